Context: an optimization exercise on an open-source flow, tuned for small area and a short achievable clock period. The choices shown serve that exercise and are no tape-out recipe.
Where RTL was checked, it was by simulation tests only, not by an equivalence proof against the original.
The runs stand in the order in which they began. Some may have run side by side, so a run need not build on the results above it, and the first need not be the original design.
Some runs may be left out. An edit can pass the tests and still lose a function that they never use.
No functional check of the RTL was part of runs 12 and 16.
Power and IR drop assume default switching activity.

### flow/design.v
module Decoder_2_to_4_Unit
(
    input   wire    [3 : 0] alu_fun,     
    output  reg     arith_En,
    output  reg     logic_En,
    output  reg     cmp_En,
    output  reg     shift_En
);
wire    [1:0]   alu_fun_MSBs = alu_fun[3:2];
always @ (*)
    begin
        case (alu_fun_MSBs)
        2'b00 : begin
                    arith_En = 1'b1;    
                    logic_En = 1'b0;
                    cmp_En = 1'b0;
                    shift_En = 1'b0;
                end 
        2'b01 : begin
                    arith_En = 1'b0;   
                    logic_En = 1'b1;    
                    cmp_En = 1'b0;
                    shift_En = 1'b0;
                end 
        2'b10 : begin
                    arith_En = 1'b0;   
                    logic_En = 1'b0;
                    cmp_En = 1'b1;      
                    shift_En = 1'b0;
                end 
        2'b11 : begin
                    arith_En = 1'b0;   
                    logic_En = 1'b0;
                    cmp_En = 1'b0;
                    shift_En = 1'b1;    
                end 
        endcase
    end
endmodule
module Arithmetic_Unit #(parameter Data_In_Width = 16)
(
    input   wire    signed  [Data_In_Width-1 : 0]    A_in ,      
    input   wire    signed  [Data_In_Width-1 : 0]    B_in ,      
    input   wire                          [3 : 0]    alu_fun,    
    input   wire                                     CLK_in,
    input   wire                                     RST_in,
    input   wire                                     arith_En,
    output  reg         [(2*Data_In_Width)-1 : 0]    arith_out,  
    output  reg                                      arith_flag,
    output  reg                                      over_flow
);
wire    [1:0]   alu_fun_LSBs = alu_fun[1:0];      
reg     [(2*Data_In_Width)-1 : 0]   arith_out_comb;
reg     arith_flag_comb;
reg     over_flow_comb;
always @ (posedge CLK_in or negedge RST_in)   
    begin
        if (!RST_in)
            begin
               arith_out  <= 'sb0; 
               arith_flag <= 1'b0;
               over_flow  <= 1'b0;
            end
        else
            begin
                arith_out  <= arith_out_comb;
                arith_flag <= arith_flag_comb;
                over_flow  <= over_flow_comb;
            end
    end
always @ (*)
    begin
        if (arith_En)
            begin
                arith_flag_comb = 1'b1;
                case (alu_fun_LSBs)
                    2'b00 : {over_flow_comb , arith_out_comb} = A_in + B_in ;
                    2'b10 : {over_flow_comb , arith_out_comb} = A_in * B_in ;
                    2'b01 : {over_flow_comb , arith_out_comb} = A_in - B_in ;
                    2'b11 : begin over_flow_comb = 1'b0; arith_out_comb = (B_in != 'sb0) ? A_in / B_in : 'sb0 ; end   
                endcase
            end
        else
            begin
                arith_flag_comb = 1'b0;
                arith_out_comb = 'sb0;
                over_flow_comb = 1'b0;
            end
    end
endmodule
module Logic_Unit #(parameter Data_In_Width = 16) 
(
    input   wire    [Data_In_Width-1 : 0]    A_in ,    
    input   wire    [Data_In_Width-1 : 0]    B_in ,    
    input   wire                  [3 : 0]    alu_fun,  
    input   wire                             CLK_in,
    input   wire                             RST_in,
    input   wire                             logic_En,
    output  reg    [Data_In_Width-1 : 0]     logic_out, 
    output  reg                              logic_flag
);
wire    [1:0]   alu_fun_LSBs = alu_fun[1:0];      
reg     [Data_In_Width-1 : 0]   logic_out_comb;
reg     logic_flag_comb;
always @ (posedge CLK_in or negedge RST_in)       
    begin
        if (!RST_in)
            begin
                logic_out  <= 'b0;
                logic_flag <= 1'b0;
            end
        else
            begin
                logic_out  <= logic_out_comb;
                logic_flag <= logic_flag_comb;
            end
    end
always @ (*)
    begin
        if (logic_En)
            begin
                logic_flag_comb = 1'b1;
                case (alu_fun_LSBs)
                2'b00 : logic_out_comb = A_in & B_in;    
                2'b01 : logic_out_comb = A_in | B_in;    
                2'b10 : logic_out_comb = ~(A_in & B_in);     
                2'b11 : logic_out_comb = ~(A_in | B_in);     
                endcase
            end
        else
            begin
                logic_flag_comb = 1'b0;
                logic_out_comb = 'b0;
            end
    end
endmodule
module CMP_Unit #(parameter Data_In_Width = 16)
(
    input   wire    signed  [Data_In_Width-1 : 0]    A_in ,      
    input   wire    signed  [Data_In_Width-1 : 0]    B_in ,      
    input   wire                          [3 : 0]    alu_fun,    
    input   wire                                     CLK_in,
    input   wire                                     RST_in,
    input   wire                                     cmp_En,
    output  reg             [1 : 0]                  cmp_out,
    output  reg                                      cmp_flag
);
wire    [1 : 0]   alu_fun_LSBs = alu_fun[1:0];      
reg     [1 : 0]   cmp_out_comb;
reg     cmp_flag_comb;
always @ (posedge CLK_in or negedge RST_in)
    begin
        if (!RST_in)
            begin
                cmp_out  <= 'sb0;
                cmp_flag <= 1'b0;
            end
        else
            begin
                cmp_out  <= cmp_out_comb;
                cmp_flag <= cmp_flag_comb;
            end
    end
always @ (*)
    begin
        if (cmp_En)
            begin
                case (alu_fun_LSBs)
                2'b00 : begin
                            cmp_flag_comb = 1'b0;
                            cmp_out_comb = 'sb0;
                        end
                2'b01 : begin
                            cmp_flag_comb = 1'b1;
                            cmp_out_comb = (A_in == B_in) ? 'sd1 : 'sd0;
                        end
                2'b10 : begin
                            cmp_flag_comb = 1'b1;
                            cmp_out_comb = (A_in > B_in) ?  'sd2 : 'sd0;
                        end
                2'b11 : begin   
                            cmp_flag_comb = 1'b1;
                            cmp_out_comb = (A_in < B_in) ?  'sd3 : 'sd0;
                        end
                endcase
            end
        else
            begin
                cmp_flag_comb = 1'b0;
                cmp_out_comb = 'sb0;
            end
    end
endmodule
module Shift_unit #(parameter Data_In_Width = 16)
(
    input   wire    signed  [Data_In_Width-1 : 0]    A_in ,      
    input   wire    signed  [Data_In_Width-1 : 0]    B_in ,      
    input   wire                          [3 : 0]    alu_fun,    
    input   wire                                     CLK_in,
    input   wire                                     RST_in,
    input   wire                                     shift_En,
    output  reg     signed  [Data_In_Width-1 : 0]    shift_out, 
    output  reg                                      shift_flag
);
wire    [1:0]   alu_fun_LSBs = alu_fun[1:0];      
reg     [Data_In_Width-1 : 0]   shift_out_comb;
reg     shift_flag_comb;
always @ (posedge CLK_in or negedge RST_in)
    begin
        if (!RST_in)
            begin
                shift_out  <= 'sb0;
                shift_flag <= 1'b0;
            end
        else
            begin
                shift_out  <= shift_out_comb;
                shift_flag <= shift_flag_comb;
            end
    end
always @ (*)
    begin
        if (shift_En)
            begin
                shift_flag_comb = 1'b1;
                case (alu_fun_LSBs)
                2'b00 : shift_out_comb = (A_in >> 1'b1);    
                2'b01 : shift_out_comb = (A_in << 1'b1);    
                2'b10 : shift_out_comb = (B_in >> 1'b1);    
                2'b11 : shift_out_comb = (B_in << 1'b1);    
                endcase
            end
        else
            begin
                shift_flag_comb = 1'b0;
                shift_out_comb = 'sb0;
            end
    end
endmodule
module ALU_Top #(parameter Data_In_Width = 16)
(
    input   wire            [Data_In_Width-1 : 0]    A ,      
    input   wire            [Data_In_Width-1 : 0]    B ,      
    input   wire                          [3 : 0]    ALU_FUN,   
    input   wire                                     CLK,
    input   wire                                     RST,
    output  wire      [(2*Data_In_Width)-1 : 0]      Arith_OUT,   
    output  wire                                     Arith_Flag,
    output  wire            [Data_In_Width-1 : 0]    Logic_OUT, 
    output  wire                                     Logic_Flag,
    output  wire                          [1 : 0]    CMP_OUT,
    output  wire                                     CMP_Flag,
    output  wire            [Data_In_Width-1 : 0]    Shift_OUT, 
    output  wire                                     Shift_Flag
);
wire    Arith_Enable;
wire    Logic_Enable;
wire    CMP_Enable;
wire    Shift_Enable;
wire    Over_Flow;
Decoder_2_to_4_Unit ins_Decoder_2_to_4_Unit (
    .alu_fun (ALU_FUN),
    .arith_En (Arith_Enable),
    .logic_En (Logic_Enable),
    .cmp_En (CMP_Enable),
    .shift_En (Shift_Enable)
);
Arithmetic_Unit ins_Arithmetic_Unit (
    .A_in (A),
    .B_in (B),
    .alu_fun (ALU_FUN),
    .CLK_in (CLK),
    .RST_in (RST),
    .arith_En (Arith_Enable),
    .arith_out (Arith_OUT),
    .arith_flag (Arith_Flag),
    .over_flow (Over_Flow)
);
Logic_Unit ins_Logic_unit (
    .A_in (A),
    .B_in (B),
    .alu_fun (ALU_FUN),
    .CLK_in (CLK),
    .RST_in (RST),
    .logic_En (Logic_Enable),
    .logic_out (Logic_OUT),
    .logic_flag (Logic_Flag)
);
CMP_Unit ins_CMP_Unit (
    .A_in (A),
    .B_in (B),
    .alu_fun  (ALU_FUN),
    .CLK_in (CLK),
    .RST_in (RST),
    .cmp_En (CMP_Enable),
    .cmp_out (CMP_OUT),
    .cmp_flag (CMP_Flag)
);
Shift_unit ins_Shift_Unit (
    .A_in (A),
    .B_in (B),
    .alu_fun  (ALU_FUN),
    .CLK_in (CLK),
    .RST_in (RST),
    .shift_En (Shift_Enable),
    .shift_out (Shift_OUT),
    .shift_flag (Shift_Flag)
);
endmodule
### flow/run.sh
#!/bin/bash
# synth_recipe.tcl (not shown) runs the flow's synth.tcl, then flattens the netlist and writes it again
# the make line also repeats each setting of config.mk as NAME=value (left out here)
make -C /OpenROAD-flow-scripts/flow DESIGN_CONFIG=/design/flow/config.mk WORK_HOME=/design/flow/orfs CLKGATE_MAP_FILE= SYNTH_SCRIPT=/design/flow/synth_recipe.tcl finish
### flow/config.mk
export PLATFORM = sky130hd
export DESIGN_NAME = ALU_Top
export DESIGN_NICKNAME = ALU_Top
export VERILOG_FILES = /design/flow/design.v
export SDC_FILE = /design/flow/constraint.sdc
export NUM_CORES = 4
export LEC_CHECK = 0
export CAP_MARGIN = 20
export CORE_MARGIN = 2
export CORE_UTILIZATION = 40
export SLEW_MARGIN = 20
### flow/constraint.sdc
create_clock -name core_clock -period 85.0 [get_ports {CLK}]
set_input_delay 17.0000 -clock core_clock [delete_from_list [all_inputs] [get_ports {CLK}]]
set_output_delay 17.0000 -clock core_clock [all_outputs]
set_load 0.01 [all_outputs]
==> impl_results.md, run 1 <==
- Capturing element type of the critical path: flip-flop
- Number of detailed-routing iterations run before antenna repair: 6
- Number of placed cells counting well taps: 8206
- Detail Placement HPWL: 151000 µm
- Path category of the worst min-delay check: primary input to async pin
- Final core utilization: 50.3%
- Final ANT Viol Nets: 0
- Die Span Y: 337 µm
- Cell repeated most along the worst path: buf_4
- Slowest Stage Delay on Critical Path: 0.66 ns
- Area grow syn2layout: 25.2%
- Dominant cell by count in the synthesized netlist: ha_1
- Area leader, netlist: ha_1
- CTS tree: done
- Slew of the pin with the lowest slew margin: 1.21 ns
- Routed metal-1 wire length: 82400 µm
- Critical path startpoint category: primary input
- Final Max Tran Viols: 0
- H-Tree Level Count: 3
- Area enclosed by the die boundary: 113000 µm²
- Initial standard-cell utilization of the core: 40.2%
- Detail-routed via count per cell: 5.97
- Detailed-route wire length: 188000 µm
- Final cell count without fillers: 8293
- Met3 routed WL: 16400 µm
- Number of antenna violations at the first check in global routing: 8
- Worst EP arrival: 82.66 ns
- Largest net degree at the start of global routing: 64
- Via Count: 49500
- Outcome: timing/DRC/antenna clean
- Sink count of the clock tree: 70
- Critical path start-end classification: primary input to flip-flop
- Global router's overall resource usage: 32.1%
- Diodes inserted: 0
- Fin Hold WS: 16.53 ns
- Asr flop ratio synth: 100%
- RePlAce Congestion: 1.04
- Final count of hold timing violations: 0
- Fraction of synthesized cell area taken by the top area cell type: 18.7%
- Headroom to the max-slew limit: 19.1%
- Number of distinct library cells after synthesis: 113
- Post-DR wirelength/cell: 22.7 µm
- Top Metal Used: met5
- Post-detailed-route DRC marker count: 0
- Share of the cycle needed by the critical path after routing: 96.9%
- Total I/O pin count: 108
- Number of enable-type register cells in the synthesized netlist: 0
- Gate count after technology mapping: 5930
- Max-cap viol count: 0
- Most frequently used flop master after synthesis: dfrtp_1
- Remaining Overflow, GRT: 0
- Post-synthesis cell area: 44300 µm²
- Iteration-0 DRC count of the detailed router: 5071
- Max FO, Critical Path: 24
- Post-synth top cells: 662 x ha_1, 596 x nand2_1, 593 x nor2_1
- Synth top area cells: ha_1 19%, fa_1 12%, xnor2_1 5.7%, nand2_1 5.1%, nor2_1 5.0%
- Average cell area after synthesis: 7.47 µm²
- Final setup fails: 0
- Seq cells post-synth: 70
- Cts hold-fix bufs: 0
- Data required time of the worst path: 85.31 ns
- Number of global-route vias before repair: 47200
- Root Buffer Master: clkbuf_16
- Wire length of the first global-routing pass: 282000 µm
- Cell type of the slowest stage on the worst timing path: or4b_2
- Final #Nets: 7764
- Share of synthesized area occupied by flip-flops and latches: 3.96%
- Buffer levels on the longest clock path: 2
- Standard-cell rows: 122
- Count of port buffers added during placement: 107
- Warnings, synthesis: 5
- Ratio of cells with drive above 1 in the final layout: 19.7%
- Chip Width: 337 µm
- Met2 routed wirelength: 81800 µm
- Num CTS Buffers: 9
- Min Clock Period, post-route: 82.35 ns
- Clock slew at reported path FFs: 0.09 ns
- Area of the core: 110000 µm²
- Highest attainable clock frequency: 12.1 MHz
## how the worst max path moves through the flow
stage          startpoint                                 to  slack, ns  cells after the start
6_report             B[2]  ins_Arithmetic_Unit.arith_out[12]       2.65                    310
5_1_grt              B[2]  ins_Arithmetic_Unit.arith_out[12]      -0.43                    320
4_1_cts              B[0]  ins_Arithmetic_Unit.arith_out[12]       0.06                    305
3_5_place_dp         B[0]  ins_Arithmetic_Unit.arith_out[12]      -3.79                    306
3_3_place_gp         B[0]  ins_Arithmetic_Unit.arith_out[12]      -3.90                    308
2_1_floorplan        B[0]  ins_Arithmetic_Unit.arith_out[24]       0.02                    318
## area by class of cell
cell class / count / area (µm²)
fillers: 10900 / 54800
multi-input cells: 5332 / 42500
repair buffers: 911 / 7280
well taps: 1488 / 1860
inverters: 476 / 1790
flip-flops and latches: 70 / 1750
clock buffers: 9 / 225
clock inverters: 7 / 56.3
## worst max-delay path, delay by kind of cell
family | cells | cell delay, ns
and+or+nand+nor | 88 | 15.52
adders and majority gates | 32 | 9.93
AOI/OAI and AO/OA | 138 | 29.99
xor gates and xnor gates | 2 | 0.26
buffers and inverters | 45 | 7.97
muxes | 5 | 1.73
## layer usage
metal  GRT usage [%]  vias to the layer above
li1                -                    23000
met1            44.4                    23800
met2            51.3                     2230
met3            4.60                      441
met4            9.96                        6
met5               0                        -
## sequential cells by signal (all words and copies together), names as in the netlist
signal                          count
ins_Arithmetic_Unit.arith_out      32
ins_Logic_unit.logic_out           16
ins_Shift_Unit.shift_out           16
ins_CMP_Unit.cmp_out                2
ins_Arithmetic_Unit.arith_flag      1
ins_CMP_Unit.cmp_flag               1
ins_Logic_unit.logic_flag           1
ins_Shift_Unit.shift_flag           1
## metrics by stage
stage	setup TNS, ns	worst slack [ns]	area, µm²
6_report	0	2.65	55400
5_1_grt	-7.36	-0.428	55400
3_3_place_gp	-104.08	-3.90	52800
4_1_cts	0	0.0576	53400
2_1_floorplan	0	0.0163	45000
3_5_place_dp	-103.12	-3.79	52800
## kinds of logic after synthesis
family          count (synthesis)  synth area share (%)
simple gates                 1955                  20.7
compound gates               1733                  26.7
fa+ha+maj                     926                  30.7
buf+inv                       679                  5.83
xor+xnor                      444                  8.78
mux                           121                  3.34
flops                          70                  3.96
other cells                     2                0.0170
## what timing repair did
| action | in CTS | in global routing |
|---|---|---|
| buffers inserted | 6 | 64 |
| hold endpoints to repair | 0 | 0 |
| pin swaps | 9 | 82 |
| cloned | 0 | 1 |
| endpoints found under the setup margin | 32 | 32 |
| resized for setup | 85 | 325 |
## cell usage in the layout (no fill, tap or decap), types with 45 or more instances in the layout
| cell type | count |
|---|---|
| ha_1 | 646 |
| xor2_1 | 158 |
| and2_1 | 45 |
| nand4_1 | 49 |
| nand2_1 | 580 |
| nor2b_1 | 52 |
| a21oi_1 | 382 |
| nor3_1 | 134 |
| xnor2_1 | 276 |
| o21a_1 | 127 |
| a31oi_1 | 47 |
| inv_1 | 459 |
| o31ai_1 | 52 |
| nand3_1 | 120 |
| a21o_1 | 191 |
| dfrtp_1 | 70 |
| conb_1 | 152 |
| nor2_1 | 569 |
| o211ai_1 | 72 |
| or3_1 | 63 |
| nand2b_1 | 54 |
| or2_2 | 45 |
| buf_4 | 784 |
| mux2_2 | 71 |
| fa_1 | 264 |
| o21ai_0 | 218 |
| a21oi_2 | 49 |
| clkdlybuf4s50_1 | 97 |
| o21bai_1 | 48 |
Power of run 1 is left out: the tool's default activity adds up to more than one toggle a clock period on the data nets, which glitch-free logic cannot reach.
==> inputs of run 2 (changes only) <==
--- a/flow/design.v
+++ b/flow/design.v
@@ -39,54 +39,89 @@
 endmodule
 module Arithmetic_Unit #(parameter Data_In_Width = 16)
 (
-    input   wire    signed  [Data_In_Width-1 : 0]    A_in ,      
-    input   wire    signed  [Data_In_Width-1 : 0]    B_in ,      
-    input   wire                          [3 : 0]    alu_fun,    
+    input   wire    signed  [Data_In_Width-1 : 0]    A_in ,
+    input   wire    signed  [Data_In_Width-1 : 0]    B_in ,
+    input   wire                          [3 : 0]    alu_fun,
     input   wire                                     CLK_in,
     input   wire                                     RST_in,
     input   wire                                     arith_En,
-    output  reg         [(2*Data_In_Width)-1 : 0]    arith_out,  
-    output  reg                                      arith_flag,
-    output  reg                                      over_flow
+    output  reg         [(2*Data_In_Width)-1 : 0]    arith_out,
+    output  reg                                      arith_flag
 );
-wire    [1:0]   alu_fun_LSBs = alu_fun[1:0];      
-reg     [(2*Data_In_Width)-1 : 0]   arith_out_comb;
-reg     arith_flag_comb;
-reg     over_flow_comb;
-always @ (posedge CLK_in or negedge RST_in)   
+localparam N = Data_In_Width;
+wire            sub = alu_fun[0];
+wire [N : 0]    addsub = {A_in[N-1], A_in} + ({B_in[N-1], B_in} ^ {(N+1){sub}}) + {{N{1'b0}}, sub};
+wire signed [2*N-1 : 0] prod = A_in * B_in;
+wire [N-1 : 0]  quot;
+Div_Unsigned #(.N(N)) ins_div (
+    .a ((A_in[N-1]) ? (~A_in + 1'b1) : A_in),
+    .b ((B_in[N-1]) ? (~B_in + 1'b1) : B_in),
+    .q (quot)
+);
+wire            b_nz = |B_in;
+wire            q_neg = A_in[N-1] ^ B_in[N-1];
+wire [N : 0]    quot_s = q_neg ? (~{1'b0, quot} + 1'b1) : {1'b0, quot};
+reg [2*N-1 : 0] arith_out_comb;
+always @ (*)
+    begin
+        if (arith_En)
+            case (alu_fun[1:0])
+                2'b00, 2'b01 : arith_out_comb = {{(N-1){addsub[N]}}, addsub};
+                2'b10        : arith_out_comb = prod;
+                2'b11        : arith_out_comb = b_nz ? {{(N-1){quot_s[N]}}, quot_s} : {(2*N){1'b0}};
+            endcase
+        else
+            arith_out_comb = {(2*N){1'b0}};
+    end
+always @ (posedge CLK_in or negedge RST_in)
     begin
         if (!RST_in)
             begin
-               arith_out  <= 'sb0; 
+               arith_out  <= {(2*N){1'b0}};
                arith_flag <= 1'b0;
-               over_flow  <= 1'b0;
             end
         else
             begin
                 arith_out  <= arith_out_comb;
-                arith_flag <= arith_flag_comb;
-                over_flow  <= over_flow_comb;
+                arith_flag <= arith_En;
             end
     end
-always @ (*)
-    begin
-        if (arith_En)
-            begin
-                arith_flag_comb = 1'b1;
-                case (alu_fun_LSBs)
-                    2'b00 : {over_flow_comb , arith_out_comb} = A_in + B_in ;
-                    2'b10 : {over_flow_comb , arith_out_comb} = A_in * B_in ;
-                    2'b01 : {over_flow_comb , arith_out_comb} = A_in - B_in ;
-                    2'b11 : begin over_flow_comb = 1'b0; arith_out_comb = (B_in != 'sb0) ? A_in / B_in : 'sb0 ; end   
-                endcase
-            end
-        else
-            begin
-                arith_flag_comb = 1'b0;
-                arith_out_comb = 'sb0;
-                over_flow_comb = 1'b0;
-            end
+endmodule
+module Div_Unsigned #(parameter N = 16)
+(
+    input  wire [N-1 : 0] a,
+    input  wire [N-1 : 0] b,
+    output wire [N-1 : 0] q
+);
+wire [N-1 : 0] rem [0 : N];    
+assign rem[N] = {N{1'b0}};
+genvar k;
+generate
+    for (k = N-1; k >= 0; k = k - 1) begin : row
+        localparam W = N - k;
+        wire [W-1 : 0] t;
+        wire [W : 0]   d;
+        wire           b_hi_zero;
+        if (W == 1) begin : first
+            assign t = a[k];
+            assign b_hi_zero = ~|b[N-1 : 1];
+        end else begin : rest
+            assign t = {rem[k+1][W-2 : 0], a[k]};
+            if (W == N) begin : last
+                assign b_hi_zero = 1'b1;
+            end else begin : mid
+                assign b_hi_zero = ~|b[N-1 : W];
+            end
+        end
+        assign d = {1'b0, t} - {1'b0, b[W-1 : 0]};
+        assign q[k] = b_hi_zero & ~d[W];
+        if (W == N) begin : full
+            assign rem[k] = q[k] ? d[W-1 : 0] : t;
+        end else begin : part
+            assign rem[k] = {{(N-W){1'b0}}, (q[k] ? d[W-1 : 0] : t)};
+        end
     end
+endgenerate
 endmodule
 module Logic_Unit #(parameter Data_In_Width = 16) 
 (
@@ -239,25 +274,24 @@
 endmodule
 module ALU_Top #(parameter Data_In_Width = 16)
 (
-    input   wire            [Data_In_Width-1 : 0]    A ,      
-    input   wire            [Data_In_Width-1 : 0]    B ,      
-    input   wire                          [3 : 0]    ALU_FUN,   
+    input   wire            [Data_In_Width-1 : 0]    A ,
+    input   wire            [Data_In_Width-1 : 0]    B ,
+    input   wire                          [3 : 0]    ALU_FUN,
     input   wire                                     CLK,
     input   wire                                     RST,
-    output  wire      [(2*Data_In_Width)-1 : 0]      Arith_OUT,   
+    output  wire      [(2*Data_In_Width)-1 : 0]      Arith_OUT,
     output  wire                                     Arith_Flag,
-    output  wire            [Data_In_Width-1 : 0]    Logic_OUT, 
+    output  wire            [Data_In_Width-1 : 0]    Logic_OUT,
     output  wire                                     Logic_Flag,
     output  wire                          [1 : 0]    CMP_OUT,
     output  wire                                     CMP_Flag,
-    output  wire            [Data_In_Width-1 : 0]    Shift_OUT, 
+    output  wire            [Data_In_Width-1 : 0]    Shift_OUT,
     output  wire                                     Shift_Flag
 );
 wire    Arith_Enable;
 wire    Logic_Enable;
 wire    CMP_Enable;
 wire    Shift_Enable;
-wire    Over_Flow;
 Decoder_2_to_4_Unit ins_Decoder_2_to_4_Unit (
     .alu_fun (ALU_FUN),
     .arith_En (Arith_Enable),
@@ -273,8 +307,7 @@
     .RST_in (RST),
     .arith_En (Arith_Enable),
     .arith_out (Arith_OUT),
-    .arith_flag (Arith_Flag),
-    .over_flow (Over_Flow)
+    .arith_flag (Arith_Flag)
 );
 Logic_Unit ins_Logic_unit (
     .A_in (A),
@@ -289,7 +322,7 @@
 CMP_Unit ins_CMP_Unit (
     .A_in (A),
     .B_in (B),
-    .alu_fun  (ALU_FUN),
+    .alu_fun (ALU_FUN),
     .CLK_in (CLK),
     .RST_in (RST),
     .cmp_En (CMP_Enable),
@@ -299,7 +332,7 @@
 Shift_unit ins_Shift_Unit (
     .A_in (A),
     .B_in (B),
-    .alu_fun  (ALU_FUN),
+    .alu_fun (ALU_FUN),
     .CLK_in (CLK),
     .RST_in (RST),
     .shift_En (Shift_Enable),
==> impl_results.md, run 2 <==
- Outcome: timing/DRC/antenna clean
- Capturing element type of the critical path: flip-flop
- Commonest cells after routing, fill and taps aside: 362 x inv_1, 283 x ha_1, 277 x fa_1, 271 x nand2_1, 270 x nor2_1
- Fin Setup TNS: 0 ns (unchanged)
- Final ANT Viol Nets: 0 (unchanged)
- Die Span Y: 243 µm (-28%)
- Via Count: 20900 (-58%)
- Final setup fails: 0 (unchanged)
- Ratio of cells with drive above 1 in the final layout: 6.61% (-13 points)
- Root Buffer Master: clkbuf_16
- Max-cap viol count: 0 (unchanged)
- Final #Nets: 3421 (-56%)
- Post-DR wirelength/cell: 22.6 µm (-0.15%)
- Final core utilization: 44.6% (-5.7 points)
- Highest attainable clock frequency: 18.4 MHz (+51%)
- Number of global-route vias before repair: 21200 (-55%)
- Diodes inserted: 0 (unchanged)
- Average cell area after synthesis: 8.29 µm² (+11%)
- Detail Placement HPWL: 63800 µm (-58%)
- Standard-cell rows: 87 (-29%)
- Area enclosed by the die boundary: 59000 µm² (-48%)
- Part of the power in the clock network: 4.2%
- Net switching power of the design: 520 µW
- Sequential group share of total power: 4.2%
- Gate count after technology mapping: 2754 (-54%)
- Buffer levels on the longest clock path: 2 (unchanged)
- Number of enable-type register cells in the synthesized netlist: 0 (unchanged)
- Number of detailed-routing iterations run before antenna repair: 6 (unchanged)
- Area leader, netlist: fa_1
- Cts hold-fix bufs: 0 (unchanged)
- Fraction of synthesized cell area taken by the top area cell type: 24.3% (+5.6 points)
- Combinational power share: 91.6%
- Leakage dissipation: 11.9 nW
- Critical path start-end classification: primary input to flip-flop
- Largest net degree at the start of global routing: 56 (-13%)
- Area of the core: 56400 µm² (-49%)
- Dominant cell by count in the synthesized netlist: inv_1
- Remaining Overflow, GRT: 0 (unchanged)
- Post-synthesis cell area: 22800 µm² (-48%)
- Synth top area cells: fa_1 24%, ha_1 16%, dfrtp_1 7.7%, inv_1 6.0%, xnor2_1 4.6%
- Asr flop ratio synth: 100% (unchanged)
- Worst IR drop on VDD: 0.0603 mV
- Num CTS Buffers: 9 (unchanged)
- Final count of hold timing violations: 0 (unchanged)
- Number of distinct library cells after synthesis: 100 (-12%)
- Warnings, synthesis: 6 (+1)
- Share of the cycle needed by the critical path after routing: 64.0% (-33 points)
- PwrDens: 37.9 nW/µm²
- Chip Width: 243 µm (-28%)
- Most frequent standard cell in the layout excluding fill and tap cells: inv_1
- Cells resized by post-CTS repair: 0 (-100%)
- Most frequently used flop master after synthesis: dfrtp_1
- Global router's overall resource usage: 27.6% (-4.5 points)
- Sink count of the clock tree: 70 (unchanged)
- Path category of the worst min-delay check: primary input to async pin
- Reg with most FFs: ins_Arithmetic_Unit.arith_out
- H-Tree Level Count: 3 (unchanged)
- Final Max Tran Viols: 0 (unchanged)
- Detail-routed via count per cell: 5.82 (-2.6%)
- Clock slew at reported path FFs: 0.08 ns (about the same)
- Max FO, Critical Path: 24 (unchanged)
- RePlAce Congestion: 0.944 (-9.2%)
- Initial standard-cell utilization of the core: 40.5% (+0.32 points)
- Switching portion of total power: 54.6%
- Seq cells post-synth: 70 (unchanged)
- Min Clock Period, post-route: 54.39 ns (-27.96 ns)
- Post-detailed-route DRC marker count: 0 (unchanged)
- Data required time of the worst path: 85.19 ns (-0.12 ns)
- Total I/O pin count: 108 (unchanged)
- Cell repeated most along the worst path: ha_1
- Headroom to the max-slew limit: 22.1% (+3.0 points)
- Slew of the pin with the lowest slew margin: 1.15 ns (-0.0576 ns)
- Wire length of the first global-routing pass: 126000 µm (-55%)
- Count of port buffers added during placement: 107 (unchanged)
- Largest registers: ins_Arithmetic_Unit.arith_out: 32 flops, ins_Logic_unit.logic_out: 16 flops, ins_Shift_Unit.shift_out: 16 flops
- Area grow syn2layout: 10.1%
- Cell type of the slowest stage on the worst timing path: clkdlybuf4s50_1
- Worst EP arrival: 54.58 ns (-28.08 ns)
- Post-CTS setup buffer count: 0 (-6)
- Number of antenna violations at the first check in global routing: 3 (-5)
- Critical path startpoint category: primary input
- Iteration-0 DRC count of the detailed router: 2036 (-60%)
- Unrepaired setup endpoints after global routing: false
- Slowest Stage Delay on Critical Path: 0.83 ns (+0.17 ns)
- Number of flip-flops under the largest register name: 32 (unchanged)
- Detailed-route wire length: 81100 µm (-57%)
- Share of synthesized area occupied by flip-flops and latches: 7.67% (+3.7 points)
- Internal portion of total power: 432 µW
- CTS tree: done
- Post-synth top cells: 362 x inv_1, 283 x ha_1, 277 x fa_1
## run 2: path summary, 6_finish.rpt
check                      startpoint                                end  slack (ns)  cells past startpoint
hold / removal                    RST  ins_Arithmetic_Unit.arith_out[19]       16.56                      1
max in group asynchronous         RST  ins_Arithmetic_Unit.arith_out[16]       67.42                      2
min in group core_clock    ALU_FUN[0]       ins_Shift_Unit.shift_out[15]       17.19                      2
setup / recovery                 A[6]  ins_Arithmetic_Unit.arith_out[13]       30.61                    135
## run 2: cells by family (layout without fill, tap and decap cells)
kind of cell,after synthesis,in the layout,synth area share [%]
mux,60,60,3.45
compound gates,579,579,17.4
xor+xnor,172,172,6.60
simple gates,828,828,16.9
flops,70,70,7.67
buf+inv,485,559,8.21
fa+ha+maj,560,560,39.8
## run 2: metrics by stage
stage	area, µm²	cells	power [mW]	hold slack, ns	setup WS (ns)
after floorplan	22800	2754	0.683	16.70	36.93
after global placement	24800	3567	0.894	16.97	31.05
after detailed placement	24800	3568	0.900	16.97	30.80
after CTS	25100	3584	0.949	16.56	31.02
after global routing	25100	3584	1.06	16.57	27.72
final	25100	3584	0.952	16.56	30.61
## run 2: critical path: cells and delay by family
| family | cells | cell delay, ns |
|---|---|---|
| buffers and inverters | 10 | 2.17 |
| multiplexers | 9 | 3.29 |
| adder cells (fa/ha/maj) | 16 | 5.59 |
| AND/OR/NAND/NOR | 37 | 10.25 |
| AO/OA/AOI/OAI | 63 | 16.25 |
## run 2: layout make-up
cell class / count / area (µm²)
fillers: 5645 / 31300
repair buffers: 165 / 1500
multi-input cells: 2199 / 19200
clock inverters: 7 / 61.3
flip-flops and latches: 70 / 1750
well taps: 756 / 946
clock buffers: 9 / 225
inverters: 378 / 1420
## run 2: power groups by stage
| stage | clock network (mW) | registers, mW | logic, mW |
|---|---|---|---|
| 2_1_floorplan | 0 | 0.0426 | 0.641 |
| 3_3_place_gp | 0 | 0.0408 | 0.854 |
| 3_5_place_dp | 0 | 0.0407 | 0.859 |
| 4_1_cts | 0.0404 | 0.0403 | 0.868 |
| 5_1_grt | 0.0417 | 0.0406 | 0.974 |
| 6_report | 0.0399 | 0.0402 | 0.872 |
## run 2: layer usage
layer / track usage [%] / wire, µm / part of all wire [%] / vias up
li1: - / - / - / 9424
met1: 37.8 / 34500 / 42 / 10300
met2: 43.2 / 36400 / 45 / 951
met3: 4.25 / 6430 / 7.9 / 179
met4: 11.8 / 3840 / 4.7 / 2
met5: 0 / 13 / 0.016 / -
==> inputs of run 3 (changes only) <==
--- a/flow/design.v
+++ b/flow/design.v
@@ -51,7 +51,8 @@
 localparam N = Data_In_Width;
 wire            sub = alu_fun[0];
 wire [N : 0]    addsub = {A_in[N-1], A_in} + ({B_in[N-1], B_in} ^ {(N+1){sub}}) + {{N{1'b0}}, sub};
-wire signed [2*N-1 : 0] prod = A_in * B_in;
+wire [2*N-1 : 0] prod;
+Mul_Booth ins_mul (.a (A_in), .b (B_in), .p (prod));
 wire [N-1 : 0]  quot;
 Div_Unsigned #(.N(N)) ins_div (
     .a ((A_in[N-1]) ? (~A_in + 1'b1) : A_in),
@@ -123,6 +124,985 @@
     end
 endgenerate
 endmodule
+module Mul_Booth
+(
+    input  wire [15 : 0] a,
+    input  wire [15 : 0] b,
+    output wire [31 : 0] p
+);
+wire one0;
+wire two0;
+wire neg0;
+wire y0_1;
+wire y0_2;
+wire y0_3;
+wire y0_4;
+wire y0_5;
+wire y0_6;
+wire y0_7;
+wire y0_8;
+wire y0_9;
+wire y0_10;
+wire y0_11;
+wire y0_12;
+wire y0_13;
+wire y0_14;
+wire y0_15;
+wire y0_16;
+wire y0_17;
+wire y0_18;
+wire one1;
+wire two1;
+wire neg1;
+wire y1_19;
+wire y1_20;
+wire y1_21;
+wire y1_22;
+wire y1_23;
+wire y1_24;
+wire y1_25;
+wire y1_26;
+wire y1_27;
+wire y1_28;
+wire y1_29;
+wire y1_30;
+wire y1_31;
+wire y1_32;
+wire y1_33;
+wire y1_34;
+wire y1_35;
+wire y1_36;
+wire one2;
+wire two2;
+wire neg2;
+wire y2_37;
+wire y2_38;
+wire y2_39;
+wire y2_40;
+wire y2_41;
+wire y2_42;
+wire y2_43;
+wire y2_44;
+wire y2_45;
+wire y2_46;
+wire y2_47;
+wire y2_48;
+wire y2_49;
+wire y2_50;
+wire y2_51;
+wire y2_52;
+wire y2_53;
+wire y2_54;
+wire one3;
+wire two3;
+wire neg3;
+wire y3_55;
+wire y3_56;
+wire y3_57;
+wire y3_58;
+wire y3_59;
+wire y3_60;
+wire y3_61;
+wire y3_62;
+wire y3_63;
+wire y3_64;
+wire y3_65;
+wire y3_66;
+wire y3_67;
+wire y3_68;
+wire y3_69;
+wire y3_70;
+wire y3_71;
+wire y3_72;
+wire one4;
+wire two4;
+wire neg4;
+wire y4_73;
+wire y4_74;
+wire y4_75;
+wire y4_76;
+wire y4_77;
+wire y4_78;
+wire y4_79;
+wire y4_80;
+wire y4_81;
+wire y4_82;
+wire y4_83;
+wire y4_84;
+wire y4_85;
+wire y4_86;
+wire y4_87;
+wire y4_88;
+wire y4_89;
+wire y4_90;
+wire one5;
+wire two5;
+wire neg5;
+wire y5_91;
+wire y5_92;
+wire y5_93;
+wire y5_94;
+wire y5_95;
+wire y5_96;
+wire y5_97;
+wire y5_98;
+wire y5_99;
+wire y5_100;
+wire y5_101;
+wire y5_102;
+wire y5_103;
+wire y5_104;
+wire y5_105;
+wire y5_106;
+wire y5_107;
+wire y5_108;
+wire one6;
+wire two6;
+wire neg6;
+wire y6_109;
+wire y6_110;
+wire y6_111;
+wire y6_112;
+wire y6_113;
+wire y6_114;
+wire y6_115;
+wire y6_116;
+wire y6_117;
+wire y6_118;
+wire y6_119;
+wire y6_120;
+wire y6_121;
+wire y6_122;
+wire y6_123;
+wire y6_124;
+wire y6_125;
+wire y6_126;
+wire one7;
+wire two7;
+wire neg7;
+wire y7_127;
+wire y7_128;
+wire y7_129;
+wire y7_130;
+wire y7_131;
+wire y7_132;
+wire y7_133;
+wire y7_134;
+wire y7_135;
+wire y7_136;
+wire y7_137;
+wire y7_138;
+wire y7_139;
+wire y7_140;
+wire y7_141;
+wire y7_142;
+wire y7_143;
+wire y7_144;
+wire s145;
+wire c146;
+wire s147;
+wire c148;
+wire s149;
+wire c150;
+wire s151;
+wire c152;
+wire s153;
+wire c154;
+wire s155;
+wire c156;
+wire s157;
+wire c158;
+wire s159;
+wire c160;
+wire s161;
+wire c162;
+wire s163;
+wire c164;
+wire s165;
+wire c166;
+wire s167;
+wire c168;
+wire s169;
+wire c170;
+wire s171;
+wire c172;
+wire s173;
+wire c174;
+wire s175;
+wire c176;
+wire s177;
+wire c178;
+wire s179;
+wire c180;
+wire s181;
+wire c182;
+wire s183;
+wire c184;
+wire s185;
+wire c186;
+wire s187;
+wire c188;
+wire s189;
+wire c190;
+wire s191;
+wire c192;
+wire s193;
+wire c194;
+wire s195;
+wire c196;
+wire s197;
+wire c198;
+wire s199;
+wire c200;
+wire s201;
+wire c202;
+wire s203;
+wire c204;
+wire s205;
+wire c206;
+wire s207;
+wire c208;
+wire s209;
+wire c210;
+wire s211;
+wire c212;
+wire s213;
+wire c214;
+wire s215;
+wire c216;
+wire s217;
+wire c218;
+wire s219;
+wire c220;
+wire s221;
+wire c222;
+wire s223;
+wire c224;
+wire s225;
+wire c226;
+wire s227;
+wire c228;
+wire s229;
+wire c230;
+wire s231;
+wire c232;
+wire s233;
+wire c234;
+wire s235;
+wire c236;
+wire s237;
+wire c238;
+wire s239;
+wire c240;
+wire s241;
+wire c242;
+wire s243;
+wire c244;
+wire s245;
+wire c246;
+wire s247;
+wire c248;
+wire s249;
+wire c250;
+wire s251;
+wire c252;
+wire s253;
+wire c254;
+wire s255;
+wire c256;
+wire s257;
+wire c258;
+wire s259;
+wire c260;
+wire s261;
+wire c262;
+wire s263;
+wire c264;
+wire s265;
+wire c266;
+wire s267;
+wire c268;
+wire s269;
+wire c270;
+wire s271;
+wire c272;
+wire s273;
+wire c274;
+wire s275;
+wire c276;
+wire s277;
+wire c278;
+wire s279;
+wire c280;
+wire s281;
+wire c282;
+wire s283;
+wire c284;
+wire s285;
+wire c286;
+wire s287;
+wire c288;
+wire s289;
+wire c290;
+wire s291;
+wire c292;
+wire s293;
+wire c294;
+wire s295;
+wire c296;
+wire s297;
+wire c298;
+wire s299;
+wire c300;
+wire s301;
+wire c302;
+wire s303;
+wire c304;
+wire s305;
+wire c306;
+wire s307;
+wire c308;
+wire s309;
+wire c310;
+wire s311;
+wire c312;
+wire s313;
+wire c314;
+wire s315;
+wire c316;
+wire s317;
+wire c318;
+wire s319;
+wire c320;
+wire s321;
+wire c322;
+wire s323;
+wire c324;
+wire s325;
+wire c326;
+wire s327;
+wire c328;
+wire s329;
+wire c330;
+wire s331;
+wire c332;
+wire s333;
+wire c334;
+wire s335;
+wire c336;
+wire s337;
+wire c338;
+wire s339;
+wire c340;
+wire s341;
+wire c342;
+wire s343;
+wire c344;
+wire s345;
+wire c346;
+wire s347;
+wire c348;
+wire s349;
+wire c350;
+wire s351;
+wire c352;
+wire s353;
+wire c354;
+wire s355;
+wire c356;
+wire s357;
+wire c358;
+wire s359;
+wire c360;
+wire s361;
+wire c362;
+wire s363;
+wire c364;
+wire s365;
+wire c366;
+wire s367;
+wire c368;
+wire s369;
+wire c370;
+wire s371;
+wire c372;
+wire s373;
+wire c374;
+wire s375;
+wire c376;
+wire s377;
+wire c378;
+wire s379;
+wire c380;
+wire s381;
+wire c382;
+wire s383;
+wire c384;
+wire s385;
+wire c386;
+wire s387;
+wire c388;
+wire s389;
+wire c390;
+wire s391;
+wire c392;
+wire s393;
+wire c394;
+wire s395;
+wire c396;
+wire s397;
+wire c398;
+wire s399;
+wire c400;
+wire s401;
+wire c402;
+wire s403;
+wire c404;
+wire s405;
+wire c406;
+wire s407;
+wire c408;
+wire s409;
+wire c410;
+wire s411;
+wire c412;
+wire s413;
+wire c414;
+wire s415;
+wire c416;
+wire s417;
+wire c418;
+wire s419;
+wire c420;
+wire s421;
+wire c422;
+wire s423;
+wire c424;
+wire s425;
+wire c426;
+wire s427;
+wire c428;
+wire s429;
+wire c430;
+wire s431;
+wire c432;
+wire s433;
+wire c434;
+wire s435;
+wire c436;
+wire s437;
+wire c438;
+wire s439;
+wire c440;
+wire s441;
+wire c442;
+wire s443;
+wire c444;
+wire s445;
+wire c446;
+assign one0 = 1'b0 ^ b[0];
+assign two0 = (b[1] & ~b[0] & ~1'b0) | (~b[1] & b[0] & 1'b0);
+assign neg0 = b[1];
+assign y0_1 = ((one0 & a[0]) | (two0 & 1'b0)) ^ neg0;
+assign y0_2 = ((one0 & a[1]) | (two0 & a[0])) ^ neg0;
+assign y0_3 = ((one0 & a[2]) | (two0 & a[1])) ^ neg0;
+assign y0_4 = ((one0 & a[3]) | (two0 & a[2])) ^ neg0;
+assign y0_5 = ((one0 & a[4]) | (two0 & a[3])) ^ neg0;
+assign y0_6 = ((one0 & a[5]) | (two0 & a[4])) ^ neg0;
+assign y0_7 = ((one0 & a[6]) | (two0 & a[5])) ^ neg0;
+assign y0_8 = ((one0 & a[7]) | (two0 & a[6])) ^ neg0;
+assign y0_9 = ((one0 & a[8]) | (two0 & a[7])) ^ neg0;
+assign y0_10 = ((one0 & a[9]) | (two0 & a[8])) ^ neg0;
+assign y0_11 = ((one0 & a[10]) | (two0 & a[9])) ^ neg0;
+assign y0_12 = ((one0 & a[11]) | (two0 & a[10])) ^ neg0;
+assign y0_13 = ((one0 & a[12]) | (two0 & a[11])) ^ neg0;
+assign y0_14 = ((one0 & a[13]) | (two0 & a[12])) ^ neg0;
+assign y0_15 = ((one0 & a[14]) | (two0 & a[13])) ^ neg0;
+assign y0_16 = ((one0 & a[15]) | (two0 & a[14])) ^ neg0;
+assign y0_17 = ((one0 & a[15]) | (two0 & a[15])) ^ neg0;
+assign y0_18 = ((one0 & a[15]) | (two0 & a[15])) ^ neg0;
+assign one1 = b[1] ^ b[2];
+assign two1 = (b[3] & ~b[2] & ~b[1]) | (~b[3] & b[2] & b[1]);
+assign neg1 = b[3];
+assign y1_19 = ((one1 & a[0]) | (two1 & 1'b0)) ^ neg1;
+assign y1_20 = ((one1 & a[1]) | (two1 & a[0])) ^ neg1;
+assign y1_21 = ((one1 & a[2]) | (two1 & a[1])) ^ neg1;
+assign y1_22 = ((one1 & a[3]) | (two1 & a[2])) ^ neg1;
+assign y1_23 = ((one1 & a[4]) | (two1 & a[3])) ^ neg1;
+assign y1_24 = ((one1 & a[5]) | (two1 & a[4])) ^ neg1;
+assign y1_25 = ((one1 & a[6]) | (two1 & a[5])) ^ neg1;
+assign y1_26 = ((one1 & a[7]) | (two1 & a[6])) ^ neg1;
+assign y1_27 = ((one1 & a[8]) | (two1 & a[7])) ^ neg1;
+assign y1_28 = ((one1 & a[9]) | (two1 & a[8])) ^ neg1;
+assign y1_29 = ((one1 & a[10]) | (two1 & a[9])) ^ neg1;
+assign y1_30 = ((one1 & a[11]) | (two1 & a[10])) ^ neg1;
+assign y1_31 = ((one1 & a[12]) | (two1 & a[11])) ^ neg1;
+assign y1_32 = ((one1 & a[13]) | (two1 & a[12])) ^ neg1;
+assign y1_33 = ((one1 & a[14]) | (two1 & a[13])) ^ neg1;
+assign y1_34 = ((one1 & a[15]) | (two1 & a[14])) ^ neg1;
+assign y1_35 = ((one1 & a[15]) | (two1 & a[15])) ^ neg1;
+assign y1_36 = ((one1 & a[15]) | (two1 & a[15])) ^ neg1;
+assign one2 = b[3] ^ b[4];
+assign two2 = (b[5] & ~b[4] & ~b[3]) | (~b[5] & b[4] & b[3]);
+assign neg2 = b[5];
+assign y2_37 = ((one2 & a[0]) | (two2 & 1'b0)) ^ neg2;
+assign y2_38 = ((one2 & a[1]) | (two2 & a[0])) ^ neg2;
+assign y2_39 = ((one2 & a[2]) | (two2 & a[1])) ^ neg2;
+assign y2_40 = ((one2 & a[3]) | (two2 & a[2])) ^ neg2;
+assign y2_41 = ((one2 & a[4]) | (two2 & a[3])) ^ neg2;
+assign y2_42 = ((one2 & a[5]) | (two2 & a[4])) ^ neg2;
+assign y2_43 = ((one2 & a[6]) | (two2 & a[5])) ^ neg2;
+assign y2_44 = ((one2 & a[7]) | (two2 & a[6])) ^ neg2;
+assign y2_45 = ((one2 & a[8]) | (two2 & a[7])) ^ neg2;
+assign y2_46 = ((one2 & a[9]) | (two2 & a[8])) ^ neg2;
+assign y2_47 = ((one2 & a[10]) | (two2 & a[9])) ^ neg2;
+assign y2_48 = ((one2 & a[11]) | (two2 & a[10])) ^ neg2;
+assign y2_49 = ((one2 & a[12]) | (two2 & a[11])) ^ neg2;
+assign y2_50 = ((one2 & a[13]) | (two2 & a[12])) ^ neg2;
+assign y2_51 = ((one2 & a[14]) | (two2 & a[13])) ^ neg2;
+assign y2_52 = ((one2 & a[15]) | (two2 & a[14])) ^ neg2;
+assign y2_53 = ((one2 & a[15]) | (two2 & a[15])) ^ neg2;
+assign y2_54 = ((one2 & a[15]) | (two2 & a[15])) ^ neg2;
+assign one3 = b[5] ^ b[6];
+assign two3 = (b[7] & ~b[6] & ~b[5]) | (~b[7] & b[6] & b[5]);
+assign neg3 = b[7];
+assign y3_55 = ((one3 & a[0]) | (two3 & 1'b0)) ^ neg3;
+assign y3_56 = ((one3 & a[1]) | (two3 & a[0])) ^ neg3;
+assign y3_57 = ((one3 & a[2]) | (two3 & a[1])) ^ neg3;
+assign y3_58 = ((one3 & a[3]) | (two3 & a[2])) ^ neg3;
+assign y3_59 = ((one3 & a[4]) | (two3 & a[3])) ^ neg3;
+assign y3_60 = ((one3 & a[5]) | (two3 & a[4])) ^ neg3;
+assign y3_61 = ((one3 & a[6]) | (two3 & a[5])) ^ neg3;
+assign y3_62 = ((one3 & a[7]) | (two3 & a[6])) ^ neg3;
+assign y3_63 = ((one3 & a[8]) | (two3 & a[7])) ^ neg3;
+assign y3_64 = ((one3 & a[9]) | (two3 & a[8])) ^ neg3;
+assign y3_65 = ((one3 & a[10]) | (two3 & a[9])) ^ neg3;
+assign y3_66 = ((one3 & a[11]) | (two3 & a[10])) ^ neg3;
+assign y3_67 = ((one3 & a[12]) | (two3 & a[11])) ^ neg3;
+assign y3_68 = ((one3 & a[13]) | (two3 & a[12])) ^ neg3;
+assign y3_69 = ((one3 & a[14]) | (two3 & a[13])) ^ neg3;
+assign y3_70 = ((one3 & a[15]) | (two3 & a[14])) ^ neg3;
+assign y3_71 = ((one3 & a[15]) | (two3 & a[15])) ^ neg3;
+assign y3_72 = ((one3 & a[15]) | (two3 & a[15])) ^ neg3;
+assign one4 = b[7] ^ b[8];
+assign two4 = (b[9] & ~b[8] & ~b[7]) | (~b[9] & b[8] & b[7]);
+assign neg4 = b[9];
+assign y4_73 = ((one4 & a[0]) | (two4 & 1'b0)) ^ neg4;
+assign y4_74 = ((one4 & a[1]) | (two4 & a[0])) ^ neg4;
+assign y4_75 = ((one4 & a[2]) | (two4 & a[1])) ^ neg4;
+assign y4_76 = ((one4 & a[3]) | (two4 & a[2])) ^ neg4;
+assign y4_77 = ((one4 & a[4]) | (two4 & a[3])) ^ neg4;
+assign y4_78 = ((one4 & a[5]) | (two4 & a[4])) ^ neg4;
+assign y4_79 = ((one4 & a[6]) | (two4 & a[5])) ^ neg4;
+assign y4_80 = ((one4 & a[7]) | (two4 & a[6])) ^ neg4;
+assign y4_81 = ((one4 & a[8]) | (two4 & a[7])) ^ neg4;
+assign y4_82 = ((one4 & a[9]) | (two4 & a[8])) ^ neg4;
+assign y4_83 = ((one4 & a[10]) | (two4 & a[9])) ^ neg4;
+assign y4_84 = ((one4 & a[11]) | (two4 & a[10])) ^ neg4;
+assign y4_85 = ((one4 & a[12]) | (two4 & a[11])) ^ neg4;
+assign y4_86 = ((one4 & a[13]) | (two4 & a[12])) ^ neg4;
+assign y4_87 = ((one4 & a[14]) | (two4 & a[13])) ^ neg4;
+assign y4_88 = ((one4 & a[15]) | (two4 & a[14])) ^ neg4;
+assign y4_89 = ((one4 & a[15]) | (two4 & a[15])) ^ neg4;
+assign y4_90 = ((one4 & a[15]) | (two4 & a[15])) ^ neg4;
+assign one5 = b[9] ^ b[10];
+assign two5 = (b[11] & ~b[10] & ~b[9]) | (~b[11] & b[10] & b[9]);
+assign neg5 = b[11];
+assign y5_91 = ((one5 & a[0]) | (two5 & 1'b0)) ^ neg5;
+assign y5_92 = ((one5 & a[1]) | (two5 & a[0])) ^ neg5;
+assign y5_93 = ((one5 & a[2]) | (two5 & a[1])) ^ neg5;
+assign y5_94 = ((one5 & a[3]) | (two5 & a[2])) ^ neg5;
+assign y5_95 = ((one5 & a[4]) | (two5 & a[3])) ^ neg5;
+assign y5_96 = ((one5 & a[5]) | (two5 & a[4])) ^ neg5;
+assign y5_97 = ((one5 & a[6]) | (two5 & a[5])) ^ neg5;
+assign y5_98 = ((one5 & a[7]) | (two5 & a[6])) ^ neg5;
+assign y5_99 = ((one5 & a[8]) | (two5 & a[7])) ^ neg5;
+assign y5_100 = ((one5 & a[9]) | (two5 & a[8])) ^ neg5;
+assign y5_101 = ((one5 & a[10]) | (two5 & a[9])) ^ neg5;
+assign y5_102 = ((one5 & a[11]) | (two5 & a[10])) ^ neg5;
+assign y5_103 = ((one5 & a[12]) | (two5 & a[11])) ^ neg5;
+assign y5_104 = ((one5 & a[13]) | (two5 & a[12])) ^ neg5;
+assign y5_105 = ((one5 & a[14]) | (two5 & a[13])) ^ neg5;
+assign y5_106 = ((one5 & a[15]) | (two5 & a[14])) ^ neg5;
+assign y5_107 = ((one5 & a[15]) | (two5 & a[15])) ^ neg5;
+assign y5_108 = ((one5 & a[15]) | (two5 & a[15])) ^ neg5;
+assign one6 = b[11] ^ b[12];
+assign two6 = (b[13] & ~b[12] & ~b[11]) | (~b[13] & b[12] & b[11]);
+assign neg6 = b[13];
+assign y6_109 = ((one6 & a[0]) | (two6 & 1'b0)) ^ neg6;
+assign y6_110 = ((one6 & a[1]) | (two6 & a[0])) ^ neg6;
+assign y6_111 = ((one6 & a[2]) | (two6 & a[1])) ^ neg6;
+assign y6_112 = ((one6 & a[3]) | (two6 & a[2])) ^ neg6;
+assign y6_113 = ((one6 & a[4]) | (two6 & a[3])) ^ neg6;
+assign y6_114 = ((one6 & a[5]) | (two6 & a[4])) ^ neg6;
+assign y6_115 = ((one6 & a[6]) | (two6 & a[5])) ^ neg6;
+assign y6_116 = ((one6 & a[7]) | (two6 & a[6])) ^ neg6;
+assign y6_117 = ((one6 & a[8]) | (two6 & a[7])) ^ neg6;
+assign y6_118 = ((one6 & a[9]) | (two6 & a[8])) ^ neg6;
+assign y6_119 = ((one6 & a[10]) | (two6 & a[9])) ^ neg6;
+assign y6_120 = ((one6 & a[11]) | (two6 & a[10])) ^ neg6;
+assign y6_121 = ((one6 & a[12]) | (two6 & a[11])) ^ neg6;
+assign y6_122 = ((one6 & a[13]) | (two6 & a[12])) ^ neg6;
+assign y6_123 = ((one6 & a[14]) | (two6 & a[13])) ^ neg6;
+assign y6_124 = ((one6 & a[15]) | (two6 & a[14])) ^ neg6;
+assign y6_125 = ((one6 & a[15]) | (two6 & a[15])) ^ neg6;
+assign y6_126 = ((one6 & a[15]) | (two6 & a[15])) ^ neg6;
+assign one7 = b[13] ^ b[14];
+assign two7 = (b[15] & ~b[14] & ~b[13]) | (~b[15] & b[14] & b[13]);
+assign neg7 = b[15];
+assign y7_127 = ((one7 & a[0]) | (two7 & 1'b0)) ^ neg7;
+assign y7_128 = ((one7 & a[1]) | (two7 & a[0])) ^ neg7;
+assign y7_129 = ((one7 & a[2]) | (two7 & a[1])) ^ neg7;
+assign y7_130 = ((one7 & a[3]) | (two7 & a[2])) ^ neg7;
+assign y7_131 = ((one7 & a[4]) | (two7 & a[3])) ^ neg7;
+assign y7_132 = ((one7 & a[5]) | (two7 & a[4])) ^ neg7;
+assign y7_133 = ((one7 & a[6]) | (two7 & a[5])) ^ neg7;
+assign y7_134 = ((one7 & a[7]) | (two7 & a[6])) ^ neg7;
+assign y7_135 = ((one7 & a[8]) | (two7 & a[7])) ^ neg7;
+assign y7_136 = ((one7 & a[9]) | (two7 & a[8])) ^ neg7;
+assign y7_137 = ((one7 & a[10]) | (two7 & a[9])) ^ neg7;
+assign y7_138 = ((one7 & a[11]) | (two7 & a[10])) ^ neg7;
+assign y7_139 = ((one7 & a[12]) | (two7 & a[11])) ^ neg7;
+assign y7_140 = ((one7 & a[13]) | (two7 & a[12])) ^ neg7;
+assign y7_141 = ((one7 & a[14]) | (two7 & a[13])) ^ neg7;
+assign y7_142 = ((one7 & a[15]) | (two7 & a[14])) ^ neg7;
+assign y7_143 = ((one7 & a[15]) | (two7 & a[15])) ^ neg7;
+assign y7_144 = ((one7 & a[15]) | (two7 & a[15])) ^ neg7;
+assign s145 = y0_11 ^ y1_27;
+assign c146 = y0_11 & y1_27;
+assign s147 = y0_12 ^ y1_28;
+assign c148 = y0_12 & y1_28;
+assign s149 = y0_13 ^ y1_29 ^ y2_45;
+assign c150 = (y0_13 & y1_29) | (y0_13 & y2_45) | (y1_29 & y2_45);
+assign s151 = y3_61 ^ y4_77;
+assign c152 = y3_61 & y4_77;
+assign s153 = y0_14 ^ y1_30 ^ y2_46;
+assign c154 = (y0_14 & y1_30) | (y0_14 & y2_46) | (y1_30 & y2_46);
+assign s155 = y3_62 ^ y4_78;
+assign c156 = y3_62 & y4_78;
+assign s157 = y0_15 ^ y1_31 ^ y2_47;
+assign c158 = (y0_15 & y1_31) | (y0_15 & y2_47) | (y1_31 & y2_47);
+assign s159 = y3_63 ^ y4_79 ^ y5_95;
+assign c160 = (y3_63 & y4_79) | (y3_63 & y5_95) | (y4_79 & y5_95);
+assign s161 = y6_111 ^ y7_127;
+assign c162 = y6_111 & y7_127;
+assign s163 = y0_16 ^ y1_32 ^ y2_48;
+assign c164 = (y0_16 & y1_32) | (y0_16 & y2_48) | (y1_32 & y2_48);
+assign s165 = y3_64 ^ y4_80 ^ y5_96;
+assign c166 = (y3_64 & y4_80) | (y3_64 & y5_96) | (y4_80 & y5_96);
+assign s167 = y6_112 ^ y7_128;
+assign c168 = y6_112 & y7_128;
+assign s169 = y0_17 ^ y1_33 ^ y2_49;
+assign c170 = (y0_17 & y1_33) | (y0_17 & y2_49) | (y1_33 & y2_49);
+assign s171 = y3_65 ^ y4_81 ^ y5_97;
+assign c172 = (y3_65 & y4_81) | (y3_65 & y5_97) | (y4_81 & y5_97);
+assign s173 = y6_113 ^ y7_129;
+assign c174 = y6_113 & y7_129;
+assign s175 = ~y0_18 ^ y1_34 ^ y2_50;
+assign c176 = (~y0_18 & y1_34) | (~y0_18 & y2_50) | (y1_34 & y2_50);
+assign s177 = y3_66 ^ y4_82 ^ y5_98;
+assign c178 = (y3_66 & y4_82) | (y3_66 & y5_98) | (y4_82 & y5_98);
+assign s179 = y6_114 ^ y7_130 ^ 1'b1;
+assign c180 = (y6_114 & y7_130) | (y6_114 & 1'b1) | (y7_130 & 1'b1);
+assign s181 = y1_35 ^ y2_51 ^ y3_67;
+assign c182 = (y1_35 & y2_51) | (y1_35 & y3_67) | (y2_51 & y3_67);
+assign s183 = y4_83 ^ y5_99 ^ y6_115;
+assign c184 = (y4_83 & y5_99) | (y4_83 & y6_115) | (y5_99 & y6_115);
+assign s185 = y7_131 ^ 1'b1;
+assign c186 = y7_131 & 1'b1;
+assign s187 = ~y1_36 ^ y2_52 ^ y3_68;
+assign c188 = (~y1_36 & y2_52) | (~y1_36 & y3_68) | (y2_52 & y3_68);
+assign s189 = y4_84 ^ y5_100 ^ y6_116;
+assign c190 = (y4_84 & y5_100) | (y4_84 & y6_116) | (y5_100 & y6_116);
+assign s191 = y2_53 ^ y3_69 ^ y4_85;
+assign c192 = (y2_53 & y3_69) | (y2_53 & y4_85) | (y3_69 & y4_85);
+assign s193 = y5_101 ^ y6_117;
+assign c194 = y5_101 & y6_117;
+assign s195 = ~y2_54 ^ y3_70 ^ y4_86;
+assign c196 = (~y2_54 & y3_70) | (~y2_54 & y4_86) | (y3_70 & y4_86);
+assign s197 = y3_71 ^ y4_87;
+assign c198 = y3_71 & y4_87;
+assign s199 = y0_7 ^ y1_23;
+assign c200 = y0_7 & y1_23;
+assign s201 = y0_8 ^ y1_24;
+assign c202 = y0_8 & y1_24;
+assign s203 = y0_9 ^ y1_25 ^ y2_41;
+assign c204 = (y0_9 & y1_25) | (y0_9 & y2_41) | (y1_25 & y2_41);
+assign s205 = y3_57 ^ y4_73;
+assign c206 = y3_57 & y4_73;
+assign s207 = y0_10 ^ y1_26 ^ y2_42;
+assign c208 = (y0_10 & y1_26) | (y0_10 & y2_42) | (y1_26 & y2_42);
+assign s209 = y3_58 ^ y4_74;
+assign c210 = y3_58 & y4_74;
+assign s211 = y2_43 ^ y3_59 ^ y4_75;
+assign c212 = (y2_43 & y3_59) | (y2_43 & y4_75) | (y3_59 & y4_75);
+assign s213 = y5_91 ^ neg5 ^ s145;
+assign c214 = (y5_91 & neg5) | (y5_91 & s145) | (neg5 & s145);
+assign s215 = y2_44 ^ y3_60 ^ y4_76;
+assign c216 = (y2_44 & y3_60) | (y2_44 & y4_76) | (y3_60 & y4_76);
+assign s217 = y5_92 ^ s147 ^ c146;
+assign c218 = (y5_92 & s147) | (y5_92 & c146) | (s147 & c146);
+assign s219 = y5_93 ^ y6_109 ^ neg6;
+assign c220 = (y5_93 & y6_109) | (y5_93 & neg6) | (y6_109 & neg6);
+assign s221 = s149 ^ s151 ^ c148;
+assign c222 = (s149 & s151) | (s149 & c148) | (s151 & c148);
+assign s223 = y5_94 ^ y6_110 ^ s153;
+assign c224 = (y5_94 & y6_110) | (y5_94 & s153) | (y6_110 & s153);
+assign s225 = s155 ^ c150 ^ c152;
+assign c226 = (s155 & c150) | (s155 & c152) | (c150 & c152);
+assign s227 = neg7 ^ s157 ^ s159;
+assign c228 = (neg7 & s157) | (neg7 & s159) | (s157 & s159);
+assign s229 = s161 ^ c154 ^ c156;
+assign c230 = (s161 & c154) | (s161 & c156) | (c154 & c156);
+assign s231 = s163 ^ s165 ^ s167;
+assign c232 = (s163 & s165) | (s163 & s167) | (s165 & s167);
+assign s233 = c158 ^ c160 ^ c162;
+assign c234 = (c158 & c160) | (c158 & c162) | (c160 & c162);
+assign s235 = s169 ^ s171 ^ s173;
+assign c236 = (s169 & s171) | (s169 & s173) | (s171 & s173);
+assign s237 = c164 ^ c166 ^ c168;
+assign c238 = (c164 & c166) | (c164 & c168) | (c166 & c168);
+assign s239 = s175 ^ s177 ^ s179;
+assign c240 = (s175 & s177) | (s175 & s179) | (s177 & s179);
+assign s241 = c170 ^ c172 ^ c174;
+assign c242 = (c170 & c172) | (c170 & c174) | (c172 & c174);
+assign s243 = s181 ^ s183 ^ s185;
+assign c244 = (s181 & s183) | (s181 & s185) | (s183 & s185);
+assign s245 = c176 ^ c178 ^ c180;
+assign c246 = (c176 & c178) | (c176 & c180) | (c178 & c180);
+assign s247 = y7_132 ^ s187 ^ s189;
+assign c248 = (y7_132 & s187) | (y7_132 & s189) | (s187 & s189);
+assign s249 = c182 ^ c184 ^ c186;
+assign c250 = (c182 & c184) | (c182 & c186) | (c184 & c186);
+assign s251 = y7_133 ^ 1'b1 ^ s191;
+assign c252 = (y7_133 & 1'b1) | (y7_133 & s191) | (1'b1 & s191);
+assign s253 = s193 ^ c188 ^ c190;
+assign c254 = (s193 & c188) | (s193 & c190) | (c188 & c190);
+assign s255 = y5_102 ^ y6_118 ^ y7_134;
+assign c256 = (y5_102 & y6_118) | (y5_102 & y7_134) | (y6_118 & y7_134);
+assign s257 = s195 ^ c192 ^ c194;
+assign c258 = (s195 & c192) | (s195 & c194) | (c192 & c194);
+assign s259 = y5_103 ^ y6_119 ^ y7_135;
+assign c260 = (y5_103 & y6_119) | (y5_103 & y7_135) | (y6_119 & y7_135);
+assign s261 = 1'b1 ^ s197 ^ c196;
+assign c262 = (1'b1 & s197) | (1'b1 & c196) | (s197 & c196);
+assign s263 = ~y3_72 ^ y4_88 ^ y5_104;
+assign c264 = (~y3_72 & y4_88) | (~y3_72 & y5_104) | (y4_88 & y5_104);
+assign s265 = y6_120 ^ y7_136 ^ c198;
+assign c266 = (y6_120 & y7_136) | (y6_120 & c198) | (y7_136 & c198);
+assign s267 = y4_89 ^ y5_105 ^ y6_121;
+assign c268 = (y4_89 & y5_105) | (y4_89 & y6_121) | (y5_105 & y6_121);
+assign s269 = y7_137 ^ 1'b1;
+assign c270 = y7_137 & 1'b1;
+assign s271 = ~y4_90 ^ y5_106 ^ y6_122;
+assign c272 = (~y4_90 & y5_106) | (~y4_90 & y6_122) | (y5_106 & y6_122);
+assign s273 = y5_107 ^ y6_123;
+assign c274 = y5_107 & y6_123;
+assign s275 = y0_5 ^ y1_21;
+assign c276 = y0_5 & y1_21;
+assign s277 = y0_6 ^ y1_22;
+assign c278 = y0_6 & y1_22;
+assign s279 = y2_39 ^ y3_55 ^ neg3;
+assign c280 = (y2_39 & y3_55) | (y2_39 & neg3) | (y3_55 & neg3);
+assign s281 = y2_40 ^ y3_56 ^ s201;
+assign c282 = (y2_40 & y3_56) | (y2_40 & s201) | (y3_56 & s201);
+assign s283 = neg4 ^ s203 ^ s205;
+assign c284 = (neg4 & s203) | (neg4 & s205) | (s203 & s205);
+assign s285 = s207 ^ s209 ^ c204;
+assign c286 = (s207 & s209) | (s207 & c204) | (s209 & c204);
+assign s287 = s211 ^ s213 ^ c208;
+assign c288 = (s211 & s213) | (s211 & c208) | (s213 & c208);
+assign s289 = s215 ^ s217 ^ c212;
+assign c290 = (s215 & s217) | (s215 & c212) | (s217 & c212);
+assign s291 = s219 ^ s221 ^ c216;
+assign c292 = (s219 & s221) | (s219 & c216) | (s221 & c216);
+assign s293 = s223 ^ s225 ^ c220;
+assign c294 = (s223 & s225) | (s223 & c220) | (s225 & c220);
+assign s295 = s227 ^ s229 ^ c224;
+assign c296 = (s227 & s229) | (s227 & c224) | (s229 & c224);
+assign s297 = s231 ^ s233 ^ c228;
+assign c298 = (s231 & s233) | (s231 & c228) | (s233 & c228);
+assign s299 = s235 ^ s237 ^ c232;
+assign c300 = (s235 & s237) | (s235 & c232) | (s237 & c232);
+assign s301 = s239 ^ s241 ^ c236;
+assign c302 = (s239 & s241) | (s239 & c236) | (s241 & c236);
+assign s303 = s243 ^ s245 ^ c240;
+assign c304 = (s243 & s245) | (s243 & c240) | (s245 & c240);
+assign s305 = s247 ^ s249 ^ c244;
+assign c306 = (s247 & s249) | (s247 & c244) | (s249 & c244);
+assign s307 = s251 ^ s253 ^ c248;
+assign c308 = (s251 & s253) | (s251 & c248) | (s253 & c248);
+assign s309 = s255 ^ s257 ^ c252;
+assign c310 = (s255 & s257) | (s255 & c252) | (s257 & c252);
+assign s311 = s259 ^ s261 ^ c256;
+assign c312 = (s259 & s261) | (s259 & c256) | (s261 & c256);
+assign s313 = s263 ^ s265 ^ c260;
+assign c314 = (s263 & s265) | (s263 & c260) | (s265 & c260);
+assign s315 = s267 ^ s269 ^ c264;
+assign c316 = (s267 & s269) | (s267 & c264) | (s269 & c264);
+assign s317 = y7_138 ^ s271 ^ c268;
+assign c318 = (y7_138 & s271) | (y7_138 & c268) | (s271 & c268);
+assign s319 = y7_139 ^ 1'b1 ^ s273;
+assign c320 = (y7_139 & 1'b1) | (y7_139 & s273) | (1'b1 & s273);
+assign s321 = ~y5_108 ^ y6_124 ^ y7_140;
+assign c322 = (~y5_108 & y6_124) | (~y5_108 & y7_140) | (y6_124 & y7_140);
+assign s323 = y6_125 ^ y7_141;
+assign c324 = y6_125 & y7_141;
+assign s325 = y0_3 ^ y1_19;
+assign c326 = y0_3 & y1_19;
+assign s327 = y0_4 ^ y1_20;
+assign c328 = y0_4 & y1_20;
+assign s329 = y2_37 ^ neg2 ^ s275;
+assign c330 = (y2_37 & neg2) | (y2_37 & s275) | (neg2 & s275);
+assign s331 = y2_38 ^ s277 ^ c276;
+assign c332 = (y2_38 & s277) | (y2_38 & c276) | (s277 & c276);
+assign s333 = s199 ^ s279 ^ c278;
+assign c334 = (s199 & s279) | (s199 & c278) | (s279 & c278);
+assign s335 = c200 ^ s281 ^ c280;
+assign c336 = (c200 & s281) | (c200 & c280) | (s281 & c280);
+assign s337 = c202 ^ s283 ^ c282;
+assign c338 = (c202 & s283) | (c202 & c282) | (s283 & c282);
+assign s339 = c206 ^ s285 ^ c284;
+assign c340 = (c206 & s285) | (c206 & c284) | (s285 & c284);
+assign s341 = c210 ^ s287 ^ c286;
+assign c342 = (c210 & s287) | (c210 & c286) | (s287 & c286);
+assign s343 = c214 ^ s289 ^ c288;
+assign c344 = (c214 & s289) | (c214 & c288) | (s289 & c288);
+assign s345 = c218 ^ s291 ^ c290;
+assign c346 = (c218 & s291) | (c218 & c290) | (s291 & c290);
+assign s347 = c222 ^ s293 ^ c292;
+assign c348 = (c222 & s293) | (c222 & c292) | (s293 & c292);
+assign s349 = c226 ^ s295 ^ c294;
+assign c350 = (c226 & s295) | (c226 & c294) | (s295 & c294);
+assign s351 = c230 ^ s297 ^ c296;
+assign c352 = (c230 & s297) | (c230 & c296) | (s297 & c296);
+assign s353 = c234 ^ s299 ^ c298;
+assign c354 = (c234 & s299) | (c234 & c298) | (s299 & c298);
+assign s355 = c238 ^ s301 ^ c300;
+assign c356 = (c238 & s301) | (c238 & c300) | (s301 & c300);
+assign s357 = c242 ^ s303 ^ c302;
+assign c358 = (c242 & s303) | (c242 & c302) | (s303 & c302);
+assign s359 = c246 ^ s305 ^ c304;
+assign c360 = (c246 & s305) | (c246 & c304) | (s305 & c304);
+assign s361 = c250 ^ s307 ^ c306;
+assign c362 = (c250 & s307) | (c250 & c306) | (s307 & c306);
+assign s363 = c254 ^ s309 ^ c308;
+assign c364 = (c254 & s309) | (c254 & c308) | (s309 & c308);
+assign s365 = c258 ^ s311 ^ c310;
+assign c366 = (c258 & s311) | (c258 & c310) | (s311 & c310);
+assign s367 = c262 ^ s313 ^ c312;
+assign c368 = (c262 & s313) | (c262 & c312) | (s313 & c312);
+assign s369 = c266 ^ s315 ^ c314;
+assign c370 = (c266 & s315) | (c266 & c314) | (s315 & c314);
+assign s371 = c270 ^ s317 ^ c316;
+assign c372 = (c270 & s317) | (c270 & c316) | (s317 & c316);
+assign s373 = c272 ^ s319 ^ c318;
+assign c374 = (c272 & s319) | (c272 & c318) | (s319 & c318);
+assign s375 = c274 ^ s321 ^ c320;
+assign c376 = (c274 & s321) | (c274 & c320) | (s321 & c320);
+assign s377 = 1'b1 ^ s323 ^ c322;
+assign c378 = (1'b1 & s323) | (1'b1 & c322) | (s323 & c322);
+assign s379 = ~y6_126 ^ y7_142 ^ c324;
+assign c380 = (~y6_126 & y7_142) | (~y6_126 & c324) | (y7_142 & c324);
+assign s381 = y7_143 ^ 1'b1;
+assign c382 = y7_143 & 1'b1;
+assign s383 = y0_1 ^ neg0;
+assign c384 = y0_1 & neg0;
+assign s385 = y0_2 ^ c384;
+assign c386 = y0_2 & c384;
+assign s387 = neg1 ^ s325 ^ c386;
+assign c388 = (neg1 & s325) | (neg1 & c386) | (s325 & c386);
+assign s389 = s327 ^ c326 ^ c388;
+assign c390 = (s327 & c326) | (s327 & c388) | (c326 & c388);
+assign s391 = s329 ^ c328 ^ c390;
+assign c392 = (s329 & c328) | (s329 & c390) | (c328 & c390);
+assign s393 = s331 ^ c330 ^ c392;
+assign c394 = (s331 & c330) | (s331 & c392) | (c330 & c392);
+assign s395 = s333 ^ c332 ^ c394;
+assign c396 = (s333 & c332) | (s333 & c394) | (c332 & c394);
+assign s397 = s335 ^ c334 ^ c396;
+assign c398 = (s335 & c334) | (s335 & c396) | (c334 & c396);
+assign s399 = s337 ^ c336 ^ c398;
+assign c400 = (s337 & c336) | (s337 & c398) | (c336 & c398);
+assign s401 = s339 ^ c338 ^ c400;
+assign c402 = (s339 & c338) | (s339 & c400) | (c338 & c400);
+assign s403 = s341 ^ c340 ^ c402;
+assign c404 = (s341 & c340) | (s341 & c402) | (c340 & c402);
+assign s405 = s343 ^ c342 ^ c404;
+assign c406 = (s343 & c342) | (s343 & c404) | (c342 & c404);
+assign s407 = s345 ^ c344 ^ c406;
+assign c408 = (s345 & c344) | (s345 & c406) | (c344 & c406);
+assign s409 = s347 ^ c346 ^ c408;
+assign c410 = (s347 & c346) | (s347 & c408) | (c346 & c408);
+assign s411 = s349 ^ c348 ^ c410;
+assign c412 = (s349 & c348) | (s349 & c410) | (c348 & c410);
+assign s413 = s351 ^ c350 ^ c412;
+assign c414 = (s351 & c350) | (s351 & c412) | (c350 & c412);
+assign s415 = s353 ^ c352 ^ c414;
+assign c416 = (s353 & c352) | (s353 & c414) | (c352 & c414);
+assign s417 = s355 ^ c354 ^ c416;
+assign c418 = (s355 & c354) | (s355 & c416) | (c354 & c416);
+assign s419 = s357 ^ c356 ^ c418;
+assign c420 = (s357 & c356) | (s357 & c418) | (c356 & c418);
+assign s421 = s359 ^ c358 ^ c420;
+assign c422 = (s359 & c358) | (s359 & c420) | (c358 & c420);
+assign s423 = s361 ^ c360 ^ c422;
+assign c424 = (s361 & c360) | (s361 & c422) | (c360 & c422);
+assign s425 = s363 ^ c362 ^ c424;
+assign c426 = (s363 & c362) | (s363 & c424) | (c362 & c424);
+assign s427 = s365 ^ c364 ^ c426;
+assign c428 = (s365 & c364) | (s365 & c426) | (c364 & c426);
+assign s429 = s367 ^ c366 ^ c428;
+assign c430 = (s367 & c366) | (s367 & c428) | (c366 & c428);
+assign s431 = s369 ^ c368 ^ c430;
+assign c432 = (s369 & c368) | (s369 & c430) | (c368 & c430);
+assign s433 = s371 ^ c370 ^ c432;
+assign c434 = (s371 & c370) | (s371 & c432) | (c370 & c432);
+assign s435 = s373 ^ c372 ^ c434;
+assign c436 = (s373 & c372) | (s373 & c434) | (c372 & c434);
+assign s437 = s375 ^ c374 ^ c436;
+assign c438 = (s375 & c374) | (s375 & c436) | (c374 & c436);
+assign s439 = s377 ^ c376 ^ c438;
+assign c440 = (s377 & c376) | (s377 & c438) | (c376 & c438);
+assign s441 = s379 ^ c378 ^ c440;
+assign c442 = (s379 & c378) | (s379 & c440) | (c378 & c440);
+assign s443 = s381 ^ c380 ^ c442;
+assign c444 = (s381 & c380) | (s381 & c442) | (c380 & c442);
+assign s445 = ~y7_144 ^ c382 ^ c444;
+assign c446 = (~y7_144 & c382) | (~y7_144 & c444) | (c382 & c444);
+assign p[0] = s383;
+assign p[1] = s385;
+assign p[2] = s387;
+assign p[3] = s389;
+assign p[4] = s391;
+assign p[5] = s393;
+assign p[6] = s395;
+assign p[7] = s397;
+assign p[8] = s399;
+assign p[9] = s401;
+assign p[10] = s403;
+assign p[11] = s405;
+assign p[12] = s407;
+assign p[13] = s409;
+assign p[14] = s411;
+assign p[15] = s413;
+assign p[16] = s415;
+assign p[17] = s417;
+assign p[18] = s419;
+assign p[19] = s421;
+assign p[20] = s423;
+assign p[21] = s425;
+assign p[22] = s427;
+assign p[23] = s429;
+assign p[24] = s431;
+assign p[25] = s433;
+assign p[26] = s435;
+assign p[27] = s437;
+assign p[28] = s439;
+assign p[29] = s441;
+assign p[30] = s443;
+assign p[31] = s445;
+endmodule
 module Logic_Unit #(parameter Data_In_Width = 16) 
 (
     input   wire    [Data_In_Width-1 : 0]    A_in ,    
==> impl_results.md, run 3 <==
- Share of synthesized area occupied by flip-flops and latches: 9.21% (+1.5 points)
- Sink count of the clock tree: 70 (unchanged)
- Remaining Overflow, GRT: 0 (unchanged)
- Cell repeated most along the worst path: ha_1
- Multiplexer share of the synthesized area: 4.49% (+1.0 points)
- Warnings, synthesis: 6 (unchanged)
- Sequential group share of total power: 6.8% (+2.6 points)
- Diodes inserted: 0 (unchanged)
- Fin Setup TNS: 0 ns (unchanged)
- Compound-Gate Fraction of Synth Area: 22.2% (+4.8 points)
- Number of distinct library cells after synthesis: 90 (-10%)
- Number of enable-type register cells in the synthesized netlist: 0 (unchanged)
- Worst EP arrival: 54.21 ns (-0.37 ns)
- Part of the power in the clock network: 7.0% (+2.8 points)
- Worst IR drop on VDD: 0.0278 mV (-54%)
- Top Metal Used: met5
- Number of detailed-routing iterations run before antenna repair: 6 (unchanged)
- Cells resized by post-CTS repair: 0 (unchanged)
- Met2 routed wirelength: 31100 µm (-15%)
- Ratio of cells with drive above 1 in the final layout: 7.15% (+0.54 points)
- Gate count after technology mapping: 2332 (-15%)
- Final count of hold timing violations: 0 (unchanged)
- Met3 routed WL: 6520 µm (+1.4%)
- Die Span Y: 222 µm (-8.6%)
- Num CTS Buffers: 9 (unchanged)
- Initial standard-cell utilization of the core: 40.7% (+0.18 points)
- Wire length of the first global-routing pass: 108000 µm (-15%)
- Number of antenna violations at the first check in global routing: 1 (-2)
- Final core utilization: 45.1% (+0.49 points)
- Min Clock Period, post-route: 53.97 ns (-0.420 ns)
- Area grow syn2layout: 10.8%
- Post-Synth Simple-Gate Area: 14.4% (-2.5 points)
- Origin of the worst setup path: B[6]
- Number of flip-flops under the largest register name: 32 (unchanged)
- Number of global-route vias before repair: 17900 (-15%)
- Capturing element type of the critical path: flip-flop
- Net switching power of the design: 311 µW (-40%)
- Leakage dissipation: 9.27 nW (-22%)
- Internal portion of total power: 272 µW (-37%)
- Cell type of the slowest stage on the worst timing path: nor4_2
- Area of the core: 46800 µm² (-17%)
- Xor-xnor portion of the synthesized cell area: 13.3% (+6.7 points)
- Clock slew at reported path FFs: 0.07 ns (about the same)
- Detailed-route wire length: 70200 µm (-14%)
- Most frequently used flop master after synthesis: dfrtp_1
- Largest net degree at the start of global routing: 71 (+27%)
- Post-CTS setup buffer count: 0 (unchanged)
- Final ANT Viol Nets: 0 (unchanged)
- Global router's overall resource usage: 28.3% (+0.65 points)
- Total I/O pin count: 108 (unchanged)
- RePlAce Congestion: 0.984 (+4.3%)
- Share of the cycle needed by the critical path after routing: 63.5% (-0.49 points)
- Buffer levels on the longest clock path: 2 (unchanged)
- Area enclosed by the die boundary: 49300 µm² (-16%)
- Average cell area after synthesis: 8.15 µm² (-1.6%)
- Standard-cell rows: 79 (-9.2%)
- Combinational power share: 86.2% (-5.4 points)
- Chip Width: 222 µm (-8.6%)
- Max-cap viol count: 0 (unchanged)
- Post-synthesis cell area: 19000 µm² (-17%)
- Path category of the worst min-delay check: primary input to async pin
- Max FO, Critical Path: 28 (+17%)
- Switching portion of total power: 53.4% (-1.2 points)
- Dominant combinational cell family by area after synthesis: adder cells
- Final #Nets: 2777 (-19%)
- Cts hold-fix bufs: 0 (unchanged)
- Headroom to the max-slew limit: 26.8% (+4.7 points)
- Critical path start-end classification: primary input to flip-flop
- Iteration-0 DRC count of the detailed router: 1848 (-9.2%)
- Post-synthesis adder-cell area fraction: 29.3% (-11 points)
- Post-detailed-route DRC marker count: 0 (unchanged)
- Final setup fails: 0 (unchanged)
- Highest attainable clock frequency: 18.5 MHz (+0.78%)
- Via Count: 18100 (-13%)
- Unrepaired setup endpoints after global routing: false
- Synth top area cells: ha_1 15%, fa_1 14%, xnor2_1 11%, dfrtp_1 9.2%, a22oi_1 5.0%
- Detail Placement HPWL: 52900 µm (-17%)
- H-Tree Level Count: 3 (unchanged)
- Crit path capture: ins_Arithmetic_Unit.arith_out[19]
- Asr flop ratio synth: 100% (unchanged)
- CTS tree: done
- Detail-routed via count per cell: 6.08 (+4.5%)
- Number of inserted filler cells in the final layout: 4644 (-18%)
- Largest registers: ins_Arithmetic_Unit.arith_out: 32 flops, ins_Logic_unit.logic_out: 16 flops, ins_Shift_Unit.shift_out: 16 flops
- Area leader, netlist: ha_1
- Count of port buffers added during placement: 107 (unchanged)
- Slowest Stage Delay on Critical Path: 0.81 ns (-0.02 ns)
- Critical path startpoint category: primary input
- Seq cells post-synth: 70 (unchanged)
- Commonest cells after routing, fill and taps aside: 235 x xnor2_1, 235 x ha_1, 208 x inv_1, 154 x nand2_1, 151 x nor2_1
- Data required time of the worst path: 85.24 ns (+0.05 ns)
- Post-DR wirelength/cell: 23.5 µm (+3.9%)
- Fraction of synthesized cell area taken by the top area cell type: 15.5% (-8.8 points)
- PwrDens: 27.7 nW/µm² (-27%)
- Reg with most FFs: ins_Arithmetic_Unit.arith_out
- Slew of the pin with the lowest slew margin: 1.09 ns (-0.0647 ns)
- Root Buffer Master: clkbuf_16
- Routed metal-1 wire length: 30400 µm (-12%)
- Post-synth top cells: 236 x xnor2_1, 235 x ha_1, 208 x inv_1
- Dominant cell by count in the synthesized netlist: xnor2_1
- Final Max Tran Viols: 0 (unchanged)
- Outcome: timing/DRC/antenna clean
run 3: changes by cell type in the layout (fill, tap and decap cells not counted), sizes merged, moves of 13 or more:
cell / change
a21oi: -15
a211oi: -13
a22oi: +124
nand2: -116
inv: -152
nor3: -13
xnor2: +116
a21boi: +17
ha: -48
fa: -146
o41ai: -16
nor2: -120
run 3: worst min path at each step:
stage | start | endpoint | slack (ns) | cells past startpoint
floorplan | RST | ins_Arithmetic_Unit.arith_flag | 16.70 | 0
global placement | RST | ins_Arithmetic_Unit.arith_out[23] | 17.19 | 1
detailed placement | RST | ins_Arithmetic_Unit.arith_out[23] | 17.18 | 1
CTS | RST | ins_Arithmetic_Unit.arith_out[22] | 16.78 | 1
global route | RST | ins_Arithmetic_Unit.arith_out[22] | 16.84 | 1
finish | RST | ins_Arithmetic_Unit.arith_out[21] | 16.76 | 1
run 3: cell type report:
cell class	count	area (µm²)	share of cell area [%]
multi-input combinational	1914	16000	75.8
clock inverter	7	77.6	0.368
timing repair buffer	164	1480	7.01
inverter	214	803	3.81
tap	607	759	3.61
clock buffer	9	225	1.07
sequential	70	1750	8.32
run 3: worst max-delay path, delay by kind of cell:
kind            cells  cell delay [ns]
compound gates     54            14.25
xor+xnor            1             0.16
fa+ha+maj          17             5.56
buf+inv            12             2.13
mux                 8             2.67
simple gates       46            12.32
run 3: layer usage:
| layer | track usage, % | vias to the layer above |
|---|---|---|
| li1 | - | 8257 |
| met1 | 38.9 | 8802 |
| met4 | 9.59 | 2 |
| met3 | 4.41 | 140 |
| met2 | 45.1 | 945 |
| met5 | 0 | - |
run 3: cells by family (layout without fill, tap and decap cells):
family | after synthesis | after routing
mux | 67 | 67
fa+ha+maj | 366 | 366
xor+xnor | 288 | 288
flops | 70 | 70
buf+inv | 348 | 394
simple gates | 564 | 564
compound gates | 629 | 629
run 3: per-stage QoR:
stage	setup slack [ns]	instances	hold WS [ns]	power (mW)	cell area, µm²
final	31.03	2985	16.76	0.584	21100
after floorplan	36.43	2332	16.70	0.365	19000
after CTS	31.56	2985	16.78	0.579	21100
after detailed placement	31.23	2969	17.18	0.533	20800
after global placement	32.53	2969	17.19	0.531	20800
after global routing	28.31	2985	16.84	0.642	21100
run 3: power by group through the flow:
stage | combinational (mW) | clock (mW) | sequential, mW
6_report | 0.503 | 0.0410 | 0.0394
3_5_place_dp | 0.493 | 0 | 0.0402
5_1_grt | 0.560 | 0.0425 | 0.0399
4_1_cts | 0.498 | 0.0417 | 0.0396
3_3_place_gp | 0.491 | 0 | 0.0400
2_1_floorplan | 0.322 | 0 | 0.0428
==> inputs of run 4 (changes only) <==
--- a/flow/config.mk
+++ b/flow/config.mk
@@ -5,6 +5,7 @@
 export SDC_FILE = /design/flow/constraint.sdc
 export NUM_CORES = 4
 export LEC_CHECK = 0
+export ABC_AREA = 1
 export CAP_MARGIN = 20
 export CORE_MARGIN = 2
 export CORE_UTILIZATION = 40
==> impl_results.md, run 4 <==
- Outcome: timing/DRC/antenna clean
- Ratio of cells with drive above 1 in the final layout: 7.29% (+0.14 points)
- Sequential group share of total power: 7.7% (+0.9 points)
- Number of distinct library cells after synthesis: 61 (-32%)
- Commonest cells after routing, fill and taps aside: 364 x nand2_1, 344 x inv_1, 235 x ha_1, 224 x xor2_1, 203 x a21oi_1
- Place WS: 32.88 ns (+1.65 ns)
- Synth top area cells: ha_1 16%, fa_1 14%, xor2_1 11%, dfrtp_1 9.7%, nand2_1 7.5%
- Count of port buffers added during placement: 107 (unchanged)
- Share of the cycle needed by the critical path after routing: 61.3% (-2.2 points)
- Xor-xnor portion of the synthesized cell area: 11.9% (-1.4 points)
- Chip Width: 217 µm (-2.3%)
- Cell type of the slowest stage on the worst timing path: clkdlybuf4s50_1
- Largest registers: ins_Arithmetic_Unit.arith_out: 32 flops, ins_Logic_unit.logic_out: 16 flops, ins_Shift_Unit.shift_out: 16 flops
- Worst IR drop on VDD: 0.0490 mV (+76%)
- Critical path startpoint category: primary input
- Remaining Overflow, GRT: 0 (unchanged)
- H-Tree Level Count: 3 (unchanged)
- Slew of the pin with the lowest slew margin: 1.00 ns (-0.0865 ns)
- Max FO, Critical Path: 25 (-11%)
- Combinational power share: 84.0% (-2.2 points)
- Reg with most FFs: ins_Arithmetic_Unit.arith_out
- Fin Setup TNS: 0 ns (unchanged)
- Gate count after technology mapping: 2449 (+5.0%)
- Cells resized by post-CTS repair: 0 (unchanged)
- Dominant combinational cell family by area after synthesis: adder cells
- Net switching power of the design: 276 µW (-11%)
- Final ANT Viol Nets: 0 (unchanged)
- Critical path start-end classification: primary input to flip-flop
- Most frequent standard cell in the layout excluding fill and tap cells: nand2_1
- Dominant cell by count in the synthesized netlist: nand2_1
- Number of detailed-routing iterations run before antenna repair: 5 (-1)
- Post-route setup slack: 32.90 ns (+1.87 ns)
- Diodes inserted: 0 (unchanged)
- Most frequently used flop master after synthesis: dfrtp_1
- Post-CTS setup buffer count: 0 (unchanged)
- Final count of hold timing violations: 0 (unchanged)
- Number of enable-type register cells in the synthesized netlist: 0 (unchanged)
- Worst EP arrival: 52.37 ns (-1.84 ns)
- Iteration-0 DRC count of the detailed router: 1330 (-28%)
- Final #Nets: 2896 (+4.3%)
- Area grow syn2layout: 10.3%
- Asr flop ratio synth: 100% (unchanged)
- RePlAce Congestion: 0.943 (-4.2%)
- Final setup fails: 0 (unchanged)
- Post-detailed-route DRC marker count: 0 (unchanged)
- Global router's overall resource usage: 26.2% (-2.1 points)
- Initial standard-cell utilization of the core: 40.7% (+0.054 points)
- Final Max Tran Viols: 0 (unchanged)
- Multiplexer share of the synthesized area: 0.0621% (-4.4 points)
- Area leader, netlist: ha_1
- Compound-Gate Fraction of Synth Area: 20.3% (-2.0 points)
- Post-Synth Simple-Gate Area: 17.0% (+2.6 points)
- Share of synthesized area occupied by flip-flops and latches: 9.67% (+0.45 points)
- Headroom to the max-slew limit: 33.2% (+6.4 points)
- Wire length of the first global-routing pass: 96400 µm (-10%)
- Average cell area after synthesis: 7.40 µm² (-9.2%)
- Part of the power in the clock network: 8.3% (+1.3 points)
- Highest attainable clock frequency: 19.2 MHz (+3.6%)
- Slowest Stage Delay on Critical Path: 1.06 ns (+0.25 ns)
- Area enclosed by the die boundary: 47000 µm² (-4.6%)
- Number of flip-flops under the largest register name: 32 (unchanged)
- Fraction of synthesized cell area taken by the top area cell type: 16.2% (+0.76 points)
- Path category of the worst min-delay check: primary input to async pin
- Detailed-route wire length: 61600 µm (-12%)
- Pwr Total: 520 µW (-11%)
- Area of the core: 44500 µm² (-4.8%)
- Clock slew at reported path FFs: 0.07 ns (about the same)
- Detail Placement HPWL: 47400 µm (-10%)
- Standard-cell rows: 77 (-2.5%)
- Warnings, synthesis: 6 (unchanged)
- Detail-routed via count per cell: 5.55 (-8.6%)
- Post-synthesis adder-cell area fraction: 30.7% (+1.4 points)
- Post-synthesis cell area: 18100 µm² (-4.7%)
- Buffer levels on the longest clock path: 2 (unchanged)
- Number of global-route vias before repair: 17300 (-3.4%)
- Capturing element type of the critical path: flip-flop
- Number of antenna violations at the first check in global routing: 0 (-1)
- Unrepaired setup endpoints after global routing: false
- Seq cells post-synth: 70 (unchanged)
- CTS tree: done
- Root Buffer Master: clkbuf_16
- Cell repeated most along the worst path: nand2_1
- Sink count of the clock tree: 70 (unchanged)
- Via Count: 17200 (-5.4%)
- Die Span Y: 217 µm (-2.3%)
- Leakage dissipation: 10.0 nW (+8.4%)
- Cts hold-fix bufs: 0 (unchanged)
- Switching portion of total power: 53.0% (-0.32 points)
- Post-synth top cells: 364 x nand2_1, 344 x inv_1, 235 x ha_1
- Data required time of the worst path: 85.27 ns (+0.03 ns)
- Post-DR wirelength/cell: 19.9 µm (-15%)
- Min Clock Period, post-route: 52.10 ns (-1.87 ns)
- Max-cap viol count: 0 (unchanged)
- Total I/O pin count: 108 (unchanged)
- Internal portion of total power: 244 µW (-10%)
- Largest net degree at the start of global routing: 71 (unchanged)
- Num CTS Buffers: 9 (unchanged)
- PwrDens: 26.0 nW/µm² (-6.1%)
- Fin Hold WS: 16.80 ns (+0.0495 ns)
## run 4: cell count changes in the layout (fill, tap and decap cells not counted), sizes merged, moves of 59 or more
cell / change
nand2: +234
xnor2: -216
xor2: +173
inv: +146
a22oi: -126
o22ai: +124
a21oi: +86
o21ai: +79
nor2: -59
## run 4: layer usage
layer	up-vias	GRT usage [%]	part of all wire, %
met1	8151	32.6	42
met4	0	11.1	4.5
met2	637	45.8	48
met5	-	0	0
met3	159	2.88	5.4
li1	8212	-	-
## run 4: layout make-up
cell class                      count  area [µm²]
Clock buffer                       11         243
Clock inverter                      5        82.6
Timing Repair Buffer              134        1270
Multi-Input combinational cell   1899       14500
Inverter                          378        1430
Tap cell                          592         741
Fill cell                        4640       24500
Sequential cell                    70        1750
## run 4: cell families after synthesis
logic type	Yosys count
simple gates	658
xor+xnor	245
mux	1
flops	70
compound gates	629
fa+ha+maj	366
buf+inv	480
## run 4: metrics by stage
step | util (%) | instances | area [µm²]
6_report | 44.9 | 3089 | 20000
3_3_place_gp | 44.2 | 3073 | 19700
3_5_place_dp | 44.2 | 3073 | 19700
5_1_grt | 44.9 | 3089 | 20000
2_1_floorplan | - | 2449 | 18100
4_1_cts | 44.9 | 3089 | 20000
## run 4: power groups by stage
stage | registers [mW] | logic [mW] | clock network [mW]
after floorplan | 0.0421 | 0.311 | 0
after global placement | 0.0406 | 0.436 | 0
after detailed placement | 0.0406 | 0.438 | 0
after CTS | 0.0401 | 0.442 | 0.0441
after global routing | 0.0402 | 0.505 | 0.0454
final | 0.0399 | 0.437 | 0.0432
## run 4: worst max-delay path by stage
stage	start	to	slack (ns)	cells past startpoint
finish	B[1]	ins_Arithmetic_Unit.arith_out[15]	32.90	207
global route	B[1]	ins_Arithmetic_Unit.arith_out[15]	28.94	208
CTS	B[1]	ins_Arithmetic_Unit.arith_out[15]	33.18	207
detailed placement	B[1]	ins_Arithmetic_Unit.arith_out[15]	32.88	207
global placement	B[1]	ins_Arithmetic_Unit.arith_out[15]	34.14	208
floorplan	B[1]	ins_Arithmetic_Unit.arith_out[21]	40.15	201
## run 4: critical path: cells and delay by family
family	cells	cell delay, ns
buffers and inverters	25	5.18
adder cells (fa/ha/maj)	16	5.43
AND/OR/NAND/NOR	88	12.32
AO/OA/AOI/OAI	78	12.28
==> inputs of run 5 (changes only) <==
--- a/flow/design.v
+++ b/flow/design.v
@@ -54,7 +54,7 @@
 wire [2*N-1 : 0] prod;
 Mul_Booth ins_mul (.a (A_in), .b (B_in), .p (prod));
 wire [N-1 : 0]  quot;
-Div_Unsigned #(.N(N)) ins_div (
+Div_Unsigned ins_div (
     .a ((A_in[N-1]) ? (~A_in + 1'b1) : A_in),
     .b ((B_in[N-1]) ? (~B_in + 1'b1) : B_in),
     .q (quot)
@@ -88,41 +88,1187 @@
             end
     end
 endmodule
-module Div_Unsigned #(parameter N = 16)
+module Div_Unsigned
 (
-    input  wire [N-1 : 0] a,
-    input  wire [N-1 : 0] b,
-    output wire [N-1 : 0] q
+    input  wire [15 : 0] a,
+    input  wire [15 : 0] b,
+    output wire [15 : 0] q
 );
-wire [N-1 : 0] rem [0 : N];    
-assign rem[N] = {N{1'b0}};
-genvar k;
-generate
-    for (k = N-1; k >= 0; k = k - 1) begin : row
-        localparam W = N - k;
-        wire [W-1 : 0] t;
-        wire [W : 0]   d;
-        wire           b_hi_zero;
-        if (W == 1) begin : first
-            assign t = a[k];
-            assign b_hi_zero = ~|b[N-1 : 1];
-        end else begin : rest
-            assign t = {rem[k+1][W-2 : 0], a[k]};
-            if (W == N) begin : last
-                assign b_hi_zero = 1'b1;
-            end else begin : mid
-                assign b_hi_zero = ~|b[N-1 : W];
-            end
-        end
-        assign d = {1'b0, t} - {1'b0, b[W-1 : 0]};
-        assign q[k] = b_hi_zero & ~d[W];
-        if (W == N) begin : full
-            assign rem[k] = q[k] ? d[W-1 : 0] : t;
-        end else begin : part
-            assign rem[k] = {{(N-W){1'b0}}, (q[k] ? d[W-1 : 0] : t)};
-        end
-    end
-endgenerate
+wire g15_0;
+wire p15_0;
+wire [0:0] r15;
+wire g14_0;
+wire p14_0;
+wire g14_1;
+wire p14_1;
+wire x14_g1;
+wire x14_p1;
+wire [1:0] r14;
+wire g13_0;
+wire p13_0;
+wire g13_1;
+wire p13_1;
+wire g13_2;
+wire p13_2;
+wire x13_g1;
+wire x13_p1;
+wire x13_g2;
+wire x13_p2;
+wire [2:0] r13;
+wire g12_0;
+wire p12_0;
+wire g12_1;
+wire p12_1;
+wire g12_2;
+wire p12_2;
+wire g12_3;
+wire p12_3;
+wire x12_g1;
+wire x12_p1;
+wire x12_g2;
+wire x12_p2;
+wire x12_g3;
+wire x12_p3;
+wire [3:0] r12;
+wire g11_0;
+wire p11_0;
+wire g11_1;
+wire p11_1;
+wire g11_2;
+wire p11_2;
+wire g11_3;
+wire p11_3;
+wire g11_4;
+wire p11_4;
+wire x11_g1;
+wire x11_p1;
+wire x11_g2;
+wire x11_p2;
+wire x11_g3;
+wire x11_p3;
+wire x11_g4;
+wire x11_p4;
+wire [4:0] r11;
+wire g10_0;
+wire p10_0;
+wire g10_1;
+wire p10_1;
+wire g10_2;
+wire p10_2;
+wire g10_3;
+wire p10_3;
+wire g10_4;
+wire p10_4;
+wire g10_5;
+wire p10_5;
+wire x10_g1;
+wire x10_p1;
+wire x10_g2;
+wire x10_p2;
+wire x10_g3;
+wire x10_p3;
+wire x10_g4;
+wire x10_p4;
+wire x10_g5;
+wire x10_p5;
+wire [5:0] r10;
+wire g9_0;
+wire p9_0;
+wire g9_1;
+wire p9_1;
+wire g9_2;
+wire p9_2;
+wire g9_3;
+wire p9_3;
+wire g9_4;
+wire p9_4;
+wire g9_5;
+wire p9_5;
+wire g9_6;
+wire p9_6;
+wire x9_g1;
+wire x9_p1;
+wire x9_g2;
+wire x9_p2;
+wire x9_g3;
+wire x9_p3;
+wire x9_g4;
+wire x9_p4;
+wire x9_g5;
+wire x9_p5;
+wire x9_g6;
+wire x9_p6;
+wire [6:0] r9;
+wire g8_0;
+wire p8_0;
+wire g8_1;
+wire p8_1;
+wire g8_2;
+wire p8_2;
+wire g8_3;
+wire p8_3;
+wire g8_4;
+wire p8_4;
+wire g8_5;
+wire p8_5;
+wire g8_6;
+wire p8_6;
+wire g8_7;
+wire p8_7;
+wire x8_g1;
+wire x8_p1;
+wire x8_g2;
+wire x8_p2;
+wire x8_g3;
+wire x8_p3;
+wire x8_g4;
+wire x8_p4;
+wire x8_g5;
+wire x8_p5;
+wire x8_g6;
+wire x8_p6;
+wire x8_g7;
+wire x8_p7;
+wire [7:0] r8;
+wire g7_0;
+wire p7_0;
+wire g7_1;
+wire p7_1;
+wire g7_2;
+wire p7_2;
+wire g7_3;
+wire p7_3;
+wire g7_4;
+wire p7_4;
+wire g7_5;
+wire p7_5;
+wire g7_6;
+wire p7_6;
+wire g7_7;
+wire p7_7;
+wire g7_8;
+wire p7_8;
+wire x7_g1;
+wire x7_p1;
+wire x7_g2;
+wire x7_p2;
+wire x7_g3;
+wire x7_p3;
+wire x7_g4;
+wire x7_p4;
+wire x7_g5;
+wire x7_p5;
+wire x7_g6;
+wire x7_p6;
+wire x7_g7;
+wire x7_p7;
+wire x7_g8;
+wire x7_p8;
+wire [8:0] r7;
+wire g6_0;
+wire p6_0;
+wire g6_1;
+wire p6_1;
+wire g6_2;
+wire p6_2;
+wire g6_3;
+wire p6_3;
+wire g6_4;
+wire p6_4;
+wire g6_5;
+wire p6_5;
+wire g6_6;
+wire p6_6;
+wire g6_7;
+wire p6_7;
+wire g6_8;
+wire p6_8;
+wire g6_9;
+wire p6_9;
+wire x6_g1;
+wire x6_p1;
+wire x6_g2;
+wire x6_p2;
+wire x6_g3;
+wire x6_p3;
+wire x6_g4;
+wire x6_p4;
+wire x6_g5;
+wire x6_p5;
+wire x6_g6;
+wire x6_p6;
+wire x6_g7;
+wire x6_p7;
+wire x6_g8;
+wire x6_p8;
+wire x6_g9;
+wire x6_p9;
+wire [9:0] r6;
+wire g5_0;
+wire p5_0;
+wire g5_1;
+wire p5_1;
+wire g5_2;
+wire p5_2;
+wire g5_3;
+wire p5_3;
+wire g5_4;
+wire p5_4;
+wire g5_5;
+wire p5_5;
+wire g5_6;
+wire p5_6;
+wire g5_7;
+wire p5_7;
+wire g5_8;
+wire p5_8;
+wire g5_9;
+wire p5_9;
+wire g5_10;
+wire p5_10;
+wire x5_g1;
+wire x5_p1;
+wire x5_g2;
+wire x5_p2;
+wire x5_g3;
+wire x5_p3;
+wire x5_g4;
+wire x5_p4;
+wire x5_g5;
+wire x5_p5;
+wire x5_g6;
+wire x5_p6;
+wire x5_g7;
+wire x5_p7;
+wire x5_g8;
+wire x5_p8;
+wire x5_g9;
+wire x5_p9;
+wire x5_g10;
+wire x5_p10;
+wire [10:0] r5;
+wire g4_0;
+wire p4_0;
+wire g4_1;
+wire p4_1;
+wire g4_2;
+wire p4_2;
+wire g4_3;
+wire p4_3;
+wire g4_4;
+wire p4_4;
+wire g4_5;
+wire p4_5;
+wire g4_6;
+wire p4_6;
+wire g4_7;
+wire p4_7;
+wire g4_8;
+wire p4_8;
+wire g4_9;
+wire p4_9;
+wire g4_10;
+wire p4_10;
+wire g4_11;
+wire p4_11;
+wire x4_g1;
+wire x4_p1;
+wire x4_g2;
+wire x4_p2;
+wire x4_g3;
+wire x4_p3;
+wire x4_g4;
+wire x4_p4;
+wire x4_g5;
+wire x4_p5;
+wire x4_g6;
+wire x4_p6;
+wire x4_g7;
+wire x4_p7;
+wire x4_g8;
+wire x4_p8;
+wire x4_g9;
+wire x4_p9;
+wire x4_g10;
+wire x4_p10;
+wire x4_g11;
+wire x4_p11;
+wire [11:0] r4;
+wire g3_0;
+wire p3_0;
+wire g3_1;
+wire p3_1;
+wire g3_2;
+wire p3_2;
+wire g3_3;
+wire p3_3;
+wire g3_4;
+wire p3_4;
+wire g3_5;
+wire p3_5;
+wire g3_6;
+wire p3_6;
+wire g3_7;
+wire p3_7;
+wire g3_8;
+wire p3_8;
+wire g3_9;
+wire p3_9;
+wire g3_10;
+wire p3_10;
+wire g3_11;
+wire p3_11;
+wire g3_12;
+wire p3_12;
+wire x3_g1;
+wire x3_p1;
+wire x3_g2;
+wire x3_p2;
+wire x3_g3;
+wire x3_p3;
+wire x3_g4;
+wire x3_p4;
+wire x3_g5;
+wire x3_p5;
+wire x3_g6;
+wire x3_p6;
+wire x3_g7;
+wire x3_p7;
+wire x3_g8;
+wire x3_p8;
+wire x3_g9;
+wire x3_p9;
+wire x3_g10;
+wire x3_p10;
+wire x3_g11;
+wire x3_p11;
+wire x3_g12;
+wire x3_p12;
+wire [12:0] r3;
+wire g2_0;
+wire p2_0;
+wire g2_1;
+wire p2_1;
+wire g2_2;
+wire p2_2;
+wire g2_3;
+wire p2_3;
+wire g2_4;
+wire p2_4;
+wire g2_5;
+wire p2_5;
+wire g2_6;
+wire p2_6;
+wire g2_7;
+wire p2_7;
+wire g2_8;
+wire p2_8;
+wire g2_9;
+wire p2_9;
+wire g2_10;
+wire p2_10;
+wire g2_11;
+wire p2_11;
+wire g2_12;
+wire p2_12;
+wire g2_13;
+wire p2_13;
+wire x2_g1;
+wire x2_p1;
+wire x2_g2;
+wire x2_p2;
+wire x2_g3;
+wire x2_p3;
+wire x2_g4;
+wire x2_p4;
+wire x2_g5;
+wire x2_p5;
+wire x2_g6;
+wire x2_p6;
+wire x2_g7;
+wire x2_p7;
+wire x2_g8;
+wire x2_p8;
+wire x2_g9;
+wire x2_p9;
+wire x2_g10;
+wire x2_p10;
+wire x2_g11;
+wire x2_p11;
+wire x2_g12;
+wire x2_p12;
+wire x2_g13;
+wire x2_p13;
+wire [13:0] r2;
+wire g1_0;
+wire p1_0;
+wire g1_1;
+wire p1_1;
+wire g1_2;
+wire p1_2;
+wire g1_3;
+wire p1_3;
+wire g1_4;
+wire p1_4;
+wire g1_5;
+wire p1_5;
+wire g1_6;
+wire p1_6;
+wire g1_7;
+wire p1_7;
+wire g1_8;
+wire p1_8;
+wire g1_9;
+wire p1_9;
+wire g1_10;
+wire p1_10;
+wire g1_11;
+wire p1_11;
+wire g1_12;
+wire p1_12;
+wire g1_13;
+wire p1_13;
+wire g1_14;
+wire p1_14;
+wire x1_g1;
+wire x1_p1;
+wire x1_g2;
+wire x1_p2;
+wire x1_g3;
+wire x1_p3;
+wire x1_g4;
+wire x1_p4;
+wire x1_g5;
+wire x1_p5;
+wire x1_g6;
+wire x1_p6;
+wire x1_g7;
+wire x1_p7;
+wire x1_g8;
+wire x1_p8;
+wire x1_g9;
+wire x1_p9;
+wire x1_g10;
+wire x1_p10;
+wire x1_g11;
+wire x1_p11;
+wire x1_g12;
+wire x1_p12;
+wire x1_g13;
+wire x1_p13;
+wire x1_g14;
+wire x1_p14;
+wire [14:0] r1;
+wire g0_0;
+wire p0_0;
+wire g0_1;
+wire p0_1;
+wire g0_2;
+wire p0_2;
+wire g0_3;
+wire p0_3;
+wire g0_4;
+wire p0_4;
+wire g0_5;
+wire p0_5;
+wire g0_6;
+wire p0_6;
+wire g0_7;
+wire p0_7;
+wire g0_8;
+wire p0_8;
+wire g0_9;
+wire p0_9;
+wire g0_10;
+wire p0_10;
+wire g0_11;
+wire p0_11;
+wire g0_12;
+wire p0_12;
+wire g0_13;
+wire p0_13;
+wire g0_14;
+wire p0_14;
+wire g0_15;
+wire p0_15;
+wire x0_g1;
+wire x0_p1;
+wire x0_g2;
+wire x0_p2;
+wire x0_g3;
+wire x0_p3;
+wire x0_g4;
+wire x0_p4;
+wire x0_g5;
+wire x0_p5;
+wire x0_g6;
+wire x0_p6;
+wire x0_g7;
+wire x0_p7;
+wire x0_g8;
+wire x0_p8;
+wire x0_g9;
+wire x0_p9;
+wire x0_g10;
+wire x0_p10;
+wire x0_g11;
+wire x0_p11;
+wire x0_g12;
+wire x0_p12;
+wire x0_g13;
+wire x0_p13;
+wire x0_g14;
+wire x0_p14;
+wire x0_g15;
+wire x0_p15;
+assign g15_0 = a[15] & ~b[0];
+assign p15_0 = a[15] | ~b[0];
+assign q[15] = p15_0 & ~|b[15:1];
+assign r15[0] = a[15] ^ (q[15] & ~(b[0] ^ 1'b1));
+assign g14_0 = a[14] & ~b[0];
+assign p14_0 = a[14] | ~b[0];
+assign g14_1 = r15[0] & ~b[1];
+assign p14_1 = r15[0] | ~b[1];
+assign x14_g1 = g14_1 | (p14_1 & p14_0);
+assign x14_p1 = p14_1 & p14_0;
+assign q[14] = x14_g1 & ~|b[15:2];
+assign r14[0] = a[14] ^ (q[14] & ~(b[0] ^ 1'b1));
+assign r14[1] = r15[0] ^ (q[14] & ~(b[1] ^ p14_0));
+assign g13_0 = a[13] & ~b[0];
+assign p13_0 = a[13] | ~b[0];
+assign g13_1 = r14[0] & ~b[1];
+assign p13_1 = r14[0] | ~b[1];
+assign g13_2 = r14[1] & ~b[2];
+assign p13_2 = r14[1] | ~b[2];
+assign x13_g1 = g13_1 | (p13_1 & p13_0);
+assign x13_p1 = p13_1 & p13_0;
+assign x13_g2 = g13_2 | (p13_2 & x13_g1);
+assign x13_p2 = p13_2 & x13_p1;
+assign q[13] = x13_g2 & ~|b[15:3];
+assign r13[0] = a[13] ^ (q[13] & ~(b[0] ^ 1'b1));
+assign r13[1] = r14[0] ^ (q[13] & ~(b[1] ^ p13_0));
+assign r13[2] = r14[1] ^ (q[13] & ~(b[2] ^ x13_g1));
+assign g12_0 = a[12] & ~b[0];
+assign p12_0 = a[12] | ~b[0];
+assign g12_1 = r13[0] & ~b[1];
+assign p12_1 = r13[0] | ~b[1];
+assign g12_2 = r13[1] & ~b[2];
+assign p12_2 = r13[1] | ~b[2];
+assign g12_3 = r13[2] & ~b[3];
+assign p12_3 = r13[2] | ~b[3];
+assign x12_g1 = g12_1 | (p12_1 & p12_0);
+assign x12_p1 = p12_1 & p12_0;
+assign x12_g2 = g12_2 | (p12_2 & x12_g1);
+assign x12_p2 = p12_2 & x12_p1;
+assign x12_g3 = g12_3 | (p12_3 & x12_g2);
+assign x12_p3 = p12_3 & x12_p2;
+assign q[12] = x12_g3 & ~|b[15:4];
+assign r12[0] = a[12] ^ (q[12] & ~(b[0] ^ 1'b1));
+assign r12[1] = r13[0] ^ (q[12] & ~(b[1] ^ p12_0));
+assign r12[2] = r13[1] ^ (q[12] & ~(b[2] ^ x12_g1));
+assign r12[3] = r13[2] ^ (q[12] & ~(b[3] ^ x12_g2));
+assign g11_0 = a[11] & ~b[0];
+assign p11_0 = a[11] | ~b[0];
+assign g11_1 = r12[0] & ~b[1];
+assign p11_1 = r12[0] | ~b[1];
+assign g11_2 = r12[1] & ~b[2];
+assign p11_2 = r12[1] | ~b[2];
+assign g11_3 = r12[2] & ~b[3];
+assign p11_3 = r12[2] | ~b[3];
+assign g11_4 = r12[3] & ~b[4];
+assign p11_4 = r12[3] | ~b[4];
+assign x11_g1 = g11_1 | (p11_1 & p11_0);
+assign x11_p1 = p11_1 & p11_0;
+assign x11_g2 = g11_2 | (p11_2 & x11_g1);
+assign x11_p2 = p11_2 & x11_p1;
+assign x11_g3 = g11_3 | (p11_3 & x11_g2);
+assign x11_p3 = p11_3 & x11_p2;
+assign x11_g4 = g11_4 | (p11_4 & x11_g3);
+assign x11_p4 = p11_4 & x11_p3;
+assign q[11] = x11_g4 & ~|b[15:5];
+assign r11[0] = a[11] ^ (q[11] & ~(b[0] ^ 1'b1));
+assign r11[1] = r12[0] ^ (q[11] & ~(b[1] ^ p11_0));
+assign r11[2] = r12[1] ^ (q[11] & ~(b[2] ^ x11_g1));
+assign r11[3] = r12[2] ^ (q[11] & ~(b[3] ^ x11_g2));
+assign r11[4] = r12[3] ^ (q[11] & ~(b[4] ^ x11_g3));
+assign g10_0 = a[10] & ~b[0];
+assign p10_0 = a[10] | ~b[0];
+assign g10_1 = r11[0] & ~b[1];
+assign p10_1 = r11[0] | ~b[1];
+assign g10_2 = r11[1] & ~b[2];
+assign p10_2 = r11[1] | ~b[2];
+assign g10_3 = r11[2] & ~b[3];
+assign p10_3 = r11[2] | ~b[3];
+assign g10_4 = r11[3] & ~b[4];
+assign p10_4 = r11[3] | ~b[4];
+assign g10_5 = r11[4] & ~b[5];
+assign p10_5 = r11[4] | ~b[5];
+assign x10_g1 = g10_1 | (p10_1 & p10_0);
+assign x10_p1 = p10_1 & p10_0;
+assign x10_g2 = g10_2 | (p10_2 & x10_g1);
+assign x10_p2 = p10_2 & x10_p1;
+assign x10_g3 = g10_3 | (p10_3 & x10_g2);
+assign x10_p3 = p10_3 & x10_p2;
+assign x10_g4 = g10_4 | (p10_4 & x10_g3);
+assign x10_p4 = p10_4 & x10_p3;
+assign x10_g5 = g10_5 | (p10_5 & x10_g4);
+assign x10_p5 = p10_5 & x10_p4;
+assign q[10] = x10_g5 & ~|b[15:6];
+assign r10[0] = a[10] ^ (q[10] & ~(b[0] ^ 1'b1));
+assign r10[1] = r11[0] ^ (q[10] & ~(b[1] ^ p10_0));
+assign r10[2] = r11[1] ^ (q[10] & ~(b[2] ^ x10_g1));
+assign r10[3] = r11[2] ^ (q[10] & ~(b[3] ^ x10_g2));
+assign r10[4] = r11[3] ^ (q[10] & ~(b[4] ^ x10_g3));
+assign r10[5] = r11[4] ^ (q[10] & ~(b[5] ^ x10_g4));
+assign g9_0 = a[9] & ~b[0];
+assign p9_0 = a[9] | ~b[0];
+assign g9_1 = r10[0] & ~b[1];
+assign p9_1 = r10[0] | ~b[1];
+assign g9_2 = r10[1] & ~b[2];
+assign p9_2 = r10[1] | ~b[2];
+assign g9_3 = r10[2] & ~b[3];
+assign p9_3 = r10[2] | ~b[3];
+assign g9_4 = r10[3] & ~b[4];
+assign p9_4 = r10[3] | ~b[4];
+assign g9_5 = r10[4] & ~b[5];
+assign p9_5 = r10[4] | ~b[5];
+assign g9_6 = r10[5] & ~b[6];
+assign p9_6 = r10[5] | ~b[6];
+assign x9_g1 = g9_1 | (p9_1 & p9_0);
+assign x9_p1 = p9_1 & p9_0;
+assign x9_g2 = g9_2 | (p9_2 & x9_g1);
+assign x9_p2 = p9_2 & x9_p1;
+assign x9_g3 = g9_3 | (p9_3 & x9_g2);
+assign x9_p3 = p9_3 & x9_p2;
+assign x9_g4 = g9_4 | (p9_4 & x9_g3);
+assign x9_p4 = p9_4 & x9_p3;
+assign x9_g5 = g9_5 | (p9_5 & x9_g4);
+assign x9_p5 = p9_5 & x9_p4;
+assign x9_g6 = g9_6 | (p9_6 & x9_g5);
+assign x9_p6 = p9_6 & x9_p5;
+assign q[9] = x9_g6 & ~|b[15:7];
+assign r9[0] = a[9] ^ (q[9] & ~(b[0] ^ 1'b1));
+assign r9[1] = r10[0] ^ (q[9] & ~(b[1] ^ p9_0));
+assign r9[2] = r10[1] ^ (q[9] & ~(b[2] ^ x9_g1));
+assign r9[3] = r10[2] ^ (q[9] & ~(b[3] ^ x9_g2));
+assign r9[4] = r10[3] ^ (q[9] & ~(b[4] ^ x9_g3));
+assign r9[5] = r10[4] ^ (q[9] & ~(b[5] ^ x9_g4));
+assign r9[6] = r10[5] ^ (q[9] & ~(b[6] ^ x9_g5));
+assign g8_0 = a[8] & ~b[0];
+assign p8_0 = a[8] | ~b[0];
+assign g8_1 = r9[0] & ~b[1];
+assign p8_1 = r9[0] | ~b[1];
+assign g8_2 = r9[1] & ~b[2];
+assign p8_2 = r9[1] | ~b[2];
+assign g8_3 = r9[2] & ~b[3];
+assign p8_3 = r9[2] | ~b[3];
+assign g8_4 = r9[3] & ~b[4];
+assign p8_4 = r9[3] | ~b[4];
+assign g8_5 = r9[4] & ~b[5];
+assign p8_5 = r9[4] | ~b[5];
+assign g8_6 = r9[5] & ~b[6];
+assign p8_6 = r9[5] | ~b[6];
+assign g8_7 = r9[6] & ~b[7];
+assign p8_7 = r9[6] | ~b[7];
+assign x8_g1 = g8_1 | (p8_1 & p8_0);
+assign x8_p1 = p8_1 & p8_0;
+assign x8_g2 = g8_2 | (p8_2 & x8_g1);
+assign x8_p2 = p8_2 & x8_p1;
+assign x8_g3 = g8_3 | (p8_3 & x8_g2);
+assign x8_p3 = p8_3 & x8_p2;
+assign x8_g4 = g8_4 | (p8_4 & x8_g3);
+assign x8_p4 = p8_4 & x8_p3;
+assign x8_g5 = g8_5 | (p8_5 & x8_g4);
+assign x8_p5 = p8_5 & x8_p4;
+assign x8_g6 = g8_6 | (p8_6 & x8_g5);
+assign x8_p6 = p8_6 & x8_p5;
+assign x8_g7 = g8_7 | (p8_7 & x8_g6);
+assign x8_p7 = p8_7 & x8_p6;
+assign q[8] = x8_g7 & ~|b[15:8];
+assign r8[0] = a[8] ^ (q[8] & ~(b[0] ^ 1'b1));
+assign r8[1] = r9[0] ^ (q[8] & ~(b[1] ^ p8_0));
+assign r8[2] = r9[1] ^ (q[8] & ~(b[2] ^ x8_g1));
+assign r8[3] = r9[2] ^ (q[8] & ~(b[3] ^ x8_g2));
+assign r8[4] = r9[3] ^ (q[8] & ~(b[4] ^ x8_g3));
+assign r8[5] = r9[4] ^ (q[8] & ~(b[5] ^ x8_g4));
+assign r8[6] = r9[5] ^ (q[8] & ~(b[6] ^ x8_g5));
+assign r8[7] = r9[6] ^ (q[8] & ~(b[7] ^ x8_g6));
+assign g7_0 = a[7] & ~b[0];
+assign p7_0 = a[7] | ~b[0];
+assign g7_1 = r8[0] & ~b[1];
+assign p7_1 = r8[0] | ~b[1];
+assign g7_2 = r8[1] & ~b[2];
+assign p7_2 = r8[1] | ~b[2];
+assign g7_3 = r8[2] & ~b[3];
+assign p7_3 = r8[2] | ~b[3];
+assign g7_4 = r8[3] & ~b[4];
+assign p7_4 = r8[3] | ~b[4];
+assign g7_5 = r8[4] & ~b[5];
+assign p7_5 = r8[4] | ~b[5];
+assign g7_6 = r8[5] & ~b[6];
+assign p7_6 = r8[5] | ~b[6];
+assign g7_7 = r8[6] & ~b[7];
+assign p7_7 = r8[6] | ~b[7];
+assign g7_8 = r8[7] & ~b[8];
+assign p7_8 = r8[7] | ~b[8];
+assign x7_g1 = g7_1 | (p7_1 & p7_0);
+assign x7_p1 = p7_1 & p7_0;
+assign x7_g2 = g7_2 | (p7_2 & x7_g1);
+assign x7_p2 = p7_2 & x7_p1;
+assign x7_g3 = g7_3 | (p7_3 & x7_g2);
+assign x7_p3 = p7_3 & x7_p2;
+assign x7_g4 = g7_4 | (p7_4 & x7_g3);
+assign x7_p4 = p7_4 & x7_p3;
+assign x7_g5 = g7_5 | (p7_5 & x7_g4);
+assign x7_p5 = p7_5 & x7_p4;
+assign x7_g6 = g7_6 | (p7_6 & x7_g5);
+assign x7_p6 = p7_6 & x7_p5;
+assign x7_g7 = g7_7 | (p7_7 & x7_g6);
+assign x7_p7 = p7_7 & x7_p6;
+assign x7_g8 = g7_8 | (p7_8 & x7_g7);
+assign x7_p8 = p7_8 & x7_p7;
+assign q[7] = x7_g8 & ~|b[15:9];
+assign r7[0] = a[7] ^ (q[7] & ~(b[0] ^ 1'b1));
+assign r7[1] = r8[0] ^ (q[7] & ~(b[1] ^ p7_0));
+assign r7[2] = r8[1] ^ (q[7] & ~(b[2] ^ x7_g1));
+assign r7[3] = r8[2] ^ (q[7] & ~(b[3] ^ x7_g2));
+assign r7[4] = r8[3] ^ (q[7] & ~(b[4] ^ x7_g3));
+assign r7[5] = r8[4] ^ (q[7] & ~(b[5] ^ x7_g4));
+assign r7[6] = r8[5] ^ (q[7] & ~(b[6] ^ x7_g5));
+assign r7[7] = r8[6] ^ (q[7] & ~(b[7] ^ x7_g6));
+assign r7[8] = r8[7] ^ (q[7] & ~(b[8] ^ x7_g7));
+assign g6_0 = a[6] & ~b[0];
+assign p6_0 = a[6] | ~b[0];
+assign g6_1 = r7[0] & ~b[1];
+assign p6_1 = r7[0] | ~b[1];
+assign g6_2 = r7[1] & ~b[2];
+assign p6_2 = r7[1] | ~b[2];
+assign g6_3 = r7[2] & ~b[3];
+assign p6_3 = r7[2] | ~b[3];
+assign g6_4 = r7[3] & ~b[4];
+assign p6_4 = r7[3] | ~b[4];
+assign g6_5 = r7[4] & ~b[5];
+assign p6_5 = r7[4] | ~b[5];
+assign g6_6 = r7[5] & ~b[6];
+assign p6_6 = r7[5] | ~b[6];
+assign g6_7 = r7[6] & ~b[7];
+assign p6_7 = r7[6] | ~b[7];
+assign g6_8 = r7[7] & ~b[8];
+assign p6_8 = r7[7] | ~b[8];
+assign g6_9 = r7[8] & ~b[9];
+assign p6_9 = r7[8] | ~b[9];
+assign x6_g1 = g6_1 | (p6_1 & p6_0);
+assign x6_p1 = p6_1 & p6_0;
+assign x6_g2 = g6_2 | (p6_2 & x6_g1);
+assign x6_p2 = p6_2 & x6_p1;
+assign x6_g3 = g6_3 | (p6_3 & x6_g2);
+assign x6_p3 = p6_3 & x6_p2;
+assign x6_g4 = g6_4 | (p6_4 & x6_g3);
+assign x6_p4 = p6_4 & x6_p3;
+assign x6_g5 = g6_5 | (p6_5 & x6_g4);
+assign x6_p5 = p6_5 & x6_p4;
+assign x6_g6 = g6_6 | (p6_6 & x6_g5);
+assign x6_p6 = p6_6 & x6_p5;
+assign x6_g7 = g6_7 | (p6_7 & x6_g6);
+assign x6_p7 = p6_7 & x6_p6;
+assign x6_g8 = g6_8 | (p6_8 & x6_g7);
+assign x6_p8 = p6_8 & x6_p7;
+assign x6_g9 = g6_9 | (p6_9 & x6_g8);
+assign x6_p9 = p6_9 & x6_p8;
+assign q[6] = x6_g9 & ~|b[15:10];
+assign r6[0] = a[6] ^ (q[6] & ~(b[0] ^ 1'b1));
+assign r6[1] = r7[0] ^ (q[6] & ~(b[1] ^ p6_0));
+assign r6[2] = r7[1] ^ (q[6] & ~(b[2] ^ x6_g1));
+assign r6[3] = r7[2] ^ (q[6] & ~(b[3] ^ x6_g2));
+assign r6[4] = r7[3] ^ (q[6] & ~(b[4] ^ x6_g3));
+assign r6[5] = r7[4] ^ (q[6] & ~(b[5] ^ x6_g4));
+assign r6[6] = r7[5] ^ (q[6] & ~(b[6] ^ x6_g5));
+assign r6[7] = r7[6] ^ (q[6] & ~(b[7] ^ x6_g6));
+assign r6[8] = r7[7] ^ (q[6] & ~(b[8] ^ x6_g7));
+assign r6[9] = r7[8] ^ (q[6] & ~(b[9] ^ x6_g8));
+assign g5_0 = a[5] & ~b[0];
+assign p5_0 = a[5] | ~b[0];
+assign g5_1 = r6[0] & ~b[1];
+assign p5_1 = r6[0] | ~b[1];
+assign g5_2 = r6[1] & ~b[2];
+assign p5_2 = r6[1] | ~b[2];
+assign g5_3 = r6[2] & ~b[3];
+assign p5_3 = r6[2] | ~b[3];
+assign g5_4 = r6[3] & ~b[4];
+assign p5_4 = r6[3] | ~b[4];
+assign g5_5 = r6[4] & ~b[5];
+assign p5_5 = r6[4] | ~b[5];
+assign g5_6 = r6[5] & ~b[6];
+assign p5_6 = r6[5] | ~b[6];
+assign g5_7 = r6[6] & ~b[7];
+assign p5_7 = r6[6] | ~b[7];
+assign g5_8 = r6[7] & ~b[8];
+assign p5_8 = r6[7] | ~b[8];
+assign g5_9 = r6[8] & ~b[9];
+assign p5_9 = r6[8] | ~b[9];
+assign g5_10 = r6[9] & ~b[10];
+assign p5_10 = r6[9] | ~b[10];
+assign x5_g1 = g5_1 | (p5_1 & p5_0);
+assign x5_p1 = p5_1 & p5_0;
+assign x5_g2 = g5_2 | (p5_2 & x5_g1);
+assign x5_p2 = p5_2 & x5_p1;
+assign x5_g3 = g5_3 | (p5_3 & x5_g2);
+assign x5_p3 = p5_3 & x5_p2;
+assign x5_g4 = g5_4 | (p5_4 & x5_g3);
+assign x5_p4 = p5_4 & x5_p3;
+assign x5_g5 = g5_5 | (p5_5 & x5_g4);
+assign x5_p5 = p5_5 & x5_p4;
+assign x5_g6 = g5_6 | (p5_6 & x5_g5);
+assign x5_p6 = p5_6 & x5_p5;
+assign x5_g7 = g5_7 | (p5_7 & x5_g6);
+assign x5_p7 = p5_7 & x5_p6;
+assign x5_g8 = g5_8 | (p5_8 & x5_g7);
+assign x5_p8 = p5_8 & x5_p7;
+assign x5_g9 = g5_9 | (p5_9 & x5_g8);
+assign x5_p9 = p5_9 & x5_p8;
+assign x5_g10 = g5_10 | (p5_10 & x5_g9);
+assign x5_p10 = p5_10 & x5_p9;
+assign q[5] = x5_g10 & ~|b[15:11];
+assign r5[0] = a[5] ^ (q[5] & ~(b[0] ^ 1'b1));
+assign r5[1] = r6[0] ^ (q[5] & ~(b[1] ^ p5_0));
+assign r5[2] = r6[1] ^ (q[5] & ~(b[2] ^ x5_g1));
+assign r5[3] = r6[2] ^ (q[5] & ~(b[3] ^ x5_g2));
+assign r5[4] = r6[3] ^ (q[5] & ~(b[4] ^ x5_g3));
+assign r5[5] = r6[4] ^ (q[5] & ~(b[5] ^ x5_g4));
+assign r5[6] = r6[5] ^ (q[5] & ~(b[6] ^ x5_g5));
+assign r5[7] = r6[6] ^ (q[5] & ~(b[7] ^ x5_g6));
+assign r5[8] = r6[7] ^ (q[5] & ~(b[8] ^ x5_g7));
+assign r5[9] = r6[8] ^ (q[5] & ~(b[9] ^ x5_g8));
+assign r5[10] = r6[9] ^ (q[5] & ~(b[10] ^ x5_g9));
+assign g4_0 = a[4] & ~b[0];
+assign p4_0 = a[4] | ~b[0];
+assign g4_1 = r5[0] & ~b[1];
+assign p4_1 = r5[0] | ~b[1];
+assign g4_2 = r5[1] & ~b[2];
+assign p4_2 = r5[1] | ~b[2];
+assign g4_3 = r5[2] & ~b[3];
+assign p4_3 = r5[2] | ~b[3];
+assign g4_4 = r5[3] & ~b[4];
+assign p4_4 = r5[3] | ~b[4];
+assign g4_5 = r5[4] & ~b[5];
+assign p4_5 = r5[4] | ~b[5];
+assign g4_6 = r5[5] & ~b[6];
+assign p4_6 = r5[5] | ~b[6];
+assign g4_7 = r5[6] & ~b[7];
+assign p4_7 = r5[6] | ~b[7];
+assign g4_8 = r5[7] & ~b[8];
+assign p4_8 = r5[7] | ~b[8];
+assign g4_9 = r5[8] & ~b[9];
+assign p4_9 = r5[8] | ~b[9];
+assign g4_10 = r5[9] & ~b[10];
+assign p4_10 = r5[9] | ~b[10];
+assign g4_11 = r5[10] & ~b[11];
+assign p4_11 = r5[10] | ~b[11];
+assign x4_g1 = g4_1 | (p4_1 & p4_0);
+assign x4_p1 = p4_1 & p4_0;
+assign x4_g2 = g4_2 | (p4_2 & x4_g1);
+assign x4_p2 = p4_2 & x4_p1;
+assign x4_g3 = g4_3 | (p4_3 & x4_g2);
+assign x4_p3 = p4_3 & x4_p2;
+assign x4_g4 = g4_4 | (p4_4 & x4_g3);
+assign x4_p4 = p4_4 & x4_p3;
+assign x4_g5 = g4_5 | (p4_5 & x4_g4);
+assign x4_p5 = p4_5 & x4_p4;
+assign x4_g6 = g4_6 | (p4_6 & x4_g5);
+assign x4_p6 = p4_6 & x4_p5;
+assign x4_g7 = g4_7 | (p4_7 & x4_g6);
+assign x4_p7 = p4_7 & x4_p6;
+assign x4_g8 = g4_8 | (p4_8 & x4_g7);
+assign x4_p8 = p4_8 & x4_p7;
+assign x4_g9 = g4_9 | (p4_9 & x4_g8);
+assign x4_p9 = p4_9 & x4_p8;
+assign x4_g10 = g4_10 | (p4_10 & x4_g9);
+assign x4_p10 = p4_10 & x4_p9;
+assign x4_g11 = g4_11 | (p4_11 & x4_g10);
+assign x4_p11 = p4_11 & x4_p10;
+assign q[4] = x4_g11 & ~|b[15:12];
+assign r4[0] = a[4] ^ (q[4] & ~(b[0] ^ 1'b1));
+assign r4[1] = r5[0] ^ (q[4] & ~(b[1] ^ p4_0));
+assign r4[2] = r5[1] ^ (q[4] & ~(b[2] ^ x4_g1));
+assign r4[3] = r5[2] ^ (q[4] & ~(b[3] ^ x4_g2));
+assign r4[4] = r5[3] ^ (q[4] & ~(b[4] ^ x4_g3));
+assign r4[5] = r5[4] ^ (q[4] & ~(b[5] ^ x4_g4));
+assign r4[6] = r5[5] ^ (q[4] & ~(b[6] ^ x4_g5));
+assign r4[7] = r5[6] ^ (q[4] & ~(b[7] ^ x4_g6));
+assign r4[8] = r5[7] ^ (q[4] & ~(b[8] ^ x4_g7));
+assign r4[9] = r5[8] ^ (q[4] & ~(b[9] ^ x4_g8));
+assign r4[10] = r5[9] ^ (q[4] & ~(b[10] ^ x4_g9));
+assign r4[11] = r5[10] ^ (q[4] & ~(b[11] ^ x4_g10));
+assign g3_0 = a[3] & ~b[0];
+assign p3_0 = a[3] | ~b[0];
+assign g3_1 = r4[0] & ~b[1];
+assign p3_1 = r4[0] | ~b[1];
+assign g3_2 = r4[1] & ~b[2];
+assign p3_2 = r4[1] | ~b[2];
+assign g3_3 = r4[2] & ~b[3];
+assign p3_3 = r4[2] | ~b[3];
+assign g3_4 = r4[3] & ~b[4];
+assign p3_4 = r4[3] | ~b[4];
+assign g3_5 = r4[4] & ~b[5];
+assign p3_5 = r4[4] | ~b[5];
+assign g3_6 = r4[5] & ~b[6];
+assign p3_6 = r4[5] | ~b[6];
+assign g3_7 = r4[6] & ~b[7];
+assign p3_7 = r4[6] | ~b[7];
+assign g3_8 = r4[7] & ~b[8];
+assign p3_8 = r4[7] | ~b[8];
+assign g3_9 = r4[8] & ~b[9];
+assign p3_9 = r4[8] | ~b[9];
+assign g3_10 = r4[9] & ~b[10];
+assign p3_10 = r4[9] | ~b[10];
+assign g3_11 = r4[10] & ~b[11];
+assign p3_11 = r4[10] | ~b[11];
+assign g3_12 = r4[11] & ~b[12];
+assign p3_12 = r4[11] | ~b[12];
+assign x3_g1 = g3_1 | (p3_1 & p3_0);
+assign x3_p1 = p3_1 & p3_0;
+assign x3_g2 = g3_2 | (p3_2 & x3_g1);
+assign x3_p2 = p3_2 & x3_p1;
+assign x3_g3 = g3_3 | (p3_3 & x3_g2);
+assign x3_p3 = p3_3 & x3_p2;
+assign x3_g4 = g3_4 | (p3_4 & x3_g3);
+assign x3_p4 = p3_4 & x3_p3;
+assign x3_g5 = g3_5 | (p3_5 & x3_g4);
+assign x3_p5 = p3_5 & x3_p4;
+assign x3_g6 = g3_6 | (p3_6 & x3_g5);
+assign x3_p6 = p3_6 & x3_p5;
+assign x3_g7 = g3_7 | (p3_7 & x3_g6);
+assign x3_p7 = p3_7 & x3_p6;
+assign x3_g8 = g3_8 | (p3_8 & x3_g7);
+assign x3_p8 = p3_8 & x3_p7;
+assign x3_g9 = g3_9 | (p3_9 & x3_g8);
+assign x3_p9 = p3_9 & x3_p8;
+assign x3_g10 = g3_10 | (p3_10 & x3_g9);
+assign x3_p10 = p3_10 & x3_p9;
+assign x3_g11 = g3_11 | (p3_11 & x3_g10);
+assign x3_p11 = p3_11 & x3_p10;
+assign x3_g12 = g3_12 | (p3_12 & x3_g11);
+assign x3_p12 = p3_12 & x3_p11;
+assign q[3] = x3_g12 & ~|b[15:13];
+assign r3[0] = a[3] ^ (q[3] & ~(b[0] ^ 1'b1));
+assign r3[1] = r4[0] ^ (q[3] & ~(b[1] ^ p3_0));
+assign r3[2] = r4[1] ^ (q[3] & ~(b[2] ^ x3_g1));
+assign r3[3] = r4[2] ^ (q[3] & ~(b[3] ^ x3_g2));
+assign r3[4] = r4[3] ^ (q[3] & ~(b[4] ^ x3_g3));
+assign r3[5] = r4[4] ^ (q[3] & ~(b[5] ^ x3_g4));
+assign r3[6] = r4[5] ^ (q[3] & ~(b[6] ^ x3_g5));
+assign r3[7] = r4[6] ^ (q[3] & ~(b[7] ^ x3_g6));
+assign r3[8] = r4[7] ^ (q[3] & ~(b[8] ^ x3_g7));
+assign r3[9] = r4[8] ^ (q[3] & ~(b[9] ^ x3_g8));
+assign r3[10] = r4[9] ^ (q[3] & ~(b[10] ^ x3_g9));
+assign r3[11] = r4[10] ^ (q[3] & ~(b[11] ^ x3_g10));
+assign r3[12] = r4[11] ^ (q[3] & ~(b[12] ^ x3_g11));
+assign g2_0 = a[2] & ~b[0];
+assign p2_0 = a[2] | ~b[0];
+assign g2_1 = r3[0] & ~b[1];
+assign p2_1 = r3[0] | ~b[1];
+assign g2_2 = r3[1] & ~b[2];
+assign p2_2 = r3[1] | ~b[2];
+assign g2_3 = r3[2] & ~b[3];
+assign p2_3 = r3[2] | ~b[3];
+assign g2_4 = r3[3] & ~b[4];
+assign p2_4 = r3[3] | ~b[4];
+assign g2_5 = r3[4] & ~b[5];
+assign p2_5 = r3[4] | ~b[5];
+assign g2_6 = r3[5] & ~b[6];
+assign p2_6 = r3[5] | ~b[6];
+assign g2_7 = r3[6] & ~b[7];
+assign p2_7 = r3[6] | ~b[7];
+assign g2_8 = r3[7] & ~b[8];
+assign p2_8 = r3[7] | ~b[8];
+assign g2_9 = r3[8] & ~b[9];
+assign p2_9 = r3[8] | ~b[9];
+assign g2_10 = r3[9] & ~b[10];
+assign p2_10 = r3[9] | ~b[10];
+assign g2_11 = r3[10] & ~b[11];
+assign p2_11 = r3[10] | ~b[11];
+assign g2_12 = r3[11] & ~b[12];
+assign p2_12 = r3[11] | ~b[12];
+assign g2_13 = r3[12] & ~b[13];
+assign p2_13 = r3[12] | ~b[13];
+assign x2_g1 = g2_1 | (p2_1 & p2_0);
+assign x2_p1 = p2_1 & p2_0;
+assign x2_g2 = g2_2 | (p2_2 & x2_g1);
+assign x2_p2 = p2_2 & x2_p1;
+assign x2_g3 = g2_3 | (p2_3 & x2_g2);
+assign x2_p3 = p2_3 & x2_p2;
+assign x2_g4 = g2_4 | (p2_4 & x2_g3);
+assign x2_p4 = p2_4 & x2_p3;
+assign x2_g5 = g2_5 | (p2_5 & x2_g4);
+assign x2_p5 = p2_5 & x2_p4;
+assign x2_g6 = g2_6 | (p2_6 & x2_g5);
+assign x2_p6 = p2_6 & x2_p5;
+assign x2_g7 = g2_7 | (p2_7 & x2_g6);
+assign x2_p7 = p2_7 & x2_p6;
+assign x2_g8 = g2_8 | (p2_8 & x2_g7);
+assign x2_p8 = p2_8 & x2_p7;
+assign x2_g9 = g2_9 | (p2_9 & x2_g8);
+assign x2_p9 = p2_9 & x2_p8;
+assign x2_g10 = g2_10 | (p2_10 & x2_g9);
+assign x2_p10 = p2_10 & x2_p9;
+assign x2_g11 = g2_11 | (p2_11 & x2_g10);
+assign x2_p11 = p2_11 & x2_p10;
+assign x2_g12 = g2_12 | (p2_12 & x2_g11);
+assign x2_p12 = p2_12 & x2_p11;
+assign x2_g13 = g2_13 | (p2_13 & x2_g12);
+assign x2_p13 = p2_13 & x2_p12;
+assign q[2] = x2_g13 & ~|b[15:14];
+assign r2[0] = a[2] ^ (q[2] & ~(b[0] ^ 1'b1));
+assign r2[1] = r3[0] ^ (q[2] & ~(b[1] ^ p2_0));
+assign r2[2] = r3[1] ^ (q[2] & ~(b[2] ^ x2_g1));
+assign r2[3] = r3[2] ^ (q[2] & ~(b[3] ^ x2_g2));
+assign r2[4] = r3[3] ^ (q[2] & ~(b[4] ^ x2_g3));
+assign r2[5] = r3[4] ^ (q[2] & ~(b[5] ^ x2_g4));
+assign r2[6] = r3[5] ^ (q[2] & ~(b[6] ^ x2_g5));
+assign r2[7] = r3[6] ^ (q[2] & ~(b[7] ^ x2_g6));
+assign r2[8] = r3[7] ^ (q[2] & ~(b[8] ^ x2_g7));
+assign r2[9] = r3[8] ^ (q[2] & ~(b[9] ^ x2_g8));
+assign r2[10] = r3[9] ^ (q[2] & ~(b[10] ^ x2_g9));
+assign r2[11] = r3[10] ^ (q[2] & ~(b[11] ^ x2_g10));
+assign r2[12] = r3[11] ^ (q[2] & ~(b[12] ^ x2_g11));
+assign r2[13] = r3[12] ^ (q[2] & ~(b[13] ^ x2_g12));
+assign g1_0 = a[1] & ~b[0];
+assign p1_0 = a[1] | ~b[0];
+assign g1_1 = r2[0] & ~b[1];
+assign p1_1 = r2[0] | ~b[1];
+assign g1_2 = r2[1] & ~b[2];
+assign p1_2 = r2[1] | ~b[2];
+assign g1_3 = r2[2] & ~b[3];
+assign p1_3 = r2[2] | ~b[3];
+assign g1_4 = r2[3] & ~b[4];
+assign p1_4 = r2[3] | ~b[4];
+assign g1_5 = r2[4] & ~b[5];
+assign p1_5 = r2[4] | ~b[5];
+assign g1_6 = r2[5] & ~b[6];
+assign p1_6 = r2[5] | ~b[6];
+assign g1_7 = r2[6] & ~b[7];
+assign p1_7 = r2[6] | ~b[7];
+assign g1_8 = r2[7] & ~b[8];
+assign p1_8 = r2[7] | ~b[8];
+assign g1_9 = r2[8] & ~b[9];
+assign p1_9 = r2[8] | ~b[9];
+assign g1_10 = r2[9] & ~b[10];
+assign p1_10 = r2[9] | ~b[10];
+assign g1_11 = r2[10] & ~b[11];
+assign p1_11 = r2[10] | ~b[11];
+assign g1_12 = r2[11] & ~b[12];
+assign p1_12 = r2[11] | ~b[12];
+assign g1_13 = r2[12] & ~b[13];
+assign p1_13 = r2[12] | ~b[13];
+assign g1_14 = r2[13] & ~b[14];
+assign p1_14 = r2[13] | ~b[14];
+assign x1_g1 = g1_1 | (p1_1 & p1_0);
+assign x1_p1 = p1_1 & p1_0;
+assign x1_g2 = g1_2 | (p1_2 & x1_g1);
+assign x1_p2 = p1_2 & x1_p1;
+assign x1_g3 = g1_3 | (p1_3 & x1_g2);
+assign x1_p3 = p1_3 & x1_p2;
+assign x1_g4 = g1_4 | (p1_4 & x1_g3);
+assign x1_p4 = p1_4 & x1_p3;
+assign x1_g5 = g1_5 | (p1_5 & x1_g4);
+assign x1_p5 = p1_5 & x1_p4;
+assign x1_g6 = g1_6 | (p1_6 & x1_g5);
+assign x1_p6 = p1_6 & x1_p5;
+assign x1_g7 = g1_7 | (p1_7 & x1_g6);
+assign x1_p7 = p1_7 & x1_p6;
+assign x1_g8 = g1_8 | (p1_8 & x1_g7);
+assign x1_p8 = p1_8 & x1_p7;
+assign x1_g9 = g1_9 | (p1_9 & x1_g8);
+assign x1_p9 = p1_9 & x1_p8;
+assign x1_g10 = g1_10 | (p1_10 & x1_g9);
+assign x1_p10 = p1_10 & x1_p9;
+assign x1_g11 = g1_11 | (p1_11 & x1_g10);
+assign x1_p11 = p1_11 & x1_p10;
+assign x1_g12 = g1_12 | (p1_12 & x1_g11);
+assign x1_p12 = p1_12 & x1_p11;
+assign x1_g13 = g1_13 | (p1_13 & x1_g12);
+assign x1_p13 = p1_13 & x1_p12;
+assign x1_g14 = g1_14 | (p1_14 & x1_g13);
+assign x1_p14 = p1_14 & x1_p13;
+assign q[1] = x1_g14 & ~|b[15:15];
+assign r1[0] = a[1] ^ (q[1] & ~(b[0] ^ 1'b1));
+assign r1[1] = r2[0] ^ (q[1] & ~(b[1] ^ p1_0));
+assign r1[2] = r2[1] ^ (q[1] & ~(b[2] ^ x1_g1));
+assign r1[3] = r2[2] ^ (q[1] & ~(b[3] ^ x1_g2));
+assign r1[4] = r2[3] ^ (q[1] & ~(b[4] ^ x1_g3));
+assign r1[5] = r2[4] ^ (q[1] & ~(b[5] ^ x1_g4));
+assign r1[6] = r2[5] ^ (q[1] & ~(b[6] ^ x1_g5));
+assign r1[7] = r2[6] ^ (q[1] & ~(b[7] ^ x1_g6));
+assign r1[8] = r2[7] ^ (q[1] & ~(b[8] ^ x1_g7));
+assign r1[9] = r2[8] ^ (q[1] & ~(b[9] ^ x1_g8));
+assign r1[10] = r2[9] ^ (q[1] & ~(b[10] ^ x1_g9));
+assign r1[11] = r2[10] ^ (q[1] & ~(b[11] ^ x1_g10));
+assign r1[12] = r2[11] ^ (q[1] & ~(b[12] ^ x1_g11));
+assign r1[13] = r2[12] ^ (q[1] & ~(b[13] ^ x1_g12));
+assign r1[14] = r2[13] ^ (q[1] & ~(b[14] ^ x1_g13));
+assign g0_0 = a[0] & ~b[0];
+assign p0_0 = a[0] | ~b[0];
+assign g0_1 = r1[0] & ~b[1];
+assign p0_1 = r1[0] | ~b[1];
+assign g0_2 = r1[1] & ~b[2];
+assign p0_2 = r1[1] | ~b[2];
+assign g0_3 = r1[2] & ~b[3];
+assign p0_3 = r1[2] | ~b[3];
+assign g0_4 = r1[3] & ~b[4];
+assign p0_4 = r1[3] | ~b[4];
+assign g0_5 = r1[4] & ~b[5];
+assign p0_5 = r1[4] | ~b[5];
+assign g0_6 = r1[5] & ~b[6];
+assign p0_6 = r1[5] | ~b[6];
+assign g0_7 = r1[6] & ~b[7];
+assign p0_7 = r1[6] | ~b[7];
+assign g0_8 = r1[7] & ~b[8];
+assign p0_8 = r1[7] | ~b[8];
+assign g0_9 = r1[8] & ~b[9];
+assign p0_9 = r1[8] | ~b[9];
+assign g0_10 = r1[9] & ~b[10];
+assign p0_10 = r1[9] | ~b[10];
+assign g0_11 = r1[10] & ~b[11];
+assign p0_11 = r1[10] | ~b[11];
+assign g0_12 = r1[11] & ~b[12];
+assign p0_12 = r1[11] | ~b[12];
+assign g0_13 = r1[12] & ~b[13];
+assign p0_13 = r1[12] | ~b[13];
+assign g0_14 = r1[13] & ~b[14];
+assign p0_14 = r1[13] | ~b[14];
+assign g0_15 = r1[14] & ~b[15];
+assign p0_15 = r1[14] | ~b[15];
+assign x0_g1 = g0_1 | (p0_1 & p0_0);
+assign x0_p1 = p0_1 & p0_0;
+assign x0_g2 = g0_2 | (p0_2 & x0_g1);
+assign x0_p2 = p0_2 & x0_p1;
+assign x0_g3 = g0_3 | (p0_3 & x0_g2);
+assign x0_p3 = p0_3 & x0_p2;
+assign x0_g4 = g0_4 | (p0_4 & x0_g3);
+assign x0_p4 = p0_4 & x0_p3;
+assign x0_g5 = g0_5 | (p0_5 & x0_g4);
+assign x0_p5 = p0_5 & x0_p4;
+assign x0_g6 = g0_6 | (p0_6 & x0_g5);
+assign x0_p6 = p0_6 & x0_p5;
+assign x0_g7 = g0_7 | (p0_7 & x0_g6);
+assign x0_p7 = p0_7 & x0_p6;
+assign x0_g8 = g0_8 | (p0_8 & x0_g7);
+assign x0_p8 = p0_8 & x0_p7;
+assign x0_g9 = g0_9 | (p0_9 & x0_g8);
+assign x0_p9 = p0_9 & x0_p8;
+assign x0_g10 = g0_10 | (p0_10 & x0_g9);
+assign x0_p10 = p0_10 & x0_p9;
+assign x0_g11 = g0_11 | (p0_11 & x0_g10);
+assign x0_p11 = p0_11 & x0_p10;
+assign x0_g12 = g0_12 | (p0_12 & x0_g11);
+assign x0_p12 = p0_12 & x0_p11;
+assign x0_g13 = g0_13 | (p0_13 & x0_g12);
+assign x0_p13 = p0_13 & x0_p12;
+assign x0_g14 = g0_14 | (p0_14 & x0_g13);
+assign x0_p14 = p0_14 & x0_p13;
+assign x0_g15 = g0_15 | (p0_15 & x0_g14);
+assign x0_p15 = p0_15 & x0_p14;
+assign q[0] = x0_g15 & 1'b1;
 endmodule
 module Mul_Booth
 (
==> impl_results.md, run 5 <==
- Detail Placement HPWL: 51100 µm (+7.9%)
- Headroom to the max-slew limit: 37.9% (+4.7 points)
- Largest net degree at the start of global routing: 71 (unchanged)
- PwrDens: 25.5 nW/µm² (-2.0%)
- Cts hold-fix bufs: 0 (unchanged)
- Count of port buffers added during placement: 107 (unchanged)
- H-Tree Level Count: 3 (unchanged)
- Number of detailed-routing iterations run before antenna repair: 5 (unchanged)
- Post-CTS setup buffer count: 0 (unchanged)
- Final #Nets: 3073 (+6.1%)
- Final cell count without fillers: 3430 (+11%)
- Slew of the pin with the lowest slew margin: 0.931 ns (-0.0711 ns)
- Initial standard-cell utilization of the core: 40.7% (-0.046 points)
- Critical path start-end classification: primary input to flip-flop
- Most frequently used flop master after synthesis: dfrtp_1
- Sink count of the clock tree: 70 (unchanged)
- Detailed-route wire length: 67900 µm (+10%)
- Iteration-0 DRC count of the detailed router: 1783 (+34%)
- Area enclosed by the die boundary: 49300 µm² (+4.8%)
- CTS tree: done
- Final ANT Viol Nets: 0 (unchanged)
- Seq cells post-synth: 70 (unchanged)
- Standard-cell rows: 79 (+2.6%)
- Most frequent standard cell in the layout excluding fill and tap cells: nand2_1
- Max-cap viol count: 0 (unchanged)
- Ratio of cells with drive above 1 in the final layout: 12.6% (+5.3 points)
- Area leader, netlist: fa_1
- Global router's overall resource usage: 27.4% (+1.2 points)
- RePlAce Congestion: 0.959 (+1.7%)
- Cell repeated most along the worst path: nand3_2
- Outcome: timing/DRC/antenna clean
- Post-detailed-route DRC marker count: 0 (unchanged)
- Largest registers: ins_Arithmetic_Unit.arith_out: 32 flops, ins_Logic_unit.logic_out: 16 flops, ins_Shift_Unit.shift_out: 16 flops
- Worst IR drop on VDD: 0.0526 mV (+7.5%)
- Worst EP arrival: 38.64 ns (-13.73 ns)
- Area of the core: 46800 µm² (+5.0%)
- Pwr Total: 525 µW (+0.85%)
- Post-synth top cells: 530 x nand2_1, 384 x inv_1, 240 x xor2_1
- Post-synthesis cell area: 19000 µm² (+4.9%)
- Gate count after technology mapping: 2796 (+14%)
- Area grow syn2layout: 8.21%
- Top Metal Used: met4
- Commonest cells after routing, fill and taps aside: 530 x nand2_1, 384 x inv_1, 238 x xor2_1, 174 x nor2_1, 172 x nand3_1
- Total I/O pin count: 108 (unchanged)
- Dominant cell by count in the synthesized netlist: nand2_1
- Slowest Stage Delay on Critical Path: 0.57 ns (-0.49 ns)
- Post-DR wirelength/cell: 19.8 µm (-0.79%)
- Leakage dissipation: 10.2 nW (+1.9%)
- Cells resized by post-CTS repair: 0 (unchanged)
- Routed metal-1 wire length: 29200 µm (+14%)
- Number of global-route vias before repair: 18700 (+8.3%)
- Cell type of the slowest stage on the worst timing path: inv_2
- Share of synthesized area occupied by flip-flops and latches: 9.21% (-0.45 points)
- Met2 routed wirelength: 30500 µm (+2.1%)
- Average cell area after synthesis: 6.80 µm² (-8.1%)
- Wire length of the first global-routing pass: 106000 µm (+9.9%)
- Number of distinct library cells after synthesis: 69 (+13%)
- Synth top area cells: fa_1 12%, xor2_1 11%, nand2_1 10%, dfrtp_1 9.2%, inv_1 7.6%
- Num CTS Buffers: 9 (unchanged)
- Highest attainable clock frequency: 26.0 MHz (+36%)
- Met3 routed WL: 5740 µm (+71%)
- Warnings, synthesis: 5 (-1)
- Chip Width: 222 µm (+2.4%)
- Max FO, Critical Path: 26 (+4.0%)
- Asr flop ratio synth: 100% (unchanged)
- Fraction of synthesized cell area taken by the top area cell type: 12.3% (-3.9 points)
- Detail-routed via count per cell: 5.55 (about the same)
- Reg with most FFs: ins_Arithmetic_Unit.arith_out
- Share of the cycle needed by the critical path after routing: 45.2% (-16 points)
- Remaining Overflow, GRT: 0 (unchanged)
- Data required time of the worst path: 85.22 ns (-0.05 ns)
- Min Clock Period, post-route: 38.41 ns (-13.69 ns)
- Final setup fails: 0 (unchanged)
- Fin Setup TNS: 0 ns (unchanged)
- Capturing element type of the critical path: flip-flop
- Buffer levels on the longest clock path: 2 (unchanged)
- Critical path startpoint category: primary input
- Final count of hold timing violations: 0 (unchanged)
- Number of placed cells counting well taps: 3413 (+11%)
- Clock slew at reported path FFs: 0.06 ns (about the same)
- Path category of the worst min-delay check: primary input to async pin
- Die Span Y: 222 µm (+2.4%)
- Number of flip-flops under the largest register name: 32 (unchanged)
- Final Max Tran Viols: 0 (unchanged)
- Number of antenna violations at the first check in global routing: 1 (+1)
- Unrepaired setup endpoints after global routing: false
- Number of enable-type register cells in the synthesized netlist: 0 (unchanged)
- Root Buffer Master: clkbuf_16
- Via Count: 19000 (+11%)
[run 5: changes by cell type after synthesis, sizes merged, moves of 49 or more]
cell / change
nand2: +239
inv: +82
nand3: +164
nor2: +96
o21ai: -49
nand4: +55
a21oi: -67
ha: -134
[run 5: worst max-delay path: cells and delay by family]
| kind | cells | cell delay (ns) |
|---|---|---|
| AND/OR/NAND/NOR | 154 | 15.62 |
| buffers and inverters | 22 | 3.40 |
| XOR/XNOR | 4 | 1.08 |
| AO/OA/AOI/OAI | 7 | 0.90 |
| adder cells (fa/ha/maj) | 2 | 0.51 |
[run 5: routing by layer]
metal  vias to the layer above  track usage (%)
met2                       810             43.6
met4                         0             9.94
met5                         -                0
met1                      9017             37.0
met3                       158             4.74
li1                       9050                -
[run 5: area by class of cell]
class                           count  area [µm²]
Multi-Input combinational cell   2132       14600
Tap cell                          607         759
Clock inverter                      7        57.6
Inverter                          462        1830
Timing Repair Buffer              142        1320
Clock buffer                        9         225
Fill cell                        4803       26200
Sequential cell                    70        1750
Antenna cell                        1        2.50
[run 5: power by group]
part	switching (mW)	internal (mW)	leakage [nW]
Clock	0.0161	0.0201	0.134
Sequential	0.00115	0.0372	0.941
Combinational	0.280	0.170	9.17
Total	0.297	0.227	10.2
[run 5: through the flow]
step | util [%] | setup WS, ns | hold slack (ns) | cell area, µm²
after floorplan | - | 50.52 | 16.70 | 19000
after global placement | 43.4 | 46.98 | 17.14 | 20300
after detailed placement | 43.4 | 46.43 | 17.16 | 20300
after CTS | 44.0 | 46.72 | 16.78 | 20600
after global routing | 44.0 | 44.34 | 16.82 | 20600
final | 44.0 | 46.59 | 16.74 | 20600
[run 5: kinds of logic (layout without fill, tap and decap cells)]
logic type,count (synthesis),count (layout),share of synthesized area [%]
buffers and inverters,594,620,13.9
and+or+nand+nor,1208,1208,32.7
other,0,1,0
adders and majority gates,218,218,19.0
xor gates and xnor gates,247,247,11.4
DFF,70,70,9.21
AOI/OAI and AO/OA,458,458,13.7
muxes,1,1,0.0592
[run 5: worst max-delay path by stage]
stage | startpoint | slack (ns) | to
2_1_floorplan | B[11] | 50.52 | ins_Arithmetic_Unit.arith_out[21]
3_3_place_gp | B[1] | 46.98 | ins_Arithmetic_Unit.arith_out[16]
3_5_place_dp | B[1] | 46.43 | ins_Arithmetic_Unit.arith_out[17]
4_1_cts | B[1] | 46.72 | ins_Arithmetic_Unit.arith_out[25]
5_1_grt | B[1] | 44.34 | ins_Arithmetic_Unit.arith_out[16]
6_report | B[1] | 46.59 | ins_Arithmetic_Unit.arith_out[25]
==> inputs of run 6 (changes only) <==
--- a/flow/config.mk
+++ b/flow/config.mk
@@ -8,5 +8,6 @@
 export ABC_AREA = 1
 export CAP_MARGIN = 20
 export CORE_MARGIN = 2
-export CORE_UTILIZATION = 40
+export CORE_UTILIZATION = 65
+export PLACE_DENSITY = 0.8
 export SLEW_MARGIN = 20
==> impl_results.md, run 6 <==
- Share of the cycle needed by the critical path after routing: 45.2% (about the same)
- Global router's overall resource usage: 42.6% (+15 points)
- Unrepaired setup endpoints after global routing: false
- Slew of the pin with the lowest slew margin: 0.979 ns (+0.0480 ns)
- Worst EP arrival: 38.62 ns (-0.02 ns)
- Number of detailed-routing iterations run before antenna repair: 7 (+2)
- Asr flop ratio synth: 100% (unchanged)
- Area enclosed by the die boundary: 30600 µm² (-38%)
- Root Buffer Master: clkbuf_16
- PwrDens: 27.7 nW/µm² (+8.4%)
- Number of global-route vias before repair: 19400 (+3.4%)
- Highest attainable clock frequency: 26.0 MHz (about the same)
- Critical path start-end classification: primary input to flip-flop
- Detail-routed via count per cell: 6.23 (+12%)
- Post-synth top cells: 530 x nand2_1, 384 x inv_1, 240 x xor2_1
- Sink count of the clock tree: 70 (unchanged)
- Cells resized by post-CTS repair: 0 (unchanged)
- Most frequently used flop master after synthesis: dfrtp_1
- Ratio of cells with drive above 1 in the final layout: 12.5% (-0.12 points)
- Detail Placement HPWL: 48200 µm (-5.7%)
- Final count of hold timing violations: 0 (unchanged)
- Cell type of the slowest stage on the worst timing path: clkdlybuf4s50_1
- Cell repeated most along the worst path: nand3_2
- Post-DR wirelength/cell: 20.6 µm (+4.1%)
- Max FO, Critical Path: 19 (-27%)
- Number of antenna violations at the first check in global routing: 0 (-1)
- Clock slew at reported path FFs: 0.07 ns (about the same)
- Reg with most FFs: ins_Arithmetic_Unit.arith_out
- Via Count: 19900 (+4.8%)
- Final ANT Viol Nets: 0 (unchanged)
- Buffer levels on the longest clock path: 2 (unchanged)
- Leakage dissipation: 10.2 nW (-0.17%)
- Worst IR drop on VDD: 0.143 mV (+170%)
- Final setup fails: 0 (unchanged)
- Most frequent standard cell in the layout excluding fill and tap cells: nand2_1
- Final #Nets: 3069 (-0.13%)
- Critical path startpoint category: primary input
- H-Tree Level Count: 3 (unchanged)
- Chip Width: 175 µm (-21%)
- Fin Setup TNS: 0 ns (unchanged)
- Iteration-0 DRC count of the detailed router: 2376 (+33%)
- Die Span Y: 175 µm (-21%)
- Min Clock Period, post-route: 38.44 ns (+0.0257 ns)
- Capturing element type of the critical path: flip-flop
- Slowest Stage Delay on Critical Path: 0.91 ns (+0.34 ns)
- Average cell area after synthesis: 6.80 µm² (unchanged)
- Gate family responsible for the most delay along the worst path: simple AND/OR/NAND/NOR gates
- Largest registers: ins_Arithmetic_Unit.arith_out: 32 flops, ins_Logic_unit.logic_out: 16 flops, ins_Shift_Unit.shift_out: 16 flops
- Standard-cell rows: 62 (-22%)
- Max-cap viol count: 0 (unchanged)
- Largest net degree at the start of global routing: 71 (unchanged)
- Post-synthesis cell area: 19000 µm² (unchanged)
- Synth top area cells: fa_1 12%, xor2_1 11%, nand2_1 10%, dfrtp_1 9.2%, inv_1 7.6%
- Post-CTS setup buffer count: 0 (unchanged)
- RePlAce Congestion: 1.02 (+6.8%)
- Count of port buffers added during placement: 107 (unchanged)
- Warnings, synthesis: 5 (unchanged)
- Pwr Total: 561 µW (+6.9%)
- Share of synthesized area occupied by flip-flops and latches: 9.21% (unchanged)
- Remaining Overflow, GRT: 0 (unchanged)
- Headroom to the max-slew limit: 34.5% (-3.4 points)
- Number of enable-type register cells in the synthesized netlist: 0 (unchanged)
- Detailed-route wire length: 66000 µm (-2.8%)
- Commonest cells after routing, fill and taps aside: 530 x nand2_1, 384 x inv_1, 238 x xor2_1, 174 x nor2_1, 172 x nand3_1
- Wire length of the first global-routing pass: 103000 µm (-3.2%)
- Total I/O pin count: 108 (unchanged)
- Post-detailed-route DRC marker count: 0 (unchanged)
- Area leader, netlist: fa_1
- Final Max Tran Viols: 0 (unchanged)
- Num CTS Buffers: 9 (unchanged)
- Data required time of the worst path: 85.18 ns (-0.04 ns)
- CTS tree: done
- Count of buffering cells on the critical path with inverters included: 24 (+9.1%)
- Cts hold-fix bufs: 0 (unchanged)
- Initial standard-cell utilization of the core: 66.1% (+25 points)
- Seq cells post-synth: 70 (unchanged)
- Fraction of synthesized cell area taken by the top area cell type: 12.3% (unchanged)
- Area of the core: 28800 µm² (-38%)
- Number of flip-flops under the largest register name: 32 (unchanged)
- Dominant cell by count in the synthesized netlist: nand2_1
- Number of distinct library cells after synthesis: 69 (unchanged)
- Area grow syn2layout: 6.63%
- Gate count after technology mapping: 2796 (unchanged)
- Outcome: timing/DRC/antenna clean
- Path category of the worst min-delay check: primary input to async pin
run 6: cell types whose count changed in the layout (fill, tap and decap cells not counted), sizes merged:
cell           before  now
buf                38   33
inv               448  449
clkdlybuf4s50     104  105
clkinv             17   16
run 6: worst max path at each step:
stage,startpoint,to,depth (start not counted)
final,B[8],ins_Arithmetic_Unit.arith_out[19],197
after global routing,B[1],ins_Arithmetic_Unit.arith_out[21],196
after CTS,B[1],ins_Arithmetic_Unit.arith_out[19],195
after detailed placement,B[0],ins_Arithmetic_Unit.arith_out[19],195
after global placement,B[10],ins_Arithmetic_Unit.arith_out[18],189
after floorplan,B[11],ins_Arithmetic_Unit.arith_out[21],191
run 6: logic make-up after synthesis:
kind of cell	after synthesis	share of synthesized area, %
flip-flops	70	9.21
AND/OR/NAND/NOR	1208	32.7
adder cells (fa/ha/maj)	218	19.0
AO/OA/AOI/OAI	458	13.7
buffers and inverters	594	13.9
XOR/XNOR	247	11.4
multiplexers	1	0.0592
run 6: area by class of cell:
class                      instances  area, µm²
clock inverter                     7       61.3
fill                            2469       8500
inverter                         462       1830
clock buffer                       9        225
sequential                        70       1750
multi-input combinational       2132      14600
antenna                            1       2.50
tap                              384        480
timing repair buffer             138       1290
run 6: layer usage:
metal	global-route usage, %	vias up	routed length, µm
li1	-	9062	-
met1	50.7	9134	23400
met2	68.7	1355	29600
met3	9.55	390	7790
met4	29.0	0	5170
met5	0	-	0
run 6: where the power goes:
| group | internal [mW] | total, mW | leakage (nW) | switching [mW] |
|---|---|---|---|---|
| clock network | 0.0204 | 0.0381 | 0.135 | 0.0177 |
| logic | 0.180 | 0.484 | 9.15 | 0.304 |
| registers | 0.0372 | 0.0388 | 0.941 | 0.00164 |
| total | 0.237 | 0.561 | 10.2 | 0.323 |
run 6: stage by stage:
stage	worst slack (ns)	hold WS, ns	cell area (µm²)	instances	util (%)
after floorplan	50.52	16.70	19000	2796	-
after detailed placement	46.83	17.27	20000	3186	69.4
final	46.56	16.88	20300	3203	70.5
after global placement	47.60	17.26	20000	3186	69.4
after global routing	44.57	16.96	20300	3202	70.4
after CTS	47.09	16.92	20300	3202	70.4
==> inputs of run 7 (changes only) <==
--- a/flow/design.v
+++ b/flow/design.v
@@ -54,9 +54,9 @@
 wire [2*N-1 : 0] prod;
 Mul_Booth ins_mul (.a (A_in), .b (B_in), .p (prod));
 wire [N-1 : 0]  quot;
-Div_Unsigned ins_div (
+Div_Mag ins_div (
     .a ((A_in[N-1]) ? (~A_in + 1'b1) : A_in),
-    .b ((B_in[N-1]) ? (~B_in + 1'b1) : B_in),
+    .b (B_in),
     .q (quot)
 );
 wire            b_nz = |B_in;
@@ -88,21 +88,27 @@
             end
     end
 endmodule
-module Div_Unsigned
+module Div_Mag
 (
     input  wire [15 : 0] a,
     input  wire [15 : 0] b,
     output wire [15 : 0] q
 );
+wire s = b[15];
+wire [15 : 0] bx = b ^ {16{~s}};
 wire g15_0;
 wire p15_0;
+wire g15_c;
+wire hi1;
 wire [0:0] r15;
 wire g14_0;
 wire p14_0;
 wire g14_1;
 wire p14_1;
+wire g14_c;
 wire x14_g1;
 wire x14_p1;
+wire hi2;
 wire [1:0] r14;
 wire g13_0;
 wire p13_0;
@@ -110,10 +116,12 @@
 wire p13_1;
 wire g13_2;
 wire p13_2;
+wire g13_c;
 wire x13_g1;
 wire x13_p1;
 wire x13_g2;
 wire x13_p2;
+wire hi3;
 wire [2:0] r13;
 wire g12_0;
 wire p12_0;
@@ -123,12 +131,14 @@
 wire p12_2;
 wire g12_3;
 wire p12_3;
+wire g12_c;
 wire x12_g1;
 wire x12_p1;
 wire x12_g2;
 wire x12_p2;
 wire x12_g3;
 wire x12_p3;
+wire hi4;
 wire [3:0] r12;
 wire g11_0;
 wire p11_0;
@@ -140,6 +150,7 @@
 wire p11_3;
 wire g11_4;
 wire p11_4;
+wire g11_c;
 wire x11_g1;
 wire x11_p1;
 wire x11_g2;
@@ -148,6 +159,7 @@
 wire x11_p3;
 wire x11_g4;
 wire x11_p4;
+wire hi5;
 wire [4:0] r11;
 wire g10_0;
 wire p10_0;
@@ -161,6 +173,7 @@
 wire p10_4;
 wire g10_5;
 wire p10_5;
+wire g10_c;
 wire x10_g1;
 wire x10_p1;
 wire x10_g2;
@@ -171,6 +184,7 @@
 wire x10_p4;
 wire x10_g5;
 wire x10_p5;
+wire hi6;
 wire [5:0] r10;
 wire g9_0;
 wire p9_0;
@@ -186,6 +200,7 @@
 wire p9_5;
 wire g9_6;
 wire p9_6;
+wire g9_c;
 wire x9_g1;
 wire x9_p1;
 wire x9_g2;
@@ -198,6 +213,7 @@
 wire x9_p5;
 wire x9_g6;
 wire x9_p6;
+wire hi7;
 wire [6:0] r9;
 wire g8_0;
 wire p8_0;
@@ -215,6 +231,7 @@
 wire p8_6;
 wire g8_7;
 wire p8_7;
+wire g8_c;
 wire x8_g1;
 wire x8_p1;
 wire x8_g2;
@@ -229,6 +246,7 @@
 wire x8_p6;
 wire x8_g7;
 wire x8_p7;
+wire hi8;
 wire [7:0] r8;
 wire g7_0;
 wire p7_0;
@@ -248,6 +266,7 @@
 wire p7_7;
 wire g7_8;
 wire p7_8;
+wire g7_c;
 wire x7_g1;
 wire x7_p1;
 wire x7_g2;
@@ -264,6 +283,7 @@
 wire x7_p7;
 wire x7_g8;
 wire x7_p8;
+wire hi9;
 wire [8:0] r7;
 wire g6_0;
 wire p6_0;
@@ -285,6 +305,7 @@
 wire p6_8;
 wire g6_9;
 wire p6_9;
+wire g6_c;
 wire x6_g1;
 wire x6_p1;
 wire x6_g2;
@@ -303,6 +324,7 @@
 wire x6_p8;
 wire x6_g9;
 wire x6_p9;
+wire hi10;
 wire [9:0] r6;
 wire g5_0;
 wire p5_0;
@@ -326,6 +348,7 @@
 wire p5_9;
 wire g5_10;
 wire p5_10;
+wire g5_c;
 wire x5_g1;
 wire x5_p1;
 wire x5_g2;
@@ -346,6 +369,7 @@
 wire x5_p9;
 wire x5_g10;
 wire x5_p10;
+wire hi11;
 wire [10:0] r5;
 wire g4_0;
 wire p4_0;
@@ -371,6 +395,7 @@
 wire p4_10;
 wire g4_11;
 wire p4_11;
+wire g4_c;
 wire x4_g1;
 wire x4_p1;
 wire x4_g2;
@@ -393,6 +418,7 @@
 wire x4_p10;
 wire x4_g11;
 wire x4_p11;
+wire hi12;
 wire [11:0] r4;
 wire g3_0;
 wire p3_0;
@@ -420,6 +446,7 @@
 wire p3_11;
 wire g3_12;
 wire p3_12;
+wire g3_c;
 wire x3_g1;
 wire x3_p1;
 wire x3_g2;
@@ -444,6 +471,7 @@
 wire x3_p11;
 wire x3_g12;
 wire x3_p12;
+wire hi13;
 wire [12:0] r3;
 wire g2_0;
 wire p2_0;
@@ -473,6 +501,7 @@
 wire p2_12;
 wire g2_13;
 wire p2_13;
+wire g2_c;
 wire x2_g1;
 wire x2_p1;
 wire x2_g2;
@@ -499,6 +528,7 @@
 wire x2_p12;
 wire x2_g13;
 wire x2_p13;
+wire hi14;
 wire [13:0] r2;
 wire g1_0;
 wire p1_0;
@@ -530,6 +560,7 @@
 wire p1_13;
 wire g1_14;
 wire p1_14;
+wire g1_c;
 wire x1_g1;
 wire x1_p1;
 wire x1_g2;
@@ -558,6 +589,7 @@
 wire x1_p13;
 wire x1_g14;
 wire x1_p14;
+wire hi15;
 wire [14:0] r1;
 wire g0_0;
 wire p0_0;
@@ -591,6 +623,7 @@
 wire p0_14;
 wire g0_15;
 wire p0_15;
+wire g0_c;
 wire x0_g1;
 wire x0_p1;
 wire x0_g2;
@@ -621,63 +654,72 @@
 wire x0_p14;
 wire x0_g15;
 wire x0_p15;
-assign g15_0 = a[15] & ~b[0];
-assign p15_0 = a[15] | ~b[0];
-assign q[15] = p15_0 & ~|b[15:1];
-assign r15[0] = a[15] ^ (q[15] & ~(b[0] ^ 1'b1));
-assign g14_0 = a[14] & ~b[0];
-assign p14_0 = a[14] | ~b[0];
-assign g14_1 = r15[0] & ~b[1];
-assign p14_1 = r15[0] | ~b[1];
-assign x14_g1 = g14_1 | (p14_1 & p14_0);
+assign g15_0 = a[15] & bx[0];
+assign p15_0 = a[15] | bx[0];
+assign g15_c = g15_0 | (p15_0 & ~s);
+assign hi1 = s ? &b[15:1] : ~|b[15:1];
+assign q[15] = g15_c & hi1;
+assign r15[0] = a[15] ^ (q[15] & (bx[0] ^ ~s));
+assign g14_0 = a[14] & bx[0];
+assign p14_0 = a[14] | bx[0];
+assign g14_1 = r15[0] & bx[1];
+assign p14_1 = r15[0] | bx[1];
+assign g14_c = g14_0 | (p14_0 & ~s);
+assign x14_g1 = g14_1 | (p14_1 & g14_c);
 assign x14_p1 = p14_1 & p14_0;
-assign q[14] = x14_g1 & ~|b[15:2];
-assign r14[0] = a[14] ^ (q[14] & ~(b[0] ^ 1'b1));
-assign r14[1] = r15[0] ^ (q[14] & ~(b[1] ^ p14_0));
-assign g13_0 = a[13] & ~b[0];
-assign p13_0 = a[13] | ~b[0];
-assign g13_1 = r14[0] & ~b[1];
-assign p13_1 = r14[0] | ~b[1];
-assign g13_2 = r14[1] & ~b[2];
-assign p13_2 = r14[1] | ~b[2];
-assign x13_g1 = g13_1 | (p13_1 & p13_0);
+assign hi2 = s ? &b[15:2] : ~|b[15:2];
+assign q[14] = x14_g1 & hi2;
+assign r14[0] = a[14] ^ (q[14] & (bx[0] ^ ~s));
+assign r14[1] = r15[0] ^ (q[14] & (bx[1] ^ g14_c));
+assign g13_0 = a[13] & bx[0];
+assign p13_0 = a[13] | bx[0];
+assign g13_1 = r14[0] & bx[1];
+assign p13_1 = r14[0] | bx[1];
+assign g13_2 = r14[1] & bx[2];
+assign p13_2 = r14[1] | bx[2];
+assign g13_c = g13_0 | (p13_0 & ~s);
+assign x13_g1 = g13_1 | (p13_1 & g13_c);
 assign x13_p1 = p13_1 & p13_0;
 assign x13_g2 = g13_2 | (p13_2 & x13_g1);
 assign x13_p2 = p13_2 & x13_p1;
-assign q[13] = x13_g2 & ~|b[15:3];
-assign r13[0] = a[13] ^ (q[13] & ~(b[0] ^ 1'b1));
-assign r13[1] = r14[0] ^ (q[13] & ~(b[1] ^ p13_0));
-assign r13[2] = r14[1] ^ (q[13] & ~(b[2] ^ x13_g1));
-assign g12_0 = a[12] & ~b[0];
-assign p12_0 = a[12] | ~b[0];
-assign g12_1 = r13[0] & ~b[1];
-assign p12_1 = r13[0] | ~b[1];
-assign g12_2 = r13[1] & ~b[2];
-assign p12_2 = r13[1] | ~b[2];
-assign g12_3 = r13[2] & ~b[3];
-assign p12_3 = r13[2] | ~b[3];
-assign x12_g1 = g12_1 | (p12_1 & p12_0);
+assign hi3 = s ? &b[15:3] : ~|b[15:3];
+assign q[13] = x13_g2 & hi3;
+assign r13[0] = a[13] ^ (q[13] & (bx[0] ^ ~s));
+assign r13[1] = r14[0] ^ (q[13] & (bx[1] ^ g13_c));
+assign r13[2] = r14[1] ^ (q[13] & (bx[2] ^ x13_g1));
+assign g12_0 = a[12] & bx[0];
+assign p12_0 = a[12] | bx[0];
+assign g12_1 = r13[0] & bx[1];
+assign p12_1 = r13[0] | bx[1];
+assign g12_2 = r13[1] & bx[2];
+assign p12_2 = r13[1] | bx[2];
+assign g12_3 = r13[2] & bx[3];
+assign p12_3 = r13[2] | bx[3];
+assign g12_c = g12_0 | (p12_0 & ~s);
+assign x12_g1 = g12_1 | (p12_1 & g12_c);
 assign x12_p1 = p12_1 & p12_0;
 assign x12_g2 = g12_2 | (p12_2 & x12_g1);
 assign x12_p2 = p12_2 & x12_p1;
 assign x12_g3 = g12_3 | (p12_3 & x12_g2);
 assign x12_p3 = p12_3 & x12_p2;
-assign q[12] = x12_g3 & ~|b[15:4];
-assign r12[0] = a[12] ^ (q[12] & ~(b[0] ^ 1'b1));
-assign r12[1] = r13[0] ^ (q[12] & ~(b[1] ^ p12_0));
-assign r12[2] = r13[1] ^ (q[12] & ~(b[2] ^ x12_g1));
-assign r12[3] = r13[2] ^ (q[12] & ~(b[3] ^ x12_g2));
-assign g11_0 = a[11] & ~b[0];
-assign p11_0 = a[11] | ~b[0];
-assign g11_1 = r12[0] & ~b[1];
-assign p11_1 = r12[0] | ~b[1];
-assign g11_2 = r12[1] & ~b[2];
-assign p11_2 = r12[1] | ~b[2];
-assign g11_3 = r12[2] & ~b[3];
-assign p11_3 = r12[2] | ~b[3];
-assign g11_4 = r12[3] & ~b[4];
-assign p11_4 = r12[3] | ~b[4];
-assign x11_g1 = g11_1 | (p11_1 & p11_0);
+assign hi4 = s ? &b[15:4] : ~|b[15:4];
+assign q[12] = x12_g3 & hi4;
+assign r12[0] = a[12] ^ (q[12] & (bx[0] ^ ~s));
+assign r12[1] = r13[0] ^ (q[12] & (bx[1] ^ g12_c));
+assign r12[2] = r13[1] ^ (q[12] & (bx[2] ^ x12_g1));
+assign r12[3] = r13[2] ^ (q[12] & (bx[3] ^ x12_g2));
+assign g11_0 = a[11] & bx[0];
+assign p11_0 = a[11] | bx[0];
+assign g11_1 = r12[0] & bx[1];
+assign p11_1 = r12[0] | bx[1];
+assign g11_2 = r12[1] & bx[2];
+assign p11_2 = r12[1] | bx[2];
+assign g11_3 = r12[2] & bx[3];
+assign p11_3 = r12[2] | bx[3];
+assign g11_4 = r12[3] & bx[4];
+assign p11_4 = r12[3] | bx[4];
+assign g11_c = g11_0 | (p11_0 & ~s);
+assign x11_g1 = g11_1 | (p11_1 & g11_c);
 assign x11_p1 = p11_1 & p11_0;
 assign x11_g2 = g11_2 | (p11_2 & x11_g1);
 assign x11_p2 = p11_2 & x11_p1;
@@ -685,25 +727,27 @@
 assign x11_p3 = p11_3 & x11_p2;
 assign x11_g4 = g11_4 | (p11_4 & x11_g3);
 assign x11_p4 = p11_4 & x11_p3;
-assign q[11] = x11_g4 & ~|b[15:5];
-assign r11[0] = a[11] ^ (q[11] & ~(b[0] ^ 1'b1));
-assign r11[1] = r12[0] ^ (q[11] & ~(b[1] ^ p11_0));
-assign r11[2] = r12[1] ^ (q[11] & ~(b[2] ^ x11_g1));
-assign r11[3] = r12[2] ^ (q[11] & ~(b[3] ^ x11_g2));
-assign r11[4] = r12[3] ^ (q[11] & ~(b[4] ^ x11_g3));
-assign g10_0 = a[10] & ~b[0];
-assign p10_0 = a[10] | ~b[0];
-assign g10_1 = r11[0] & ~b[1];
-assign p10_1 = r11[0] | ~b[1];
-assign g10_2 = r11[1] & ~b[2];
-assign p10_2 = r11[1] | ~b[2];
-assign g10_3 = r11[2] & ~b[3];
-assign p10_3 = r11[2] | ~b[3];
-assign g10_4 = r11[3] & ~b[4];
-assign p10_4 = r11[3] | ~b[4];
-assign g10_5 = r11[4] & ~b[5];
-assign p10_5 = r11[4] | ~b[5];
-assign x10_g1 = g10_1 | (p10_1 & p10_0);
+assign hi5 = s ? &b[15:5] : ~|b[15:5];
+assign q[11] = x11_g4 & hi5;
+assign r11[0] = a[11] ^ (q[11] & (bx[0] ^ ~s));
+assign r11[1] = r12[0] ^ (q[11] & (bx[1] ^ g11_c));
+assign r11[2] = r12[1] ^ (q[11] & (bx[2] ^ x11_g1));
+assign r11[3] = r12[2] ^ (q[11] & (bx[3] ^ x11_g2));
+assign r11[4] = r12[3] ^ (q[11] & (bx[4] ^ x11_g3));
+assign g10_0 = a[10] & bx[0];
+assign p10_0 = a[10] | bx[0];
+assign g10_1 = r11[0] & bx[1];
+assign p10_1 = r11[0] | bx[1];
+assign g10_2 = r11[1] & bx[2];
+assign p10_2 = r11[1] | bx[2];
+assign g10_3 = r11[2] & bx[3];
+assign p10_3 = r11[2] | bx[3];
+assign g10_4 = r11[3] & bx[4];
+assign p10_4 = r11[3] | bx[4];
+assign g10_5 = r11[4] & bx[5];
+assign p10_5 = r11[4] | bx[5];
+assign g10_c = g10_0 | (p10_0 & ~s);
+assign x10_g1 = g10_1 | (p10_1 & g10_c);
 assign x10_p1 = p10_1 & p10_0;
 assign x10_g2 = g10_2 | (p10_2 & x10_g1);
 assign x10_p2 = p10_2 & x10_p1;
@@ -713,28 +757,30 @@
 assign x10_p4 = p10_4 & x10_p3;
 assign x10_g5 = g10_5 | (p10_5 & x10_g4);
 assign x10_p5 = p10_5 & x10_p4;
-assign q[10] = x10_g5 & ~|b[15:6];
-assign r10[0] = a[10] ^ (q[10] & ~(b[0] ^ 1'b1));
-assign r10[1] = r11[0] ^ (q[10] & ~(b[1] ^ p10_0));
-assign r10[2] = r11[1] ^ (q[10] & ~(b[2] ^ x10_g1));
-assign r10[3] = r11[2] ^ (q[10] & ~(b[3] ^ x10_g2));
-assign r10[4] = r11[3] ^ (q[10] & ~(b[4] ^ x10_g3));
-assign r10[5] = r11[4] ^ (q[10] & ~(b[5] ^ x10_g4));
-assign g9_0 = a[9] & ~b[0];
-assign p9_0 = a[9] | ~b[0];
-assign g9_1 = r10[0] & ~b[1];
-assign p9_1 = r10[0] | ~b[1];
-assign g9_2 = r10[1] & ~b[2];
-assign p9_2 = r10[1] | ~b[2];
-assign g9_3 = r10[2] & ~b[3];
-assign p9_3 = r10[2] | ~b[3];
-assign g9_4 = r10[3] & ~b[4];
-assign p9_4 = r10[3] | ~b[4];
-assign g9_5 = r10[4] & ~b[5];
-assign p9_5 = r10[4] | ~b[5];
-assign g9_6 = r10[5] & ~b[6];
-assign p9_6 = r10[5] | ~b[6];
-assign x9_g1 = g9_1 | (p9_1 & p9_0);
+assign hi6 = s ? &b[15:6] : ~|b[15:6];
+assign q[10] = x10_g5 & hi6;
+assign r10[0] = a[10] ^ (q[10] & (bx[0] ^ ~s));
+assign r10[1] = r11[0] ^ (q[10] & (bx[1] ^ g10_c));
+assign r10[2] = r11[1] ^ (q[10] & (bx[2] ^ x10_g1));
+assign r10[3] = r11[2] ^ (q[10] & (bx[3] ^ x10_g2));
+assign r10[4] = r11[3] ^ (q[10] & (bx[4] ^ x10_g3));
+assign r10[5] = r11[4] ^ (q[10] & (bx[5] ^ x10_g4));
+assign g9_0 = a[9] & bx[0];
+assign p9_0 = a[9] | bx[0];
+assign g9_1 = r10[0] & bx[1];
+assign p9_1 = r10[0] | bx[1];
+assign g9_2 = r10[1] & bx[2];
+assign p9_2 = r10[1] | bx[2];
+assign g9_3 = r10[2] & bx[3];
+assign p9_3 = r10[2] | bx[3];
+assign g9_4 = r10[3] & bx[4];
+assign p9_4 = r10[3] | bx[4];
+assign g9_5 = r10[4] & bx[5];
+assign p9_5 = r10[4] | bx[5];
+assign g9_6 = r10[5] & bx[6];
+assign p9_6 = r10[5] | bx[6];
+assign g9_c = g9_0 | (p9_0 & ~s);
+assign x9_g1 = g9_1 | (p9_1 & g9_c);
 assign x9_p1 = p9_1 & p9_0;
 assign x9_g2 = g9_2 | (p9_2 & x9_g1);
 assign x9_p2 = p9_2 & x9_p1;
@@ -746,31 +792,33 @@
 assign x9_p5 = p9_5 & x9_p4;
 assign x9_g6 = g9_6 | (p9_6 & x9_g5);
 assign x9_p6 = p9_6 & x9_p5;
-assign q[9] = x9_g6 & ~|b[15:7];
-assign r9[0] = a[9] ^ (q[9] & ~(b[0] ^ 1'b1));
-assign r9[1] = r10[0] ^ (q[9] & ~(b[1] ^ p9_0));
-assign r9[2] = r10[1] ^ (q[9] & ~(b[2] ^ x9_g1));
-assign r9[3] = r10[2] ^ (q[9] & ~(b[3] ^ x9_g2));
-assign r9[4] = r10[3] ^ (q[9] & ~(b[4] ^ x9_g3));
-assign r9[5] = r10[4] ^ (q[9] & ~(b[5] ^ x9_g4));
-assign r9[6] = r10[5] ^ (q[9] & ~(b[6] ^ x9_g5));
-assign g8_0 = a[8] & ~b[0];
-assign p8_0 = a[8] | ~b[0];
-assign g8_1 = r9[0] & ~b[1];
-assign p8_1 = r9[0] | ~b[1];
-assign g8_2 = r9[1] & ~b[2];
-assign p8_2 = r9[1] | ~b[2];
-assign g8_3 = r9[2] & ~b[3];
-assign p8_3 = r9[2] | ~b[3];
-assign g8_4 = r9[3] & ~b[4];
-assign p8_4 = r9[3] | ~b[4];
-assign g8_5 = r9[4] & ~b[5];
-assign p8_5 = r9[4] | ~b[5];
-assign g8_6 = r9[5] & ~b[6];
-assign p8_6 = r9[5] | ~b[6];
-assign g8_7 = r9[6] & ~b[7];
-assign p8_7 = r9[6] | ~b[7];
-assign x8_g1 = g8_1 | (p8_1 & p8_0);
+assign hi7 = s ? &b[15:7] : ~|b[15:7];
+assign q[9] = x9_g6 & hi7;
+assign r9[0] = a[9] ^ (q[9] & (bx[0] ^ ~s));
+assign r9[1] = r10[0] ^ (q[9] & (bx[1] ^ g9_c));
+assign r9[2] = r10[1] ^ (q[9] & (bx[2] ^ x9_g1));
+assign r9[3] = r10[2] ^ (q[9] & (bx[3] ^ x9_g2));
+assign r9[4] = r10[3] ^ (q[9] & (bx[4] ^ x9_g3));
+assign r9[5] = r10[4] ^ (q[9] & (bx[5] ^ x9_g4));
+assign r9[6] = r10[5] ^ (q[9] & (bx[6] ^ x9_g5));
+assign g8_0 = a[8] & bx[0];
+assign p8_0 = a[8] | bx[0];
+assign g8_1 = r9[0] & bx[1];
+assign p8_1 = r9[0] | bx[1];
+assign g8_2 = r9[1] & bx[2];
+assign p8_2 = r9[1] | bx[2];
+assign g8_3 = r9[2] & bx[3];
+assign p8_3 = r9[2] | bx[3];
+assign g8_4 = r9[3] & bx[4];
+assign p8_4 = r9[3] | bx[4];
+assign g8_5 = r9[4] & bx[5];
+assign p8_5 = r9[4] | bx[5];
+assign g8_6 = r9[5] & bx[6];
+assign p8_6 = r9[5] | bx[6];
+assign g8_7 = r9[6] & bx[7];
+assign p8_7 = r9[6] | bx[7];
+assign g8_c = g8_0 | (p8_0 & ~s);
+assign x8_g1 = g8_1 | (p8_1 & g8_c);
 assign x8_p1 = p8_1 & p8_0;
 assign x8_g2 = g8_2 | (p8_2 & x8_g1);
 assign x8_p2 = p8_2 & x8_p1;
@@ -784,34 +832,36 @@
 assign x8_p6 = p8_6 & x8_p5;
 assign x8_g7 = g8_7 | (p8_7 & x8_g6);
 assign x8_p7 = p8_7 & x8_p6;
-assign q[8] = x8_g7 & ~|b[15:8];
-assign r8[0] = a[8] ^ (q[8] & ~(b[0] ^ 1'b1));
-assign r8[1] = r9[0] ^ (q[8] & ~(b[1] ^ p8_0));
-assign r8[2] = r9[1] ^ (q[8] & ~(b[2] ^ x8_g1));
-assign r8[3] = r9[2] ^ (q[8] & ~(b[3] ^ x8_g2));
-assign r8[4] = r9[3] ^ (q[8] & ~(b[4] ^ x8_g3));
-assign r8[5] = r9[4] ^ (q[8] & ~(b[5] ^ x8_g4));
-assign r8[6] = r9[5] ^ (q[8] & ~(b[6] ^ x8_g5));
-assign r8[7] = r9[6] ^ (q[8] & ~(b[7] ^ x8_g6));
-assign g7_0 = a[7] & ~b[0];
-assign p7_0 = a[7] | ~b[0];
-assign g7_1 = r8[0] & ~b[1];
-assign p7_1 = r8[0] | ~b[1];
-assign g7_2 = r8[1] & ~b[2];
-assign p7_2 = r8[1] | ~b[2];
-assign g7_3 = r8[2] & ~b[3];
-assign p7_3 = r8[2] | ~b[3];
-assign g7_4 = r8[3] & ~b[4];
-assign p7_4 = r8[3] | ~b[4];
-assign g7_5 = r8[4] & ~b[5];
-assign p7_5 = r8[4] | ~b[5];
-assign g7_6 = r8[5] & ~b[6];
-assign p7_6 = r8[5] | ~b[6];
-assign g7_7 = r8[6] & ~b[7];
-assign p7_7 = r8[6] | ~b[7];
-assign g7_8 = r8[7] & ~b[8];
-assign p7_8 = r8[7] | ~b[8];
-assign x7_g1 = g7_1 | (p7_1 & p7_0);
+assign hi8 = s ? &b[15:8] : ~|b[15:8];
+assign q[8] = x8_g7 & hi8;
+assign r8[0] = a[8] ^ (q[8] & (bx[0] ^ ~s));
+assign r8[1] = r9[0] ^ (q[8] & (bx[1] ^ g8_c));
+assign r8[2] = r9[1] ^ (q[8] & (bx[2] ^ x8_g1));
+assign r8[3] = r9[2] ^ (q[8] & (bx[3] ^ x8_g2));
+assign r8[4] = r9[3] ^ (q[8] & (bx[4] ^ x8_g3));
+assign r8[5] = r9[4] ^ (q[8] & (bx[5] ^ x8_g4));
+assign r8[6] = r9[5] ^ (q[8] & (bx[6] ^ x8_g5));
+assign r8[7] = r9[6] ^ (q[8] & (bx[7] ^ x8_g6));
+assign g7_0 = a[7] & bx[0];
+assign p7_0 = a[7] | bx[0];
+assign g7_1 = r8[0] & bx[1];
+assign p7_1 = r8[0] | bx[1];
+assign g7_2 = r8[1] & bx[2];
+assign p7_2 = r8[1] | bx[2];
+assign g7_3 = r8[2] & bx[3];
+assign p7_3 = r8[2] | bx[3];
+assign g7_4 = r8[3] & bx[4];
+assign p7_4 = r8[3] | bx[4];
+assign g7_5 = r8[4] & bx[5];
+assign p7_5 = r8[4] | bx[5];
+assign g7_6 = r8[5] & bx[6];
+assign p7_6 = r8[5] | bx[6];
+assign g7_7 = r8[6] & bx[7];
+assign p7_7 = r8[6] | bx[7];
+assign g7_8 = r8[7] & bx[8];
+assign p7_8 = r8[7] | bx[8];
+assign g7_c = g7_0 | (p7_0 & ~s);
+assign x7_g1 = g7_1 | (p7_1 & g7_c);
 assign x7_p1 = p7_1 & p7_0;
 assign x7_g2 = g7_2 | (p7_2 & x7_g1);
 assign x7_p2 = p7_2 & x7_p1;
@@ -827,37 +877,39 @@
 assign x7_p7 = p7_7 & x7_p6;
 assign x7_g8 = g7_8 | (p7_8 & x7_g7);
 assign x7_p8 = p7_8 & x7_p7;
-assign q[7] = x7_g8 & ~|b[15:9];
-assign r7[0] = a[7] ^ (q[7] & ~(b[0] ^ 1'b1));
-assign r7[1] = r8[0] ^ (q[7] & ~(b[1] ^ p7_0));
-assign r7[2] = r8[1] ^ (q[7] & ~(b[2] ^ x7_g1));
-assign r7[3] = r8[2] ^ (q[7] & ~(b[3] ^ x7_g2));
-assign r7[4] = r8[3] ^ (q[7] & ~(b[4] ^ x7_g3));
-assign r7[5] = r8[4] ^ (q[7] & ~(b[5] ^ x7_g4));
-assign r7[6] = r8[5] ^ (q[7] & ~(b[6] ^ x7_g5));
-assign r7[7] = r8[6] ^ (q[7] & ~(b[7] ^ x7_g6));
-assign r7[8] = r8[7] ^ (q[7] & ~(b[8] ^ x7_g7));
-assign g6_0 = a[6] & ~b[0];
-assign p6_0 = a[6] | ~b[0];
-assign g6_1 = r7[0] & ~b[1];
-assign p6_1 = r7[0] | ~b[1];
-assign g6_2 = r7[1] & ~b[2];
-assign p6_2 = r7[1] | ~b[2];
-assign g6_3 = r7[2] & ~b[3];
-assign p6_3 = r7[2] | ~b[3];
-assign g6_4 = r7[3] & ~b[4];
-assign p6_4 = r7[3] | ~b[4];
-assign g6_5 = r7[4] & ~b[5];
-assign p6_5 = r7[4] | ~b[5];
-assign g6_6 = r7[5] & ~b[6];
-assign p6_6 = r7[5] | ~b[6];
-assign g6_7 = r7[6] & ~b[7];
-assign p6_7 = r7[6] | ~b[7];
-assign g6_8 = r7[7] & ~b[8];
-assign p6_8 = r7[7] | ~b[8];
-assign g6_9 = r7[8] & ~b[9];
-assign p6_9 = r7[8] | ~b[9];
-assign x6_g1 = g6_1 | (p6_1 & p6_0);
+assign hi9 = s ? &b[15:9] : ~|b[15:9];
+assign q[7] = x7_g8 & hi9;
+assign r7[0] = a[7] ^ (q[7] & (bx[0] ^ ~s));
+assign r7[1] = r8[0] ^ (q[7] & (bx[1] ^ g7_c));
+assign r7[2] = r8[1] ^ (q[7] & (bx[2] ^ x7_g1));
+assign r7[3] = r8[2] ^ (q[7] & (bx[3] ^ x7_g2));
+assign r7[4] = r8[3] ^ (q[7] & (bx[4] ^ x7_g3));
+assign r7[5] = r8[4] ^ (q[7] & (bx[5] ^ x7_g4));
+assign r7[6] = r8[5] ^ (q[7] & (bx[6] ^ x7_g5));
+assign r7[7] = r8[6] ^ (q[7] & (bx[7] ^ x7_g6));
+assign r7[8] = r8[7] ^ (q[7] & (bx[8] ^ x7_g7));
+assign g6_0 = a[6] & bx[0];
+assign p6_0 = a[6] | bx[0];
+assign g6_1 = r7[0] & bx[1];
+assign p6_1 = r7[0] | bx[1];
+assign g6_2 = r7[1] & bx[2];
+assign p6_2 = r7[1] | bx[2];
+assign g6_3 = r7[2] & bx[3];
+assign p6_3 = r7[2] | bx[3];
+assign g6_4 = r7[3] & bx[4];
+assign p6_4 = r7[3] | bx[4];
+assign g6_5 = r7[4] & bx[5];
+assign p6_5 = r7[4] | bx[5];
+assign g6_6 = r7[5] & bx[6];
+assign p6_6 = r7[5] | bx[6];
+assign g6_7 = r7[6] & bx[7];
+assign p6_7 = r7[6] | bx[7];
+assign g6_8 = r7[7] & bx[8];
+assign p6_8 = r7[7] | bx[8];
+assign g6_9 = r7[8] & bx[9];
+assign p6_9 = r7[8] | bx[9];
+assign g6_c = g6_0 | (p6_0 & ~s);
+assign x6_g1 = g6_1 | (p6_1 & g6_c);
 assign x6_p1 = p6_1 & p6_0;
 assign x6_g2 = g6_2 | (p6_2 & x6_g1);
 assign x6_p2 = p6_2 & x6_p1;
@@ -875,40 +927,42 @@
 assign x6_p8 = p6_8 & x6_p7;
 assign x6_g9 = g6_9 | (p6_9 & x6_g8);
 assign x6_p9 = p6_9 & x6_p8;
-assign q[6] = x6_g9 & ~|b[15:10];
-assign r6[0] = a[6] ^ (q[6] & ~(b[0] ^ 1'b1));
-assign r6[1] = r7[0] ^ (q[6] & ~(b[1] ^ p6_0));
-assign r6[2] = r7[1] ^ (q[6] & ~(b[2] ^ x6_g1));
-assign r6[3] = r7[2] ^ (q[6] & ~(b[3] ^ x6_g2));
-assign r6[4] = r7[3] ^ (q[6] & ~(b[4] ^ x6_g3));
-assign r6[5] = r7[4] ^ (q[6] & ~(b[5] ^ x6_g4));
-assign r6[6] = r7[5] ^ (q[6] & ~(b[6] ^ x6_g5));
-assign r6[7] = r7[6] ^ (q[6] & ~(b[7] ^ x6_g6));
-assign r6[8] = r7[7] ^ (q[6] & ~(b[8] ^ x6_g7));
-assign r6[9] = r7[8] ^ (q[6] & ~(b[9] ^ x6_g8));
-assign g5_0 = a[5] & ~b[0];
-assign p5_0 = a[5] | ~b[0];
-assign g5_1 = r6[0] & ~b[1];
-assign p5_1 = r6[0] | ~b[1];
-assign g5_2 = r6[1] & ~b[2];
-assign p5_2 = r6[1] | ~b[2];
-assign g5_3 = r6[2] & ~b[3];
-assign p5_3 = r6[2] | ~b[3];
-assign g5_4 = r6[3] & ~b[4];
-assign p5_4 = r6[3] | ~b[4];
-assign g5_5 = r6[4] & ~b[5];
-assign p5_5 = r6[4] | ~b[5];
-assign g5_6 = r6[5] & ~b[6];
-assign p5_6 = r6[5] | ~b[6];
-assign g5_7 = r6[6] & ~b[7];
-assign p5_7 = r6[6] | ~b[7];
-assign g5_8 = r6[7] & ~b[8];
-assign p5_8 = r6[7] | ~b[8];
-assign g5_9 = r6[8] & ~b[9];
-assign p5_9 = r6[8] | ~b[9];
-assign g5_10 = r6[9] & ~b[10];
-assign p5_10 = r6[9] | ~b[10];
-assign x5_g1 = g5_1 | (p5_1 & p5_0);
+assign hi10 = s ? &b[15:10] : ~|b[15:10];
+assign q[6] = x6_g9 & hi10;
+assign r6[0] = a[6] ^ (q[6] & (bx[0] ^ ~s));
+assign r6[1] = r7[0] ^ (q[6] & (bx[1] ^ g6_c));
+assign r6[2] = r7[1] ^ (q[6] & (bx[2] ^ x6_g1));
+assign r6[3] = r7[2] ^ (q[6] & (bx[3] ^ x6_g2));
+assign r6[4] = r7[3] ^ (q[6] & (bx[4] ^ x6_g3));
+assign r6[5] = r7[4] ^ (q[6] & (bx[5] ^ x6_g4));
+assign r6[6] = r7[5] ^ (q[6] & (bx[6] ^ x6_g5));
+assign r6[7] = r7[6] ^ (q[6] & (bx[7] ^ x6_g6));
+assign r6[8] = r7[7] ^ (q[6] & (bx[8] ^ x6_g7));
+assign r6[9] = r7[8] ^ (q[6] & (bx[9] ^ x6_g8));
+assign g5_0 = a[5] & bx[0];
+assign p5_0 = a[5] | bx[0];
+assign g5_1 = r6[0] & bx[1];
+assign p5_1 = r6[0] | bx[1];
+assign g5_2 = r6[1] & bx[2];
+assign p5_2 = r6[1] | bx[2];
+assign g5_3 = r6[2] & bx[3];
+assign p5_3 = r6[2] | bx[3];
+assign g5_4 = r6[3] & bx[4];
+assign p5_4 = r6[3] | bx[4];
+assign g5_5 = r6[4] & bx[5];
+assign p5_5 = r6[4] | bx[5];
+assign g5_6 = r6[5] & bx[6];
+assign p5_6 = r6[5] | bx[6];
+assign g5_7 = r6[6] & bx[7];
+assign p5_7 = r6[6] | bx[7];
+assign g5_8 = r6[7] & bx[8];
+assign p5_8 = r6[7] | bx[8];
+assign g5_9 = r6[8] & bx[9];
+assign p5_9 = r6[8] | bx[9];
+assign g5_10 = r6[9] & bx[10];
+assign p5_10 = r6[9] | bx[10];
+assign g5_c = g5_0 | (p5_0 & ~s);
+assign x5_g1 = g5_1 | (p5_1 & g5_c);
 assign x5_p1 = p5_1 & p5_0;
 assign x5_g2 = g5_2 | (p5_2 & x5_g1);
 assign x5_p2 = p5_2 & x5_p1;
@@ -928,43 +982,45 @@
 assign x5_p9 = p5_9 & x5_p8;
 assign x5_g10 = g5_10 | (p5_10 & x5_g9);
 assign x5_p10 = p5_10 & x5_p9;
-assign q[5] = x5_g10 & ~|b[15:11];
-assign r5[0] = a[5] ^ (q[5] & ~(b[0] ^ 1'b1));
-assign r5[1] = r6[0] ^ (q[5] & ~(b[1] ^ p5_0));
-assign r5[2] = r6[1] ^ (q[5] & ~(b[2] ^ x5_g1));
-assign r5[3] = r6[2] ^ (q[5] & ~(b[3] ^ x5_g2));
-assign r5[4] = r6[3] ^ (q[5] & ~(b[4] ^ x5_g3));
-assign r5[5] = r6[4] ^ (q[5] & ~(b[5] ^ x5_g4));
-assign r5[6] = r6[5] ^ (q[5] & ~(b[6] ^ x5_g5));
-assign r5[7] = r6[6] ^ (q[5] & ~(b[7] ^ x5_g6));
-assign r5[8] = r6[7] ^ (q[5] & ~(b[8] ^ x5_g7));
-assign r5[9] = r6[8] ^ (q[5] & ~(b[9] ^ x5_g8));
-assign r5[10] = r6[9] ^ (q[5] & ~(b[10] ^ x5_g9));
-assign g4_0 = a[4] & ~b[0];
-assign p4_0 = a[4] | ~b[0];
-assign g4_1 = r5[0] & ~b[1];
-assign p4_1 = r5[0] | ~b[1];
-assign g4_2 = r5[1] & ~b[2];
-assign p4_2 = r5[1] | ~b[2];
-assign g4_3 = r5[2] & ~b[3];
-assign p4_3 = r5[2] | ~b[3];
-assign g4_4 = r5[3] & ~b[4];
-assign p4_4 = r5[3] | ~b[4];
-assign g4_5 = r5[4] & ~b[5];
-assign p4_5 = r5[4] | ~b[5];
-assign g4_6 = r5[5] & ~b[6];
-assign p4_6 = r5[5] | ~b[6];
-assign g4_7 = r5[6] & ~b[7];
-assign p4_7 = r5[6] | ~b[7];
-assign g4_8 = r5[7] & ~b[8];
-assign p4_8 = r5[7] | ~b[8];
-assign g4_9 = r5[8] & ~b[9];
-assign p4_9 = r5[8] | ~b[9];
-assign g4_10 = r5[9] & ~b[10];
-assign p4_10 = r5[9] | ~b[10];
-assign g4_11 = r5[10] & ~b[11];
-assign p4_11 = r5[10] | ~b[11];
-assign x4_g1 = g4_1 | (p4_1 & p4_0);
+assign hi11 = s ? &b[15:11] : ~|b[15:11];
+assign q[5] = x5_g10 & hi11;
+assign r5[0] = a[5] ^ (q[5] & (bx[0] ^ ~s));
+assign r5[1] = r6[0] ^ (q[5] & (bx[1] ^ g5_c));
+assign r5[2] = r6[1] ^ (q[5] & (bx[2] ^ x5_g1));
+assign r5[3] = r6[2] ^ (q[5] & (bx[3] ^ x5_g2));
+assign r5[4] = r6[3] ^ (q[5] & (bx[4] ^ x5_g3));
+assign r5[5] = r6[4] ^ (q[5] & (bx[5] ^ x5_g4));
+assign r5[6] = r6[5] ^ (q[5] & (bx[6] ^ x5_g5));
+assign r5[7] = r6[6] ^ (q[5] & (bx[7] ^ x5_g6));
+assign r5[8] = r6[7] ^ (q[5] & (bx[8] ^ x5_g7));
+assign r5[9] = r6[8] ^ (q[5] & (bx[9] ^ x5_g8));
+assign r5[10] = r6[9] ^ (q[5] & (bx[10] ^ x5_g9));
+assign g4_0 = a[4] & bx[0];
+assign p4_0 = a[4] | bx[0];
+assign g4_1 = r5[0] & bx[1];
+assign p4_1 = r5[0] | bx[1];
+assign g4_2 = r5[1] & bx[2];
+assign p4_2 = r5[1] | bx[2];
+assign g4_3 = r5[2] & bx[3];
+assign p4_3 = r5[2] | bx[3];
+assign g4_4 = r5[3] & bx[4];
+assign p4_4 = r5[3] | bx[4];
+assign g4_5 = r5[4] & bx[5];
+assign p4_5 = r5[4] | bx[5];
+assign g4_6 = r5[5] & bx[6];
+assign p4_6 = r5[5] | bx[6];
+assign g4_7 = r5[6] & bx[7];
+assign p4_7 = r5[6] | bx[7];
+assign g4_8 = r5[7] & bx[8];
+assign p4_8 = r5[7] | bx[8];
+assign g4_9 = r5[8] & bx[9];
+assign p4_9 = r5[8] | bx[9];
+assign g4_10 = r5[9] & bx[10];
+assign p4_10 = r5[9] | bx[10];
+assign g4_11 = r5[10] & bx[11];
+assign p4_11 = r5[10] | bx[11];
+assign g4_c = g4_0 | (p4_0 & ~s);
+assign x4_g1 = g4_1 | (p4_1 & g4_c);
 assign x4_p1 = p4_1 & p4_0;
 assign x4_g2 = g4_2 | (p4_2 & x4_g1);
 assign x4_p2 = p4_2 & x4_p1;
@@ -986,46 +1042,48 @@
 assign x4_p10 = p4_10 & x4_p9;
 assign x4_g11 = g4_11 | (p4_11 & x4_g10);
 assign x4_p11 = p4_11 & x4_p10;
-assign q[4] = x4_g11 & ~|b[15:12];
-assign r4[0] = a[4] ^ (q[4] & ~(b[0] ^ 1'b1));
-assign r4[1] = r5[0] ^ (q[4] & ~(b[1] ^ p4_0));
-assign r4[2] = r5[1] ^ (q[4] & ~(b[2] ^ x4_g1));
-assign r4[3] = r5[2] ^ (q[4] & ~(b[3] ^ x4_g2));
-assign r4[4] = r5[3] ^ (q[4] & ~(b[4] ^ x4_g3));
-assign r4[5] = r5[4] ^ (q[4] & ~(b[5] ^ x4_g4));
-assign r4[6] = r5[5] ^ (q[4] & ~(b[6] ^ x4_g5));
-assign r4[7] = r5[6] ^ (q[4] & ~(b[7] ^ x4_g6));
-assign r4[8] = r5[7] ^ (q[4] & ~(b[8] ^ x4_g7));
-assign r4[9] = r5[8] ^ (q[4] & ~(b[9] ^ x4_g8));
-assign r4[10] = r5[9] ^ (q[4] & ~(b[10] ^ x4_g9));
-assign r4[11] = r5[10] ^ (q[4] & ~(b[11] ^ x4_g10));
-assign g3_0 = a[3] & ~b[0];
-assign p3_0 = a[3] | ~b[0];
-assign g3_1 = r4[0] & ~b[1];
-assign p3_1 = r4[0] | ~b[1];
-assign g3_2 = r4[1] & ~b[2];
-assign p3_2 = r4[1] | ~b[2];
-assign g3_3 = r4[2] & ~b[3];
-assign p3_3 = r4[2] | ~b[3];
-assign g3_4 = r4[3] & ~b[4];
-assign p3_4 = r4[3] | ~b[4];
-assign g3_5 = r4[4] & ~b[5];
-assign p3_5 = r4[4] | ~b[5];
-assign g3_6 = r4[5] & ~b[6];
-assign p3_6 = r4[5] | ~b[6];
-assign g3_7 = r4[6] & ~b[7];
-assign p3_7 = r4[6] | ~b[7];
-assign g3_8 = r4[7] & ~b[8];
-assign p3_8 = r4[7] | ~b[8];
-assign g3_9 = r4[8] & ~b[9];
-assign p3_9 = r4[8] | ~b[9];
-assign g3_10 = r4[9] & ~b[10];
-assign p3_10 = r4[9] | ~b[10];
-assign g3_11 = r4[10] & ~b[11];
-assign p3_11 = r4[10] | ~b[11];
-assign g3_12 = r4[11] & ~b[12];
-assign p3_12 = r4[11] | ~b[12];
-assign x3_g1 = g3_1 | (p3_1 & p3_0);
+assign hi12 = s ? &b[15:12] : ~|b[15:12];
+assign q[4] = x4_g11 & hi12;
+assign r4[0] = a[4] ^ (q[4] & (bx[0] ^ ~s));
+assign r4[1] = r5[0] ^ (q[4] & (bx[1] ^ g4_c));
+assign r4[2] = r5[1] ^ (q[4] & (bx[2] ^ x4_g1));
+assign r4[3] = r5[2] ^ (q[4] & (bx[3] ^ x4_g2));
+assign r4[4] = r5[3] ^ (q[4] & (bx[4] ^ x4_g3));
+assign r4[5] = r5[4] ^ (q[4] & (bx[5] ^ x4_g4));
+assign r4[6] = r5[5] ^ (q[4] & (bx[6] ^ x4_g5));
+assign r4[7] = r5[6] ^ (q[4] & (bx[7] ^ x4_g6));
+assign r4[8] = r5[7] ^ (q[4] & (bx[8] ^ x4_g7));
+assign r4[9] = r5[8] ^ (q[4] & (bx[9] ^ x4_g8));
+assign r4[10] = r5[9] ^ (q[4] & (bx[10] ^ x4_g9));
+assign r4[11] = r5[10] ^ (q[4] & (bx[11] ^ x4_g10));
+assign g3_0 = a[3] & bx[0];
+assign p3_0 = a[3] | bx[0];
+assign g3_1 = r4[0] & bx[1];
+assign p3_1 = r4[0] | bx[1];
+assign g3_2 = r4[1] & bx[2];
+assign p3_2 = r4[1] | bx[2];
+assign g3_3 = r4[2] & bx[3];
+assign p3_3 = r4[2] | bx[3];
+assign g3_4 = r4[3] & bx[4];
+assign p3_4 = r4[3] | bx[4];
+assign g3_5 = r4[4] & bx[5];
+assign p3_5 = r4[4] | bx[5];
+assign g3_6 = r4[5] & bx[6];
+assign p3_6 = r4[5] | bx[6];
+assign g3_7 = r4[6] & bx[7];
+assign p3_7 = r4[6] | bx[7];
+assign g3_8 = r4[7] & bx[8];
+assign p3_8 = r4[7] | bx[8];
+assign g3_9 = r4[8] & bx[9];
+assign p3_9 = r4[8] | bx[9];
+assign g3_10 = r4[9] & bx[10];
+assign p3_10 = r4[9] | bx[10];
+assign g3_11 = r4[10] & bx[11];
+assign p3_11 = r4[10] | bx[11];
+assign g3_12 = r4[11] & bx[12];
+assign p3_12 = r4[11] | bx[12];
+assign g3_c = g3_0 | (p3_0 & ~s);
+assign x3_g1 = g3_1 | (p3_1 & g3_c);
 assign x3_p1 = p3_1 & p3_0;
 assign x3_g2 = g3_2 | (p3_2 & x3_g1);
 assign x3_p2 = p3_2 & x3_p1;
@@ -1049,49 +1107,51 @@
 assign x3_p11 = p3_11 & x3_p10;
 assign x3_g12 = g3_12 | (p3_12 & x3_g11);
 assign x3_p12 = p3_12 & x3_p11;
-assign q[3] = x3_g12 & ~|b[15:13];
-assign r3[0] = a[3] ^ (q[3] & ~(b[0] ^ 1'b1));
-assign r3[1] = r4[0] ^ (q[3] & ~(b[1] ^ p3_0));
-assign r3[2] = r4[1] ^ (q[3] & ~(b[2] ^ x3_g1));
-assign r3[3] = r4[2] ^ (q[3] & ~(b[3] ^ x3_g2));
-assign r3[4] = r4[3] ^ (q[3] & ~(b[4] ^ x3_g3));
-assign r3[5] = r4[4] ^ (q[3] & ~(b[5] ^ x3_g4));
-assign r3[6] = r4[5] ^ (q[3] & ~(b[6] ^ x3_g5));
-assign r3[7] = r4[6] ^ (q[3] & ~(b[7] ^ x3_g6));
-assign r3[8] = r4[7] ^ (q[3] & ~(b[8] ^ x3_g7));
-assign r3[9] = r4[8] ^ (q[3] & ~(b[9] ^ x3_g8));
-assign r3[10] = r4[9] ^ (q[3] & ~(b[10] ^ x3_g9));
-assign r3[11] = r4[10] ^ (q[3] & ~(b[11] ^ x3_g10));
-assign r3[12] = r4[11] ^ (q[3] & ~(b[12] ^ x3_g11));
-assign g2_0 = a[2] & ~b[0];
-assign p2_0 = a[2] | ~b[0];
-assign g2_1 = r3[0] & ~b[1];
-assign p2_1 = r3[0] | ~b[1];
-assign g2_2 = r3[1] & ~b[2];
-assign p2_2 = r3[1] | ~b[2];
-assign g2_3 = r3[2] & ~b[3];
-assign p2_3 = r3[2] | ~b[3];
-assign g2_4 = r3[3] & ~b[4];
-assign p2_4 = r3[3] | ~b[4];
-assign g2_5 = r3[4] & ~b[5];
-assign p2_5 = r3[4] | ~b[5];
-assign g2_6 = r3[5] & ~b[6];
-assign p2_6 = r3[5] | ~b[6];
-assign g2_7 = r3[6] & ~b[7];
-assign p2_7 = r3[6] | ~b[7];
-assign g2_8 = r3[7] & ~b[8];
-assign p2_8 = r3[7] | ~b[8];
-assign g2_9 = r3[8] & ~b[9];
-assign p2_9 = r3[8] | ~b[9];
-assign g2_10 = r3[9] & ~b[10];
-assign p2_10 = r3[9] | ~b[10];
-assign g2_11 = r3[10] & ~b[11];
-assign p2_11 = r3[10] | ~b[11];
-assign g2_12 = r3[11] & ~b[12];
-assign p2_12 = r3[11] | ~b[12];
-assign g2_13 = r3[12] & ~b[13];
-assign p2_13 = r3[12] | ~b[13];
-assign x2_g1 = g2_1 | (p2_1 & p2_0);
+assign hi13 = s ? &b[15:13] : ~|b[15:13];
+assign q[3] = x3_g12 & hi13;
+assign r3[0] = a[3] ^ (q[3] & (bx[0] ^ ~s));
+assign r3[1] = r4[0] ^ (q[3] & (bx[1] ^ g3_c));
+assign r3[2] = r4[1] ^ (q[3] & (bx[2] ^ x3_g1));
+assign r3[3] = r4[2] ^ (q[3] & (bx[3] ^ x3_g2));
+assign r3[4] = r4[3] ^ (q[3] & (bx[4] ^ x3_g3));
+assign r3[5] = r4[4] ^ (q[3] & (bx[5] ^ x3_g4));
+assign r3[6] = r4[5] ^ (q[3] & (bx[6] ^ x3_g5));
+assign r3[7] = r4[6] ^ (q[3] & (bx[7] ^ x3_g6));
+assign r3[8] = r4[7] ^ (q[3] & (bx[8] ^ x3_g7));
+assign r3[9] = r4[8] ^ (q[3] & (bx[9] ^ x3_g8));
+assign r3[10] = r4[9] ^ (q[3] & (bx[10] ^ x3_g9));
+assign r3[11] = r4[10] ^ (q[3] & (bx[11] ^ x3_g10));
+assign r3[12] = r4[11] ^ (q[3] & (bx[12] ^ x3_g11));
+assign g2_0 = a[2] & bx[0];
+assign p2_0 = a[2] | bx[0];
+assign g2_1 = r3[0] & bx[1];
+assign p2_1 = r3[0] | bx[1];
+assign g2_2 = r3[1] & bx[2];
+assign p2_2 = r3[1] | bx[2];
+assign g2_3 = r3[2] & bx[3];
+assign p2_3 = r3[2] | bx[3];
+assign g2_4 = r3[3] & bx[4];
+assign p2_4 = r3[3] | bx[4];
+assign g2_5 = r3[4] & bx[5];
+assign p2_5 = r3[4] | bx[5];
+assign g2_6 = r3[5] & bx[6];
+assign p2_6 = r3[5] | bx[6];
+assign g2_7 = r3[6] & bx[7];
+assign p2_7 = r3[6] | bx[7];
+assign g2_8 = r3[7] & bx[8];
+assign p2_8 = r3[7] | bx[8];
+assign g2_9 = r3[8] & bx[9];
+assign p2_9 = r3[8] | bx[9];
+assign g2_10 = r3[9] & bx[10];
+assign p2_10 = r3[9] | bx[10];
+assign g2_11 = r3[10] & bx[11];
+assign p2_11 = r3[10] | bx[11];
+assign g2_12 = r3[11] & bx[12];
+assign p2_12 = r3[11] | bx[12];
+assign g2_13 = r3[12] & bx[13];
+assign p2_13 = r3[12] | bx[13];
+assign g2_c = g2_0 | (p2_0 & ~s);
+assign x2_g1 = g2_1 | (p2_1 & g2_c);
 assign x2_p1 = p2_1 & p2_0;
 assign x2_g2 = g2_2 | (p2_2 & x2_g1);
 assign x2_p2 = p2_2 & x2_p1;
@@ -1117,52 +1177,54 @@
 assign x2_p12 = p2_12 & x2_p11;
 assign x2_g13 = g2_13 | (p2_13 & x2_g12);
 assign x2_p13 = p2_13 & x2_p12;
-assign q[2] = x2_g13 & ~|b[15:14];
-assign r2[0] = a[2] ^ (q[2] & ~(b[0] ^ 1'b1));
-assign r2[1] = r3[0] ^ (q[2] & ~(b[1] ^ p2_0));
-assign r2[2] = r3[1] ^ (q[2] & ~(b[2] ^ x2_g1));
-assign r2[3] = r3[2] ^ (q[2] & ~(b[3] ^ x2_g2));
-assign r2[4] = r3[3] ^ (q[2] & ~(b[4] ^ x2_g3));
-assign r2[5] = r3[4] ^ (q[2] & ~(b[5] ^ x2_g4));
-assign r2[6] = r3[5] ^ (q[2] & ~(b[6] ^ x2_g5));
-assign r2[7] = r3[6] ^ (q[2] & ~(b[7] ^ x2_g6));
-assign r2[8] = r3[7] ^ (q[2] & ~(b[8] ^ x2_g7));
-assign r2[9] = r3[8] ^ (q[2] & ~(b[9] ^ x2_g8));
-assign r2[10] = r3[9] ^ (q[2] & ~(b[10] ^ x2_g9));
-assign r2[11] = r3[10] ^ (q[2] & ~(b[11] ^ x2_g10));
-assign r2[12] = r3[11] ^ (q[2] & ~(b[12] ^ x2_g11));
-assign r2[13] = r3[12] ^ (q[2] & ~(b[13] ^ x2_g12));
-assign g1_0 = a[1] & ~b[0];
-assign p1_0 = a[1] | ~b[0];
-assign g1_1 = r2[0] & ~b[1];
-assign p1_1 = r2[0] | ~b[1];
-assign g1_2 = r2[1] & ~b[2];
-assign p1_2 = r2[1] | ~b[2];
-assign g1_3 = r2[2] & ~b[3];
-assign p1_3 = r2[2] | ~b[3];
-assign g1_4 = r2[3] & ~b[4];
-assign p1_4 = r2[3] | ~b[4];
-assign g1_5 = r2[4] & ~b[5];
-assign p1_5 = r2[4] | ~b[5];
-assign g1_6 = r2[5] & ~b[6];
-assign p1_6 = r2[5] | ~b[6];
-assign g1_7 = r2[6] & ~b[7];
-assign p1_7 = r2[6] | ~b[7];
-assign g1_8 = r2[7] & ~b[8];
-assign p1_8 = r2[7] | ~b[8];
-assign g1_9 = r2[8] & ~b[9];
-assign p1_9 = r2[8] | ~b[9];
-assign g1_10 = r2[9] & ~b[10];
-assign p1_10 = r2[9] | ~b[10];
-assign g1_11 = r2[10] & ~b[11];
-assign p1_11 = r2[10] | ~b[11];
-assign g1_12 = r2[11] & ~b[12];
-assign p1_12 = r2[11] | ~b[12];
-assign g1_13 = r2[12] & ~b[13];
-assign p1_13 = r2[12] | ~b[13];
-assign g1_14 = r2[13] & ~b[14];
-assign p1_14 = r2[13] | ~b[14];
-assign x1_g1 = g1_1 | (p1_1 & p1_0);
+assign hi14 = s ? &b[15:14] : ~|b[15:14];
+assign q[2] = x2_g13 & hi14;
+assign r2[0] = a[2] ^ (q[2] & (bx[0] ^ ~s));
+assign r2[1] = r3[0] ^ (q[2] & (bx[1] ^ g2_c));
+assign r2[2] = r3[1] ^ (q[2] & (bx[2] ^ x2_g1));
+assign r2[3] = r3[2] ^ (q[2] & (bx[3] ^ x2_g2));
+assign r2[4] = r3[3] ^ (q[2] & (bx[4] ^ x2_g3));
+assign r2[5] = r3[4] ^ (q[2] & (bx[5] ^ x2_g4));
+assign r2[6] = r3[5] ^ (q[2] & (bx[6] ^ x2_g5));
+assign r2[7] = r3[6] ^ (q[2] & (bx[7] ^ x2_g6));
+assign r2[8] = r3[7] ^ (q[2] & (bx[8] ^ x2_g7));
+assign r2[9] = r3[8] ^ (q[2] & (bx[9] ^ x2_g8));
+assign r2[10] = r3[9] ^ (q[2] & (bx[10] ^ x2_g9));
+assign r2[11] = r3[10] ^ (q[2] & (bx[11] ^ x2_g10));
+assign r2[12] = r3[11] ^ (q[2] & (bx[12] ^ x2_g11));
+assign r2[13] = r3[12] ^ (q[2] & (bx[13] ^ x2_g12));
+assign g1_0 = a[1] & bx[0];
+assign p1_0 = a[1] | bx[0];
+assign g1_1 = r2[0] & bx[1];
+assign p1_1 = r2[0] | bx[1];
+assign g1_2 = r2[1] & bx[2];
+assign p1_2 = r2[1] | bx[2];
+assign g1_3 = r2[2] & bx[3];
+assign p1_3 = r2[2] | bx[3];
+assign g1_4 = r2[3] & bx[4];
+assign p1_4 = r2[3] | bx[4];
+assign g1_5 = r2[4] & bx[5];
+assign p1_5 = r2[4] | bx[5];
+assign g1_6 = r2[5] & bx[6];
+assign p1_6 = r2[5] | bx[6];
+assign g1_7 = r2[6] & bx[7];
+assign p1_7 = r2[6] | bx[7];
+assign g1_8 = r2[7] & bx[8];
+assign p1_8 = r2[7] | bx[8];
+assign g1_9 = r2[8] & bx[9];
+assign p1_9 = r2[8] | bx[9];
+assign g1_10 = r2[9] & bx[10];
+assign p1_10 = r2[9] | bx[10];
+assign g1_11 = r2[10] & bx[11];
+assign p1_11 = r2[10] | bx[11];
+assign g1_12 = r2[11] & bx[12];
+assign p1_12 = r2[11] | bx[12];
+assign g1_13 = r2[12] & bx[13];
+assign p1_13 = r2[12] | bx[13];
+assign g1_14 = r2[13] & bx[14];
+assign p1_14 = r2[13] | bx[14];
+assign g1_c = g1_0 | (p1_0 & ~s);
+assign x1_g1 = g1_1 | (p1_1 & g1_c);
 assign x1_p1 = p1_1 & p1_0;
 assign x1_g2 = g1_2 | (p1_2 & x1_g1);
 assign x1_p2 = p1_2 & x1_p1;
@@ -1190,55 +1252,57 @@
 assign x1_p13 = p1_13 & x1_p12;
 assign x1_g14 = g1_14 | (p1_14 & x1_g13);
 assign x1_p14 = p1_14 & x1_p13;
-assign q[1] = x1_g14 & ~|b[15:15];
-assign r1[0] = a[1] ^ (q[1] & ~(b[0] ^ 1'b1));
-assign r1[1] = r2[0] ^ (q[1] & ~(b[1] ^ p1_0));
-assign r1[2] = r2[1] ^ (q[1] & ~(b[2] ^ x1_g1));
-assign r1[3] = r2[2] ^ (q[1] & ~(b[3] ^ x1_g2));
-assign r1[4] = r2[3] ^ (q[1] & ~(b[4] ^ x1_g3));
-assign r1[5] = r2[4] ^ (q[1] & ~(b[5] ^ x1_g4));
-assign r1[6] = r2[5] ^ (q[1] & ~(b[6] ^ x1_g5));
-assign r1[7] = r2[6] ^ (q[1] & ~(b[7] ^ x1_g6));
-assign r1[8] = r2[7] ^ (q[1] & ~(b[8] ^ x1_g7));
-assign r1[9] = r2[8] ^ (q[1] & ~(b[9] ^ x1_g8));
-assign r1[10] = r2[9] ^ (q[1] & ~(b[10] ^ x1_g9));
-assign r1[11] = r2[10] ^ (q[1] & ~(b[11] ^ x1_g10));
-assign r1[12] = r2[11] ^ (q[1] & ~(b[12] ^ x1_g11));
-assign r1[13] = r2[12] ^ (q[1] & ~(b[13] ^ x1_g12));
-assign r1[14] = r2[13] ^ (q[1] & ~(b[14] ^ x1_g13));
-assign g0_0 = a[0] & ~b[0];
-assign p0_0 = a[0] | ~b[0];
-assign g0_1 = r1[0] & ~b[1];
-assign p0_1 = r1[0] | ~b[1];
-assign g0_2 = r1[1] & ~b[2];
-assign p0_2 = r1[1] | ~b[2];
-assign g0_3 = r1[2] & ~b[3];
-assign p0_3 = r1[2] | ~b[3];
-assign g0_4 = r1[3] & ~b[4];
-assign p0_4 = r1[3] | ~b[4];
-assign g0_5 = r1[4] & ~b[5];
-assign p0_5 = r1[4] | ~b[5];
-assign g0_6 = r1[5] & ~b[6];
-assign p0_6 = r1[5] | ~b[6];
-assign g0_7 = r1[6] & ~b[7];
-assign p0_7 = r1[6] | ~b[7];
-assign g0_8 = r1[7] & ~b[8];
-assign p0_8 = r1[7] | ~b[8];
-assign g0_9 = r1[8] & ~b[9];
-assign p0_9 = r1[8] | ~b[9];
-assign g0_10 = r1[9] & ~b[10];
-assign p0_10 = r1[9] | ~b[10];
-assign g0_11 = r1[10] & ~b[11];
-assign p0_11 = r1[10] | ~b[11];
-assign g0_12 = r1[11] & ~b[12];
-assign p0_12 = r1[11] | ~b[12];
-assign g0_13 = r1[12] & ~b[13];
-assign p0_13 = r1[12] | ~b[13];
-assign g0_14 = r1[13] & ~b[14];
-assign p0_14 = r1[13] | ~b[14];
-assign g0_15 = r1[14] & ~b[15];
-assign p0_15 = r1[14] | ~b[15];
-assign x0_g1 = g0_1 | (p0_1 & p0_0);
+assign hi15 = s ? &b[15:15] : ~|b[15:15];
+assign q[1] = x1_g14 & hi15;
+assign r1[0] = a[1] ^ (q[1] & (bx[0] ^ ~s));
+assign r1[1] = r2[0] ^ (q[1] & (bx[1] ^ g1_c));
+assign r1[2] = r2[1] ^ (q[1] & (bx[2] ^ x1_g1));
+assign r1[3] = r2[2] ^ (q[1] & (bx[3] ^ x1_g2));
+assign r1[4] = r2[3] ^ (q[1] & (bx[4] ^ x1_g3));
+assign r1[5] = r2[4] ^ (q[1] & (bx[5] ^ x1_g4));
+assign r1[6] = r2[5] ^ (q[1] & (bx[6] ^ x1_g5));
+assign r1[7] = r2[6] ^ (q[1] & (bx[7] ^ x1_g6));
+assign r1[8] = r2[7] ^ (q[1] & (bx[8] ^ x1_g7));
+assign r1[9] = r2[8] ^ (q[1] & (bx[9] ^ x1_g8));
+assign r1[10] = r2[9] ^ (q[1] & (bx[10] ^ x1_g9));
+assign r1[11] = r2[10] ^ (q[1] & (bx[11] ^ x1_g10));
+assign r1[12] = r2[11] ^ (q[1] & (bx[12] ^ x1_g11));
+assign r1[13] = r2[12] ^ (q[1] & (bx[13] ^ x1_g12));
+assign r1[14] = r2[13] ^ (q[1] & (bx[14] ^ x1_g13));
+assign g0_0 = a[0] & bx[0];
+assign p0_0 = a[0] | bx[0];
+assign g0_1 = r1[0] & bx[1];
+assign p0_1 = r1[0] | bx[1];
+assign g0_2 = r1[1] & bx[2];
+assign p0_2 = r1[1] | bx[2];
+assign g0_3 = r1[2] & bx[3];
+assign p0_3 = r1[2] | bx[3];
+assign g0_4 = r1[3] & bx[4];
+assign p0_4 = r1[3] | bx[4];
+assign g0_5 = r1[4] & bx[5];
+assign p0_5 = r1[4] | bx[5];
+assign g0_6 = r1[5] & bx[6];
+assign p0_6 = r1[5] | bx[6];
+assign g0_7 = r1[6] & bx[7];
+assign p0_7 = r1[6] | bx[7];
+assign g0_8 = r1[7] & bx[8];
+assign p0_8 = r1[7] | bx[8];
+assign g0_9 = r1[8] & bx[9];
+assign p0_9 = r1[8] | bx[9];
+assign g0_10 = r1[9] & bx[10];
+assign p0_10 = r1[9] | bx[10];
+assign g0_11 = r1[10] & bx[11];
+assign p0_11 = r1[10] | bx[11];
+assign g0_12 = r1[11] & bx[12];
+assign p0_12 = r1[11] | bx[12];
+assign g0_13 = r1[12] & bx[13];
+assign p0_13 = r1[12] | bx[13];
+assign g0_14 = r1[13] & bx[14];
+assign p0_14 = r1[13] | bx[14];
+assign g0_15 = r1[14] & bx[15];
+assign p0_15 = r1[14] | bx[15];
+assign g0_c = g0_0 | (p0_0 & ~s);
+assign x0_g1 = g0_1 | (p0_1 & g0_c);
 assign x0_p1 = p0_1 & p0_0;
 assign x0_g2 = g0_2 | (p0_2 & x0_g1);
 assign x0_p2 = p0_2 & x0_p1;
==> flow/flow/run.sh (new file) <==
#!/bin/bash
# The standard layout, with repair_timing aiming for 48 ns of setup slack
# (an optimisation target only: the clock and constraints are unchanged).
set -euo pipefail
bash standard.sh synth > synth.log 2>&1
bash standard.sh SETUP_SLACK_MARGIN=48 finish > layout.log 2>&1
==> flow/standard.sh (new file) <==
#!/bin/bash
# synth_recipe.tcl (not shown) runs the flow's synth.tcl, then flattens the netlist and writes it again
# the make line also repeats each setting of config.mk as NAME=value (left out here)
make -C /OpenROAD-flow-scripts/flow DESIGN_CONFIG=/design/flow/config.mk WORK_HOME=/design/flow/orfs CLKGATE_MAP_FILE= SYNTH_SCRIPT=/design/flow/synth_recipe.tcl "${@:-finish}"
--- a/flow/config.mk
+++ b/flow/config.mk
@@ -8,6 +8,5 @@
 export ABC_AREA = 1
 export CAP_MARGIN = 20
 export CORE_MARGIN = 2
-export CORE_UTILIZATION = 65
-export PLACE_DENSITY = 0.8
+export CORE_UTILIZATION = 40
 export SLEW_MARGIN = 20
removed: flow/run.sh
==> impl_results.md, run 7 <==
- Largest net degree at the start of global routing: 71 (unchanged)
- Number of flip-flops under the largest register name: 32 (unchanged)
- Standard-cell rows: 78 (+26%)
- Number of detailed-routing iterations run before antenna repair: 6 (-1)
- Fin Setup TNS: 0 ns (unchanged)
- Global routing usage on met1: 35.8% (-15 points)
- Headroom to the max-slew limit: 14.7% (-20 points)
- Gate count after technology mapping: 2704 (-3.3%)
- Peak-usage layer in the global routing report: met2
- Data required time of the worst path: 85.12 ns (-0.06 ns)
- Slowest Stage Delay on Critical Path: 1.01 ns (+0.10 ns)
- Final #Nets: 3090 (+0.68%)
- Area grow syn2layout: 19.4%
- Warnings, synthesis: 5 (unchanged)
- Largest registers: ins_Arithmetic_Unit.arith_out: 32 flops, ins_Logic_unit.logic_out: 16 flops, ins_Shift_Unit.shift_out: 16 flops
- Post-route setup slack: 49.29 ns (+2.72 ns)
- Post-DR wirelength/cell: 20.2 µm (-1.9%)
- Diodes inserted: 0 (-1)
- Worst EP arrival: 35.83 ns (-2.79 ns)
- PwrDens: 24.8 nW/µm² (-10%)
- Cts hold-fix bufs: 0 (unchanged)
- Final count of hold timing violations: 0 (unchanged)
- Cell repeated most along the worst path: nand3_2
- Most frequent standard cell in the layout excluding fill and tap cells: nand2_1
- Post-detailed-route DRC marker count: 0 (unchanged)
- H-Tree Level Count: 3 (unchanged)
- Number of enable-type register cells in the synthesized netlist: 0 (unchanged)
- Outcome: timing/DRC/antenna clean
- Clock slew at reported path FFs: 0.06 ns (about the same)
- Initial standard-cell utilization of the core: 40.4% (-26 points)
- Ratio of cells with drive above 1 in the final layout: 18.0% (+5.5 points)
- Chip Width: 218 µm (+24%)
- Number of global-route vias before repair: 18100 (-6.5%)
- Final Max Tran Viols: 0 (unchanged)
- Average cell area after synthesis: 6.75 µm² (-0.78%)
- Min Clock Period, post-route: 35.71 ns (-2.72 ns)
- Detailed-route wire length: 69300 µm (+5.1%)
- Reg with most FFs: ins_Arithmetic_Unit.arith_out
- Worst IR drop on VDD: 0.0551 mV (-61%)
- Most frequently used flop master after synthesis: dfrtp_1
- Unrepaired setup endpoints after global routing: false
- Root Buffer Master: clkbuf_16
- Fraction of synthesized cell area taken by the top area cell type: 13.2% (+0.88 points)
- Area leader, netlist: xor2_1
- Post-synth top cells: 579 x nand2_1, 338 x inv_1, 275 x xor2_1
- Number of inserted filler cells in the final layout: 4609 (+87%)
- Area enclosed by the die boundary: 47300 µm² (+55%)
- Count of port buffers added during placement: 107 (unchanged)
- Dominant cell by count in the synthesized netlist: nand2_1
- Number of antenna violations at the first check in global routing: 0 (unchanged)
- M2 GR Usage: 48.3% (-20 points)
- Capturing element type of the critical path: flip-flop
- Area of the core: 45200 µm² (+57%)
- Number of placed cells counting well taps: 3322 (+4.3%)
- Leakage dissipation: 10.7 nW (+4.8%)
- Buffer levels on the longest clock path: 2 (unchanged)
- Commonest cells after routing, fill and taps aside: 534 x nand2_1, 320 x inv_1, 258 x xor2_1, 181 x nand3_1, 136 x o22ai_1
- Detail-routed via count per cell: 5.59 (-10%)
- Highest attainable clock frequency: 28.0 MHz (+7.6%)
- Iteration-0 DRC count of the detailed router: 1771 (-25%)
- Remaining Overflow, GRT: 0 (unchanged)
- Total I/O pin count: 108 (unchanged)
- Global router's overall resource usage: 28.2% (-14 points)
- Num CTS Buffers: 9 (unchanged)
- GR met3 Demand/Resource: 3.36% (-6.2 points)
- Die Span Y: 218 µm (+24%)
- Share of synthesized area occupied by flip-flops and latches: 9.60% (+0.39 points)
- Seq cells post-synth: 70 (unchanged)
- Via Count: 19200 (-3.8%)
- Path category of the worst min-delay check: primary input to async pin
- Share of the cycle needed by the critical path after routing: 42.0% (-3.2 points)
- Synth top area cells: xor2_1 13%, fa_1 13%, nand2_1 12%, dfrtp_1 9.6%, ha_1 7.5%
- CTS tree: done
- RePlAce Congestion: 0.961 (-6.2%)
- Max-cap viol count: 0 (unchanged)
- Post-synthesis cell area: 18200 µm² (-4.0%)
- Wire length of the first global-routing pass: 104000 µm (+1.1%)
- Sink count of the clock tree: 70 (unchanged)
- Final ANT Viol Nets: 0 (unchanged)
- Final setup fails: 0 (unchanged)
- Cell type of the slowest stage on the worst timing path: a2111oi_0
- Asr flop ratio synth: 100% (unchanged)
- Critical path start-end classification: primary input to flip-flop
- Detail Placement HPWL: 50600 µm (+5.1%)
- Final cell count without fillers: 3430 (+7.1%)
- Place WS: 46.68 ns (-0.152 ns)
- Critical path startpoint category: primary input
- Max FO, Critical Path: 10 (-9)
- Pwr Total: 541 µW (-3.5%)
- Slew of the pin with the lowest slew margin: 1.25 ns (+0.269 ns)
- Number of distinct library cells after synthesis: 66 (-4.3%)
[run 7: changes by cell type in the layout (fill, tap and decap cells not counted), sizes merged, moves of 20 or more]
| cell | before | now |
|---|---|---|
| clkdlybuf4s50 | 105 | 75 |
| nand3 | 258 | 280 |
| clkbuf | 9 | 30 |
| inv | 449 | 395 |
| xor2 | 241 | 276 |
| buf | 33 | 134 |
| nor2 | 190 | 142 |
| o21ai | 151 | 131 |
| nand4 | 67 | 32 |
| xnor2 | 6 | 26 |
[run 7: cell families (layout without fill, tap and decap cells)]
logic type | count (synthesis) | count (layout) | share of synthesized area [%]
multiplexers | 2 | 2 | 0.117
AO/OA/AOI/OAI | 449 | 449 | 14.3
flip-flops | 70 | 70 | 9.60
XOR/XNOR | 302 | 302 | 14.6
AND/OR/NAND/NOR | 1111 | 1113 | 29.0
buffers and inverters | 543 | 667 | 12.0
adder cells (fa/ha/maj) | 227 | 227 | 20.4
[run 7: per-layer routing]
layer,vias up,wire (µm)
met5,-,0
met4,0,3600
met3,205,5150
met1,9152,27200
met2,859,33400
li1,8963,-
[run 7: power breakdown]
| part | switching (mW) | leakage, nW | internal [mW] |
|---|---|---|---|
| registers | 0.00133 | 0.941 | 0.0372 |
| clock network | 0.0161 | 0.136 | 0.0204 |
| logic | 0.287 | 9.64 | 0.179 |
[run 7: layout make-up]
type | count | area (µm²) | share of cell area [%]
Clock buffer | 9 | 225 | 1.03
Clock inverter | 7 | 63.8 | 0.293
Tap cell | 600 | 751 | 3.44
Sequential cell | 70 | 1750 | 8.04
Multi-Input combinational cell | 2093 | 15000 | 68.9
Timing Repair inverter | 2 | 12.5 | 0.0574
Inverter | 410 | 1760 | 8.07
Timing Repair Buffer | 239 | 2220 | 10.2
[run 7: through the flow]
stage,cell area [µm²],util (%),hold WS [ns]
2_1_floorplan,18200,-,16.70
3_3_place_gp,19800,43.8,17.24
3_5_place_dp,19800,43.8,17.25
4_1_cts,20200,44.6,16.88
5_1_grt,21800,48.2,16.94
6_report,21800,48.2,16.86
[run 7: what timing repair did]
action,in CTS,in global routing
resized for setup,24,329
buffers inserted,1,83
setup endpoints to repair,23,32
pin swaps,0,49
cloned,0,8
[run 7: final timing paths]
check | startpoint | endpoint | slack (ns)
min | RST | ins_Logic_unit.logic_flag | 16.86
min in group core_clock | A[1] | ins_Shift_Unit.shift_out[0] | 17.06
max | A[1] | ins_Arithmetic_Unit.arith_out[2] | 49.29
max in group asynchronous | RST | ins_Arithmetic_Unit.arith_flag | 67.55
[run 7: critical path: cells and delay by family]
family	cells	cell delay [ns]
AOI/OAI and AO/OA	4	1.59
xor gates and xnor gates	7	1.57
adders and majority gates	2	0.38
buffers and inverters	27	2.56
and+or+nand+nor	138	12.65
==> inputs of run 8 (changes only) <==
==> flow/run.sh (new file) <==
#!/bin/bash
# synth_recipe.tcl (not shown) runs the flow's synth.tcl, then flattens the netlist and writes it again
# the make line also repeats each setting of config.mk as NAME=value (left out here)
make -C /OpenROAD-flow-scripts/flow DESIGN_CONFIG=/design/flow/config.mk WORK_HOME=/design/flow/orfs CLKGATE_MAP_FILE= SYNTH_SCRIPT=/design/flow/synth_recipe.tcl finish
removed: flow/flow/run.sh
removed: flow/standard.sh
==> impl_results.md, run 8 <==
- Highest attainable clock frequency: 26.1 MHz (-6.7%)
- Remaining Overflow, GRT: 0 (unchanged)
- Seq cells post-synth: 70 (unchanged)
- Share of the cycle needed by the critical path after routing: 45.0% (+3.0 points)
- Synth top area cells: xor2_1 13%, fa_1 13%, nand2_1 12%, dfrtp_1 9.6%, ha_1 7.5%
- Detailed-route wire length: 66500 µm (-4.1%)
- Fraction of synthesized cell area taken by the top area cell type: 13.2% (unchanged)
- Final #Nets: 2999 (-2.9%)
- Critical path startpoint category: primary input
- H-Tree Level Count: 3 (unchanged)
- Gate family responsible for the most delay along the worst path: simple AND/OR/NAND/NOR gates
- Via Count: 18500 (-3.4%)
- Num CTS Buffers: 9 (unchanged)
- Detail Placement HPWL: 50600 µm (unchanged)
- Max FO, Critical Path: 20 (+10)
- Final core utilization: 44.5% (-3.7 points)
- Leakage dissipation: 10.0 nW (-6.6%)
- Max-cap viol count: 0 (unchanged)
- Global router's overall resource usage: 28.2% (unchanged)
- Diodes inserted: 0 (unchanged)
- Detail-routed via count per cell: 5.55 (-0.78%)
- Number of global-route vias before repair: 18100 (-0.011%)
- PwrDens: 26.0 nW/µm² (+4.9%)
- Headroom to the max-slew limit: 19.0% (+4.3 points)
- Capturing element type of the critical path: flip-flop
- Count of buffering cells on the critical path with inverters included: 26 (-3.7%)
- Number of flip-flops under the largest register name: 32 (unchanged)
- Unrepaired setup endpoints after global routing: false
- Data required time of the worst path: 85.20 ns (+0.08 ns)
- Slowest Stage Delay on Critical Path: 0.77 ns (-0.24 ns)
- Clock slew at reported path FFs: 0.06 ns (about the same)
- Min Clock Period, post-route: 38.28 ns (+2.57 ns)
- Average cell area after synthesis: 6.75 µm² (unchanged)
- Area leader, netlist: xor2_1
- Ratio of cells with drive above 1 in the final layout: 9.93% (-8.1 points)
- Worst IR drop on VDD: 0.0523 mV (-5.0%)
- Number of detailed-routing iterations run before antenna repair: 6 (unchanged)
- Standard-cell rows: 78 (unchanged)
- Buffer levels on the longest clock path: 2 (unchanged)
- Cell type of the slowest stage on the worst timing path: clkdlybuf4s50_1
- Commonest cells after routing, fill and taps aside: 579 x nand2_1, 338 x inv_1, 272 x xor2_1, 206 x nand3_1, 136 x o22ai_1
- Final setup fails: 0 (unchanged)
- Cts hold-fix bufs: 0 (unchanged)
- Most frequently used flop master after synthesis: dfrtp_1
- Most frequent standard cell in the layout excluding fill and tap cells: nand2_1
- Fin Hold WS: 16.86 ns (+0.00690 ns)
- Largest net degree at the start of global routing: 71 (unchanged)
- Storage element area: 1750 µm² (unchanged)
- Slew of the pin with the lowest slew margin: 1.18 ns (-0.0632 ns)
- Total I/O pin count: 108 (unchanged)
- Fin Setup TNS: 0 ns (unchanged)
- Post-CTS setup buffer count: 0 (-1)
- Asr flop ratio synth: 100% (unchanged)
- Iteration-0 DRC count of the detailed router: 1476 (-17%)
- Area of combinational cells with multiple inputs: 14400 µm² (-4.3%)
- CTS tree: done
- Final count of hold timing violations: 0 (unchanged)
- Share of synthesized area occupied by flip-flops and latches: 9.60% (unchanged)
- Worst EP arrival: 38.48 ns (+2.65 ns)
- Initial standard-cell utilization of the core: 40.4% (unchanged)
- Gate count after technology mapping: 2704 (unchanged)
- Post-DR wirelength/cell: 19.9 µm (-1.5%)
- RePlAce Congestion: 0.961 (unchanged)
- Number of distinct library cells after synthesis: 66 (unchanged)
- Cells resized by post-CTS repair: 0 (-100%)
- Root Buffer Master: clkbuf_16
- Post-detailed-route DRC marker count: 0 (unchanged)
- Area grow syn2layout: 10.2%
- Final Max Tran Viols: 0 (unchanged)
- Critical path start-end classification: primary input to flip-flop
- Warnings, synthesis: 5 (unchanged)
- Number of enable-type register cells in the synthesized netlist: 0 (unchanged)
- Dominant cell by count in the synthesized netlist: nand2_1
- Post-synthesis cell area: 18200 µm² (unchanged)
- Final ANT Viol Nets: 0 (unchanged)
- Largest registers: ins_Arithmetic_Unit.arith_out: 32 flops, ins_Logic_unit.logic_out: 16 flops, ins_Shift_Unit.shift_out: 16 flops
- Number of antenna violations at the first check in global routing: 0 (unchanged)
- Area of the core: 45200 µm² (unchanged)
- Reg with most FFs: ins_Arithmetic_Unit.arith_out
- Cell repeated most along the worst path: nand3_2
- Die Span Y: 218 µm (unchanged)
- Pwr Total: 524 µW (-3.2%)
- Chip Width: 218 µm (unchanged)
- Post-synth top cells: 579 x nand2_1, 338 x inv_1, 275 x xor2_1
- Number of inserted filler cells in the final layout: 4744 (+2.9%)
- Area enclosed by the die boundary: 47300 µm² (unchanged)
- Sink count of the clock tree: 70 (unchanged)
- Wire length of the first global-routing pass: 104000 µm (about the same)
- Path category of the worst min-delay check: primary input to async pin
- Count of port buffers added during placement: 107 (unchanged)
- Outcome: timing/DRC/antenna clean
[run 8: changes by cell type in the layout (fill, tap and decap cells not counted), sizes merged]
cell,previous run,this run
buf,134,47
clkbuf,30,9
clkdlybuf4s50,75,105
clkinv,18,10
clkinvlp,6,2
dlymetal6s2s,9,0
inv,395,405
nand2,627,625
[run 8: cell families after synthesis]
kind of cell / synth area share [%]
fa+ha+maj: 20.4
simple gates: 29.0
mux: 0.117
compound gates: 14.3
flops: 9.60
xor+xnor: 14.6
buf+inv: 12.0
[run 8: area by class of cell]
type | instances | area share [%]
timing repair buffer | 152 | 6.96
clock buffer | 9 | 1.12
clock inverter | 7 | 0.317
tap | 600 | 3.73
inverter | 410 | 7.77
multi-input combinational | 2091 | 71.4
sequential | 70 | 8.71
[run 8: layer usage]
layer  share of wire (%)  wire length, µm  global-route usage, %  vias up
met5                   0                0                      0        -
met4                 4.3             2830                   11.5        0
met3                 6.6             4380                   3.18      162
met2                  49            32400                   48.5      773
met1                  40            26900                   35.9     8802
li1                    -                -                      -     8788
[run 8: where the power goes]
group,internal (mW),switching [mW]
sequential,0.0372,0.00132
combinational,0.171,0.278
clock,0.0204,0.0160
[run 8: worst max-delay path by stage]
stage               start                                 to  slack, ns  cells after the start
finish               A[1]  ins_Arithmetic_Unit.arith_out[14]      46.72                    200
global placement     A[1]  ins_Arithmetic_Unit.arith_out[14]      47.08                    203
floorplan            B[7]  ins_Arithmetic_Unit.arith_out[21]      50.64                    203
global route         A[1]  ins_Arithmetic_Unit.arith_out[14]      44.15                    204
CTS                  A[1]  ins_Arithmetic_Unit.arith_out[14]      46.94                    203
detailed placement   A[1]  ins_Arithmetic_Unit.arith_out[14]      46.68                    203
[run 8: through the flow]
| step | instances | area, µm² | worst slack [ns] |
|---|---|---|---|
| 6_report | 3339 | 20100 | 46.72 |
| 5_1_grt | 3339 | 20100 | 44.15 |
| 4_1_cts | 3338 | 20100 | 46.94 |
| 3_5_place_dp | 3322 | 19800 | 46.68 |
| 3_3_place_gp | 3322 | 19800 | 47.08 |
| 2_1_floorplan | 2704 | 18200 | 50.64 |
==> inputs of run 9 (changes only) <==
==> flow/flow/run.sh (new file) <==
#!/bin/bash
# The standard layout, except that the port buffers are buf_1 cells (ORFS
# otherwise picks clkdlybuf4s50_1 delay cells); every port is still buffered.
set -euo pipefail
bash standard.sh synth > synth.log 2>&1
bash standard.sh "BUFFER_PORTS_ARGS=-buffer_cell sky130_fd_sc_hd__buf_1" finish > layout.log 2>&1
==> flow/standard.sh (new file) <==
#!/bin/bash
# synth_recipe.tcl (not shown) runs the flow's synth.tcl, then flattens the netlist and writes it again
# the make line also repeats each setting of config.mk as NAME=value (left out here)
make -C /OpenROAD-flow-scripts/flow DESIGN_CONFIG=/design/flow/config.mk WORK_HOME=/design/flow/orfs CLKGATE_MAP_FILE= SYNTH_SCRIPT=/design/flow/synth_recipe.tcl "${@:-finish}"
removed: flow/run.sh
==> impl_results.md, run 9 <==
- Outcome: timing/DRC/antenna clean
- Post-synthesis adder-cell area fraction: 20.4% (unchanged)
- CTS tree: done
- Critical path start-end classification: primary input to flip-flop
- RePlAce Congestion: 0.959 (-0.24%)
- Wire length of the first global-routing pass: 103000 µm (-1.0%)
- Ratio of cells with drive above 1 in the final layout: 9.94% (about the same)
- Path category of the worst min-delay check: primary input to async pin
- Asr flop ratio synth: 100% (unchanged)
- Via Count: 18600 (+0.50%)
- Detailed-route wire length: 65900 µm (-0.85%)
- Largest registers: ins_Arithmetic_Unit.arith_out: 32 flops, ins_Logic_unit.logic_out: 16 flops, ins_Shift_Unit.shift_out: 16 flops
- Area of the core: 45200 µm² (unchanged)
- Sink count of the clock tree: 70 (unchanged)
- Post-synthesis cell area: 18200 µm² (unchanged)
- Pwr Total: 509 µW (-2.9%)
- Num CTS Buffers: 9 (unchanged)
- Post-synth top cells: 579 x nand2_1, 338 x inv_1, 275 x xor2_1
- Xor-xnor portion of the synthesized cell area: 14.6% (unchanged)
- PwrDens: 26.1 nW/µm² (+0.39%)
- Number of flip-flops under the largest register name: 32 (unchanged)
- Dominant combinational cell family by area after synthesis: simple AND/OR/NAND/NOR gates
- Final #Nets: 2997 (-0.067%)
- Root Buffer Master: clkbuf_16
- Headroom to the max-slew limit: 21.1% (+2.1 points)
- Capturing element type of the critical path: flip-flop
- Die Span Y: 218 µm (unchanged)
- Global router's overall resource usage: 27.7% (-0.51 points)
- Final Max Tran Viols: 0 (unchanged)
- Initial standard-cell utilization of the core: 40.4% (unchanged)
- Clock slew at reported path FFs: 0.07 ns (about the same)
- Remaining Overflow, GRT: 0 (unchanged)
- Most frequent standard cell in the layout excluding fill and tap cells: nand2_1
- Number of distinct library cells after synthesis: 66 (unchanged)
- Fin Setup TNS: 0 ns (unchanged)
- Seq cells post-synth: 70 (unchanged)
- Reg with most FFs: ins_Arithmetic_Unit.arith_out
- Post-CTS setup buffer count: 0 (unchanged)
- Commonest cells after routing, fill and taps aside: 579 x nand2_1, 338 x inv_1, 272 x xor2_1, 206 x nand3_1
- Unrepaired setup endpoints after global routing: false
- Synth top area cells: xor2_1 13%, fa_1 13%, nand2_1 12%, dfrtp_1 9.6%, ha_1 7.5%
- Most frequently used flop master after synthesis: dfrtp_1
- Share of the cycle needed by the critical path after routing: 45.3% (+0.30 points)
- Largest net degree at the start of global routing: 71 (unchanged)
- Share of synthesized area occupied by flip-flops and latches: 9.60% (unchanged)
- Min Clock Period, post-route: 38.54 ns (+0.257 ns)
- Multiplexer share of the synthesized area: 0.117% (unchanged)
- Final count of hold timing violations: 0 (unchanged)
- Standard-cell rows: 78 (unchanged)
- Average cell area after synthesis: 6.75 µm² (unchanged)
- Cells resized by post-CTS repair: 0 (unchanged)
- Area grow syn2layout: 6.59%
- Worst EP arrival: 38.75 ns (+0.27 ns)
- Data required time of the worst path: 85.21 ns (about the same)
- Number of antenna violations at the first check in global routing: 0 (unchanged)
- Post-detailed-route DRC marker count: 0 (unchanged)
- Final ANT Viol Nets: 0 (unchanged)
- Compound-Gate Fraction of Synth Area: 14.3% (unchanged)
- Final setup fails: 0 (unchanged)
- Area leader, netlist: xor2_1
- Number of detailed-routing iterations run before antenna repair: 6 (unchanged)
- Chip Width: 218 µm (unchanged)
- Detail Placement HPWL: 50000 µm (-1.2%)
- Warnings, synthesis: 5 (unchanged)
- Slowest Stage Delay on Critical Path: 0.86 ns (+0.09 ns)
- Number of global-route vias before repair: 18400 (+1.4%)
- Area enclosed by the die boundary: 47300 µm² (unchanged)
- Leakage dissipation: 9.75 nW (-2.5%)
- Count of port buffers added during placement: 107 (unchanged)
- Post-Synth Simple-Gate Area: 29.0% (unchanged)
- Number of enable-type register cells in the synthesized netlist: 0 (unchanged)
- Iteration-0 DRC count of the detailed router: 1618 (+9.6%)
- Total I/O pin count: 108 (unchanged)
- Worst IR drop on VDD: 0.0531 mV (+1.5%)
- Slew of the pin with the lowest slew margin: 1.18 ns (-0.00288 ns)
- Post-DR wirelength/cell: 19.8 µm (-0.79%)
- Detail-routed via count per cell: 5.58 (+0.56%)
- Cell repeated most along the worst path: nand3_2
- Critical path startpoint category: primary input
- Diodes inserted: 0 (unchanged)
- Dominant cell by count in the synthesized netlist: nand2_1
- Cts hold-fix bufs: 0 (unchanged)
- Max-cap viol count: 0 (unchanged)
- H-Tree Level Count: 3 (unchanged)
- Max FO, Critical Path: 22 (+10%)
- Highest attainable clock frequency: 25.9 MHz (-0.67%)
- Buffer levels on the longest clock path: 2 (unchanged)
- Gate count after technology mapping: 2704 (unchanged)
- Fraction of synthesized cell area taken by the top area cell type: 13.2% (unchanged)
- Cell type of the slowest stage on the worst timing path: inv_1
## run 9: cell types whose count changed in the layout (fill, tap and decap cells not counted), sizes merged
cell,previous run,this run
buf,47,147
inv,405,406
clkinvlp,2,0
clkdlybuf4s50,105,0
clkbuf,9,12
clkinv,10,11
## run 9: area by class of cell
type	count	area, µm²
fill	4753	25700
multi-input combinational	2091	14300
sequential	70	1750
inverter	410	1560
tap	600	751
timing repair buffer	150	737
clock buffer	9	225
clock inverter	7	76.3
## run 9: worst max-delay path: cells and delay by family
kind            cells  cell delay [ns]
simple gates      171            16.25
xor+xnor            4             0.80
fa+ha+maj           2             0.51
buf+inv            28             3.75
compound gates      1             0.36
## run 9: metrics by stage
stage	instance area [µm²]	hold slack, ns	utilization, %	worst slack [ns]	std cells
floorplan	18200	16.70	-	50.64	2704
global placement	19100	17.24	42.3	46.64	3320
detailed placement	19100	17.26	42.3	46.03	3320
CTS	19400	16.89	43.0	46.28	3336
global route	19400	16.95	43.0	43.98	3337
finish	19400	16.86	43.0	46.46	3337
## run 9: path summary, 6_finish.rpt
| kind | end | depth (start not counted) | from |
|---|---|---|---|
| min in group core_clock | ins_Shift_Unit.shift_out[15] | 3 | ALU_FUN[2] |
| max in group asynchronous | ins_Arithmetic_Unit.arith_out[11] | 2 | RST |
| min | ins_Logic_unit.logic_out[0] | 2 | RST |
| max | ins_Arithmetic_Unit.arith_out[14] | 206 | B[11] |
## run 9: power breakdown
part / switching [mW] / leakage, nW / internal (mW)
clock network: 0.0173 / 0.149 / 0.0209
registers: 0.00142 / 0.941 / 0.0372
logic: 0.270 / 8.66 / 0.162
## run 9: kinds of logic after synthesis
logic type,count (synthesis)
mux,2
compound gates,449
xor+xnor,302
fa+ha+maj,227
flops,70
simple gates,1111
buf+inv,543
## run 9: routing by layer
metal | track usage [%] | share of wire (%) | vias to the layer above
met2 | 47.0 | 48 | 768
li1 | - | - | 8784
met5 | 0 | 0 | -
met1 | 34.7 | 41 | 8890
met3 | 3.29 | 6.5 | 176
met4 | 13.8 | 5.1 | 0
==> inputs of run 10 (changes only) <==
==> flow/flow/run.sh (replaced) <==
#!/bin/bash
# The standard layout, repair_timing aiming for 46 ns of setup slack, with power recovery after global routing: gates on
# paths with positive slack are downsized (an optimisation step only: the
# clock and constraints are unchanged).
set -euo pipefail
bash standard.sh synth > synth.log 2>&1
bash standard.sh SETUP_SLACK_MARGIN=46 RECOVER_POWER=100 finish > layout.log 2>&1
==> impl_results.md, run 10 <==
- Share of synthesized area occupied by flip-flops and latches: 9.60% (unchanged)
- Post-detailed-route DRC marker count: 0 (unchanged)
- Cell area reported after detailed placement: 19800 µm² (+3.6%)
- Fraction of synthesized cell area taken by the top area cell type: 13.2% (unchanged)
- SO Faults: capacitance limit, slew limit
- Area grow syn2layout: 11.1%
- Final setup fails: 0 (unchanged)
- Final core utilization: 44.8% (+1.8 points)
- Area of the core: 45200 µm² (unchanged)
- PwrDens: 25.8 nW/µm² (-1.3%)
- Asr flop ratio synth: 100% (unchanged)
- Post-route setup slack: 41.95 ns (-4.51 ns)
- Wire length of the first global-routing pass: 104000 µm (+1.0%)
- Pwr Total: 523 µW (+2.9%)
- GR met3 Demand/Resource: 3.18% (-0.11 points)
- Dominant cell by count in the synthesized netlist: nand2_1
- Path category of the worst min-delay check: primary input to flip-flop
- Number of placed cells counting well taps: 3322 (+0.060%)
- Headroom to the max-slew limit: -149% (-170 points)
- Final Max Tran Viols: 139 (+139)
- Global routing usage on met1: 35.9% (+1.2 points)
- Largest registers: ins_Arithmetic_Unit.arith_out: 32 flops, ins_Logic_unit.logic_out: 16 flops, ins_Shift_Unit.shift_out: 16 flops
- Post-synth top cells: 579 x nand2_1, 338 x inv_1, 275 x xor2_1
- Min Clock Period, post-route: 43.05 ns (+4.51 ns)
- Average cell area after synthesis: 6.75 µm² (unchanged)
- Net switching power of the design: 295 µW (+2.3%)
- Switching portion of total power: 56.5% (-0.29 points)
- Most frequently used flop master after synthesis: dfrtp_1
- Detail-routed via count per cell: 5.54 (-0.72%)
- Highest attainable clock frequency: 23.2 MHz (-10%)
- Worst EP arrival: 43.27 ns (+4.52 ns)
- Final ANT Viol Nets: 0 (unchanged)
- Gate count after technology mapping: 2704 (unchanged)
- Final #Nets: 3016 (+0.63%)
- Cell area after layout: 20300 µm² (+4.2%)
- Sink count of the clock tree: 70 (unchanged)
- Area leader, netlist: xor2_1
- Internal portion of total power: 228 µW (+3.5%)
- Post-DR wirelength/cell: 19.9 µm (+0.73%)
- Root Buffer Master: clkbuf_16
- Capturing element type of the critical path: flip-flop
- CTS tree: done
- Slew of the pin with the lowest slew margin: 3.73 ns (+2.55 ns)
- Xor-xnor portion of the synthesized cell area: 14.6% (unchanged)
- Num CTS Buffers: 9 (unchanged)
- Number of inserted filler cells in the final layout: 4745 (-0.17%)
- Synth top area cells: xor2_1 13%, fa_1 13%, nand2_1 12%, dfrtp_1 9.6%, ha_1 7.5%
- Buffer levels on the longest clock path: 2 (unchanged)
- Place WS: 46.68 ns (+0.644 ns)
- Post-Synth Simple-Gate Area: 29.0% (unchanged)
- RePlAce Congestion: 0.961 (+0.24%)
- Largest net degree at the start of global routing: 71 (unchanged)
- Share of the cycle needed by the critical path after routing: 50.6% (+5.3 points)
- Part of the power in the clock network: 7.0% (-0.5 points)
- Total I/O pin count: 108 (unchanged)
- Number of flip-flops under the largest register name: 32 (unchanged)
- Area enclosed by the die boundary: 47300 µm² (unchanged)
- Count of port buffers added during placement: 107 (unchanged)
- Ratio of cells with drive above 1 in the final layout: 9.94% (about the same)
- Final cell count without fillers: 3356 (+0.57%)
- Peak-usage layer in the global routing report: met2
- Detailed-route wire length: 66800 µm (+1.3%)
- Detail Placement HPWL: 50600 µm (+1.2%)
- Number of enable-type register cells in the synthesized netlist: 0 (unchanged)
- Warnings, synthesis: 5 (unchanged)
- Data required time of the worst path: 85.22 ns (about the same)
- Clock slew at reported path FFs: 0.07 ns (about the same)
- Post-synthesis cell area: 18200 µm² (unchanged)
- Global router's overall resource usage: 28.2% (+0.51 points)
- Remaining Overflow, GRT: 0 (unchanged)
- Initial standard-cell utilization of the core: 40.4% (unchanged)
- Fin Setup TNS: 0 ns (unchanged)
- Unrepaired setup endpoints after global routing: false
- Worst IR drop on VDD: 0.0524 mV (-1.3%)
- Most frequent standard cell in the layout excluding fill and tap cells: nand2_1
- Multiplexer share of the synthesized area: 0.117% (unchanged)
- Standard-cell rows: 78 (unchanged)
- Critical path startpoint category: primary input
- Chip Width: 218 µm (unchanged)
- Compound-Gate Fraction of Synth Area: 14.3% (unchanged)
- Number of distinct library cells after synthesis: 66 (unchanged)
- Via Count: 18600 (-0.15%)
- Iteration-0 DRC count of the detailed router: 1644 (+1.6%)
- Number of detailed-routing iterations run before antenna repair: 6 (unchanged)
- Critical path start-end classification: primary input to flip-flop
- Number of antenna violations at the first check in global routing: 0 (unchanged)
- Commonest cells after routing, fill and taps aside: 584 x nand2_1, 338 x inv_1, 269 x xor2_1, 212 x nand3_1, 137 x nor2_1
- Storage element area: 1750 µm² (unchanged)
- Dominant combinational cell family by area after synthesis: simple AND/OR/NAND/NOR gates
- Outcome: complete, but fails checks
- Cell repeated most along the worst path: nand3_2
- Cts hold-fix bufs: 0 (unchanged)
- Combinational power share: 85.7% (+0.8 points)
- Leakage dissipation: 10.3 nW (+5.2%)
- Max-cap viol count: 3 (+3)
- Die Span Y: 218 µm (unchanged)
- Diodes inserted: 0 (unchanged)
- Final count of hold timing violations: 0 (unchanged)
- Fin Hold WS: 17.23 ns (+0.375 ns)
- Sequential group share of total power: 7.3% (-0.3 points)
- Reg with most FFs: ins_Arithmetic_Unit.arith_out
- H-Tree Level Count: 3 (unchanged)
- Number of global-route vias before repair: 18100 (-1.4%)
- M2 GR Usage: 48.5% (+1.5 points)
- Cell type of the slowest stage on the worst timing path: clkbuf_1
- Seq cells post-synth: 70 (unchanged)
- Max FO, Critical Path: 25 (+14%)
- Post-synthesis adder-cell area fraction: 20.4% (unchanged)
- Area of combinational cells with multiple inputs: 14300 µm² (-0.15%)
- Slowest Stage Delay on Critical Path: 1.41 ns (+0.55 ns)
[run 10: cell counts after synthesis]
Identical to the previous run, type by type.
[run 10: power groups by stage]
stage          combinational (mW)  clock, mW  sequential, mW
5_1_grt                     0.495     0.0386          0.0387
6_report                    0.448     0.0365          0.0383
3_5_place_dp                0.458          0          0.0391
4_1_cts                     0.460     0.0373          0.0386
2_1_floorplan               0.261          0          0.0410
3_3_place_gp                0.453          0          0.0392
[run 10: cells by family after synthesis]
group | after synthesis
buffers and inverters | 543
AO/OA/AOI/OAI | 449
XOR/XNOR | 302
AND/OR/NAND/NOR | 1111
adder cells (fa/ha/maj) | 227
flip-flops | 70
multiplexers | 2
[run 10: what timing repair did]
action,in CTS,in global routing
buffers inserted,0,15
resized for setup,0,70
setup endpoints to repair,0,32
[run 10: worst paths after layout]
check                       from  slack, ns                           endpoint  cells past startpoint
min in group asynchronous    RST      18.03          ins_Logic_unit.logic_flag                      2
max                         B[1]      41.95  ins_Arithmetic_Unit.arith_out[22]                    201
max in group asynchronous    RST      64.86     ins_Arithmetic_Unit.arith_flag                      2
min                        B[14]      17.23       ins_Shift_Unit.shift_out[15]                      3
[run 10: metal layers]
layer  vias up  wire (µm)  part of all wire, %
met2       737      32300                   48
met5         -          0                    0
li1       8823          -                    -
met1      8851      27000                   40
met3       179       4390                  6.6
met4         0       3050                  4.6
[run 10: area by class of cell]
cell class              count  share of cell area (%)
clock inverters             7                   0.315
multi-input cells        2093                    70.7
repair buffers            167                    7.65
inverters                 410                    7.88
well taps                 600                    3.70
clock buffers               9                    1.11
flip-flops and latches     70                    8.64
[run 10: critical path: cells and delay by family]
kind / cells / cell delay, ns
and+or+nand+nor: 160 / 16.28
buffers and inverters: 29 / 7.27
xor gates and xnor gates: 6 / 1.20
AOI/OAI and AO/OA: 4 / 0.76
adders and majority gates: 2 / 0.66
==> inputs of run 11 (changes only) <==
==> flow/flow/run.sh (replaced) <==
#!/bin/bash
# The standard layout, except that the port buffers are buf_1 cells (ORFS
# otherwise picks clkdlybuf4s50_1 delay cells; every port is still buffered),
# and repair_timing aims for 47 ns of setup slack (an optimisation target
# only: the clock and constraints are unchanged).
set -euo pipefail
bash standard.sh synth > synth.log 2>&1
bash standard.sh "BUFFER_PORTS_ARGS=-buffer_cell sky130_fd_sc_hd__buf_1" SETUP_SLACK_MARGIN=47 finish > layout.log 2>&1
==> impl_results.md, run 11 <==
- Most frequently used flop master after synthesis: dfrtp_1
- Final ANT Viol Nets: 0 (unchanged)
- Leakage dissipation: 10.2 nW (-0.23%)
- Worst IR drop on VDD: 0.0530 mV (+1.1%)
- Remaining Overflow, GRT: 0 (unchanged)
- Wire length of the first global-routing pass: 103000 µm (-1.0%)
- Post-synth top cells: 579 x nand2_1, 338 x inv_1, 275 x xor2_1
- Number of global-route vias before repair: 18400 (+1.5%)
- Average cell area after synthesis: 6.75 µm² (unchanged)
- Post-synthesis cell area: 18200 µm² (unchanged)
- Sink count of the clock tree: 70 (unchanged)
- Gate count after technology mapping: 2704 (unchanged)
- Final #Nets: 3071 (+1.8%)
- Chip Width: 218 µm (unchanged)
- Warnings, synthesis: 5 (unchanged)
- Highest attainable clock frequency: 27.8 MHz (+20%)
- Number of antenna violations at the first check in global routing: 0 (unchanged)
- Area enclosed by the die boundary: 47300 µm² (unchanged)
- Synth top area cells: xor2_1 13%, fa_1 13%, nand2_1 12%, dfrtp_1 9.6%, ha_1 7.5%
- Largest registers: ins_Arithmetic_Unit.arith_out: 32 flops, ins_Logic_unit.logic_out: 16 flops, ins_Shift_Unit.shift_out: 16 flops
- Fraction of synthesized cell area taken by the top area cell type: 13.2% (unchanged)
- Fin Setup TNS: 0 ns (unchanged)
- Unrepaired setup endpoints after global routing: false
- Number of enable-type register cells in the synthesized netlist: 0 (unchanged)
- Origin of the worst setup path: B[3]
- Internal portion of total power: 226 µW (-0.62%)
- Dominant cell by count in the synthesized netlist: nand2_1
- Asr flop ratio synth: 100% (unchanged)
- Commonest cells after routing, fill and taps aside: 570 x nand2_1, 329 x inv_1, 268 x xor2_1, 200 x nand3_1, 136 x o22ai_1
- Final setup fails: 0 (unchanged)
- Reg with most FFs: ins_Arithmetic_Unit.arith_out
- Critical path start-end classification: primary input to flip-flop
- Outcome: timing/DRC/antenna clean
- Largest net degree at the start of global routing: 71 (unchanged)
- Slew of the pin with the lowest slew margin: 1.10 ns (-2.63 ns)
- Switching portion of total power: 56.6% (+0.16 points)
- Final cell count without fillers: 3411 (+1.6%)
- Cell area reported after detailed placement: 19100 µm² (-3.4%)
- Post-detailed-route DRC marker count: 0 (unchanged)
- Via Count: 19100 (+2.9%)
- Gate family responsible for the most delay along the worst path: simple AND/OR/NAND/NOR gates
- Most frequent standard cell in the layout excluding fill and tap cells: nand2_1
- Headroom to the max-slew limit: 24.7% (+170 points)
- Critical path startpoint category: primary input
- Total I/O pin count: 108 (unchanged)
- Global router's overall resource usage: 27.7% (-0.52 points)
- Buffer levels on the longest clock path: 2 (unchanged)
- Number of placed cells counting well taps: 3320 (-0.060%)
- Final count of hold timing violations: 0 (unchanged)
- Data required time of the worst path: 85.22 ns (about the same)
- Number of detailed-routing iterations run before antenna repair: 7 (+1)
- Dominant combinational cell family by area after synthesis: simple AND/OR/NAND/NOR gates
- Standard-cell rows: 78 (unchanged)
- Net switching power of the design: 296 µW (about the same)
- Post-DR wirelength/cell: 19.9 µm (about the same)
- Number of distinct library cells after synthesis: 66 (unchanged)
- Cell repeated most along the worst path: nand3_2
- Share of synthesized area occupied by flip-flops and latches: 9.60% (unchanged)
- H-Tree Level Count: 3 (unchanged)
- Seq cells post-synth: 70 (unchanged)
- Slowest Stage Delay on Critical Path: 0.35 ns (-1.06 ns)
- Min Clock Period, post-route: 36.02 ns (-7.04 ns)
- Post-synthesis adder-cell area fraction: 20.4% (unchanged)
- Ratio of cells with drive above 1 in the final layout: 14.3% (+4.4 points)
- Post-Synth Simple-Gate Area: 29.0% (unchanged)
- Area grow syn2layout: 12.9%
- Initial standard-cell utilization of the core: 40.4% (unchanged)
- Cell type of the slowest stage on the worst timing path: a221oi_2
- Iteration-0 DRC count of the detailed router: 1679 (+2.1%)
- Area leader, netlist: xor2_1
- Max-cap viol count: 0 (-3)
- Xor-xnor portion of the synthesized cell area: 14.6% (unchanged)
- PwrDens: 25.3 nW/µm² (-1.9%)
- Final Max Tran Viols: 0 (-100%)
- Sequential group share of total power: 7.4% (about the same)
- Multiplexer share of the synthesized area: 0.117% (unchanged)
- Num CTS Buffers: 9 (unchanged)
- Compound-Gate Fraction of Synth Area: 14.3% (unchanged)
- Count of buffering cells on the critical path with inverters included: 32 (+10%)
- Clock slew at reported path FFs: 0.07 ns (about the same)
- Detailed-route wire length: 67800 µm (+1.5%)
- RePlAce Congestion: 0.959 (-0.24%)
- Root Buffer Master: clkbuf_16
- Path category of the worst min-delay check: primary input to async pin
- Cell area after layout: 20600 µm² (+1.7%)
- Detail-routed via count per cell: 5.61 (+1.2%)
- Area of the core: 45200 µm² (unchanged)
- Part of the power in the clock network: 7.3% (+0.3 points)
- Capturing element type of the critical path: flip-flop
- Worst EP arrival: 36.23 ns (-7.04 ns)
- Die Span Y: 218 µm (unchanged)
- Max FO, Critical Path: 16 (-36%)
- Combinational power share: 85.3% (-0.4 points)
- Detail Placement HPWL: 50000 µm (-1.2%)
- Count of port buffers added during placement: 107 (unchanged)
- Share of the cycle needed by the critical path after routing: 42.4% (-8.3 points)
- Diodes inserted: 0 (unchanged)
- CTS tree: done
- Number of flip-flops under the largest register name: 32 (unchanged)
[run 11: cell counts after synthesis]
No cell type changed its count.
[run 11: final timing paths]
path                                                endpoint  cells past startpoint  slack (ns)
worst min-delay path             ins_Logic_unit.logic_out[0]                      2       16.86
max in group asynchronous  ins_Arithmetic_Unit.arith_out[11]                      2       67.57
worst max-delay path        ins_Arithmetic_Unit.arith_out[8]                    203       48.98
min in group core_clock         ins_Shift_Unit.shift_out[15]                      3       16.97
[run 11: metrics by stage]
stage | hold slack, ns | total power [mW] | utilization, % | worst slack (ns)
global route | 16.95 | 0.566 | 45.6 | 46.81
global placement | 17.24 | 0.470 | 42.3 | 46.64
detailed placement | 17.26 | 0.476 | 42.3 | 46.03
floorplan | 16.70 | 0.302 | - | 50.64
finish | 16.86 | 0.522 | 45.6 | 48.98
CTS | 16.89 | 0.517 | 43.0 | 47.04
[run 11: routing by layer]
metal	track usage, %	routed length, µm
met1	34.6	27300
met2	47.1	31900
met5	0	0
met3	3.29	4690
met4	13.7	3880
[run 11: cells by family after synthesis]
group,count (synthesis)
compound gates,449
xor+xnor,302
fa+ha+maj,227
buf+inv,543
flops,70
mux,2
simple gates,1111
[run 11: layout make-up]
cell class | count | area (µm²)
Fill cell | 4678 | 24600
Multi-Input combinational cell | 2093 | 14600
Sequential cell | 70 | 1750
Inverter | 410 | 1740
Timing Repair Buffer | 220 | 1420
Tap cell | 600 | 751
Clock buffer | 9 | 225
Clock inverter | 7 | 76.3
Timing Repair inverter | 2 | 13.8
[run 11: power by group through the flow]
stage          Clock, mW  Sequential [mW]  Combinational (mW)
2_1_floorplan          0           0.0410               0.261
3_3_place_gp           0           0.0392               0.431
3_5_place_dp           0           0.0392               0.437
4_1_cts           0.0387           0.0386               0.439
5_1_grt           0.0402           0.0388               0.487
6_report          0.0383           0.0386               0.445
[run 11: timing repair]
action	in CTS	in global routing
gates cloned	1	6
setup endpoints to repair	23	32
pin swaps	0	14
resized for setup	4	185
hold endpoints to repair	0	0
hold buffers	0	0
setup buffers	0	68
==> inputs of run 12 (changes only) <==
--- a/flow/design.v
+++ b/flow/design.v
@@ -45,12 +45,11 @@
     input   wire                                     CLK_in,
     input   wire                                     RST_in,
     input   wire                                     arith_En,
+    input   wire            [Data_In_Width : 0]      addsub,     
     output  reg         [(2*Data_In_Width)-1 : 0]    arith_out,
     output  reg                                      arith_flag
 );
 localparam N = Data_In_Width;
-wire            sub = alu_fun[0];
-wire [N : 0]    addsub = {A_in[N-1], A_in} + ({B_in[N-1], B_in} ^ {(N+1){sub}}) + {{N{1'b0}}, sub};
 wire [2*N-1 : 0] prod;
 Mul_Booth ins_mul (.a (A_in), .b (B_in), .p (prod));
 wire [N-1 : 0]  quot;
@@ -2367,17 +2366,20 @@
     input   wire                                     CLK_in,
     input   wire                                     RST_in,
     input   wire                                     cmp_En,
+    input   wire                                     a_lt_b,     
     output  reg             [1 : 0]                  cmp_out,
     output  reg                                      cmp_flag
 );
 wire    [1 : 0]   alu_fun_LSBs = alu_fun[1:0];      
+wire              a_eq_b = (A_in == B_in);
+wire              a_gt_b = ~a_lt_b & ~a_eq_b;
 reg     [1 : 0]   cmp_out_comb;
 reg     cmp_flag_comb;
 always @ (posedge CLK_in or negedge RST_in)
     begin
         if (!RST_in)
             begin
-                cmp_out  <= 'sb0;
+                cmp_out  <= 2'b0;
                 cmp_flag <= 1'b0;
             end
         else
@@ -2393,26 +2395,26 @@
                 case (alu_fun_LSBs)
                 2'b00 : begin
                             cmp_flag_comb = 1'b0;
-                            cmp_out_comb = 'sb0;
+                            cmp_out_comb = 2'd0;
                         end
                 2'b01 : begin
                             cmp_flag_comb = 1'b1;
-                            cmp_out_comb = (A_in == B_in) ? 'sd1 : 'sd0;
+                            cmp_out_comb = a_eq_b ? 2'd1 : 2'd0;
                         end
                 2'b10 : begin
                             cmp_flag_comb = 1'b1;
-                            cmp_out_comb = (A_in > B_in) ?  'sd2 : 'sd0;
+                            cmp_out_comb = a_gt_b ? 2'd2 : 2'd0;
                         end
-                2'b11 : begin   
+                2'b11 : begin
                             cmp_flag_comb = 1'b1;
-                            cmp_out_comb = (A_in < B_in) ?  'sd3 : 'sd0;
+                            cmp_out_comb = a_lt_b ? 2'd3 : 2'd0;
                         end
                 endcase
             end
         else
             begin
                 cmp_flag_comb = 1'b0;
-                cmp_out_comb = 'sb0;
+                cmp_out_comb = 2'd0;
             end
     end
 endmodule
@@ -2482,6 +2484,10 @@
 wire    Logic_Enable;
 wire    CMP_Enable;
 wire    Shift_Enable;
+wire                         Sub_Sel = ALU_FUN[0] | ALU_FUN[3];
+wire    [Data_In_Width : 0]  Add_Sub = {A[Data_In_Width-1], A}
+                                     + ({B[Data_In_Width-1], B} ^ {(Data_In_Width+1){Sub_Sel}})
+                                     + {{Data_In_Width{1'b0}}, Sub_Sel};
 Decoder_2_to_4_Unit ins_Decoder_2_to_4_Unit (
     .alu_fun (ALU_FUN),
     .arith_En (Arith_Enable),
@@ -2496,6 +2502,7 @@
     .CLK_in (CLK),
     .RST_in (RST),
     .arith_En (Arith_Enable),
+    .addsub (Add_Sub),
     .arith_out (Arith_OUT),
     .arith_flag (Arith_Flag)
 );
@@ -2516,6 +2523,7 @@
     .CLK_in (CLK),
     .RST_in (RST),
     .cmp_En (CMP_Enable),
+    .a_lt_b (Add_Sub[Data_In_Width]),
     .cmp_out (CMP_OUT),
     .cmp_flag (CMP_Flag)
 );
==> flow/flow/run.sh (replaced) <==
#!/bin/bash
# The standard layout, except that the port buffers are buf_1 cells (ORFS
# otherwise picks clkdlybuf4s50_1 delay cells); every port is still buffered.
set -euo pipefail
bash standard.sh synth > synth.log 2>&1
bash standard.sh "BUFFER_PORTS_ARGS=-buffer_cell sky130_fd_sc_hd__buf_1" finish > layout.log 2>&1
==> impl_results.md, run 12 <==
- Data required time of the worst path: 85.21 ns (about the same)
- Root Buffer Master: clkbuf_16
- Cell type of the slowest stage on the worst timing path: clkinv_1
- Post-CTS setup buffer count: 0 (unchanged)
- Synth top area cells: fa_1 12%, xor2_1 12%, nand2_1 10%, dfrtp_1 9.3%, inv_1 6.6%
- Number of placed cells counting well taps: 3257 (-1.9%)
- Number of global-route vias before repair: 18300 (-0.57%)
- Global router's overall resource usage: 26.3% (-1.4 points)
- Critical path start-end classification: primary input to flip-flop
- RePlAce Congestion: 0.958 (about the same)
- Number of flip-flops under the largest register name: 32 (unchanged)
- Final Max Tran Viols: 0 (unchanged)
- Area of the core: 46600 µm² (+3.0%)
- Diodes inserted: 0 (unchanged)
- Max-cap viol count: 0 (unchanged)
- PwrDens: 26.0 nW/µm² (+2.6%)
- Cell repeated most along the worst path: nand3_2
- Place WS: 46.39 ns (+0.360 ns)
- Gate count after technology mapping: 2628 (-2.8%)
- Initial standard-cell utilization of the core: 40.5% (+0.075 points)
- Reg with most FFs: ins_Arithmetic_Unit.arith_out
- Capturing element type of the critical path: flip-flop
- Detail-routed via count per cell: 5.65 (+0.72%)
- Final #Nets: 2911 (-5.2%)
- Max FO, Critical Path: 18 (+2)
- Largest registers: ins_Arithmetic_Unit.arith_out: 32 flops, ins_Logic_unit.logic_out: 16 flops, ins_Shift_Unit.shift_out: 16 flops
- Average cell area after synthesis: 7.17 µm² (+6.2%)
- Slowest Stage Delay on Critical Path: 0.81 ns (+0.46 ns)
- Number of enable-type register cells in the synthesized netlist: 0 (unchanged)
- Outcome: timing/DRC/antenna clean
- Worst IR drop on VDD: 0.0655 mV (+23%)
- Largest net degree at the start of global routing: 71 (unchanged)
- H-Tree Level Count: 3 (unchanged)
- Number of detailed-routing iterations run before antenna repair: 6 (-1)
- Min Clock Period, post-route: 38.42 ns (+2.40 ns)
- Count of port buffers added during placement: 107 (unchanged)
- Slew of the pin with the lowest slew margin: 1.08 ns (-0.0214 ns)
- Post-detailed-route DRC marker count: 0 (unchanged)
- Fin Hold WS: 16.85 ns (-0.00460 ns)
- Highest attainable clock frequency: 26.0 MHz (-6.3%)
- Via Count: 18500 (-3.3%)
- Leakage dissipation: 9.81 nW (-4.2%)
- Most frequent standard cell in the layout excluding fill and tap cells: nand2_1
- Most frequently used flop master after synthesis: dfrtp_1
- Detailed-route wire length: 65200 µm (-3.8%)
- Ratio of cells with drive above 1 in the final layout: 14.5% (+0.17 points)
- Detail Placement HPWL: 49000 µm (-2.0%)
- Path category of the worst min-delay check: primary input to async pin
- Final setup fails: 0 (unchanged)
- CTS tree: done
- Share of the cycle needed by the critical path after routing: 45.2% (+2.8 points)
- Iteration-0 DRC count of the detailed router: 1651 (-1.7%)
- Seq cells post-synth: 70 (unchanged)
- Buffer levels on the longest clock path: 2 (unchanged)
- Cts hold-fix bufs: 0 (unchanged)
- Area enclosed by the die boundary: 48800 µm² (+3.2%)
- Headroom to the max-slew limit: 28.0% (+3.3 points)
- Post-synthesis cell area: 18800 µm² (+3.2%)
- Final ANT Viol Nets: 0 (unchanged)
- Fin Setup TNS: 0 ns (unchanged)
- Count of buffering cells on the critical path with inverters included: 27 (-16%)
- Commonest cells after routing, fill and taps aside: 517 x nand2_1, 331 x inv_1, 252 x xor2_1, 186 x nand3_1, 126 x o22ai_1
- Number of distinct library cells after synthesis: 79 (+20%)
- Wire length of the first global-routing pass: 103000 µm (about the same)
- Final cell count without fillers: 3274 (-4.0%)
- Worst EP arrival: 38.63 ns (+2.40 ns)
- Gate family responsible for the most delay along the worst path: simple AND/OR/NAND/NOR gates
- Total I/O pin count: 108 (unchanged)
- Warnings, synthesis: 5 (unchanged)
- Post-DR wirelength/cell: 19.9 µm (+0.23%)
- Die Span Y: 221 µm (+1.6%)
- Area grow syn2layout: 5.32%
- Final count of hold timing violations: 0 (unchanged)
- Share of synthesized area occupied by flip-flops and latches: 9.30% (-0.30 points)
- Sink count of the clock tree: 70 (unchanged)
- Critical path startpoint category: primary input
- Remaining Overflow, GRT: 0 (unchanged)
- Fraction of synthesized cell area taken by the top area cell type: 12.4% (-0.76 points)
- Chip Width: 221 µm (+1.6%)
- Number of antenna violations at the first check in global routing: 0 (unchanged)
- Cells resized by post-CTS repair: 0 (-4)
- Area leader, netlist: fa_1
- Post-synth top cells: 517 x nand2_1, 331 x inv_1, 254 x xor2_1
- Post-route setup slack: 46.58 ns (-2.40 ns)
- Clock slew at reported path FFs: 0.07 ns (about the same)
- Dominant cell by count in the synthesized netlist: nand2_1
- Num CTS Buffers: 9 (unchanged)
- Asr flop ratio synth: 100% (unchanged)
- Unrepaired setup endpoints after global routing: false
- Standard-cell rows: 79 (+1.3%)
-- run 12: changes by cell type in the layout (fill, tap and decap cells not counted), moves of 16 or more --
cell / change
nand2_1: -53
buf_4: -51
nand2_2: +34
o21ai_0: -25
a21oi_1: -17
a221oi_1: +16
nand3_2: +16
nor2_1: -16
xor2_1: -16
-- run 12: power by group --
group,switching [mW],internal [mW]
logic,0.271,0.165
clock network,0.0174,0.0232
registers,0.00164,0.0372
total,0.290,0.225
-- run 12: routing by layer --
metal	GRT usage (%)	up-vias	wire length [µm]
met3	3.65	205	4950
met2	44.7	854	31300
met4	11.6	0	3110
met1	33.1	8845	25900
met5	0	-	0
li1	-	8580	-
-- run 12: cells by family (layout without fill, tap and decap cells) --
| logic type | Yosys count | in the layout | synth area share [%] |
|---|---|---|---|
| muxes | 2 | 2 | 0.113 |
| AOI/OAI and AO/OA | 419 | 419 | 13.4 |
| DFF | 70 | 70 | 9.30 |
| xor gates and xnor gates | 288 | 288 | 14.1 |
| adders and majority gates | 211 | 211 | 18.7 |
| and+or+nand+nor | 1106 | 1106 | 30.8 |
| buffers and inverters | 532 | 571 | 13.6 |
-- run 12: stage by stage --
step           area [µm²]  power [mW]  utilization (%)
2_1_floorplan       18800       0.316                -
3_3_place_gp        19500       0.480             41.9
3_5_place_dp        19500       0.483             41.9
4_1_cts             19800       0.526             42.6
5_1_grt             19800       0.570             42.6
6_report            19800       0.515             42.6
-- run 12: final timing paths --
path	to	slack, ns	cells past startpoint	start
min	ins_Shift_Unit.shift_out[4]	16.85	2	RST
max in group asynchronous	ins_Arithmetic_Unit.arith_out[1]	67.45	2	RST
max	ins_Arithmetic_Unit.arith_out[19]	46.58	190	B[7]
min in group core_clock	ins_CMP_Unit.cmp_flag	17.01	3	ALU_FUN[3]
-- run 12: final cells by class --
| class | count | area [µm²] |
|---|---|---|
| clock buffers | 9 | 225 |
| clock inverters | 7 | 81.3 |
| fillers | 4817 | 26700 |
| inverters | 397 | 1660 |
| multi-input cells | 2026 | 14600 |
| flip-flops and latches | 70 | 1750 |
| well taps | 607 | 759 |
| repair buffers | 158 | 812 |
==> inputs of run 13 (changes only) <==
==> flow/design.v: back to that of run 7 <==
--- a/flow/config.mk
+++ b/flow/config.mk
@@ -9,4 +9,6 @@
 export CAP_MARGIN = 20
 export CORE_MARGIN = 2
 export CORE_UTILIZATION = 40
+export CTS_BUF_LIST = sky130_fd_sc_hd__clkbuf_8
+export CTS_CLUSTER_SIZE = 25
 export SLEW_MARGIN = 20
==> impl_results.md, run 13 <==
- Post-DR wirelength/cell: 19.8 µm (-0.82%)
- Most frequent standard cell in the layout excluding fill and tap cells: nand2_1
- Area leader, netlist: xor2_1
- Share of synthesized area occupied by flip-flops and latches: 9.60% (+0.30 points)
- Area grow syn2layout: 6.03%
- Die Span Y: 218 µm (-1.5%)
- Path category of the worst min-delay check: primary input to async pin
- Slew of the pin with the lowest slew margin: 1.17 ns (+0.0900 ns)
- Highest attainable clock frequency: 25.9 MHz (-0.31%)
- Iteration-0 DRC count of the detailed router: 1659 (+0.48%)
- Gate count after technology mapping: 2704 (+2.9%)
- Post-route setup slack: 46.46 ns (-0.121 ns)
- Cts hold-fix bufs: 0 (unchanged)
- Number of flip-flops under the largest register name: 32 (unchanged)
- Diodes inserted: 0 (unchanged)
- Largest net degree at the start of global routing: 71 (unchanged)
- Largest registers: ins_Arithmetic_Unit.arith_out: 32 flops, ins_Logic_unit.logic_out: 16 flops, ins_Shift_Unit.shift_out: 16 flops
- Chip Width: 218 µm (-1.5%)
- Final #Nets: 2997 (+3.0%)
- Number of global-route vias before repair: 18400 (+0.70%)
- Standard-cell rows: 78 (-1.3%)
- Unrepaired setup endpoints after global routing: false
- Number of enable-type register cells in the synthesized netlist: 0 (unchanged)
- Cell type of the slowest stage on the worst timing path: inv_1
- Number of distinct library cells after synthesis: 66 (-16%)
- Outcome: timing/DRC/antenna clean
- Critical path startpoint category: primary input
- Data required time of the worst path: 85.23 ns (+0.02 ns)
- Num CTS Buffers: 9 (unchanged)
- Post-synth top cells: 579 x nand2_1, 338 x inv_1, 275 x xor2_1
- Number of detailed-routing iterations run before antenna repair: 6 (unchanged)
- Synth top area cells: xor2_1 13%, fa_1 13%, nand2_1 12%, dfrtp_1 9.6%, ha_1 7.5%
- Worst EP arrival: 38.77 ns (+0.14 ns)
- Share of the cycle needed by the critical path after routing: 45.3% (+0.14 points)
- Detail-routed via count per cell: 5.60 (-0.88%)
- Count of port buffers added during placement: 107 (unchanged)
- Final count of hold timing violations: 0 (unchanged)
- CTS tree: done
- Most frequently used flop master after synthesis: dfrtp_1
- Final cell count without fillers: 3337 (+1.9%)
- Average cell area after synthesis: 6.75 µm² (-5.8%)
- Fin Hold WS: 16.82 ns (-0.0319 ns)
- Remaining Overflow, GRT: 0 (unchanged)
- Clock slew at reported path FFs: 0.10 ns (+0.03 ns)
- Final core utilization: 42.8% (+0.21 points)
- Post-detailed-route DRC marker count: 0 (unchanged)
- RePlAce Congestion: 0.959 (about the same)
- Capturing element type of the critical path: flip-flop
- Post-CTS setup buffer count: 0 (unchanged)
- Detail Placement HPWL: 50000 µm (+2.0%)
- Fin Setup TNS: 0 ns (unchanged)
- Asr flop ratio synth: 100% (unchanged)
- Area of the core: 45200 µm² (-2.9%)
- Leakage dissipation: 9.71 nW (-1.1%)
- Headroom to the max-slew limit: 21.9% (-6.0 points)
- Sink count of the clock tree: 70 (unchanged)
- Slowest Stage Delay on Critical Path: 0.85 ns (+0.04 ns)
- Buffer levels on the longest clock path: 2 (unchanged)
- Area enclosed by the die boundary: 47300 µm² (-3.1%)
- Cells resized by post-CTS repair: 0 (unchanged)
- Via Count: 18700 (+1.0%)
- Commonest cells after routing, fill and taps aside: 579 x nand2_1, 338 x inv_1, 272 x xor2_1, 206 x nand3_1
- H-Tree Level Count: 3 (unchanged)
- Final Max Tran Viols: 0 (unchanged)
- Dominant cell by count in the synthesized netlist: nand2_1
- Initial standard-cell utilization of the core: 40.4% (-0.075 points)
- Post-synthesis cell area: 18200 µm² (-3.1%)
- Number of placed cells counting well taps: 3320 (+1.9%)
- Seq cells post-synth: 70 (unchanged)
- Max-cap viol count: 0 (unchanged)
- Wire length of the first global-routing pass: 103000 µm (+0.14%)
- Critical path start-end classification: primary input to flip-flop
- Root Buffer Master: clkbuf_8
- Warnings, synthesis: 5 (unchanged)
- Max FO, Critical Path: 22 (+4)
- Total I/O pin count: 108 (unchanged)
- PwrDens: 25.7 nW/µm² (-0.90%)
- Place WS: 46.03 ns (-0.360 ns)
- Worst IR drop on VDD: 0.0531 mV (-19%)
- Min Clock Period, post-route: 38.54 ns (+0.121 ns)
- Detailed-route wire length: 66000 µm (+1.1%)
- Fraction of synthesized cell area taken by the top area cell type: 13.2% (+0.76 points)
- Ratio of cells with drive above 1 in the final layout: 9.94% (-4.5 points)
- Final ANT Viol Nets: 0 (unchanged)
- Global router's overall resource usage: 27.7% (+1.4 points)
- Final setup fails: 0 (unchanged)
- Reg with most FFs: ins_Arithmetic_Unit.arith_out
- Cell repeated most along the worst path: nand3_2
- Number of antenna violations at the first check in global routing: 0 (unchanged)
==> run 13: metrics by stage <==
step | cell area, µm² | total power, mW
after CTS | 19300 | 0.506
after global routing | 19300 | 0.544
final | 19300 | 0.498
after detailed placement | 19100 | 0.476
after floorplan | 18200 | 0.302
after global placement | 19100 | 0.470
==> run 13: power by group <==
group | internal (mW) | switching, mW | total (mW) | leakage, nW
registers | 0.0371 | 0.00142 | 0.0386 | 0.941
logic | 0.162 | 0.270 | 0.432 | 8.66
clock network | 0.0117 | 0.0160 | 0.0277 | 0.103
==> run 13: worst max-delay path: cells and delay by family <==
family	cells	cell delay [ns]
XOR/XNOR	4	0.76
AO/OA/AOI/OAI	1	0.37
adder cells (fa/ha/maj)	2	0.51
buffers and inverters	27	3.70
AND/OR/NAND/NOR	172	16.31
==> run 13: worst max-delay path by stage <==
| stage | from | to | slack [ns] | cells past startpoint |
|---|---|---|---|---|
| 4_1_cts | B[11] | ins_Arithmetic_Unit.arith_out[14] | 46.31 | 202 |
| 5_1_grt | B[11] | ins_Arithmetic_Unit.arith_out[14] | 44.01 | 212 |
| 6_report | B[11] | ins_Arithmetic_Unit.arith_out[14] | 46.46 | 206 |
| 3_3_place_gp | B[11] | ins_Arithmetic_Unit.arith_out[14] | 46.64 | 204 |
| 3_5_place_dp | B[11] | ins_Arithmetic_Unit.arith_out[14] | 46.03 | 205 |
| 2_1_floorplan | B[7] | ins_Arithmetic_Unit.arith_out[21] | 50.64 | 203 |
==> run 13: layout make-up <==
type | count | area [µm²]
Multi-Input combinational cell | 2091 | 14300
Tap cell | 600 | 751
Clock buffer | 9 | 124
Fill cell | 4768 | 25800
Clock inverter | 7 | 76.3
Sequential cell | 70 | 1750
Inverter | 410 | 1560
Timing Repair Buffer | 150 | 737
==> run 13: routing by layer <==
metal	global-route usage [%]	routed length, µm
met4	14.4	3570
met2	46.8	31300
met5	0	0
met3	3.35	4210
met1	34.7	26900
==> run 13: kinds of logic (layout without fill, tap and decap cells) <==
group,after synthesis,count (layout),share of synthesized area (%)
mux,2,2,0.117
compound gates,449,449,14.3
simple gates,1111,1111,29.0
buf+inv,543,576,12.0
xor+xnor,302,302,14.6
flops,70,70,9.60
fa+ha+maj,227,227,20.4
==> inputs of run 14 (changes only) <==
==> flow/flow/run.sh (replaced) <==
#!/bin/bash
# The standard layout, except that the port buffers are buf_1 cells (ORFS
# otherwise picks clkdlybuf4s50_1 delay cells; every port is still buffered),
# and repair_timing aims for 47 ns of setup slack (an optimisation target
# only: the clock and constraints are unchanged).
set -euo pipefail
bash standard.sh synth > synth.log 2>&1
bash standard.sh "BUFFER_PORTS_ARGS=-buffer_cell sky130_fd_sc_hd__buf_1" SETUP_SLACK_MARGIN=47 finish > layout.log 2>&1
==> impl_results.md, run 14 <==
- Post-Synth Simple-Gate Area: 29.0% (unchanged)
- Sink count of the clock tree: 70 (unchanged)
- Commonest cells after routing, fill and taps aside: 570 x nand2_1, 329 x inv_1, 268 x xor2_1, 200 x nand3_1, 136 x o22ai_1
- Share of synthesized area occupied by flip-flops and latches: 9.60% (unchanged)
- Detailed-route wire length: 67800 µm (+2.8%)
- Diodes inserted: 0 (unchanged)
- Most frequently used flop master after synthesis: dfrtp_1
- Cell repeated most along the worst path: nand3_2
- Post-DR wirelength/cell: 19.9 µm (+0.53%)
- Wire length of the first global-routing pass: 103000 µm (about the same)
- H-Tree Level Count: 3 (unchanged)
- Compound-Gate Fraction of Synth Area: 14.3% (unchanged)
- Area of the core: 45200 µm² (unchanged)
- CTS tree: done
- Fin Setup TNS: 0 ns (unchanged)
- Capturing element type of the critical path: flip-flop
- Final cell count without fillers: 3411 (+2.2%)
- Buffer levels on the longest clock path: 2 (unchanged)
- Pwr Total: 513 µW (+3.0%)
- Number of enable-type register cells in the synthesized netlist: 0 (unchanged)
- Standard-cell rows: 78 (unchanged)
- Place WS: 46.03 ns (unchanged)
- Cell type of the slowest stage on the worst timing path: clkbuf_8
- Post-synthesis adder-cell area fraction: 20.4% (unchanged)
- Worst EP arrival: 36.27 ns (-2.50 ns)
- Dominant combinational cell family by area after synthesis: simple AND/OR/NAND/NOR gates
- Area leader, netlist: xor2_1
- Data required time of the worst path: 85.22 ns (about the same)
- Number of inserted filler cells in the final layout: 4680 (-1.8%)
- Area grow syn2layout: 12.3%
- Multiplexer share of the synthesized area: 0.117% (unchanged)
- Max-cap viol count: 0 (unchanged)
- RePlAce Congestion: 0.959 (unchanged)
- Post-synthesis cell area: 18200 µm² (unchanged)
- Gate count after technology mapping: 2704 (unchanged)
- Post-synth top cells: 579 x nand2_1, 338 x inv_1, 275 x xor2_1
- Iteration-0 DRC count of the detailed router: 1671 (+0.72%)
- Number of detailed-routing iterations run before antenna repair: 6 (unchanged)
- Clock slew at reported path FFs: 0.09 ns (about the same)
- Root Buffer Master: clkbuf_8
- Reg with most FFs: ins_Arithmetic_Unit.arith_out
- Final ANT Viol Nets: 0 (unchanged)
- Dominant cell by count in the synthesized netlist: nand2_1
- Final #Nets: 3071 (+2.5%)
- Final count of hold timing violations: 0 (unchanged)
- Highest attainable clock frequency: 27.7 MHz (+6.9%)
- Seq cells post-synth: 70 (unchanged)
- Count of port buffers added during placement: 107 (unchanged)
- PwrDens: 25.0 nW/µm² (-2.7%)
- Number of distinct library cells after synthesis: 66 (unchanged)
- Chip Width: 218 µm (unchanged)
- Slew of the pin with the lowest slew margin: 1.09 ns (-0.0844 ns)
- Number of antenna violations at the first check in global routing: 0 (unchanged)
- Largest net degree at the start of global routing: 71 (unchanged)
- Critical path startpoint category: primary input
- Largest registers: ins_Arithmetic_Unit.arith_out: 32 flops, ins_Logic_unit.logic_out: 16 flops, ins_Shift_Unit.shift_out: 16 flops
- Number of placed cells counting well taps: 3320 (unchanged)
- Area enclosed by the die boundary: 47300 µm² (unchanged)
- Number of global-route vias before repair: 18400 (+0.098%)
- Headroom to the max-slew limit: 25.8% (+3.8 points)
- Count of buffering cells on the critical path with inverters included: 31 (+15%)
- Warnings, synthesis: 5 (unchanged)
- Xor-xnor portion of the synthesized cell area: 14.6% (unchanged)
- Cell area reported after detailed placement: 19100 µm² (unchanged)
- Post-route setup slack: 48.95 ns (+2.49 ns)
- Min Clock Period, post-route: 36.05 ns (-2.49 ns)
- Path category of the worst min-delay check: primary input to async pin
- Detail-routed via count per cell: 5.60 (+0.11%)
- Die Span Y: 218 µm (unchanged)
- Gate family responsible for the most delay along the worst path: simple AND/OR/NAND/NOR gates
- Via Count: 19100 (+2.3%)
- Unrepaired setup endpoints after global routing: false
- Max FO, Critical Path: 25 (+14%)
- Asr flop ratio synth: 100% (unchanged)
- Average cell area after synthesis: 6.75 µm² (unchanged)
- Detail Placement HPWL: 50000 µm (unchanged)
- Worst IR drop on VDD: 0.0544 mV (+2.4%)
- Share of the cycle needed by the critical path after routing: 42.4% (-2.9 points)
- Synth top area cells: xor2_1 13%, fa_1 13%, nand2_1 12%, dfrtp_1 9.6%, ha_1 7.5%
- Initial standard-cell utilization of the core: 40.4% (unchanged)
- Cell area after layout: 20500 µm² (+5.9%)
- Final Max Tran Viols: 0 (unchanged)
- Most frequent standard cell in the layout excluding fill and tap cells: nand2_1
- Leakage dissipation: 10.2 nW (+4.8%)
- Ratio of cells with drive above 1 in the final layout: 14.3% (+4.4 points)
- Number of flip-flops under the largest register name: 32 (unchanged)
- Global router's overall resource usage: 27.7% (about the same)
- Slowest Stage Delay on Critical Path: 0.32 ns (-0.53 ns)
- Fraction of synthesized cell area taken by the top area cell type: 13.2% (unchanged)
- Outcome: timing/DRC/antenna clean
- Post-detailed-route DRC marker count: 0 (unchanged)
- Num CTS Buffers: 9 (unchanged)
- Total I/O pin count: 108 (unchanged)
- Critical path start-end classification: primary input to flip-flop
- Final setup fails: 0 (unchanged)
- Remaining Overflow, GRT: 0 (unchanged)
==> run 14: cell types whose count changed in the layout (fill, tap and decap cells not counted), sizes merged <==
cell / previous run / this run
buf: 147 / 205
clkbuf: 12 / 24
inv: 406 / 394
clkinvlp: 0 / 8
clkinv: 11 / 17
nand2: 625 / 627
==> run 14: report_power, final <==
| group | internal (mW) | switching, mW | total (mW) |
|---|---|---|---|
| clock network | 0.0117 | 0.0161 | 0.0278 |
| registers | 0.0371 | 0.00145 | 0.0386 |
| logic | 0.169 | 0.278 | 0.447 |
| total | 0.217 | 0.296 | 0.513 |
==> run 14: what timing repair did <==
action	4_1_cts	5_1_grt
hold buffers	0	0
setup endpoints to repair	22	32
pin swaps	0	14
resized for setup	3	177
cloned	1	6
setup buffers	0	68
==> run 14: layout make-up <==
cell class | instances | area (µm²) | area share, %
well taps | 600 | 751 | 3.66
clock inverters | 7 | 76.3 | 0.372
flip-flops and latches | 70 | 1750 | 8.55
repair buffers | 220 | 1410 | 6.90
inverters | 410 | 1720 | 8.39
clock buffers | 9 | 124 | 0.604
repair inverters | 2 | 13.8 | 0.0672
multi-input cells | 2093 | 14600 | 71.5
==> run 14: cell families after synthesis <==
| kind of cell | after synthesis |
|---|---|
| DFF | 70 |
| muxes | 2 |
| and+or+nand+nor | 1111 |
| adders and majority gates | 227 |
| AOI/OAI and AO/OA | 449 |
| xor gates and xnor gates | 302 |
| buffers and inverters | 543 |
==> run 14: worst max path at each step <==
stage                                              to  slack, ns   from  depth (start not counted)
floorplan           ins_Arithmetic_Unit.arith_out[21]      50.64   B[7]                        203
global placement    ins_Arithmetic_Unit.arith_out[14]      46.64  B[11]                        204
CTS                 ins_Arithmetic_Unit.arith_out[14]      47.02   B[7]                        203
detailed placement  ins_Arithmetic_Unit.arith_out[14]      46.03  B[11]                        205
global route        ins_Arithmetic_Unit.arith_out[19]      46.81  B[13]                        212
finish              ins_Arithmetic_Unit.arith_out[26]      48.95   B[1]                        202
==> run 14: metrics by stage <==
| stage | hold WS [ns] | utilization (%) |
|---|---|---|
| 2_1_floorplan | 16.70 | - |
| 3_3_place_gp | 17.24 | 42.3 |
| 3_5_place_dp | 17.26 | 42.3 |
| 4_1_cts | 16.85 | 42.8 |
| 5_1_grt | 16.91 | 45.4 |
| 6_report | 16.83 | 45.4 |
==> run 14: metal layers <==
layer	share of wire (%)	vias to the layer above	routed length [µm]	track usage (%)
li1	-	8930	-	-
met2	47	860	32000	46.9
met5	0	-	0	0
met4	5.7	0	3840	14.4
met3	7.0	205	4760	3.35
met1	40	9115	27100	34.5
==> inputs of run 15 (changes only) <==
==> flow/flow/run.sh (replaced) <==
#!/bin/bash
# The standard layout, except that the port buffers are buf_1 cells (ORFS
# otherwise picks clkdlybuf4s50_1 delay cells; every port is still buffered),
# and repair_timing aims for 50 ns of setup slack (an optimisation target
# only: the clock and constraints are unchanged).
set -euo pipefail
bash standard.sh synth > synth.log 2>&1
bash standard.sh "BUFFER_PORTS_ARGS=-buffer_cell sky130_fd_sc_hd__buf_1" SETUP_SLACK_MARGIN=50 finish > layout.log 2>&1
==> impl_results.md, run 15 <==
- Cell repeated most along the worst path: nand3_2
- Sink count of the clock tree: 70 (unchanged)
- Number of detailed-routing iterations run before antenna repair: 7 (+1)
- Compound-Gate Fraction of Synth Area: 14.3% (unchanged)
- Path category of the worst min-delay check: primary input to async pin
- Capturing element type of the critical path: flip-flop
- Slew of the pin with the lowest slew margin: 1.11 ns (+0.0210 ns)
- Share of synthesized area occupied by flip-flops and latches: 9.60% (unchanged)
- Dominant combinational cell family by area after synthesis: simple AND/OR/NAND/NOR gates
- Combinational power share: 88.4% (+1.3 points)
- Detail Placement HPWL: 50000 µm (unchanged)
- Number of antenna violations at the first check in global routing: 0 (unchanged)
- Final core utilization: 51.1% (+5.8 points)
- Net switching power of the design: 325 µW (+9.8%)
- Cts hold-fix bufs: 0 (unchanged)
- Die Span Y: 218 µm (unchanged)
- Area enclosed by the die boundary: 47300 µm² (unchanged)
- Synth top area cells: xor2_1 13%, fa_1 13%, nand2_1 12%, dfrtp_1 9.6%, ha_1 7.5%
- Average cell area after synthesis: 6.75 µm² (unchanged)
- Total I/O pin count: 108 (unchanged)
- CTS tree: done
- Number of distinct library cells after synthesis: 66 (unchanged)
- Share of the cycle needed by the critical path after routing: 41.6% (-0.79 points)
- Number of enable-type register cells in the synthesized netlist: 0 (unchanged)
- Number of placed cells counting well taps: 3320 (unchanged)
- Data required time of the worst path: 85.21 ns (about the same)
- Area grow syn2layout: 26.6%
- Remaining Overflow, GRT: 0 (unchanged)
- Critical path startpoint category: primary input
- Post-synthesis cell area: 18200 µm² (unchanged)
- Final count of hold timing violations: 0 (unchanged)
- Num CTS Buffers: 9 (unchanged)
- Switching portion of total power: 56.9% (-0.73 points)
- Root Buffer Master: clkbuf_8
- Xor-xnor portion of the synthesized cell area: 14.6% (unchanged)
- Via Count: 20000 (+4.9%)
- Slowest Stage Delay on Critical Path: 0.35 ns (+0.03 ns)
- Internal portion of total power: 246 µW (+13%)
- Detail-routed via count per cell: 5.67 (+1.3%)
- Wire length of the first global-routing pass: 108000 µm (+5.2%)
- Area leader, netlist: xor2_1
- Final #Nets: 3194 (+4.0%)
- Largest registers: ins_Arithmetic_Unit.arith_out: 32 flops, ins_Logic_unit.logic_out: 16 flops, ins_Shift_Unit.shift_out: 16 flops
- Chip Width: 218 µm (unchanged)
- Post-DR wirelength/cell: 20.6 µm (+3.6%)
- RePlAce Congestion: 0.959 (unchanged)
- Final ANT Viol Nets: 0 (unchanged)
- Most frequently used flop master after synthesis: dfrtp_1
- Headroom to the max-slew limit: 25.6% (-0.19 points)
- Count of port buffers added during placement: 107 (unchanged)
- Min Clock Period, post-route: 35.38 ns (-0.669 ns)
- Highest attainable clock frequency: 28.3 MHz (+1.9%)
- Post-synth top cells: 579 x nand2_1, 338 x inv_1, 275 x xor2_1
- Outcome: timing/DRC/antenna clean
- Warnings, synthesis: 5 (unchanged)
- Reg with most FFs: ins_Arithmetic_Unit.arith_out
- Gate family responsible for the most delay along the worst path: simple AND/OR/NAND/NOR gates
- Buffer levels on the longest clock path: 2 (unchanged)
- Asr flop ratio synth: 100% (unchanged)
- Count of buffering cells on the critical path with inverters included: 31 (unchanged)
- Standard-cell rows: 78 (unchanged)
- Unrepaired setup endpoints after global routing: true
- Number of global-route vias before repair: 19000 (+3.2%)
- Final Max Tran Viols: 0 (unchanged)
- Number of flip-flops under the largest register name: 32 (unchanged)
- Fraction of synthesized cell area taken by the top area cell type: 13.2% (unchanged)
- Area of the core: 45200 µm² (unchanged)
- H-Tree Level Count: 3 (unchanged)
- Gate count after technology mapping: 2704 (unchanged)
- PwrDens: 24.7 nW/µm² (-1.3%)
- Max-cap viol count: 0 (unchanged)
- Commonest cells after routing, fill and taps aside: 496 x nand2_1, 311 x inv_1, 254 x xor2_1, 205 x buf_4, 147 x nand3_1
- Post-synthesis adder-cell area fraction: 20.4% (unchanged)
- Global router's overall resource usage: 29.3% (+1.6 points)
- Pwr Total: 571 µW (+11%)
- Worst IR drop on VDD: 0.0713 mV (+31%)
- Most frequent standard cell in the layout excluding fill and tap cells: nand2_1
- Diodes inserted: 0 (unchanged)
- Place WS: 46.03 ns (unchanged)
- Post-detailed-route DRC marker count: 0 (unchanged)
- Sequential group share of total power: 6.8% (-0.7 points)
- Final setup fails: 0 (unchanged)
- Final cell count without fillers: 3534 (+3.6%)
- Leakage dissipation: 11.2 nW (+9.7%)
- Critical path start-end classification: primary input to flip-flop
- Clock slew at reported path FFs: 0.10 ns (about the same)
- Iteration-0 DRC count of the detailed router: 1790 (+7.1%)
- Largest net degree at the start of global routing: 71 (unchanged)
- Post-route setup slack: 49.62 ns (+0.669 ns)
- Seq cells post-synth: 70 (unchanged)
- Fin Setup TNS: 0 ns (unchanged)
- Dominant cell by count in the synthesized netlist: nand2_1
- Ratio of cells with drive above 1 in the final layout: 25.8% (+12 points)
- Multiplexer share of the synthesized area: 0.117% (unchanged)
- Worst EP arrival: 35.59 ns (-0.68 ns)
- Max FO, Critical Path: 8 (-68%)
- Post-Synth Simple-Gate Area: 29.0% (unchanged)
- Detailed-route wire length: 72800 µm (+7.4%)
- Cell type of the slowest stage on the worst timing path: nor3_1
- Part of the power in the clock network: 4.8% (-0.6 points)
- Initial standard-cell utilization of the core: 40.4% (unchanged)
-- run 15: cell counts after synthesis --
Identical to the previous run, type by type.
-- run 15: timing repair --
item / in CTS / in global routing
setup buffers: 84 / 104
gates resized for setup: 192 / 342
pin swaps: 30 / 155
endpoints found under the setup margin: 32 / 32
gates cloned: 8 / 2
-- run 15: through the flow --
step                      area [µm²]  hold slack [ns]
after CTS                      20800            16.85
after global routing           23100            16.91
after detailed placement       19100            17.26
after floorplan                18200            16.70
final                          23100            16.83
after global placement         19100            17.24
-- run 15: power by group through the flow --
stage / registers [mW] / logic (mW) / clock network [mW]
floorplan: 0.0410 / 0.261 / 0
global placement: 0.0392 / 0.431 / 0
detailed placement: 0.0392 / 0.437 / 0
CTS: 0.0386 / 0.454 / 0.0284
global route: 0.0388 / 0.547 / 0.0297
finish: 0.0386 / 0.505 / 0.0277
-- run 15: final cells by class --
class	count	area [µm²]
fill	4388	22100
multi-input combinational	2093	16000
timing repair buffer	343	2590
inverter	410	1830
sequential	70	1750
tap	600	751
clock buffer	9	124
clock inverter	7	76.3
timing repair inverter	2	13.8
-- run 15: worst max-delay path by stage --
stage	start	end	slack, ns	cells past startpoint
after global placement	B[11]	ins_Arithmetic_Unit.arith_out[14]	46.64	204
final	B[13]	ins_Arithmetic_Unit.arith_out[26]	49.62	183
after floorplan	B[7]	ins_Arithmetic_Unit.arith_out[21]	50.64	203
after detailed placement	B[11]	ins_Arithmetic_Unit.arith_out[14]	46.03	205
after CTS	B[3]	ins_Arithmetic_Unit.arith_out[22]	50.01	206
after global routing	B[9]	ins_Arithmetic_Unit.arith_out[16]	48.34	196
-- run 15: layer usage --
| metal | wire length, µm | track usage (%) | vias up |
|---|---|---|---|
| li1 | - | - | 9176 |
| met1 | 28000 | 36.8 | 9647 |
| met2 | 34500 | 49.1 | 955 |
| met3 | 5500 | 3.26 | 271 |
| met4 | 4820 | 16.4 | 0 |
| met5 | 0 | 0 | - |
-- run 15: kinds of logic after synthesis --
kind of cell               after synthesis
xor gates and xnor gates               302
DFF                                     70
muxes                                    2
adders and majority gates              227
and+or+nand+nor                       1111
buffers and inverters                  543
AOI/OAI and AO/OA                      449
==> inputs of run 16 (changes only) <==
--- a/flow/design.v
+++ b/flow/design.v
@@ -54,14 +54,20 @@
 wire [2*N-1 : 0] prod;
 Mul_Booth ins_mul (.a (A_in), .b (B_in), .p (prod));
 wire [N-1 : 0]  quot;
+wire [N-1 : 0]  a_mag;
 Div_Mag ins_div (
-    .a ((A_in[N-1]) ? (~A_in + 1'b1) : A_in),
+    .a (a_mag),
     .b (B_in),
     .q (quot)
 );
+assign          a_mag = (A_in[N-1]) ? (~A_in + 1'b1) : A_in;
 wire            b_nz = |B_in;
 wire            q_neg = A_in[N-1] ^ B_in[N-1];
-wire [N : 0]    quot_s = q_neg ? (~{1'b0, quot} + 1'b1) : {1'b0, quot};
+wire [N-1 : 0]  b_x = B_in ^ {N{~B_in[N-1]}};
+wire [N : 0]    mag_cmp = {1'b0, a_mag} + {1'b0, b_x} + {{N{1'b0}}, ~B_in[N-1]};
+wire            q_sx = q_neg & mag_cmp[N];
+wire [N-1 : 0]  quot_n = ~quot + 1'b1;
+wire [N : 0]    quot_s = {q_sx, (q_neg ? quot_n : quot)};
 reg [2*N-1 : 0] arith_out_comb;
 always @ (*)
     begin
==> flow/flow/run.sh (replaced) <==
#!/bin/bash
# The standard layout, except that the port buffers are buf_1 cells (ORFS
# otherwise picks clkdlybuf4s50_1 delay cells; every port is still buffered),
# and repair_timing aims for 47 ns of setup slack (an optimisation target
# only: the clock and constraints are unchanged).
set -euo pipefail
bash standard.sh synth > synth.log 2>&1
bash standard.sh "BUFFER_PORTS_ARGS=-buffer_cell sky130_fd_sc_hd__buf_1" SETUP_SLACK_MARGIN=47 finish > layout.log 2>&1
==> impl_results.md, run 16 <==
- Outcome: timing/DRC/antenna clean
- Post-synth top cells: 563 x nand2_1, 396 x inv_1, 254 x xor2_1
- Number of distinct library cells after synthesis: 65 (-1.5%)
- Average cell area after synthesis: 6.65 µm² (-1.4%)
- Dominant cell by count in the synthesized netlist: nand2_1
- Highest attainable clock frequency: 27.8 MHz (-1.6%)
- Unrepaired setup endpoints after global routing: false
- Area of the core: 45600 µm² (+0.86%)
- Clock slew at reported path FFs: 0.10 ns (about the same)
- H-Tree Level Count: 3 (unchanged)
- Post-DR wirelength/cell: 19.6 µm (-4.9%)
- Initial standard-cell utilization of the core: 40.8% (+0.37 points)
- Wire length of the first global-routing pass: 104000 µm (-3.4%)
- Detail-routed via count per cell: 5.55 (-2.2%)
- Number of antenna violations at the first check in global routing: 0 (unchanged)
- Number of global-route vias before repair: 18900 (-0.78%)
- Largest registers: ins_Arithmetic_Unit.arith_out: 32 flops, ins_Logic_unit.logic_out: 16 flops, ins_Shift_Unit.shift_out: 16 flops
- Remaining Overflow, GRT: 0 (unchanged)
- Critical path start-end classification: primary input to flip-flop
- Post-detailed-route DRC marker count: 0 (unchanged)
- Fin Setup TNS: 0 ns (unchanged)
- Gate count after technology mapping: 2791 (+3.2%)
- Share of synthesized area occupied by flip-flops and latches: 9.43% (-0.17 points)
- Capturing element type of the critical path: flip-flop
- Iteration-0 DRC count of the detailed router: 1713 (-4.3%)
- Number of flip-flops under the largest register name: 32 (unchanged)
- Headroom to the max-slew limit: 28.7% (+3.1 points)
- Diodes inserted: 0 (unchanged)
- Standard-cell rows: 78 (unchanged)
- Reg with most FFs: ins_Arithmetic_Unit.arith_out
- Count of port buffers added during placement: 107 (unchanged)
- Post-synthesis cell area: 18600 µm² (+1.8%)
- Sink count of the clock tree: 70 (unchanged)
- Area grow syn2layout: 7.91%
- Commonest cells after routing, fill and taps aside: 562 x nand2_1, 394 x inv_1, 247 x xor2_1, 186 x nor2_1, 150 x nand3_1
- Area enclosed by the die boundary: 48200 µm² (+1.8%)
- Place WS: 47.95 ns (+1.91 ns)
- Max FO, Critical Path: 19 (+11)
- Area leader, netlist: fa_1
- Final setup fails: 0 (unchanged)
- Final count of hold timing violations: 0 (unchanged)
- Leakage dissipation: 10.2 nW (-8.9%)
- Final Max Tran Viols: 0 (unchanged)
- Cell type of the slowest stage on the worst timing path: buf_1
- Most frequently used flop master after synthesis: dfrtp_1
- Largest net degree at the start of global routing: 71 (unchanged)
- Synth top area cells: fa_1 13%, xor2_1 12%, nand2_1 11%, dfrtp_1 9.4%, ha_1 8.4%
- Max-cap viol count: 0 (unchanged)
- CTS tree: done
- Slew of the pin with the lowest slew margin: 1.07 ns (-0.0401 ns)
- Data required time of the worst path: 85.26 ns (+0.05 ns)
- Buffer levels on the longest clock path: 2 (unchanged)
- Cell repeated most along the worst path: nand3_2
- Detail Placement HPWL: 50000 µm (about the same)
- Count of buffering cells on the critical path with inverters included: 22 (-29%)
- Critical path startpoint category: primary input
- Path category of the worst min-delay check: primary input to async pin
- Global router's overall resource usage: 27.9% (-1.5 points)
- Cts hold-fix bufs: 0 (unchanged)
- Fin Hold WS: 16.84 ns (+0.0101 ns)
- Number of detailed-routing iterations run before antenna repair: 6 (-1)
- Asr flop ratio synth: 100% (unchanged)
- Total I/O pin count: 108 (unchanged)
- Min Clock Period, post-route: 35.95 ns (+0.566 ns)
- Most frequent standard cell in the layout excluding fill and tap cells: nand2_1
- Worst IR drop on VDD: 0.115 mV (+62%)
- Seq cells post-synth: 70 (unchanged)
- RePlAce Congestion: 0.960 (about the same)
- Final ANT Viol Nets: 0 (unchanged)
- Ratio of cells with drive above 1 in the final layout: 10.4% (-15 points)
- Root Buffer Master: clkbuf_8
- Chip Width: 219 µm (+0.88%)
- Post-route setup slack: 49.05 ns (-0.566 ns)
- Num CTS Buffers: 9 (unchanged)
- Gate family responsible for the most delay along the worst path: simple AND/OR/NAND/NOR gates
- Final #Nets: 3115 (-2.5%)
- PwrDens: 27.4 nW/µm² (+11%)
- Share of the cycle needed by the critical path after routing: 42.3% (+0.67 points)
- Detailed-route wire length: 67300 µm (-7.5%)
- Number of enable-type register cells in the synthesized netlist: 0 (unchanged)
- Worst EP arrival: 36.21 ns (+0.62 ns)
- Pwr Total: 550 µW (-3.7%)
- Die Span Y: 219 µm (+0.88%)
- Fraction of synthesized cell area taken by the top area cell type: 12.6% (-0.59 points)
- Warnings, synthesis: 5 (unchanged)
- Slowest Stage Delay on Critical Path: 0.53 ns (+0.18 ns)
- Via Count: 19100 (-4.8%)
-- run 16: cell types whose count changed after synthesis, sizes merged, moves of 12 or more --
| cell | previous run | this run |
|---|---|---|
| xnor2 | 26 | 7 |
| nand4 | 32 | 66 |
| nand3 | 280 | 219 |
| buf | 56 | 43 |
| a21oi | 127 | 146 |
| clkinv | 9 | 21 |
| o21ai | 131 | 148 |
| xor2 | 276 | 258 |
| inv | 401 | 452 |
| clkbuf | 74 | 87 |
| nor2 | 142 | 190 |
| ha | 110 | 124 |
| nand2 | 625 | 607 |
-- run 16: final cells by class --
type / instances / area (µm²)
Sequential cell: 70 / 1750
Timing Repair Buffer: 164 / 885
Tap cell: 600 / 751
Fill cell: 4794 / 25500
Inverter: 473 / 1840
Clock buffer: 9 / 124
Clock inverter: 7 / 130
Multi-Input combinational cell: 2118 / 14600
-- run 16: what timing repair did --
item	4_1_cts	5_1_grt
setup endpoints to repair	0	8
buffers inserted	0	6
gates resized for setup	0	59
-- run 16: stage by stage --
stage	cell area, µm²	instances	util (%)
4_1_cts	19800	3435	43.5
3_5_place_dp	19600	3419	42.9
3_3_place_gp	19600	3418	42.9
6_report	20000	3441	44.0
5_1_grt	20000	3441	44.0
2_1_floorplan	18600	2791	-
-- run 16: layer usage --
| layer | wire (µm) | share of wire [%] | GRT usage, % |
|---|---|---|---|
| met1 | 27200 | 40 | 34.0 |
| met2 | 31900 | 47 | 48.0 |
| met3 | 4900 | 7.3 | 4.55 |
| met4 | 3340 | 5.0 | 12.9 |
| met5 | 0 | 0 | 0 |
-- run 16: cells by family after synthesis --
group | count (synthesis) | synth area share (%)
flops | 70 | 9.43
compound gates | 486 | 15.1
buf+inv | 603 | 12.8
fa+ha+maj | 241 | 21.0
simple gates | 1124 | 28.9
mux | 2 | 0.115
xor+xnor | 265 | 12.7
-- run 16: report_power, final --
| group | switching (mW) | internal (mW) |
|---|---|---|
| logic | 0.299 | 0.177 |
| registers | 0.00150 | 0.0372 |
| clock network | 0.0151 | 0.0200 |
-- run 16: path summary, 6_finish.rpt --
kind / end / from / slack, ns / cells past startpoint
worst max-delay path: ins_Arithmetic_Unit.arith_out[14] / A[2] / 49.05 / 188
max in group asynchronous: ins_Arithmetic_Unit.arith_out[13] / RST / 67.57 / 2
min in group core_clock: ins_Shift_Unit.shift_out[15] / ALU_FUN[2] / 16.95 / 3
worst min-delay path: ins_Logic_unit.logic_out[9] / RST / 16.84 / 2
==> inputs of run 17 (changes only) <==
--- a/flow/design.v
+++ b/flow/design.v
@@ -54,20 +54,14 @@
 wire [2*N-1 : 0] prod;
 Mul_Booth ins_mul (.a (A_in), .b (B_in), .p (prod));
 wire [N-1 : 0]  quot;
-wire [N-1 : 0]  a_mag;
 Div_Mag ins_div (
-    .a (a_mag),
+    .a ((A_in[N-1]) ? (~A_in + 1'b1) : A_in),
     .b (B_in),
     .q (quot)
 );
-assign          a_mag = (A_in[N-1]) ? (~A_in + 1'b1) : A_in;
 wire            b_nz = |B_in;
 wire            q_neg = A_in[N-1] ^ B_in[N-1];
-wire [N-1 : 0]  b_x = B_in ^ {N{~B_in[N-1]}};
-wire [N : 0]    mag_cmp = {1'b0, a_mag} + {1'b0, b_x} + {{N{1'b0}}, ~B_in[N-1]};
-wire            q_sx = q_neg & mag_cmp[N];
-wire [N-1 : 0]  quot_n = ~quot + 1'b1;
-wire [N : 0]    quot_s = {q_sx, (q_neg ? quot_n : quot)};
+wire [N : 0]    quot_s = q_neg ? (~{1'b0, quot} + 1'b1) : {1'b0, quot};
 reg [2*N-1 : 0] arith_out_comb;
 always @ (*)
     begin
@@ -144,6 +138,8 @@
 wire x12_p2;
 wire x12_g3;
 wire x12_p3;
+wire x12_g4;
+wire x12_p4;
 wire hi4;
 wire [3:0] r12;
 wire g11_0;
@@ -165,6 +161,8 @@
 wire x11_p3;
 wire x11_g4;
 wire x11_p4;
+wire x11_g5;
+wire x11_p5;
 wire hi5;
 wire [4:0] r11;
 wire g10_0;
@@ -190,6 +188,10 @@
 wire x10_p4;
 wire x10_g5;
 wire x10_p5;
+wire x10_g6;
+wire x10_p6;
+wire x10_g7;
+wire x10_p7;
 wire hi6;
 wire [5:0] r10;
 wire g9_0;
@@ -219,6 +221,10 @@
 wire x9_p5;
 wire x9_g6;
 wire x9_p6;
+wire x9_g7;
+wire x9_p7;
+wire x9_g8;
+wire x9_p8;
 wire hi7;
 wire [6:0] r9;
 wire g8_0;
@@ -252,6 +258,12 @@
 wire x8_p6;
 wire x8_g7;
 wire x8_p7;
+wire x8_g8;
+wire x8_p8;
+wire x8_g9;
+wire x8_p9;
+wire x8_g10;
+wire x8_p10;
 wire hi8;
 wire [7:0] r8;
 wire g7_0;
@@ -289,6 +301,12 @@
 wire x7_p7;
 wire x7_g8;
 wire x7_p8;
+wire x7_g9;
+wire x7_p9;
+wire x7_g10;
+wire x7_p10;
+wire x7_g11;
+wire x7_p11;
 wire hi9;
 wire [8:0] r7;
 wire g6_0;
@@ -330,6 +348,14 @@
 wire x6_p8;
 wire x6_g9;
 wire x6_p9;
+wire x6_g10;
+wire x6_p10;
+wire x6_g11;
+wire x6_p11;
+wire x6_g12;
+wire x6_p12;
+wire x6_g13;
+wire x6_p13;
 wire hi10;
 wire [9:0] r6;
 wire g5_0;
@@ -375,6 +401,14 @@
 wire x5_p9;
 wire x5_g10;
 wire x5_p10;
+wire x5_g11;
+wire x5_p11;
+wire x5_g12;
+wire x5_p12;
+wire x5_g13;
+wire x5_p13;
+wire x5_g14;
+wire x5_p14;
 wire hi11;
 wire [10:0] r5;
 wire g4_0;
@@ -424,6 +458,16 @@
 wire x4_p10;
 wire x4_g11;
 wire x4_p11;
+wire x4_g12;
+wire x4_p12;
+wire x4_g13;
+wire x4_p13;
+wire x4_g14;
+wire x4_p14;
+wire x4_g15;
+wire x4_p15;
+wire x4_g16;
+wire x4_p16;
 wire hi12;
 wire [11:0] r4;
 wire g3_0;
@@ -477,6 +521,16 @@
 wire x3_p11;
 wire x3_g12;
 wire x3_p12;
+wire x3_g13;
+wire x3_p13;
+wire x3_g14;
+wire x3_p14;
+wire x3_g15;
+wire x3_p15;
+wire x3_g16;
+wire x3_p16;
+wire x3_g17;
+wire x3_p17;
 wire hi13;
 wire [12:0] r3;
 wire g2_0;
@@ -534,6 +588,18 @@
 wire x2_p12;
 wire x2_g13;
 wire x2_p13;
+wire x2_g14;
+wire x2_p14;
+wire x2_g15;
+wire x2_p15;
+wire x2_g16;
+wire x2_p16;
+wire x2_g17;
+wire x2_p17;
+wire x2_g18;
+wire x2_p18;
+wire x2_g19;
+wire x2_p19;
 wire hi14;
 wire [13:0] r2;
 wire g1_0;
@@ -595,6 +661,18 @@
 wire x1_p13;
 wire x1_g14;
 wire x1_p14;
+wire x1_g15;
+wire x1_p15;
+wire x1_g16;
+wire x1_p16;
+wire x1_g17;
+wire x1_p17;
+wire x1_g18;
+wire x1_p18;
+wire x1_g19;
+wire x1_p19;
+wire x1_g20;
+wire x1_p20;
 wire hi15;
 wire [14:0] r1;
 wire g0_0;
@@ -660,6 +738,20 @@
 wire x0_p14;
 wire x0_g15;
 wire x0_p15;
+wire x0_g16;
+wire x0_p16;
+wire x0_g17;
+wire x0_p17;
+wire x0_g18;
+wire x0_p18;
+wire x0_g19;
+wire x0_p19;
+wire x0_g20;
+wire x0_p20;
+wire x0_g21;
+wire x0_p21;
+wire x0_g22;
+wire x0_p22;
 assign g15_0 = a[15] & bx[0];
 assign p15_0 = a[15] | bx[0];
 assign g15_c = g15_0 | (p15_0 & ~s);
@@ -704,16 +796,18 @@
 assign g12_c = g12_0 | (p12_0 & ~s);
 assign x12_g1 = g12_1 | (p12_1 & g12_c);
 assign x12_p1 = p12_1 & p12_0;
-assign x12_g2 = g12_2 | (p12_2 & x12_g1);
-assign x12_p2 = p12_2 & x12_p1;
-assign x12_g3 = g12_3 | (p12_3 & x12_g2);
-assign x12_p3 = p12_3 & x12_p2;
+assign x12_g2 = g12_3 | (p12_3 & g12_2);
+assign x12_p2 = p12_3 & p12_2;
+assign x12_g3 = g12_2 | (p12_2 & x12_g1);
+assign x12_p3 = p12_2 & x12_p1;
+assign x12_g4 = x12_g2 | (x12_p2 & x12_g1);
+assign x12_p4 = x12_p2 & x12_p1;
 assign hi4 = s ? &b[15:4] : ~|b[15:4];
-assign q[12] = x12_g3 & hi4;
+assign q[12] = x12_g4 & hi4;
 assign r12[0] = a[12] ^ (q[12] & (bx[0] ^ ~s));
 assign r12[1] = r13[0] ^ (q[12] & (bx[1] ^ g12_c));
 assign r12[2] = r13[1] ^ (q[12] & (bx[2] ^ x12_g1));
-assign r12[3] = r13[2] ^ (q[12] & (bx[3] ^ x12_g2));
+assign r12[3] = r13[2] ^ (q[12] & (bx[3] ^ x12_g3));
 assign g11_0 = a[11] & bx[0];
 assign p11_0 = a[11] | bx[0];
 assign g11_1 = r12[0] & bx[1];
@@ -727,19 +821,21 @@
 assign g11_c = g11_0 | (p11_0 & ~s);
 assign x11_g1 = g11_1 | (p11_1 & g11_c);
 assign x11_p1 = p11_1 & p11_0;
-assign x11_g2 = g11_2 | (p11_2 & x11_g1);
-assign x11_p2 = p11_2 & x11_p1;
-assign x11_g3 = g11_3 | (p11_3 & x11_g2);
-assign x11_p3 = p11_3 & x11_p2;
-assign x11_g4 = g11_4 | (p11_4 & x11_g3);
-assign x11_p4 = p11_4 & x11_p3;
+assign x11_g2 = g11_3 | (p11_3 & g11_2);
+assign x11_p2 = p11_3 & p11_2;
+assign x11_g3 = g11_2 | (p11_2 & x11_g1);
+assign x11_p3 = p11_2 & x11_p1;
+assign x11_g4 = x11_g2 | (x11_p2 & x11_g1);
+assign x11_p4 = x11_p2 & x11_p1;
+assign x11_g5 = g11_4 | (p11_4 & x11_g4);
+assign x11_p5 = p11_4 & x11_p4;
 assign hi5 = s ? &b[15:5] : ~|b[15:5];
-assign q[11] = x11_g4 & hi5;
+assign q[11] = x11_g5 & hi5;
 assign r11[0] = a[11] ^ (q[11] & (bx[0] ^ ~s));
 assign r11[1] = r12[0] ^ (q[11] & (bx[1] ^ g11_c));
 assign r11[2] = r12[1] ^ (q[11] & (bx[2] ^ x11_g1));
-assign r11[3] = r12[2] ^ (q[11] & (bx[3] ^ x11_g2));
-assign r11[4] = r12[3] ^ (q[11] & (bx[4] ^ x11_g3));
+assign r11[3] = r12[2] ^ (q[11] & (bx[3] ^ x11_g3));
+assign r11[4] = r12[3] ^ (q[11] & (bx[4] ^ x11_g4));
 assign g10_0 = a[10] & bx[0];
 assign p10_0 = a[10] | bx[0];
 assign g10_1 = r11[0] & bx[1];
@@ -755,22 +851,26 @@
 assign g10_c = g10_0 | (p10_0 & ~s);
 assign x10_g1 = g10_1 | (p10_1 & g10_c);
 assign x10_p1 = p10_1 & p10_0;
-assign x10_g2 = g10_2 | (p10_2 & x10_g1);
-assign x10_p2 = p10_2 & x10_p1;
-assign x10_g3 = g10_3 | (p10_3 & x10_g2);
-assign x10_p3 = p10_3 & x10_p2;
-assign x10_g4 = g10_4 | (p10_4 & x10_g3);
-assign x10_p4 = p10_4 & x10_p3;
-assign x10_g5 = g10_5 | (p10_5 & x10_g4);
-assign x10_p5 = p10_5 & x10_p4;
+assign x10_g2 = g10_3 | (p10_3 & g10_2);
+assign x10_p2 = p10_3 & p10_2;
+assign x10_g3 = g10_5 | (p10_5 & g10_4);
+assign x10_p3 = p10_5 & p10_4;
+assign x10_g4 = g10_2 | (p10_2 & x10_g1);
+assign x10_p4 = p10_2 & x10_p1;
+assign x10_g5 = x10_g2 | (x10_p2 & x10_g1);
+assign x10_p5 = x10_p2 & x10_p1;
+assign x10_g6 = g10_4 | (p10_4 & x10_g5);
+assign x10_p6 = p10_4 & x10_p5;
+assign x10_g7 = x10_g3 | (x10_p3 & x10_g5);
+assign x10_p7 = x10_p3 & x10_p5;
 assign hi6 = s ? &b[15:6] : ~|b[15:6];
-assign q[10] = x10_g5 & hi6;
+assign q[10] = x10_g7 & hi6;
 assign r10[0] = a[10] ^ (q[10] & (bx[0] ^ ~s));
 assign r10[1] = r11[0] ^ (q[10] & (bx[1] ^ g10_c));
 assign r10[2] = r11[1] ^ (q[10] & (bx[2] ^ x10_g1));
-assign r10[3] = r11[2] ^ (q[10] & (bx[3] ^ x10_g2));
-assign r10[4] = r11[3] ^ (q[10] & (bx[4] ^ x10_g3));
-assign r10[5] = r11[4] ^ (q[10] & (bx[5] ^ x10_g4));
+assign r10[3] = r11[2] ^ (q[10] & (bx[3] ^ x10_g4));
+assign r10[4] = r11[3] ^ (q[10] & (bx[4] ^ x10_g5));
+assign r10[5] = r11[4] ^ (q[10] & (bx[5] ^ x10_g6));
 assign g9_0 = a[9] & bx[0];
 assign p9_0 = a[9] | bx[0];
 assign g9_1 = r10[0] & bx[1];
@@ -788,25 +888,29 @@
 assign g9_c = g9_0 | (p9_0 & ~s);
 assign x9_g1 = g9_1 | (p9_1 & g9_c);
 assign x9_p1 = p9_1 & p9_0;
-assign x9_g2 = g9_2 | (p9_2 & x9_g1);
-assign x9_p2 = p9_2 & x9_p1;
-assign x9_g3 = g9_3 | (p9_3 & x9_g2);
-assign x9_p3 = p9_3 & x9_p2;
-assign x9_g4 = g9_4 | (p9_4 & x9_g3);
-assign x9_p4 = p9_4 & x9_p3;
-assign x9_g5 = g9_5 | (p9_5 & x9_g4);
-assign x9_p5 = p9_5 & x9_p4;
-assign x9_g6 = g9_6 | (p9_6 & x9_g5);
-assign x9_p6 = p9_6 & x9_p5;
+assign x9_g2 = g9_3 | (p9_3 & g9_2);
+assign x9_p2 = p9_3 & p9_2;
+assign x9_g3 = g9_5 | (p9_5 & g9_4);
+assign x9_p3 = p9_5 & p9_4;
+assign x9_g4 = g9_2 | (p9_2 & x9_g1);
+assign x9_p4 = p9_2 & x9_p1;
+assign x9_g5 = x9_g2 | (x9_p2 & x9_g1);
+assign x9_p5 = x9_p2 & x9_p1;
+assign x9_g6 = g9_4 | (p9_4 & x9_g5);
+assign x9_p6 = p9_4 & x9_p5;
+assign x9_g7 = x9_g3 | (x9_p3 & x9_g5);
+assign x9_p7 = x9_p3 & x9_p5;
+assign x9_g8 = g9_6 | (p9_6 & x9_g7);
+assign x9_p8 = p9_6 & x9_p7;
 assign hi7 = s ? &b[15:7] : ~|b[15:7];
-assign q[9] = x9_g6 & hi7;
+assign q[9] = x9_g8 & hi7;
 assign r9[0] = a[9] ^ (q[9] & (bx[0] ^ ~s));
 assign r9[1] = r10[0] ^ (q[9] & (bx[1] ^ g9_c));
 assign r9[2] = r10[1] ^ (q[9] & (bx[2] ^ x9_g1));
-assign r9[3] = r10[2] ^ (q[9] & (bx[3] ^ x9_g2));
-assign r9[4] = r10[3] ^ (q[9] & (bx[4] ^ x9_g3));
-assign r9[5] = r10[4] ^ (q[9] & (bx[5] ^ x9_g4));
-assign r9[6] = r10[5] ^ (q[9] & (bx[6] ^ x9_g5));
+assign r9[3] = r10[2] ^ (q[9] & (bx[3] ^ x9_g4));
+assign r9[4] = r10[3] ^ (q[9] & (bx[4] ^ x9_g5));
+assign r9[5] = r10[4] ^ (q[9] & (bx[5] ^ x9_g6));
+assign r9[6] = r10[5] ^ (q[9] & (bx[6] ^ x9_g7));
 assign g8_0 = a[8] & bx[0];
 assign p8_0 = a[8] | bx[0];
 assign g8_1 = r9[0] & bx[1];
@@ -826,28 +930,34 @@
 assign g8_c = g8_0 | (p8_0 & ~s);
 assign x8_g1 = g8_1 | (p8_1 & g8_c);
 assign x8_p1 = p8_1 & p8_0;
-assign x8_g2 = g8_2 | (p8_2 & x8_g1);
-assign x8_p2 = p8_2 & x8_p1;
-assign x8_g3 = g8_3 | (p8_3 & x8_g2);
-assign x8_p3 = p8_3 & x8_p2;
-assign x8_g4 = g8_4 | (p8_4 & x8_g3);
-assign x8_p4 = p8_4 & x8_p3;
-assign x8_g5 = g8_5 | (p8_5 & x8_g4);
-assign x8_p5 = p8_5 & x8_p4;
-assign x8_g6 = g8_6 | (p8_6 & x8_g5);
-assign x8_p6 = p8_6 & x8_p5;
-assign x8_g7 = g8_7 | (p8_7 & x8_g6);
-assign x8_p7 = p8_7 & x8_p6;
+assign x8_g2 = g8_3 | (p8_3 & g8_2);
+assign x8_p2 = p8_3 & p8_2;
+assign x8_g3 = g8_5 | (p8_5 & g8_4);
+assign x8_p3 = p8_5 & p8_4;
+assign x8_g4 = g8_7 | (p8_7 & g8_6);
+assign x8_p4 = p8_7 & p8_6;
+assign x8_g5 = g8_2 | (p8_2 & x8_g1);
+assign x8_p5 = p8_2 & x8_p1;
+assign x8_g6 = x8_g2 | (x8_p2 & x8_g1);
+assign x8_p6 = x8_p2 & x8_p1;
+assign x8_g7 = g8_4 | (p8_4 & x8_g6);
+assign x8_p7 = p8_4 & x8_p6;
+assign x8_g8 = x8_g3 | (x8_p3 & x8_g6);
+assign x8_p8 = x8_p3 & x8_p6;
+assign x8_g9 = g8_6 | (p8_6 & x8_g8);
+assign x8_p9 = p8_6 & x8_p8;
+assign x8_g10 = x8_g4 | (x8_p4 & x8_g8);
+assign x8_p10 = x8_p4 & x8_p8;
 assign hi8 = s ? &b[15:8] : ~|b[15:8];
-assign q[8] = x8_g7 & hi8;
+assign q[8] = x8_g10 & hi8;
 assign r8[0] = a[8] ^ (q[8] & (bx[0] ^ ~s));
 assign r8[1] = r9[0] ^ (q[8] & (bx[1] ^ g8_c));
 assign r8[2] = r9[1] ^ (q[8] & (bx[2] ^ x8_g1));
-assign r8[3] = r9[2] ^ (q[8] & (bx[3] ^ x8_g2));
-assign r8[4] = r9[3] ^ (q[8] & (bx[4] ^ x8_g3));
-assign r8[5] = r9[4] ^ (q[8] & (bx[5] ^ x8_g4));
-assign r8[6] = r9[5] ^ (q[8] & (bx[6] ^ x8_g5));
-assign r8[7] = r9[6] ^ (q[8] & (bx[7] ^ x8_g6));
+assign r8[3] = r9[2] ^ (q[8] & (bx[3] ^ x8_g5));
+assign r8[4] = r9[3] ^ (q[8] & (bx[4] ^ x8_g6));
+assign r8[5] = r9[4] ^ (q[8] & (bx[5] ^ x8_g7));
+assign r8[6] = r9[5] ^ (q[8] & (bx[6] ^ x8_g8));
+assign r8[7] = r9[6] ^ (q[8] & (bx[7] ^ x8_g9));
 assign g7_0 = a[7] & bx[0];
 assign p7_0 = a[7] | bx[0];
 assign g7_1 = r8[0] & bx[1];
@@ -869,31 +979,37 @@
 assign g7_c = g7_0 | (p7_0 & ~s);
 assign x7_g1 = g7_1 | (p7_1 & g7_c);
 assign x7_p1 = p7_1 & p7_0;
-assign x7_g2 = g7_2 | (p7_2 & x7_g1);
-assign x7_p2 = p7_2 & x7_p1;
-assign x7_g3 = g7_3 | (p7_3 & x7_g2);
-assign x7_p3 = p7_3 & x7_p2;
-assign x7_g4 = g7_4 | (p7_4 & x7_g3);
-assign x7_p4 = p7_4 & x7_p3;
-assign x7_g5 = g7_5 | (p7_5 & x7_g4);
-assign x7_p5 = p7_5 & x7_p4;
-assign x7_g6 = g7_6 | (p7_6 & x7_g5);
-assign x7_p6 = p7_6 & x7_p5;
-assign x7_g7 = g7_7 | (p7_7 & x7_g6);
-assign x7_p7 = p7_7 & x7_p6;
-assign x7_g8 = g7_8 | (p7_8 & x7_g7);
-assign x7_p8 = p7_8 & x7_p7;
+assign x7_g2 = g7_3 | (p7_3 & g7_2);
+assign x7_p2 = p7_3 & p7_2;
+assign x7_g3 = g7_5 | (p7_5 & g7_4);
+assign x7_p3 = p7_5 & p7_4;
+assign x7_g4 = g7_7 | (p7_7 & g7_6);
+assign x7_p4 = p7_7 & p7_6;
+assign x7_g5 = g7_2 | (p7_2 & x7_g1);
+assign x7_p5 = p7_2 & x7_p1;
+assign x7_g6 = x7_g2 | (x7_p2 & x7_g1);
+assign x7_p6 = x7_p2 & x7_p1;
+assign x7_g7 = g7_4 | (p7_4 & x7_g6);
+assign x7_p7 = p7_4 & x7_p6;
+assign x7_g8 = x7_g3 | (x7_p3 & x7_g6);
+assign x7_p8 = x7_p3 & x7_p6;
+assign x7_g9 = g7_6 | (p7_6 & x7_g8);
+assign x7_p9 = p7_6 & x7_p8;
+assign x7_g10 = x7_g4 | (x7_p4 & x7_g8);
+assign x7_p10 = x7_p4 & x7_p8;
+assign x7_g11 = g7_8 | (p7_8 & x7_g10);
+assign x7_p11 = p7_8 & x7_p10;
 assign hi9 = s ? &b[15:9] : ~|b[15:9];
-assign q[7] = x7_g8 & hi9;
+assign q[7] = x7_g11 & hi9;
 assign r7[0] = a[7] ^ (q[7] & (bx[0] ^ ~s));
 assign r7[1] = r8[0] ^ (q[7] & (bx[1] ^ g7_c));
 assign r7[2] = r8[1] ^ (q[7] & (bx[2] ^ x7_g1));
-assign r7[3] = r8[2] ^ (q[7] & (bx[3] ^ x7_g2));
-assign r7[4] = r8[3] ^ (q[7] & (bx[4] ^ x7_g3));
-assign r7[5] = r8[4] ^ (q[7] & (bx[5] ^ x7_g4));
-assign r7[6] = r8[5] ^ (q[7] & (bx[6] ^ x7_g5));
-assign r7[7] = r8[6] ^ (q[7] & (bx[7] ^ x7_g6));
-assign r7[8] = r8[7] ^ (q[7] & (bx[8] ^ x7_g7));
+assign r7[3] = r8[2] ^ (q[7] & (bx[3] ^ x7_g5));
+assign r7[4] = r8[3] ^ (q[7] & (bx[4] ^ x7_g6));
+assign r7[5] = r8[4] ^ (q[7] & (bx[5] ^ x7_g7));
+assign r7[6] = r8[5] ^ (q[7] & (bx[6] ^ x7_g8));
+assign r7[7] = r8[6] ^ (q[7] & (bx[7] ^ x7_g9));
+assign r7[8] = r8[7] ^ (q[7] & (bx[8] ^ x7_g10));
 assign g6_0 = a[6] & bx[0];
 assign p6_0 = a[6] | bx[0];
 assign g6_1 = r7[0] & bx[1];
@@ -917,34 +1033,42 @@
 assign g6_c = g6_0 | (p6_0 & ~s);
 assign x6_g1 = g6_1 | (p6_1 & g6_c);
 assign x6_p1 = p6_1 & p6_0;
-assign x6_g2 = g6_2 | (p6_2 & x6_g1);
-assign x6_p2 = p6_2 & x6_p1;
-assign x6_g3 = g6_3 | (p6_3 & x6_g2);
-assign x6_p3 = p6_3 & x6_p2;
-assign x6_g4 = g6_4 | (p6_4 & x6_g3);
-assign x6_p4 = p6_4 & x6_p3;
-assign x6_g5 = g6_5 | (p6_5 & x6_g4);
-assign x6_p5 = p6_5 & x6_p4;
-assign x6_g6 = g6_6 | (p6_6 & x6_g5);
-assign x6_p6 = p6_6 & x6_p5;
-assign x6_g7 = g6_7 | (p6_7 & x6_g6);
-assign x6_p7 = p6_7 & x6_p6;
-assign x6_g8 = g6_8 | (p6_8 & x6_g7);
-assign x6_p8 = p6_8 & x6_p7;
-assign x6_g9 = g6_9 | (p6_9 & x6_g8);
-assign x6_p9 = p6_9 & x6_p8;
+assign x6_g2 = g6_3 | (p6_3 & g6_2);
+assign x6_p2 = p6_3 & p6_2;
+assign x6_g3 = g6_5 | (p6_5 & g6_4);
+assign x6_p3 = p6_5 & p6_4;
+assign x6_g4 = g6_7 | (p6_7 & g6_6);
+assign x6_p4 = p6_7 & p6_6;
+assign x6_g5 = g6_9 | (p6_9 & g6_8);
+assign x6_p5 = p6_9 & p6_8;
+assign x6_g6 = g6_2 | (p6_2 & x6_g1);
+assign x6_p6 = p6_2 & x6_p1;
+assign x6_g7 = x6_g2 | (x6_p2 & x6_g1);
+assign x6_p7 = x6_p2 & x6_p1;
+assign x6_g8 = g6_4 | (p6_4 & x6_g7);
+assign x6_p8 = p6_4 & x6_p7;
+assign x6_g9 = x6_g3 | (x6_p3 & x6_g7);
+assign x6_p9 = x6_p3 & x6_p7;
+assign x6_g10 = g6_6 | (p6_6 & x6_g9);
+assign x6_p10 = p6_6 & x6_p9;
+assign x6_g11 = x6_g4 | (x6_p4 & x6_g9);
+assign x6_p11 = x6_p4 & x6_p9;
+assign x6_g12 = g6_8 | (p6_8 & x6_g11);
+assign x6_p12 = p6_8 & x6_p11;
+assign x6_g13 = x6_g5 | (x6_p5 & x6_g11);
+assign x6_p13 = x6_p5 & x6_p11;
 assign hi10 = s ? &b[15:10] : ~|b[15:10];
-assign q[6] = x6_g9 & hi10;
+assign q[6] = x6_g13 & hi10;
 assign r6[0] = a[6] ^ (q[6] & (bx[0] ^ ~s));
 assign r6[1] = r7[0] ^ (q[6] & (bx[1] ^ g6_c));
 assign r6[2] = r7[1] ^ (q[6] & (bx[2] ^ x6_g1));
-assign r6[3] = r7[2] ^ (q[6] & (bx[3] ^ x6_g2));
-assign r6[4] = r7[3] ^ (q[6] & (bx[4] ^ x6_g3));
-assign r6[5] = r7[4] ^ (q[6] & (bx[5] ^ x6_g4));
-assign r6[6] = r7[5] ^ (q[6] & (bx[6] ^ x6_g5));
-assign r6[7] = r7[6] ^ (q[6] & (bx[7] ^ x6_g6));
-assign r6[8] = r7[7] ^ (q[6] & (bx[8] ^ x6_g7));
-assign r6[9] = r7[8] ^ (q[6] & (bx[9] ^ x6_g8));
+assign r6[3] = r7[2] ^ (q[6] & (bx[3] ^ x6_g6));
+assign r6[4] = r7[3] ^ (q[6] & (bx[4] ^ x6_g7));
+assign r6[5] = r7[4] ^ (q[6] & (bx[5] ^ x6_g8));
+assign r6[6] = r7[5] ^ (q[6] & (bx[6] ^ x6_g9));
+assign r6[7] = r7[6] ^ (q[6] & (bx[7] ^ x6_g10));
+assign r6[8] = r7[7] ^ (q[6] & (bx[8] ^ x6_g11));
+assign r6[9] = r7[8] ^ (q[6] & (bx[9] ^ x6_g12));
 assign g5_0 = a[5] & bx[0];
 assign p5_0 = a[5] | bx[0];
 assign g5_1 = r6[0] & bx[1];
@@ -970,37 +1094,45 @@
 assign g5_c = g5_0 | (p5_0 & ~s);
 assign x5_g1 = g5_1 | (p5_1 & g5_c);
 assign x5_p1 = p5_1 & p5_0;
-assign x5_g2 = g5_2 | (p5_2 & x5_g1);
-assign x5_p2 = p5_2 & x5_p1;
-assign x5_g3 = g5_3 | (p5_3 & x5_g2);
-assign x5_p3 = p5_3 & x5_p2;
-assign x5_g4 = g5_4 | (p5_4 & x5_g3);
-assign x5_p4 = p5_4 & x5_p3;
-assign x5_g5 = g5_5 | (p5_5 & x5_g4);
-assign x5_p5 = p5_5 & x5_p4;
-assign x5_g6 = g5_6 | (p5_6 & x5_g5);
-assign x5_p6 = p5_6 & x5_p5;
-assign x5_g7 = g5_7 | (p5_7 & x5_g6);
-assign x5_p7 = p5_7 & x5_p6;
-assign x5_g8 = g5_8 | (p5_8 & x5_g7);
-assign x5_p8 = p5_8 & x5_p7;
-assign x5_g9 = g5_9 | (p5_9 & x5_g8);
-assign x5_p9 = p5_9 & x5_p8;
-assign x5_g10 = g5_10 | (p5_10 & x5_g9);
-assign x5_p10 = p5_10 & x5_p9;
+assign x5_g2 = g5_3 | (p5_3 & g5_2);
+assign x5_p2 = p5_3 & p5_2;
+assign x5_g3 = g5_5 | (p5_5 & g5_4);
+assign x5_p3 = p5_5 & p5_4;
+assign x5_g4 = g5_7 | (p5_7 & g5_6);
+assign x5_p4 = p5_7 & p5_6;
+assign x5_g5 = g5_9 | (p5_9 & g5_8);
+assign x5_p5 = p5_9 & p5_8;
+assign x5_g6 = g5_2 | (p5_2 & x5_g1);
+assign x5_p6 = p5_2 & x5_p1;
+assign x5_g7 = x5_g2 | (x5_p2 & x5_g1);
+assign x5_p7 = x5_p2 & x5_p1;
+assign x5_g8 = g5_4 | (p5_4 & x5_g7);
+assign x5_p8 = p5_4 & x5_p7;
+assign x5_g9 = x5_g3 | (x5_p3 & x5_g7);
+assign x5_p9 = x5_p3 & x5_p7;
+assign x5_g10 = g5_6 | (p5_6 & x5_g9);
+assign x5_p10 = p5_6 & x5_p9;
+assign x5_g11 = x5_g4 | (x5_p4 & x5_g9);
+assign x5_p11 = x5_p4 & x5_p9;
+assign x5_g12 = g5_8 | (p5_8 & x5_g11);
+assign x5_p12 = p5_8 & x5_p11;
+assign x5_g13 = x5_g5 | (x5_p5 & x5_g11);
+assign x5_p13 = x5_p5 & x5_p11;
+assign x5_g14 = g5_10 | (p5_10 & x5_g13);
+assign x5_p14 = p5_10 & x5_p13;
 assign hi11 = s ? &b[15:11] : ~|b[15:11];
-assign q[5] = x5_g10 & hi11;
+assign q[5] = x5_g14 & hi11;
 assign r5[0] = a[5] ^ (q[5] & (bx[0] ^ ~s));
 assign r5[1] = r6[0] ^ (q[5] & (bx[1] ^ g5_c));
 assign r5[2] = r6[1] ^ (q[5] & (bx[2] ^ x5_g1));
-assign r5[3] = r6[2] ^ (q[5] & (bx[3] ^ x5_g2));
-assign r5[4] = r6[3] ^ (q[5] & (bx[4] ^ x5_g3));
-assign r5[5] = r6[4] ^ (q[5] & (bx[5] ^ x5_g4));
-assign r5[6] = r6[5] ^ (q[5] & (bx[6] ^ x5_g5));
-assign r5[7] = r6[6] ^ (q[5] & (bx[7] ^ x5_g6));
-assign r5[8] = r6[7] ^ (q[5] & (bx[8] ^ x5_g7));
-assign r5[9] = r6[8] ^ (q[5] & (bx[9] ^ x5_g8));
-assign r5[10] = r6[9] ^ (q[5] & (bx[10] ^ x5_g9));
+assign r5[3] = r6[2] ^ (q[5] & (bx[3] ^ x5_g6));
+assign r5[4] = r6[3] ^ (q[5] & (bx[4] ^ x5_g7));
+assign r5[5] = r6[4] ^ (q[5] & (bx[5] ^ x5_g8));
+assign r5[6] = r6[5] ^ (q[5] & (bx[6] ^ x5_g9));
+assign r5[7] = r6[6] ^ (q[5] & (bx[7] ^ x5_g10));
+assign r5[8] = r6[7] ^ (q[5] & (bx[8] ^ x5_g11));
+assign r5[9] = r6[8] ^ (q[5] & (bx[9] ^ x5_g12));
+assign r5[10] = r6[9] ^ (q[5] & (bx[10] ^ x5_g13));
 assign g4_0 = a[4] & bx[0];
 assign p4_0 = a[4] | bx[0];
 assign g4_1 = r5[0] & bx[1];
@@ -1028,40 +1160,50 @@
 assign g4_c = g4_0 | (p4_0 & ~s);
 assign x4_g1 = g4_1 | (p4_1 & g4_c);
 assign x4_p1 = p4_1 & p4_0;
-assign x4_g2 = g4_2 | (p4_2 & x4_g1);
-assign x4_p2 = p4_2 & x4_p1;
-assign x4_g3 = g4_3 | (p4_3 & x4_g2);
-assign x4_p3 = p4_3 & x4_p2;
-assign x4_g4 = g4_4 | (p4_4 & x4_g3);
-assign x4_p4 = p4_4 & x4_p3;
-assign x4_g5 = g4_5 | (p4_5 & x4_g4);
-assign x4_p5 = p4_5 & x4_p4;
-assign x4_g6 = g4_6 | (p4_6 & x4_g5);
-assign x4_p6 = p4_6 & x4_p5;
-assign x4_g7 = g4_7 | (p4_7 & x4_g6);
-assign x4_p7 = p4_7 & x4_p6;
-assign x4_g8 = g4_8 | (p4_8 & x4_g7);
-assign x4_p8 = p4_8 & x4_p7;
-assign x4_g9 = g4_9 | (p4_9 & x4_g8);
-assign x4_p9 = p4_9 & x4_p8;
-assign x4_g10 = g4_10 | (p4_10 & x4_g9);
-assign x4_p10 = p4_10 & x4_p9;
-assign x4_g11 = g4_11 | (p4_11 & x4_g10);
-assign x4_p11 = p4_11 & x4_p10;
+assign x4_g2 = g4_3 | (p4_3 & g4_2);
+assign x4_p2 = p4_3 & p4_2;
+assign x4_g3 = g4_5 | (p4_5 & g4_4);
+assign x4_p3 = p4_5 & p4_4;
+assign x4_g4 = g4_7 | (p4_7 & g4_6);
+assign x4_p4 = p4_7 & p4_6;
+assign x4_g5 = g4_9 | (p4_9 & g4_8);
+assign x4_p5 = p4_9 & p4_8;
+assign x4_g6 = g4_11 | (p4_11 & g4_10);
+assign x4_p6 = p4_11 & p4_10;
+assign x4_g7 = g4_2 | (p4_2 & x4_g1);
+assign x4_p7 = p4_2 & x4_p1;
+assign x4_g8 = x4_g2 | (x4_p2 & x4_g1);
+assign x4_p8 = x4_p2 & x4_p1;
+assign x4_g9 = g4_4 | (p4_4 & x4_g8);
+assign x4_p9 = p4_4 & x4_p8;
+assign x4_g10 = x4_g3 | (x4_p3 & x4_g8);
+assign x4_p10 = x4_p3 & x4_p8;
+assign x4_g11 = g4_6 | (p4_6 & x4_g10);
+assign x4_p11 = p4_6 & x4_p10;
+assign x4_g12 = x4_g4 | (x4_p4 & x4_g10);
+assign x4_p12 = x4_p4 & x4_p10;
+assign x4_g13 = g4_8 | (p4_8 & x4_g12);
+assign x4_p13 = p4_8 & x4_p12;
+assign x4_g14 = x4_g5 | (x4_p5 & x4_g12);
+assign x4_p14 = x4_p5 & x4_p12;
+assign x4_g15 = g4_10 | (p4_10 & x4_g14);
+assign x4_p15 = p4_10 & x4_p14;
+assign x4_g16 = x4_g6 | (x4_p6 & x4_g14);
+assign x4_p16 = x4_p6 & x4_p14;
 assign hi12 = s ? &b[15:12] : ~|b[15:12];
-assign q[4] = x4_g11 & hi12;
+assign q[4] = x4_g16 & hi12;
 assign r4[0] = a[4] ^ (q[4] & (bx[0] ^ ~s));
 assign r4[1] = r5[0] ^ (q[4] & (bx[1] ^ g4_c));
 assign r4[2] = r5[1] ^ (q[4] & (bx[2] ^ x4_g1));
-assign r4[3] = r5[2] ^ (q[4] & (bx[3] ^ x4_g2));
-assign r4[4] = r5[3] ^ (q[4] & (bx[4] ^ x4_g3));
-assign r4[5] = r5[4] ^ (q[4] & (bx[5] ^ x4_g4));
-assign r4[6] = r5[5] ^ (q[4] & (bx[6] ^ x4_g5));
-assign r4[7] = r5[6] ^ (q[4] & (bx[7] ^ x4_g6));
-assign r4[8] = r5[7] ^ (q[4] & (bx[8] ^ x4_g7));
-assign r4[9] = r5[8] ^ (q[4] & (bx[9] ^ x4_g8));
-assign r4[10] = r5[9] ^ (q[4] & (bx[10] ^ x4_g9));
-assign r4[11] = r5[10] ^ (q[4] & (bx[11] ^ x4_g10));
+assign r4[3] = r5[2] ^ (q[4] & (bx[3] ^ x4_g7));
+assign r4[4] = r5[3] ^ (q[4] & (bx[4] ^ x4_g8));
+assign r4[5] = r5[4] ^ (q[4] & (bx[5] ^ x4_g9));
+assign r4[6] = r5[5] ^ (q[4] & (bx[6] ^ x4_g10));
+assign r4[7] = r5[6] ^ (q[4] & (bx[7] ^ x4_g11));
+assign r4[8] = r5[7] ^ (q[4] & (bx[8] ^ x4_g12));
+assign r4[9] = r5[8] ^ (q[4] & (bx[9] ^ x4_g13));
+assign r4[10] = r5[9] ^ (q[4] & (bx[10] ^ x4_g14));
+assign r4[11] = r5[10] ^ (q[4] & (bx[11] ^ x4_g15));
 assign g3_0 = a[3] & bx[0];
 assign p3_0 = a[3] | bx[0];
 assign g3_1 = r4[0] & bx[1];
@@ -1091,43 +1233,53 @@
 assign g3_c = g3_0 | (p3_0 & ~s);
 assign x3_g1 = g3_1 | (p3_1 & g3_c);
 assign x3_p1 = p3_1 & p3_0;
-assign x3_g2 = g3_2 | (p3_2 & x3_g1);
-assign x3_p2 = p3_2 & x3_p1;
-assign x3_g3 = g3_3 | (p3_3 & x3_g2);
-assign x3_p3 = p3_3 & x3_p2;
-assign x3_g4 = g3_4 | (p3_4 & x3_g3);
-assign x3_p4 = p3_4 & x3_p3;
-assign x3_g5 = g3_5 | (p3_5 & x3_g4);
-assign x3_p5 = p3_5 & x3_p4;
-assign x3_g6 = g3_6 | (p3_6 & x3_g5);
-assign x3_p6 = p3_6 & x3_p5;
-assign x3_g7 = g3_7 | (p3_7 & x3_g6);
-assign x3_p7 = p3_7 & x3_p6;
-assign x3_g8 = g3_8 | (p3_8 & x3_g7);
-assign x3_p8 = p3_8 & x3_p7;
-assign x3_g9 = g3_9 | (p3_9 & x3_g8);
-assign x3_p9 = p3_9 & x3_p8;
-assign x3_g10 = g3_10 | (p3_10 & x3_g9);
-assign x3_p10 = p3_10 & x3_p9;
-assign x3_g11 = g3_11 | (p3_11 & x3_g10);
-assign x3_p11 = p3_11 & x3_p10;
-assign x3_g12 = g3_12 | (p3_12 & x3_g11);
-assign x3_p12 = p3_12 & x3_p11;
+assign x3_g2 = g3_3 | (p3_3 & g3_2);
+assign x3_p2 = p3_3 & p3_2;
+assign x3_g3 = g3_5 | (p3_5 & g3_4);
+assign x3_p3 = p3_5 & p3_4;
+assign x3_g4 = g3_7 | (p3_7 & g3_6);
+assign x3_p4 = p3_7 & p3_6;
+assign x3_g5 = g3_9 | (p3_9 & g3_8);
+assign x3_p5 = p3_9 & p3_8;
+assign x3_g6 = g3_11 | (p3_11 & g3_10);
+assign x3_p6 = p3_11 & p3_10;
+assign x3_g7 = g3_2 | (p3_2 & x3_g1);
+assign x3_p7 = p3_2 & x3_p1;
+assign x3_g8 = x3_g2 | (x3_p2 & x3_g1);
+assign x3_p8 = x3_p2 & x3_p1;
+assign x3_g9 = g3_4 | (p3_4 & x3_g8);
+assign x3_p9 = p3_4 & x3_p8;
+assign x3_g10 = x3_g3 | (x3_p3 & x3_g8);
+assign x3_p10 = x3_p3 & x3_p8;
+assign x3_g11 = g3_6 | (p3_6 & x3_g10);
+assign x3_p11 = p3_6 & x3_p10;
+assign x3_g12 = x3_g4 | (x3_p4 & x3_g10);
+assign x3_p12 = x3_p4 & x3_p10;
+assign x3_g13 = g3_8 | (p3_8 & x3_g12);
+assign x3_p13 = p3_8 & x3_p12;
+assign x3_g14 = x3_g5 | (x3_p5 & x3_g12);
+assign x3_p14 = x3_p5 & x3_p12;
+assign x3_g15 = g3_10 | (p3_10 & x3_g14);
+assign x3_p15 = p3_10 & x3_p14;
+assign x3_g16 = x3_g6 | (x3_p6 & x3_g14);
+assign x3_p16 = x3_p6 & x3_p14;
+assign x3_g17 = g3_12 | (p3_12 & x3_g16);
+assign x3_p17 = p3_12 & x3_p16;
 assign hi13 = s ? &b[15:13] : ~|b[15:13];
-assign q[3] = x3_g12 & hi13;
+assign q[3] = x3_g17 & hi13;
 assign r3[0] = a[3] ^ (q[3] & (bx[0] ^ ~s));
 assign r3[1] = r4[0] ^ (q[3] & (bx[1] ^ g3_c));
 assign r3[2] = r4[1] ^ (q[3] & (bx[2] ^ x3_g1));
-assign r3[3] = r4[2] ^ (q[3] & (bx[3] ^ x3_g2));
-assign r3[4] = r4[3] ^ (q[3] & (bx[4] ^ x3_g3));
-assign r3[5] = r4[4] ^ (q[3] & (bx[5] ^ x3_g4));
-assign r3[6] = r4[5] ^ (q[3] & (bx[6] ^ x3_g5));
-assign r3[7] = r4[6] ^ (q[3] & (bx[7] ^ x3_g6));
-assign r3[8] = r4[7] ^ (q[3] & (bx[8] ^ x3_g7));
-assign r3[9] = r4[8] ^ (q[3] & (bx[9] ^ x3_g8));
-assign r3[10] = r4[9] ^ (q[3] & (bx[10] ^ x3_g9));
-assign r3[11] = r4[10] ^ (q[3] & (bx[11] ^ x3_g10));
-assign r3[12] = r4[11] ^ (q[3] & (bx[12] ^ x3_g11));
+assign r3[3] = r4[2] ^ (q[3] & (bx[3] ^ x3_g7));
+assign r3[4] = r4[3] ^ (q[3] & (bx[4] ^ x3_g8));
+assign r3[5] = r4[4] ^ (q[3] & (bx[5] ^ x3_g9));
+assign r3[6] = r4[5] ^ (q[3] & (bx[6] ^ x3_g10));
+assign r3[7] = r4[6] ^ (q[3] & (bx[7] ^ x3_g11));
+assign r3[8] = r4[7] ^ (q[3] & (bx[8] ^ x3_g12));
+assign r3[9] = r4[8] ^ (q[3] & (bx[9] ^ x3_g13));
+assign r3[10] = r4[9] ^ (q[3] & (bx[10] ^ x3_g14));
+assign r3[11] = r4[10] ^ (q[3] & (bx[11] ^ x3_g15));
+assign r3[12] = r4[11] ^ (q[3] & (bx[12] ^ x3_g16));
 assign g2_0 = a[2] & bx[0];
 assign p2_0 = a[2] | bx[0];
 assign g2_1 = r3[0] & bx[1];
@@ -1159,46 +1311,58 @@
 assign g2_c = g2_0 | (p2_0 & ~s);
 assign x2_g1 = g2_1 | (p2_1 & g2_c);
 assign x2_p1 = p2_1 & p2_0;
-assign x2_g2 = g2_2 | (p2_2 & x2_g1);
-assign x2_p2 = p2_2 & x2_p1;
-assign x2_g3 = g2_3 | (p2_3 & x2_g2);
-assign x2_p3 = p2_3 & x2_p2;
-assign x2_g4 = g2_4 | (p2_4 & x2_g3);
-assign x2_p4 = p2_4 & x2_p3;
-assign x2_g5 = g2_5 | (p2_5 & x2_g4);
-assign x2_p5 = p2_5 & x2_p4;
-assign x2_g6 = g2_6 | (p2_6 & x2_g5);
-assign x2_p6 = p2_6 & x2_p5;
-assign x2_g7 = g2_7 | (p2_7 & x2_g6);
-assign x2_p7 = p2_7 & x2_p6;
-assign x2_g8 = g2_8 | (p2_8 & x2_g7);
-assign x2_p8 = p2_8 & x2_p7;
-assign x2_g9 = g2_9 | (p2_9 & x2_g8);
-assign x2_p9 = p2_9 & x2_p8;
-assign x2_g10 = g2_10 | (p2_10 & x2_g9);
-assign x2_p10 = p2_10 & x2_p9;
-assign x2_g11 = g2_11 | (p2_11 & x2_g10);
-assign x2_p11 = p2_11 & x2_p10;
-assign x2_g12 = g2_12 | (p2_12 & x2_g11);
-assign x2_p12 = p2_12 & x2_p11;
-assign x2_g13 = g2_13 | (p2_13 & x2_g12);
-assign x2_p13 = p2_13 & x2_p12;
+assign x2_g2 = g2_3 | (p2_3 & g2_2);
+assign x2_p2 = p2_3 & p2_2;
+assign x2_g3 = g2_5 | (p2_5 & g2_4);
+assign x2_p3 = p2_5 & p2_4;
+assign x2_g4 = g2_7 | (p2_7 & g2_6);
+assign x2_p4 = p2_7 & p2_6;
+assign x2_g5 = g2_9 | (p2_9 & g2_8);
+assign x2_p5 = p2_9 & p2_8;
+assign x2_g6 = g2_11 | (p2_11 & g2_10);
+assign x2_p6 = p2_11 & p2_10;
+assign x2_g7 = g2_13 | (p2_13 & g2_12);
+assign x2_p7 = p2_13 & p2_12;
+assign x2_g8 = g2_2 | (p2_2 & x2_g1);
+assign x2_p8 = p2_2 & x2_p1;
+assign x2_g9 = x2_g2 | (x2_p2 & x2_g1);
+assign x2_p9 = x2_p2 & x2_p1;
+assign x2_g10 = g2_4 | (p2_4 & x2_g9);
+assign x2_p10 = p2_4 & x2_p9;
+assign x2_g11 = x2_g3 | (x2_p3 & x2_g9);
+assign x2_p11 = x2_p3 & x2_p9;
+assign x2_g12 = g2_6 | (p2_6 & x2_g11);
+assign x2_p12 = p2_6 & x2_p11;
+assign x2_g13 = x2_g4 | (x2_p4 & x2_g11);
+assign x2_p13 = x2_p4 & x2_p11;
+assign x2_g14 = g2_8 | (p2_8 & x2_g13);
+assign x2_p14 = p2_8 & x2_p13;
+assign x2_g15 = x2_g5 | (x2_p5 & x2_g13);
+assign x2_p15 = x2_p5 & x2_p13;
+assign x2_g16 = g2_10 | (p2_10 & x2_g15);
+assign x2_p16 = p2_10 & x2_p15;
+assign x2_g17 = x2_g6 | (x2_p6 & x2_g15);
+assign x2_p17 = x2_p6 & x2_p15;
+assign x2_g18 = g2_12 | (p2_12 & x2_g17);
+assign x2_p18 = p2_12 & x2_p17;
+assign x2_g19 = x2_g7 | (x2_p7 & x2_g17);
+assign x2_p19 = x2_p7 & x2_p17;
 assign hi14 = s ? &b[15:14] : ~|b[15:14];
-assign q[2] = x2_g13 & hi14;
+assign q[2] = x2_g19 & hi14;
 assign r2[0] = a[2] ^ (q[2] & (bx[0] ^ ~s));
 assign r2[1] = r3[0] ^ (q[2] & (bx[1] ^ g2_c));
 assign r2[2] = r3[1] ^ (q[2] & (bx[2] ^ x2_g1));
-assign r2[3] = r3[2] ^ (q[2] & (bx[3] ^ x2_g2));
-assign r2[4] = r3[3] ^ (q[2] & (bx[4] ^ x2_g3));
-assign r2[5] = r3[4] ^ (q[2] & (bx[5] ^ x2_g4));
-assign r2[6] = r3[5] ^ (q[2] & (bx[6] ^ x2_g5));
-assign r2[7] = r3[6] ^ (q[2] & (bx[7] ^ x2_g6));
-assign r2[8] = r3[7] ^ (q[2] & (bx[8] ^ x2_g7));
-assign r2[9] = r3[8] ^ (q[2] & (bx[9] ^ x2_g8));
-assign r2[10] = r3[9] ^ (q[2] & (bx[10] ^ x2_g9));
-assign r2[11] = r3[10] ^ (q[2] & (bx[11] ^ x2_g10));
-assign r2[12] = r3[11] ^ (q[2] & (bx[12] ^ x2_g11));
-assign r2[13] = r3[12] ^ (q[2] & (bx[13] ^ x2_g12));
+assign r2[3] = r3[2] ^ (q[2] & (bx[3] ^ x2_g8));
+assign r2[4] = r3[3] ^ (q[2] & (bx[4] ^ x2_g9));
+assign r2[5] = r3[4] ^ (q[2] & (bx[5] ^ x2_g10));
+assign r2[6] = r3[5] ^ (q[2] & (bx[6] ^ x2_g11));
+assign r2[7] = r3[6] ^ (q[2] & (bx[7] ^ x2_g12));
+assign r2[8] = r3[7] ^ (q[2] & (bx[8] ^ x2_g13));
+assign r2[9] = r3[8] ^ (q[2] & (bx[9] ^ x2_g14));
+assign r2[10] = r3[9] ^ (q[2] & (bx[10] ^ x2_g15));
+assign r2[11] = r3[10] ^ (q[2] & (bx[11] ^ x2_g16));
+assign r2[12] = r3[11] ^ (q[2] & (bx[12] ^ x2_g17));
+assign r2[13] = r3[12] ^ (q[2] & (bx[13] ^ x2_g18));
 assign g1_0 = a[1] & bx[0];
 assign p1_0 = a[1] | bx[0];
 assign g1_1 = r2[0] & bx[1];
@@ -1232,49 +1396,61 @@
 assign g1_c = g1_0 | (p1_0 & ~s);
 assign x1_g1 = g1_1 | (p1_1 & g1_c);
 assign x1_p1 = p1_1 & p1_0;
-assign x1_g2 = g1_2 | (p1_2 & x1_g1);
-assign x1_p2 = p1_2 & x1_p1;
-assign x1_g3 = g1_3 | (p1_3 & x1_g2);
-assign x1_p3 = p1_3 & x1_p2;
-assign x1_g4 = g1_4 | (p1_4 & x1_g3);
-assign x1_p4 = p1_4 & x1_p3;
-assign x1_g5 = g1_5 | (p1_5 & x1_g4);
-assign x1_p5 = p1_5 & x1_p4;
-assign x1_g6 = g1_6 | (p1_6 & x1_g5);
-assign x1_p6 = p1_6 & x1_p5;
-assign x1_g7 = g1_7 | (p1_7 & x1_g6);
-assign x1_p7 = p1_7 & x1_p6;
-assign x1_g8 = g1_8 | (p1_8 & x1_g7);
-assign x1_p8 = p1_8 & x1_p7;
-assign x1_g9 = g1_9 | (p1_9 & x1_g8);
-assign x1_p9 = p1_9 & x1_p8;
-assign x1_g10 = g1_10 | (p1_10 & x1_g9);
-assign x1_p10 = p1_10 & x1_p9;
-assign x1_g11 = g1_11 | (p1_11 & x1_g10);
-assign x1_p11 = p1_11 & x1_p10;
-assign x1_g12 = g1_12 | (p1_12 & x1_g11);
-assign x1_p12 = p1_12 & x1_p11;
-assign x1_g13 = g1_13 | (p1_13 & x1_g12);
-assign x1_p13 = p1_13 & x1_p12;
-assign x1_g14 = g1_14 | (p1_14 & x1_g13);
-assign x1_p14 = p1_14 & x1_p13;
+assign x1_g2 = g1_3 | (p1_3 & g1_2);
+assign x1_p2 = p1_3 & p1_2;
+assign x1_g3 = g1_5 | (p1_5 & g1_4);
+assign x1_p3 = p1_5 & p1_4;
+assign x1_g4 = g1_7 | (p1_7 & g1_6);
+assign x1_p4 = p1_7 & p1_6;
+assign x1_g5 = g1_9 | (p1_9 & g1_8);
+assign x1_p5 = p1_9 & p1_8;
+assign x1_g6 = g1_11 | (p1_11 & g1_10);
+assign x1_p6 = p1_11 & p1_10;
+assign x1_g7 = g1_13 | (p1_13 & g1_12);
+assign x1_p7 = p1_13 & p1_12;
+assign x1_g8 = g1_2 | (p1_2 & x1_g1);
+assign x1_p8 = p1_2 & x1_p1;
+assign x1_g9 = x1_g2 | (x1_p2 & x1_g1);
+assign x1_p9 = x1_p2 & x1_p1;
+assign x1_g10 = g1_4 | (p1_4 & x1_g9);
+assign x1_p10 = p1_4 & x1_p9;
+assign x1_g11 = x1_g3 | (x1_p3 & x1_g9);
+assign x1_p11 = x1_p3 & x1_p9;
+assign x1_g12 = g1_6 | (p1_6 & x1_g11);
+assign x1_p12 = p1_6 & x1_p11;
+assign x1_g13 = x1_g4 | (x1_p4 & x1_g11);
+assign x1_p13 = x1_p4 & x1_p11;
+assign x1_g14 = g1_8 | (p1_8 & x1_g13);
+assign x1_p14 = p1_8 & x1_p13;
+assign x1_g15 = x1_g5 | (x1_p5 & x1_g13);
+assign x1_p15 = x1_p5 & x1_p13;
+assign x1_g16 = g1_10 | (p1_10 & x1_g15);
+assign x1_p16 = p1_10 & x1_p15;
+assign x1_g17 = x1_g6 | (x1_p6 & x1_g15);
+assign x1_p17 = x1_p6 & x1_p15;
+assign x1_g18 = g1_12 | (p1_12 & x1_g17);
+assign x1_p18 = p1_12 & x1_p17;
+assign x1_g19 = x1_g7 | (x1_p7 & x1_g17);
+assign x1_p19 = x1_p7 & x1_p17;
+assign x1_g20 = g1_14 | (p1_14 & x1_g19);
+assign x1_p20 = p1_14 & x1_p19;
 assign hi15 = s ? &b[15:15] : ~|b[15:15];
-assign q[1] = x1_g14 & hi15;
+assign q[1] = x1_g20 & hi15;
 assign r1[0] = a[1] ^ (q[1] & (bx[0] ^ ~s));
 assign r1[1] = r2[0] ^ (q[1] & (bx[1] ^ g1_c));
 assign r1[2] = r2[1] ^ (q[1] & (bx[2] ^ x1_g1));
-assign r1[3] = r2[2] ^ (q[1] & (bx[3] ^ x1_g2));
-assign r1[4] = r2[3] ^ (q[1] & (bx[4] ^ x1_g3));
-assign r1[5] = r2[4] ^ (q[1] & (bx[5] ^ x1_g4));
-assign r1[6] = r2[5] ^ (q[1] & (bx[6] ^ x1_g5));
-assign r1[7] = r2[6] ^ (q[1] & (bx[7] ^ x1_g6));
-assign r1[8] = r2[7] ^ (q[1] & (bx[8] ^ x1_g7));
-assign r1[9] = r2[8] ^ (q[1] & (bx[9] ^ x1_g8));
-assign r1[10] = r2[9] ^ (q[1] & (bx[10] ^ x1_g9));
-assign r1[11] = r2[10] ^ (q[1] & (bx[11] ^ x1_g10));
-assign r1[12] = r2[11] ^ (q[1] & (bx[12] ^ x1_g11));
-assign r1[13] = r2[12] ^ (q[1] & (bx[13] ^ x1_g12));
-assign r1[14] = r2[13] ^ (q[1] & (bx[14] ^ x1_g13));
+assign r1[3] = r2[2] ^ (q[1] & (bx[3] ^ x1_g8));
+assign r1[4] = r2[3] ^ (q[1] & (bx[4] ^ x1_g9));
+assign r1[5] = r2[4] ^ (q[1] & (bx[5] ^ x1_g10));
+assign r1[6] = r2[5] ^ (q[1] & (bx[6] ^ x1_g11));
+assign r1[7] = r2[6] ^ (q[1] & (bx[7] ^ x1_g12));
+assign r1[8] = r2[7] ^ (q[1] & (bx[8] ^ x1_g13));
+assign r1[9] = r2[8] ^ (q[1] & (bx[9] ^ x1_g14));
+assign r1[10] = r2[9] ^ (q[1] & (bx[10] ^ x1_g15));
+assign r1[11] = r2[10] ^ (q[1] & (bx[11] ^ x1_g16));
+assign r1[12] = r2[11] ^ (q[1] & (bx[12] ^ x1_g17));
+assign r1[13] = r2[12] ^ (q[1] & (bx[13] ^ x1_g18));
+assign r1[14] = r2[13] ^ (q[1] & (bx[14] ^ x1_g19));
 assign g0_0 = a[0] & bx[0];
 assign p0_0 = a[0] | bx[0];
 assign g0_1 = r1[0] & bx[1];
@@ -1310,35 +1486,49 @@
 assign g0_c = g0_0 | (p0_0 & ~s);
 assign x0_g1 = g0_1 | (p0_1 & g0_c);
 assign x0_p1 = p0_1 & p0_0;
-assign x0_g2 = g0_2 | (p0_2 & x0_g1);
-assign x0_p2 = p0_2 & x0_p1;
-assign x0_g3 = g0_3 | (p0_3 & x0_g2);
-assign x0_p3 = p0_3 & x0_p2;
-assign x0_g4 = g0_4 | (p0_4 & x0_g3);
-assign x0_p4 = p0_4 & x0_p3;
-assign x0_g5 = g0_5 | (p0_5 & x0_g4);
-assign x0_p5 = p0_5 & x0_p4;
-assign x0_g6 = g0_6 | (p0_6 & x0_g5);
-assign x0_p6 = p0_6 & x0_p5;
-assign x0_g7 = g0_7 | (p0_7 & x0_g6);
-assign x0_p7 = p0_7 & x0_p6;
-assign x0_g8 = g0_8 | (p0_8 & x0_g7);
-assign x0_p8 = p0_8 & x0_p7;
-assign x0_g9 = g0_9 | (p0_9 & x0_g8);
-assign x0_p9 = p0_9 & x0_p8;
-assign x0_g10 = g0_10 | (p0_10 & x0_g9);
-assign x0_p10 = p0_10 & x0_p9;
-assign x0_g11 = g0_11 | (p0_11 & x0_g10);
-assign x0_p11 = p0_11 & x0_p10;
-assign x0_g12 = g0_12 | (p0_12 & x0_g11);
-assign x0_p12 = p0_12 & x0_p11;
-assign x0_g13 = g0_13 | (p0_13 & x0_g12);
-assign x0_p13 = p0_13 & x0_p12;
-assign x0_g14 = g0_14 | (p0_14 & x0_g13);
-assign x0_p14 = p0_14 & x0_p13;
-assign x0_g15 = g0_15 | (p0_15 & x0_g14);
-assign x0_p15 = p0_15 & x0_p14;
-assign q[0] = x0_g15 & 1'b1;
+assign x0_g2 = g0_3 | (p0_3 & g0_2);
+assign x0_p2 = p0_3 & p0_2;
+assign x0_g3 = g0_5 | (p0_5 & g0_4);
+assign x0_p3 = p0_5 & p0_4;
+assign x0_g4 = g0_7 | (p0_7 & g0_6);
+assign x0_p4 = p0_7 & p0_6;
+assign x0_g5 = g0_9 | (p0_9 & g0_8);
+assign x0_p5 = p0_9 & p0_8;
+assign x0_g6 = g0_11 | (p0_11 & g0_10);
+assign x0_p6 = p0_11 & p0_10;
+assign x0_g7 = g0_13 | (p0_13 & g0_12);
+assign x0_p7 = p0_13 & p0_12;
+assign x0_g8 = g0_15 | (p0_15 & g0_14);
+assign x0_p8 = p0_15 & p0_14;
+assign x0_g9 = g0_2 | (p0_2 & x0_g1);
+assign x0_p9 = p0_2 & x0_p1;
+assign x0_g10 = x0_g2 | (x0_p2 & x0_g1);
+assign x0_p10 = x0_p2 & x0_p1;
+assign x0_g11 = g0_4 | (p0_4 & x0_g10);
+assign x0_p11 = p0_4 & x0_p10;
+assign x0_g12 = x0_g3 | (x0_p3 & x0_g10);
+assign x0_p12 = x0_p3 & x0_p10;
+assign x0_g13 = g0_6 | (p0_6 & x0_g12);
+assign x0_p13 = p0_6 & x0_p12;
+assign x0_g14 = x0_g4 | (x0_p4 & x0_g12);
+assign x0_p14 = x0_p4 & x0_p12;
+assign x0_g15 = g0_8 | (p0_8 & x0_g14);
+assign x0_p15 = p0_8 & x0_p14;
+assign x0_g16 = x0_g5 | (x0_p5 & x0_g14);
+assign x0_p16 = x0_p5 & x0_p14;
+assign x0_g17 = g0_10 | (p0_10 & x0_g16);
+assign x0_p17 = p0_10 & x0_p16;
+assign x0_g18 = x0_g6 | (x0_p6 & x0_g16);
+assign x0_p18 = x0_p6 & x0_p16;
+assign x0_g19 = g0_12 | (p0_12 & x0_g18);
+assign x0_p19 = p0_12 & x0_p18;
+assign x0_g20 = x0_g7 | (x0_p7 & x0_g18);
+assign x0_p20 = x0_p7 & x0_p18;
+assign x0_g21 = g0_14 | (p0_14 & x0_g20);
+assign x0_p21 = p0_14 & x0_p20;
+assign x0_g22 = x0_g8 | (x0_p8 & x0_g20);
+assign x0_p22 = x0_p8 & x0_p20;
+assign q[0] = x0_g22 & 1'b1;
 endmodule
 module Mul_Booth
 (
==> impl_results.md, run 17 <==
- Outcome: timing/DRC/antenna clean
- Combinational power share: 86.5% (about the same)
- Commonest cells after routing, fill and taps aside: 604 x nand2_1, 318 x inv_1, 242 x xor2_1, 196 x nand3_1, 145 x o21ai_0
- Final setup fails: 0 (unchanged)
- Max FO, Critical Path: 16 (-3)
- Iteration-0 DRC count of the detailed router: 1648 (-3.8%)
- Detail-routed via count per cell: 5.64 (+1.6%)
- Global router's overall resource usage: 28.1% (+0.18 points)
- Standard-cell rows: 79 (+1.3%)
- Final Max Tran Viols: 0 (unchanged)
- Final #Nets: 3034 (-2.6%)
- Cts hold-fix bufs: 0 (unchanged)
- Max-cap viol count: 0 (unchanged)
- Number of global-route vias before repair: 18400 (-2.4%)
- Count of buffering cells on the critical path with inverters included: 13 (-41%)
- Count of port buffers added during placement: 107 (unchanged)
- Share of the cycle needed by the critical path after routing: 42.0% (-0.33 points)
- Clock slew at reported path FFs: 0.09 ns (about the same)
- Detail Placement HPWL: 51000 µm (+2.0%)
- Warnings, synthesis: 5 (unchanged)
- Number of placed cells counting well taps: 3363 (-1.6%)
- Slew of the pin with the lowest slew margin: 1.10 ns (+0.0344 ns)
- Switching portion of total power: 57.5% (about the same)
- RePlAce Congestion: 0.952 (-0.79%)
- Cell type of the slowest stage on the worst timing path: buf_1
- Capturing element type of the critical path: flip-flop
- Headroom to the max-slew limit: 26.4% (-2.2 points)
- Critical path startpoint category: primary input
- Final count of hold timing violations: 0 (unchanged)
- Internal portion of total power: 222 µW (-5.2%)
- Final cell count without fillers: 3382 (-1.7%)
- Via Count: 19100 (-0.10%)
- Sequential group share of total power: 7.4% (+0.4 points)
- Area enclosed by the die boundary: 48500 µm² (+0.61%)
- Total I/O pin count: 108 (unchanged)
- Chip Width: 220 µm (+0.31%)
- Reg with most FFs: ins_Arithmetic_Unit.arith_out
- Post-CTS setup buffer count: 0 (unchanged)
- Most frequently used flop master after synthesis: dfrtp_1
- Worst EP arrival: 35.91 ns (-0.30 ns)
- Largest net degree at the start of global routing: 71 (unchanged)
- Post-DR wirelength/cell: 20.2 µm (+3.3%)
- Area grow syn2layout: 5.52%
- Seq cells post-synth: 70 (unchanged)
- Initial standard-cell utilization of the core: 40.3% (-0.44 points)
- Ratio of cells with drive above 1 in the final layout: 10.9% (+0.54 points)
- Die Span Y: 220 µm (+0.31%)
- Part of the power in the clock network: 6.2% (-0.2 points)
- Largest registers: ins_Arithmetic_Unit.arith_out: 32 flops, ins_Logic_unit.logic_out: 16 flops, ins_Shift_Unit.shift_out: 16 flops
- Wire length of the first global-routing pass: 105000 µm (+0.27%)
- Detailed-route wire length: 68400 µm (+1.5%)
- Buffer levels on the longest clock path: 2 (unchanged)
- Final ANT Viol Nets: 0 (unchanged)
- Path category of the worst min-delay check: primary input to async pin
- Gate family responsible for the most delay along the worst path: simple AND/OR/NAND/NOR gates
- Most frequent standard cell in the layout excluding fill and tap cells: nand2_1
- Unrepaired setup endpoints after global routing: false
- Post-synthesis cell area: 18700 µm² (+0.63%)
- Root Buffer Master: clkbuf_8
- Number of enable-type register cells in the synthesized netlist: 0 (unchanged)
- Cell repeated most along the worst path: nand2_1
- H-Tree Level Count: 3 (unchanged)
- Slowest Stage Delay on Critical Path: 0.55 ns (+0.02 ns)
- Gate count after technology mapping: 2735 (-2.0%)
- Share of synthesized area occupied by flip-flops and latches: 9.37% (-0.059 points)
- PwrDens: 26.4 nW/µm² (-3.5%)
- Data required time of the worst path: 85.25 ns (about the same)
- Net switching power of the design: 300 µW (-5.0%)
- Highest attainable clock frequency: 28.0 MHz (+0.78%)
- Dominant cell by count in the synthesized netlist: nand2_1
- Sink count of the clock tree: 70 (unchanged)
- Area of the core: 46400 µm² (+1.7%)
- Fin Setup TNS: 0 ns (unchanged)
- Number of antenna violations at the first check in global routing: 2 (+2)
- Post-detailed-route DRC marker count: 0 (unchanged)
- Average cell area after synthesis: 6.83 µm² (+2.7%)
- Num CTS Buffers: 9 (unchanged)
- Asr flop ratio synth: 100% (unchanged)
- Number of flip-flops under the largest register name: 32 (unchanged)
- Critical path start-end classification: primary input to flip-flop
- Area leader, netlist: fa_1
- Remaining Overflow, GRT: 0 (unchanged)
- CTS tree: done
- Min Clock Period, post-route: 35.67 ns (-0.279 ns)
- Number of distinct library cells after synthesis: 72 (+11%)
- Fraction of synthesized cell area taken by the top area cell type: 12.5% (-0.079 points)
- Post-synth top cells: 604 x nand2_1, 318 x inv_1, 245 x xor2_1
- Leakage dissipation: 9.92 nW (-2.4%)
- Number of detailed-routing iterations run before antenna repair: 5 (-1)
- Worst IR drop on VDD: 0.0714 mV (-38%)
- Synth top area cells: fa_1 13%, nand2_1 12%, xor2_1 11%, dfrtp_1 9.4%, ha_1 7.4%
run 17: changes by cell type after synthesis, sizes merged, moves of 17 or more:
cell	before	now
nand2	607	695
inv	452	362
a21oi	146	129
xnor2	7	35
o21ai	148	181
clkbuf	87	68
nor2	190	131
run 17: layout make-up:
class / instances / area, µm²
clock inverters: 7 / 97.6
clock buffers: 9 / 124
flip-flops and latches: 70 / 1750
diodes: 1 / 2.50
well taps: 607 / 759
fillers: 4842 / 26600
multi-input cells: 2160 / 14800
repair inverters: 1 / 5.00
repair buffers: 148 / 737
inverters: 379 / 1490
run 17: final timing paths:
check	endpoint	slack (ns)	start	depth (start not counted)
max	ins_Arithmetic_Unit.arith_out[20]	49.33	A[13]	168
min	ins_Arithmetic_Unit.arith_out[23]	16.57	RST	1
max in group asynchronous	ins_Arithmetic_Unit.arith_out[4]	67.83	RST	2
min in group core_clock	ins_Shift_Unit.shift_out[0]	16.92	ALU_FUN[2]	3
run 17: per-stage QoR:
step	hold slack [ns]	instance area [µm²]	util (%)	setup slack [ns]	power, mW
global placement	17.23	19400	41.9	49.16	0.481
finish	16.57	19700	42.5	49.33	0.522
floorplan	16.70	18700	-	52.30	0.315
detailed placement	17.25	19400	41.9	48.63	0.483
global route	16.59	19700	42.5	47.01	0.574
CTS	16.82	19700	42.4	49.02	0.518
run 17: cell families after synthesis:
logic type      after synthesis  share of synthesized area [%]
compound gates              495                           15.3
xor+xnor                    285                           14.0
fa+ha+maj                   227                           19.9
buf+inv                     505                           12.0
flops                        70                           9.37
mux                           2                          0.114
simple gates               1151                           29.4
run 17: routing by layer:
layer / GRT usage, % / vias up / routed length (µm)
li1: - / 8948 / -
met1: 37.1 / 9092 / 28900
met2: 45.5 / 844 / 31000
met3: 3.31 / 189 / 5040
met4: 13.6 / 0 / 3430
met5: 0 / - / 0
run 17: timing repair:
action / CTS / global route
endpoints found under the setup margin: 0 / 19
hold endpoints to repair: 0 / 0
gates resized for setup: 0 / 21
run 17: power groups by stage:
stage / Sequential, mW / Combinational [mW] / Clock, mW
4_1_cts: 0.0385 / 0.446 / 0.0331
3_3_place_gp: 0.0390 / 0.442 / 0
5_1_grt: 0.0388 / 0.501 / 0.0340
6_report: 0.0384 / 0.451 / 0.0322
2_1_floorplan: 0.0411 / 0.274 / 0
3_5_place_dp: 0.0392 / 0.444 / 0
==> inputs of run 18 (changes only) <==
--- a/flow/config.mk
+++ b/flow/config.mk
@@ -11,4 +11,5 @@
 export CORE_UTILIZATION = 40
 export CTS_BUF_LIST = sky130_fd_sc_hd__clkbuf_8
 export CTS_CLUSTER_SIZE = 25
+export GPL_TIMING_DRIVEN = 1
 export SLEW_MARGIN = 20
==> impl_results.md, run 18 <==
- Synth top area cells: fa_1 13%, nand2_1 12%, xor2_1 11%, dfrtp_1 9.4%, ha_1 7.4%
- Final count of hold timing violations: 0 (unchanged)
- Post-detailed-route DRC marker count: 0 (unchanged)
- Data required time of the worst path: 85.25 ns (about the same)
- Sequential group share of total power: 7.4% (about the same)
- Post-DR wirelength/cell: 20.2 µm (unchanged)
- Critical path start-end classification: primary input to flip-flop
- Detail-routed via count per cell: 5.64 (unchanged)
- Critical path startpoint category: primary input
- Via Count: 19100 (unchanged)
- Leakage dissipation: 9.92 nW (unchanged)
- Cell type of the slowest stage on the worst timing path: buf_1
- Fin Setup TNS: 0 ns (unchanged)
- Place WS: 48.63 ns (unchanged)
- Area enclosed by the die boundary: 48500 µm² (unchanged)
- RePlAce Congestion: 0.952 (unchanged)
- Outcome: timing/DRC/antenna clean
- Num CTS Buffers: 9 (unchanged)
- Ratio of cells with drive above 1 in the final layout: 10.9% (unchanged)
- Cell repeated most along the worst path: nand2_1
- Seq cells post-synth: 70 (unchanged)
- Chip Width: 220 µm (unchanged)
- PwrDens: 26.4 nW/µm² (unchanged)
- Headroom to the max-slew limit: 26.4% (unchanged)
- Share of synthesized area occupied by flip-flops and latches: 9.37% (unchanged)
- Standard-cell rows: 79 (unchanged)
- Area leader, netlist: fa_1
- Met3 routed WL: 5040 µm (unchanged)
- Net switching power of the design: 300 µW (unchanged)
- Worst EP arrival: 35.91 ns (about the same)
- Worst IR drop on VDD: 0.0714 mV (unchanged)
- Warnings, synthesis: 5 (unchanged)
- Final #Nets: 3034 (unchanged)
- Post-route setup slack: 49.33 ns (unchanged)
- Cells resized by post-CTS repair: 0 (unchanged)
- Min Clock Period, post-route: 35.67 ns (unchanged)
- Buffer levels on the longest clock path: 2 (unchanged)
- Count of port buffers added during placement: 107 (unchanged)
- Initial standard-cell utilization of the core: 40.3% (unchanged)
- Detail Placement HPWL: 51000 µm (unchanged)
- Dominant cell by count in the synthesized netlist: nand2_1
- Unrepaired setup endpoints after global routing: false
- Combinational power share: 86.5% (about the same)
- Reg with most FFs: ins_Arithmetic_Unit.arith_out
- Root Buffer Master: clkbuf_8
- Final Max Tran Viols: 0 (unchanged)
- Capturing element type of the critical path: flip-flop
- Post-synth top cells: 604 x nand2_1, 318 x inv_1, 245 x xor2_1
- Internal portion of total power: 222 µW (unchanged)
- Area grow syn2layout: 5.52% (unchanged)
- Max-cap viol count: 0 (unchanged)
- Slowest Stage Delay on Critical Path: 0.55 ns (about the same)
- Sink count of the clock tree: 70 (unchanged)
- Number of enable-type register cells in the synthesized netlist: 0 (unchanged)
- Remaining Overflow, GRT: 0 (unchanged)
- Number of distinct library cells after synthesis: 72 (unchanged)
- Post-synthesis cell area: 18700 µm² (unchanged)
- Clock slew at reported path FFs: 0.09 ns (about the same)
- Number of detailed-routing iterations run before antenna repair: 5 (unchanged)
- Commonest cells after routing, fill and taps aside: 604 x nand2_1, 318 x inv_1, 242 x xor2_1, 196 x nand3_1, 145 x o21ai_0
- Number of global-route vias before repair: 18400 (unchanged)
- Final ANT Viol Nets: 0 (unchanged)
- Average cell area after synthesis: 6.83 µm² (unchanged)
- Highest attainable clock frequency: 28.0 MHz (unchanged)
- Die Span Y: 220 µm (unchanged)
- Part of the power in the clock network: 6.2% (about the same)
- Max FO, Critical Path: 16 (unchanged)
- Share of the cycle needed by the critical path after routing: 42.0% (unchanged)
- Wire length of the first global-routing pass: 105000 µm (unchanged)
- Final setup fails: 0 (unchanged)
- Path category of the worst min-delay check: primary input to async pin
- Largest registers: ins_Arithmetic_Unit.arith_out: 32 flops, ins_Logic_unit.logic_out: 16 flops, ins_Shift_Unit.shift_out: 16 flops
- Routed metal-1 wire length: 28900 µm (unchanged)
- Gate count after technology mapping: 2735 (unchanged)
- Slew of the pin with the lowest slew margin: 1.10 ns (unchanged)
- Switching portion of total power: 57.5% (unchanged)
- Area of the core: 46400 µm² (unchanged)
- Most frequently used flop master after synthesis: dfrtp_1
- Detailed-route wire length: 68400 µm (unchanged)
- Asr flop ratio synth: 100% (unchanged)
- Cts hold-fix bufs: 0 (unchanged)
- H-Tree Level Count: 3 (unchanged)
- Number of antenna violations at the first check in global routing: 2 (unchanged)
- Number of flip-flops under the largest register name: 32 (unchanged)
- Largest net degree at the start of global routing: 71 (unchanged)
- CTS tree: done
- Most frequent standard cell in the layout excluding fill and tap cells: nand2_1
- Fraction of synthesized cell area taken by the top area cell type: 12.5% (unchanged)
- Total I/O pin count: 108 (unchanged)
- Post-CTS setup buffer count: 0 (unchanged)
- Global router's overall resource usage: 28.1% (unchanged)
- Met2 routed wirelength: 31000 µm (unchanged)
- Top Metal Used: met4
- Iteration-0 DRC count of the detailed router: 1648 (unchanged)
[run 18: cell counts in the layout (fill, tap and decap cells not counted)]
No cell type changed its count.
[run 18: path summary, 6_finish.rpt]
check / from / slack, ns / end / cells past startpoint
max in group asynchronous: RST / 67.83 / ins_Arithmetic_Unit.arith_out[4] / 2
min in group core_clock: ALU_FUN[2] / 16.92 / ins_Shift_Unit.shift_out[0] / 3
max: A[13] / 49.33 / ins_Arithmetic_Unit.arith_out[20] / 168
min: RST / 16.57 / ins_Arithmetic_Unit.arith_out[23] / 1
[run 18: area by class of cell]
type,count,area [µm²]
flip-flops and latches,70,1750
diodes,1,2.50
well taps,607,759
inverters,379,1490
multi-input cells,2160,14800
fillers,4842,26600
clock buffers,9,124
repair buffers,148,737
clock inverters,7,97.6
repair inverters,1,5.00
[run 18: critical path, delay by kind of cell]
family | cells | cell delay [ns]
buffers and inverters | 13 | 2.35
and+or+nand+nor | 138 | 13.18
xor gates and xnor gates | 4 | 1.08
adders and majority gates | 1 | 0.19
AOI/OAI and AO/OA | 12 | 1.99
[run 18: layer usage]
metal	track usage, %	vias to the layer above
li1	-	8948
met1	37.1	9092
met2	45.5	844
met3	3.31	189
met4	13.6	0
met5	0	-
[run 18: through the flow]
step,std cells,util (%),hold WS [ns],power (mW),instance area [µm²]
global route,3381,42.5,16.59,0.574,19700
detailed placement,3363,41.9,17.25,0.483,19400
global placement,3363,41.9,17.23,0.481,19400
floorplan,2735,-,16.70,0.315,18700
finish,3382,42.5,16.57,0.522,19700
CTS,3379,42.4,16.82,0.518,19700
[run 18: cell families after synthesis]
group	Yosys count	share of synthesized area (%)
flip-flops	70	9.37
AO/OA/AOI/OAI	495	15.3
adder cells (fa/ha/maj)	227	19.9
AND/OR/NAND/NOR	1151	29.4
XOR/XNOR	285	14.0
multiplexers	2	0.114
buffers and inverters	505	12.0
[run 18: power groups by stage]
stage                     Clock [mW]  Combinational, mW  Sequential, mW
after detailed placement           0              0.444          0.0392
after global placement             0              0.442          0.0390
after CTS                     0.0331              0.446          0.0385
after floorplan                    0              0.274          0.0411
final                         0.0322              0.451          0.0384
after global routing          0.0340              0.501          0.0388
==> inputs of run 19 (changes only) <==
==> flow/flow/run.sh (replaced) <==
#!/bin/bash
# The standard layout, except that the port buffers are buf_1 cells (ORFS
# otherwise picks clkdlybuf4s50_1 delay cells; every port is still buffered),
# and repair_timing aims for 49 ns of setup slack (an optimisation target
# only: the clock and constraints are unchanged).
set -euo pipefail
bash standard.sh synth > synth.log 2>&1
bash standard.sh "BUFFER_PORTS_ARGS=-buffer_cell sky130_fd_sc_hd__buf_1" SETUP_SLACK_MARGIN=49 finish > layout.log 2>&1
--- a/flow/config.mk
+++ b/flow/config.mk
@@ -11,5 +11,4 @@
 export CORE_UTILIZATION = 40
 export CTS_BUF_LIST = sky130_fd_sc_hd__clkbuf_8
 export CTS_CLUSTER_SIZE = 25
-export GPL_TIMING_DRIVEN = 1
 export SLEW_MARGIN = 20
==> impl_results.md, run 19 <==
- Outcome: timing/DRC/antenna clean
- Gate count after technology mapping: 2735 (unchanged)
- Capturing element type of the critical path: flip-flop
- Number of flip-flops under the largest register name: 32 (unchanged)
- Largest net degree at the start of global routing: 71 (unchanged)
- Detail Placement HPWL: 51000 µm (unchanged)
- Area grow syn2layout: 13.1%
- Part of the power in the clock network: 6.0% (-0.2 points)
- Share of the cycle needed by the critical path after routing: 40.4% (-1.5 points)
- Root Buffer Master: clkbuf_8
- Commonest cells after routing, fill and taps aside: 581 x nand2_1, 312 x inv_1, 239 x xor2_1, 185 x nand3_1, 144 x o21ai_0
- Post-DR wirelength/cell: 20.3 µm (+0.26%)
- Final core utilization: 45.6% (+3.1 points)
- Final ANT Viol Nets: 0 (unchanged)
- Unrepaired setup endpoints after global routing: false
- Final Max Tran Viols: 0 (unchanged)
- Fraction of synthesized cell area taken by the top area cell type: 12.5% (unchanged)
- Area enclosed by the die boundary: 48500 µm² (unchanged)
- Area of the core: 46400 µm² (unchanged)
- Most frequent standard cell in the layout excluding fill and tap cells: nand2_1
- Via Count: 19500 (+2.4%)
- Warnings, synthesis: 5 (unchanged)
- Number of global-route vias before repair: 18400 (unchanged)
- Cell type of the slowest stage on the worst timing path: xnor2_1
- Clock slew at reported path FFs: 0.09 ns (about the same)
- RePlAce Congestion: 0.952 (unchanged)
- Share of synthesized area occupied by flip-flops and latches: 9.37% (unchanged)
- Min Clock Period, post-route: 34.37 ns (-1.30 ns)
- Highest attainable clock frequency: 29.1 MHz (+3.8%)
- Worst EP arrival: 34.61 ns (-1.30 ns)
- Asr flop ratio synth: 100% (unchanged)
- Cts hold-fix bufs: 0 (unchanged)
- Number of inserted filler cells in the final layout: 4753 (-1.8%)
- Final setup fails: 0 (unchanged)
- Die Span Y: 220 µm (unchanged)
- Internal portion of total power: 233 µW (+4.8%)
- Slowest Stage Delay on Critical Path: 0.32 ns (-0.23 ns)
- Wire length of the first global-routing pass: 105000 µm (unchanged)
- Critical path startpoint category: primary input
- Chip Width: 220 µm (unchanged)
- Headroom to the max-slew limit: 24.8% (-1.6 points)
- Standard-cell rows: 79 (unchanged)
- Detailed-route wire length: 70300 µm (+2.9%)
- Reg with most FFs: ins_Arithmetic_Unit.arith_out
- Number of distinct library cells after synthesis: 72 (unchanged)
- Final #Nets: 3122 (+2.9%)
- Largest registers: ins_Arithmetic_Unit.arith_out: 32 flops, ins_Logic_unit.logic_out: 16 flops, ins_Shift_Unit.shift_out: 16 flops
- Max FO, Critical Path: 27 (+11)
- CTS tree: done
- Buffer levels on the longest clock path: 2 (unchanged)
- Final count of hold timing violations: 0 (unchanged)
- Area leader, netlist: fa_1
- Data required time of the worst path: 85.25 ns (about the same)
- Number of detailed-routing iterations run before antenna repair: 6 (+1)
- Num CTS Buffers: 9 (unchanged)
- Post-detailed-route DRC marker count: 0 (unchanged)
- Net switching power of the design: 307 µW (+2.5%)
- Path category of the worst min-delay check: primary input to async pin
- Number of enable-type register cells in the synthesized netlist: 0 (unchanged)
- Count of buffering cells on the critical path with inverters included: 19 (+6)
- PwrDens: 25.5 nW/µm² (-3.5%)
- Seq cells post-synth: 70 (unchanged)
- Sequential group share of total power: 7.1% (-0.3 points)
- Count of port buffers added during placement: 107 (unchanged)
- Initial standard-cell utilization of the core: 40.3% (unchanged)
- Average cell area after synthesis: 6.83 µm² (unchanged)
- Post-synthesis cell area: 18700 µm² (unchanged)
- H-Tree Level Count: 3 (unchanged)
- Ratio of cells with drive above 1 in the final layout: 16.7% (+5.8 points)
- Total I/O pin count: 108 (unchanged)
- Fin Setup TNS: 0 ns (unchanged)
- Gate family responsible for the most delay along the worst path: simple AND/OR/NAND/NOR gates
- Detail-routed via count per cell: 5.63 (-0.20%)
- Slew of the pin with the lowest slew margin: 1.12 ns (+0.0236 ns)
- Sink count of the clock tree: 70 (unchanged)
- Leakage dissipation: 10.5 nW (+6.3%)
- Iteration-0 DRC count of the detailed router: 1677 (+1.8%)
- Combinational power share: 86.9% (+0.4 points)
- Dominant cell by count in the synthesized netlist: nand2_1
- Switching portion of total power: 56.9% (-0.55 points)
- Number of antenna violations at the first check in global routing: 2 (unchanged)
- Worst IR drop on VDD: 0.0719 mV (+0.70%)
- Critical path start-end classification: primary input to flip-flop
- Synth top area cells: fa_1 13%, nand2_1 12%, xor2_1 11%, dfrtp_1 9.4%, ha_1 7.4%
- Most frequently used flop master after synthesis: dfrtp_1
- Global router's overall resource usage: 28.1% (unchanged)
- Max-cap viol count: 0 (unchanged)
- Cell repeated most along the worst path: nand2_1
- Remaining Overflow, GRT: 0 (unchanged)
- Post-synth top cells: 604 x nand2_1, 318 x inv_1, 245 x xor2_1
- Pwr Total: 540 µW (+3.5%)
-- run 19: final timing paths --
kind	startpoint	end	cells past startpoint
setup / recovery	B[15]	ins_Arithmetic_Unit.arith_out[17]	167
hold / removal	RST	ins_Arithmetic_Unit.arith_out[23]	1
max in group asynchronous	RST	ins_Arithmetic_Unit.arith_out[4]	2
min in group core_clock	ALU_FUN[2]	ins_Shift_Unit.shift_out[0]	3
-- run 19: timing repair --
action,CTS,global route
resized for setup,0,237
endpoints found under the hold margin,0,0
buffers inserted,0,81
setup endpoints to repair,0,32
-- run 19: final cells by class --
type,count,area [µm²],share of cell area [%]
repair inverters,2,13.8,0.0651
flip-flops and latches,70,1750,8.28
inverters,379,1640,7.76
clock inverters,7,97.6,0.462
clock buffers,9,124,0.586
diodes,1,2.50,0.0118
multi-input cells,2163,15200,71.9
repair buffers,232,1560,7.35
well taps,607,759,3.59
-- run 19: power by group through the flow --
stage / sequential [mW] / clock [mW] / combinational (mW)
3_3_place_gp: 0.0390 / 0 / 0.442
2_1_floorplan: 0.0411 / 0 / 0.274
6_report: 0.0384 / 0.0322 / 0.469
4_1_cts: 0.0385 / 0.0331 / 0.446
3_5_place_dp: 0.0392 / 0 / 0.444
5_1_grt: 0.0388 / 0.0340 / 0.519
-- run 19: logic make-up after synthesis --
| logic type | synth area share (%) |
|---|---|
| and+or+nand+nor | 29.4 |
| buffers and inverters | 12.0 |
| AOI/OAI and AO/OA | 15.3 |
| xor gates and xnor gates | 14.0 |
| adders and majority gates | 19.9 |
| DFF | 9.37 |
| muxes | 0.114 |
-- run 19: stage by stage --
stage                     area, µm²  setup WS, ns  hold WS, ns  instances
final                         21100         50.63        16.57       3470
after CTS                     19700         49.02        16.82       3379
after global placement        19400         49.16        17.23       3363
after global routing          21100         48.83        16.59       3469
after floorplan               18700         52.30        16.70       2735
after detailed placement      19400         48.63        17.25       3363
-- run 19: metal layers --
metal | GRT usage (%) | vias to the layer above | routed length [µm]
met1 | 37.1 | 9318 | 29400
li1 | - | 9129 | -
met2 | 45.5 | 892 | 32000
met5 | 0 | - | 0
met3 | 3.31 | 191 | 5470
met4 | 13.6 | 0 | 3460
==> inputs of run 20 (changes only) <==
==> flow/flow/run.sh (replaced) <==
#!/bin/bash
# The standard layout, except that the port buffers are buf_1 cells (ORFS
# otherwise picks clkdlybuf4s50_1 delay cells; every port is still buffered),
# and repair_timing aims for 47 ns of setup slack (an optimisation target
# only: the clock and constraints are unchanged).
set -euo pipefail
bash standard.sh synth > synth.log 2>&1
bash standard.sh "BUFFER_PORTS_ARGS=-buffer_cell sky130_fd_sc_hd__buf_1" SETUP_SLACK_MARGIN=47 finish > layout.log 2>&1
--- a/flow/config.mk
+++ b/flow/config.mk
@@ -6,9 +6,9 @@
 export NUM_CORES = 4
 export LEC_CHECK = 0
 export ABC_AREA = 1
-export CAP_MARGIN = 20
+export CAP_MARGIN = 5
 export CORE_MARGIN = 2
 export CORE_UTILIZATION = 40
 export CTS_BUF_LIST = sky130_fd_sc_hd__clkbuf_8
 export CTS_CLUSTER_SIZE = 25
-export SLEW_MARGIN = 20
+export SLEW_MARGIN = 5
==> impl_results.md, run 20 <==
- Area of the core: 46400 µm² (unchanged)
- Largest net degree at the start of global routing: 71 (unchanged)
- Outcome: timing/DRC/antenna clean
- Global router's overall resource usage: 28.1% (unchanged)
- Largest registers: ins_Arithmetic_Unit.arith_out: 32 flops, ins_Logic_unit.logic_out: 16 flops, ins_Shift_Unit.shift_out: 16 flops
- Final setup fails: 0 (unchanged)
- Most frequent standard cell in the layout excluding fill and tap cells: nand2_1
- Average cell area after synthesis: 6.83 µm² (unchanged)
- Slew of the pin with the lowest slew margin: 1.19 ns (+0.0619 ns)
- Final count of hold timing violations: 0 (unchanged)
- Post-route setup slack: 49.47 ns (-1.17 ns)
- Via Count: 19000 (-2.8%)
- Gate count after technology mapping: 2735 (unchanged)
- Area leader, netlist: fa_1
- Wire length of the first global-routing pass: 105000 µm (unchanged)
- CTS tree: done
- Path category of the worst min-delay check: primary input to async pin
- Post-synthesis cell area: 18700 µm² (unchanged)
- Cell area after layout: 19700 µm² (-6.8%)
- Final #Nets: 3034 (-2.8%)
- Initial standard-cell utilization of the core: 40.3% (unchanged)
- Sink count of the clock tree: 70 (unchanged)
- Remaining Overflow, GRT: 0 (unchanged)
- Number of detailed-routing iterations run before antenna repair: 5 (-1)
- Fin Setup TNS: 0 ns (unchanged)
- Final cell count without fillers: 3382 (-2.5%)
- RePlAce Congestion: 0.952 (unchanged)
- Detail Placement HPWL: 51000 µm (unchanged)
- Max FO, Critical Path: 20 (-26%)
- Min Clock Period, post-route: 35.53 ns (+1.17 ns)
- Asr flop ratio synth: 100% (unchanged)
- Number of placed cells counting well taps: 3363 (unchanged)
- Critical path startpoint category: primary input
- Post-detailed-route DRC marker count: 0 (unchanged)
- Cell area reported after detailed placement: 19400 µm² (unchanged)
- H-Tree Level Count: 3 (unchanged)
- Chip Width: 220 µm (unchanged)
- Gate family responsible for the most delay along the worst path: simple AND/OR/NAND/NOR gates
- Reg with most FFs: ins_Arithmetic_Unit.arith_out
- Total I/O pin count: 108 (unchanged)
- Most frequently used flop master after synthesis: dfrtp_1
- Worst IR drop on VDD: 0.0710 mV (-1.3%)
- Commonest cells after routing, fill and taps aside: 604 x nand2_1, 318 x inv_1, 242 x xor2_1, 196 x nand3_1, 145 x o21ai_0
- Unrepaired setup endpoints after global routing: false
- Root Buffer Master: clkbuf_8
- Origin of the worst setup path: A[2]
- Highest attainable clock frequency: 28.1 MHz (-3.3%)
- Post-synth top cells: 604 x nand2_1, 318 x inv_1, 245 x xor2_1
- Seq cells post-synth: 70 (unchanged)
- Cell repeated most along the worst path: nand2_1
- Cts hold-fix bufs: 0 (unchanged)
- Final Max Tran Viols: 0 (unchanged)
- Number of enable-type register cells in the synthesized netlist: 0 (unchanged)
- Leakage dissipation: 9.91 nW (-6.0%)
- Num CTS Buffers: 9 (unchanged)
- Share of synthesized area occupied by flip-flops and latches: 9.37% (unchanged)
- Detail-routed via count per cell: 5.61 (-0.25%)
- Max-cap viol count: 0 (unchanged)
- Cell type of the slowest stage on the worst timing path: buf_1
- Number of antenna violations at the first check in global routing: 2 (unchanged)
- Count of port buffers added during placement: 107 (unchanged)
- Place WS: 48.63 ns (unchanged)
- Data required time of the worst path: 85.22 ns (-0.03 ns)
- Number of flip-flops under the largest register name: 32 (unchanged)
- Ratio of cells with drive above 1 in the final layout: 10.9% (-5.8 points)
- Headroom to the max-slew limit: 20.4% (-4.4 points)
- PwrDens: 26.5 nW/µm² (+3.9%)
- Die Span Y: 220 µm (unchanged)
- Number of distinct library cells after synthesis: 72 (unchanged)
- Post-DR wirelength/cell: 20.1 µm (-0.64%)
- Dominant cell by count in the synthesized netlist: nand2_1
- Number of global-route vias before repair: 18400 (unchanged)
- Share of the cycle needed by the critical path after routing: 41.8% (+1.4 points)
- Clock slew at reported path FFs: 0.09 ns (about the same)
- Critical path start-end classification: primary input to flip-flop
- Area enclosed by the die boundary: 48500 µm² (unchanged)
- Standard-cell rows: 79 (unchanged)
- Warnings, synthesis: 5 (unchanged)
- Area grow syn2layout: 5.47%
- Iteration-0 DRC count of the detailed router: 1624 (-3.2%)
- Final ANT Viol Nets: 0 (unchanged)
- Slowest Stage Delay on Critical Path: 0.47 ns (+0.15 ns)
- Count of buffering cells on the critical path with inverters included: 12 (-7)
- Capturing element type of the critical path: flip-flop
- Detailed-route wire length: 68100 µm (-3.2%)
- Fraction of synthesized cell area taken by the top area cell type: 12.5% (unchanged)
- Buffer levels on the longest clock path: 2 (unchanged)
- Worst EP arrival: 35.75 ns (+1.14 ns)
- Synth top area cells: fa_1 13%, nand2_1 12%, xor2_1 11%, dfrtp_1 9.4%, ha_1 7.4%
run 20: cell counts after synthesis:
Identical to the previous run, type by type.
run 20: report_power, final:
part	leakage, nW	switching, mW	total [mW]	internal (mW)
clock network	0.111	0.0156	0.0322	0.0166
logic	8.86	0.284	0.452	0.168
registers	0.941	0.00125	0.0384	0.0372
total	9.91	0.301	0.523	0.222
run 20: cell families (layout without fill, tap and decap cells):
family	count (synthesis)	count (layout)	synth area share [%]
AO/OA/AOI/OAI	495	495	15.3
XOR/XNOR	285	285	14.0
adder cells (fa/ha/maj)	227	227	19.9
buffers and inverters	505	544	12.0
flip-flops	70	70	9.37
multiplexers	2	2	0.114
other	0	1	0
AND/OR/NAND/NOR	1151	1151	29.4
run 20: metal layers:
layer | wire (µm) | share of wire [%] | vias to the layer above | track usage, %
met5 | 0 | 0 | - | 0
met4 | 3250 | 4.8 | 0 | 13.6
li1 | - | - | 8946 | -
met2 | 31000 | 46 | 851 | 45.5
met1 | 28800 | 42 | 9007 | 37.1
met3 | 5060 | 7.4 | 183 | 3.31
run 20: worst max path at each step:
stage	to	slack, ns	cells after the start
after floorplan	ins_Arithmetic_Unit.arith_out[21]	52.30	178
after global placement	ins_Arithmetic_Unit.arith_out[19]	49.16	163
after detailed placement	ins_Arithmetic_Unit.arith_out[20]	48.63	169
after CTS	ins_Arithmetic_Unit.arith_out[20]	49.02	169
after global routing	ins_Arithmetic_Unit.arith_out[20]	47.10	169
final	ins_Arithmetic_Unit.arith_out[20]	49.47	168
run 20: stage by stage:
stage	utilization [%]	power, mW	hold WS [ns]
6_report	42.5	0.523	16.79
5_1_grt	42.5	0.574	16.87
4_1_cts	42.4	0.518	16.82
3_5_place_dp	41.9	0.483	17.25
3_3_place_gp	41.9	0.481	17.23
2_1_floorplan	-	0.315	16.70
run 20: repair_timing:
item	CTS	global route
endpoints found under the setup margin	0	19
endpoints found under the hold margin	0	0
gates resized for setup	0	22
buffers inserted	0	1
run 20: area by class of cell:
cell class / count / area (µm²)
clock buffers: 9 / 124
repair inverters: 1 / 5.00
flip-flops and latches: 70 / 1750
fillers: 4844 / 26600
inverters: 379 / 1490
clock inverters: 7 / 97.6
multi-input cells: 2160 / 14800
well taps: 607 / 759
diodes: 1 / 2.50
repair buffers: 148 / 724
==> inputs of run 21 (changes only) <==
--- a/flow/design.v
+++ b/flow/design.v
@@ -2567,6 +2567,9 @@
     output  reg                                      cmp_flag
 );
 wire    [1 : 0]   alu_fun_LSBs = alu_fun[1:0];      
+wire              a_eq_b = (A_in == B_in);
+wire              a_lt_b = (A_in < B_in);
+wire              a_gt_b = ~a_lt_b & ~a_eq_b;
 reg     [1 : 0]   cmp_out_comb;
 reg     cmp_flag_comb;
 always @ (posedge CLK_in or negedge RST_in)
@@ -2593,15 +2596,15 @@
                         end
                 2'b01 : begin
                             cmp_flag_comb = 1'b1;
-                            cmp_out_comb = (A_in == B_in) ? 'sd1 : 'sd0;
+                            cmp_out_comb = a_eq_b ? 'sd1 : 'sd0;
                         end
                 2'b10 : begin
                             cmp_flag_comb = 1'b1;
-                            cmp_out_comb = (A_in > B_in) ?  'sd2 : 'sd0;
+                            cmp_out_comb = a_gt_b ? 'sd2 : 'sd0;
                         end
                 2'b11 : begin   
                             cmp_flag_comb = 1'b1;
-                            cmp_out_comb = (A_in < B_in) ?  'sd3 : 'sd0;
+                            cmp_out_comb = a_lt_b ? 'sd3 : 'sd0;
                         end
                 endcase
             end
--- a/flow/config.mk
+++ b/flow/config.mk
@@ -6,9 +6,9 @@
 export NUM_CORES = 4
 export LEC_CHECK = 0
 export ABC_AREA = 1
-export CAP_MARGIN = 5
+export CAP_MARGIN = 20
 export CORE_MARGIN = 2
 export CORE_UTILIZATION = 40
 export CTS_BUF_LIST = sky130_fd_sc_hd__clkbuf_8
 export CTS_CLUSTER_SIZE = 25
-export SLEW_MARGIN = 5
+export SLEW_MARGIN = 20
==> impl_results.md, run 21 <==
- Outcome: timing/DRC/antenna clean
- Largest registers: ins_Arithmetic_Unit.arith_out: 32 flops, ins_Logic_unit.logic_out: 16 flops, ins_Shift_Unit.shift_out: 16 flops
- Headroom to the max-slew limit: 19.8% (-0.56 points)
- Post-route setup slack: 49.41 ns (-0.0622 ns)
- Fin Setup TNS: 0 ns (unchanged)
- Detailed-route wire length: 65600 µm (-3.7%)
- Post-DR wirelength/cell: 19.4 µm (-3.8%)
- Area grow syn2layout: 6.41%
- Final Max Tran Viols: 0 (unchanged)
- Final setup fails: 0 (unchanged)
- Final ANT Viol Nets: 0 (unchanged)
- Post-detailed-route DRC marker count: 0 (unchanged)
- Detail Placement HPWL: 49600 µm (-2.7%)
- Num CTS Buffers: 9 (unchanged)
- Place WS: 48.58 ns (-0.0527 ns)
- Via Count: 18900 (-0.52%)
- Final #Nets: 3047 (+0.43%)
- Die Span Y: 218 µm (-1.1%)
- Min Clock Period, post-route: 35.59 ns (+0.0622 ns)
- Share of synthesized area occupied by flip-flops and latches: 9.58% (+0.21 points)
- H-Tree Level Count: 3 (unchanged)
- Number of global-route vias before repair: 18400 (-0.20%)
- Final count of hold timing violations: 0 (unchanged)
- RePlAce Congestion: 0.920 (-3.4%)
- Critical path startpoint category: primary input
- Gate count after technology mapping: 2746 (+0.40%)
- Commonest cells after routing, fill and taps aside: 641 x nand2_1, 305 x inv_1, 244 x xor2_1, 223 x nand3_1, 142 x o21ai_0
- Leakage dissipation: 9.83 nW (-0.83%)
- Largest net degree at the start of global routing: 59 (-17%)
- Share of the cycle needed by the critical path after routing: 41.9% (+0.073 points)
- Root Buffer Master: clkbuf_8
- Total I/O pin count: 108 (unchanged)
- Max-cap viol count: 0 (unchanged)
- Slowest Stage Delay on Critical Path: 0.43 ns (-0.04 ns)
- Slew of the pin with the lowest slew margin: 1.19 ns (+0.00540 ns)
- Storage element area: 1750 µm² (unchanged)
- Worst IR drop on VDD: 0.108 mV (+52%)
- Synth top area cells: nand2_1 13%, fa_1 13%, xor2_1 12%, dfrtp_1 9.6%, ha_1 7.5%
- Asr flop ratio synth: 100% (unchanged)
- Warnings, synthesis: 5 (unchanged)
- Data required time of the worst path: 85.26 ns (+0.04 ns)
- CTS tree: done
- Number of antenna violations at the first check in global routing: 0 (-2)
- Average cell area after synthesis: 6.66 µm² (-2.6%)
- Seq cells post-synth: 70 (unchanged)
- PwrDens: 25.4 nW/µm² (-4.1%)
- Highest attainable clock frequency: 28.1 MHz (-0.17%)
- Post-synthesis cell area: 18300 µm² (-2.2%)
- Fraction of synthesized cell area taken by the top area cell type: 13.2% (+0.63 points)
- Remaining Overflow, GRT: 0 (unchanged)
- Path category of the worst min-delay check: primary input to async pin
- Number of inserted filler cells in the final layout: 4794 (-1.0%)
- Number of distinct library cells after synthesis: 65 (-9.7%)
- Unrepaired setup endpoints after global routing: false
- Critical path start-end classification: primary input to flip-flop
- Max FO, Critical Path: 21 (+5.0%)
- Worst EP arrival: 35.85 ns (+0.10 ns)
- Diodes inserted: 0 (-1)
- Most frequently used flop master after synthesis: dfrtp_1
- Iteration-0 DRC count of the detailed router: 1905 (+17%)
- Area of combinational cells with multiple inputs: 14500 µm² (-1.8%)
- Sink count of the clock tree: 70 (unchanged)
- Standard-cell rows: 78 (-1.3%)
- Clock slew at reported path FFs: 0.12 ns (+0.03 ns)
- Detail-routed via count per cell: 5.58 (-0.66%)
- Area enclosed by the die boundary: 47400 µm² (-2.2%)
- Chip Width: 218 µm (-1.1%)
- Initial standard-cell utilization of the core: 40.4% (+0.045 points)
- Global router's overall resource usage: 27.6% (-0.47 points)
- Area leader, netlist: nand2_1
- Wire length of the first global-routing pass: 103000 µm (-1.9%)
- Reg with most FFs: ins_Arithmetic_Unit.arith_out
- Count of port buffers added during placement: 107 (unchanged)
- Post-synth top cells: 641 x nand2_1, 306 x inv_1, 249 x xor2_1
- Cell repeated most along the worst path: nand2_1
- Pwr Total: 495 µW (-5.4%)
- Area of the core: 45300 µm² (-2.3%)
- Cell type of the slowest stage on the worst timing path: xnor2_1
- Cts hold-fix bufs: 0 (unchanged)
- Number of detailed-routing iterations run before antenna repair: 6 (+1)
- Number of flip-flops under the largest register name: 32 (unchanged)
- Number of enable-type register cells in the synthesized netlist: 0 (unchanged)
- Buffer levels on the longest clock path: 2 (unchanged)
- Most frequent standard cell in the layout excluding fill and tap cells: nand2_1
- Dominant cell by count in the synthesized netlist: nand2_1
- Ratio of cells with drive above 1 in the final layout: 9.69% (-1.2 points)
- Capturing element type of the critical path: flip-flop
[run 21: cell types whose count changed after synthesis, sizes merged, moves of 4 or more]
cell	before	now
a21oi	129	123
buf	58	69
clkbuf	68	63
inv	362	356
nand2	695	705
nand3	230	247
nor2	131	135
o211ai	11	7
o21ai	181	177
[run 21: where the power goes]
| group | switching [mW] | total, mW | internal [mW] |
|---|---|---|---|
| sequential | 0.00176 | 0.0389 | 0.0372 |
| combinational | 0.266 | 0.428 | 0.162 |
| clock | 0.0168 | 0.0280 | 0.0113 |
| total | 0.285 | 0.495 | 0.210 |
[run 21: cells by family (layout without fill, tap and decap cells)]
kind of cell,after synthesis,in the layout,synth area share (%)
simple gates,1170,1170,29.2
buf+inv,506,547,11.6
compound gates,484,484,15.2
xor+xnor,287,287,14.0
fa+ha+maj,227,227,20.3
flops,70,70,9.58
mux,2,2,0.116
[run 21: final timing paths]
path	from	endpoint
max in group asynchronous	RST	ins_Logic_unit.logic_out[7]
min	RST	ins_Arithmetic_Unit.arith_out[2]
max	A[1]	ins_Arithmetic_Unit.arith_out[18]
min in group core_clock	ALU_FUN[2]	ins_Shift_Unit.shift_out[15]
[run 21: layer usage]
layer  share of wire [%]  GRT usage, %  vias up
met2                  48          47.5      782
met5                   0             0        -
li1                    -             -     8980
met1                  41          35.1     8955
met3                 6.8          3.17      172
met4                 4.1          11.2        0
[run 21: area by class of cell]
class,count,area share [%]
clock buffer,9,0.637
clock inverter,7,0.328
tap,600,3.86
inverter,373,7.47
sequential,70,9.01
timing repair inverter,1,0.0450
multi-input combinational,2170,74.6
timing repair buffer,157,4.10
[run 21: repair_timing]
| action | CTS | global route |
|---|---|---|
| setup endpoints to repair | 0 | 20 |
| gates resized for setup | 0 | 34 |
| setup buffers | 0 | 3 |
[run 21: critical path, delay by kind of cell]
kind | cells | cell delay (ns)
simple gates | 137 | 13.66
buf+inv | 15 | 2.05
compound gates | 13 | 2.02
xor+xnor | 2 | 0.56
fa+ha+maj | 2 | 0.46
[run 21: per-stage QoR]
stage | instance area (µm²) | hold WS, ns | instances | util (%)
final | 19400 | 16.50 | 3387 | 43.0
after global routing | 19400 | 16.51 | 3387 | 43.0
after CTS | 19300 | 16.51 | 3383 | 42.7
after detailed placement | 19100 | 16.94 | 3367 | 42.3
after global placement | 19100 | 16.93 | 3367 | 42.3
after floorplan | 18300 | 16.70 | 2746 | -
==> inputs of run 22 (changes only) <==
--- a/flow/config.mk
+++ b/flow/config.mk
@@ -9,6 +9,4 @@
 export CAP_MARGIN = 20
 export CORE_MARGIN = 2
 export CORE_UTILIZATION = 40
-export CTS_BUF_LIST = sky130_fd_sc_hd__clkbuf_8
-export CTS_CLUSTER_SIZE = 25
 export SLEW_MARGIN = 20
==> impl_results.md, run 22 <==
- Critical path start-end classification: primary input to flip-flop
- Reg with most FFs: ins_Arithmetic_Unit.arith_out
- Clock slew at reported path FFs: 0.08 ns (-0.04 ns)
- Number of flip-flops under the largest register name: 32 (unchanged)
- Fraction of synthesized cell area taken by the top area cell type: 13.2% (unchanged)
- Global router's overall resource usage: 27.7% (+0.084 points)
- Area leader, netlist: nand2_1
- Share of synthesized area occupied by flip-flops and latches: 9.58% (unchanged)
- Count of port buffers added during placement: 107 (unchanged)
- Worst EP arrival: 35.86 ns (about the same)
- Average cell area after synthesis: 6.66 µm² (unchanged)
- Outcome: timing/DRC/antenna clean
- Max-cap viol count: 0 (unchanged)
- Num CTS Buffers: 9 (unchanged)
- Die Span Y: 218 µm (unchanged)
- Most frequently used flop master after synthesis: dfrtp_1
- Min Clock Period, post-route: 35.63 ns (+0.0383 ns)
- Unrepaired setup endpoints after global routing: false
- Final setup fails: 0 (unchanged)
- CTS tree: done
- Initial standard-cell utilization of the core: 40.4% (unchanged)
- Final ANT Viol Nets: 0 (unchanged)
- Dominant cell by count in the synthesized netlist: nand2_1
- Largest net degree at the start of global routing: 59 (unchanged)
- Root Buffer Master: clkbuf_16
- Sink count of the clock tree: 70 (unchanged)
- Post-route setup slack: 49.37 ns (-0.0383 ns)
- Detail Placement HPWL: 49600 µm (unchanged)
- Ratio of cells with drive above 1 in the final layout: 10.1% (+0.41 points)
- Chip Width: 218 µm (unchanged)
- Seq cells post-synth: 70 (unchanged)
- Detailed-route wire length: 66000 µm (+0.62%)
- Wire length of the first global-routing pass: 103000 µm (+0.34%)
- Capturing element type of the critical path: flip-flop
- Max FO, Critical Path: 21 (unchanged)
- Iteration-0 DRC count of the detailed router: 1831 (-3.9%)
- Number of antenna violations at the first check in global routing: 0 (unchanged)
- Path category of the worst min-delay check: primary input to async pin
- Leakage dissipation: 9.93 nW (+0.97%)
- Detail-routed via count per cell: 5.60 (+0.41%)
- H-Tree Level Count: 3 (unchanged)
- Fin Setup TNS: 0 ns (unchanged)
- Asr flop ratio synth: 100% (unchanged)
- Warnings, synthesis: 5 (unchanged)
- RePlAce Congestion: 0.920 (unchanged)
- Data required time of the worst path: 85.22 ns (-0.04 ns)
- PwrDens: 25.8 nW/µm² (+1.5%)
- Place WS: 48.58 ns (unchanged)
- Number of enable-type register cells in the synthesized netlist: 0 (unchanged)
- Via Count: 19000 (+0.62%)
- Critical path startpoint category: primary input
- Post-detailed-route DRC marker count: 0 (unchanged)
- Share of the cycle needed by the critical path after routing: 41.9% (+0.045 points)
- Synth top area cells: nand2_1 13%, fa_1 13%, xor2_1 12%, dfrtp_1 9.6%, ha_1 7.5%
- Post-DR wirelength/cell: 19.4 µm (+0.41%)
- Final count of hold timing violations: 0 (unchanged)
- Commonest cells after routing, fill and taps aside: 641 x nand2_1, 305 x inv_1, 243 x xor2_1, 223 x nand3_1, 142 x o21ai_0
- Slowest Stage Delay on Critical Path: 0.36 ns (-0.07 ns)
- Area of the core: 45300 µm² (unchanged)
- Diodes inserted: 0 (unchanged)
- Slew of the pin with the lowest slew margin: 1.18 ns (-0.00983 ns)
- Final Max Tran Viols: 0 (unchanged)
- Number of global-route vias before repair: 18500 (+0.44%)
- Remaining Overflow, GRT: 0 (unchanged)
- Most frequent standard cell in the layout excluding fill and tap cells: nand2_1
- Area enclosed by the die boundary: 47400 µm² (unchanged)
- Largest registers: ins_Arithmetic_Unit.arith_out: 32 flops, ins_Logic_unit.logic_out: 16 flops, ins_Shift_Unit.shift_out: 16 flops
- Post-synthesis cell area: 18300 µm² (unchanged)
- Final core utilization: 43.4% (+0.41 points)
- Fin Hold WS: 16.55 ns (+0.0455 ns)
- Post-synth top cells: 641 x nand2_1, 306 x inv_1, 249 x xor2_1
- Buffer levels on the longest clock path: 2 (unchanged)
- Headroom to the max-slew limit: 20.5% (+0.66 points)
- Number of distinct library cells after synthesis: 65 (unchanged)
- Gate count after technology mapping: 2746 (unchanged)
- Cell repeated most along the worst path: nand2_1
- Highest attainable clock frequency: 28.1 MHz (-0.11%)
- Number of detailed-routing iterations run before antenna repair: 6 (unchanged)
- Final #Nets: 3054 (+0.23%)
- Cell type of the slowest stage on the worst timing path: xnor2_1
- Standard-cell rows: 78 (unchanged)
- Worst IR drop on VDD: 0.108 mV (-0.29%)
- Area grow syn2layout: 7.44%
- Total I/O pin count: 108 (unchanged)
run 22: final timing paths:
kind / from / to / slack (ns) / depth (start not counted)
max in group asynchronous: RST / ins_Shift_Unit.shift_out[1] / 67.42 / 2
max: A[1] / ins_Arithmetic_Unit.arith_out[18] / 49.37 / 167
min in group core_clock: ALU_FUN[2] / ins_Shift_Unit.shift_out[15] / 16.97 / 3
min: RST / ins_Arithmetic_Unit.arith_out[2] / 16.55 / 1
run 22: final cells by class:
class	count	area [µm²]
inverters	373	1470
repair buffers	164	853
repair inverters	1	8.76
flip-flops and latches	70	1750
well taps	600	751
clock inverters	7	63.8
multi-input cells	2170	14500
clock buffers	9	225
fillers	4774	25600
run 22: timing repair:
item / 4_1_cts / 5_1_grt
buffers inserted: 0 / 10
setup endpoints to repair: 0 / 21
hold buffers: 0 / 0
gates resized for setup: 0 / 45
run 22: kinds of logic (layout without fill, tap and decap cells):
| logic type | Yosys count | count (layout) | share of synthesized area, % |
|---|---|---|---|
| AND/OR/NAND/NOR | 1170 | 1170 | 29.2 |
| adder cells (fa/ha/maj) | 227 | 227 | 20.3 |
| flip-flops | 70 | 70 | 9.58 |
| AO/OA/AOI/OAI | 484 | 484 | 15.2 |
| XOR/XNOR | 287 | 287 | 14.0 |
| buffers and inverters | 506 | 554 | 11.6 |
| multiplexers | 2 | 2 | 0.116 |
run 22: layer usage:
| layer | vias to the layer above | wire length [µm] | GRT usage, % | share of wire [%] |
|---|---|---|---|---|
| li1 | 8992 | - | - | - |
| met4 | 0 | 2990 | 11.5 | 4.5 |
| met2 | 803 | 31300 | 47.7 | 47 |
| met5 | - | 0 | 0 | 0 |
| met3 | 208 | 4620 | 3.31 | 7.0 |
| met1 | 9003 | 27100 | 35.0 | 41 |
run 22: critical path: cells and delay by family:
family | cells | cell delay [ns]
buf+inv | 16 | 1.90
compound gates | 13 | 2.16
fa+ha+maj | 2 | 0.44
xor+xnor | 5 | 1.27
simple gates | 131 | 13.05
run 22: where the power goes:
part           switching, mW  internal (mW)
Sequential           0.00173         0.0372
Clock                 0.0182         0.0205
Combinational          0.267          0.162
Total                  0.287          0.220
run 22: stage by stage:
stage / total power, mW / std cells / cell area (µm²)
after detailed placement: 0.471 / 3367 / 19100
after global placement: 0.467 / 3367 / 19100
after CTS: 0.512 / 3383 / 19400
final: 0.507 / 3394 / 19600
after floorplan: 0.307 / 2746 / 18300
after global routing: 0.558 / 3394 / 19600

-- port drivers added, routing unchanged --
The results above use ideal ports. As a check the final layouts listed here were re-extracted and re-timed, cells and wires unchanged. Step 1 sets driving cells, clkbuf_16 on the clock port and buf_2 on the other inputs (assumed; they add their load-dependent delay and slew). Step 2 moves the port delays by t, midway between the first and last clock arrival at a register: inputs arrive t later, outputs are due t later. That takes back most of the time a late clock gives input paths. Three values: no drivers, after step 1, after step 2; two values: the first two.
| run | t (ns) | setup WS [ns] | worst slew at a driven data input, ns | pins driven straight from the clock port |
|---|---|---|---|---|
| run 1 | 0.441 | 2.655 / 2.692 / 2.252 | 0.18 | 1 |
| run 2 | 0.425 | 30.611 / 30.637 / 30.212 | 0.07 | 1 |
| run 3 | 0.415 | 31.031 / 31.055 / 30.640 | 0.08 | 1 |
| run 4 | 0.410 | 32.899 / 32.920 / 32.510 | 0.05 | 1 |
| run 5 | 0.405 | 46.587 / 46.606 / 46.201 | 0.05 | 1 |
| run 6 | 0.382 | 46.562 / 46.582 / 46.200 | 0.05 | 1 |
| run 7 | 0.389 | 49.286 / 49.309 / 48.920 | 0.06 | 1 |
| run 8 | 0.387 | 46.719 / 46.743 / 46.356 | 0.06 | 1 |
| run 9 | 0.373 | 46.462 / 46.478 / 46.105 | 0.03 | 1 |
| run 10 | 0.389 | 41.949 / 41.955 / 41.566 | 0.06 | 1 |
| run 11 | 0.378 | 48.985 / 48.997 / 48.619 | 0.05 | 1 |
| run 12 | 0.394 | 46.581 / 46.603 / 46.210 | 0.06 | 1 |
| run 13 | 0.398 | 46.460 / 46.473 / 46.075 | 0.03 | 1 |
| run 14 | 0.397 | 48.952 / 48.967 / 48.570 | 0.05 | 1 |
| run 15 | 0.389 | 49.620 / 49.607 / 49.218 | 0.07 | 1 |
| run 16 | 0.390 | 49.054 / 49.022 / 48.632 | 0.07 | 1 |
| run 17 | 0.434 | 49.333 / 49.356 / 48.921 | 0.06 | 1 |
| run 18 | 0.434 | 49.333 / 49.356 / 48.921 | 0.06 | 1 |
| run 19 | 0.437 | 50.634 / 50.662 / 50.225 | 0.07 | 1 |
| run 20 | 0.434 | 49.468 / 49.473 / 49.039 | 0.06 | 1 |
| run 21 | 0.424 | 49.405 / 49.427 / 49.002 | 0.08 | 1 |
| run 22 | 0.399 | 49.367 / 49.396 / 48.997 | 0.07 | 1 |
For run 20, which loses most, drivers alone change the setup slack by +0.005 ns; drivers and shift together by -0.429 ns.
